Context: an optimization exercise on an open-source flow, tuned for small area, a short achievable clock period and few clock cycles per item. The choices shown serve that exercise and are no tape-out recipe. At most, simulation tests tie the RTL to the original design; equivalence was not proved. The runs stand in the order in which they began. Some may have run side by side, so a run need not build on the results above it, and the first need not be the original design. The series may have gaps, and a smaller design here may also do less where the tests do not look. For runs 1 to 16 and 25, only the layout was checked, not whether the RTL still works. Power figures rest on the tool's default switching activity, not on a simulated workload.

`flow/design.v`:
```
module mac3_const (
  input  wire [7:0] x0, x1, x2,
  input  wire [7:0] g0, g1, g2,
  output wire [18:0] so, co
);
  wire t0 = ~(x0[0] & g0[0]);
  wire t1 = ~(x0[0] & g0[1]);
  wire t2 = ~(x0[0] & g0[2]);
  wire t3 = ~(x0[0] & g0[3]);
  wire t4 = ~(x0[0] & g0[4]);
  wire t5 = ~(x0[0] & g0[5]);
  wire t6 = ~(x0[0] & g0[6]);
  wire t7 = (x0[0] & g0[7]);
  wire t8 = ~(x0[1] & g0[0]);
  wire t9 = ~(x0[1] & g0[1]);
  wire t10 = ~(x0[1] & g0[2]);
  wire t11 = ~(x0[1] & g0[3]);
  wire t12 = ~(x0[1] & g0[4]);
  wire t13 = ~(x0[1] & g0[5]);
  wire t14 = ~(x0[1] & g0[6]);
  wire t15 = (x0[1] & g0[7]);
  wire t16 = ~(x0[2] & g0[0]);
  wire t17 = ~(x0[2] & g0[1]);
  wire t18 = ~(x0[2] & g0[2]);
  wire t19 = ~(x0[2] & g0[3]);
  wire t20 = ~(x0[2] & g0[4]);
  wire t21 = ~(x0[2] & g0[5]);
  wire t22 = ~(x0[2] & g0[6]);
  wire t23 = (x0[2] & g0[7]);
  wire t24 = ~(x0[3] & g0[0]);
  wire t25 = ~(x0[3] & g0[1]);
  wire t26 = ~(x0[3] & g0[2]);
  wire t27 = ~(x0[3] & g0[3]);
  wire t28 = ~(x0[3] & g0[4]);
  wire t29 = ~(x0[3] & g0[5]);
  wire t30 = ~(x0[3] & g0[6]);
  wire t31 = (x0[3] & g0[7]);
  wire t32 = ~(x0[4] & g0[0]);
  wire t33 = ~(x0[4] & g0[1]);
  wire t34 = ~(x0[4] & g0[2]);
  wire t35 = ~(x0[4] & g0[3]);
  wire t36 = ~(x0[4] & g0[4]);
  wire t37 = ~(x0[4] & g0[5]);
  wire t38 = ~(x0[4] & g0[6]);
  wire t39 = (x0[4] & g0[7]);
  wire t40 = ~(x0[5] & g0[0]);
  wire t41 = ~(x0[5] & g0[1]);
  wire t42 = ~(x0[5] & g0[2]);
  wire t43 = ~(x0[5] & g0[3]);
  wire t44 = ~(x0[5] & g0[4]);
  wire t45 = ~(x0[5] & g0[5]);
  wire t46 = ~(x0[5] & g0[6]);
  wire t47 = (x0[5] & g0[7]);
  wire t48 = ~(x0[6] & g0[0]);
  wire t49 = ~(x0[6] & g0[1]);
  wire t50 = ~(x0[6] & g0[2]);
  wire t51 = ~(x0[6] & g0[3]);
  wire t52 = ~(x0[6] & g0[4]);
  wire t53 = ~(x0[6] & g0[5]);
  wire t54 = ~(x0[6] & g0[6]);
  wire t55 = (x0[6] & g0[7]);
  wire t56 = (x0[7] & g0[0]);
  wire t57 = (x0[7] & g0[1]);
  wire t58 = (x0[7] & g0[2]);
  wire t59 = (x0[7] & g0[3]);
  wire t60 = (x0[7] & g0[4]);
  wire t61 = (x0[7] & g0[5]);
  wire t62 = (x0[7] & g0[6]);
  wire t63 = ~(x0[7] & g0[7]);
  wire t64 = ~(x1[0] & g1[0]);
  wire t65 = ~(x1[0] & g1[1]);
  wire t66 = ~(x1[0] & g1[2]);
  wire t67 = ~(x1[0] & g1[3]);
  wire t68 = ~(x1[0] & g1[4]);
  wire t69 = ~(x1[0] & g1[5]);
  wire t70 = ~(x1[0] & g1[6]);
  wire t71 = (x1[0] & g1[7]);
  wire t72 = ~(x1[1] & g1[0]);
  wire t73 = ~(x1[1] & g1[1]);
  wire t74 = ~(x1[1] & g1[2]);
  wire t75 = ~(x1[1] & g1[3]);
  wire t76 = ~(x1[1] & g1[4]);
  wire t77 = ~(x1[1] & g1[5]);
  wire t78 = ~(x1[1] & g1[6]);
  wire t79 = (x1[1] & g1[7]);
  wire t80 = ~(x1[2] & g1[0]);
  wire t81 = ~(x1[2] & g1[1]);
  wire t82 = ~(x1[2] & g1[2]);
  wire t83 = ~(x1[2] & g1[3]);
  wire t84 = ~(x1[2] & g1[4]);
  wire t85 = ~(x1[2] & g1[5]);
  wire t86 = ~(x1[2] & g1[6]);
  wire t87 = (x1[2] & g1[7]);
  wire t88 = ~(x1[3] & g1[0]);
  wire t89 = ~(x1[3] & g1[1]);
  wire t90 = ~(x1[3] & g1[2]);
  wire t91 = ~(x1[3] & g1[3]);
  wire t92 = ~(x1[3] & g1[4]);
  wire t93 = ~(x1[3] & g1[5]);
  wire t94 = ~(x1[3] & g1[6]);
  wire t95 = (x1[3] & g1[7]);
  wire t96 = ~(x1[4] & g1[0]);
  wire t97 = ~(x1[4] & g1[1]);
  wire t98 = ~(x1[4] & g1[2]);
  wire t99 = ~(x1[4] & g1[3]);
  wire t100 = ~(x1[4] & g1[4]);
  wire t101 = ~(x1[4] & g1[5]);
  wire t102 = ~(x1[4] & g1[6]);
  wire t103 = (x1[4] & g1[7]);
  wire t104 = ~(x1[5] & g1[0]);
  wire t105 = ~(x1[5] & g1[1]);
  wire t106 = ~(x1[5] & g1[2]);
  wire t107 = ~(x1[5] & g1[3]);
  wire t108 = ~(x1[5] & g1[4]);
  wire t109 = ~(x1[5] & g1[5]);
  wire t110 = ~(x1[5] & g1[6]);
  wire t111 = (x1[5] & g1[7]);
  wire t112 = ~(x1[6] & g1[0]);
  wire t113 = ~(x1[6] & g1[1]);
  wire t114 = ~(x1[6] & g1[2]);
  wire t115 = ~(x1[6] & g1[3]);
  wire t116 = ~(x1[6] & g1[4]);
  wire t117 = ~(x1[6] & g1[5]);
  wire t118 = ~(x1[6] & g1[6]);
  wire t119 = (x1[6] & g1[7]);
  wire t120 = (x1[7] & g1[0]);
  wire t121 = (x1[7] & g1[1]);
  wire t122 = (x1[7] & g1[2]);
  wire t123 = (x1[7] & g1[3]);
  wire t124 = (x1[7] & g1[4]);
  wire t125 = (x1[7] & g1[5]);
  wire t126 = (x1[7] & g1[6]);
  wire t127 = ~(x1[7] & g1[7]);
  wire t128 = ~(x2[0] & g2[0]);
  wire t129 = ~(x2[0] & g2[1]);
  wire t130 = ~(x2[0] & g2[2]);
  wire t131 = ~(x2[0] & g2[3]);
  wire t132 = ~(x2[0] & g2[4]);
  wire t133 = ~(x2[0] & g2[5]);
  wire t134 = ~(x2[0] & g2[6]);
  wire t135 = (x2[0] & g2[7]);
  wire t136 = ~(x2[1] & g2[0]);
  wire t137 = ~(x2[1] & g2[1]);
  wire t138 = ~(x2[1] & g2[2]);
  wire t139 = ~(x2[1] & g2[3]);
  wire t140 = ~(x2[1] & g2[4]);
  wire t141 = ~(x2[1] & g2[5]);
  wire t142 = ~(x2[1] & g2[6]);
  wire t143 = (x2[1] & g2[7]);
  wire t144 = ~(x2[2] & g2[0]);
  wire t145 = ~(x2[2] & g2[1]);
  wire t146 = ~(x2[2] & g2[2]);
  wire t147 = ~(x2[2] & g2[3]);
  wire t148 = ~(x2[2] & g2[4]);
  wire t149 = ~(x2[2] & g2[5]);
  wire t150 = ~(x2[2] & g2[6]);
  wire t151 = (x2[2] & g2[7]);
  wire t152 = ~(x2[3] & g2[0]);
  wire t153 = ~(x2[3] & g2[1]);
  wire t154 = ~(x2[3] & g2[2]);
  wire t155 = ~(x2[3] & g2[3]);
  wire t156 = ~(x2[3] & g2[4]);
  wire t157 = ~(x2[3] & g2[5]);
  wire t158 = ~(x2[3] & g2[6]);
  wire t159 = (x2[3] & g2[7]);
  wire t160 = ~(x2[4] & g2[0]);
  wire t161 = ~(x2[4] & g2[1]);
  wire t162 = ~(x2[4] & g2[2]);
  wire t163 = ~(x2[4] & g2[3]);
  wire t164 = ~(x2[4] & g2[4]);
  wire t165 = ~(x2[4] & g2[5]);
  wire t166 = ~(x2[4] & g2[6]);
  wire t167 = (x2[4] & g2[7]);
  wire t168 = ~(x2[5] & g2[0]);
  wire t169 = ~(x2[5] & g2[1]);
  wire t170 = ~(x2[5] & g2[2]);
  wire t171 = ~(x2[5] & g2[3]);
  wire t172 = ~(x2[5] & g2[4]);
  wire t173 = ~(x2[5] & g2[5]);
  wire t174 = ~(x2[5] & g2[6]);
  wire t175 = (x2[5] & g2[7]);
  wire t176 = ~(x2[6] & g2[0]);
  wire t177 = ~(x2[6] & g2[1]);
  wire t178 = ~(x2[6] & g2[2]);
  wire t179 = ~(x2[6] & g2[3]);
  wire t180 = ~(x2[6] & g2[4]);
  wire t181 = ~(x2[6] & g2[5]);
  wire t182 = ~(x2[6] & g2[6]);
  wire t183 = (x2[6] & g2[7]);
  wire t184 = (x2[7] & g2[0]);
  wire t185 = (x2[7] & g2[1]);
  wire t186 = (x2[7] & g2[2]);
  wire t187 = (x2[7] & g2[3]);
  wire t188 = (x2[7] & g2[4]);
  wire t189 = (x2[7] & g2[5]);
  wire t190 = (x2[7] & g2[6]);
  wire t191 = ~(x2[7] & g2[7]);
  wire t192 = ~(t0 ^ t64);
  wire t193 = t0 | t64;
  wire t194, t195;
  ha_bit u196 (.a(t128), .b(t192), .s(t194), .co(t195));
  wire t196, t197;
  fa_bit u198 (.a(t1), .b(t8), .c(t65), .s(t196), .co(t197));
  wire t198, t199;
  fa_bit u200 (.a(t72), .b(t129), .c(t136), .s(t198), .co(t199));
  wire t200, t201;
  fa_bit u202 (.a(t193), .b(t196), .c(t198), .s(t200), .co(t201));
  wire t202, t203;
  ha_bit u204 (.a(t195), .b(t200), .s(t202), .co(t203));
  wire t204 = ~(t2 ^ t9);
  wire t205 = t2 | t9;
  wire t206, t207;
  fa_bit u208 (.a(t16), .b(t66), .c(t73), .s(t206), .co(t207));
  wire t208, t209;
  fa_bit u210 (.a(t80), .b(t130), .c(t137), .s(t208), .co(t209));
  wire t210, t211;
  fa_bit u212 (.a(t144), .b(t197), .c(t199), .s(t210), .co(t211));
  wire t212, t213;
  fa_bit u214 (.a(t204), .b(t206), .c(t208), .s(t212), .co(t213));
  wire t214, t215;
  fa_bit u216 (.a(t201), .b(t210), .c(t212), .s(t214), .co(t215));
  wire t216, t217;
  ha_bit u218 (.a(t203), .b(t214), .s(t216), .co(t217));
  wire t218, t219;
  fa_bit u220 (.a(t3), .b(t10), .c(t17), .s(t218), .co(t219));
  wire t220, t221;
  fa_bit u222 (.a(t24), .b(t67), .c(t74), .s(t220), .co(t221));
  wire t222, t223;
  fa_bit u224 (.a(t81), .b(t88), .c(t131), .s(t222), .co(t223));
  wire t224, t225;
  fa_bit u226 (.a(t138), .b(t145), .c(t152), .s(t224), .co(t225));
  wire t226, t227;
  fa_bit u228 (.a(t205), .b(t207), .c(t209), .s(t226), .co(t227));
  wire t228, t229;
  fa_bit u230 (.a(t218), .b(t220), .c(t222), .s(t228), .co(t229));
  wire t230, t231;
  fa_bit u232 (.a(t224), .b(t211), .c(t213), .s(t230), .co(t231));
  wire t232, t233;
  fa_bit u234 (.a(t226), .b(t228), .c(t215), .s(t232), .co(t233));
  wire t234, t235;
  fa_bit u236 (.a(t230), .b(t217), .c(t232), .s(t234), .co(t235));
  wire t236 = ~(t4 ^ t11);
  wire t237 = t4 | t11;
  wire t238, t239;
  fa_bit u240 (.a(t18), .b(t25), .c(t32), .s(t238), .co(t239));
  wire t240, t241;
  fa_bit u242 (.a(t68), .b(t75), .c(t82), .s(t240), .co(t241));
  wire t242, t243;
  fa_bit u244 (.a(t89), .b(t96), .c(t132), .s(t242), .co(t243));
  wire t244, t245;
  fa_bit u246 (.a(t139), .b(t146), .c(t153), .s(t244), .co(t245));
  wire t246, t247;
  fa_bit u248 (.a(t160), .b(t219), .c(t221), .s(t246), .co(t247));
  wire t248, t249;
  fa_bit u250 (.a(t223), .b(t225), .c(t236), .s(t248), .co(t249));
  wire t250, t251;
  fa_bit u252 (.a(t238), .b(t240), .c(t242), .s(t250), .co(t251));
  wire t252, t253;
  fa_bit u254 (.a(t244), .b(t227), .c(t229), .s(t252), .co(t253));
  wire t254, t255;
  fa_bit u256 (.a(t246), .b(t248), .c(t250), .s(t254), .co(t255));
  wire t256, t257;
  fa_bit u258 (.a(t231), .b(t252), .c(t254), .s(t256), .co(t257));
  wire t258, t259;
  fa_bit u260 (.a(t233), .b(t256), .c(t235), .s(t258), .co(t259));
  wire t260 = ~(t5 ^ t12);
  wire t261 = t5 | t12;
  wire t262, t263;
  fa_bit u264 (.a(t19), .b(t26), .c(t33), .s(t262), .co(t263));
  wire t264, t265;
  fa_bit u266 (.a(t40), .b(t69), .c(t76), .s(t264), .co(t265));
  wire t266, t267;
  fa_bit u268 (.a(t83), .b(t90), .c(t97), .s(t266), .co(t267));
  wire t268, t269;
  fa_bit u270 (.a(t104), .b(t133), .c(t140), .s(t268), .co(t269));
  wire t270, t271;
  fa_bit u272 (.a(t147), .b(t154), .c(t161), .s(t270), .co(t271));
  wire t272, t273;
  fa_bit u274 (.a(t168), .b(t237), .c(t239), .s(t272), .co(t273));
  wire t274, t275;
  fa_bit u276 (.a(t241), .b(t243), .c(t245), .s(t274), .co(t275));
  wire t276, t277;
  fa_bit u278 (.a(t260), .b(t262), .c(t264), .s(t276), .co(t277));
  wire t278, t279;
  fa_bit u280 (.a(t266), .b(t268), .c(t270), .s(t278), .co(t279));
  wire t280, t281;
  fa_bit u282 (.a(t247), .b(t249), .c(t251), .s(t280), .co(t281));
  wire t282, t283;
  fa_bit u284 (.a(t272), .b(t274), .c(t276), .s(t282), .co(t283));
  wire t284, t285;
  fa_bit u286 (.a(t278), .b(t253), .c(t255), .s(t284), .co(t285));
  wire t286, t287;
  fa_bit u288 (.a(t280), .b(t282), .c(t257), .s(t286), .co(t287));
  wire t288, t289;
  fa_bit u290 (.a(t284), .b(t286), .c(t259), .s(t288), .co(t289));
  wire t290 = ~(t6 ^ t13);
  wire t291 = t6 | t13;
  wire t292, t293;
  fa_bit u294 (.a(t20), .b(t27), .c(t34), .s(t292), .co(t293));
  wire t294, t295;
  fa_bit u296 (.a(t41), .b(t48), .c(t70), .s(t294), .co(t295));
  wire t296, t297;
  fa_bit u298 (.a(t77), .b(t84), .c(t91), .s(t296), .co(t297));
  wire t298, t299;
  fa_bit u300 (.a(t98), .b(t105), .c(t112), .s(t298), .co(t299));
  wire t300, t301;
  fa_bit u302 (.a(t134), .b(t141), .c(t148), .s(t300), .co(t301));
  wire t302, t303;
  fa_bit u304 (.a(t155), .b(t162), .c(t169), .s(t302), .co(t303));
  wire t304, t305;
  fa_bit u306 (.a(t176), .b(t261), .c(t263), .s(t304), .co(t305));
  wire t306, t307;
  fa_bit u308 (.a(t265), .b(t267), .c(t269), .s(t306), .co(t307));
  wire t308, t309;
  fa_bit u310 (.a(t271), .b(t290), .c(t292), .s(t308), .co(t309));
  wire t310, t311;
  fa_bit u312 (.a(t294), .b(t296), .c(t298), .s(t310), .co(t311));
  wire t312, t313;
  fa_bit u314 (.a(t300), .b(t302), .c(t273), .s(t312), .co(t313));
  wire t314, t315;
  fa_bit u316 (.a(t275), .b(t277), .c(t279), .s(t314), .co(t315));
  wire t316, t317;
  fa_bit u318 (.a(t304), .b(t306), .c(t308), .s(t316), .co(t317));
  wire t318, t319;
  fa_bit u320 (.a(t310), .b(t312), .c(t281), .s(t318), .co(t319));
  wire t320, t321;
  fa_bit u322 (.a(t283), .b(t314), .c(t316), .s(t320), .co(t321));
  wire t322, t323;
  fa_bit u324 (.a(t318), .b(t285), .c(t320), .s(t322), .co(t323));
  wire t324, t325;
  ha_bit u326 (.a(t287), .b(t322), .s(t324), .co(t325));
  wire t326 = ~(t7 ^ t14);
  wire t327 = t7 | t14;
  wire t328, t329;
  fa_bit u330 (.a(t21), .b(t28), .c(t35), .s(t328), .co(t329));
  wire t330, t331;
  fa_bit u332 (.a(t42), .b(t49), .c(t56), .s(t330), .co(t331));
  wire t332, t333;
  fa_bit u334 (.a(t71), .b(t78), .c(t85), .s(t332), .co(t333));
  wire t334, t335;
  fa_bit u336 (.a(t92), .b(t99), .c(t106), .s(t334), .co(t335));
  wire t336, t337;
  fa_bit u338 (.a(t113), .b(t120), .c(t135), .s(t336), .co(t337));
  wire t338, t339;
  fa_bit u340 (.a(t142), .b(t149), .c(t156), .s(t338), .co(t339));
  wire t340, t341;
  fa_bit u342 (.a(t163), .b(t170), .c(t177), .s(t340), .co(t341));
  wire t342, t343;
  fa_bit u344 (.a(t184), .b(t291), .c(t293), .s(t342), .co(t343));
  wire t344, t345;
  fa_bit u346 (.a(t295), .b(t297), .c(t299), .s(t344), .co(t345));
  wire t346, t347;
  fa_bit u348 (.a(t301), .b(t303), .c(t326), .s(t346), .co(t347));
  wire t348, t349;
  fa_bit u350 (.a(t328), .b(t330), .c(t332), .s(t348), .co(t349));
  wire t350, t351;
  fa_bit u352 (.a(t334), .b(t336), .c(t338), .s(t350), .co(t351));
  wire t352, t353;
  fa_bit u354 (.a(t340), .b(t305), .c(t307), .s(t352), .co(t353));
  wire t354, t355;
  fa_bit u356 (.a(t309), .b(t311), .c(t342), .s(t354), .co(t355));
  wire t356, t357;
  fa_bit u358 (.a(t344), .b(t346), .c(t348), .s(t356), .co(t357));
  wire t358, t359;
  fa_bit u360 (.a(t350), .b(t313), .c(t315), .s(t358), .co(t359));
  wire t360, t361;
  fa_bit u362 (.a(t317), .b(t352), .c(t354), .s(t360), .co(t361));
  wire t362, t363;
  fa_bit u364 (.a(t356), .b(t319), .c(t358), .s(t362), .co(t363));
  wire t364, t365;
  fa_bit u366 (.a(t321), .b(t360), .c(t362), .s(t364), .co(t365));
  wire t366, t367;
  ha_bit u368 (.a(t323), .b(t325), .s(t366), .co(t367));
  wire t368, t369;
  fa_bit u370 (.a(t15), .b(t22), .c(t29), .s(t368), .co(t369));
  wire t370, t371;
  fa_bit u372 (.a(t36), .b(t43), .c(t50), .s(t370), .co(t371));
  wire t372, t373;
  fa_bit u374 (.a(t57), .b(t79), .c(t86), .s(t372), .co(t373));
  wire t374, t375;
  fa_bit u376 (.a(t93), .b(t100), .c(t107), .s(t374), .co(t375));
  wire t376, t377;
  fa_bit u378 (.a(t114), .b(t121), .c(t143), .s(t376), .co(t377));
  wire t378, t379;
  fa_bit u380 (.a(t150), .b(t157), .c(t164), .s(t378), .co(t379));
  wire t380, t381;
  fa_bit u382 (.a(t171), .b(t178), .c(t185), .s(t380), .co(t381));
  wire t382, t383;
  fa_bit u384 (.a(t327), .b(t329), .c(t331), .s(t382), .co(t383));
  wire t384, t385;
  fa_bit u386 (.a(t333), .b(t335), .c(t337), .s(t384), .co(t385));
  wire t386, t387;
  fa_bit u388 (.a(t339), .b(t341), .c(t368), .s(t386), .co(t387));
  wire t388, t389;
  fa_bit u390 (.a(t370), .b(t372), .c(t374), .s(t388), .co(t389));
  wire t390, t391;
  fa_bit u392 (.a(t376), .b(t378), .c(t380), .s(t390), .co(t391));
  wire t392, t393;
  fa_bit u394 (.a(t343), .b(t345), .c(t347), .s(t392), .co(t393));
  wire t394, t395;
  fa_bit u396 (.a(t349), .b(t351), .c(t382), .s(t394), .co(t395));
  wire t396, t397;
  fa_bit u398 (.a(t384), .b(t386), .c(t388), .s(t396), .co(t397));
  wire t398, t399;
  fa_bit u400 (.a(t390), .b(t353), .c(t355), .s(t398), .co(t399));
  wire t400, t401;
  fa_bit u402 (.a(t357), .b(t392), .c(t394), .s(t400), .co(t401));
  wire t402, t403;
  fa_bit u404 (.a(t396), .b(t359), .c(t361), .s(t402), .co(t403));
  wire t404, t405;
  fa_bit u406 (.a(t398), .b(t400), .c(t363), .s(t404), .co(t405));
  wire t406, t407;
  fa_bit u408 (.a(t402), .b(t404), .c(t365), .s(t406), .co(t407));
  wire t408, t409;
  fa_bit u410 (.a(t23), .b(t30), .c(t37), .s(t408), .co(t409));
  wire t410, t411;
  fa_bit u412 (.a(t44), .b(t51), .c(t58), .s(t410), .co(t411));
  wire t412, t413;
  fa_bit u414 (.a(t87), .b(t94), .c(t101), .s(t412), .co(t413));
  wire t414, t415;
  fa_bit u416 (.a(t108), .b(t115), .c(t122), .s(t414), .co(t415));
  wire t416, t417;
  fa_bit u418 (.a(t151), .b(t158), .c(t165), .s(t416), .co(t417));
  wire t418, t419;
  fa_bit u420 (.a(t172), .b(t179), .c(t186), .s(t418), .co(t419));
  wire t420, t421;
  fa_bit u422 (.a(t369), .b(t371), .c(t373), .s(t420), .co(t421));
  wire t422, t423;
  fa_bit u424 (.a(t375), .b(t377), .c(t379), .s(t422), .co(t423));
  wire t424, t425;
  fa_bit u426 (.a(t381), .b(t408), .c(t410), .s(t424), .co(t425));
  wire t426, t427;
  fa_bit u428 (.a(t412), .b(t414), .c(t416), .s(t426), .co(t427));
  wire t428, t429;
  fa_bit u430 (.a(t418), .b(t383), .c(t385), .s(t428), .co(t429));
  wire t430, t431;
  fa_bit u432 (.a(t387), .b(t389), .c(t391), .s(t430), .co(t431));
  wire t432, t433;
  fa_bit u434 (.a(t420), .b(t422), .c(t424), .s(t432), .co(t433));
  wire t434, t435;
  fa_bit u436 (.a(t426), .b(t393), .c(t395), .s(t434), .co(t435));
  wire t436, t437;
  fa_bit u438 (.a(t397), .b(t428), .c(t430), .s(t436), .co(t437));
  wire t438, t439;
  fa_bit u440 (.a(t432), .b(t399), .c(t401), .s(t438), .co(t439));
  wire t440, t441;
  fa_bit u442 (.a(t434), .b(t436), .c(t403), .s(t440), .co(t441));
  wire t442, t443;
  fa_bit u444 (.a(t438), .b(t405), .c(t440), .s(t442), .co(t443));
  wire t444, t445;
  fa_bit u446 (.a(t31), .b(t38), .c(t45), .s(t444), .co(t445));
  wire t446, t447;
  fa_bit u448 (.a(t52), .b(t59), .c(t95), .s(t446), .co(t447));
  wire t448, t449;
  fa_bit u450 (.a(t102), .b(t109), .c(t116), .s(t448), .co(t449));
  wire t450, t451;
  fa_bit u452 (.a(t123), .b(t159), .c(t166), .s(t450), .co(t451));
  wire t452, t453;
  fa_bit u454 (.a(t173), .b(t180), .c(t187), .s(t452), .co(t453));
  wire t454, t455;
  fa_bit u456 (.a(t409), .b(t411), .c(t413), .s(t454), .co(t455));
  wire t456, t457;
  fa_bit u458 (.a(t415), .b(t417), .c(t419), .s(t456), .co(t457));
  wire t458, t459;
  fa_bit u460 (.a(t444), .b(t446), .c(t448), .s(t458), .co(t459));
  wire t460, t461;
  fa_bit u462 (.a(t450), .b(t452), .c(t421), .s(t460), .co(t461));
  wire t462, t463;
  fa_bit u464 (.a(t423), .b(t425), .c(t427), .s(t462), .co(t463));
  wire t464, t465;
  fa_bit u466 (.a(t454), .b(t456), .c(t458), .s(t464), .co(t465));
  wire t466, t467;
  fa_bit u468 (.a(t460), .b(t429), .c(t431), .s(t466), .co(t467));
  wire t468, t469;
  fa_bit u470 (.a(t433), .b(t462), .c(t464), .s(t468), .co(t469));
  wire t470, t471;
  fa_bit u472 (.a(t435), .b(t437), .c(t466), .s(t470), .co(t471));
  wire t472, t473;
  fa_bit u474 (.a(t468), .b(t439), .c(t470), .s(t472), .co(t473));
  wire t474, t475;
  ha_bit u476 (.a(t441), .b(t472), .s(t474), .co(t475));
  wire t476 = ~(t39 ^ t46);
  wire t477 = t39 | t46;
  wire t478, t479;
  fa_bit u480 (.a(t53), .b(t60), .c(t103), .s(t478), .co(t479));
  wire t480, t481;
  fa_bit u482 (.a(t110), .b(t117), .c(t124), .s(t480), .co(t481));
  wire t482, t483;
  fa_bit u484 (.a(t167), .b(t174), .c(t181), .s(t482), .co(t483));
  wire t484, t485;
  fa_bit u486 (.a(t188), .b(t445), .c(t447), .s(t484), .co(t485));
  wire t486, t487;
  fa_bit u488 (.a(t449), .b(t451), .c(t453), .s(t486), .co(t487));
  wire t488, t489;
  fa_bit u490 (.a(t476), .b(t478), .c(t480), .s(t488), .co(t489));
  wire t490, t491;
  fa_bit u492 (.a(t482), .b(t455), .c(t457), .s(t490), .co(t491));
  wire t492, t493;
  fa_bit u494 (.a(t459), .b(t484), .c(t486), .s(t492), .co(t493));
  wire t494, t495;
  fa_bit u496 (.a(t488), .b(t461), .c(t463), .s(t494), .co(t495));
  wire t496, t497;
  fa_bit u498 (.a(t465), .b(t490), .c(t492), .s(t496), .co(t497));
  wire t498, t499;
  fa_bit u500 (.a(t494), .b(t467), .c(t469), .s(t498), .co(t499));
  wire t500, t501;
  fa_bit u502 (.a(t496), .b(t471), .c(t498), .s(t500), .co(t501));
  wire t502, t503;
  ha_bit u504 (.a(t473), .b(t500), .s(t502), .co(t503));
  wire t504, t505;
  fa_bit u506 (.a(t47), .b(t54), .c(t61), .s(t504), .co(t505));
  wire t506, t507;
  fa_bit u508 (.a(t111), .b(t118), .c(t125), .s(t506), .co(t507));
  wire t508, t509;
  fa_bit u510 (.a(t175), .b(t182), .c(t189), .s(t508), .co(t509));
  wire t510, t511;
  fa_bit u512 (.a(t477), .b(t479), .c(t481), .s(t510), .co(t511));
  wire t512, t513;
  fa_bit u514 (.a(t483), .b(t504), .c(t506), .s(t512), .co(t513));
  wire t514, t515;
  fa_bit u516 (.a(t508), .b(t485), .c(t487), .s(t514), .co(t515));
  wire t516, t517;
  fa_bit u518 (.a(t489), .b(t510), .c(t512), .s(t516), .co(t517));
  wire t518, t519;
  fa_bit u520 (.a(t491), .b(t493), .c(t514), .s(t518), .co(t519));
  wire t520, t521;
  fa_bit u522 (.a(t516), .b(t495), .c(t497), .s(t520), .co(t521));
  wire t522, t523;
  fa_bit u524 (.a(t518), .b(t520), .c(t499), .s(t522), .co(t523));
  wire t524, t525;
  ha_bit u526 (.a(t522), .b(t501), .s(t524), .co(t525));
  wire t526, t527;
  fa_bit u528 (.a(t55), .b(t62), .c(t119), .s(t526), .co(t527));
  wire t528, t529;
  fa_bit u530 (.a(t126), .b(t183), .c(t190), .s(t528), .co(t529));
  wire t530, t531;
  fa_bit u532 (.a(t505), .b(t507), .c(t509), .s(t530), .co(t531));
  wire t532, t533;
  fa_bit u534 (.a(t526), .b(t528), .c(t511), .s(t532), .co(t533));
  wire t534, t535;
  fa_bit u536 (.a(t513), .b(t530), .c(t532), .s(t534), .co(t535));
  wire t536, t537;
  fa_bit u538 (.a(t515), .b(t517), .c(t534), .s(t536), .co(t537));
  wire t538, t539;
  fa_bit u540 (.a(t519), .b(t536), .c(t521), .s(t538), .co(t539));
  wire t540, t541;
  ha_bit u542 (.a(t538), .b(t523), .s(t540), .co(t541));
  wire t542, t543;
  fa_bit u544 (.a(t63), .b(t127), .c(t191), .s(t542), .co(t543));
  wire t544, t545;
  fa_bit u546 (.a(t527), .b(t529), .c(t542), .s(t544), .co(t545));
  wire t546, t547;
  fa_bit u548 (.a(t531), .b(t544), .c(t533), .s(t546), .co(t547));
  wire t548, t549;
  fa_bit u550 (.a(t535), .b(t546), .c(t537), .s(t548), .co(t549));
  wire t550, t551;
  ha_bit u552 (.a(t548), .b(t539), .s(t550), .co(t551));
  wire t552 = ~(t543 ^ t545);
  wire t553 = t543 | t545;
  wire t554, t555;
  fa_bit u556 (.a(t552), .b(t547), .c(t549), .s(t554), .co(t555));
  wire t556 = ~t553;
  assign so = {1'b0, 1'b1, t556, t554, t550, t525, t503, t475, t443, t407, t367, t364, t324, t288, t258, t234, t216, t202, t194};
  assign co = {1'b0, t553, t555, t551, t541, t540, t524, t502, t474, t442, t406, t366, t289, 1'b0, 1'b0, 1'b0, 1'b0, 1'b0, 1'b0};
endmodule
module mac3_cs (
  input  wire [7:0] x0, x1, x2,
  input  wire [7:0] g0, g1, g2,
  input  wire [18:0] si, ci,
  output wire [18:0] so, co
);
  wire t0 = ~(x0[0] & g0[0]);
  wire t1 = ~(x0[0] & g0[1]);
  wire t2 = ~(x0[0] & g0[2]);
  wire t3 = ~(x0[0] & g0[3]);
  wire t4 = ~(x0[0] & g0[4]);
  wire t5 = ~(x0[0] & g0[5]);
  wire t6 = ~(x0[0] & g0[6]);
  wire t7 = (x0[0] & g0[7]);
  wire t8 = ~(x0[1] & g0[0]);
  wire t9 = ~(x0[1] & g0[1]);
  wire t10 = ~(x0[1] & g0[2]);
  wire t11 = ~(x0[1] & g0[3]);
  wire t12 = ~(x0[1] & g0[4]);
  wire t13 = ~(x0[1] & g0[5]);
  wire t14 = ~(x0[1] & g0[6]);
  wire t15 = (x0[1] & g0[7]);
  wire t16 = ~(x0[2] & g0[0]);
  wire t17 = ~(x0[2] & g0[1]);
  wire t18 = ~(x0[2] & g0[2]);
  wire t19 = ~(x0[2] & g0[3]);
  wire t20 = ~(x0[2] & g0[4]);
  wire t21 = ~(x0[2] & g0[5]);
  wire t22 = ~(x0[2] & g0[6]);
  wire t23 = (x0[2] & g0[7]);
  wire t24 = ~(x0[3] & g0[0]);
  wire t25 = ~(x0[3] & g0[1]);
  wire t26 = ~(x0[3] & g0[2]);
  wire t27 = ~(x0[3] & g0[3]);
  wire t28 = ~(x0[3] & g0[4]);
  wire t29 = ~(x0[3] & g0[5]);
  wire t30 = ~(x0[3] & g0[6]);
  wire t31 = (x0[3] & g0[7]);
  wire t32 = ~(x0[4] & g0[0]);
  wire t33 = ~(x0[4] & g0[1]);
  wire t34 = ~(x0[4] & g0[2]);
  wire t35 = ~(x0[4] & g0[3]);
  wire t36 = ~(x0[4] & g0[4]);
  wire t37 = ~(x0[4] & g0[5]);
  wire t38 = ~(x0[4] & g0[6]);
  wire t39 = (x0[4] & g0[7]);
  wire t40 = ~(x0[5] & g0[0]);
  wire t41 = ~(x0[5] & g0[1]);
  wire t42 = ~(x0[5] & g0[2]);
  wire t43 = ~(x0[5] & g0[3]);
  wire t44 = ~(x0[5] & g0[4]);
  wire t45 = ~(x0[5] & g0[5]);
  wire t46 = ~(x0[5] & g0[6]);
  wire t47 = (x0[5] & g0[7]);
  wire t48 = ~(x0[6] & g0[0]);
  wire t49 = ~(x0[6] & g0[1]);
  wire t50 = ~(x0[6] & g0[2]);
  wire t51 = ~(x0[6] & g0[3]);
  wire t52 = ~(x0[6] & g0[4]);
  wire t53 = ~(x0[6] & g0[5]);
  wire t54 = ~(x0[6] & g0[6]);
  wire t55 = (x0[6] & g0[7]);
  wire t56 = (x0[7] & g0[0]);
  wire t57 = (x0[7] & g0[1]);
  wire t58 = (x0[7] & g0[2]);
  wire t59 = (x0[7] & g0[3]);
  wire t60 = (x0[7] & g0[4]);
  wire t61 = (x0[7] & g0[5]);
  wire t62 = (x0[7] & g0[6]);
  wire t63 = ~(x0[7] & g0[7]);
  wire t64 = ~(x1[0] & g1[0]);
  wire t65 = ~(x1[0] & g1[1]);
  wire t66 = ~(x1[0] & g1[2]);
  wire t67 = ~(x1[0] & g1[3]);
  wire t68 = ~(x1[0] & g1[4]);
  wire t69 = ~(x1[0] & g1[5]);
  wire t70 = ~(x1[0] & g1[6]);
  wire t71 = (x1[0] & g1[7]);
  wire t72 = ~(x1[1] & g1[0]);
  wire t73 = ~(x1[1] & g1[1]);
  wire t74 = ~(x1[1] & g1[2]);
  wire t75 = ~(x1[1] & g1[3]);
  wire t76 = ~(x1[1] & g1[4]);
  wire t77 = ~(x1[1] & g1[5]);
  wire t78 = ~(x1[1] & g1[6]);
  wire t79 = (x1[1] & g1[7]);
  wire t80 = ~(x1[2] & g1[0]);
  wire t81 = ~(x1[2] & g1[1]);
  wire t82 = ~(x1[2] & g1[2]);
  wire t83 = ~(x1[2] & g1[3]);
  wire t84 = ~(x1[2] & g1[4]);
  wire t85 = ~(x1[2] & g1[5]);
  wire t86 = ~(x1[2] & g1[6]);
  wire t87 = (x1[2] & g1[7]);
  wire t88 = ~(x1[3] & g1[0]);
  wire t89 = ~(x1[3] & g1[1]);
  wire t90 = ~(x1[3] & g1[2]);
  wire t91 = ~(x1[3] & g1[3]);
  wire t92 = ~(x1[3] & g1[4]);
  wire t93 = ~(x1[3] & g1[5]);
  wire t94 = ~(x1[3] & g1[6]);
  wire t95 = (x1[3] & g1[7]);
  wire t96 = ~(x1[4] & g1[0]);
  wire t97 = ~(x1[4] & g1[1]);
  wire t98 = ~(x1[4] & g1[2]);
  wire t99 = ~(x1[4] & g1[3]);
  wire t100 = ~(x1[4] & g1[4]);
  wire t101 = ~(x1[4] & g1[5]);
  wire t102 = ~(x1[4] & g1[6]);
  wire t103 = (x1[4] & g1[7]);
  wire t104 = ~(x1[5] & g1[0]);
  wire t105 = ~(x1[5] & g1[1]);
  wire t106 = ~(x1[5] & g1[2]);
  wire t107 = ~(x1[5] & g1[3]);
  wire t108 = ~(x1[5] & g1[4]);
  wire t109 = ~(x1[5] & g1[5]);
  wire t110 = ~(x1[5] & g1[6]);
  wire t111 = (x1[5] & g1[7]);
  wire t112 = ~(x1[6] & g1[0]);
  wire t113 = ~(x1[6] & g1[1]);
  wire t114 = ~(x1[6] & g1[2]);
  wire t115 = ~(x1[6] & g1[3]);
  wire t116 = ~(x1[6] & g1[4]);
  wire t117 = ~(x1[6] & g1[5]);
  wire t118 = ~(x1[6] & g1[6]);
  wire t119 = (x1[6] & g1[7]);
  wire t120 = (x1[7] & g1[0]);
  wire t121 = (x1[7] & g1[1]);
  wire t122 = (x1[7] & g1[2]);
  wire t123 = (x1[7] & g1[3]);
  wire t124 = (x1[7] & g1[4]);
  wire t125 = (x1[7] & g1[5]);
  wire t126 = (x1[7] & g1[6]);
  wire t127 = ~(x1[7] & g1[7]);
  wire t128 = ~(x2[0] & g2[0]);
  wire t129 = ~(x2[0] & g2[1]);
  wire t130 = ~(x2[0] & g2[2]);
  wire t131 = ~(x2[0] & g2[3]);
  wire t132 = ~(x2[0] & g2[4]);
  wire t133 = ~(x2[0] & g2[5]);
  wire t134 = ~(x2[0] & g2[6]);
  wire t135 = (x2[0] & g2[7]);
  wire t136 = ~(x2[1] & g2[0]);
  wire t137 = ~(x2[1] & g2[1]);
  wire t138 = ~(x2[1] & g2[2]);
  wire t139 = ~(x2[1] & g2[3]);
  wire t140 = ~(x2[1] & g2[4]);
  wire t141 = ~(x2[1] & g2[5]);
  wire t142 = ~(x2[1] & g2[6]);
  wire t143 = (x2[1] & g2[7]);
  wire t144 = ~(x2[2] & g2[0]);
  wire t145 = ~(x2[2] & g2[1]);
  wire t146 = ~(x2[2] & g2[2]);
  wire t147 = ~(x2[2] & g2[3]);
  wire t148 = ~(x2[2] & g2[4]);
  wire t149 = ~(x2[2] & g2[5]);
  wire t150 = ~(x2[2] & g2[6]);
  wire t151 = (x2[2] & g2[7]);
  wire t152 = ~(x2[3] & g2[0]);
  wire t153 = ~(x2[3] & g2[1]);
  wire t154 = ~(x2[3] & g2[2]);
  wire t155 = ~(x2[3] & g2[3]);
  wire t156 = ~(x2[3] & g2[4]);
  wire t157 = ~(x2[3] & g2[5]);
  wire t158 = ~(x2[3] & g2[6]);
  wire t159 = (x2[3] & g2[7]);
  wire t160 = ~(x2[4] & g2[0]);
  wire t161 = ~(x2[4] & g2[1]);
  wire t162 = ~(x2[4] & g2[2]);
  wire t163 = ~(x2[4] & g2[3]);
  wire t164 = ~(x2[4] & g2[4]);
  wire t165 = ~(x2[4] & g2[5]);
  wire t166 = ~(x2[4] & g2[6]);
  wire t167 = (x2[4] & g2[7]);
  wire t168 = ~(x2[5] & g2[0]);
  wire t169 = ~(x2[5] & g2[1]);
  wire t170 = ~(x2[5] & g2[2]);
  wire t171 = ~(x2[5] & g2[3]);
  wire t172 = ~(x2[5] & g2[4]);
  wire t173 = ~(x2[5] & g2[5]);
  wire t174 = ~(x2[5] & g2[6]);
  wire t175 = (x2[5] & g2[7]);
  wire t176 = ~(x2[6] & g2[0]);
  wire t177 = ~(x2[6] & g2[1]);
  wire t178 = ~(x2[6] & g2[2]);
  wire t179 = ~(x2[6] & g2[3]);
  wire t180 = ~(x2[6] & g2[4]);
  wire t181 = ~(x2[6] & g2[5]);
  wire t182 = ~(x2[6] & g2[6]);
  wire t183 = (x2[6] & g2[7]);
  wire t184 = (x2[7] & g2[0]);
  wire t185 = (x2[7] & g2[1]);
  wire t186 = (x2[7] & g2[2]);
  wire t187 = (x2[7] & g2[3]);
  wire t188 = (x2[7] & g2[4]);
  wire t189 = (x2[7] & g2[5]);
  wire t190 = (x2[7] & g2[6]);
  wire t191 = ~(x2[7] & g2[7]);
  wire t192, t193;
  fa_bit u194 (.a(si[0]), .b(ci[0]), .c(t0), .s(t192), .co(t193));
  wire t194, t195;
  fa_bit u196 (.a(t64), .b(t128), .c(t192), .s(t194), .co(t195));
  wire t196, t197;
  fa_bit u198 (.a(si[1]), .b(ci[1]), .c(t1), .s(t196), .co(t197));
  wire t198, t199;
  fa_bit u200 (.a(t8), .b(t65), .c(t72), .s(t198), .co(t199));
  wire t200, t201;
  fa_bit u202 (.a(t129), .b(t136), .c(t193), .s(t200), .co(t201));
  wire t202, t203;
  fa_bit u204 (.a(t196), .b(t198), .c(t195), .s(t202), .co(t203));
  wire t204, t205;
  ha_bit u206 (.a(t200), .b(t202), .s(t204), .co(t205));
  wire t206, t207;
  fa_bit u208 (.a(si[2]), .b(ci[2]), .c(t2), .s(t206), .co(t207));
  wire t208, t209;
  fa_bit u210 (.a(t9), .b(t16), .c(t66), .s(t208), .co(t209));
  wire t210, t211;
  fa_bit u212 (.a(t73), .b(t80), .c(t130), .s(t210), .co(t211));
  wire t212, t213;
  fa_bit u214 (.a(t137), .b(t144), .c(t197), .s(t212), .co(t213));
  wire t214, t215;
  fa_bit u216 (.a(t206), .b(t199), .c(t208), .s(t214), .co(t215));
  wire t216, t217;
  fa_bit u218 (.a(t210), .b(t201), .c(t212), .s(t216), .co(t217));
  wire t218, t219;
  fa_bit u220 (.a(t214), .b(t203), .c(t216), .s(t218), .co(t219));
  wire t220, t221;
  ha_bit u222 (.a(t205), .b(t218), .s(t220), .co(t221));
  wire t222, t223;
  fa_bit u224 (.a(si[3]), .b(ci[3]), .c(t3), .s(t222), .co(t223));
  wire t224, t225;
  fa_bit u226 (.a(t10), .b(t17), .c(t24), .s(t224), .co(t225));
  wire t226, t227;
  fa_bit u228 (.a(t67), .b(t74), .c(t81), .s(t226), .co(t227));
  wire t228, t229;
  fa_bit u230 (.a(t88), .b(t131), .c(t138), .s(t228), .co(t229));
  wire t230, t231;
  fa_bit u232 (.a(t145), .b(t152), .c(t207), .s(t230), .co(t231));
  wire t232, t233;
  fa_bit u234 (.a(t222), .b(t209), .c(t211), .s(t232), .co(t233));
  wire t234, t235;
  fa_bit u236 (.a(t224), .b(t226), .c(t228), .s(t234), .co(t235));
  wire t236, t237;
  fa_bit u238 (.a(t213), .b(t230), .c(t215), .s(t236), .co(t237));
  wire t238, t239;
  fa_bit u240 (.a(t232), .b(t234), .c(t217), .s(t238), .co(t239));
  wire t240, t241;
  fa_bit u242 (.a(t236), .b(t238), .c(t219), .s(t240), .co(t241));
  wire t242, t243;
  ha_bit u244 (.a(t221), .b(t240), .s(t242), .co(t243));
  wire t244, t245;
  fa_bit u246 (.a(si[4]), .b(ci[4]), .c(t4), .s(t244), .co(t245));
  wire t246, t247;
  fa_bit u248 (.a(t11), .b(t18), .c(t25), .s(t246), .co(t247));
  wire t248, t249;
  fa_bit u250 (.a(t32), .b(t68), .c(t75), .s(t248), .co(t249));
  wire t250, t251;
  fa_bit u252 (.a(t82), .b(t89), .c(t96), .s(t250), .co(t251));
  wire t252, t253;
  fa_bit u254 (.a(t132), .b(t139), .c(t146), .s(t252), .co(t253));
  wire t254, t255;
  fa_bit u256 (.a(t153), .b(t160), .c(t223), .s(t254), .co(t255));
  wire t256, t257;
  fa_bit u258 (.a(t244), .b(t225), .c(t227), .s(t256), .co(t257));
  wire t258, t259;
  fa_bit u260 (.a(t229), .b(t246), .c(t248), .s(t258), .co(t259));
  wire t260, t261;
  fa_bit u262 (.a(t250), .b(t252), .c(t231), .s(t260), .co(t261));
  wire t262, t263;
  fa_bit u264 (.a(t254), .b(t233), .c(t235), .s(t262), .co(t263));
  wire t264, t265;
  fa_bit u266 (.a(t256), .b(t258), .c(t260), .s(t264), .co(t265));
  wire t266, t267;
  fa_bit u268 (.a(t237), .b(t262), .c(t239), .s(t266), .co(t267));
  wire t268, t269;
  fa_bit u270 (.a(t264), .b(t266), .c(t241), .s(t268), .co(t269));
  wire t270, t271;
  ha_bit u272 (.a(t243), .b(t268), .s(t270), .co(t271));
  wire t272, t273;
  fa_bit u274 (.a(si[5]), .b(ci[5]), .c(t5), .s(t272), .co(t273));
  wire t274, t275;
  fa_bit u276 (.a(t12), .b(t19), .c(t26), .s(t274), .co(t275));
  wire t276, t277;
  fa_bit u278 (.a(t33), .b(t40), .c(t69), .s(t276), .co(t277));
  wire t278, t279;
  fa_bit u280 (.a(t76), .b(t83), .c(t90), .s(t278), .co(t279));
  wire t280, t281;
  fa_bit u282 (.a(t97), .b(t104), .c(t133), .s(t280), .co(t281));
  wire t282, t283;
  fa_bit u284 (.a(t140), .b(t147), .c(t154), .s(t282), .co(t283));
  wire t284, t285;
  fa_bit u286 (.a(t161), .b(t168), .c(t245), .s(t284), .co(t285));
  wire t286, t287;
  fa_bit u288 (.a(t272), .b(t247), .c(t249), .s(t286), .co(t287));
  wire t288, t289;
  fa_bit u290 (.a(t251), .b(t253), .c(t274), .s(t288), .co(t289));
  wire t290, t291;
  fa_bit u292 (.a(t276), .b(t278), .c(t280), .s(t290), .co(t291));
  wire t292, t293;
  fa_bit u294 (.a(t282), .b(t255), .c(t284), .s(t292), .co(t293));
  wire t294, t295;
  fa_bit u296 (.a(t257), .b(t259), .c(t286), .s(t294), .co(t295));
  wire t296, t297;
  fa_bit u298 (.a(t288), .b(t261), .c(t290), .s(t296), .co(t297));
  wire t298, t299;
  fa_bit u300 (.a(t292), .b(t263), .c(t265), .s(t298), .co(t299));
  wire t300, t301;
  fa_bit u302 (.a(t294), .b(t296), .c(t267), .s(t300), .co(t301));
  wire t302, t303;
  fa_bit u304 (.a(t298), .b(t300), .c(t269), .s(t302), .co(t303));
  wire t304, t305;
  ha_bit u306 (.a(t271), .b(t302), .s(t304), .co(t305));
  wire t306, t307;
  fa_bit u308 (.a(si[6]), .b(ci[6]), .c(t6), .s(t306), .co(t307));
  wire t308, t309;
  fa_bit u310 (.a(t13), .b(t20), .c(t27), .s(t308), .co(t309));
  wire t310, t311;
  fa_bit u312 (.a(t34), .b(t41), .c(t48), .s(t310), .co(t311));
  wire t312, t313;
  fa_bit u314 (.a(t70), .b(t77), .c(t84), .s(t312), .co(t313));
  wire t314, t315;
  fa_bit u316 (.a(t91), .b(t98), .c(t105), .s(t314), .co(t315));
  wire t316, t317;
  fa_bit u318 (.a(t112), .b(t134), .c(t141), .s(t316), .co(t317));
  wire t318, t319;
  fa_bit u320 (.a(t148), .b(t155), .c(t162), .s(t318), .co(t319));
  wire t320, t321;
  fa_bit u322 (.a(t169), .b(t176), .c(t273), .s(t320), .co(t321));
  wire t322, t323;
  fa_bit u324 (.a(t306), .b(t275), .c(t277), .s(t322), .co(t323));
  wire t324, t325;
  fa_bit u326 (.a(t279), .b(t281), .c(t283), .s(t324), .co(t325));
  wire t326, t327;
  fa_bit u328 (.a(t308), .b(t310), .c(t312), .s(t326), .co(t327));
  wire t328, t329;
  fa_bit u330 (.a(t314), .b(t316), .c(t318), .s(t328), .co(t329));
  wire t330, t331;
  fa_bit u332 (.a(t285), .b(t320), .c(t287), .s(t330), .co(t331));
  wire t332, t333;
  fa_bit u334 (.a(t289), .b(t291), .c(t322), .s(t332), .co(t333));
  wire t334, t335;
  fa_bit u336 (.a(t324), .b(t326), .c(t328), .s(t334), .co(t335));
  wire t336, t337;
  fa_bit u338 (.a(t293), .b(t330), .c(t295), .s(t336), .co(t337));
  wire t338, t339;
  fa_bit u340 (.a(t297), .b(t332), .c(t334), .s(t338), .co(t339));
  wire t340, t341;
  fa_bit u342 (.a(t336), .b(t299), .c(t338), .s(t340), .co(t341));
  wire t342, t343;
  fa_bit u344 (.a(t301), .b(t340), .c(t303), .s(t342), .co(t343));
  wire t344, t345;
  fa_bit u346 (.a(si[7]), .b(ci[7]), .c(t7), .s(t344), .co(t345));
  wire t346, t347;
  fa_bit u348 (.a(t14), .b(t21), .c(t28), .s(t346), .co(t347));
  wire t348, t349;
  fa_bit u350 (.a(t35), .b(t42), .c(t49), .s(t348), .co(t349));
  wire t350, t351;
  fa_bit u352 (.a(t56), .b(t71), .c(t78), .s(t350), .co(t351));
  wire t352, t353;
  fa_bit u354 (.a(t85), .b(t92), .c(t99), .s(t352), .co(t353));
  wire t354, t355;
  fa_bit u356 (.a(t106), .b(t113), .c(t120), .s(t354), .co(t355));
  wire t356, t357;
  fa_bit u358 (.a(t135), .b(t142), .c(t149), .s(t356), .co(t357));
  wire t358, t359;
  fa_bit u360 (.a(t156), .b(t163), .c(t170), .s(t358), .co(t359));
  wire t360, t361;
  fa_bit u362 (.a(t177), .b(t184), .c(t307), .s(t360), .co(t361));
  wire t362, t363;
  fa_bit u364 (.a(t344), .b(t309), .c(t311), .s(t362), .co(t363));
  wire t364, t365;
  fa_bit u366 (.a(t313), .b(t315), .c(t317), .s(t364), .co(t365));
  wire t366, t367;
  fa_bit u368 (.a(t319), .b(t346), .c(t348), .s(t366), .co(t367));
  wire t368, t369;
  fa_bit u370 (.a(t350), .b(t352), .c(t354), .s(t368), .co(t369));
  wire t370, t371;
  fa_bit u372 (.a(t356), .b(t358), .c(t321), .s(t370), .co(t371));
  wire t372, t373;
  fa_bit u374 (.a(t360), .b(t323), .c(t325), .s(t372), .co(t373));
  wire t374, t375;
  fa_bit u376 (.a(t327), .b(t329), .c(t362), .s(t374), .co(t375));
  wire t376, t377;
  fa_bit u378 (.a(t364), .b(t366), .c(t368), .s(t376), .co(t377));
  wire t378, t379;
  fa_bit u380 (.a(t370), .b(t331), .c(t333), .s(t378), .co(t379));
  wire t380, t381;
  fa_bit u382 (.a(t372), .b(t335), .c(t374), .s(t380), .co(t381));
  wire t382, t383;
  fa_bit u384 (.a(t376), .b(t337), .c(t378), .s(t382), .co(t383));
  wire t384, t385;
  fa_bit u386 (.a(t339), .b(t380), .c(t382), .s(t384), .co(t385));
  wire t386, t387;
  ha_bit u388 (.a(t341), .b(t384), .s(t386), .co(t387));
  wire t388, t389;
  fa_bit u390 (.a(si[8]), .b(ci[8]), .c(t15), .s(t388), .co(t389));
  wire t390, t391;
  fa_bit u392 (.a(t22), .b(t29), .c(t36), .s(t390), .co(t391));
  wire t392, t393;
  fa_bit u394 (.a(t43), .b(t50), .c(t57), .s(t392), .co(t393));
  wire t394, t395;
  fa_bit u396 (.a(t79), .b(t86), .c(t93), .s(t394), .co(t395));
  wire t396, t397;
  fa_bit u398 (.a(t100), .b(t107), .c(t114), .s(t396), .co(t397));
  wire t398, t399;
  fa_bit u400 (.a(t121), .b(t143), .c(t150), .s(t398), .co(t399));
  wire t400, t401;
  fa_bit u402 (.a(t157), .b(t164), .c(t171), .s(t400), .co(t401));
  wire t402, t403;
  fa_bit u404 (.a(t178), .b(t185), .c(t345), .s(t402), .co(t403));
  wire t404, t405;
  fa_bit u406 (.a(t388), .b(t347), .c(t349), .s(t404), .co(t405));
  wire t406, t407;
  fa_bit u408 (.a(t351), .b(t353), .c(t355), .s(t406), .co(t407));
  wire t408, t409;
  fa_bit u410 (.a(t357), .b(t359), .c(t390), .s(t408), .co(t409));
  wire t410, t411;
  fa_bit u412 (.a(t392), .b(t394), .c(t396), .s(t410), .co(t411));
  wire t412, t413;
  fa_bit u414 (.a(t398), .b(t400), .c(t361), .s(t412), .co(t413));
  wire t414, t415;
  fa_bit u416 (.a(t402), .b(t363), .c(t365), .s(t414), .co(t415));
  wire t416, t417;
  fa_bit u418 (.a(t367), .b(t369), .c(t404), .s(t416), .co(t417));
  wire t418, t419;
  fa_bit u420 (.a(t406), .b(t408), .c(t371), .s(t418), .co(t419));
  wire t420, t421;
  fa_bit u422 (.a(t410), .b(t412), .c(t373), .s(t420), .co(t421));
  wire t422, t423;
  fa_bit u424 (.a(t375), .b(t414), .c(t377), .s(t422), .co(t423));
  wire t424, t425;
  fa_bit u426 (.a(t416), .b(t418), .c(t420), .s(t424), .co(t425));
  wire t426, t427;
  fa_bit u428 (.a(t379), .b(t381), .c(t422), .s(t426), .co(t427));
  wire t428, t429;
  fa_bit u430 (.a(t424), .b(t383), .c(t426), .s(t428), .co(t429));
  wire t430, t431;
  ha_bit u432 (.a(t385), .b(t428), .s(t430), .co(t431));
  wire t432, t433;
  fa_bit u434 (.a(si[9]), .b(ci[9]), .c(t23), .s(t432), .co(t433));
  wire t434, t435;
  fa_bit u436 (.a(t30), .b(t37), .c(t44), .s(t434), .co(t435));
  wire t436, t437;
  fa_bit u438 (.a(t51), .b(t58), .c(t87), .s(t436), .co(t437));
  wire t438, t439;
  fa_bit u440 (.a(t94), .b(t101), .c(t108), .s(t438), .co(t439));
  wire t440, t441;
  fa_bit u442 (.a(t115), .b(t122), .c(t151), .s(t440), .co(t441));
  wire t442, t443;
  fa_bit u444 (.a(t158), .b(t165), .c(t172), .s(t442), .co(t443));
  wire t444, t445;
  fa_bit u446 (.a(t179), .b(t186), .c(t389), .s(t444), .co(t445));
  wire t446, t447;
  fa_bit u448 (.a(t432), .b(t391), .c(t393), .s(t446), .co(t447));
  wire t448, t449;
  fa_bit u450 (.a(t395), .b(t397), .c(t399), .s(t448), .co(t449));
  wire t450, t451;
  fa_bit u452 (.a(t401), .b(t434), .c(t436), .s(t450), .co(t451));
  wire t452, t453;
  fa_bit u454 (.a(t438), .b(t440), .c(t442), .s(t452), .co(t453));
  wire t454, t455;
  fa_bit u456 (.a(t403), .b(t444), .c(t405), .s(t454), .co(t455));
  wire t456, t457;
  fa_bit u458 (.a(t407), .b(t409), .c(t411), .s(t456), .co(t457));
  wire t458, t459;
  fa_bit u460 (.a(t446), .b(t448), .c(t413), .s(t458), .co(t459));
  wire t460, t461;
  fa_bit u462 (.a(t450), .b(t452), .c(t454), .s(t460), .co(t461));
  wire t462, t463;
  fa_bit u464 (.a(t415), .b(t417), .c(t419), .s(t462), .co(t463));
  wire t464, t465;
  fa_bit u466 (.a(t456), .b(t458), .c(t460), .s(t464), .co(t465));
  wire t466, t467;
  fa_bit u468 (.a(t421), .b(t423), .c(t462), .s(t466), .co(t467));
  wire t468, t469;
  fa_bit u470 (.a(t464), .b(t425), .c(t427), .s(t468), .co(t469));
  wire t470, t471;
  fa_bit u472 (.a(t466), .b(t468), .c(t429), .s(t470), .co(t471));
  wire t472, t473;
  fa_bit u474 (.a(si[10]), .b(ci[10]), .c(t31), .s(t472), .co(t473));
  wire t474, t475;
  fa_bit u476 (.a(t38), .b(t45), .c(t52), .s(t474), .co(t475));
  wire t476, t477;
  fa_bit u478 (.a(t59), .b(t95), .c(t102), .s(t476), .co(t477));
  wire t478, t479;
  fa_bit u480 (.a(t109), .b(t116), .c(t123), .s(t478), .co(t479));
  wire t480, t481;
  fa_bit u482 (.a(t159), .b(t166), .c(t173), .s(t480), .co(t481));
  wire t482, t483;
  fa_bit u484 (.a(t180), .b(t187), .c(t433), .s(t482), .co(t483));
  wire t484, t485;
  fa_bit u486 (.a(t472), .b(t435), .c(t437), .s(t484), .co(t485));
  wire t486, t487;
  fa_bit u488 (.a(t439), .b(t441), .c(t443), .s(t486), .co(t487));
  wire t488, t489;
  fa_bit u490 (.a(t474), .b(t476), .c(t478), .s(t488), .co(t489));
  wire t490, t491;
  fa_bit u492 (.a(t480), .b(t445), .c(t482), .s(t490), .co(t491));
  wire t492, t493;
  fa_bit u494 (.a(t447), .b(t449), .c(t451), .s(t492), .co(t493));
  wire t494, t495;
  fa_bit u496 (.a(t453), .b(t484), .c(t486), .s(t494), .co(t495));
  wire t496, t497;
  fa_bit u498 (.a(t488), .b(t490), .c(t455), .s(t496), .co(t497));
  wire t498, t499;
  fa_bit u500 (.a(t457), .b(t459), .c(t492), .s(t498), .co(t499));
  wire t500, t501;
  fa_bit u502 (.a(t494), .b(t461), .c(t496), .s(t500), .co(t501));
  wire t502, t503;
  fa_bit u504 (.a(t463), .b(t498), .c(t465), .s(t502), .co(t503));
  wire t504, t505;
  fa_bit u506 (.a(t500), .b(t467), .c(t502), .s(t504), .co(t505));
  wire t506, t507;
  ha_bit u508 (.a(t469), .b(t504), .s(t506), .co(t507));
  wire t508, t509;
  fa_bit u510 (.a(si[11]), .b(ci[11]), .c(t39), .s(t508), .co(t509));
  wire t510, t511;
  fa_bit u512 (.a(t46), .b(t53), .c(t60), .s(t510), .co(t511));
  wire t512, t513;
  fa_bit u514 (.a(t103), .b(t110), .c(t117), .s(t512), .co(t513));
  wire t514, t515;
  fa_bit u516 (.a(t124), .b(t167), .c(t174), .s(t514), .co(t515));
  wire t516, t517;
  fa_bit u518 (.a(t181), .b(t188), .c(t473), .s(t516), .co(t517));
  wire t518, t519;
  fa_bit u520 (.a(t508), .b(t475), .c(t477), .s(t518), .co(t519));
  wire t520, t521;
  fa_bit u522 (.a(t479), .b(t481), .c(t510), .s(t520), .co(t521));
  wire t522, t523;
  fa_bit u524 (.a(t512), .b(t514), .c(t483), .s(t522), .co(t523));
  wire t524, t525;
  fa_bit u526 (.a(t516), .b(t485), .c(t487), .s(t524), .co(t525));
  wire t526, t527;
  fa_bit u528 (.a(t489), .b(t518), .c(t520), .s(t526), .co(t527));
  wire t528, t529;
  fa_bit u530 (.a(t522), .b(t491), .c(t493), .s(t528), .co(t529));
  wire t530, t531;
  fa_bit u532 (.a(t495), .b(t524), .c(t526), .s(t530), .co(t531));
  wire t532, t533;
  fa_bit u534 (.a(t497), .b(t528), .c(t499), .s(t532), .co(t533));
  wire t534, t535;
  fa_bit u536 (.a(t530), .b(t501), .c(t532), .s(t534), .co(t535));
  wire t536, t537;
  fa_bit u538 (.a(t503), .b(t534), .c(t505), .s(t536), .co(t537));
  wire t538, t539;
  fa_bit u540 (.a(si[12]), .b(ci[12]), .c(t47), .s(t538), .co(t539));
  wire t540, t541;
  fa_bit u542 (.a(t54), .b(t61), .c(t111), .s(t540), .co(t541));
  wire t542, t543;
  fa_bit u544 (.a(t118), .b(t125), .c(t175), .s(t542), .co(t543));
  wire t544, t545;
  fa_bit u546 (.a(t182), .b(t189), .c(t509), .s(t544), .co(t545));
  wire t546, t547;
  fa_bit u548 (.a(t538), .b(t511), .c(t513), .s(t546), .co(t547));
  wire t548, t549;
  fa_bit u550 (.a(t515), .b(t540), .c(t542), .s(t548), .co(t549));
  wire t550, t551;
  fa_bit u552 (.a(t517), .b(t544), .c(t519), .s(t550), .co(t551));
  wire t552, t553;
  fa_bit u554 (.a(t521), .b(t546), .c(t523), .s(t552), .co(t553));
  wire t554, t555;
  fa_bit u556 (.a(t548), .b(t550), .c(t525), .s(t554), .co(t555));
  wire t556, t557;
  fa_bit u558 (.a(t527), .b(t552), .c(t529), .s(t556), .co(t557));
  wire t558, t559;
  fa_bit u560 (.a(t554), .b(t531), .c(t556), .s(t558), .co(t559));
  wire t560, t561;
  fa_bit u562 (.a(t533), .b(t558), .c(t535), .s(t560), .co(t561));
  wire t562, t563;
  fa_bit u564 (.a(si[13]), .b(ci[13]), .c(t55), .s(t562), .co(t563));
  wire t564, t565;
  fa_bit u566 (.a(t62), .b(t119), .c(t126), .s(t564), .co(t565));
  wire t566, t567;
  fa_bit u568 (.a(t183), .b(t190), .c(t539), .s(t566), .co(t567));
  wire t568, t569;
  fa_bit u570 (.a(t562), .b(t541), .c(t543), .s(t568), .co(t569));
  wire t570, t571;
  fa_bit u572 (.a(t564), .b(t545), .c(t566), .s(t570), .co(t571));
  wire t572, t573;
  fa_bit u574 (.a(t547), .b(t549), .c(t568), .s(t572), .co(t573));
  wire t574, t575;
  fa_bit u576 (.a(t570), .b(t551), .c(t553), .s(t574), .co(t575));
  wire t576, t577;
  fa_bit u578 (.a(t572), .b(t555), .c(t574), .s(t576), .co(t577));
  wire t578, t579;
  fa_bit u580 (.a(t557), .b(t576), .c(t559), .s(t578), .co(t579));
  wire t580, t581;
  fa_bit u582 (.a(si[14]), .b(ci[14]), .c(t63), .s(t580), .co(t581));
  wire t582, t583;
  fa_bit u584 (.a(t127), .b(t191), .c(t563), .s(t582), .co(t583));
  wire t584, t585;
  fa_bit u586 (.a(t580), .b(t565), .c(t567), .s(t584), .co(t585));
  wire t586, t587;
  fa_bit u588 (.a(t582), .b(t569), .c(t584), .s(t586), .co(t587));
  wire t588, t589;
  fa_bit u590 (.a(t571), .b(t573), .c(t586), .s(t588), .co(t589));
  wire t590, t591;
  fa_bit u592 (.a(t575), .b(t588), .c(t577), .s(t590), .co(t591));
  wire t592, t593;
  fa_bit u594 (.a(si[15]), .b(ci[15]), .c(t581), .s(t592), .co(t593));
  wire t594, t595;
  fa_bit u596 (.a(t583), .b(t592), .c(t585), .s(t594), .co(t595));
  wire t596, t597;
  fa_bit u598 (.a(t587), .b(t594), .c(t589), .s(t596), .co(t597));
  wire t598, t599;
  fa_bit u600 (.a(si[16]), .b(ci[16]), .c(t593), .s(t598), .co(t599));
  wire t600, t601;
  ha_bit u602 (.a(t598), .b(t595), .s(t600), .co(t601));
  wire t602, t603;
  fa_bit u604 (.a(si[17]), .b(ci[17]), .c(t599), .s(t602), .co(t603));
  wire t604, t605;
  ha_bit u606 (.a(si[18]), .b(ci[18]), .s(t604), .co(t605));
  assign so = {t604, t602, t600, t596, t590, t578, t560, t507, t506, t431, t387, t386, t305, t304, t270, t242, t220, t204, t194};
  assign co = {t603, t601, t597, t591, t579, t561, t537, t536, t471, t470, t430, t343, t342, 1'b0, 1'b0, 1'b0, 1'b0, 1'b0, 1'b0};
endmodule
module fa_bit (input wire a, b, c, output wire s, co);
  assign s = a ^ b ^ c;
  assign co = (a & b) | (a & c) | (b & c);
endmodule
module ha_bit (input wire a, b, output wire s, co);
  assign s = a ^ b;
  assign co = a & b;
endmodule
module MyDesign (
  input   wire dut_run,
  output  wire dut_busy,
  input   wire reset_b,
  input   wire clk,
  output wire        input_sram_write_enable,
  output wire [11:0] input_sram_write_addresss,
  output wire [15:0] input_sram_write_data,
  output reg  [11:0] input_sram_read_address,
  input  wire [15:0] input_sram_read_data,
  output wire        output_sram_write_enable,
  output reg  [11:0] output_sram_write_addresss,
  output wire [15:0] output_sram_write_data,
  output wire [11:0] output_sram_read_address,
  input  wire [15:0] output_sram_read_data,
  output wire        scratchpad_sram_write_enable,
  output wire [11:0] scratchpad_sram_write_addresss,
  output wire [15:0] scratchpad_sram_write_data,
  output wire [11:0] scratchpad_sram_read_address,
  input  wire [15:0] scratchpad_sram_read_data,
  output wire        weights_sram_write_enable,
  output wire [11:0] weights_sram_write_addresss,
  output wire [15:0] weights_sram_write_data,
  output wire [11:0] weights_sram_read_address,
  input  wire [15:0] weights_sram_read_data
);
  assign input_sram_write_enable   = 1'b0;
  assign input_sram_write_addresss = 12'd0;
  assign input_sram_write_data     = 16'd0;
  reg        busy;
  reg        av;                  
  reg  [2:0] wcnt;                
  reg  [3:0] endsr;               
  wire       start = dut_run & ~busy;
  reg        pv, ph;
  reg  [5:0] pr;
  reg  [4:0] pj;
  reg  [6:0] nreg;
  wire [4:0] cmask = {nreg[6], |nreg[6:5], |nreg[6:4], |nreg[6:3], |nreg[6:2]};
  wire [5:0] rmask = {nreg[6], |nreg[6:5], |nreg[6:4], |nreg[6:3], |nreg[6:2], |nreg[6:1]};
  wire       lastcol = (pj == cmask);
  wire       lastrow = (pr == rmask);
  reg  [15:0] XR, XRp, XA, XAp, XB, XBp;
  reg         xv, xh, xlast, xn4;
  reg  [5:0]  xr;
  reg  [4:0]  xj;
  wire        endd = xh & (&XR);
  reg  [6:0]  wra;                
  reg  [4:0]  jA, jB, jC, jD;     
  always @(posedge clk) begin
    if (!reset_b) begin
      busy  <= 1'b0;
      av    <= 1'b0;
      pv    <= 1'b0;
      endsr <= 4'd0;
    end else begin
      endsr <= {endsr[2:0], endd};
      if (start) begin
        busy <= 1'b1;
        av   <= 1'b1;
        pv   <= 1'b0;
      end else begin
        if (endsr[3]) busy <= 1'b0;
        if (endd) begin
          av <= 1'b0;
          pv <= 1'b0;
        end else
          pv <= av;
      end
    end
  end
  always @(posedge clk) begin
    if (!reset_b) begin
      wcnt <= 3'd6;
    end else if (start) begin
      input_sram_read_address <= 12'd0;
      ph   <= 1'b1;
      wcnt <= 3'd0;
      wra  <= 7'd0;
    end else begin
      if (av) input_sram_read_address <= input_sram_read_address + 12'd1;
      if (wcnt != 3'd6) begin
        wcnt <= wcnt + 3'd1;
      end
      if (wcnt < 3'd4)
        wra <= {4'd0, wcnt + 3'd1};
      else
        wra <= {2'b10, pj};
      if (pv) begin
        if (ph) begin
          ph   <= 1'b0;
          pr   <= 6'd0;
          pj   <= 5'd0;
          nreg <= input_sram_read_data[6:0];
        end else if (lastcol) begin
          pj <= 5'd0;
          if (lastrow) ph <= 1'b1;
          else         pr <= pr + 6'd1;
        end else
          pj <= pj + 5'd1;
      end
    end
  end
  always @(posedge clk) begin
    XR  <= input_sram_read_data;
    XRp <= XR;
    XA  <= scratchpad_sram_read_data;
    XAp <= XA;
    XB  <= weights_sram_read_data;
    XBp <= XB;
    xh    <= pv & ph;
    xv    <= pv & ~ph;
    xr    <= pr;
    xj    <= pj;
    xlast <= lastcol & lastrow;
    xn4   <= ~|cmask[4:1];
    jA <= xj;
    jB <= jA;
    jC <= jB;
    jD <= jC;
  end
  assign scratchpad_sram_read_address   = {7'd0, pj};
  assign scratchpad_sram_write_enable   = busy;
  assign scratchpad_sram_write_addresss = {7'd0, xj};
  assign scratchpad_sram_write_data     = XR;
  assign weights_sram_read_address      = {5'd0, wra};
  assign weights_sram_write_enable      = busy;
  assign weights_sram_write_addresss    = {7'b0000010, jA};
  assign weights_sram_write_data        = XA;
  assign output_sram_read_address       = {7'b1000000, jB};
  reg [7:0] k00, k01, k02, k10, k11, k12, k20, k21, k22;
  always @(posedge clk) begin
    case (wcnt)
      3'd1: begin k00 <= weights_sram_read_data[15:8]; k01 <= weights_sram_read_data[7:0]; end
      3'd2: begin k02 <= weights_sram_read_data[15:8]; k10 <= weights_sram_read_data[7:0]; end
      3'd3: begin k11 <= weights_sram_read_data[15:8]; k12 <= weights_sram_read_data[7:0]; end
      3'd4: begin k20 <= weights_sram_read_data[15:8]; k21 <= weights_sram_read_data[7:0]; end
      3'd5: begin k22 <= weights_sram_read_data[15:8]; end
      default: ;
    endcase
  end
  wire [18:0] s1a, c1a, s1b, c1b, s2a, c2a, s2b, c2b, s3a, c3a, s3b, c3b;
  reg  [18:0] P1sa, P1ca, P1sb, P1cb, P2sa, P2ca, P2sb, P2cb, P3sa, P3ca, P3sb, P3cb;
  mac3_const m1a (.x0(XRp[15:8]), .x1(XRp[7:0]), .x2(XR[15:8]), .g0(k20), .g1(k21), .g2(k22), .so(s1a), .co(c1a));
  mac3_const m1b (.x0(XRp[7:0]), .x1(XR[15:8]), .x2(XR[7:0]),  .g0(k20), .g1(k21), .g2(k22), .so(s1b), .co(c1b));
  mac3_cs    m2a (.x0(XAp[15:8]), .x1(XAp[7:0]), .x2(XA[15:8]), .g0(k10), .g1(k11), .g2(k12),
                  .si(P1sa), .ci(P1ca), .so(s2a), .co(c2a));
  mac3_cs    m2b (.x0(XAp[7:0]), .x1(XA[15:8]), .x2(XA[7:0]),  .g0(k10), .g1(k11), .g2(k12),
                  .si(P1sb), .ci(P1cb), .so(s2b), .co(c2b));
  mac3_cs    m3a (.x0(XBp[15:8]), .x1(XBp[7:0]), .x2(XB[15:8]), .g0(k00), .g1(k01), .g2(k02),
                  .si(P2sa), .ci(P2ca), .so(s3a), .co(c3a));
  mac3_cs    m3b (.x0(XBp[7:0]), .x1(XB[15:8]), .x2(XB[7:0]),  .g0(k00), .g1(k01), .g2(k02),
                  .si(P2sb), .ci(P2cb), .so(s3b), .co(c3b));
  always @(posedge clk) begin
    P1sa <= s1a; P1ca <= c1a; P1sb <= s1b; P1cb <= c1b;
    P2sa <= s2a; P2ca <= c2a; P2sb <= s2b; P2cb <= c2b;
    P3sa <= s3a; P3ca <= c3a; P3sb <= s3b; P3cb <= c3b;
  end
  wire [18:0] sum0 = ~P3sa + ~P3ca;
  wire [18:0] sum1 = ~P3sb + ~P3cb;
  wire [6:0]  r0 = sum0[18] ? 7'd0 : (|sum0[17:7] ? 7'd127 : sum0[6:0]);
  wire [6:0]  r1 = sum1[18] ? 7'd0 : (|sum1[17:7] ? 7'd127 : sum1[6:0]);
  reg  [6:0]  H;
  always @(posedge clk) H <= (r1 > r0) ? r1 : r0;
  reg [4:0] T1, T2, T3, T4;
  wire [4:0] T0 = {xv & (|xr[5:1]) & (|xj), ~xr[0], xr[1] ^ xj[0], xlast, xn4};
  always @(posedge clk) begin
    if (!reset_b) begin
      T1 <= 5'd0; T2 <= 5'd0; T3 <= 5'd0; T4 <= 5'd0;
    end else begin
      T1 <= T0; T2 <= T1; T3 <= T2; T4 <= T3;
    end
  end
  wire t_ov = T4[4], t_even = T4[3], t_par = T4[2], t_last = T4[1], t_n4 = T4[0];
  reg  [6:0]  Creg, Hhold, pend;
  reg  [11:0] oaddr;
  reg         owe;
  reg  [6:0]  owh, owl;
  wire [6:0]  cv   = t_n4 ? Hhold : Creg;
  wire [6:0]  item = (H > cv) ? H : cv;
  always @(posedge clk) Creg <= output_sram_read_data[14:8];
  always @(posedge clk) begin
    if (!reset_b) begin
      owe <= 1'b0;
    end else begin
      owe <= t_ov & (t_even | t_par | t_last);
    end
  end
  always @(posedge clk) begin
    if (start) oaddr <= 12'd0;
    if (t_ov) begin
      if (t_even) begin
        Hhold <= H;
        owh   <= H;
        output_sram_write_addresss <= {7'b1000000, jD};
      end else begin
        output_sram_write_addresss <= oaddr;
        if (t_par) begin
          owh <= pend;
          owl <= item;
          oaddr <= oaddr + 12'd1;
        end else begin
          pend <= item;
          owh  <= item;
          owl  <= 7'd0;
          if (t_last) oaddr <= oaddr + 12'd1;
        end
      end
    end
  end
  assign output_sram_write_enable = owe;
  assign output_sram_write_data   = {1'b0, owh, 1'b0, owl};
  assign dut_busy = busy;
endmodule
```
`flow/run.sh`:
```
#!/bin/bash
# synth_recipe.tcl (not shown) runs the flow's synth.tcl, then flattens the netlist and writes it again
# the make line also repeats each setting of config.mk as NAME=value (left out here)
make -C /OpenROAD-flow-scripts/flow DESIGN_CONFIG=/design/flow/config.mk WORK_HOME=/design/flow/orfs CLKGATE_MAP_FILE= SYNTH_SCRIPT=/design/flow/synth_recipe.tcl finish
```
`flow/config.mk`:
```
export PLATFORM = sky130hd
export DESIGN_NAME = MyDesign
export DESIGN_NICKNAME = MyDesign
export VERILOG_FILES = /design/flow/design.v
export SDC_FILE = /design/flow/constraint.sdc
export NUM_CORES = 4
export LEC_CHECK = 0
export CAP_MARGIN = 70
export CORE_MARGIN = 2
export CORE_UTILIZATION = 40
export SLEW_MARGIN = 70
export SYNTH_HIERARCHICAL = 1
```
`flow/constraint.sdc`:
```
create_clock -name core_clock -period 12.0 [get_ports {clk}]
set_input_delay 2.4000 -clock core_clock [delete_from_list [all_inputs] [get_ports {clk}]]
set_output_delay 2.4000 -clock core_clock [all_outputs]
set_load 0.01 [all_outputs]
```
==> summary.md, run 1 <==
| Metric | Value |
|---|---|
| Status | finished clean |
| P_int | 8.93 mW |
| Slowest stage cell, crit path | fa_1 |
| Initial Util | 0.403 |
| Slowest stage delay, CP | 0.52 ns |
| Hold Crit Class | reg2reg |
| Worst Setup Start Kind | register |
| Hold Path End | jD[0] |
| Post-layout minimum cycle time | 4.66 ns |
| P&R area growth vs syn | 9.73% |
| Core ar. | 122000 um^2 |
| CP endpoint kind | register |
| Post-synthesis area per instance | 12.0 um^2 |
| Antenna Cells | 0 |
| Most common cell after layout, fill and taps aside | fa_1 |
| Antenna-violating nets left | 0 |
| Clk slew on worst S/H paths | 0.06 ns |
| Total grt overflow | 0 |
| Library cells used by synthesis | 69 |
| Setup TNS Final | 0 ns |
| DRT iter0 DRCs | 2464 |
| Drt pass-1 iters | 5 |
| Largest net degree at the start of global routing | 34 |
| Critical path class | reg2reg |
| Flop2flop setup slack | 7.34 ns |
| I/O Pins | 232 |
| Dpl cell area | 51100 um^2 |
| Seq pwr share | 0.192 |
| Largest family of logic cells by synthesized area | adder cells |
| RSZ-0062 raised after global routing | false |
| Post-Route WL | 128000 um |
| Hpwl dp | 102000 um |
| Post-synth top flop | dfxtp_1 |
| Final hold vios | 0 |
| Register bit total from synthesis | 564 |
| Worst Setup Slack, final | 7.34 ns |
| PortBufs | 157 |
| Synth Cell Area | 48900 um^2 |
| DIE HEIGHT | 354 um |
| CTS Hold Bufs | 0 |
| Yosys warnings | 7 |
| Initial antenna violation count | 5 |
| CTS Buf Count | 73 |
| Seq/Total Area, Yosys | 0.261 |
| # rows | 128 |
| FFs w/ async S/R, synth | 0 |
| GPL Wtd Cong | 0.857 |
| Synth Instances | 4088 |
| Worst reg2reg path startpoint | k10[0] |
| Die X | 354 um |
| Reg2reg end | P2ca[11] |
| Nets | 5511 |
| CP required | 12.53 ns |
| Simple-Gate Fraction of Synth Area | 0.131 |
| Clock share of power | 0.147 |
| TritonCTS clock tree | built |
| Pre-CTS worst setup slack | 7.22 ns |
| CTS Sinks | 564 |
| DR WL/cell | 21.8 um |
| # fillers | 11200 |
| Setup bufs post-CTS | 0 |
| Post-Synth Adder-Cell Area | 0.492 |
| Count of flip-flops with a built-in enable after synthesis | 148 |
| H-tree Lvls | 3 |
| Final setup fails | 0 |
| Hold path startpoint | jC[0] |
| Post_cts resized | 0 |
| Clock latency on the worst-skew pair | 0.70 ns |
| Number of global-route vias before repair | 33500 |
| F_max | 214 MHz |
| First-pass GRT wire length | 200000 um |
| Compound-Gate Fraction of Synth Area | 0.0267 |
| DIE AREA | 125000 um^2 |
| Sw power | 6.84 mW |
| Slew Viols, Final | 0 |
| Final Cell Area | 53700 um^2 |
| CP Max Fanout | 6 |
| XOR/XNOR share of the synthesized area | 0.00680 |
| Clock tree buffer depth | 3 |
| Period utilization | 0.389 |
| Final core utilization | 0.442 |
| Worst EP arrival | 5.20 ns |
| Drt via density | 5.11 |
| R2R depth | 11 |
| Worst Skew | 0.0540 ns |
| Share of power burned in combinational logic | 0.661 |
| Switching share of power | 0.434 |
| Leak | 20.7 nW |
| WHS Path Cells | 0 |
| Hold slack final | 0.328 ns |
| Layout cell share with drive strength beyond 1 | 0.111 |
| CP most frequent cell | fa_1 |
| Via count | 30000 |
| Post-route DRC | 0 |
| Root Buffer Master | clkbuf_16 |
| Most frequent cells in the layout | 1118 x fa_1, 936 x nand2_1, 343 x dfxtp_1, 298 x and2_1, 148 x edfxtp_1 |
| Total track usage | 0.210 |
| Crit-path cells | buf_2 -> buf_4 -> buf_2 -> and2_1 -> fa_1 -> fa_1 -> fa_1 -> fa_1 -> fa_1 -> fa_1 -> fa_1 |
| Post-synthesis mux area share | 0.00706 |
| Peak supply drop | 0.293 mV |
| Max-cap viol count | 0 |
| Power density over the cells | 294 nW/um^2 |
==> layout make-up <==
class / instances / area, um^2 / area share
Multi-Input combinational cell: 3057 / 33000 / 0.615
Inverter: 136 / 510 / 0.00951
Clock buffer: 87 / 2030 / 0.0377
Clock inverter: 47 / 515 / 0.00960
Timing Repair Buffer: 357 / 2660 / 0.0495
Sequential cell: 564 / 13000 / 0.241
Tap cell: 1625 / 2030 / 0.0379
==> metal layers <==
| layer | vias up | GRT usage | routed length [um] |
|---|---|---|---|
| met3 | 287 | 0.0542 | 12200 |
| met4 | 0 | 0.0804 | 4900 |
| met2 | 1534 | 0.328 | 58800 |
| met1 | 15600 | 0.281 | 52200 |
| li1 | 12600 | - | - |
| met5 | - | 0 | 0 |
==> worst max-delay path by stage <==
stage,from,to,slack [ns],cells after the start
floorplan,XAp[1],P2cb[11],7.62,11
global placement,P3sa[0],H[4],6.94,19
detailed placement,P3sa[0],H[3],7.22,20
CTS,P3sa[0],H[3],7.18,20
global route,P3sa[0],H[3],7.00,21
finish,k10[0],P2ca[11],7.34,11
==> per-module statistics from Yosys (local to each module, per instance) <==
module | cell area, um^2 | copies in the design | cells inside
MyDesign | 17900 | 1 | 1360
mac3_const | 1400 | 2 | 270
mac3_cs | 1280 | 4 | 253
fa_bit | 20.0 | 1116 | 1
ha_bit | 12.5 | 60 | 1
==> critical path, delay by kind of cell (launching register included) <==
| kind | cells | cell delay, ns |
|---|---|---|
| AND/OR/NAND/NOR | 1 | 0.19 |
| buffers and inverters | 3 | 0.54 |
| flip-flops | 1 | 0.48 |
| adder cells (fa/ha/maj) | 7 | 3.31 |
==> cell usage after synthesis, types with 17 or more instances <==
cell type	instances	area, um^2
mux2_2	20	225
a21oi_1	41	205
xnor2_1	21	184
o21ai_0	62	310
dfxtp_1	416	8330
ha_1	137	1710
xor2_1	17	149
nand3_1	28	140
fa_1	1118	22400
nand2_1	936	3510
and2_1	300	1880
nor2_1	75	282
edfxtp_1	148	4440
buf_4	403	3030
inv_1	136	510
==> through the flow <==
step / total power [mW] / instances
after global routing: 17.7 / 5873
after detailed placement: 13.7 / 5736
final: 15.8 / 5873
after CTS: 16.1 / 5870
after floorplan: 15.0 / 4185
after global placement: 13.2 / 5553
==> cells by family after synthesis <==
logic type,count (synthesis)
AOI/OAI and AO/OA,199
xor gates and xnor gates,38
adders and majority gates,1255
buffers and inverters,564
DFF,564
muxes,32
other,10
and+or+nand+nor,1426
==> power groups by stage <==
stage / clock network [mW] / logic, mW / registers (mW)
after detailed placement: 0 / 10.6 / 3.06
after global routing: 2.46 / 12.2 / 3.06
final: 2.32 / 10.4 / 3.02
after global placement: 0 / 10.1 / 3.12
after CTS: 2.38 / 10.7 / 3.02
after floorplan: 0 / 12.1 / 2.95
==> run 2, diff against run 1 <==
--- a/flow/config.mk
+++ b/flow/config.mk
@@ -5,8 +5,8 @@
 export SDC_FILE = /design/flow/constraint.sdc
 export NUM_CORES = 4
 export LEC_CHECK = 0
-export CAP_MARGIN = 70
+export CAP_MARGIN = 20
 export CORE_MARGIN = 2
 export CORE_UTILIZATION = 40
-export SLEW_MARGIN = 70
+export SLEW_MARGIN = 20
 export SYNTH_HIERARCHICAL = 1
==> summary.md, run 2 <==
| Metric | Value |
|---|---|
| Status | finished clean (unchanged) |
| Post_cts resized | 0 (unchanged) |
| Leak | 19.8 nW (was 20.7 nW) |
| I/O Pins | 232 (unchanged) |
| Clk slew on worst S/H paths | 0.07 ns (was 0.06 ns) |
| Post-synth top flop | dfxtp_1 (unchanged) |
| Final setup fails | 0 (unchanged) |
| Synth top area share | 0.457 (unchanged) |
| Period utilization | 0.431 (was 0.389) |
| # rows | 128 (unchanged) |
| Clock tree buffer depth | 3 (unchanged) |
| Layout cell share with drive strength beyond 1 | 0.0453 (was 0.111) |
| Worst EP arrival | 5.74 ns (was 5.20 ns) |
| Post-synthesis area per instance | 12.0 um^2 (unchanged) |
| Number of global-route vias before repair | 32900 (was 33500) |
| Register Area | 12800 um^2 (was 13000 um^2) |
| DR WL/cell | 22.4 um (was 21.8 um) |
| Synth top area cells | fa_1 46%, dfxtp_1 17%, edfxtp_1 9.1% (unchanged) |
| Switching share of power | 0.433 (was 0.434) |
| CTS Hold Bufs | 0 (unchanged) |
| Nets | 5322 (was 5511) |
| Drt via density | 5.20 (was 5.11) |
| Top cells by count, synth | 1118 x fa_1, 936 x nand2_1, 416 x dfxtp_1 (unchanged) |
| Most common cell after layout, fill and taps aside | fa_1 (unchanged) |
| Total track usage | 0.209 (was 0.210) |
| Synth Instances | 4088 (unchanged) |
| Post-layout minimum cycle time | 5.17 ns (was 4.66 ns) |
| Post-Route WL | 127000 um (was 128000 um) |
| P_int | 8.81 mW (was 8.93 mW) |
| Most common cell in the netlist | fa_1 (unchanged) |
| P&R area growth vs syn | 6.94% (was 9.73%) |
| DIE AREA | 125000 um^2 (unchanged) |
| TritonCTS clock tree | built (unchanged) |
| Initial Util | 0.403 (unchanged) |
| Total chip power | 15.5 mW (was 15.8 mW) |
| Worst Setup Slack, final | 6.83 ns (was 7.34 ns) |
| CTS Sinks | 564 (unchanged) |
| GPL Wtd Cong | 0.857 (unchanged) |
| Worst Setup Start Kind | register (unchanged) |
| PortBufs | 157 (unchanged) |
| Most frequent cells in the layout | 1118 x fa_1, 936 x nand2_1, 413 x dfxtp_1, 300 x and2_1, 157 x clkdlybuf4s50_1 (was 1118 x fa_1, 936 x nand2_1, 343 x dfxtp_1, 298 x and2_1, 148 x edfxtp_1) |
| Worst Skew | 0.0500 ns (was 0.0540 ns) |
| First-pass GRT wire length | 198000 um (was 200000 um) |
| Die X | 354 um (unchanged) |
| Via count | 29500 (was 30000) |
| Final hold vios | 0 (unchanged) |
| CP required | 12.57 ns (was 12.53 ns) |
| Root Buffer Master | clkbuf_16 (unchanged) |
| DRT iter0 DRCs | 2313 (was 2464) |
| Seq pwr share | 0.199 (was 0.192) |
| Setup bufs post-CTS | 0 (unchanged) |
| Synth Cell Area | 48900 um^2 (unchanged) |
| RSZ-0062 raised after global routing | false (unchanged) |
| CTS Buf Count | 70 (was 73) |
| Core ar. | 122000 um^2 (unchanged) |
| FFs w/ async S/R, synth | 0 (unchanged) |
| Seq/Total Area, Yosys | 0.261 (unchanged) |
| Peak supply drop | 0.251 mV (was 0.293 mV) |
| Antenna-violating nets left | 0 (unchanged) |
| Yosys warnings | 7 (unchanged) |
| Power density over the cells | 297 nW/um^2 (was 294 nW/um^2) |
| Register bit total from synthesis | 564 (unchanged) |
| Drt pass-1 iters | 5 (unchanged) |
| CP endpoint kind | register (unchanged) |
| Total grt overflow | 0 (unchanged) |
| Final core utilization | 0.431 (was 0.442) |
| Worst-Margin Slew | 1.20 ns |
| Post-route DRC | 0 (unchanged) |
| Clock share of power | 0.142 (was 0.147) |
| Clock latency on the worst-skew pair | 0.68 ns (was 0.70 ns) |
| Hold Crit Class | reg2reg (unchanged) |
| Flop2flop setup slack | 6.83 ns (was 7.34 ns) |
| Pre-CTS worst setup slack | 6.86 ns (was 7.22 ns) |
| Rel. slew slack | 0.197 |
| Max-cap viol count | 0 (unchanged) |
| Hpwl dp | 93800 um (was 102000 um) |
| F_max | 193 MHz (was 214 MHz) |
| Cell accounting for the most synthesized area | fa_1 (unchanged) |
| Largest net degree at the start of global routing | 34 (unchanged) |
| Library cells used by synthesis | 69 (unchanged) |
| Slew Viols, Final | 0 (unchanged) |
| CP Max Fanout | 7 (was 6) |
| # fillers | 11200 (about the same) |
| Share of power burned in combinational logic | 0.659 (was 0.661) |
| DIE HEIGHT | 354 um (unchanged) |
| Initial antenna violation count | 1 (was 5) |
| Setup TNS Final | 0 ns (unchanged) |
| Multi-input logic area | 32900 um^2 (was 33000 um^2) |
| Sw power | 6.73 mW (was 6.84 mW) |
| H-tree Lvls | 3 (unchanged) |
| Count of flip-flops with a built-in enable after synthesis | 148 (unchanged) |
| Critical path class | reg2reg (unchanged) |
## run 2: modules after synthesis, one instance, submodules excluded
module      cells inside  area, um^2  copies in the design
ha_bit                 1        12.5                    60
MyDesign            1360       17900                     1
mac3_cs              253        1280                     4
fa_bit                 1        20.0                  1116
mac3_const           270        1400                     2
## run 2: logic make-up (layout without fill, tap and decap cells)
family / after synthesis / count (layout) / synth area share
adders and majority gates: 1255 / 1255 / 0.492
muxes: 32 / 32 / 0.00706
AOI/OAI and AO/OA: 199 / 199 / 0.0267
and+or+nand+nor: 1426 / 1426 / 0.131
other: 10 / 108 / 0.000767
xor gates and xnor gates: 38 / 38 / 0.00680
DFF: 564 / 564 / 0.261
buffers and inverters: 564 / 437 / 0.0746
## run 2: cell type report
class,instances,area share
Inverter,136,0.00975
Multi-Input combinational cell,3057,0.628
Clock inverter,38,0.00832
Sequential cell,564,0.244
Tap cell,1625,0.0389
Clock buffer,92,0.0386
Timing Repair Buffer,171,0.0320
Antenna cell,1,0.0000478
## run 2: worst max-delay path, stage by stage (launching register included)
cell and delay, ns:
dfxtp_1 0.31, inv_1 0.04, ha_1 0.22, fa_1 0.41, a21o_1 0.23, a221oi_2 0.44, o21ai_0 0.21, xnor2_1 0.18
o2111ai_1 0.13, nor3_1 0.67, nand3b_1 0.47, and2_1 0.31, ha_1 0.18, inv_1 0.05, a21o_1 0.10, a21oi_1 0.06
o21ai_0 0.18, nor2_1 0.11, or3_1 0.46, o2bb2ai_1 0.30
## run 2: worst paths after layout
path	startpoint	endpoint	cells past startpoint
hold reg to reg	jC[2]	jD[2]	0
setup / recovery	P3sa[0]	H[3]	19
setup reg to reg	P3sa[0]	H[3]	19
hold / removal	jC[2]	jD[2]	0
## run 2: per-layer routing
layer	GRT usage	routed length, um	vias to the layer above
met1	0.280	51800	15600
met2	0.325	58200	1407
met3	0.0525	11900	304
li1	-	-	12200
met4	0.0864	5430	0
met5	0	0	-
## run 2: power groups by stage
stage | registers [mW] | clock network, mW | logic, mW
after global placement | 3.12 | 0 | 10.1
final | 3.09 | 2.21 | 10.2
after global routing | 3.13 | 2.35 | 12.0
after detailed placement | 3.12 | 0 | 10.4
after floorplan | 2.95 | 0 | 12.1
after CTS | 3.08 | 2.27 | 10.5
## run 2: stage by stage
step / instances / hold WS [ns] / cell area, um^2
6_report: 5684 / 0.317 / 52300
4_1_cts: 5683 / 0.293 / 52300
5_1_grt: 5683 / 0.305 / 52300
3_5_place_dp: 5553 / 0.314 / 49900
3_3_place_gp: 5553 / 0.314 / 49900
2_1_floorplan: 4185 / 0.310 / 49300
==> run 3, diff against run 2 <==
--- a/flow/config.mk
+++ b/flow/config.mk
@@ -5,8 +5,8 @@
 export SDC_FILE = /design/flow/constraint.sdc
 export NUM_CORES = 4
 export LEC_CHECK = 0
-export CAP_MARGIN = 20
+export CAP_MARGIN = 85
 export CORE_MARGIN = 2
 export CORE_UTILIZATION = 40
-export SLEW_MARGIN = 20
+export SLEW_MARGIN = 85
 export SYNTH_HIERARCHICAL = 1
==> summary.md, run 3 <==
| Metric | Value |
|---|---|
| Final core utilization | 0.464 (was 0.431) |
| Via count | 31500 (was 29500) |
| Most frequent cells in the layout | 1112 x fa_1, 925 x nand2_1, 312 x dfxtp_1, 296 x and2_1, 230 x buf_1 (was 1118 x fa_1, 936 x nand2_1, 413 x dfxtp_1, 300 x and2_1, 157 x clkdlybuf4s50_1) |
| CP required | 12.58 ns (was 12.57 ns) |
| Synth Instances | 4088 (unchanged) |
| I/O Pins | 232 (unchanged) |
| GPL Wtd Cong | 0.857 (unchanged) |
| Layout cell share with drive strength beyond 1 | 0.163 (was 0.0453) |
| Clk slew on worst S/H paths | 0.06 ns (was 0.07 ns) |
| Total track usage | 0.214 (was 0.209) |
| DIE HEIGHT | 354 um (unchanged) |
| Most common cell in the netlist | fa_1 (unchanged) |
| Final hold vios | 0 (unchanged) |
| Register Area | 13100 um^2 (was 12800 um^2) |
| Clock latency on the worst-skew pair | 0.69 ns (was 0.68 ns) |
| Top cells by count, synth | 1118 x fa_1, 936 x nand2_1, 416 x dfxtp_1 (unchanged) |
| Antenna-violating nets left | 0 (unchanged) |
| Total chip power | 16.2 mW (was 15.5 mW) |
| Hold slack final | 0.325 ns (was 0.317 ns) |
| Post-synth top flop | dfxtp_1 (unchanged) |
| CP most frequent cell | clkdlybuf4s50_1 |
| DR WL/cell | 20.8 um (was 22.4 um) |
| Multi-input logic area | 33600 um^2 (was 32900 um^2) |
| Seq/Total Area, Yosys | 0.261 (unchanged) |
| CTS Buf Count | 70 (unchanged) |
| Status | finished clean (unchanged) |
| Synth top area cells | fa_1 46%, dfxtp_1 17%, edfxtp_1 9.1% (unchanged) |
| Most common cell after layout, fill and taps aside | fa_1 (unchanged) |
| Nets | 5897 (was 5322) |
| Post-route DRC | 0 (unchanged) |
| First-pass GRT wire length | 205000 um (was 198000 um) |
| Setup TNS Final | 0 ns (unchanged) |
| Max-cap viol count | 0 (unchanged) |
| Synth top area share | 0.457 (unchanged) |
| Slowest stage cell, crit path | clkdlybuf4s50_1 (was nor3_1) |
| CTS Hold Bufs | 0 (unchanged) |
| Hold Crit Class | reg2reg (unchanged) |
| Number of global-route vias before repair | 35000 (was 32900) |
| CTS Sinks | 564 (unchanged) |
| Clock tree buffer depth | 3 (unchanged) |
| Slew Viols, Final | 0 (unchanged) |
| Cell accounting for the most synthesized area | fa_1 (unchanged) |
| P&R area growth vs syn | 15.3% (was 6.94%) |
| Final setup fails | 0 (unchanged) |
| F_max | 167 MHz (was 193 MHz) |
| Count of flip-flops with a built-in enable after synthesis | 148 (unchanged) |
| Antenna Cells | 0 (was 1) |
| # rows | 128 (unchanged) |
| Initial Util | 0.403 (unchanged) |
| Root Buffer Master | clkbuf_16 (unchanged) |
| Leak | 21.8 nW (was 19.8 nW) |
| DRT iter0 DRCs | 2643 (was 2313) |
| Post-layout minimum cycle time | 5.99 ns (was 5.17 ns) |
| RSZ-0062 raised after global routing | false (unchanged) |
| Die X | 354 um (unchanged) |
| # fillers | 10900 (was 11200) |
| CP Max Fanout | 6 (was 7) |
| Setup bufs post-CTS | 0 (unchanged) |
| CP endpoint kind | register (unchanged) |
| Worst EP arrival | 6.57 ns (was 5.74 ns) |
| Total grt overflow | 0 (unchanged) |
| Post-Route WL | 130000 um (was 127000 um) |
| Drt pass-1 iters | 7 (was 5) |
| Power density over the cells | 287 nW/um^2 (was 297 nW/um^2) |
| Worst Skew | 0.0528 ns (was 0.0500 ns) |
| FFs w/ async S/R, synth | 0 (unchanged) |
| Initial antenna violation count | 3 (was 1) |
| DIE AREA | 125000 um^2 (unchanged) |
| Worst Setup Start Kind | register (unchanged) |
| Post-synthesis area per instance | 12.0 um^2 (unchanged) |
| Post_cts resized | 0 (unchanged) |
| Library cells used by synthesis | 69 (unchanged) |
| Synth Cell Area | 48900 um^2 (unchanged) |
| Drt via density | 5.03 (was 5.20) |
| PortBufs | 157 (unchanged) |
| Register bit total from synthesis | 564 (unchanged) |
| TritonCTS clock tree | built (unchanged) |
| H-tree Lvls | 3 (unchanged) |
| Largest net degree at the start of global routing | 34 (unchanged) |
| Slowest stage delay, CP | 0.54 ns (was 0.67 ns) |
| Critical path class | reg2reg (unchanged) |
| Hpwl dp | 109000 um (was 93800 um) |
| Core ar. | 122000 um^2 (unchanged) |
| Peak supply drop | 0.259 mV (was 0.251 mV) |
| Yosys warnings | 7 (unchanged) |
| Period utilization | 0.499 (was 0.431) |
==> run 3: layer usage <==
| metal | track usage | wire [um] |
|---|---|---|
| met1 | 0.291 | 53000 |
| met2 | 0.335 | 60300 |
| met3 | 0.0469 | 11400 |
| met4 | 0.0856 | 5520 |
| met5 | 0 | 0 |
==> run 3: per-module statistics from Yosys (local to each module, per instance) <==
module | copies in the design | area (um^2) | flip-flops and latches | cells inside
mac3_const | 2 | 1400 | 0 | 270
ha_bit | 60 | 12.5 | 0 | 1
mac3_cs | 4 | 1280 | 0 | 253
MyDesign | 1 | 17900 | 564 | 1360
fa_bit | 1116 | 20.0 | 0 | 1
==> run 3: path summary, 6_finish.rpt <==
path	start	endpoint	slack [ns]	cells past startpoint
worst max-delay path	P3sb[1]	H[3]	6.01	25
worst min-delay path	jC[1]	jD[1]	0.33	0
worst max register to register	P3sb[1]	H[3]	6.01	25
worst min register to register	jC[1]	jD[1]	0.33	0
==> run 3: power breakdown <==
group	total [mW]	internal [mW]	switching, mW	leakage [nW]
clock	2.23	1.31	0.921	1.17
sequential	2.97	2.69	0.272	4.90
combinational	11.0	5.19	5.80	15.7
==> run 3: cells by family (layout without fill, tap and decap cells) <==
group | after synthesis | count (layout) | synth area share
simple gates | 1426 | 1426 | 0.131
fa+ha+maj | 1255 | 1255 | 0.492
flops | 564 | 564 | 0.261
buf+inv | 564 | 1012 | 0.0746
compound gates | 199 | 199 | 0.0267
xor+xnor | 38 | 38 | 0.00680
mux | 32 | 32 | 0.00706
other cells | 10 | 107 | 0.000767
==> run 3: final cells by class <==
type,instances,area share
multi-input cells,3057,0.596
flip-flops and latches,564,0.233
repair buffers,746,0.0835
well taps,1625,0.0360
clock buffers,94,0.0350
inverters,136,0.00905
clock inverters,36,0.00761
==> run 3: critical path: cells and delay by family (launching register included) <==
| kind | cells | cell delay [ns] |
|---|---|---|
| AOI/OAI and AO/OA | 8 | 1.43 |
| adders and majority gates | 2 | 0.53 |
| buffers and inverters | 9 | 2.46 |
| DFF | 1 | 0.31 |
| and+or+nand+nor | 6 | 1.14 |
==> run 3: through the flow <==
| stage | cells | setup WS [ns] | cell area, um^2 |
|---|---|---|---|
| finish | 6258 | 6.01 | 56400 |
| global route | 6258 | 5.64 | 56400 |
| CTS | 6238 | 5.95 | 55800 |
| detailed placement | 6108 | 5.98 | 53400 |
| global placement | 5553 | 6.94 | 49900 |
| floorplan | 4185 | 7.62 | 49300 |
==> run 4, diff against run 3 <==
==> flow/config.mk (replaced) <==
export PLATFORM = sky130hd
export DESIGN_NAME = MyDesign
export DESIGN_NICKNAME = MyDesign
export VERILOG_FILES = /design/flow/design.v
export SDC_FILE = /design/flow/constraint.sdc
export NUM_CORES = 4
export LEC_CHECK = 0
export CAP_MARGIN = 70
export CORE_MARGIN = 2
export CORE_UTILIZATION = 60
export SLEW_MARGIN = 70
export SYNTH_HIERARCHICAL = 1
==> summary.md, run 4 <==
| Metric | Value |
|---|---|
| Post-Route WL | 132000 um (was 130000 um) |
| Synth Cell Area | 48900 um^2 (unchanged) |
| CP required | 12.58 ns (about the same) |
| DIE HEIGHT | 290 um (was 354 um) |
| Hpwl dp | 105000 um (was 109000 um) |
| Library cells used by synthesis | 69 (unchanged) |
| Layout cell share with drive strength beyond 1 | 0.107 (was 0.163) |
| Initial antenna violation count | 6 (was 3) |
| Drt via density | 5.79 (was 5.03) |
| RSZ-0062 raised after global routing | false (unchanged) |
| Worst reg2reg path startpoint | P3sa[0] (was P3sb[1]) |
| Initial Util | 0.607 (was 0.403) |
| Count of flip-flops with a built-in enable after synthesis | 148 (unchanged) |
| Die X | 290 um (was 354 um) |
| Yosys warnings | 7 (unchanged) |
| Antenna-violating nets left | 0 (unchanged) |
| Post-synthesis area per instance | 12.0 um^2 (unchanged) |
| First-pass GRT wire length | 205000 um (about the same) |
| Crit path from | P3sa[0] (was P3sb[1]) |
| Nets | 5496 (was 5897) |
| Clock tree buffer depth | 3 (unchanged) |
| Synth Instances | 4088 (unchanged) |
| Slowest stage delay, CP | 0.46 ns (was 0.54 ns) |
| Top cells by count, synth | 1118 x fa_1, 936 x nand2_1, 416 x dfxtp_1 (unchanged) |
| H-tree Lvls | 2 (was 3) |
| Worst Skew | 0.0403 ns (was 0.0528 ns) |
| Post-layout minimum cycle time | 4.73 ns (was 5.99 ns) |
| R2R depth | 20 (was 25) |
| Post-synth top flop | dfxtp_1 (unchanged) |
| DRT iter0 DRCs | 2543 (was 2643) |
| Seq/Total Area, Yosys | 0.261 (unchanged) |
| Critical path class | reg2reg (unchanged) |
| # rows | 104 (was 128) |
| Post_cts resized | 0 (unchanged) |
| DIE AREA | 83900 um^2 (was 125000 um^2) |
| F_max | 212 MHz (was 167 MHz) |
| Placed Cells | 5168 (was 6108) |
| Status | finished clean (unchanged) |
| Synth top area share | 0.457 (unchanged) |
| Root Buffer Master | clkbuf_16 (unchanged) |
| DR WL/cell | 24.9 um (was 20.8 um) |
| Post-route DRC | 0 (unchanged) |
| FFs w/ async S/R, synth | 0 (unchanged) |
| Drt pass-1 iters | 6 (was 7) |
| Period utilization | 0.394 (was 0.499) |
| Setup bufs post-CTS | 0 (unchanged) |
| Most common cell after layout, fill and taps aside | fa_1 (unchanged) |
| Reg2reg end | H[4] (was H[3]) |
| Crit-path cells | inv_1 -> ha_1 -> fa_1 -> a21o_1 -> a22o_1 -> o211ai_1 -> a31oi_1 -> mux2_2 -> a211oi_4 -> buf_2 -> nand3b_1 -> and2_1 -> ha_1 -> inv_1 -> a21o_1 -> a21oi_1 -> o21ai_0 -> nor2_1 -> or3_1 -> o2bb2ai_1 |
| CP endpoint kind | register (unchanged) |
| Final hold vios | 0 (unchanged) |
| Largest net degree at the start of global routing | 34 (unchanged) |
| Setup TNS Final | 0 ns (unchanged) |
| I/O Pins | 232 (unchanged) |
| # fillers | 6276 (was 10900) |
| CP Max Fanout | 7 (was 6) |
| Hold slack final | 0.329 ns (was 0.325 ns) |
| End point of the critical path | H[4] (was H[3]) |
| Max-cap viol count | 0 (unchanged) |
| P&R area growth vs syn | 7.64% (was 15.3%) |
| Finished Layout Cells | 5288 (was 6258) |
| Clock latency on the worst-skew pair | 0.67 ns (was 0.69 ns) |
| GPL Wtd Cong | 0.900 (was 0.857) |
| CTS Buf Count | 61 (was 70) |
| Clk slew on worst S/H paths | 0.06 ns (about the same) |
| CTS Sinks | 564 (unchanged) |
| PortBufs | 157 (unchanged) |
| Hold Crit Class | reg2reg (unchanged) |
| Final setup fails | 0 (unchanged) |
| Number of global-route vias before repair | 34700 (was 35000) |
| Total grt overflow | 0 (unchanged) |
| Most frequent cells in the layout | 1118 x fa_1, 936 x nand2_1, 338 x dfxtp_1, 298 x and2_1, 148 x edfxtp_1 (was 1112 x fa_1, 925 x nand2_1, 312 x dfxtp_1, 296 x and2_1, 230 x buf_1) |
| Via count | 30600 (was 31500) |
| Slowest stage cell, crit path | or3_1 (was clkdlybuf4s50_1) |
| Synth top area cells | fa_1 46%, dfxtp_1 17%, edfxtp_1 9.1% (unchanged) |
| Worst Setup Start Kind | register (unchanged) |
| Worst EP arrival | 5.30 ns (was 6.57 ns) |
| Core ar. | 80700 um^2 (was 122000 um^2) |
| Flop2flop setup slack | 7.27 ns (was 6.01 ns) |
| Total track usage | 0.330 (was 0.214) |
| Register bit total from synthesis | 564 (unchanged) |
| Slew Viols, Final | 0 (unchanged) |
| TritonCTS clock tree | built (unchanged) |
| CTS Hold Bufs | 0 (unchanged) |
| Cell accounting for the most synthesized area | fa_1 (unchanged) |
| Most common cell in the netlist | fa_1 (unchanged) |
==> run 4: worst min-delay path by stage <==
stage / cells past startpoint / slack (ns) / end / startpoint
6_report: 0 / 0.33 / jD[4] / jC[4]
3_5_place_dp: 0 / 0.31 / jD[2] / jC[2]
3_3_place_gp: 0 / 0.31 / jD[2] / jC[2]
2_1_floorplan: 0 / 0.31 / jD[0] / jC[0]
5_1_grt: 0 / 0.33 / jD[0] / jC[0]
4_1_cts: 0 / 0.33 / jD[2] / jC[2]
==> run 4: worst max-delay path, delay by kind of cell, from the launching register on <==
kind,cells,cell delay (ns)
buf+inv,3,0.32
simple gates,4,1.17
mux,1,0.33
compound gates,9,1.67
fa+ha+maj,3,0.82
flops,1,0.31
==> run 4: per-module statistics from Yosys (local to each module, per instance) <==
module | area [um^2] | flip-flops and latches | times used | cells inside
MyDesign | 17900 | 564 | 1 | 1360
mac3_const | 1400 | 0 | 2 | 270
mac3_cs | 1280 | 0 | 4 | 253
fa_bit | 20.0 | 0 | 1116 | 1
ha_bit | 12.5 | 0 | 60 | 1
==> run 4: cell type report <==
type,instances,area [um^2],share of cell area
sequential,564,13000,0.246
multi-input combinational,3057,33000,0.627
antenna,1,2.50,0.0000475
tap,1060,1330,0.0252
inverter,136,510,0.00969
timing repair buffer,354,2690,0.0511
clock inverter,35,368,0.00698
clock buffer,81,1790,0.0339
==> run 4: cells by family after synthesis <==
kind of cell             synth area share
other                            0.000767
multiplexers                      0.00706
adder cells (fa/ha/maj)             0.492
flip-flops                          0.261
AND/OR/NAND/NOR                     0.131
buffers and inverters              0.0746
AO/OA/AOI/OAI                      0.0267
XOR/XNOR                          0.00680
==> run 4: routing by layer <==
metal / share of wire / global-route usage / wire [um]
met4: 0.060 / 0.165 / 7960
met1: 0.37 / 0.428 / 48800
met5: 0.00024 / 0 / 31
met3: 0.088 / 0.0672 / 11600
met2: 0.48 / 0.533 / 63400
==> run 4: per-stage QoR <==
| stage | worst slack [ns] | area (um^2) | util |
|---|---|---|---|
| 3_3_place_gp | 7.04 | 49100 | 0.609 |
| 4_1_cts | 7.29 | 52600 | 0.652 |
| 3_5_place_dp | 7.34 | 50400 | 0.625 |
| 6_report | 7.27 | 52700 | 0.653 |
| 2_1_floorplan | 7.62 | 49300 | - |
| 5_1_grt | 7.01 | 52700 | 0.653 |
Power of run 4 is not shown: the default activity estimate is doubtful for this run.
==> run 5, diff against run 4 <==
--- a/flow/design.v
+++ b/flow/design.v
@@ -1,7 +1,7 @@
-module mac3_const (
+module mac_s1 (
   input  wire [7:0] x0, x1, x2,
   input  wire [7:0] g0, g1, g2,
-  output wire [18:0] so, co
+  output wire [28:0] o
 );
   wire t0 = ~(x0[0] & g0[0]);
   wire t1 = ~(x0[0] & g0[1]);
@@ -214,11 +214,11 @@
   wire t208, t209;
   fa_bit u210 (.a(t80), .b(t130), .c(t137), .s(t208), .co(t209));
   wire t210, t211;
-  fa_bit u212 (.a(t144), .b(t197), .c(t199), .s(t210), .co(t211));
+  fa_bit u212 (.a(t144), .b(t204), .c(t197), .s(t210), .co(t211));
   wire t212, t213;
-  fa_bit u214 (.a(t204), .b(t206), .c(t208), .s(t212), .co(t213));
+  fa_bit u214 (.a(t199), .b(t206), .c(t208), .s(t212), .co(t213));
   wire t214, t215;
-  fa_bit u216 (.a(t201), .b(t210), .c(t212), .s(t214), .co(t215));
+  fa_bit u216 (.a(t210), .b(t201), .c(t212), .s(t214), .co(t215));
   wire t216, t217;
   ha_bit u218 (.a(t203), .b(t214), .s(t216), .co(t217));
   wire t218, t219;
@@ -236,9 +236,9 @@
   wire t230, t231;
   fa_bit u232 (.a(t224), .b(t211), .c(t213), .s(t230), .co(t231));
   wire t232, t233;
-  fa_bit u234 (.a(t226), .b(t228), .c(t215), .s(t232), .co(t233));
+  fa_bit u234 (.a(t226), .b(t228), .c(t230), .s(t232), .co(t233));
   wire t234, t235;
-  fa_bit u236 (.a(t230), .b(t217), .c(t232), .s(t234), .co(t235));
+  fa_bit u236 (.a(t215), .b(t232), .c(t217), .s(t234), .co(t235));
   wire t236 = ~(t4 ^ t11);
   wire t237 = t4 | t11;
   wire t238, t239;
@@ -250,15 +250,15 @@
   wire t244, t245;
   fa_bit u246 (.a(t139), .b(t146), .c(t153), .s(t244), .co(t245));
   wire t246, t247;
-  fa_bit u248 (.a(t160), .b(t219), .c(t221), .s(t246), .co(t247));
+  fa_bit u248 (.a(t160), .b(t236), .c(t219), .s(t246), .co(t247));
   wire t248, t249;
-  fa_bit u250 (.a(t223), .b(t225), .c(t236), .s(t248), .co(t249));
+  fa_bit u250 (.a(t221), .b(t223), .c(t225), .s(t248), .co(t249));
   wire t250, t251;
   fa_bit u252 (.a(t238), .b(t240), .c(t242), .s(t250), .co(t251));
   wire t252, t253;
-  fa_bit u254 (.a(t244), .b(t227), .c(t229), .s(t252), .co(t253));
+  fa_bit u254 (.a(t244), .b(t246), .c(t227), .s(t252), .co(t253));
   wire t254, t255;
-  fa_bit u256 (.a(t246), .b(t248), .c(t250), .s(t254), .co(t255));
+  fa_bit u256 (.a(t229), .b(t248), .c(t250), .s(t254), .co(t255));
   wire t256, t257;
   fa_bit u258 (.a(t231), .b(t252), .c(t254), .s(t256), .co(t257));
   wire t258, t259;
@@ -276,23 +276,23 @@
   wire t270, t271;
   fa_bit u272 (.a(t147), .b(t154), .c(t161), .s(t270), .co(t271));
   wire t272, t273;
-  fa_bit u274 (.a(t168), .b(t237), .c(t239), .s(t272), .co(t273));
+  fa_bit u274 (.a(t168), .b(t237), .c(t260), .s(t272), .co(t273));
   wire t274, t275;
-  fa_bit u276 (.a(t241), .b(t243), .c(t245), .s(t274), .co(t275));
+  fa_bit u276 (.a(t239), .b(t241), .c(t243), .s(t274), .co(t275));
   wire t276, t277;
-  fa_bit u278 (.a(t260), .b(t262), .c(t264), .s(t276), .co(t277));
+  fa_bit u278 (.a(t245), .b(t262), .c(t264), .s(t276), .co(t277));
   wire t278, t279;
   fa_bit u280 (.a(t266), .b(t268), .c(t270), .s(t278), .co(t279));
   wire t280, t281;
-  fa_bit u282 (.a(t247), .b(t249), .c(t251), .s(t280), .co(t281));
+  fa_bit u282 (.a(t272), .b(t247), .c(t249), .s(t280), .co(t281));
   wire t282, t283;
-  fa_bit u284 (.a(t272), .b(t274), .c(t276), .s(t282), .co(t283));
+  fa_bit u284 (.a(t251), .b(t274), .c(t276), .s(t282), .co(t283));
   wire t284, t285;
-  fa_bit u286 (.a(t278), .b(t253), .c(t255), .s(t284), .co(t285));
+  fa_bit u286 (.a(t278), .b(t253), .c(t280), .s(t284), .co(t285));
   wire t286, t287;
-  fa_bit u288 (.a(t280), .b(t282), .c(t257), .s(t286), .co(t287));
+  fa_bit u288 (.a(t255), .b(t282), .c(t284), .s(t286), .co(t287));
   wire t288, t289;
-  fa_bit u290 (.a(t284), .b(t286), .c(t259), .s(t288), .co(t289));
+  fa_bit u290 (.a(t257), .b(t286), .c(t259), .s(t288), .co(t289));
   wire t290 = ~(t6 ^ t13);
   wire t291 = t6 | t13;
   wire t292, t293;
@@ -308,19 +308,19 @@
   wire t302, t303;
   fa_bit u304 (.a(t155), .b(t162), .c(t169), .s(t302), .co(t303));
   wire t304, t305;
-  fa_bit u306 (.a(t176), .b(t261), .c(t263), .s(t304), .co(t305));
+  fa_bit u306 (.a(t176), .b(t261), .c(t290), .s(t304), .co(t305));
   wire t306, t307;
-  fa_bit u308 (.a(t265), .b(t267), .c(t269), .s(t306), .co(t307));
+  fa_bit u308 (.a(t263), .b(t265), .c(t267), .s(t306), .co(t307));
   wire t308, t309;
-  fa_bit u310 (.a(t271), .b(t290), .c(t292), .s(t308), .co(t309));
+  fa_bit u310 (.a(t269), .b(t271), .c(t292), .s(t308), .co(t309));
   wire t310, t311;
   fa_bit u312 (.a(t294), .b(t296), .c(t298), .s(t310), .co(t311));
   wire t312, t313;
   fa_bit u314 (.a(t300), .b(t302), .c(t273), .s(t312), .co(t313));
   wire t314, t315;
-  fa_bit u316 (.a(t275), .b(t277), .c(t279), .s(t314), .co(t315));
+  fa_bit u316 (.a(t304), .b(t275), .c(t277), .s(t314), .co(t315));
   wire t316, t317;
-  fa_bit u318 (.a(t304), .b(t306), .c(t308), .s(t316), .co(t317));
+  fa_bit u318 (.a(t279), .b(t306), .c(t308), .s(t316), .co(t317));
   wire t318, t319;
   fa_bit u320 (.a(t310), .b(t312), .c(t281), .s(t318), .co(t319));
   wire t320, t321;
@@ -346,31 +346,31 @@
   wire t340, t341;
   fa_bit u342 (.a(t163), .b(t170), .c(t177), .s(t340), .co(t341));
   wire t342, t343;
-  fa_bit u344 (.a(t184), .b(t291), .c(t293), .s(t342), .co(t343));
+  fa_bit u344 (.a(t184), .b(t291), .c(t326), .s(t342), .co(t343));
   wire t344, t345;
-  fa_bit u346 (.a(t295), .b(t297), .c(t299), .s(t344), .co(t345));
+  fa_bit u346 (.a(t293), .b(t295), .c(t297), .s(t344), .co(t345));
   wire t346, t347;
-  fa_bit u348 (.a(t301), .b(t303), .c(t326), .s(t346), .co(t347));
+  fa_bit u348 (.a(t299), .b(t301), .c(t303), .s(t346), .co(t347));
   wire t348, t349;
   fa_bit u350 (.a(t328), .b(t330), .c(t332), .s(t348), .co(t349));
   wire t350, t351;
   fa_bit u352 (.a(t334), .b(t336), .c(t338), .s(t350), .co(t351));
   wire t352, t353;
-  fa_bit u354 (.a(t340), .b(t305), .c(t307), .s(t352), .co(t353));
+  fa_bit u354 (.a(t340), .b(t305), .c(t342), .s(t352), .co(t353));
   wire t354, t355;
-  fa_bit u356 (.a(t309), .b(t311), .c(t342), .s(t354), .co(t355));
+  fa_bit u356 (.a(t307), .b(t309), .c(t311), .s(t354), .co(t355));
   wire t356, t357;
   fa_bit u358 (.a(t344), .b(t346), .c(t348), .s(t356), .co(t357));
   wire t358, t359;
-  fa_bit u360 (.a(t350), .b(t313), .c(t315), .s(t358), .co(t359));
+  fa_bit u360 (.a(t350), .b(t313), .c(t352), .s(t358), .co(t359));
   wire t360, t361;
-  fa_bit u362 (.a(t317), .b(t352), .c(t354), .s(t360), .co(t361));
+  fa_bit u362 (.a(t315), .b(t317), .c(t354), .s(t360), .co(t361));
   wire t362, t363;
-  fa_bit u364 (.a(t356), .b(t319), .c(t358), .s(t362), .co(t363));
+  fa_bit u364 (.a(t356), .b(t358), .c(t319), .s(t362), .co(t363));
   wire t364, t365;
   fa_bit u366 (.a(t321), .b(t360), .c(t362), .s(t364), .co(t365));
   wire t366, t367;
-  ha_bit u368 (.a(t323), .b(t325), .s(t366), .co(t367));
+  ha_bit u368 (.a(t323), .b(t364), .s(t366), .co(t367));
   wire t368, t369;
   fa_bit u370 (.a(t15), .b(t22), .c(t29), .s(t368), .co(t369));
   wire t370, t371;
@@ -406,11 +406,11 @@
   wire t400, t401;
   fa_bit u402 (.a(t357), .b(t392), .c(t394), .s(t400), .co(t401));
   wire t402, t403;
-  fa_bit u404 (.a(t396), .b(t359), .c(t361), .s(t402), .co(t403));
+  fa_bit u404 (.a(t396), .b(t359), .c(t398), .s(t402), .co(t403));
   wire t404, t405;
-  fa_bit u406 (.a(t398), .b(t400), .c(t363), .s(t404), .co(t405));
+  fa_bit u406 (.a(t361), .b(t400), .c(t363), .s(t404), .co(t405));
   wire t406, t407;
-  fa_bit u408 (.a(t402), .b(t404), .c(t365), .s(t406), .co(t407));
+  fa_bit u408 (.a(t402), .b(t365), .c(t404), .s(t406), .co(t407));
   wire t408, t409;
   fa_bit u410 (.a(t23), .b(t30), .c(t37), .s(t408), .co(t409));
   wire t410, t411;
@@ -488,19 +488,19 @@
   wire t482, t483;
   fa_bit u484 (.a(t167), .b(t174), .c(t181), .s(t482), .co(t483));
   wire t484, t485;
-  fa_bit u486 (.a(t188), .b(t445), .c(t447), .s(t484), .co(t485));
+  fa_bit u486 (.a(t188), .b(t476), .c(t445), .s(t484), .co(t485));
   wire t486, t487;
-  fa_bit u488 (.a(t449), .b(t451), .c(t453), .s(t486), .co(t487));
+  fa_bit u488 (.a(t447), .b(t449), .c(t451), .s(t486), .co(t487));
   wire t488, t489;
-  fa_bit u490 (.a(t476), .b(t478), .c(t480), .s(t488), .co(t489));
+  fa_bit u490 (.a(t453), .b(t478), .c(t480), .s(t488), .co(t489));
   wire t490, t491;
-  fa_bit u492 (.a(t482), .b(t455), .c(t457), .s(t490), .co(t491));
+  fa_bit u492 (.a(t482), .b(t484), .c(t455), .s(t490), .co(t491));
   wire t492, t493;
-  fa_bit u494 (.a(t459), .b(t484), .c(t486), .s(t492), .co(t493));
+  fa_bit u494 (.a(t457), .b(t459), .c(t486), .s(t492), .co(t493));
   wire t494, t495;
-  fa_bit u496 (.a(t488), .b(t461), .c(t463), .s(t494), .co(t495));
+  fa_bit u496 (.a(t488), .b(t461), .c(t490), .s(t494), .co(t495));
   wire t496, t497;
-  fa_bit u498 (.a(t465), .b(t490), .c(t492), .s(t496), .co(t497));
+  fa_bit u498 (.a(t463), .b(t465), .c(t492), .s(t496), .co(t497));
   wire t498, t499;
   fa_bit u500 (.a(t494), .b(t467), .c(t469), .s(t498), .co(t499));
   wire t500, t501;
@@ -522,11 +522,11 @@
   wire t516, t517;
   fa_bit u518 (.a(t489), .b(t510), .c(t512), .s(t516), .co(t517));
   wire t518, t519;
-  fa_bit u520 (.a(t491), .b(t493), .c(t514), .s(t518), .co(t519));
+  fa_bit u520 (.a(t491), .b(t514), .c(t493), .s(t518), .co(t519));
   wire t520, t521;
-  fa_bit u522 (.a(t516), .b(t495), .c(t497), .s(t520), .co(t521));
+  fa_bit u522 (.a(t516), .b(t495), .c(t518), .s(t520), .co(t521));
   wire t522, t523;
-  fa_bit u524 (.a(t518), .b(t520), .c(t499), .s(t522), .co(t523));
+  fa_bit u524 (.a(t497), .b(t520), .c(t499), .s(t522), .co(t523));
   wire t524, t525;
   ha_bit u526 (.a(t522), .b(t501), .s(t524), .co(t525));
   wire t526, t527;
@@ -538,9 +538,9 @@
   wire t532, t533;
   fa_bit u534 (.a(t526), .b(t528), .c(t511), .s(t532), .co(t533));
   wire t534, t535;
-  fa_bit u536 (.a(t513), .b(t530), .c(t532), .s(t534), .co(t535));
+  fa_bit u536 (.a(t513), .b(t530), .c(t515), .s(t534), .co(t535));
   wire t536, t537;
-  fa_bit u538 (.a(t515), .b(t517), .c(t534), .s(t536), .co(t537));
+  fa_bit u538 (.a(t532), .b(t517), .c(t534), .s(t536), .co(t537));
   wire t538, t539;
   fa_bit u540 (.a(t519), .b(t536), .c(t521), .s(t538), .co(t539));
   wire t540, t541;
@@ -560,14 +560,13 @@
   wire t554, t555;
   fa_bit u556 (.a(t552), .b(t547), .c(t549), .s(t554), .co(t555));
   wire t556 = ~t553;
-  assign so = {1'b0, 1'b1, t556, t554, t550, t525, t503, t475, t443, t407, t367, t364, t324, t288, t258, t234, t216, t202, t194};
-  assign co = {1'b0, t553, t555, t551, t541, t540, t524, t502, t474, t442, t406, t366, t289, 1'b0, 1'b0, 1'b0, 1'b0, 1'b0, 1'b0};
+  assign o = {t553, t555, t556, t551, t554, t541, t550, t525, t540, t524, t503, t502, t475, t474, t443, t442, t407, t406, t367, t366, t325, t289, t324, t288, t258, t234, t216, t202, t194};
 endmodule
-module mac3_cs (
+module mac_s2 (
   input  wire [7:0] x0, x1, x2,
   input  wire [7:0] g0, g1, g2,
-  input  wire [18:0] si, ci,
-  output wire [18:0] so, co
+  input  wire [28:0] i,
+  output wire [30:0] o
 );
   wire t0 = ~(x0[0] & g0[0]);
   wire t1 = ~(x0[0] & g0[1]);
@@ -762,428 +761,1026 @@
   wire t190 = (x2[7] & g2[6]);
   wire t191 = ~(x2[7] & g2[7]);
   wire t192, t193;
-  fa_bit u194 (.a(si[0]), .b(ci[0]), .c(t0), .s(t192), .co(t193));
+  fa_bit u194 (.a(i[0]), .b(t0), .c(t64), .s(t192), .co(t193));
   wire t194, t195;
-  fa_bit u196 (.a(t64), .b(t128), .c(t192), .s(t194), .co(t195));
+  ha_bit u196 (.a(t128), .b(t192), .s(t194), .co(t195));
   wire t196, t197;
-  fa_bit u198 (.a(si[1]), .b(ci[1]), .c(t1), .s(t196), .co(t197));
+  fa_bit u198 (.a(i[1]), .b(t1), .c(t8), .s(t196), .co(t197));
   wire t198, t199;
-  fa_bit u200 (.a(t8), .b(t65), .c(t72), .s(t198), .co(t199));
+  fa_bit u200 (.a(t65), .b(t72), .c(t129), .s(t198), .co(t199));
   wire t200, t201;
-  fa_bit u202 (.a(t129), .b(t136), .c(t193), .s(t200), .co(t201));
+  fa_bit u202 (.a(t136), .b(t193), .c(t196), .s(t200), .co(t201));
   wire t202, t203;
-  fa_bit u204 (.a(t196), .b(t198), .c(t195), .s(t202), .co(t203));
+  fa_bit u204 (.a(t198), .b(t195), .c(t200), .s(t202), .co(t203));
   wire t204, t205;
-  ha_bit u206 (.a(t200), .b(t202), .s(t204), .co(t205));
+  fa_bit u206 (.a(i[2]), .b(t2), .c(t9), .s(t204), .co(t205));
   wire t206, t207;
-  fa_bit u208 (.a(si[2]), .b(ci[2]), .c(t2), .s(t206), .co(t207));
+  fa_bit u208 (.a(t16), .b(t66), .c(t73), .s(t206), .co(t207));
   wire t208, t209;
-  fa_bit u210 (.a(t9), .b(t16), .c(t66), .s(t208), .co(t209));
+  fa_bit u210 (.a(t80), .b(t130), .c(t137), .s(t208), .co(t209));
   wire t210, t211;
-  fa_bit u212 (.a(t73), .b(t80), .c(t130), .s(t210), .co(t211));
+  fa_bit u212 (.a(t144), .b(t197), .c(t199), .s(t210), .co(t211));
   wire t212, t213;
-  fa_bit u214 (.a(t137), .b(t144), .c(t197), .s(t212), .co(t213));
+  fa_bit u214 (.a(t204), .b(t206), .c(t208), .s(t212), .co(t213));
   wire t214, t215;
-  fa_bit u216 (.a(t206), .b(t199), .c(t208), .s(t214), .co(t215));
+  fa_bit u216 (.a(t201), .b(t210), .c(t212), .s(t214), .co(t215));
   wire t216, t217;
-  fa_bit u218 (.a(t210), .b(t201), .c(t212), .s(t216), .co(t217));
+  ha_bit u218 (.a(t203), .b(t214), .s(t216), .co(t217));
   wire t218, t219;
-  fa_bit u220 (.a(t214), .b(t203), .c(t216), .s(t218), .co(t219));
+  fa_bit u220 (.a(i[3]), .b(t3), .c(t10), .s(t218), .co(t219));
   wire t220, t221;
-  ha_bit u222 (.a(t205), .b(t218), .s(t220), .co(t221));
+  fa_bit u222 (.a(t17), .b(t24), .c(t67), .s(t220), .co(t221));
   wire t222, t223;
-  fa_bit u224 (.a(si[3]), .b(ci[3]), .c(t3), .s(t222), .co(t223));
+  fa_bit u224 (.a(t74), .b(t81), .c(t88), .s(t222), .co(t223));
   wire t224, t225;
-  fa_bit u226 (.a(t10), .b(t17), .c(t24), .s(t224), .co(t225));
+  fa_bit u226 (.a(t131), .b(t138), .c(t145), .s(t224), .co(t225));
   wire t226, t227;
-  fa_bit u228 (.a(t67), .b(t74), .c(t81), .s(t226), .co(t227));
+  fa_bit u228 (.a(t152), .b(t205), .c(t207), .s(t226), .co(t227));
   wire t228, t229;
-  fa_bit u230 (.a(t88), .b(t131), .c(t138), .s(t228), .co(t229));
+  fa_bit u230 (.a(t209), .b(t218), .c(t220), .s(t228), .co(t229));
   wire t230, t231;
-  fa_bit u232 (.a(t145), .b(t152), .c(t207), .s(t230), .co(t231));
+  fa_bit u232 (.a(t222), .b(t224), .c(t211), .s(t230), .co(t231));
   wire t232, t233;
-  fa_bit u234 (.a(t222), .b(t209), .c(t211), .s(t232), .co(t233));
+  fa_bit u234 (.a(t213), .b(t226), .c(t228), .s(t232), .co(t233));
   wire t234, t235;
-  fa_bit u236 (.a(t224), .b(t226), .c(t228), .s(t234), .co(t235));
+  fa_bit u236 (.a(t230), .b(t215), .c(t232), .s(t234), .co(t235));
   wire t236, t237;
-  fa_bit u238 (.a(t213), .b(t230), .c(t215), .s(t236), .co(t237));
+  ha_bit u238 (.a(t217), .b(t234), .s(t236), .co(t237));
   wire t238, t239;
-  fa_bit u240 (.a(t232), .b(t234), .c(t217), .s(t238), .co(t239));
+  fa_bit u240 (.a(i[4]), .b(t4), .c(t11), .s(t238), .co(t239));
   wire t240, t241;
-  fa_bit u242 (.a(t236), .b(t238), .c(t219), .s(t240), .co(t241));
+  fa_bit u242 (.a(t18), .b(t25), .c(t32), .s(t240), .co(t241));
   wire t242, t243;
-  ha_bit u244 (.a(t221), .b(t240), .s(t242), .co(t243));
+  fa_bit u244 (.a(t68), .b(t75), .c(t82), .s(t242), .co(t243));
   wire t244, t245;
-  fa_bit u246 (.a(si[4]), .b(ci[4]), .c(t4), .s(t244), .co(t245));
+  fa_bit u246 (.a(t89), .b(t96), .c(t132), .s(t244), .co(t245));
   wire t246, t247;
-  fa_bit u248 (.a(t11), .b(t18), .c(t25), .s(t246), .co(t247));
+  fa_bit u248 (.a(t139), .b(t146), .c(t153), .s(t246), .co(t247));
   wire t248, t249;
-  fa_bit u250 (.a(t32), .b(t68), .c(t75), .s(t248), .co(t249));
+  fa_bit u250 (.a(t160), .b(t219), .c(t221), .s(t248), .co(t249));
   wire t250, t251;
-  fa_bit u252 (.a(t82), .b(t89), .c(t96), .s(t250), .co(t251));
+  fa_bit u252 (.a(t223), .b(t225), .c(t238), .s(t250), .co(t251));
   wire t252, t253;
-  fa_bit u254 (.a(t132), .b(t139), .c(t146), .s(t252), .co(t253));
+  fa_bit u254 (.a(t240), .b(t242), .c(t244), .s(t252), .co(t253));
   wire t254, t255;
-  fa_bit u256 (.a(t153), .b(t160), .c(t223), .s(t254), .co(t255));
+  fa_bit u256 (.a(t246), .b(t227), .c(t229), .s(t254), .co(t255));
   wire t256, t257;
-  fa_bit u258 (.a(t244), .b(t225), .c(t227), .s(t256), .co(t257));
+  fa_bit u258 (.a(t248), .b(t250), .c(t252), .s(t256), .co(t257));
   wire t258, t259;
-  fa_bit u260 (.a(t229), .b(t246), .c(t248), .s(t258), .co(t259));
+  fa_bit u260 (.a(t231), .b(t233), .c(t254), .s(t258), .co(t259));
   wire t260, t261;
-  fa_bit u262 (.a(t250), .b(t252), .c(t231), .s(t260), .co(t261));
+  fa_bit u262 (.a(t256), .b(t235), .c(t258), .s(t260), .co(t261));
   wire t262, t263;
-  fa_bit u264 (.a(t254), .b(t233), .c(t235), .s(t262), .co(t263));
+  ha_bit u264 (.a(t237), .b(t260), .s(t262), .co(t263));
   wire t264, t265;
-  fa_bit u266 (.a(t256), .b(t258), .c(t260), .s(t264), .co(t265));
+  fa_bit u266 (.a(i[5]), .b(t5), .c(t12), .s(t264), .co(t265));
   wire t266, t267;
-  fa_bit u268 (.a(t237), .b(t262), .c(t239), .s(t266), .co(t267));
+  fa_bit u268 (.a(t19), .b(t26), .c(t33), .s(t266), .co(t267));
   wire t268, t269;
-  fa_bit u270 (.a(t264), .b(t266), .c(t241), .s(t268), .co(t269));
+  fa_bit u270 (.a(t40), .b(t69), .c(t76), .s(t268), .co(t269));
   wire t270, t271;
-  ha_bit u272 (.a(t243), .b(t268), .s(t270), .co(t271));
+  fa_bit u272 (.a(t83), .b(t90), .c(t97), .s(t270), .co(t271));
   wire t272, t273;
-  fa_bit u274 (.a(si[5]), .b(ci[5]), .c(t5), .s(t272), .co(t273));
+  fa_bit u274 (.a(t104), .b(t133), .c(t140), .s(t272), .co(t273));
   wire t274, t275;
-  fa_bit u276 (.a(t12), .b(t19), .c(t26), .s(t274), .co(t275));
+  fa_bit u276 (.a(t147), .b(t154), .c(t161), .s(t274), .co(t275));
   wire t276, t277;
-  fa_bit u278 (.a(t33), .b(t40), .c(t69), .s(t276), .co(t277));
+  fa_bit u278 (.a(t168), .b(t239), .c(t241), .s(t276), .co(t277));
   wire t278, t279;
-  fa_bit u280 (.a(t76), .b(t83), .c(t90), .s(t278), .co(t279));
+  fa_bit u280 (.a(t243), .b(t245), .c(t247), .s(t278), .co(t279));
   wire t280, t281;
-  fa_bit u282 (.a(t97), .b(t104), .c(t133), .s(t280), .co(t281));
+  fa_bit u282 (.a(t264), .b(t266), .c(t268), .s(t280), .co(t281));
   wire t282, t283;
-  fa_bit u284 (.a(t140), .b(t147), .c(t154), .s(t282), .co(t283));
+  fa_bit u284 (.a(t270), .b(t272), .c(t274), .s(t282), .co(t283));
   wire t284, t285;
-  fa_bit u286 (.a(t161), .b(t168), .c(t245), .s(t284), .co(t285));
+  fa_bit u286 (.a(t249), .b(t251), .c(t253), .s(t284), .co(t285));
   wire t286, t287;
-  fa_bit u288 (.a(t272), .b(t247), .c(t249), .s(t286), .co(t287));
+  fa_bit u288 (.a(t276), .b(t278), .c(t280), .s(t286), .co(t287));
   wire t288, t289;
-  fa_bit u290 (.a(t251), .b(t253), .c(t274), .s(t288), .co(t289));
+  fa_bit u290 (.a(t282), .b(t255), .c(t257), .s(t288), .co(t289));
   wire t290, t291;
-  fa_bit u292 (.a(t276), .b(t278), .c(t280), .s(t290), .co(t291));
+  fa_bit u292 (.a(t284), .b(t286), .c(t259), .s(t290), .co(t291));
   wire t292, t293;
-  fa_bit u294 (.a(t282), .b(t255), .c(t284), .s(t292), .co(t293));
+  fa_bit u294 (.a(t288), .b(t290), .c(t261), .s(t292), .co(t293));
   wire t294, t295;
-  fa_bit u296 (.a(t257), .b(t259), .c(t286), .s(t294), .co(t295));
+  ha_bit u296 (.a(t263), .b(t292), .s(t294), .co(t295));
   wire t296, t297;
-  fa_bit u298 (.a(t288), .b(t261), .c(t290), .s(t296), .co(t297));
+  fa_bit u298 (.a(i[6]), .b(i[7]), .c(t6), .s(t296), .co(t297));
   wire t298, t299;
-  fa_bit u300 (.a(t292), .b(t263), .c(t265), .s(t298), .co(t299));
+  fa_bit u300 (.a(t13), .b(t20), .c(t27), .s(t298), .co(t299));
   wire t300, t301;
-  fa_bit u302 (.a(t294), .b(t296), .c(t267), .s(t300), .co(t301));
+  fa_bit u302 (.a(t34), .b(t41), .c(t48), .s(t300), .co(t301));
   wire t302, t303;
-  fa_bit u304 (.a(t298), .b(t300), .c(t269), .s(t302), .co(t303));
+  fa_bit u304 (.a(t70), .b(t77), .c(t84), .s(t302), .co(t303));
   wire t304, t305;
-  ha_bit u306 (.a(t271), .b(t302), .s(t304), .co(t305));
+  fa_bit u306 (.a(t91), .b(t98), .c(t105), .s(t304), .co(t305));
   wire t306, t307;
-  fa_bit u308 (.a(si[6]), .b(ci[6]), .c(t6), .s(t306), .co(t307));
+  fa_bit u308 (.a(t112), .b(t134), .c(t141), .s(t306), .co(t307));
   wire t308, t309;
-  fa_bit u310 (.a(t13), .b(t20), .c(t27), .s(t308), .co(t309));
+  fa_bit u310 (.a(t148), .b(t155), .c(t162), .s(t308), .co(t309));
   wire t310, t311;
-  fa_bit u312 (.a(t34), .b(t41), .c(t48), .s(t310), .co(t311));
+  fa_bit u312 (.a(t169), .b(t176), .c(t296), .s(t310), .co(t311));
   wire t312, t313;
-  fa_bit u314 (.a(t70), .b(t77), .c(t84), .s(t312), .co(t313));
+  fa_bit u314 (.a(t265), .b(t267), .c(t269), .s(t312), .co(t313));
   wire t314, t315;
-  fa_bit u316 (.a(t91), .b(t98), .c(t105), .s(t314), .co(t315));
+  fa_bit u316 (.a(t271), .b(t273), .c(t275), .s(t314), .co(t315));
   wire t316, t317;
-  fa_bit u318 (.a(t112), .b(t134), .c(t141), .s(t316), .co(t317));
+  fa_bit u318 (.a(t298), .b(t300), .c(t302), .s(t316), .co(t317));
   wire t318, t319;
-  fa_bit u320 (.a(t148), .b(t155), .c(t162), .s(t318), .co(t319));
+  fa_bit u320 (.a(t304), .b(t306), .c(t308), .s(t318), .co(t319));
   wire t320, t321;
-  fa_bit u322 (.a(t169), .b(t176), .c(t273), .s(t320), .co(t321));
+  fa_bit u322 (.a(t310), .b(t277), .c(t279), .s(t320), .co(t321));
   wire t322, t323;
-  fa_bit u324 (.a(t306), .b(t275), .c(t277), .s(t322), .co(t323));
+  fa_bit u324 (.a(t281), .b(t283), .c(t312), .s(t322), .co(t323));
   wire t324, t325;
-  fa_bit u326 (.a(t279), .b(t281), .c(t283), .s(t324), .co(t325));
+  fa_bit u326 (.a(t314), .b(t316), .c(t318), .s(t324), .co(t325));
   wire t326, t327;
-  fa_bit u328 (.a(t308), .b(t310), .c(t312), .s(t326), .co(t327));
+  fa_bit u328 (.a(t285), .b(t287), .c(t320), .s(t326), .co(t327));
   wire t328, t329;
-  fa_bit u330 (.a(t314), .b(t316), .c(t318), .s(t328), .co(t329));
+  fa_bit u330 (.a(t322), .b(t324), .c(t289), .s(t328), .co(t329));
   wire t330, t331;
-  fa_bit u332 (.a(t285), .b(t320), .c(t287), .s(t330), .co(t331));
+  fa_bit u332 (.a(t326), .b(t328), .c(t291), .s(t330), .co(t331));
   wire t332, t333;
-  fa_bit u334 (.a(t289), .b(t291), .c(t322), .s(t332), .co(t333));
+  ha_bit u334 (.a(t293), .b(t330), .s(t332), .co(t333));
   wire t334, t335;
-  fa_bit u336 (.a(t324), .b(t326), .c(t328), .s(t334), .co(t335));
+  fa_bit u336 (.a(i[8]), .b(i[9]), .c(t7), .s(t334), .co(t335));
   wire t336, t337;
-  fa_bit u338 (.a(t293), .b(t330), .c(t295), .s(t336), .co(t337));
+  fa_bit u338 (.a(t14), .b(t21), .c(t28), .s(t336), .co(t337));
   wire t338, t339;
-  fa_bit u340 (.a(t297), .b(t332), .c(t334), .s(t338), .co(t339));
+  fa_bit u340 (.a(t35), .b(t42), .c(t49), .s(t338), .co(t339));
   wire t340, t341;
-  fa_bit u342 (.a(t336), .b(t299), .c(t338), .s(t340), .co(t341));
+  fa_bit u342 (.a(t56), .b(t71), .c(t78), .s(t340), .co(t341));
   wire t342, t343;
-  fa_bit u344 (.a(t301), .b(t340), .c(t303), .s(t342), .co(t343));
+  fa_bit u344 (.a(t85), .b(t92), .c(t99), .s(t342), .co(t343));
   wire t344, t345;
-  fa_bit u346 (.a(si[7]), .b(ci[7]), .c(t7), .s(t344), .co(t345));
+  fa_bit u346 (.a(t106), .b(t113), .c(t120), .s(t344), .co(t345));
   wire t346, t347;
-  fa_bit u348 (.a(t14), .b(t21), .c(t28), .s(t346), .co(t347));
+  fa_bit u348 (.a(t135), .b(t142), .c(t149), .s(t346), .co(t347));
   wire t348, t349;
-  fa_bit u350 (.a(t35), .b(t42), .c(t49), .s(t348), .co(t349));
+  fa_bit u350 (.a(t156), .b(t163), .c(t170), .s(t348), .co(t349));
   wire t350, t351;
-  fa_bit u352 (.a(t56), .b(t71), .c(t78), .s(t350), .co(t351));
+  fa_bit u352 (.a(t177), .b(t184), .c(t297), .s(t350), .co(t351));
   wire t352, t353;
-  fa_bit u354 (.a(t85), .b(t92), .c(t99), .s(t352), .co(t353));
+  fa_bit u354 (.a(t334), .b(t299), .c(t301), .s(t352), .co(t353));
   wire t354, t355;
-  fa_bit u356 (.a(t106), .b(t113), .c(t120), .s(t354), .co(t355));
+  fa_bit u356 (.a(t303), .b(t305), .c(t307), .s(t354), .co(t355));
   wire t356, t357;
-  fa_bit u358 (.a(t135), .b(t142), .c(t149), .s(t356), .co(t357));
+  fa_bit u358 (.a(t309), .b(t336), .c(t338), .s(t356), .co(t357));
   wire t358, t359;
-  fa_bit u360 (.a(t156), .b(t163), .c(t170), .s(t358), .co(t359));
+  fa_bit u360 (.a(t340), .b(t342), .c(t344), .s(t358), .co(t359));
   wire t360, t361;
-  fa_bit u362 (.a(t177), .b(t184), .c(t307), .s(t360), .co(t361));
+  fa_bit u362 (.a(t346), .b(t348), .c(t311), .s(t360), .co(t361));
   wire t362, t363;
-  fa_bit u364 (.a(t344), .b(t309), .c(t311), .s(t362), .co(t363));
+  fa_bit u364 (.a(t350), .b(t313), .c(t315), .s(t362), .co(t363));
   wire t364, t365;
-  fa_bit u366 (.a(t313), .b(t315), .c(t317), .s(t364), .co(t365));
+  fa_bit u366 (.a(t317), .b(t319), .c(t352), .s(t364), .co(t365));
   wire t366, t367;
-  fa_bit u368 (.a(t319), .b(t346), .c(t348), .s(t366), .co(t367));
+  fa_bit u368 (.a(t354), .b(t356), .c(t358), .s(t366), .co(t367));
   wire t368, t369;
-  fa_bit u370 (.a(t350), .b(t352), .c(t354), .s(t368), .co(t369));
+  fa_bit u370 (.a(t360), .b(t321), .c(t323), .s(t368), .co(t369));
   wire t370, t371;
-  fa_bit u372 (.a(t356), .b(t358), .c(t321), .s(t370), .co(t371));
+  fa_bit u372 (.a(t362), .b(t325), .c(t364), .s(t370), .co(t371));
   wire t372, t373;
-  fa_bit u374 (.a(t360), .b(t323), .c(t325), .s(t372), .co(t373));
+  fa_bit u374 (.a(t366), .b(t327), .c(t368), .s(t372), .co(t373));
   wire t374, t375;
-  fa_bit u376 (.a(t327), .b(t329), .c(t362), .s(t374), .co(t375));
+  fa_bit u376 (.a(t370), .b(t329), .c(t372), .s(t374), .co(t375));
   wire t376, t377;
-  fa_bit u378 (.a(t364), .b(t366), .c(t368), .s(t376), .co(t377));
+  ha_bit u378 (.a(t331), .b(t374), .s(t376), .co(t377));
   wire t378, t379;
-  fa_bit u380 (.a(t370), .b(t331), .c(t333), .s(t378), .co(t379));
+  fa_bit u380 (.a(i[10]), .b(i[11]), .c(t15), .s(t378), .co(t379));
   wire t380, t381;
-  fa_bit u382 (.a(t372), .b(t335), .c(t374), .s(t380), .co(t381));
+  fa_bit u382 (.a(t22), .b(t29), .c(t36), .s(t380), .co(t381));
   wire t382, t383;
-  fa_bit u384 (.a(t376), .b(t337), .c(t378), .s(t382), .co(t383));
+  fa_bit u384 (.a(t43), .b(t50), .c(t57), .s(t382), .co(t383));
   wire t384, t385;
-  fa_bit u386 (.a(t339), .b(t380), .c(t382), .s(t384), .co(t385));
+  fa_bit u386 (.a(t79), .b(t86), .c(t93), .s(t384), .co(t385));
   wire t386, t387;
-  ha_bit u388 (.a(t341), .b(t384), .s(t386), .co(t387));
+  fa_bit u388 (.a(t100), .b(t107), .c(t114), .s(t386), .co(t387));
   wire t388, t389;
-  fa_bit u390 (.a(si[8]), .b(ci[8]), .c(t15), .s(t388), .co(t389));
+  fa_bit u390 (.a(t121), .b(t143), .c(t150), .s(t388), .co(t389));
   wire t390, t391;
-  fa_bit u392 (.a(t22), .b(t29), .c(t36), .s(t390), .co(t391));
+  fa_bit u392 (.a(t157), .b(t164), .c(t171), .s(t390), .co(t391));
   wire t392, t393;
-  fa_bit u394 (.a(t43), .b(t50), .c(t57), .s(t392), .co(t393));
+  fa_bit u394 (.a(t178), .b(t185), .c(t335), .s(t392), .co(t393));
   wire t394, t395;
-  fa_bit u396 (.a(t79), .b(t86), .c(t93), .s(t394), .co(t395));
+  fa_bit u396 (.a(t378), .b(t337), .c(t339), .s(t394), .co(t395));
   wire t396, t397;
-  fa_bit u398 (.a(t100), .b(t107), .c(t114), .s(t396), .co(t397));
+  fa_bit u398 (.a(t341), .b(t343), .c(t345), .s(t396), .co(t397));
   wire t398, t399;
-  fa_bit u400 (.a(t121), .b(t143), .c(t150), .s(t398), .co(t399));
+  fa_bit u400 (.a(t347), .b(t349), .c(t380), .s(t398), .co(t399));
   wire t400, t401;
-  fa_bit u402 (.a(t157), .b(t164), .c(t171), .s(t400), .co(t401));
+  fa_bit u402 (.a(t382), .b(t384), .c(t386), .s(t400), .co(t401));
   wire t402, t403;
-  fa_bit u404 (.a(t178), .b(t185), .c(t345), .s(t402), .co(t403));
+  fa_bit u404 (.a(t388), .b(t390), .c(t351), .s(t402), .co(t403));
   wire t404, t405;
-  fa_bit u406 (.a(t388), .b(t347), .c(t349), .s(t404), .co(t405));
+  fa_bit u406 (.a(t392), .b(t353), .c(t355), .s(t404), .co(t405));
   wire t406, t407;
-  fa_bit u408 (.a(t351), .b(t353), .c(t355), .s(t406), .co(t407));
+  fa_bit u408 (.a(t357), .b(t359), .c(t394), .s(t406), .co(t407));
   wire t408, t409;
-  fa_bit u410 (.a(t357), .b(t359), .c(t390), .s(t408), .co(t409));
+  fa_bit u410 (.a(t396), .b(t398), .c(t400), .s(t408), .co(t409));
   wire t410, t411;
-  fa_bit u412 (.a(t392), .b(t394), .c(t396), .s(t410), .co(t411));
+  fa_bit u412 (.a(t361), .b(t402), .c(t363), .s(t410), .co(t411));
   wire t412, t413;
-  fa_bit u414 (.a(t398), .b(t400), .c(t361), .s(t412), .co(t413));
+  fa_bit u414 (.a(t365), .b(t404), .c(t367), .s(t412), .co(t413));
   wire t414, t415;
-  fa_bit u416 (.a(t402), .b(t363), .c(t365), .s(t414), .co(t415));
+  fa_bit u416 (.a(t406), .b(t408), .c(t410), .s(t414), .co(t415));
   wire t416, t417;
-  fa_bit u418 (.a(t367), .b(t369), .c(t404), .s(t416), .co(t417));
+  fa_bit u418 (.a(t369), .b(t371), .c(t412), .s(t416), .co(t417));
   wire t418, t419;
-  fa_bit u420 (.a(t406), .b(t408), .c(t371), .s(t418), .co(t419));
+  fa_bit u420 (.a(t414), .b(t373), .c(t416), .s(t418), .co(t419));
   wire t420, t421;
-  fa_bit u422 (.a(t410), .b(t412), .c(t373), .s(t420), .co(t421));
+  ha_bit u422 (.a(t375), .b(t418), .s(t420), .co(t421));
   wire t422, t423;
-  fa_bit u424 (.a(t375), .b(t414), .c(t377), .s(t422), .co(t423));
+  fa_bit u424 (.a(i[12]), .b(i[13]), .c(t23), .s(t422), .co(t423));
   wire t424, t425;
-  fa_bit u426 (.a(t416), .b(t418), .c(t420), .s(t424), .co(t425));
+  fa_bit u426 (.a(t30), .b(t37), .c(t44), .s(t424), .co(t425));
   wire t426, t427;
-  fa_bit u428 (.a(t379), .b(t381), .c(t422), .s(t426), .co(t427));
+  fa_bit u428 (.a(t51), .b(t58), .c(t87), .s(t426), .co(t427));
   wire t428, t429;
-  fa_bit u430 (.a(t424), .b(t383), .c(t426), .s(t428), .co(t429));
+  fa_bit u430 (.a(t94), .b(t101), .c(t108), .s(t428), .co(t429));
   wire t430, t431;
-  ha_bit u432 (.a(t385), .b(t428), .s(t430), .co(t431));
+  fa_bit u432 (.a(t115), .b(t122), .c(t151), .s(t430), .co(t431));
   wire t432, t433;
-  fa_bit u434 (.a(si[9]), .b(ci[9]), .c(t23), .s(t432), .co(t433));
+  fa_bit u434 (.a(t158), .b(t165), .c(t172), .s(t432), .co(t433));
   wire t434, t435;
-  fa_bit u436 (.a(t30), .b(t37), .c(t44), .s(t434), .co(t435));
+  fa_bit u436 (.a(t179), .b(t186), .c(t379), .s(t434), .co(t435));
   wire t436, t437;
-  fa_bit u438 (.a(t51), .b(t58), .c(t87), .s(t436), .co(t437));
+  fa_bit u438 (.a(t422), .b(t381), .c(t383), .s(t436), .co(t437));
   wire t438, t439;
-  fa_bit u440 (.a(t94), .b(t101), .c(t108), .s(t438), .co(t439));
+  fa_bit u440 (.a(t385), .b(t387), .c(t389), .s(t438), .co(t439));
   wire t440, t441;
-  fa_bit u442 (.a(t115), .b(t122), .c(t151), .s(t440), .co(t441));
+  fa_bit u442 (.a(t391), .b(t424), .c(t426), .s(t440), .co(t441));
   wire t442, t443;
-  fa_bit u444 (.a(t158), .b(t165), .c(t172), .s(t442), .co(t443));
+  fa_bit u444 (.a(t428), .b(t430), .c(t432), .s(t442), .co(t443));
   wire t444, t445;
-  fa_bit u446 (.a(t179), .b(t186), .c(t389), .s(t444), .co(t445));
+  fa_bit u446 (.a(t393), .b(t434), .c(t395), .s(t444), .co(t445));
   wire t446, t447;
-  fa_bit u448 (.a(t432), .b(t391), .c(t393), .s(t446), .co(t447));
+  fa_bit u448 (.a(t397), .b(t399), .c(t401), .s(t446), .co(t447));
   wire t448, t449;
-  fa_bit u450 (.a(t395), .b(t397), .c(t399), .s(t448), .co(t449));
+  fa_bit u450 (.a(t436), .b(t438), .c(t403), .s(t448), .co(t449));
   wire t450, t451;
-  fa_bit u452 (.a(t401), .b(t434), .c(t436), .s(t450), .co(t451));
+  fa_bit u452 (.a(t440), .b(t442), .c(t444), .s(t450), .co(t451));
   wire t452, t453;
-  fa_bit u454 (.a(t438), .b(t440), .c(t442), .s(t452), .co(t453));
+  fa_bit u454 (.a(t405), .b(t407), .c(t409), .s(t452), .co(t453));
   wire t454, t455;
-  fa_bit u456 (.a(t403), .b(t444), .c(t405), .s(t454), .co(t455));
+  fa_bit u456 (.a(t446), .b(t448), .c(t450), .s(t454), .co(t455));
   wire t456, t457;
-  fa_bit u458 (.a(t407), .b(t409), .c(t411), .s(t456), .co(t457));
+  fa_bit u458 (.a(t411), .b(t413), .c(t452), .s(t456), .co(t457));
   wire t458, t459;
-  fa_bit u460 (.a(t446), .b(t448), .c(t413), .s(t458), .co(t459));
+  fa_bit u460 (.a(t454), .b(t415), .c(t417), .s(t458), .co(t459));
   wire t460, t461;
-  fa_bit u462 (.a(t450), .b(t452), .c(t454), .s(t460), .co(t461));
+  fa_bit u462 (.a(t456), .b(t458), .c(t419), .s(t460), .co(t461));
   wire t462, t463;
-  fa_bit u464 (.a(t415), .b(t417), .c(t419), .s(t462), .co(t463));
+  fa_bit u464 (.a(i[14]), .b(i[15]), .c(t31), .s(t462), .co(t463));
   wire t464, t465;
-  fa_bit u466 (.a(t456), .b(t458), .c(t460), .s(t464), .co(t465));
+  fa_bit u466 (.a(t38), .b(t45), .c(t52), .s(t464), .co(t465));
   wire t466, t467;
-  fa_bit u468 (.a(t421), .b(t423), .c(t462), .s(t466), .co(t467));
+  fa_bit u468 (.a(t59), .b(t95), .c(t102), .s(t466), .co(t467));
   wire t468, t469;
-  fa_bit u470 (.a(t464), .b(t425), .c(t427), .s(t468), .co(t469));
+  fa_bit u470 (.a(t109), .b(t116), .c(t123), .s(t468), .co(t469));
   wire t470, t471;
-  fa_bit u472 (.a(t466), .b(t468), .c(t429), .s(t470), .co(t471));
+  fa_bit u472 (.a(t159), .b(t166), .c(t173), .s(t470), .co(t471));
   wire t472, t473;
-  fa_bit u474 (.a(si[10]), .b(ci[10]), .c(t31), .s(t472), .co(t473));
+  fa_bit u474 (.a(t180), .b(t187), .c(t423), .s(t472), .co(t473));
   wire t474, t475;
-  fa_bit u476 (.a(t38), .b(t45), .c(t52), .s(t474), .co(t475));
+  fa_bit u476 (.a(t462), .b(t425), .c(t427), .s(t474), .co(t475));
   wire t476, t477;
-  fa_bit u478 (.a(t59), .b(t95), .c(t102), .s(t476), .co(t477));
+  fa_bit u478 (.a(t429), .b(t431), .c(t433), .s(t476), .co(t477));
   wire t478, t479;
-  fa_bit u480 (.a(t109), .b(t116), .c(t123), .s(t478), .co(t479));
+  fa_bit u480 (.a(t464), .b(t466), .c(t468), .s(t478), .co(t479));
   wire t480, t481;
-  fa_bit u482 (.a(t159), .b(t166), .c(t173), .s(t480), .co(t481));
+  fa_bit u482 (.a(t470), .b(t435), .c(t472), .s(t480), .co(t481));
   wire t482, t483;
-  fa_bit u484 (.a(t180), .b(t187), .c(t433), .s(t482), .co(t483));
+  fa_bit u484 (.a(t437), .b(t439), .c(t441), .s(t482), .co(t483));
   wire t484, t485;
-  fa_bit u486 (.a(t472), .b(t435), .c(t437), .s(t484), .co(t485));
+  fa_bit u486 (.a(t443), .b(t474), .c(t476), .s(t484), .co(t485));
   wire t486, t487;
-  fa_bit u488 (.a(t439), .b(t441), .c(t443), .s(t486), .co(t487));
+  fa_bit u488 (.a(t478), .b(t480), .c(t445), .s(t486), .co(t487));
   wire t488, t489;
-  fa_bit u490 (.a(t474), .b(t476), .c(t478), .s(t488), .co(t489));
+  fa_bit u490 (.a(t447), .b(t449), .c(t482), .s(t488), .co(t489));
   wire t490, t491;
-  fa_bit u492 (.a(t480), .b(t445), .c(t482), .s(t490), .co(t491));
+  fa_bit u492 (.a(t484), .b(t451), .c(t486), .s(t490), .co(t491));
   wire t492, t493;
-  fa_bit u494 (.a(t447), .b(t449), .c(t451), .s(t492), .co(t493));
+  fa_bit u494 (.a(t453), .b(t488), .c(t455), .s(t492), .co(t493));
   wire t494, t495;
-  fa_bit u496 (.a(t453), .b(t484), .c(t486), .s(t494), .co(t495));
+  fa_bit u496 (.a(t490), .b(t457), .c(t492), .s(t494), .co(t495));
   wire t496, t497;
-  fa_bit u498 (.a(t488), .b(t490), .c(t455), .s(t496), .co(t497));
+  ha_bit u498 (.a(t459), .b(t494), .s(t496), .co(t497));
   wire t498, t499;
-  fa_bit u500 (.a(t457), .b(t459), .c(t492), .s(t498), .co(t499));
+  fa_bit u500 (.a(i[16]), .b(i[17]), .c(t39), .s(t498), .co(t499));
   wire t500, t501;
-  fa_bit u502 (.a(t494), .b(t461), .c(t496), .s(t500), .co(t501));
+  fa_bit u502 (.a(t46), .b(t53), .c(t60), .s(t500), .co(t501));
   wire t502, t503;
-  fa_bit u504 (.a(t463), .b(t498), .c(t465), .s(t502), .co(t503));
+  fa_bit u504 (.a(t103), .b(t110), .c(t117), .s(t502), .co(t503));
   wire t504, t505;
-  fa_bit u506 (.a(t500), .b(t467), .c(t502), .s(t504), .co(t505));
+  fa_bit u506 (.a(t124), .b(t167), .c(t174), .s(t504), .co(t505));
   wire t506, t507;
-  ha_bit u508 (.a(t469), .b(t504), .s(t506), .co(t507));
+  fa_bit u508 (.a(t181), .b(t188), .c(t463), .s(t506), .co(t507));
   wire t508, t509;
-  fa_bit u510 (.a(si[11]), .b(ci[11]), .c(t39), .s(t508), .co(t509));
+  fa_bit u510 (.a(t498), .b(t465), .c(t467), .s(t508), .co(t509));
   wire t510, t511;
-  fa_bit u512 (.a(t46), .b(t53), .c(t60), .s(t510), .co(t511));
+  fa_bit u512 (.a(t469), .b(t471), .c(t500), .s(t510), .co(t511));
   wire t512, t513;
-  fa_bit u514 (.a(t103), .b(t110), .c(t117), .s(t512), .co(t513));
+  fa_bit u514 (.a(t502), .b(t504), .c(t473), .s(t512), .co(t513));
   wire t514, t515;
-  fa_bit u516 (.a(t124), .b(t167), .c(t174), .s(t514), .co(t515));
+  fa_bit u516 (.a(t506), .b(t475), .c(t477), .s(t514), .co(t515));
   wire t516, t517;
-  fa_bit u518 (.a(t181), .b(t188), .c(t473), .s(t516), .co(t517));
+  fa_bit u518 (.a(t479), .b(t508), .c(t510), .s(t516), .co(t517));
   wire t518, t519;
-  fa_bit u520 (.a(t508), .b(t475), .c(t477), .s(t518), .co(t519));
+  fa_bit u520 (.a(t512), .b(t481), .c(t483), .s(t518), .co(t519));
   wire t520, t521;
-  fa_bit u522 (.a(t479), .b(t481), .c(t510), .s(t520), .co(t521));
+  fa_bit u522 (.a(t485), .b(t514), .c(t516), .s(t520), .co(t521));
   wire t522, t523;
-  fa_bit u524 (.a(t512), .b(t514), .c(t483), .s(t522), .co(t523));
+  fa_bit u524 (.a(t487), .b(t518), .c(t489), .s(t522), .co(t523));
   wire t524, t525;
-  fa_bit u526 (.a(t516), .b(t485), .c(t487), .s(t524), .co(t525));
+  fa_bit u526 (.a(t520), .b(t491), .c(t522), .s(t524), .co(t525));
   wire t526, t527;
-  fa_bit u528 (.a(t489), .b(t518), .c(t520), .s(t526), .co(t527));
+  fa_bit u528 (.a(t493), .b(t524), .c(t495), .s(t526), .co(t527));
   wire t528, t529;
-  fa_bit u530 (.a(t522), .b(t491), .c(t493), .s(t528), .co(t529));
+  fa_bit u530 (.a(i[18]), .b(i[19]), .c(t47), .s(t528), .co(t529));
   wire t530, t531;
-  fa_bit u532 (.a(t495), .b(t524), .c(t526), .s(t530), .co(t531));
+  fa_bit u532 (.a(t54), .b(t61), .c(t111), .s(t530), .co(t531));
   wire t532, t533;
-  fa_bit u534 (.a(t497), .b(t528), .c(t499), .s(t532), .co(t533));
+  fa_bit u534 (.a(t118), .b(t125), .c(t175), .s(t532), .co(t533));
   wire t534, t535;
-  fa_bit u536 (.a(t530), .b(t501), .c(t532), .s(t534), .co(t535));
+  fa_bit u536 (.a(t182), .b(t189), .c(t499), .s(t534), .co(t535));
   wire t536, t537;
-  fa_bit u538 (.a(t503), .b(t534), .c(t505), .s(t536), .co(t537));
+  fa_bit u538 (.a(t528), .b(t501), .c(t503), .s(t536), .co(t537));
   wire t538, t539;
-  fa_bit u540 (.a(si[12]), .b(ci[12]), .c(t47), .s(t538), .co(t539));
+  fa_bit u540 (.a(t505), .b(t530), .c(t532), .s(t538), .co(t539));
   wire t540, t541;
-  fa_bit u542 (.a(t54), .b(t61), .c(t111), .s(t540), .co(t541));
+  fa_bit u542 (.a(t507), .b(t534), .c(t509), .s(t540), .co(t541));
   wire t542, t543;
-  fa_bit u544 (.a(t118), .b(t125), .c(t175), .s(t542), .co(t543));
+  fa_bit u544 (.a(t511), .b(t536), .c(t513), .s(t542), .co(t543));
   wire t544, t545;
-  fa_bit u546 (.a(t182), .b(t189), .c(t509), .s(t544), .co(t545));
+  fa_bit u546 (.a(t538), .b(t540), .c(t515), .s(t544), .co(t545));
   wire t546, t547;
-  fa_bit u548 (.a(t538), .b(t511), .c(t513), .s(t546), .co(t547));
+  fa_bit u548 (.a(t517), .b(t542), .c(t519), .s(t546), .co(t547));
   wire t548, t549;
-  fa_bit u550 (.a(t515), .b(t540), .c(t542), .s(t548), .co(t549));
+  fa_bit u550 (.a(t544), .b(t521), .c(t546), .s(t548), .co(t549));
   wire t550, t551;
-  fa_bit u552 (.a(t517), .b(t544), .c(t519), .s(t550), .co(t551));
+  fa_bit u552 (.a(t523), .b(t548), .c(t525), .s(t550), .co(t551));
   wire t552, t553;
-  fa_bit u554 (.a(t521), .b(t546), .c(t523), .s(t552), .co(t553));
+  fa_bit u554 (.a(i[20]), .b(i[21]), .c(t55), .s(t552), .co(t553));
   wire t554, t555;
-  fa_bit u556 (.a(t548), .b(t550), .c(t525), .s(t554), .co(t555));
+  fa_bit u556 (.a(t62), .b(t119), .c(t126), .s(t554), .co(t555));
   wire t556, t557;
-  fa_bit u558 (.a(t527), .b(t552), .c(t529), .s(t556), .co(t557));
+  fa_bit u558 (.a(t183), .b(t190), .c(t529), .s(t556), .co(t557));
   wire t558, t559;
-  fa_bit u560 (.a(t554), .b(t531), .c(t556), .s(t558), .co(t559));
+  fa_bit u560 (.a(t552), .b(t531), .c(t533), .s(t558), .co(t559));
   wire t560, t561;
-  fa_bit u562 (.a(t533), .b(t558), .c(t535), .s(t560), .co(t561));
+  fa_bit u562 (.a(t554), .b(t535), .c(t556), .s(t560), .co(t561));
   wire t562, t563;
-  fa_bit u564 (.a(si[13]), .b(ci[13]), .c(t55), .s(t562), .co(t563));
+  fa_bit u564 (.a(t537), .b(t539), .c(t558), .s(t562), .co(t563));
   wire t564, t565;
-  fa_bit u566 (.a(t62), .b(t119), .c(t126), .s(t564), .co(t565));
+  fa_bit u566 (.a(t560), .b(t541), .c(t543), .s(t564), .co(t565));
   wire t566, t567;
-  fa_bit u568 (.a(t183), .b(t190), .c(t539), .s(t566), .co(t567));
+  fa_bit u568 (.a(t562), .b(t545), .c(t564), .s(t566), .co(t567));
   wire t568, t569;
-  fa_bit u570 (.a(t562), .b(t541), .c(t543), .s(t568), .co(t569));
+  fa_bit u570 (.a(t547), .b(t566), .c(t549), .s(t568), .co(t569));
   wire t570, t571;
-  fa_bit u572 (.a(t564), .b(t545), .c(t566), .s(t570), .co(t571));
+  fa_bit u572 (.a(i[22]), .b(i[23]), .c(t63), .s(t570), .co(t571));
   wire t572, t573;
-  fa_bit u574 (.a(t547), .b(t549), .c(t568), .s(t572), .co(t573));
+  fa_bit u574 (.a(t127), .b(t191), .c(t553), .s(t572), .co(t573));
   wire t574, t575;
-  fa_bit u576 (.a(t570), .b(t551), .c(t553), .s(t574), .co(t575));
+  fa_bit u576 (.a(t570), .b(t555), .c(t557), .s(t574), .co(t575));
   wire t576, t577;
-  fa_bit u578 (.a(t572), .b(t555), .c(t574), .s(t576), .co(t577));
+  fa_bit u578 (.a(t572), .b(t559), .c(t574), .s(t576), .co(t577));
   wire t578, t579;
-  fa_bit u580 (.a(t557), .b(t576), .c(t559), .s(t578), .co(t579));
+  fa_bit u580 (.a(t561), .b(t563), .c(t576), .s(t578), .co(t579));
   wire t580, t581;
-  fa_bit u582 (.a(si[14]), .b(ci[14]), .c(t63), .s(t580), .co(t581));
+  fa_bit u582 (.a(t565), .b(t578), .c(t567), .s(t580), .co(t581));
   wire t582, t583;
-  fa_bit u584 (.a(t127), .b(t191), .c(t563), .s(t582), .co(t583));
+  fa_bit u584 (.a(i[24]), .b(i[25]), .c(t571), .s(t582), .co(t583));
   wire t584, t585;
-  fa_bit u586 (.a(t580), .b(t565), .c(t567), .s(t584), .co(t585));
+  fa_bit u586 (.a(t573), .b(t582), .c(t575), .s(t584), .co(t585));
   wire t586, t587;
-  fa_bit u588 (.a(t582), .b(t569), .c(t584), .s(t586), .co(t587));
+  fa_bit u588 (.a(t577), .b(t584), .c(t579), .s(t586), .co(t587));
   wire t588, t589;
-  fa_bit u590 (.a(t571), .b(t573), .c(t586), .s(t588), .co(t589));
+  fa_bit u590 (.a(i[26]), .b(i[27]), .c(t583), .s(t588), .co(t589));
   wire t590, t591;
-  fa_bit u592 (.a(t575), .b(t588), .c(t577), .s(t590), .co(t591));
+  ha_bit u592 (.a(t588), .b(t585), .s(t590), .co(t591));
+  wire t592 = ~(i[28] ^ t589);
+  wire t593 = i[28] | t589;
+  assign o = {t593, t591, t592, t587, t590, t581, t586, t569, t580, t551, t568, t527, t550, t526, t497, t461, t496, t460, t421, t420, t377, t376, t333, t332, t295, t294, t262, t236, t216, t202, t194};
+endmodule
+module mac_s3 (
+  input  wire [7:0] x0, x1, x2,
+  input  wire [7:0] g0, g1, g2,
+  input  wire [30:0] i,
+  output wire [31:0] o
+);
+  wire t0 = ~(x0[0] & g0[0]);
+  wire t1 = ~(x0[0] & g0[1]);
+  wire t2 = ~(x0[0] & g0[2]);
+  wire t3 = ~(x0[0] & g0[3]);
+  wire t4 = ~(x0[0] & g0[4]);
+  wire t5 = ~(x0[0] & g0[5]);
+  wire t6 = ~(x0[0] & g0[6]);
+  wire t7 = (x0[0] & g0[7]);
+  wire t8 = ~(x0[1] & g0[0]);
+  wire t9 = ~(x0[1] & g0[1]);
+  wire t10 = ~(x0[1] & g0[2]);
+  wire t11 = ~(x0[1] & g0[3]);
+  wire t12 = ~(x0[1] & g0[4]);
+  wire t13 = ~(x0[1] & g0[5]);
+  wire t14 = ~(x0[1] & g0[6]);
+  wire t15 = (x0[1] & g0[7]);
+  wire t16 = ~(x0[2] & g0[0]);
+  wire t17 = ~(x0[2] & g0[1]);
+  wire t18 = ~(x0[2] & g0[2]);
+  wire t19 = ~(x0[2] & g0[3]);
+  wire t20 = ~(x0[2] & g0[4]);
+  wire t21 = ~(x0[2] & g0[5]);
+  wire t22 = ~(x0[2] & g0[6]);
+  wire t23 = (x0[2] & g0[7]);
+  wire t24 = ~(x0[3] & g0[0]);
+  wire t25 = ~(x0[3] & g0[1]);
+  wire t26 = ~(x0[3] & g0[2]);
+  wire t27 = ~(x0[3] & g0[3]);
+  wire t28 = ~(x0[3] & g0[4]);
+  wire t29 = ~(x0[3] & g0[5]);
+  wire t30 = ~(x0[3] & g0[6]);
+  wire t31 = (x0[3] & g0[7]);
+  wire t32 = ~(x0[4] & g0[0]);
+  wire t33 = ~(x0[4] & g0[1]);
+  wire t34 = ~(x0[4] & g0[2]);
+  wire t35 = ~(x0[4] & g0[3]);
+  wire t36 = ~(x0[4] & g0[4]);
+  wire t37 = ~(x0[4] & g0[5]);
+  wire t38 = ~(x0[4] & g0[6]);
+  wire t39 = (x0[4] & g0[7]);
+  wire t40 = ~(x0[5] & g0[0]);
+  wire t41 = ~(x0[5] & g0[1]);
+  wire t42 = ~(x0[5] & g0[2]);
+  wire t43 = ~(x0[5] & g0[3]);
+  wire t44 = ~(x0[5] & g0[4]);
+  wire t45 = ~(x0[5] & g0[5]);
+  wire t46 = ~(x0[5] & g0[6]);
+  wire t47 = (x0[5] & g0[7]);
+  wire t48 = ~(x0[6] & g0[0]);
+  wire t49 = ~(x0[6] & g0[1]);
+  wire t50 = ~(x0[6] & g0[2]);
+  wire t51 = ~(x0[6] & g0[3]);
+  wire t52 = ~(x0[6] & g0[4]);
+  wire t53 = ~(x0[6] & g0[5]);
+  wire t54 = ~(x0[6] & g0[6]);
+  wire t55 = (x0[6] & g0[7]);
+  wire t56 = (x0[7] & g0[0]);
+  wire t57 = (x0[7] & g0[1]);
+  wire t58 = (x0[7] & g0[2]);
+  wire t59 = (x0[7] & g0[3]);
+  wire t60 = (x0[7] & g0[4]);
+  wire t61 = (x0[7] & g0[5]);
+  wire t62 = (x0[7] & g0[6]);
+  wire t63 = ~(x0[7] & g0[7]);
+  wire t64 = ~(x1[0] & g1[0]);
+  wire t65 = ~(x1[0] & g1[1]);
+  wire t66 = ~(x1[0] & g1[2]);
+  wire t67 = ~(x1[0] & g1[3]);
+  wire t68 = ~(x1[0] & g1[4]);
+  wire t69 = ~(x1[0] & g1[5]);
+  wire t70 = ~(x1[0] & g1[6]);
+  wire t71 = (x1[0] & g1[7]);
+  wire t72 = ~(x1[1] & g1[0]);
+  wire t73 = ~(x1[1] & g1[1]);
+  wire t74 = ~(x1[1] & g1[2]);
+  wire t75 = ~(x1[1] & g1[3]);
+  wire t76 = ~(x1[1] & g1[4]);
+  wire t77 = ~(x1[1] & g1[5]);
+  wire t78 = ~(x1[1] & g1[6]);
+  wire t79 = (x1[1] & g1[7]);
+  wire t80 = ~(x1[2] & g1[0]);
+  wire t81 = ~(x1[2] & g1[1]);
+  wire t82 = ~(x1[2] & g1[2]);
+  wire t83 = ~(x1[2] & g1[3]);
+  wire t84 = ~(x1[2] & g1[4]);
+  wire t85 = ~(x1[2] & g1[5]);
+  wire t86 = ~(x1[2] & g1[6]);
+  wire t87 = (x1[2] & g1[7]);
+  wire t88 = ~(x1[3] & g1[0]);
+  wire t89 = ~(x1[3] & g1[1]);
+  wire t90 = ~(x1[3] & g1[2]);
+  wire t91 = ~(x1[3] & g1[3]);
+  wire t92 = ~(x1[3] & g1[4]);
+  wire t93 = ~(x1[3] & g1[5]);
+  wire t94 = ~(x1[3] & g1[6]);
+  wire t95 = (x1[3] & g1[7]);
+  wire t96 = ~(x1[4] & g1[0]);
+  wire t97 = ~(x1[4] & g1[1]);
+  wire t98 = ~(x1[4] & g1[2]);
+  wire t99 = ~(x1[4] & g1[3]);
+  wire t100 = ~(x1[4] & g1[4]);
+  wire t101 = ~(x1[4] & g1[5]);
+  wire t102 = ~(x1[4] & g1[6]);
+  wire t103 = (x1[4] & g1[7]);
+  wire t104 = ~(x1[5] & g1[0]);
+  wire t105 = ~(x1[5] & g1[1]);
+  wire t106 = ~(x1[5] & g1[2]);
+  wire t107 = ~(x1[5] & g1[3]);
+  wire t108 = ~(x1[5] & g1[4]);
+  wire t109 = ~(x1[5] & g1[5]);
+  wire t110 = ~(x1[5] & g1[6]);
+  wire t111 = (x1[5] & g1[7]);
+  wire t112 = ~(x1[6] & g1[0]);
+  wire t113 = ~(x1[6] & g1[1]);
+  wire t114 = ~(x1[6] & g1[2]);
+  wire t115 = ~(x1[6] & g1[3]);
+  wire t116 = ~(x1[6] & g1[4]);
+  wire t117 = ~(x1[6] & g1[5]);
+  wire t118 = ~(x1[6] & g1[6]);
+  wire t119 = (x1[6] & g1[7]);
+  wire t120 = (x1[7] & g1[0]);
+  wire t121 = (x1[7] & g1[1]);
+  wire t122 = (x1[7] & g1[2]);
+  wire t123 = (x1[7] & g1[3]);
+  wire t124 = (x1[7] & g1[4]);
+  wire t125 = (x1[7] & g1[5]);
+  wire t126 = (x1[7] & g1[6]);
+  wire t127 = ~(x1[7] & g1[7]);
+  wire t128 = ~(x2[0] & g2[0]);
+  wire t129 = ~(x2[0] & g2[1]);
+  wire t130 = ~(x2[0] & g2[2]);
+  wire t131 = ~(x2[0] & g2[3]);
+  wire t132 = ~(x2[0] & g2[4]);
+  wire t133 = ~(x2[0] & g2[5]);
+  wire t134 = ~(x2[0] & g2[6]);
+  wire t135 = (x2[0] & g2[7]);
+  wire t136 = ~(x2[1] & g2[0]);
+  wire t137 = ~(x2[1] & g2[1]);
+  wire t138 = ~(x2[1] & g2[2]);
+  wire t139 = ~(x2[1] & g2[3]);
+  wire t140 = ~(x2[1] & g2[4]);
+  wire t141 = ~(x2[1] & g2[5]);
+  wire t142 = ~(x2[1] & g2[6]);
+  wire t143 = (x2[1] & g2[7]);
+  wire t144 = ~(x2[2] & g2[0]);
+  wire t145 = ~(x2[2] & g2[1]);
+  wire t146 = ~(x2[2] & g2[2]);
+  wire t147 = ~(x2[2] & g2[3]);
+  wire t148 = ~(x2[2] & g2[4]);
+  wire t149 = ~(x2[2] & g2[5]);
+  wire t150 = ~(x2[2] & g2[6]);
+  wire t151 = (x2[2] & g2[7]);
+  wire t152 = ~(x2[3] & g2[0]);
+  wire t153 = ~(x2[3] & g2[1]);
+  wire t154 = ~(x2[3] & g2[2]);
+  wire t155 = ~(x2[3] & g2[3]);
+  wire t156 = ~(x2[3] & g2[4]);
+  wire t157 = ~(x2[3] & g2[5]);
+  wire t158 = ~(x2[3] & g2[6]);
+  wire t159 = (x2[3] & g2[7]);
+  wire t160 = ~(x2[4] & g2[0]);
+  wire t161 = ~(x2[4] & g2[1]);
+  wire t162 = ~(x2[4] & g2[2]);
+  wire t163 = ~(x2[4] & g2[3]);
+  wire t164 = ~(x2[4] & g2[4]);
+  wire t165 = ~(x2[4] & g2[5]);
+  wire t166 = ~(x2[4] & g2[6]);
+  wire t167 = (x2[4] & g2[7]);
+  wire t168 = ~(x2[5] & g2[0]);
+  wire t169 = ~(x2[5] & g2[1]);
+  wire t170 = ~(x2[5] & g2[2]);
+  wire t171 = ~(x2[5] & g2[3]);
+  wire t172 = ~(x2[5] & g2[4]);
+  wire t173 = ~(x2[5] & g2[5]);
+  wire t174 = ~(x2[5] & g2[6]);
+  wire t175 = (x2[5] & g2[7]);
+  wire t176 = ~(x2[6] & g2[0]);
+  wire t177 = ~(x2[6] & g2[1]);
+  wire t178 = ~(x2[6] & g2[2]);
+  wire t179 = ~(x2[6] & g2[3]);
+  wire t180 = ~(x2[6] & g2[4]);
+  wire t181 = ~(x2[6] & g2[5]);
+  wire t182 = ~(x2[6] & g2[6]);
+  wire t183 = (x2[6] & g2[7]);
+  wire t184 = (x2[7] & g2[0]);
+  wire t185 = (x2[7] & g2[1]);
+  wire t186 = (x2[7] & g2[2]);
+  wire t187 = (x2[7] & g2[3]);
+  wire t188 = (x2[7] & g2[4]);
+  wire t189 = (x2[7] & g2[5]);
+  wire t190 = (x2[7] & g2[6]);
+  wire t191 = ~(x2[7] & g2[7]);
+  wire t192, t193;
+  fa_bit u194 (.a(i[0]), .b(t0), .c(t64), .s(t192), .co(t193));
+  wire t194, t195;
+  ha_bit u196 (.a(t128), .b(t192), .s(t194), .co(t195));
+  wire t196, t197;
+  fa_bit u198 (.a(i[1]), .b(t1), .c(t8), .s(t196), .co(t197));
+  wire t198, t199;
+  fa_bit u200 (.a(t65), .b(t72), .c(t129), .s(t198), .co(t199));
+  wire t200, t201;
+  fa_bit u202 (.a(t136), .b(t193), .c(t196), .s(t200), .co(t201));
+  wire t202, t203;
+  fa_bit u204 (.a(t198), .b(t195), .c(t200), .s(t202), .co(t203));
+  wire t204, t205;
+  fa_bit u206 (.a(i[2]), .b(t2), .c(t9), .s(t204), .co(t205));
+  wire t206, t207;
+  fa_bit u208 (.a(t16), .b(t66), .c(t73), .s(t206), .co(t207));
+  wire t208, t209;
+  fa_bit u210 (.a(t80), .b(t130), .c(t137), .s(t208), .co(t209));
+  wire t210, t211;
+  fa_bit u212 (.a(t144), .b(t197), .c(t199), .s(t210), .co(t211));
+  wire t212, t213;
+  fa_bit u214 (.a(t204), .b(t206), .c(t208), .s(t212), .co(t213));
+  wire t214, t215;
+  fa_bit u216 (.a(t201), .b(t210), .c(t212), .s(t214), .co(t215));
+  wire t216, t217;
+  ha_bit u218 (.a(t203), .b(t214), .s(t216), .co(t217));
+  wire t218, t219;
+  fa_bit u220 (.a(i[3]), .b(t3), .c(t10), .s(t218), .co(t219));
+  wire t220, t221;
+  fa_bit u222 (.a(t17), .b(t24), .c(t67), .s(t220), .co(t221));
+  wire t222, t223;
+  fa_bit u224 (.a(t74), .b(t81), .c(t88), .s(t222), .co(t223));
+  wire t224, t225;
+  fa_bit u226 (.a(t131), .b(t138), .c(t145), .s(t224), .co(t225));
+  wire t226, t227;
+  fa_bit u228 (.a(t152), .b(t205), .c(t207), .s(t226), .co(t227));
+  wire t228, t229;
+  fa_bit u230 (.a(t209), .b(t218), .c(t220), .s(t228), .co(t229));
+  wire t230, t231;
+  fa_bit u232 (.a(t222), .b(t224), .c(t211), .s(t230), .co(t231));
+  wire t232, t233;
+  fa_bit u234 (.a(t213), .b(t226), .c(t228), .s(t232), .co(t233));
+  wire t234, t235;
+  fa_bit u236 (.a(t230), .b(t215), .c(t232), .s(t234), .co(t235));
+  wire t236, t237;
+  ha_bit u238 (.a(t217), .b(t234), .s(t236), .co(t237));
+  wire t238, t239;
+  fa_bit u240 (.a(i[4]), .b(t4), .c(t11), .s(t238), .co(t239));
+  wire t240, t241;
+  fa_bit u242 (.a(t18), .b(t25), .c(t32), .s(t240), .co(t241));
+  wire t242, t243;
+  fa_bit u244 (.a(t68), .b(t75), .c(t82), .s(t242), .co(t243));
+  wire t244, t245;
+  fa_bit u246 (.a(t89), .b(t96), .c(t132), .s(t244), .co(t245));
+  wire t246, t247;
+  fa_bit u248 (.a(t139), .b(t146), .c(t153), .s(t246), .co(t247));
+  wire t248, t249;
+  fa_bit u250 (.a(t160), .b(t219), .c(t221), .s(t248), .co(t249));
+  wire t250, t251;
+  fa_bit u252 (.a(t223), .b(t225), .c(t238), .s(t250), .co(t251));
+  wire t252, t253;
+  fa_bit u254 (.a(t240), .b(t242), .c(t244), .s(t252), .co(t253));
+  wire t254, t255;
+  fa_bit u256 (.a(t246), .b(t227), .c(t229), .s(t254), .co(t255));
+  wire t256, t257;
+  fa_bit u258 (.a(t248), .b(t250), .c(t252), .s(t256), .co(t257));
+  wire t258, t259;
+  fa_bit u260 (.a(t231), .b(t233), .c(t254), .s(t258), .co(t259));
+  wire t260, t261;
+  fa_bit u262 (.a(t256), .b(t235), .c(t258), .s(t260), .co(t261));
+  wire t262, t263;
+  ha_bit u264 (.a(t237), .b(t260), .s(t262), .co(t263));
+  wire t264, t265;
+  fa_bit u266 (.a(i[5]), .b(t5), .c(t12), .s(t264), .co(t265));
+  wire t266, t267;
+  fa_bit u268 (.a(t19), .b(t26), .c(t33), .s(t266), .co(t267));
+  wire t268, t269;
+  fa_bit u270 (.a(t40), .b(t69), .c(t76), .s(t268), .co(t269));
+  wire t270, t271;
+  fa_bit u272 (.a(t83), .b(t90), .c(t97), .s(t270), .co(t271));
+  wire t272, t273;
+  fa_bit u274 (.a(t104), .b(t133), .c(t140), .s(t272), .co(t273));
+  wire t274, t275;
+  fa_bit u276 (.a(t147), .b(t154), .c(t161), .s(t274), .co(t275));
+  wire t276, t277;
+  fa_bit u278 (.a(t168), .b(t239), .c(t241), .s(t276), .co(t277));
+  wire t278, t279;
+  fa_bit u280 (.a(t243), .b(t245), .c(t247), .s(t278), .co(t279));
+  wire t280, t281;
+  fa_bit u282 (.a(t264), .b(t266), .c(t268), .s(t280), .co(t281));
+  wire t282, t283;
+  fa_bit u284 (.a(t270), .b(t272), .c(t274), .s(t282), .co(t283));
+  wire t284, t285;
+  fa_bit u286 (.a(t249), .b(t251), .c(t253), .s(t284), .co(t285));
+  wire t286, t287;
+  fa_bit u288 (.a(t276), .b(t278), .c(t280), .s(t286), .co(t287));
+  wire t288, t289;
+  fa_bit u290 (.a(t282), .b(t255), .c(t257), .s(t288), .co(t289));
+  wire t290, t291;
+  fa_bit u292 (.a(t284), .b(t286), .c(t259), .s(t290), .co(t291));
+  wire t292, t293;
+  fa_bit u294 (.a(t288), .b(t290), .c(t261), .s(t292), .co(t293));
+  wire t294, t295;
+  ha_bit u296 (.a(t263), .b(t292), .s(t294), .co(t295));
+  wire t296, t297;
+  fa_bit u298 (.a(i[6]), .b(i[7]), .c(t6), .s(t296), .co(t297));
+  wire t298, t299;
+  fa_bit u300 (.a(t13), .b(t20), .c(t27), .s(t298), .co(t299));
+  wire t300, t301;
+  fa_bit u302 (.a(t34), .b(t41), .c(t48), .s(t300), .co(t301));
+  wire t302, t303;
+  fa_bit u304 (.a(t70), .b(t77), .c(t84), .s(t302), .co(t303));
+  wire t304, t305;
+  fa_bit u306 (.a(t91), .b(t98), .c(t105), .s(t304), .co(t305));
+  wire t306, t307;
+  fa_bit u308 (.a(t112), .b(t134), .c(t141), .s(t306), .co(t307));
+  wire t308, t309;
+  fa_bit u310 (.a(t148), .b(t155), .c(t162), .s(t308), .co(t309));
+  wire t310, t311;
+  fa_bit u312 (.a(t169), .b(t176), .c(t296), .s(t310), .co(t311));
+  wire t312, t313;
+  fa_bit u314 (.a(t265), .b(t267), .c(t269), .s(t312), .co(t313));
+  wire t314, t315;
+  fa_bit u316 (.a(t271), .b(t273), .c(t275), .s(t314), .co(t315));
+  wire t316, t317;
+  fa_bit u318 (.a(t298), .b(t300), .c(t302), .s(t316), .co(t317));
+  wire t318, t319;
+  fa_bit u320 (.a(t304), .b(t306), .c(t308), .s(t318), .co(t319));
+  wire t320, t321;
+  fa_bit u322 (.a(t310), .b(t277), .c(t279), .s(t320), .co(t321));
+  wire t322, t323;
+  fa_bit u324 (.a(t281), .b(t283), .c(t312), .s(t322), .co(t323));
+  wire t324, t325;
+  fa_bit u326 (.a(t314), .b(t316), .c(t318), .s(t324), .co(t325));
+  wire t326, t327;
+  fa_bit u328 (.a(t285), .b(t287), .c(t320), .s(t326), .co(t327));
+  wire t328, t329;
+  fa_bit u330 (.a(t322), .b(t324), .c(t289), .s(t328), .co(t329));
+  wire t330, t331;
+  fa_bit u332 (.a(t326), .b(t328), .c(t291), .s(t330), .co(t331));
+  wire t332, t333;
+  ha_bit u334 (.a(t293), .b(t330), .s(t332), .co(t333));
+  wire t334, t335;
+  fa_bit u336 (.a(i[8]), .b(i[9]), .c(t7), .s(t334), .co(t335));
+  wire t336, t337;
+  fa_bit u338 (.a(t14), .b(t21), .c(t28), .s(t336), .co(t337));
+  wire t338, t339;
+  fa_bit u340 (.a(t35), .b(t42), .c(t49), .s(t338), .co(t339));
+  wire t340, t341;
+  fa_bit u342 (.a(t56), .b(t71), .c(t78), .s(t340), .co(t341));
+  wire t342, t343;
+  fa_bit u344 (.a(t85), .b(t92), .c(t99), .s(t342), .co(t343));
+  wire t344, t345;
+  fa_bit u346 (.a(t106), .b(t113), .c(t120), .s(t344), .co(t345));
+  wire t346, t347;
+  fa_bit u348 (.a(t135), .b(t142), .c(t149), .s(t346), .co(t347));
+  wire t348, t349;
+  fa_bit u350 (.a(t156), .b(t163), .c(t170), .s(t348), .co(t349));
+  wire t350, t351;
+  fa_bit u352 (.a(t177), .b(t184), .c(t297), .s(t350), .co(t351));
+  wire t352, t353;
+  fa_bit u354 (.a(t334), .b(t299), .c(t301), .s(t352), .co(t353));
+  wire t354, t355;
+  fa_bit u356 (.a(t303), .b(t305), .c(t307), .s(t354), .co(t355));
+  wire t356, t357;
+  fa_bit u358 (.a(t309), .b(t336), .c(t338), .s(t356), .co(t357));
+  wire t358, t359;
+  fa_bit u360 (.a(t340), .b(t342), .c(t344), .s(t358), .co(t359));
+  wire t360, t361;
+  fa_bit u362 (.a(t346), .b(t348), .c(t311), .s(t360), .co(t361));
+  wire t362, t363;
+  fa_bit u364 (.a(t350), .b(t313), .c(t315), .s(t362), .co(t363));
+  wire t364, t365;
+  fa_bit u366 (.a(t317), .b(t319), .c(t352), .s(t364), .co(t365));
+  wire t366, t367;
+  fa_bit u368 (.a(t354), .b(t356), .c(t358), .s(t366), .co(t367));
+  wire t368, t369;
+  fa_bit u370 (.a(t360), .b(t321), .c(t323), .s(t368), .co(t369));
+  wire t370, t371;
+  fa_bit u372 (.a(t362), .b(t325), .c(t364), .s(t370), .co(t371));
+  wire t372, t373;
+  fa_bit u374 (.a(t366), .b(t327), .c(t368), .s(t372), .co(t373));
+  wire t374, t375;
+  fa_bit u376 (.a(t370), .b(t329), .c(t372), .s(t374), .co(t375));
+  wire t376, t377;
+  ha_bit u378 (.a(t331), .b(t374), .s(t376), .co(t377));
+  wire t378, t379;
+  fa_bit u380 (.a(i[10]), .b(i[11]), .c(t15), .s(t378), .co(t379));
+  wire t380, t381;
+  fa_bit u382 (.a(t22), .b(t29), .c(t36), .s(t380), .co(t381));
+  wire t382, t383;
+  fa_bit u384 (.a(t43), .b(t50), .c(t57), .s(t382), .co(t383));
+  wire t384, t385;
+  fa_bit u386 (.a(t79), .b(t86), .c(t93), .s(t384), .co(t385));
+  wire t386, t387;
+  fa_bit u388 (.a(t100), .b(t107), .c(t114), .s(t386), .co(t387));
+  wire t388, t389;
+  fa_bit u390 (.a(t121), .b(t143), .c(t150), .s(t388), .co(t389));
+  wire t390, t391;
+  fa_bit u392 (.a(t157), .b(t164), .c(t171), .s(t390), .co(t391));
+  wire t392, t393;
+  fa_bit u394 (.a(t178), .b(t185), .c(t335), .s(t392), .co(t393));
+  wire t394, t395;
+  fa_bit u396 (.a(t378), .b(t337), .c(t339), .s(t394), .co(t395));
+  wire t396, t397;
+  fa_bit u398 (.a(t341), .b(t343), .c(t345), .s(t396), .co(t397));
+  wire t398, t399;
+  fa_bit u400 (.a(t347), .b(t349), .c(t380), .s(t398), .co(t399));
+  wire t400, t401;
+  fa_bit u402 (.a(t382), .b(t384), .c(t386), .s(t400), .co(t401));
+  wire t402, t403;
+  fa_bit u404 (.a(t388), .b(t390), .c(t351), .s(t402), .co(t403));
+  wire t404, t405;
+  fa_bit u406 (.a(t392), .b(t353), .c(t355), .s(t404), .co(t405));
+  wire t406, t407;
+  fa_bit u408 (.a(t357), .b(t359), .c(t394), .s(t406), .co(t407));
+  wire t408, t409;
+  fa_bit u410 (.a(t396), .b(t398), .c(t400), .s(t408), .co(t409));
+  wire t410, t411;
+  fa_bit u412 (.a(t361), .b(t402), .c(t363), .s(t410), .co(t411));
+  wire t412, t413;
+  fa_bit u414 (.a(t365), .b(t404), .c(t367), .s(t412), .co(t413));
+  wire t414, t415;
+  fa_bit u416 (.a(t406), .b(t408), .c(t410), .s(t414), .co(t415));
+  wire t416, t417;
+  fa_bit u418 (.a(t369), .b(t371), .c(t412), .s(t416), .co(t417));
+  wire t418, t419;
+  fa_bit u420 (.a(t414), .b(t373), .c(t416), .s(t418), .co(t419));
+  wire t420, t421;
+  ha_bit u422 (.a(t375), .b(t418), .s(t420), .co(t421));
+  wire t422, t423;
+  fa_bit u424 (.a(i[12]), .b(i[13]), .c(t23), .s(t422), .co(t423));
+  wire t424, t425;
+  fa_bit u426 (.a(t30), .b(t37), .c(t44), .s(t424), .co(t425));
+  wire t426, t427;
+  fa_bit u428 (.a(t51), .b(t58), .c(t87), .s(t426), .co(t427));
+  wire t428, t429;
+  fa_bit u430 (.a(t94), .b(t101), .c(t108), .s(t428), .co(t429));
+  wire t430, t431;
+  fa_bit u432 (.a(t115), .b(t122), .c(t151), .s(t430), .co(t431));
+  wire t432, t433;
+  fa_bit u434 (.a(t158), .b(t165), .c(t172), .s(t432), .co(t433));
+  wire t434, t435;
+  fa_bit u436 (.a(t179), .b(t186), .c(t379), .s(t434), .co(t435));
+  wire t436, t437;
+  fa_bit u438 (.a(t422), .b(t381), .c(t383), .s(t436), .co(t437));
+  wire t438, t439;
+  fa_bit u440 (.a(t385), .b(t387), .c(t389), .s(t438), .co(t439));
+  wire t440, t441;
+  fa_bit u442 (.a(t391), .b(t424), .c(t426), .s(t440), .co(t441));
+  wire t442, t443;
+  fa_bit u444 (.a(t428), .b(t430), .c(t432), .s(t442), .co(t443));
+  wire t444, t445;
+  fa_bit u446 (.a(t393), .b(t434), .c(t395), .s(t444), .co(t445));
+  wire t446, t447;
+  fa_bit u448 (.a(t397), .b(t399), .c(t401), .s(t446), .co(t447));
+  wire t448, t449;
+  fa_bit u450 (.a(t436), .b(t438), .c(t403), .s(t448), .co(t449));
+  wire t450, t451;
+  fa_bit u452 (.a(t440), .b(t442), .c(t444), .s(t450), .co(t451));
+  wire t452, t453;
+  fa_bit u454 (.a(t405), .b(t407), .c(t409), .s(t452), .co(t453));
+  wire t454, t455;
+  fa_bit u456 (.a(t446), .b(t448), .c(t450), .s(t454), .co(t455));
+  wire t456, t457;
+  fa_bit u458 (.a(t411), .b(t413), .c(t452), .s(t456), .co(t457));
+  wire t458, t459;
+  fa_bit u460 (.a(t454), .b(t415), .c(t417), .s(t458), .co(t459));
+  wire t460, t461;
+  fa_bit u462 (.a(t456), .b(t458), .c(t419), .s(t460), .co(t461));
+  wire t462, t463;
+  fa_bit u464 (.a(i[14]), .b(i[15]), .c(t31), .s(t462), .co(t463));
+  wire t464, t465;
+  fa_bit u466 (.a(t38), .b(t45), .c(t52), .s(t464), .co(t465));
+  wire t466, t467;
+  fa_bit u468 (.a(t59), .b(t95), .c(t102), .s(t466), .co(t467));
+  wire t468, t469;
+  fa_bit u470 (.a(t109), .b(t116), .c(t123), .s(t468), .co(t469));
+  wire t470, t471;
+  fa_bit u472 (.a(t159), .b(t166), .c(t173), .s(t470), .co(t471));
+  wire t472, t473;
+  fa_bit u474 (.a(t180), .b(t187), .c(t423), .s(t472), .co(t473));
+  wire t474, t475;
+  fa_bit u476 (.a(t462), .b(t425), .c(t427), .s(t474), .co(t475));
+  wire t476, t477;
+  fa_bit u478 (.a(t429), .b(t431), .c(t433), .s(t476), .co(t477));
+  wire t478, t479;
+  fa_bit u480 (.a(t464), .b(t466), .c(t468), .s(t478), .co(t479));
+  wire t480, t481;
+  fa_bit u482 (.a(t470), .b(t435), .c(t472), .s(t480), .co(t481));
+  wire t482, t483;
+  fa_bit u484 (.a(t437), .b(t439), .c(t441), .s(t482), .co(t483));
+  wire t484, t485;
+  fa_bit u486 (.a(t443), .b(t474), .c(t476), .s(t484), .co(t485));
+  wire t486, t487;
+  fa_bit u488 (.a(t478), .b(t480), .c(t445), .s(t486), .co(t487));
+  wire t488, t489;
+  fa_bit u490 (.a(t447), .b(t449), .c(t482), .s(t488), .co(t489));
+  wire t490, t491;
+  fa_bit u492 (.a(t484), .b(t451), .c(t486), .s(t490), .co(t491));
+  wire t492, t493;
+  fa_bit u494 (.a(t453), .b(t488), .c(t455), .s(t492), .co(t493));
+  wire t494, t495;
+  fa_bit u496 (.a(t490), .b(t457), .c(t492), .s(t494), .co(t495));
+  wire t496, t497;
+  ha_bit u498 (.a(t459), .b(t494), .s(t496), .co(t497));
+  wire t498, t499;
+  fa_bit u500 (.a(i[16]), .b(i[17]), .c(t39), .s(t498), .co(t499));
+  wire t500, t501;
+  fa_bit u502 (.a(t46), .b(t53), .c(t60), .s(t500), .co(t501));
+  wire t502, t503;
+  fa_bit u504 (.a(t103), .b(t110), .c(t117), .s(t502), .co(t503));
+  wire t504, t505;
+  fa_bit u506 (.a(t124), .b(t167), .c(t174), .s(t504), .co(t505));
+  wire t506, t507;
+  fa_bit u508 (.a(t181), .b(t188), .c(t463), .s(t506), .co(t507));
+  wire t508, t509;
+  fa_bit u510 (.a(t498), .b(t465), .c(t467), .s(t508), .co(t509));
+  wire t510, t511;
+  fa_bit u512 (.a(t469), .b(t471), .c(t500), .s(t510), .co(t511));
+  wire t512, t513;
+  fa_bit u514 (.a(t502), .b(t504), .c(t473), .s(t512), .co(t513));
+  wire t514, t515;
+  fa_bit u516 (.a(t506), .b(t475), .c(t477), .s(t514), .co(t515));
+  wire t516, t517;
+  fa_bit u518 (.a(t479), .b(t508), .c(t510), .s(t516), .co(t517));
+  wire t518, t519;
+  fa_bit u520 (.a(t512), .b(t481), .c(t483), .s(t518), .co(t519));
+  wire t520, t521;
+  fa_bit u522 (.a(t485), .b(t514), .c(t516), .s(t520), .co(t521));
+  wire t522, t523;
+  fa_bit u524 (.a(t487), .b(t518), .c(t489), .s(t522), .co(t523));
+  wire t524, t525;
+  fa_bit u526 (.a(t520), .b(t491), .c(t522), .s(t524), .co(t525));
+  wire t526, t527;
+  fa_bit u528 (.a(t493), .b(t524), .c(t495), .s(t526), .co(t527));
+  wire t528, t529;
+  fa_bit u530 (.a(i[18]), .b(i[19]), .c(t47), .s(t528), .co(t529));
+  wire t530, t531;
+  fa_bit u532 (.a(t54), .b(t61), .c(t111), .s(t530), .co(t531));
+  wire t532, t533;
+  fa_bit u534 (.a(t118), .b(t125), .c(t175), .s(t532), .co(t533));
+  wire t534, t535;
+  fa_bit u536 (.a(t182), .b(t189), .c(t499), .s(t534), .co(t535));
+  wire t536, t537;
+  fa_bit u538 (.a(t528), .b(t501), .c(t503), .s(t536), .co(t537));
+  wire t538, t539;
+  fa_bit u540 (.a(t505), .b(t530), .c(t532), .s(t538), .co(t539));
+  wire t540, t541;
+  fa_bit u542 (.a(t507), .b(t534), .c(t509), .s(t540), .co(t541));
+  wire t542, t543;
+  fa_bit u544 (.a(t511), .b(t536), .c(t513), .s(t542), .co(t543));
+  wire t544, t545;
+  fa_bit u546 (.a(t538), .b(t540), .c(t515), .s(t544), .co(t545));
+  wire t546, t547;
+  fa_bit u548 (.a(t517), .b(t542), .c(t519), .s(t546), .co(t547));
+  wire t548, t549;
+  fa_bit u550 (.a(t544), .b(t521), .c(t546), .s(t548), .co(t549));
+  wire t550, t551;
+  fa_bit u552 (.a(t523), .b(t548), .c(t525), .s(t550), .co(t551));
+  wire t552, t553;
+  fa_bit u554 (.a(i[20]), .b(i[21]), .c(t55), .s(t552), .co(t553));
+  wire t554, t555;
+  fa_bit u556 (.a(t62), .b(t119), .c(t126), .s(t554), .co(t555));
+  wire t556, t557;
+  fa_bit u558 (.a(t183), .b(t190), .c(t529), .s(t556), .co(t557));
+  wire t558, t559;
+  fa_bit u560 (.a(t552), .b(t531), .c(t533), .s(t558), .co(t559));
+  wire t560, t561;
+  fa_bit u562 (.a(t554), .b(t535), .c(t556), .s(t560), .co(t561));
+  wire t562, t563;
+  fa_bit u564 (.a(t537), .b(t539), .c(t558), .s(t562), .co(t563));
+  wire t564, t565;
+  fa_bit u566 (.a(t560), .b(t541), .c(t543), .s(t564), .co(t565));
+  wire t566, t567;
+  fa_bit u568 (.a(t562), .b(t545), .c(t564), .s(t566), .co(t567));
+  wire t568, t569;
+  fa_bit u570 (.a(t547), .b(t566), .c(t549), .s(t568), .co(t569));
+  wire t570, t571;
+  fa_bit u572 (.a(i[22]), .b(i[23]), .c(t63), .s(t570), .co(t571));
+  wire t572, t573;
+  fa_bit u574 (.a(t127), .b(t191), .c(t553), .s(t572), .co(t573));
+  wire t574, t575;
+  fa_bit u576 (.a(t570), .b(t555), .c(t557), .s(t574), .co(t575));
+  wire t576, t577;
+  fa_bit u578 (.a(t572), .b(t559), .c(t574), .s(t576), .co(t577));
+  wire t578, t579;
+  fa_bit u580 (.a(t561), .b(t563), .c(t576), .s(t578), .co(t579));
+  wire t580, t581;
+  fa_bit u582 (.a(t565), .b(t578), .c(t567), .s(t580), .co(t581));
+  wire t582, t583;
+  fa_bit u584 (.a(i[24]), .b(i[25]), .c(t571), .s(t582), .co(t583));
+  wire t584, t585;
+  fa_bit u586 (.a(t573), .b(t582), .c(t575), .s(t584), .co(t585));
+  wire t586, t587;
+  fa_bit u588 (.a(t577), .b(t584), .c(t579), .s(t586), .co(t587));
+  wire t588, t589;
+  fa_bit u590 (.a(i[26]), .b(i[27]), .c(t583), .s(t588), .co(t589));
+  wire t590, t591;
+  ha_bit u592 (.a(t588), .b(t585), .s(t590), .co(t591));
   wire t592, t593;
-  fa_bit u594 (.a(si[15]), .b(ci[15]), .c(t581), .s(t592), .co(t593));
-  wire t594, t595;
-  fa_bit u596 (.a(t583), .b(t592), .c(t585), .s(t594), .co(t595));
-  wire t596, t597;
-  fa_bit u598 (.a(t587), .b(t594), .c(t589), .s(t596), .co(t597));
-  wire t598, t599;
-  fa_bit u600 (.a(si[16]), .b(ci[16]), .c(t593), .s(t598), .co(t599));
-  wire t600, t601;
-  ha_bit u602 (.a(t598), .b(t595), .s(t600), .co(t601));
-  wire t602, t603;
-  fa_bit u604 (.a(si[17]), .b(ci[17]), .c(t599), .s(t602), .co(t603));
-  wire t604, t605;
-  ha_bit u606 (.a(si[18]), .b(ci[18]), .s(t604), .co(t605));
-  assign so = {t604, t602, t600, t596, t590, t578, t560, t507, t506, t431, t387, t386, t305, t304, t270, t242, t220, t204, t194};
-  assign co = {t603, t601, t597, t591, t579, t561, t537, t536, t471, t470, t430, t343, t342, 1'b0, 1'b0, 1'b0, 1'b0, 1'b0, 1'b0};
+  fa_bit u594 (.a(i[28]), .b(i[29]), .c(t589), .s(t592), .co(t593));
+  assign o = {t593, i[30], t591, t592, t587, t590, t581, t586, t569, t580, t551, t568, t527, t550, t526, t497, t461, t496, t460, t421, t420, t377, t376, t333, t332, t295, t294, t262, t236, t216, t202, t194};
+endmodule
+module fin (
+  input  wire [31:0] i,
+  output wire [6:0] r
+);
+  wire [18:0] qa = {i[30], i[28], i[26], i[24], i[22], i[20], i[18], i[16], i[14], i[12], i[10], i[8], i[6], i[5], i[4], i[3], i[2], i[1], i[0]};
+  wire [18:0] qb = {i[31], i[29], i[27], i[25], i[23], i[21], i[19], i[17], i[15], i[13], i[11], i[9], i[7], 1'b0, 1'b0, 1'b0, 1'b0, 1'b0, 1'b0};
+  wire [18:0] s = ~qa + ~qb;
+  assign r = s[18] ? 7'd0 : (|s[17:7] ? 7'd127 : s[6:0]);
 endmodule
 module fa_bit (input wire a, b, c, output wire s, co);
-  assign s = a ^ b ^ c;
+  assign s  = a ^ b ^ c;
   assign co = (a & b) | (a & c) | (b & c);
 endmodule
 module ha_bit (input wire a, b, output wire s, co);
-  assign s = a ^ b;
+  assign s  = a ^ b;
   assign co = a & b;
 endmodule
 module MyDesign (
@@ -1327,29 +1924,32 @@
       default: ;
     endcase
   end
-  wire [18:0] s1a, c1a, s1b, c1b, s2a, c2a, s2b, c2b, s3a, c3a, s3b, c3b;
-  reg  [18:0] P1sa, P1ca, P1sb, P1cb, P2sa, P2ca, P2sb, P2cb, P3sa, P3ca, P3sb, P3cb;
-  mac3_const m1a (.x0(XRp[15:8]), .x1(XRp[7:0]), .x2(XR[15:8]), .g0(k20), .g1(k21), .g2(k22), .so(s1a), .co(c1a));
-  mac3_const m1b (.x0(XRp[7:0]), .x1(XR[15:8]), .x2(XR[7:0]),  .g0(k20), .g1(k21), .g2(k22), .so(s1b), .co(c1b));
-  mac3_cs    m2a (.x0(XAp[15:8]), .x1(XAp[7:0]), .x2(XA[15:8]), .g0(k10), .g1(k11), .g2(k12),
-                  .si(P1sa), .ci(P1ca), .so(s2a), .co(c2a));
-  mac3_cs    m2b (.x0(XAp[7:0]), .x1(XA[15:8]), .x2(XA[7:0]),  .g0(k10), .g1(k11), .g2(k12),
-                  .si(P1sb), .ci(P1cb), .so(s2b), .co(c2b));
-  mac3_cs    m3a (.x0(XBp[15:8]), .x1(XBp[7:0]), .x2(XB[15:8]), .g0(k00), .g1(k01), .g2(k02),
-                  .si(P2sa), .ci(P2ca), .so(s3a), .co(c3a));
-  mac3_cs    m3b (.x0(XBp[7:0]), .x1(XB[15:8]), .x2(XB[7:0]),  .g0(k00), .g1(k01), .g2(k02),
-                  .si(P2sb), .ci(P2cb), .so(s3b), .co(c3b));
+  wire [28:0] s1a, s1b;
+  wire [30:0] s2a, s2b;
+  wire [31:0] s3a, s3b;
+  reg  [28:0] P1a, P1b;
+  reg  [30:0] P2a, P2b;
+  reg  [31:0] P3a, P3b;
+  mac_s1 m1a (.x0(XRp[15:8]), .x1(XRp[7:0]), .x2(XR[15:8]), .g0(k20), .g1(k21), .g2(k22), .o(s1a));
+  mac_s1 m1b (.x0(XRp[7:0]), .x1(XR[15:8]), .x2(XR[7:0]),  .g0(k20), .g1(k21), .g2(k22), .o(s1b));
+  mac_s2 m2a (.x0(XAp[15:8]), .x1(XAp[7:0]), .x2(XA[15:8]), .g0(k10), .g1(k11), .g2(k12), .i(P1a), .o(s2a));
+  mac_s2 m2b (.x0(XAp[7:0]), .x1(XA[15:8]), .x2(XA[7:0]),  .g0(k10), .g1(k11), .g2(k12), .i(P1b), .o(s2b));
+  mac_s3 m3a (.x0(XBp[15:8]), .x1(XBp[7:0]), .x2(XB[15:8]), .g0(k00), .g1(k01), .g2(k02), .i(P2a), .o(s3a));
+  mac_s3 m3b (.x0(XBp[7:0]), .x1(XB[15:8]), .x2(XB[7:0]),  .g0(k00), .g1(k01), .g2(k02), .i(P2b), .o(s3b));
+  always @(posedge clk) begin
+    P1a <= s1a; P1b <= s1b;
+    P2a <= s2a; P2b <= s2b;
+    P3a <= s3a; P3b <= s3b;
+  end
+  wire [6:0] r0, r1;
+  fin f0 (.i(P3a), .r(r0));
+  fin f1 (.i(P3b), .r(r1));
+  reg  [6:0]  R0, R1;
   always @(posedge clk) begin
-    P1sa <= s1a; P1ca <= c1a; P1sb <= s1b; P1cb <= c1b;
-    P2sa <= s2a; P2ca <= c2a; P2sb <= s2b; P2cb <= c2b;
-    P3sa <= s3a; P3ca <= c3a; P3sb <= s3b; P3cb <= c3b;
+    R0 <= r0;
+    R1 <= r1;
   end
-  wire [18:0] sum0 = ~P3sa + ~P3ca;
-  wire [18:0] sum1 = ~P3sb + ~P3cb;
-  wire [6:0]  r0 = sum0[18] ? 7'd0 : (|sum0[17:7] ? 7'd127 : sum0[6:0]);
-  wire [6:0]  r1 = sum1[18] ? 7'd0 : (|sum1[17:7] ? 7'd127 : sum1[6:0]);
-  reg  [6:0]  H;
-  always @(posedge clk) H <= (r1 > r0) ? r1 : r0;
+  wire [6:0]  H = (R1 > R0) ? R1 : R0;
   reg [4:0] T1, T2, T3, T4;
   wire [4:0] T0 = {xv & (|xr[5:1]) & (|xj), ~xr[0], xr[1] ^ xj[0], xlast, xn4};
   always @(posedge clk) begin
==> summary.md, run 5 <==
| Metric | Value |
|---|---|
| Library cells used by synthesis | 72 (was 69) |
| Antenna-violating nets left | 0 (unchanged) |
| DIE HEIGHT | 284 um (was 290 um) |
| Hold path startpoint | jC[4] (unchanged) |
| Hold Crit Class | reg2reg (unchanged) |
| Post_cts resized | 0 (unchanged) |
| Worst Setup Start Kind | register (unchanged) |
| Flop2flop setup slack | 7.26 ns (was 7.27 ns) |
| Die X | 284 um (was 290 um) |
| I/O Pins | 232 (unchanged) |
| Post-synth top flop | dfxtp_1 (unchanged) |
| DR WL/cell | 24.8 um (was 24.9 um) |
| PortBufs | 157 (unchanged) |
| Clock tree buffer depth | 3 (unchanged) |
| Post-layout minimum cycle time | 4.74 ns (was 4.73 ns) |
| Hold Path End | jD[4] (unchanged) |
| Biggest regs | P3a (32), P3b (32) |
| Worst reg2reg path startpoint | k00[2] (was P3sa[0]) |
| Synth Instances | 3915 (was 4088) |
| Root Buffer Master | clkbuf_16 (unchanged) |
| Max-cap viol count | 0 (unchanged) |
| RSZ-0062 raised after global routing | false (unchanged) |
| CTS Buf Count | 60 (was 61) |
| Post-Route WL | 126000 um (was 132000 um) |
| Synth top area share | 0.464 (was 0.457) |
| Most common cell after layout, fill and taps aside | fa_1 (unchanged) |
| TritonCTS clock tree | built (unchanged) |
| P&R area growth vs syn | 8.05% (was 7.64%) |
| CTS Hold Bufs | 0 (unchanged) |
| Slew Viols, Final | 0 (unchanged) |
| CP Max Fanout | 7 (unchanged) |
| Post-route DRC | 0 (unchanged) |
| Period utilization | 0.395 (was 0.394) |
| Drt pass-1 iters | 6 (unchanged) |
| DIE AREA | 80600 um^2 (was 83900 um^2) |
| First-pass GRT wire length | 198000 um (was 205000 um) |
| Reg2reg end | P3b[17] (was H[4]) |
| Drt via density | 5.76 (was 5.79) |
| Post-synthesis area per instance | 12.0 um^2 (about the same) |
| Status | finished clean (unchanged) |
| Total grt overflow | 0 (unchanged) |
| DRT iter0 DRCs | 2505 (was 2543) |
| Most frequent cells in the layout | 1090 x fa_1, 922 x nand2_1, 304 x dfxtp_1, 298 x and2_1, 148 x edfxtp_1 (was 1118 x fa_1, 936 x nand2_1, 338 x dfxtp_1, 298 x and2_1, 148 x edfxtp_1) |
| CP required | 12.55 ns (was 12.58 ns) |
| Final setup fails | 0 (unchanged) |
| Register bit total from synthesis | 527 (was 564) |
| Largest net degree at the start of global routing | 34 (unchanged) |
| H-tree Lvls | 2 (unchanged) |
| Number of global-route vias before repair | 33900 (was 34700) |
| Initial antenna violation count | 5 (was 6) |
| Initial Util | 0.607 (about the same) |
| FFs w/ async S/R, synth | 0 (unchanged) |
| Cell accounting for the most synthesized area | fa_1 (unchanged) |
| # rows | 102 (was 104) |
| Core ar. | 77500 um^2 (was 80700 um^2) |
| R2R depth | 12 (was 20) |
| Yosys warnings | 7 (unchanged) |
| Final core utilization | 0.655 (was 0.653) |
| Clock latency on the worst-skew pair | 0.68 ns (was 0.67 ns) |
| Seq/Total Area, Yosys | 0.256 (was 0.261) |
| Synth Cell Area | 47000 um^2 (was 48900 um^2) |
| CTS Sinks | 527 (was 564) |
| Hpwl dp | 100000 um (was 105000 um) |
| Setup TNS Final | 0 ns (unchanged) |
| Top cells by count, synth | 1090 x fa_1, 922 x nand2_1, 379 x dfxtp_1 (was 1118 x fa_1, 936 x nand2_1, 416 x dfxtp_1) |
| Worst EP arrival | 5.30 ns (about the same) |
| Pre-CTS worst setup slack | 7.30 ns (was 7.34 ns) |
| Synth top area cells | fa_1 46%, dfxtp_1 16%, edfxtp_1 9.5% (was fa_1 46%, dfxtp_1 17%, edfxtp_1 9.1%) |
| Critical path class | reg2reg (unchanged) |
| Total track usage | 0.326 (was 0.330) |
| Via count | 29300 (was 30600) |
| F_max | 211 MHz (was 212 MHz) |
| Final hold vios | 0 (unchanged) |
| CP endpoint kind | register (unchanged) |
| Worst Skew | 0.0618 ns (was 0.0403 ns) |
| Layout cell share with drive strength beyond 1 | 0.109 (was 0.107) |
| Nets | 5284 (was 5496) |
| Count of flip-flops with a built-in enable after synthesis | 148 (unchanged) |
| Clk slew on worst S/H paths | 0.06 ns (about the same) |
| WHS Path Cells | 0 (unchanged) |
| Most common cell in the netlist | fa_1 (unchanged) |
| GPL Wtd Cong | 0.901 (was 0.900) |
| Setup bufs post-CTS | 0 (unchanged) |
| Placed Cells | 4976 (was 5168) |
| Worst Setup Slack, final | 7.26 ns (was 7.27 ns) |
| # fillers | 6009 (was 6276) |
| Finished Layout Cells | 5092 (was 5288) |
-- run 5: cell types whose count changed after synthesis, moves of 8 or more --
| cell | before | now |
|---|---|---|
| dfxtp_1 | 416 | 379 |
| a21o_1 | 16 | 1 |
| buf_4 | 403 | 359 |
| o21ai_0 | 62 | 35 |
| ha_1 | 137 | 129 |
| nand2_1 | 936 | 922 |
| o211ai_1 | 16 | 7 |
| fa_1 | 1118 | 1090 |
| a21oi_1 | 41 | 54 |
| conb_1 | 10 | 2 |
-- run 5: through the flow --
step                      area, um^2  hold slack, ns
after detailed placement       48600           0.314
final                          50800           0.322
after global placement         47400           0.313
after CTS                      50700           0.325
after floorplan                47200           0.310
after global routing           50800           0.328
-- run 5: critical path, cell delays in order, from the launching register on --
cell      delay (ns)
edfxtp_1        0.43
buf_2           0.23
buf_2           0.25
buf_4           0.19
nand2_1         0.08
fa_1            0.42
fa_1            0.39
fa_1            0.53
fa_1            0.44
fa_1            0.39
fa_1            0.46
fa_1            0.39
fa_1            0.43
-- run 5: cells by family (layout without fill, tap and decap cells) --
group / Yosys count / in the layout / synth area share
adders and majority gates: 1219 / 1219 / 0.499
other: 2 / 67 / 0.000160
and+or+nand+nor: 1397 / 1397 / 0.134
DFF: 527 / 527 / 0.256
AOI/OAI and AO/OA: 177 / 177 / 0.0258
buffers and inverters: 523 / 595 / 0.0709
muxes: 30 / 30 / 0.00692
xor gates and xnor gates: 40 / 40 / 0.00746
-- run 5: worst max path at each step --
stage,start,endpoint,cells after the start
after floorplan,XAp[1],P2b[17],11
after global placement,XR[11],P1b[15],8
after detailed placement,k00[2],P3b[17],12
after CTS,k10[2],P2b[17],11
after global routing,k00[2],P3b[17],12
final,k00[2],P3b[17],12
-- run 5: per-layer routing --
metal	GRT usage	wire [um]	vias to the layer above
li1	-	-	12100
met1	0.425	47000	15300
met2	0.527	60900	1522
met3	0.0564	10200	402
met4	0.175	8140	0
met5	0	0	-
-- run 5: final cells by class --
type | instances | area (um^2) | area share
diodes | 2 | 5.00 | 0.0000986
clock inverters | 27 | 352 | 0.00692
repair buffers | 339 | 2540 | 0.0501
clock buffers | 87 | 1740 | 0.0342
inverters | 142 | 533 | 0.0105
multi-input cells | 2928 | 32100 | 0.632
well taps | 1040 | 1300 | 0.0256
flip-flops and latches | 527 | 12200 | 0.240
-- run 5: modules after synthesis, one instance, submodules excluded --
module    flops+latches  times used
mac_s1                0           2
mac_s2                0           2
fin                   0           2
MyDesign            527           1
ha_bit                0          60
mac_s3                0           2
fa_bit                0        1090
Power of run 5 is not shown: the default activity estimate is doubtful for this run.
==> run 6, diff against run 5 <==
--- a/flow/config.mk
+++ b/flow/config.mk
@@ -8,5 +8,6 @@
 export CAP_MARGIN = 70
 export CORE_MARGIN = 2
 export CORE_UTILIZATION = 60
+export CTS_BUF_LIST = sky130_fd_sc_hd__clkbuf_4 sky130_fd_sc_hd__clkbuf_8
 export SLEW_MARGIN = 70
 export SYNTH_HIERARCHICAL = 1
==> summary.md, run 6 <==
| Metric | Value |
|---|---|
| WHS Path Cells | 0 (unchanged) |
| Status | finished clean (unchanged) |
| # fillers | 6027 (was 6009) |
| Cell accounting for the most synthesized area | fa_1 (unchanged) |
| Library cells used by synthesis | 72 (unchanged) |
| DR WL/cell | 24.6 um (was 24.8 um) |
| Total grt overflow | 0 (unchanged) |
| Post-layout minimum cycle time | 4.75 ns (was 4.74 ns) |
| Nets | 5319 (was 5284) |
| Number of global-route vias before repair | 34300 (was 33900) |
| Initial Util | 0.607 (unchanged) |
| Drt via density | 5.73 (was 5.76) |
| First-pass GRT wire length | 199000 um (was 198000 um) |
| Final hold vios | 0 (unchanged) |
| Post_cts resized | 0 (unchanged) |
| CP required | 12.55 ns (about the same) |
| Worst Setup Start Kind | register (unchanged) |
| CTS Hold Bufs | 0 (unchanged) |
| Hpwl dp | 100000 um (unchanged) |
| R2R depth | 11 (was 12) |
| Seq/Total Area, Yosys | 0.256 (unchanged) |
| Total track usage | 0.328 (was 0.326) |
| Hold Path End | jD[4] (unchanged) |
| Hold path startpoint | jC[4] (unchanged) |
| Hold Crit Class | reg2reg (unchanged) |
| Drt pass-1 iters | 6 (unchanged) |
| Synth Cell Area | 47000 um^2 (unchanged) |
| Setup bufs post-CTS | 0 (unchanged) |
| Post-Route WL | 127000 um (was 126000 um) |
| Most common cell in the netlist | fa_1 (unchanged) |
| I/O Pins | 232 (unchanged) |
| Worst Skew | 0.0459 ns (was 0.0618 ns) |
| Core ar. | 77500 um^2 (unchanged) |
| Worst reg2reg path startpoint | k10[2] (was k00[2]) |
| Largest net degree at the start of global routing | 34 (unchanged) |
| Most frequent cells in the layout | 1090 x fa_1, 922 x nand2_1, 304 x dfxtp_1, 298 x and2_1, 148 x edfxtp_1 (unchanged) |
| # rows | 102 (unchanged) |
| Most common cell after layout, fill and taps aside | fa_1 (unchanged) |
| Slew Viols, Final | 0 (unchanged) |
| Synth Instances | 3915 (unchanged) |
| CTS Sinks | 527 (unchanged) |
| Layout cell share with drive strength beyond 1 | 0.126 (was 0.109) |
| Count of flip-flops with a built-in enable after synthesis | 148 (unchanged) |
| Via count | 29600 (was 29300) |
| F_max | 210 MHz (was 211 MHz) |
| DIE AREA | 80600 um^2 (unchanged) |
| TritonCTS clock tree | built (unchanged) |
| RSZ-0062 raised after global routing | false (unchanged) |
| CTS Buf Count | 94 (was 60) |
| CP Max Fanout | 7 (unchanged) |
| H-tree Lvls | 3 (was 2) |
| Initial antenna violation count | 8 (was 5) |
| Post-synthesis area per instance | 12.0 um^2 (unchanged) |
| Final setup fails | 0 (unchanged) |
| DRT iter0 DRCs | 2621 (was 2505) |
| Post-route DRC | 0 (unchanged) |
| PortBufs | 157 (unchanged) |
| Critical path class | reg2reg (unchanged) |
| Clk slew on worst S/H paths | 0.06 ns (about the same) |
| Clock tree buffer depth | 3 (unchanged) |
| Register bit total from synthesis | 527 (unchanged) |
| Top cells by count, synth | 1090 x fa_1, 922 x nand2_1, 379 x dfxtp_1 (unchanged) |
| Biggest regs | P3a (32), P3b (32) (unchanged) |
| FFs w/ async S/R, synth | 0 (unchanged) |
| Worst EP arrival | 5.30 ns (about the same) |
| Yosys warnings | 7 (unchanged) |
| Max-cap viol count | 0 (unchanged) |
| Die X | 284 um (unchanged) |
| GPL Wtd Cong | 0.901 (unchanged) |
| Synth top area share | 0.464 (unchanged) |
| Post-synth top flop | dfxtp_1 (unchanged) |
| DIE HEIGHT | 284 um (unchanged) |
| Period utilization | 0.396 (was 0.395) |
| Flop2flop setup slack | 7.25 ns (was 7.26 ns) |
| Antenna-violating nets left | 0 (unchanged) |
| Setup TNS Final | 0 ns (unchanged) |
| Synth top area cells | fa_1 46%, dfxtp_1 16%, edfxtp_1 9.5% (unchanged) |
| Reg2reg end | P2b[17] (was P3b[17]) |
| Clock latency on the worst-skew pair | 0.73 ns (was 0.68 ns) |
| Root Buffer Master | clkbuf_8 (was clkbuf_16) |
| P&R area growth vs syn | 8.43% (was 8.05%) |
| CP endpoint kind | register (unchanged) |
[run 6: final cells by class]
| class | instances | area [um^2] | share of cell area |
|---|---|---|---|
| Antenna cell | 4 | 10.0 | 0.000196 |
| Sequential cell | 527 | 12200 | 0.239 |
| Tap cell | 1040 | 1300 | 0.0255 |
| Clock buffer | 135 | 1730 | 0.0339 |
| Clock inverter | 43 | 522 | 0.0102 |
| Multi-Input combinational cell | 2928 | 32100 | 0.630 |
| Inverter | 142 | 533 | 0.0105 |
| Timing Repair Buffer | 340 | 2560 | 0.0502 |
[run 6: how the worst max path moves through the flow]
stage	cells past startpoint	endpoint	start	slack, ns
floorplan	11	P2b[17]	XAp[1]	7.62
global placement	8	P1b[15]	XR[11]	7.27
detailed placement	12	P3b[17]	k00[2]	7.30
CTS	12	P3b[17]	k00[2]	7.26
global route	12	P3b[17]	k00[2]	7.13
finish	11	P2b[17]	k10[2]	7.25
[run 6: per-module statistics from Yosys, one instance, submodules excluded]
module	flops+latches	cells inside	area [um^2]	copies in the design
ha_bit	0	1	12.5	60
fin	0	132	905	2
mac_s2	0	250	1250	2
MyDesign	527	991	15000	1
mac_s1	0	259	1330	2
mac_s3	0	246	1230	2
fa_bit	0	1	20.0	1090
[run 6: worst max-delay path: stages, from the launching register on]
cell and delay [ns]:
edfxtp_1 0.50, buf_4 0.22, buf_2 0.22, nand2_1 0.10
fa_1 0.42, fa_1 0.39, fa_1 0.54, fa_1 0.45
fa_1 0.39, fa_1 0.46, fa_1 0.39, fa_1 0.51
[run 6: through the flow]
stage,hold slack (ns),worst slack [ns],cell area [um^2],instances,util
global placement,0.313,7.27,47400,4805,0.612
global route,0.332,7.13,51000,5159,0.658
detailed placement,0.314,7.30,48600,4976,0.628
CTS,0.328,7.26,50900,5154,0.657
finish,0.327,7.25,51000,5159,0.658
floorplan,0.310,7.62,47200,3978,-
[run 6: metal layers]
layer / vias up / track usage / share of wire
met5: - / 0 / 0.000087
met4: 2 / 0.168 / 0.058
met3: 399 / 0.0686 / 0.088
met2: 1584 / 0.532 / 0.49
met1: 15400 / 0.421 / 0.37
li1: 12200 / - / -
[run 6: logic make-up after synthesis]
group	Yosys count	synth area share
compound gates	177	0.0258
xor+xnor	40	0.00746
fa+ha+maj	1219	0.499
buf+inv	523	0.0709
flops	527	0.256
mux	30	0.00692
other cells	2	0.000160
simple gates	1397	0.134
Power of run 6 is not shown: the default activity estimate is doubtful for this run.
==> run 7, diff against run 6 <==
--- a/flow/design.v
+++ b/flow/design.v
@@ -1826,26 +1826,30 @@
   wire       lastcol = (pj == cmask);
   wire       lastrow = (pr == rmask);
   reg  [15:0] XR, XRp, XA, XAp, XB, XBp;
+  reg         weo;                
   reg         xv, xh, xlast, xn4;
   reg  [5:0]  xr;
   reg  [4:0]  xj;
-  wire        endd = xh & (&XR);
+  wire        endd = busy & xh & (&XR);
   reg  [6:0]  wra;                
   reg  [4:0]  jA, jB, jC, jD;     
   always @(posedge clk) begin
     if (!reset_b) begin
       busy  <= 1'b0;
+      weo   <= 1'b0;
       av    <= 1'b0;
       pv    <= 1'b0;
       endsr <= 4'd0;
     end else begin
       endsr <= {endsr[2:0], endd};
       if (start) begin
-        busy <= 1'b1;
+        busy  <= 1'b1;
+        weo   <= 1'b1;
         av   <= 1'b1;
         pv   <= 1'b0;
       end else begin
         if (endsr[3]) busy <= 1'b0;
+        if (endsr[0]) weo <= 1'b0;
         if (endd) begin
           av <= 1'b0;
           pv <= 1'b0;
@@ -1905,11 +1909,11 @@
     jD <= jC;
   end
   assign scratchpad_sram_read_address   = {7'd0, pj};
-  assign scratchpad_sram_write_enable   = busy;
+  assign scratchpad_sram_write_enable   = weo;
   assign scratchpad_sram_write_addresss = {7'd0, xj};
   assign scratchpad_sram_write_data     = XR;
   assign weights_sram_read_address      = {5'd0, wra};
-  assign weights_sram_write_enable      = busy;
+  assign weights_sram_write_enable      = weo;
   assign weights_sram_write_addresss    = {7'b0000010, jA};
   assign weights_sram_write_data        = XA;
   assign output_sram_read_address       = {7'b1000000, jB};
--- a/flow/config.mk
+++ b/flow/config.mk
@@ -8,6 +8,6 @@
 export CAP_MARGIN = 70
 export CORE_MARGIN = 2
 export CORE_UTILIZATION = 60
-export CTS_BUF_LIST = sky130_fd_sc_hd__clkbuf_4 sky130_fd_sc_hd__clkbuf_8
+export CTS_CLUSTER_SIZE = 30
 export SLEW_MARGIN = 70
 export SYNTH_HIERARCHICAL = 1
==> summary.md, run 7 <==
| Metric | Value |
|---|---|
| Final setup fails | 0 (unchanged) |
| Hold Crit Class | reg2reg (unchanged) |
| I/O Pins | 232 (unchanged) |
| Yosys warnings | 7 (unchanged) |
| Crit path from | k00[4] (was k10[2]) |
| Number of global-route vias before repair | 34200 (was 34300) |
| Most frequent cells in the layout | 1090 x fa_1, 919 x nand2_1, 302 x dfxtp_1, 299 x and2_1, 148 x edfxtp_1 (was 1090 x fa_1, 922 x nand2_1, 304 x dfxtp_1, 298 x and2_1, 148 x edfxtp_1) |
| Worst Setup Slack, final | 7.30 ns (was 7.25 ns) |
| Post-synth top flop | dfxtp_1 (unchanged) |
| Initial antenna violation count | 2 (was 8) |
| Nets | 5279 (was 5319) |
| Cell accounting for the most synthesized area | fa_1 (unchanged) |
| Via count | 29500 (was 29600) |
| Critical path class | reg2reg (unchanged) |
| DIE AREA | 80500 um^2 (was 80600 um^2) |
| Final hold vios | 0 (unchanged) |
| GPL Wtd Cong | 0.897 (was 0.901) |
| Library cells used by synthesis | 66 (was 72) |
| PortBufs | 157 (unchanged) |
| Clk slew on worst S/H paths | 0.07 ns (was 0.06 ns) |
| Register bit total from synthesis | 528 (was 527) |
| Pre-CTS worst setup slack | 7.32 ns (was 7.30 ns) |
| Setup TNS Final | 0 ns (unchanged) |
| Synth top area cells | fa_1 46%, dfxtp_1 16%, edfxtp_1 9.5% (unchanged) |
| CTS Buf Count | 59 (was 94) |
| Drt via density | 5.81 (was 5.73) |
| Drt pass-1 iters | 6 (unchanged) |
| # rows | 102 (unchanged) |
| Core ar. | 77500 um^2 (unchanged) |
| P&R area growth vs syn | 8.43% (about the same) |
| Die X | 284 um (about the same) |
| # fillers | 5947 (was 6027) |
| Clock tree buffer depth | 3 (unchanged) |
| CP required | 12.53 ns (was 12.55 ns) |
| Post-Route WL | 127000 um (about the same) |
| Hpwl dp | 101000 um (was 100000 um) |
| Max-cap viol count | 0 (unchanged) |
| Clock latency on the worst-skew pair | 0.67 ns (was 0.73 ns) |
| Total grt overflow | 0 (unchanged) |
| H-tree Lvls | 2 (was 3) |
| CTS Hold Bufs | 0 (unchanged) |
| DIE HEIGHT | 284 um (about the same) |
| Seq/Total Area, Yosys | 0.257 (was 0.256) |
| Top cells by count, synth | 1090 x fa_1, 919 x nand2_1, 380 x dfxtp_1 (was 1090 x fa_1, 922 x nand2_1, 379 x dfxtp_1) |
| Post_cts resized | 0 (unchanged) |
| Post-route DRC | 0 (unchanged) |
| CP Max Fanout | 6 (was 7) |
| Synth Instances | 3906 (was 3915) |
| Status | finished clean (unchanged) |
| Count of flip-flops with a built-in enable after synthesis | 148 (unchanged) |
| Root Buffer Master | clkbuf_16 (was clkbuf_8) |
| Post-layout minimum cycle time | 4.70 ns (was 4.75 ns) |
| F_max | 213 MHz (was 210 MHz) |
| Worst reg2reg path startpoint | k00[4] (was k10[2]) |
| Initial Util | 0.606 (was 0.607) |
| Synth top area share | 0.465 (was 0.464) |
| First-pass GRT wire length | 199000 um (about the same) |
| RSZ-0062 raised after global routing | false (unchanged) |
| CTS Sinks | 528 (was 527) |
| Most common cell in the netlist | fa_1 (unchanged) |
| Biggest regs | P3a (32), P3b (32) (unchanged) |
| Total track usage | 0.327 (was 0.328) |
| Largest net degree at the start of global routing | 35 (was 34) |
| Period utilization | 0.392 (was 0.396) |
| Worst EP arrival | 5.23 ns (was 5.30 ns) |
| Post-synthesis area per instance | 12.0 um^2 (about the same) |
| Slew Viols, Final | 0 (unchanged) |
| Layout cell share with drive strength beyond 1 | 0.111 (was 0.126) |
| Worst Setup Start Kind | register (unchanged) |
| DR WL/cell | 25.1 um (was 24.6 um) |
| FFs w/ async S/R, synth | 0 (unchanged) |
| CP endpoint kind | register (unchanged) |
| Synth Cell Area | 47000 um^2 (about the same) |
| Most common cell after layout, fill and taps aside | fa_1 (unchanged) |
| Setup bufs post-CTS | 0 (unchanged) |
| Hold path startpoint | P2a[30] (was jC[4]) |
| Worst Skew | 0.0303 ns (was 0.0459 ns) |
| Antenna-violating nets left | 0 (unchanged) |
| DRT iter0 DRCs | 2271 (was 2621) |
| TritonCTS clock tree | built (unchanged) |
## run 7: changes by cell type after synthesis, moves of 3 or more
cell | previous run | this run
and4_1 | 2 | 6
inv_1 | 142 | 136
o21ai_0 | 35 | 32
nand2_1 | 922 | 919
a21oi_1 | 54 | 49
nand4_1 | 15 | 12
clkbuf_1 | 14 | 17
xor2_1 | 21 | 25
and3_1 | 8 | 14
## run 7: path summary, 6_finish.rpt
check / to / slack, ns / cells after the start
hold reg to reg: P3a[30] / 0.33 / 0
setup / recovery: P3b[17] / 7.30 / 12
hold / removal: P3a[30] / 0.33 / 0
setup reg to reg: P3b[17] / 7.30 / 12
## run 7: critical path, cell delays in order, from the launching register on
cell,delay [ns]
edfxtp_1,0.38
buf_2,0.23
buf_4,0.21
buf_4,0.18
nand2_1,0.08
fa_1,0.40
fa_1,0.43
fa_1,0.57
fa_1,0.45
fa_1,0.39
fa_1,0.45
fa_1,0.39
fa_1,0.42
## run 7: area by class of cell
cell class              count  area (um^2)  share of cell area
diodes                      1         2.50           0.0000491
clock buffers              72         1660              0.0327
clock inverters            40          508             0.00997
inverters                 136          510              0.0100
multi-input cells        2925        32100               0.631
flip-flops and latches    528        12200               0.240
well taps                1040         1300              0.0256
repair buffers            343         2590              0.0509
## run 7: per-module statistics from Yosys (local to each module, per instance)
module,area [um^2],cells
MyDesign,15000,982
mac_s1,1330,259
mac_s2,1250,250
mac_s3,1230,246
fin,905,132
fa_bit,20.0,1
ha_bit,12.5,1
## run 7: cells by family after synthesis
family	synth area share
simple gates	0.135
fa+ha+maj	0.499
flops	0.257
buf+inv	0.0700
compound gates	0.0234
xor+xnor	0.00839
mux	0.00738
other cells	0.000160
## run 7: routing by layer
metal	vias up	track usage	wire, um
met2	1649	0.529	61700
met3	446	0.0675	11400
li1	12100	-	-
met5	-	0	0
met1	15300	0.416	46300
met4	0	0.181	8000
## run 7: per-stage QoR
stage | instances | util | instance area, um^2 | hold WS, ns
2_1_floorplan | 3969 | - | 47200 | 0.310
3_3_place_gp | 4796 | 0.612 | 47400 | 0.311
3_5_place_dp | 4971 | 0.629 | 48700 | 0.313
4_1_cts | 5083 | 0.657 | 50900 | 0.328
5_1_grt | 5084 | 0.657 | 50900 | 0.330
6_report | 5085 | 0.657 | 50900 | 0.327
Power of run 7 is not shown: the default activity estimate is doubtful for this run.
--- run 8: outline of the changes from run 7 ---
flow/design.v: 2006 -> 2005 lines; modules unchanged: 2
  mac_s1: edited, 564 -> 517 lines, not shown
  mac_s2: edited, 602 -> 596 lines, not shown
  mac_s3: edited, 602 -> 600 lines, shown in part
  fin: edited, 9 -> 63 lines
  MyDesign: edited, 221 -> 221 lines
==> module mac_s3, changes in run 8, first 43 of 558 lines <==
@@ -1,8 +1,8 @@
 module mac_s3 (
   input  wire [7:0] x0, x1, x2,
   input  wire [7:0] g0, g1, g2,
-  input  wire [30:0] i,
-  output wire [31:0] o
+  input  wire [54:0] i,
+  output wire [57:0] o
 );
   wire t0 = ~(x0[0] & g0[0]);
   wire t1 = ~(x0[0] & g0[1]);
@@ -237,366 +237,364 @@
   wire t230, t231;
   fa_bit u232 (.a(t222), .b(t224), .c(t211), .s(t230), .co(t231));
   wire t232, t233;
-  fa_bit u234 (.a(t213), .b(t226), .c(t228), .s(t232), .co(t233));
+  fa_bit u234 (.a(t226), .b(t213), .c(t228), .s(t232), .co(t233));
   wire t234, t235;
   fa_bit u236 (.a(t230), .b(t215), .c(t232), .s(t234), .co(t235));
   wire t236, t237;
   ha_bit u238 (.a(t217), .b(t234), .s(t236), .co(t237));
   wire t238, t239;
-  fa_bit u240 (.a(i[4]), .b(t4), .c(t11), .s(t238), .co(t239));
+  fa_bit u240 (.a(i[4]), .b(i[5]), .c(i[6]), .s(t238), .co(t239));
   wire t240, t241;
-  fa_bit u242 (.a(t18), .b(t25), .c(t32), .s(t240), .co(t241));
+  fa_bit u242 (.a(i[7]), .b(t238), .c(t4), .s(t240), .co(t241));
   wire t242, t243;
-  fa_bit u244 (.a(t68), .b(t75), .c(t82), .s(t242), .co(t243));
+  fa_bit u244 (.a(t11), .b(t18), .c(t25), .s(t242), .co(t243));
   wire t244, t245;
-  fa_bit u246 (.a(t89), .b(t96), .c(t132), .s(t244), .co(t245));
+  fa_bit u246 (.a(t32), .b(t68), .c(t75), .s(t244), .co(t245));
   wire t246, t247;
-  fa_bit u248 (.a(t139), .b(t146), .c(t153), .s(t246), .co(t247));
+  fa_bit u248 (.a(t82), .b(t89), .c(t96), .s(t246), .co(t247));
   wire t248, t249;
-  fa_bit u250 (.a(t160), .b(t219), .c(t221), .s(t248), .co(t249));
+  fa_bit u250 (.a(t132), .b(t139), .c(t146), .s(t248), .co(t249));
   wire t250, t251;
-  fa_bit u252 (.a(t223), .b(t225), .c(t238), .s(t250), .co(t251));
+  fa_bit u252 (.a(t153), .b(t160), .c(t219), .s(t250), .co(t251));
   wire t252, t253;
==> module fin as of run 8 <==
module fin (
  input  wire [57:0] i,
  output wire [6:0] r
);
  wire t0, t1;
  fa_bit u2 (.a(i[4]), .b(i[5]), .c(i[6]), .s(t0), .co(t1));
  wire t2, t3;
  fa_bit u4 (.a(i[8]), .b(i[9]), .c(i[10]), .s(t2), .co(t3));
  wire t4, t5;
  ha_bit u6 (.a(i[11]), .b(t1), .s(t4), .co(t5));
  wire t6, t7;
  fa_bit u8 (.a(i[12]), .b(i[13]), .c(i[14]), .s(t6), .co(t7));
  wire t8, t9;
  fa_bit u10 (.a(i[15]), .b(t3), .c(t6), .s(t8), .co(t9));
  wire t10, t11;
  fa_bit u12 (.a(i[16]), .b(i[17]), .c(i[18]), .s(t10), .co(t11));
  wire t12, t13;
  fa_bit u14 (.a(i[19]), .b(t7), .c(t10), .s(t12), .co(t13));
  wire t14, t15;
  fa_bit u16 (.a(i[20]), .b(i[21]), .c(i[22]), .s(t14), .co(t15));
  wire t16, t17;
  fa_bit u18 (.a(i[23]), .b(t11), .c(t14), .s(t16), .co(t17));
  wire t18, t19;
  fa_bit u20 (.a(i[24]), .b(i[25]), .c(i[26]), .s(t18), .co(t19));
  wire t20, t21;
  fa_bit u22 (.a(i[27]), .b(t15), .c(t18), .s(t20), .co(t21));
  wire t22, t23;
  fa_bit u24 (.a(i[28]), .b(i[29]), .c(i[30]), .s(t22), .co(t23));
  wire t24, t25;
  fa_bit u26 (.a(i[31]), .b(t19), .c(t22), .s(t24), .co(t25));
  wire t26, t27;
  fa_bit u28 (.a(i[32]), .b(i[33]), .c(i[34]), .s(t26), .co(t27));
  wire t28, t29;
  fa_bit u30 (.a(i[35]), .b(t23), .c(t26), .s(t28), .co(t29));
  wire t30, t31;
  fa_bit u32 (.a(i[36]), .b(i[37]), .c(i[38]), .s(t30), .co(t31));
  wire t32, t33;
  fa_bit u34 (.a(i[39]), .b(t27), .c(t30), .s(t32), .co(t33));
  wire t34, t35;
  fa_bit u36 (.a(i[40]), .b(i[41]), .c(i[42]), .s(t34), .co(t35));
  wire t36, t37;
  fa_bit u38 (.a(i[43]), .b(t31), .c(t34), .s(t36), .co(t37));
  wire t38, t39;
  fa_bit u40 (.a(i[44]), .b(i[45]), .c(i[46]), .s(t38), .co(t39));
  wire t40, t41;
  fa_bit u42 (.a(i[47]), .b(t35), .c(t38), .s(t40), .co(t41));
  wire t42, t43;
  fa_bit u44 (.a(i[48]), .b(i[49]), .c(i[50]), .s(t42), .co(t43));
  wire t44, t45;
  fa_bit u46 (.a(i[51]), .b(t39), .c(t42), .s(t44), .co(t45));
  wire t46, t47;
  fa_bit u48 (.a(i[52]), .b(i[53]), .c(i[54]), .s(t46), .co(t47));
  wire t48, t49;
  fa_bit u50 (.a(i[55]), .b(t43), .c(t46), .s(t48), .co(t49));
  wire t50 = ~(i[56] ^ i[57]);
  wire t51 = i[56] | i[57];
  wire t52, t53;
  ha_bit u54 (.a(t50), .b(t47), .s(t52), .co(t53));
  wire [18:0] qa = {t51, t52, t45, t41, t37, t33, t29, t25, t21, t17, t13, t9, t5, t2, i[7], i[3], i[2], i[1], i[0]};
  wire [18:0] qb = {t53, t49, t48, t44, t40, t36, t32, t28, t24, t20, t16, t12, t8, t4, t0, 1'b0, 1'b0, 1'b0, 1'b0};
  wire [18:0] s = ~qa + ~qb;
  assign r = s[18] ? 7'd0 : (|s[17:7] ? 7'd127 : s[6:0]);
endmodule
==> module MyDesign, changes in run 8 <==
@@ -41,6 +41,7 @@
   wire       lastcol = (pj == cmask);
   wire       lastrow = (pr == rmask);
   reg  [15:0] XR, XRp, XA, XAp, XB, XBp;
+  reg  [15:0] XRo, XAo;           
   reg         weo;                
   reg         xv, xh, xlast, xn4;
   reg  [5:0]  xr;
@@ -74,36 +75,26 @@
     end
   end
   always @(posedge clk) begin
-    if (!reset_b) begin
-      wcnt <= 3'd6;
-    end else if (start) begin
-      input_sram_read_address <= 12'd0;
-      ph   <= 1'b1;
-      wcnt <= 3'd0;
-      wra  <= 7'd0;
-    end else begin
-      if (av) input_sram_read_address <= input_sram_read_address + 12'd1;
-      if (wcnt != 3'd6) begin
-        wcnt <= wcnt + 3'd1;
-      end
-      if (wcnt < 3'd4)
-        wra <= {4'd0, wcnt + 3'd1};
-      else
-        wra <= {2'b10, pj};
-      if (pv) begin
-        if (ph) begin
-          ph   <= 1'b0;
-          pr   <= 6'd0;
-          pj   <= 5'd0;
-          nreg <= input_sram_read_data[6:0];
-        end else if (lastcol) begin
-          pj <= 5'd0;
-          if (lastrow) ph <= 1'b1;
-          else         pr <= pr + 6'd1;
-        end else
-          pj <= pj + 5'd1;
-      end
-    end
+    if (av) input_sram_read_address <= input_sram_read_address + 12'd1;
+    else    input_sram_read_address <= 12'd0;
+    if (!busy)              wcnt <= 3'd0;
+    else if (wcnt != 3'd6)  wcnt <= wcnt + 3'd1;
+    if (!busy)              wra <= 7'd0;
+    else if (wcnt < 3'd4)   wra <= {4'd0, wcnt + 3'd1};
+    else                    wra <= {2'b10, pj};
+    if (!pv)
+      ph <= 1'b1;
+    else if (ph) begin
+      ph   <= 1'b0;
+      pr   <= 6'd0;
+      pj   <= 5'd0;
+      nreg <= input_sram_read_data[6:0];
+    end else if (lastcol) begin
+      pj <= 5'd0;
+      if (lastrow) ph <= 1'b1;
+      else         pr <= pr + 6'd1;
+    end else
+      pj <= pj + 5'd1;
   end
   always @(posedge clk) begin
     XR  <= input_sram_read_data;
@@ -123,14 +114,23 @@
     jC <= jB;
     jD <= jC;
   end
+  always @(posedge clk) begin
+    if (!reset_b) begin
+      XRo <= 16'd0;
+      XAo <= 16'd0;
+    end else begin
+      XRo <= input_sram_read_data;
+      XAo <= scratchpad_sram_read_data;
+    end
+  end
   assign scratchpad_sram_read_address   = {7'd0, pj};
   assign scratchpad_sram_write_enable   = weo;
   assign scratchpad_sram_write_addresss = {7'd0, xj};
-  assign scratchpad_sram_write_data     = XR;
+  assign scratchpad_sram_write_data     = XRo;
   assign weights_sram_read_address      = {5'd0, wra};
   assign weights_sram_write_enable      = weo;
   assign weights_sram_write_addresss    = {7'b0000010, jA};
-  assign weights_sram_write_data        = XA;
+  assign weights_sram_write_data        = XAo;
   assign output_sram_read_address       = {7'b1000000, jB};
   reg [7:0] k00, k01, k02, k10, k11, k12, k20, k21, k22;
   always @(posedge clk) begin
@@ -143,12 +143,12 @@
       default: ;
     endcase
   end
-  wire [28:0] s1a, s1b;
-  wire [30:0] s2a, s2b;
-  wire [31:0] s3a, s3b;
-  reg  [28:0] P1a, P1b;
-  reg  [30:0] P2a, P2b;
-  reg  [31:0] P3a, P3b;
+  wire [50:0] s1a, s1b;
+  wire [54:0] s2a, s2b;
+  wire [57:0] s3a, s3b;
+  reg  [50:0] P1a, P1b;
+  reg  [54:0] P2a, P2b;
+  reg  [57:0] P3a, P3b;
   mac_s1 m1a (.x0(XRp[15:8]), .x1(XRp[7:0]), .x2(XR[15:8]), .g0(k20), .g1(k21), .g2(k22), .o(s1a));
   mac_s1 m1b (.x0(XRp[7:0]), .x1(XR[15:8]), .x2(XR[7:0]),  .g0(k20), .g1(k21), .g2(k22), .o(s1b));
   mac_s2 m2a (.x0(XAp[15:8]), .x1(XAp[7:0]), .x2(XA[15:8]), .g0(k10), .g1(k11), .g2(k12), .i(P1a), .o(s2a));
@@ -194,7 +194,7 @@
     end
   end
   always @(posedge clk) begin
-    if (start) oaddr <= 12'd0;
+    if (!busy) oaddr <= 12'd0;
     if (t_ov) begin
       if (t_even) begin
         Hhold <= H;
==> summary.md, run 8 <==
| Metric | Value |
|---|---|
| Status | finished clean (unchanged) |
| Setup TNS Final | 0 ns (unchanged) |
| Post-layout minimum cycle time | 4.16 ns (was 4.70 ns) |
| Largest net degree at the start of global routing | 57 (was 35) |
| Setup bufs post-CTS | 0 (unchanged) |
| Total grt overflow | 0 (unchanged) |
| Cell accounting for the most synthesized area | fa_1 (unchanged) |
| Clock tree buffer depth | 3 (unchanged) |
| Register bit total from synthesis | 704 (was 528) |
| F_max | 241 MHz (was 213 MHz) |
| DIE AREA | 89100 um^2 (was 80500 um^2) |
| Synth Cell Area | 52000 um^2 (was 47000 um^2) |
| Hold Crit Class | reg2reg (unchanged) |
| Final setup fails | 0 (unchanged) |
| Final core utilization | 0.649 (was 0.657) |
| WHS Path Cells | 0 (unchanged) |
| DRT iter0 DRCs | 2496 (was 2271) |
| Synth top area cells | fa_1 42%, dfxtp_1 22%, edfxtp_1 7.4% (was fa_1 46%, dfxtp_1 16%, edfxtp_1 9.5%) |
| Slowest stage delay, CP | 0.60 ns (was 0.57 ns) |
| Worst Setup Start Kind | register (unchanged) |
| Critical path class | reg2out (was reg2reg) |
| CP endpoint kind | primary output (was register) |
| Clock latency on the worst-skew pair | 0.64 ns (was 0.67 ns) |
| Period utilization | 0.346 (was 0.392) |
| Synth Instances | 4332 (was 3906) |
| RSZ-0062 raised after global routing | false (unchanged) |
| Worst Setup Slack, final | 7.84 ns (was 7.30 ns) |
| CTS Buf Count | 79 (was 59) |
| Pre-CTS worst setup slack | 7.90 ns (was 7.32 ns) |
| Initial antenna violation count | 1 (was 2) |
| Register Area | 15500 um^2 (was 12200 um^2) |
| Multi-input logic area | 32600 um^2 (was 32100 um^2) |
| Core ar. | 85500 um^2 (was 77500 um^2) |
| Hpwl dp | 101000 um (about the same) |
| CP Max Fanout | 9 (was 6) |
| Post-Route WL | 125000 um (was 127000 um) |
| Post-synth top flop | dfxtp_1 (unchanged) |
| Yosys warnings | 7 (unchanged) |
| Seq/Total Area, Yosys | 0.296 (was 0.257) |
| Biggest regs | P3a (58), P3b (58) (was P3a (32), P3b (32)) |
| CTS Hold Bufs | 0 (unchanged) |
| H-tree Lvls | 3 (was 2) |
| Via count | 30300 (was 29500) |
| First-pass GRT wire length | 195000 um (was 199000 um) |
| Slowest stage cell, crit path | clkdlybuf4s50_1 (was fa_1) |
| Post_cts resized | 0 (unchanged) |
| Top cells by count, synth | 1084 x fa_1, 929 x nand2_1, 575 x dfxtp_1 (was 1090 x fa_1, 919 x nand2_1, 380 x dfxtp_1) |
| Max-cap viol count | 0 (unchanged) |
| PortBufs | 157 (unchanged) |
| # rows | 107 (was 102) |
| Final hold vios | 0 (unchanged) |
| Nets | 5570 (was 5279) |
| Synth top area share | 0.417 (was 0.465) |
| Most common cell in the netlist | fa_1 (unchanged) |
| Antenna Cells | 0 (was 1) |
| WP depth | 1 (was 12) |
| Die X | 298 um (was 284 um) |
| Post-route DRC | 0 (unchanged) |
| Total track usage | 0.290 (was 0.327) |
| I/O Pins | 232 (unchanged) |
| Slew Viols, Final | 0 (unchanged) |
| Most common cell after layout, fill and taps aside | fa_1 (unchanged) |
| TritonCTS clock tree | built (unchanged) |
| Root Buffer Master | clkbuf_16 (unchanged) |
| DR WL/cell | 22.7 um (was 25.1 um) |
| FFs w/ async S/R, synth | 0 (unchanged) |
| R2R depth | 15 (was 12) |
| Drt pass-1 iters | 5 (was 6) |
| Clk slew on worst S/H paths | 0.06 ns (was 0.07 ns) |
| Library cells used by synthesis | 80 (was 66) |
| Crit-path cells | clkdlybuf4s50_1 (was buf_2 -> buf_4 -> buf_4 -> nand2_1 -> fa_1 -> fa_1 -> fa_1 -> fa_1 -> fa_1 -> fa_1 -> fa_1 -> fa_1) |
| Initial Util | 0.608 (was 0.606) |
| CP required | 9.60 ns (was 12.53 ns) |
| Delay-heaviest family, CP | buffers and inverters (was adder cells) |
| # fillers | 6638 (was 5947) |
| Layout cell share with drive strength beyond 1 | 0.106 (was 0.111) |
| P&R area growth vs syn | 6.68% (was 8.43%) |
| Worst EP arrival | 1.76 ns (was 5.23 ns) |
| Worst Skew | 0.0266 ns (was 0.0303 ns) |
| Number of global-route vias before repair | 33400 (was 34200) |
| GPL Wtd Cong | 0.894 (was 0.897) |
| Drt via density | 5.52 (was 5.81) |
| CTS Sinks | 704 (was 528) |
| Antenna-violating nets left | 0 (unchanged) |
| Post-synthesis area per instance | 12.0 um^2 (about the same) |
| Most frequent cells in the layout | 1084 x fa_1, 928 x nand2_1, 513 x dfxtp_1, 342 x and2_1, 140 x clkdlybuf4s50_1 (was 1090 x fa_1, 919 x nand2_1, 302 x dfxtp_1, 299 x and2_1, 148 x edfxtp_1) |
| Crit path buffers/inverters | 1 (was 3) |
| Count of flip-flops with a built-in enable after synthesis | 129 (was 148) |
| DIE HEIGHT | 298 um (was 284 um) |
## run 8: changes by cell type in the layout (fill, tap and decap cells not counted), sizes merged, moves of 10 or more
cell,before,now
dfxtp,380,575
and2,301,344
clkbuf,72,105
edfxtp,148,129
a41oi,0,18
nand2,919,929
## run 8: stage by stage
step / cells / area, um^2 / hold slack [ns]
6_report: 5491 / 55500 / 0.326
5_1_grt: 5491 / 55500 / 0.328
4_1_cts: 5490 / 55500 / 0.329
3_5_place_dp: 5344 / 52700 / 0.315
3_3_place_gp: 5174 / 51400 / 0.313
2_1_floorplan: 4395 / 52200 / 0.310
## run 8: worst register-to-register path, stage by stage, from the launching register on
cell and delay, ns:
dfxtp_1 0.31, fa_1 0.49, fa_1 0.48, inv_1 0.04, ha_1 0.37, a21oi_1 0.20, o21ai_1 0.12, a22oi_1 0.29
a21oi_1 0.19, o21a_1 0.23, o211ai_1 0.27, buf_2 0.21, buf_1 0.19, buf_1 0.23, buf_1 0.19, a41oi_2 0.10
## run 8: path summary, 6_finish.rpt
check             startpoint                              end  slack, ns
setup / recovery       pj[2]  scratchpad_sram_read_address[2]       7.84
hold / removal         jC[1]                            jD[1]       0.33
hold reg to reg        jC[1]                            jD[1]       0.33
setup reg to reg     P3a[24]                            R0[0]       7.88
## run 8: logic make-up after synthesis
logic type / share of synthesized area
AOI/OAI and AO/OA: 0.0278
xor gates and xnor gates: 0.00635
adders and majority gates: 0.450
buffers and inverters: 0.0857
DFF: 0.296
muxes: 0.00361
other: 0.000144
and+or+nand+nor: 0.130
## run 8: cell type report
class | count | share of cell area
clock buffer | 104 | 0.0412
clock inverter | 42 | 0.00940
inverter | 141 | 0.00954
multi-input combinational | 3015 | 0.588
sequential | 704 | 0.280
tap | 1144 | 0.0258
timing repair buffer | 341 | 0.0467
## run 8: modules after synthesis, one instance, submodules excluded
module / flops+latches / cells
MyDesign: 704 / 1208
fa_bit: 0 / 1
fin: 0 / 162
ha_bit: 0 / 1
mac_s1: 0 / 275
mac_s2: 0 / 274
mac_s3: 0 / 277
## run 8: layer usage
layer	vias up	GRT usage	wire length (um)	part of all wire
met4	0	0.0979	4590	0.037
met1	15600	0.390	50600	0.41
met2	1327	0.471	59500	0.48
met3	305	0.0631	9810	0.079
met5	-	0	0	0
li1	13100	-	-	-
Power of run 8 is not shown: the default activity estimate is doubtful for this run.
==> run 9, diff against run 8 <==
--- a/flow/design.v
+++ b/flow/design.v
@@ -1713,7 +1713,7 @@
 endmodule
 module fin (
   input  wire [57:0] i,
-  output wire [6:0] r
+  output wire [8:0] r
 );
   wire t0, t1;
   fa_bit u2 (.a(i[4]), .b(i[5]), .c(i[6]), .s(t0), .co(t1));
@@ -1772,7 +1772,7 @@
   wire [18:0] qa = {t51, t52, t45, t41, t37, t33, t29, t25, t21, t17, t13, t9, t5, t2, i[7], i[3], i[2], i[1], i[0]};
   wire [18:0] qb = {t53, t49, t48, t44, t40, t36, t32, t28, t24, t20, t16, t12, t8, t4, t0, 1'b0, 1'b0, 1'b0, 1'b0};
   wire [18:0] s = ~qa + ~qb;
-  assign r = s[18] ? 7'd0 : (|s[17:7] ? 7'd127 : s[6:0]);
+  assign r = {s[18], |s[17:7], s[6:0]};
 endmodule
 module fa_bit (input wire a, b, c, output wire s, co);
   assign s  = a ^ b ^ c;
@@ -1831,6 +1831,8 @@
   reg  [5:0]  xr;
   reg  [4:0]  xj;
   wire        endd = busy & xh & (&XR);
+  reg  [11:0] ira;                
+  reg  [4:0]  spra;               
   reg  [6:0]  wra;                
   reg  [4:0]  jA, jB, jC, jD;     
   always @(posedge clk) begin
@@ -1859,8 +1861,8 @@
     end
   end
   always @(posedge clk) begin
-    if (av) input_sram_read_address <= input_sram_read_address + 12'd1;
-    else    input_sram_read_address <= 12'd0;
+    if (av) ira <= ira + 12'd1;
+    else    ira <= 12'd0;
     if (!busy)              wcnt <= 3'd0;
     else if (wcnt != 3'd6)  wcnt <= wcnt + 3'd1;
     if (!busy)              wra <= 7'd0;
@@ -1881,6 +1883,19 @@
       pj <= pj + 5'd1;
   end
   always @(posedge clk) begin
+    if (!reset_b) begin
+      input_sram_read_address <= 12'd0;
+      spra <= 5'd0;
+    end else begin
+      if (av) input_sram_read_address <= ira + 12'd1;
+      else    input_sram_read_address <= 12'd0;
+      if (pv) begin
+        if (ph | lastcol) spra <= 5'd0;
+        else              spra <= pj + 5'd1;
+      end
+    end
+  end
+  always @(posedge clk) begin
     XR  <= input_sram_read_data;
     XRp <= XR;
     XA  <= scratchpad_sram_read_data;
@@ -1907,7 +1922,7 @@
       XAo <= scratchpad_sram_read_data;
     end
   end
-  assign scratchpad_sram_read_address   = {7'd0, pj};
+  assign scratchpad_sram_read_address   = {7'd0, spra};
   assign scratchpad_sram_write_enable   = weo;
   assign scratchpad_sram_write_addresss = {7'd0, xj};
   assign scratchpad_sram_write_data     = XRo;
@@ -1944,15 +1959,14 @@
     P2a <= s2a; P2b <= s2b;
     P3a <= s3a; P3b <= s3b;
   end
-  wire [6:0] r0, r1;
+  wire [8:0] r0, r1;
   fin f0 (.i(P3a), .r(r0));
   fin f1 (.i(P3b), .r(r1));
-  reg  [6:0]  R0, R1;
+  reg  [8:0]  R0, R1;
   always @(posedge clk) begin
     R0 <= r0;
     R1 <= r1;
   end
-  wire [6:0]  H = (R1 > R0) ? R1 : R0;
   reg [4:0] T1, T2, T3, T4;
   wire [4:0] T0 = {xv & (|xr[5:1]) & (|xj), ~xr[0], xr[1] ^ xj[0], xlast, xn4};
   always @(posedge clk) begin
@@ -1962,14 +1976,19 @@
       T1 <= T0; T2 <= T1; T3 <= T2; T4 <= T3;
     end
   end
-  wire t_ov = T4[4], t_even = T4[3], t_par = T4[2], t_last = T4[1], t_n4 = T4[0];
+  wire t_ov = T4[4], t_even = T4[3], t_par = T4[2], t_last = T4[1];
   reg  [6:0]  Creg, Hhold, pend;
   reg  [11:0] oaddr;
   reg         owe;
   reg  [6:0]  owh, owl;
-  wire [6:0]  cv   = t_n4 ? Hhold : Creg;
-  wire [6:0]  item = (H > cv) ? H : cv;
-  always @(posedge clk) Creg <= output_sram_read_data[14:8];
+  wire [6:0]  c0 = R0[8] ? 7'd0 : (R0[7] ? 7'd127 : R0[6:0]);
+  wire [6:0]  c1 = R1[8] ? 7'd0 : (R1[7] ? 7'd127 : R1[6:0]);
+  wire        g01 = c0 > c1;
+  wire        g0c = c0 > Creg;
+  wire        g1c = c1 > Creg;
+  wire [6:0]  H    = g01 ? c0 : c1;
+  wire [6:0]  item = (g01 & g0c) ? c0 : ((~g01 & g1c) ? c1 : Creg);
+  always @(posedge clk) Creg <= T3[0] ? Hhold : output_sram_read_data[14:8];
   always @(posedge clk) begin
     if (!reset_b) begin
       owe <= 1'b0;
==> summary.md, run 9 <==
| Metric | Value |
|---|---|
| Status | finished clean (unchanged) |
| DRT iter0 DRCs | 2255 (was 2496) |
| Most common cell after layout, fill and taps aside | fa_1 (unchanged) |
| DIE HEIGHT | 300 um (was 298 um) |
| Worst EP arrival | 1.85 ns (was 1.76 ns) |
| H-tree Lvls | 3 (unchanged) |
| Setup bufs post-CTS | 0 (unchanged) |
| Crit-path cells | clkdlybuf4s50_1 (unchanged) |
| Slew Viols, Final | 0 (unchanged) |
| Initial Util | 0.607 (was 0.608) |
| Most frequent cells in the layout | 1084 x fa_1, 933 x nand2_1, 532 x dfxtp_1, 341 x and2_1, 144 x inv_1 (was 1084 x fa_1, 928 x nand2_1, 513 x dfxtp_1, 342 x and2_1, 140 x clkdlybuf4s50_1) |
| Slowest stage delay, CP | 0.62 ns (was 0.60 ns) |
| Setup TNS Final | 0 ns (unchanged) |
| FFs w/ async S/R, synth | 0 (unchanged) |
| P&R area growth vs syn | 6.33% (was 6.68%) |
| Clk slew on worst S/H paths | 0.06 ns (about the same) |
| Clock latency on the worst-skew pair | 0.67 ns (was 0.64 ns) |
| Slowest stage cell, crit path | clkdlybuf4s50_1 (unchanged) |
| Layout cell share with drive strength beyond 1 | 0.0996 (was 0.106) |
| Delay-heaviest family, CP | buffers and inverters (unchanged) |
| Top cells by count, synth | 1084 x fa_1, 933 x nand2_1, 595 x dfxtp_1 (was 1084 x fa_1, 929 x nand2_1, 575 x dfxtp_1) |
| Total grt overflow | 0 (unchanged) |
| Synth top area share | 0.412 (was 0.417) |
| Total track usage | 0.295 (was 0.290) |
| PortBufs | 157 (unchanged) |
| Post-Route WL | 127000 um (was 125000 um) |
| Crit path buffers/inverters | 1 (unchanged) |
| XOR/XNOR share of the synthesized area | 0.00731 (was 0.00635) |
| RSZ-0062 raised after global routing | false (unchanged) |
| Drt via density | 5.47 (was 5.52) |
| CTS Hold Bufs | 0 (unchanged) |
| Die X | 300 um (was 298 um) |
| Post-synthesis mux area share | 0.00418 (was 0.00361) |
| TritonCTS clock tree | built (unchanged) |
| Count of flip-flops with a built-in enable after synthesis | 129 (unchanged) |
| Hpwl dp | 102000 um (was 101000 um) |
| Final hold vios | 0 (unchanged) |
| Synth Cell Area | 52700 um^2 (was 52000 um^2) |
| DIE AREA | 90200 um^2 (was 89100 um^2) |
| Core ar. | 86900 um^2 (was 85500 um^2) |
| Clock tree buffer depth | 3 (unchanged) |
| Number of global-route vias before repair | 34000 (was 33400) |
| Cell accounting for the most synthesized area | fa_1 (unchanged) |
| CTS Sinks | 724 (was 704) |
| Period utilization | 0.354 (was 0.346) |
| F_max | 235 MHz (was 241 MHz) |
| Drt pass-1 iters | 5 (unchanged) |
| GPL Wtd Cong | 0.876 (was 0.894) |
| Biggest regs | P3a (58), P3b (58) (unchanged) |
| Largest family of logic cells by synthesized area | adder cells (unchanged) |
| Seq/Total Area, Yosys | 0.299 (was 0.296) |
| First-pass GRT wire length | 200000 um (was 195000 um) |
| Antenna-violating nets left | 0 (unchanged) |
| Post_cts resized | 0 (unchanged) |
| Critical path class | reg2out (unchanged) |
| Via count | 30600 (was 30300) |
| Largest net degree at the start of global routing | 70 (was 57) |
| Synth Instances | 4420 (was 4332) |
| Register bit total from synthesis | 724 (was 704) |
| I/O Pins | 232 (unchanged) |
| Root Buffer Master | clkbuf_16 (unchanged) |
| Compound-Gate Fraction of Synth Area | 0.0216 (was 0.0278) |
| Post-Synth Adder-Cell Area | 0.446 (was 0.450) |
| Final setup fails | 0 (unchanged) |
| # rows | 108 (was 107) |
| CP Max Fanout | 15 (was 9) |
| Post-layout minimum cycle time | 4.25 ns (was 4.16 ns) |
| Worst Skew | 0.0295 ns (was 0.0266 ns) |
| Library cells used by synthesis | 64 (was 80) |
| Synth top area cells | fa_1 41%, dfxtp_1 23%, edfxtp_1 7.3% (was fa_1 42%, dfxtp_1 22%, edfxtp_1 7.4%) |
| Initial antenna violation count | 1 (unchanged) |
| Most common cell in the netlist | fa_1 (unchanged) |
| Hold Crit Class | reg2reg (unchanged) |
| Post-synth top flop | dfxtp_1 (unchanged) |
| CTS Buf Count | 80 (was 79) |
| Worst Setup Start Kind | register (unchanged) |
| DR WL/cell | 22.8 um (was 22.7 um) |
| Post-synthesis area per instance | 11.9 um^2 (was 12.0 um^2) |
| Max-cap viol count | 0 (unchanged) |
| Post-route DRC | 0 (unchanged) |
| CP required | 9.60 ns (about the same) |
| Nets | 5658 (was 5570) |
| CP endpoint kind | primary output (unchanged) |
| Yosys warnings | 7 (unchanged) |
| Simple-Gate Fraction of Synth Area | 0.137 (was 0.130) |
-- run 9: per-stage QoR --
step                utilization  instances  worst slack (ns)  area [um^2]  hold slack [ns]
global placement          0.601       5274              8.07        52200            0.311
CTS                       0.645       5583              7.71        56000            0.328
floorplan                     -       4483              8.60        53000            0.310
finish                    0.645       5584              7.75        56100            0.326
global route              0.645       5583              7.71        56100            0.335
detailed placement        0.614       5436              8.38        53300            0.315
-- run 9: area by class of cell --
type / instances / area [um^2]
Antenna cell: 1 / 2.50
Clock buffer: 110 / 2280
Clock inverter: 37 / 452
Fill cell: 6836 / 30800
Inverter: 144 / 541
Multi-Input combinational cell: 3074 / 32800
Sequential cell: 724 / 15900
Tap cell: 1155 / 1450
Timing Repair Buffer: 339 / 2590
-- run 9: per-module statistics from Yosys, one instance, submodules excluded, excerpt --
| module | cells inside | copies in the design | cell area, um^2 |
|---|---|---|---|
| mac_s3 | 277 | 2 | 1450 |
| fin | 148 | 2 | 955 |
| mac_s1 | 275 | 2 | 1450 |
| mac_s2 | 274 | 2 | 1430 |
| ha_bit | 1 | 64 | 12.5 |
| fa_bit | 1 | 1084 | 20.0 |
-- run 9: final timing paths --
path           start        to  slack [ns]  cells after the start
max             busy  dut_busy        7.75                      1
min reg2reg    jC[2]     jD[2]        0.33                      0
min            jC[2]     jD[2]        0.33                      0
max reg2reg  P3a[52]     R0[7]        8.36                     11
-- run 9: cells by family (layout without fill, tap and decap cells) --
logic type | count (synthesis) | in the layout
AOI/OAI and AO/OA | 169 | 169
xor gates and xnor gates | 44 | 44
adders and majority gates | 1228 | 1228
buffers and inverters | 685 | 630
DFF | 724 | 724
muxes | 20 | 20
other | 2 | 66
and+or+nand+nor | 1548 | 1548
-- run 9: per-layer routing --
| metal | routed length (um) | track usage | up-vias |
|---|---|---|---|
| li1 | - | - | 13300 |
| met1 | 52600 | 0.402 | 15700 |
| met2 | 60700 | 0.479 | 1251 |
| met3 | 9210 | 0.0527 | 278 |
| met4 | 4630 | 0.108 | 0 |
| met5 | 0 | 0 | - |
Power of run 9 is not shown: the default activity estimate is doubtful for this run.
==> run 10, diff against run 9 <==
--- a/flow/design.v
+++ b/flow/design.v
@@ -1,7 +1,7 @@
 module mac_s1 (
   input  wire [7:0] x0, x1, x2,
   input  wire [7:0] g0, g1, g2,
-  output wire [50:0] o
+  output wire [40:0] o
 );
   wire t0 = ~(x0[0] & g0[0]);
   wire t1 = ~(x0[0] & g0[1]);
@@ -260,7 +260,7 @@
   wire t254, t255;
   fa_bit u256 (.a(t248), .b(t229), .c(t250), .s(t254), .co(t255));
   wire t256, t257;
-  ha_bit u258 (.a(t231), .b(t252), .s(t256), .co(t257));
+  fa_bit u258 (.a(t231), .b(t252), .c(t254), .s(t256), .co(t257));
   wire t258 = ~(t5 ^ t12);
   wire t259 = t5 | t12;
   wire t260, t261;
@@ -287,238 +287,260 @@
   fa_bit u282 (.a(t272), .b(t251), .c(t274), .s(t280), .co(t281));
   wire t282, t283;
   fa_bit u284 (.a(t276), .b(t253), .c(t278), .s(t282), .co(t283));
-  wire t284 = ~(t6 ^ t13);
-  wire t285 = t6 | t13;
-  wire t286, t287;
-  fa_bit u288 (.a(t20), .b(t27), .c(t34), .s(t286), .co(t287));
+  wire t284, t285;
+  ha_bit u286 (.a(t255), .b(t280), .s(t284), .co(t285));
+  wire t286 = ~(t6 ^ t13);
+  wire t287 = t6 | t13;
   wire t288, t289;
-  fa_bit u290 (.a(t41), .b(t48), .c(t70), .s(t288), .co(t289));
+  fa_bit u290 (.a(t20), .b(t27), .c(t34), .s(t288), .co(t289));
   wire t290, t291;
-  fa_bit u292 (.a(t77), .b(t84), .c(t91), .s(t290), .co(t291));
+  fa_bit u292 (.a(t41), .b(t48), .c(t70), .s(t290), .co(t291));
   wire t292, t293;
-  fa_bit u294 (.a(t98), .b(t105), .c(t112), .s(t292), .co(t293));
+  fa_bit u294 (.a(t77), .b(t84), .c(t91), .s(t292), .co(t293));
   wire t294, t295;
-  fa_bit u296 (.a(t134), .b(t141), .c(t148), .s(t294), .co(t295));
+  fa_bit u296 (.a(t98), .b(t105), .c(t112), .s(t294), .co(t295));
   wire t296, t297;
-  fa_bit u298 (.a(t155), .b(t162), .c(t169), .s(t296), .co(t297));
+  fa_bit u298 (.a(t134), .b(t141), .c(t148), .s(t296), .co(t297));
   wire t298, t299;
-  fa_bit u300 (.a(t176), .b(t259), .c(t284), .s(t298), .co(t299));
+  fa_bit u300 (.a(t155), .b(t162), .c(t169), .s(t298), .co(t299));
   wire t300, t301;
-  fa_bit u302 (.a(t261), .b(t263), .c(t265), .s(t300), .co(t301));
+  fa_bit u302 (.a(t176), .b(t259), .c(t286), .s(t300), .co(t301));
   wire t302, t303;
-  fa_bit u304 (.a(t267), .b(t269), .c(t286), .s(t302), .co(t303));
+  fa_bit u304 (.a(t261), .b(t263), .c(t265), .s(t302), .co(t303));
   wire t304, t305;
-  fa_bit u306 (.a(t288), .b(t290), .c(t292), .s(t304), .co(t305));
+  fa_bit u306 (.a(t267), .b(t269), .c(t288), .s(t304), .co(t305));
   wire t306, t307;
-  fa_bit u308 (.a(t294), .b(t296), .c(t271), .s(t306), .co(t307));
+  fa_bit u308 (.a(t290), .b(t292), .c(t294), .s(t306), .co(t307));
   wire t308, t309;
-  fa_bit u310 (.a(t298), .b(t273), .c(t300), .s(t308), .co(t309));
+  fa_bit u310 (.a(t296), .b(t298), .c(t271), .s(t308), .co(t309));
   wire t310, t311;
-  fa_bit u312 (.a(t275), .b(t277), .c(t302), .s(t310), .co(t311));
+  fa_bit u312 (.a(t300), .b(t273), .c(t302), .s(t310), .co(t311));
   wire t312, t313;
-  fa_bit u314 (.a(t304), .b(t306), .c(t279), .s(t312), .co(t313));
+  fa_bit u314 (.a(t275), .b(t277), .c(t304), .s(t312), .co(t313));
   wire t314, t315;
-  ha_bit u316 (.a(t281), .b(t308), .s(t314), .co(t315));
-  wire t316 = ~(t7 ^ t14);
-  wire t317 = t7 | t14;
+  fa_bit u316 (.a(t306), .b(t308), .c(t279), .s(t314), .co(t315));
+  wire t316, t317;
+  fa_bit u318 (.a(t281), .b(t310), .c(t312), .s(t316), .co(t317));
   wire t318, t319;
-  fa_bit u320 (.a(t21), .b(t28), .c(t35), .s(t318), .co(t319));
-  wire t320, t321;
-  fa_bit u322 (.a(t42), .b(t49), .c(t56), .s(t320), .co(t321));
+  ha_bit u320 (.a(t314), .b(t285), .s(t318), .co(t319));
+  wire t320 = ~(t7 ^ t14);
+  wire t321 = t7 | t14;
   wire t322, t323;
-  fa_bit u324 (.a(t71), .b(t78), .c(t85), .s(t322), .co(t323));
+  fa_bit u324 (.a(t21), .b(t28), .c(t35), .s(t322), .co(t323));
   wire t324, t325;
-  fa_bit u326 (.a(t92), .b(t99), .c(t106), .s(t324), .co(t325));
+  fa_bit u326 (.a(t42), .b(t49), .c(t56), .s(t324), .co(t325));
   wire t326, t327;
-  fa_bit u328 (.a(t113), .b(t120), .c(t135), .s(t326), .co(t327));
+  fa_bit u328 (.a(t71), .b(t78), .c(t85), .s(t326), .co(t327));
   wire t328, t329;
-  fa_bit u330 (.a(t142), .b(t149), .c(t156), .s(t328), .co(t329));
+  fa_bit u330 (.a(t92), .b(t99), .c(t106), .s(t328), .co(t329));
   wire t330, t331;
-  fa_bit u332 (.a(t163), .b(t170), .c(t177), .s(t330), .co(t331));
+  fa_bit u332 (.a(t113), .b(t120), .c(t135), .s(t330), .co(t331));
   wire t332, t333;
-  fa_bit u334 (.a(t184), .b(t285), .c(t316), .s(t332), .co(t333));
+  fa_bit u334 (.a(t142), .b(t149), .c(t156), .s(t332), .co(t333));
   wire t334, t335;
-  fa_bit u336 (.a(t287), .b(t289), .c(t291), .s(t334), .co(t335));
+  fa_bit u336 (.a(t163), .b(t170), .c(t177), .s(t334), .co(t335));
   wire t336, t337;
-  fa_bit u338 (.a(t293), .b(t295), .c(t297), .s(t336), .co(t337));
+  fa_bit u338 (.a(t184), .b(t287), .c(t320), .s(t336), .co(t337));
   wire t338, t339;
-  fa_bit u340 (.a(t318), .b(t320), .c(t322), .s(t338), .co(t339));
+  fa_bit u340 (.a(t289), .b(t291), .c(t293), .s(t338), .co(t339));
   wire t340, t341;
-  fa_bit u342 (.a(t324), .b(t326), .c(t328), .s(t340), .co(t341));
+  fa_bit u342 (.a(t295), .b(t297), .c(t299), .s(t340), .co(t341));
   wire t342, t343;
-  fa_bit u344 (.a(t330), .b(t299), .c(t332), .s(t342), .co(t343));
+  fa_bit u344 (.a(t322), .b(t324), .c(t326), .s(t342), .co(t343));
   wire t344, t345;
-  fa_bit u346 (.a(t301), .b(t303), .c(t334), .s(t344), .co(t345));
+  fa_bit u346 (.a(t328), .b(t330), .c(t332), .s(t344), .co(t345));
   wire t346, t347;
-  fa_bit u348 (.a(t336), .b(t305), .c(t307), .s(t346), .co(t347));
+  fa_bit u348 (.a(t334), .b(t301), .c(t336), .s(t346), .co(t347));
   wire t348, t349;
-  fa_bit u350 (.a(t338), .b(t340), .c(t342), .s(t348), .co(t349));
+  fa_bit u350 (.a(t303), .b(t305), .c(t338), .s(t348), .co(t349));
   wire t350, t351;
-  fa_bit u352 (.a(t309), .b(t311), .c(t344), .s(t350), .co(t351));
+  fa_bit u352 (.a(t340), .b(t307), .c(t309), .s(t350), .co(t351));
   wire t352, t353;
-  ha_bit u354 (.a(t346), .b(t313), .s(t352), .co(t353));
+  fa_bit u354 (.a(t342), .b(t344), .c(t346), .s(t352), .co(t353));
   wire t354, t355;
-  fa_bit u356 (.a(t15), .b(t22), .c(t29), .s(t354), .co(t355));
+  fa_bit u356 (.a(t311), .b(t313), .c(t348), .s(t354), .co(t355));
   wire t356, t357;
-  fa_bit u358 (.a(t36), .b(t43), .c(t50), .s(t356), .co(t357));
+  fa_bit u358 (.a(t350), .b(t315), .c(t352), .s(t356), .co(t357));
   wire t358, t359;
-  fa_bit u360 (.a(t57), .b(t79), .c(t86), .s(t358), .co(t359));
+  ha_bit u360 (.a(t317), .b(t354), .s(t358), .co(t359));
   wire t360, t361;
-  fa_bit u362 (.a(t93), .b(t100), .c(t107), .s(t360), .co(t361));
+  fa_bit u362 (.a(t15), .b(t22), .c(t29), .s(t360), .co(t361));
   wire t362, t363;
-  fa_bit u364 (.a(t114), .b(t121), .c(t143), .s(t362), .co(t363));
+  fa_bit u364 (.a(t36), .b(t43), .c(t50), .s(t362), .co(t363));
   wire t364, t365;
-  fa_bit u366 (.a(t150), .b(t157), .c(t164), .s(t364), .co(t365));
+  fa_bit u366 (.a(t57), .b(t79), .c(t86), .s(t364), .co(t365));
   wire t366, t367;
-  fa_bit u368 (.a(t171), .b(t178), .c(t185), .s(t366), .co(t367));
+  fa_bit u368 (.a(t93), .b(t100), .c(t107), .s(t366), .co(t367));
   wire t368, t369;
-  fa_bit u370 (.a(t317), .b(t319), .c(t321), .s(t368), .co(t369));
+  fa_bit u370 (.a(t114), .b(t121), .c(t143), .s(t368), .co(t369));
   wire t370, t371;
-  fa_bit u372 (.a(t323), .b(t325), .c(t327), .s(t370), .co(t371));
+  fa_bit u372 (.a(t150), .b(t157), .c(t164), .s(t370), .co(t371));
   wire t372, t373;
-  fa_bit u374 (.a(t329), .b(t331), .c(t354), .s(t372), .co(t373));
+  fa_bit u374 (.a(t171), .b(t178), .c(t185), .s(t372), .co(t373));
   wire t374, t375;
-  fa_bit u376 (.a(t356), .b(t358), .c(t360), .s(t374), .co(t375));
+  fa_bit u376 (.a(t321), .b(t323), .c(t325), .s(t374), .co(t375));
   wire t376, t377;
-  fa_bit u378 (.a(t362), .b(t364), .c(t366), .s(t376), .co(t377));
+  fa_bit u378 (.a(t327), .b(t329), .c(t331), .s(t376), .co(t377));
   wire t378, t379;
-  fa_bit u380 (.a(t333), .b(t335), .c(t337), .s(t378), .co(t379));
+  fa_bit u380 (.a(t333), .b(t335), .c(t360), .s(t378), .co(t379));
   wire t380, t381;
-  fa_bit u382 (.a(t368), .b(t370), .c(t339), .s(t380), .co(t381));
+  fa_bit u382 (.a(t362), .b(t364), .c(t366), .s(t380), .co(t381));
   wire t382, t383;
-  fa_bit u384 (.a(t341), .b(t372), .c(t374), .s(t382), .co(t383));
+  fa_bit u384 (.a(t368), .b(t370), .c(t372), .s(t382), .co(t383));
   wire t384, t385;
-  fa_bit u386 (.a(t376), .b(t343), .c(t345), .s(t384), .co(t385));
+  fa_bit u386 (.a(t337), .b(t339), .c(t341), .s(t384), .co(t385));
   wire t386, t387;
-  fa_bit u388 (.a(t347), .b(t378), .c(t380), .s(t386), .co(t387));
+  fa_bit u388 (.a(t374), .b(t376), .c(t343), .s(t386), .co(t387));
   wire t388, t389;
-  fa_bit u390 (.a(t382), .b(t349), .c(t384), .s(t388), .co(t389));
+  fa_bit u390 (.a(t345), .b(t378), .c(t380), .s(t388), .co(t389));
   wire t390, t391;
-  fa_bit u392 (.a(t23), .b(t30), .c(t37), .s(t390), .co(t391));
+  fa_bit u392 (.a(t382), .b(t347), .c(t349), .s(t390), .co(t391));
   wire t392, t393;
-  fa_bit u394 (.a(t44), .b(t51), .c(t58), .s(t392), .co(t393));
+  fa_bit u394 (.a(t351), .b(t384), .c(t386), .s(t392), .co(t393));
   wire t394, t395;
-  fa_bit u396 (.a(t87), .b(t94), .c(t101), .s(t394), .co(t395));
+  fa_bit u396 (.a(t388), .b(t353), .c(t390), .s(t394), .co(t395));
   wire t396, t397;
-  fa_bit u398 (.a(t108), .b(t115), .c(t122), .s(t396), .co(t397));
+  fa_bit u398 (.a(t355), .b(t392), .c(t357), .s(t396), .co(t397));
   wire t398, t399;
-  fa_bit u400 (.a(t151), .b(t158), .c(t165), .s(t398), .co(t399));
+  fa_bit u400 (.a(t23), .b(t30), .c(t37), .s(t398), .co(t399));
   wire t400, t401;
-  fa_bit u402 (.a(t172), .b(t179), .c(t186), .s(t400), .co(t401));
+  fa_bit u402 (.a(t44), .b(t51), .c(t58), .s(t400), .co(t401));
   wire t402, t403;
-  fa_bit u404 (.a(t355), .b(t357), .c(t359), .s(t402), .co(t403));
+  fa_bit u404 (.a(t87), .b(t94), .c(t101), .s(t402), .co(t403));
   wire t404, t405;
-  fa_bit u406 (.a(t361), .b(t363), .c(t365), .s(t404), .co(t405));
+  fa_bit u406 (.a(t108), .b(t115), .c(t122), .s(t404), .co(t405));
   wire t406, t407;
-  fa_bit u408 (.a(t367), .b(t390), .c(t392), .s(t406), .co(t407));
+  fa_bit u408 (.a(t151), .b(t158), .c(t165), .s(t406), .co(t407));
   wire t408, t409;
-  fa_bit u410 (.a(t394), .b(t396), .c(t398), .s(t408), .co(t409));
+  fa_bit u410 (.a(t172), .b(t179), .c(t186), .s(t408), .co(t409));
   wire t410, t411;
-  fa_bit u412 (.a(t400), .b(t369), .c(t371), .s(t410), .co(t411));
+  fa_bit u412 (.a(t361), .b(t363), .c(t365), .s(t410), .co(t411));
   wire t412, t413;
-  fa_bit u414 (.a(t373), .b(t402), .c(t404), .s(t412), .co(t413));
+  fa_bit u414 (.a(t367), .b(t369), .c(t371), .s(t412), .co(t413));
   wire t414, t415;
-  fa_bit u416 (.a(t375), .b(t377), .c(t406), .s(t414), .co(t415));
+  fa_bit u416 (.a(t373), .b(t398), .c(t400), .s(t414), .co(t415));
   wire t416, t417;
-  fa_bit u418 (.a(t408), .b(t379), .c(t381), .s(t416), .co(t417));
+  fa_bit u418 (.a(t402), .b(t404), .c(t406), .s(t416), .co(t417));
   wire t418, t419;
-  fa_bit u420 (.a(t383), .b(t410), .c(t412), .s(t418), .co(t419));
+  fa_bit u420 (.a(t408), .b(t375), .c(t377), .s(t418), .co(t419));
   wire t420, t421;
-  fa_bit u422 (.a(t414), .b(t385), .c(t416), .s(t420), .co(t421));
+  fa_bit u422 (.a(t379), .b(t410), .c(t412), .s(t420), .co(t421));
   wire t422, t423;
-  fa_bit u424 (.a(t31), .b(t38), .c(t45), .s(t422), .co(t423));
+  fa_bit u424 (.a(t381), .b(t383), .c(t414), .s(t422), .co(t423));
   wire t424, t425;
-  fa_bit u426 (.a(t52), .b(t59), .c(t95), .s(t424), .co(t425));
+  fa_bit u426 (.a(t416), .b(t385), .c(t387), .s(t424), .co(t425));
   wire t426, t427;
-  fa_bit u428 (.a(t102), .b(t109), .c(t116), .s(t426), .co(t427));
+  fa_bit u428 (.a(t389), .b(t418), .c(t420), .s(t426), .co(t427));
   wire t428, t429;
-  fa_bit u430 (.a(t123), .b(t159), .c(t166), .s(t428), .co(t429));
+  fa_bit u430 (.a(t422), .b(t391), .c(t424), .s(t428), .co(t429));
   wire t430, t431;
-  fa_bit u432 (.a(t173), .b(t180), .c(t187), .s(t430), .co(t431));
+  fa_bit u432 (.a(t393), .b(t426), .c(t395), .s(t430), .co(t431));
   wire t432, t433;
-  fa_bit u434 (.a(t391), .b(t393), .c(t395), .s(t432), .co(t433));
+  fa_bit u434 (.a(t31), .b(t38), .c(t45), .s(t432), .co(t433));
   wire t434, t435;
-  fa_bit u436 (.a(t397), .b(t399), .c(t401), .s(t434), .co(t435));
+  fa_bit u436 (.a(t52), .b(t59), .c(t95), .s(t434), .co(t435));
   wire t436, t437;
-  fa_bit u438 (.a(t422), .b(t424), .c(t426), .s(t436), .co(t437));
+  fa_bit u438 (.a(t102), .b(t109), .c(t116), .s(t436), .co(t437));
   wire t438, t439;
-  fa_bit u440 (.a(t428), .b(t430), .c(t403), .s(t438), .co(t439));
+  fa_bit u440 (.a(t123), .b(t159), .c(t166), .s(t438), .co(t439));
   wire t440, t441;
-  fa_bit u442 (.a(t405), .b(t432), .c(t434), .s(t440), .co(t441));
+  fa_bit u442 (.a(t173), .b(t180), .c(t187), .s(t440), .co(t441));
   wire t442, t443;
-  fa_bit u444 (.a(t407), .b(t409), .c(t436), .s(t442), .co(t443));
+  fa_bit u444 (.a(t399), .b(t401), .c(t403), .s(t442), .co(t443));
   wire t444, t445;
-  fa_bit u446 (.a(t411), .b(t438), .c(t413), .s(t444), .co(t445));
+  fa_bit u446 (.a(t405), .b(t407), .c(t409), .s(t444), .co(t445));
   wire t446, t447;
-  fa_bit u448 (.a(t415), .b(t440), .c(t442), .s(t446), .co(t447));
+  fa_bit u448 (.a(t432), .b(t434), .c(t436), .s(t446), .co(t447));
   wire t448, t449;
-  ha_bit u450 (.a(t417), .b(t444), .s(t448), .co(t449));
-  wire t450 = ~(t39 ^ t46);
-  wire t451 = t39 | t46;
+  fa_bit u450 (.a(t438), .b(t440), .c(t411), .s(t448), .co(t449));
+  wire t450, t451;
+  fa_bit u452 (.a(t413), .b(t442), .c(t444), .s(t450), .co(t451));
   wire t452, t453;
-  fa_bit u454 (.a(t53), .b(t60), .c(t103), .s(t452), .co(t453));
+  fa_bit u454 (.a(t415), .b(t417), .c(t446), .s(t452), .co(t453));
   wire t454, t455;
-  fa_bit u456 (.a(t110), .b(t117), .c(t124), .s(t454), .co(t455));
+  fa_bit u456 (.a(t419), .b(t448), .c(t421), .s(t454), .co(t455));
   wire t456, t457;
-  fa_bit u458 (.a(t167), .b(t174), .c(t181), .s(t456), .co(t457));
+  fa_bit u458 (.a(t423), .b(t450), .c(t452), .s(t456), .co(t457));
   wire t458, t459;
-  fa_bit u460 (.a(t188), .b(t450), .c(t423), .s(t458), .co(t459));
+  fa_bit u460 (.a(t425), .b(t454), .c(t427), .s(t458), .co(t459));
   wire t460, t461;
-  fa_bit u462 (.a(t425), .b(t427), .c(t429), .s(t460), .co(t461));
-  wire t462, t463;
-  fa_bit u464 (.a(t431), .b(t452), .c(t454), .s(t462), .co(t463));
+  ha_bit u462 (.a(t456), .b(t429), .s(t460), .co(t461));
+  wire t462 = ~(t39 ^ t46);
+  wire t463 = t39 | t46;
   wire t464, t465;
-  fa_bit u466 (.a(t456), .b(t433), .c(t435), .s(t464), .co(t465));
+  fa_bit u466 (.a(t53), .b(t60), .c(t103), .s(t464), .co(t465));
   wire t466, t467;
-  fa_bit u468 (.a(t458), .b(t460), .c(t437), .s(t466), .co(t467));
+  fa_bit u468 (.a(t110), .b(t117), .c(t124), .s(t466), .co(t467));
   wire t468, t469;
-  fa_bit u470 (.a(t462), .b(t439), .c(t441), .s(t468), .co(t469));
+  fa_bit u470 (.a(t167), .b(t174), .c(t181), .s(t468), .co(t469));
   wire t470, t471;
-  fa_bit u472 (.a(t443), .b(t464), .c(t466), .s(t470), .co(t471));
+  fa_bit u472 (.a(t188), .b(t462), .c(t433), .s(t470), .co(t471));
   wire t472, t473;
-  ha_bit u474 (.a(t445), .b(t468), .s(t472), .co(t473));
+  fa_bit u474 (.a(t435), .b(t437), .c(t439), .s(t472), .co(t473));
   wire t474, t475;
-  fa_bit u476 (.a(t47), .b(t54), .c(t61), .s(t474), .co(t475));
+  fa_bit u476 (.a(t441), .b(t464), .c(t466), .s(t474), .co(t475));
   wire t476, t477;
-  fa_bit u478 (.a(t111), .b(t118), .c(t125), .s(t476), .co(t477));
+  fa_bit u478 (.a(t468), .b(t443), .c(t445), .s(t476), .co(t477));
   wire t478, t479;
-  fa_bit u480 (.a(t175), .b(t182), .c(t189), .s(t478), .co(t479));
+  fa_bit u480 (.a(t470), .b(t472), .c(t447), .s(t478), .co(t479));
   wire t480, t481;
-  fa_bit u482 (.a(t451), .b(t453), .c(t455), .s(t480), .co(t481));
+  fa_bit u482 (.a(t474), .b(t449), .c(t451), .s(t480), .co(t481));
   wire t482, t483;
-  fa_bit u484 (.a(t457), .b(t474), .c(t476), .s(t482), .co(t483));
+  fa_bit u484 (.a(t453), .b(t476), .c(t478), .s(t482), .co(t483));
   wire t484, t485;
-  fa_bit u486 (.a(t478), .b(t459), .c(t461), .s(t484), .co(t485));
+  fa_bit u486 (.a(t455), .b(t480), .c(t457), .s(t484), .co(t485));
   wire t486, t487;
-  fa_bit u488 (.a(t480), .b(t463), .c(t482), .s(t486), .co(t487));
+  ha_bit u488 (.a(t482), .b(t459), .s(t486), .co(t487));
   wire t488, t489;
-  fa_bit u490 (.a(t465), .b(t484), .c(t467), .s(t488), .co(t489));
+  fa_bit u490 (.a(t47), .b(t54), .c(t61), .s(t488), .co(t489));
   wire t490, t491;
-  ha_bit u492 (.a(t486), .b(t469), .s(t490), .co(t491));
+  fa_bit u492 (.a(t111), .b(t118), .c(t125), .s(t490), .co(t491));
   wire t492, t493;
-  fa_bit u494 (.a(t55), .b(t62), .c(t119), .s(t492), .co(t493));
+  fa_bit u494 (.a(t175), .b(t182), .c(t189), .s(t492), .co(t493));
   wire t494, t495;
-  fa_bit u496 (.a(t126), .b(t183), .c(t190), .s(t494), .co(t495));
+  fa_bit u496 (.a(t463), .b(t465), .c(t467), .s(t494), .co(t495));
   wire t496, t497;
-  fa_bit u498 (.a(t475), .b(t477), .c(t479), .s(t496), .co(t497));
+  fa_bit u498 (.a(t469), .b(t488), .c(t490), .s(t496), .co(t497));
   wire t498, t499;
-  fa_bit u500 (.a(t492), .b(t494), .c(t481), .s(t498), .co(t499));
+  fa_bit u500 (.a(t492), .b(t471), .c(t473), .s(t498), .co(t499));
   wire t500, t501;
-  fa_bit u502 (.a(t496), .b(t483), .c(t485), .s(t500), .co(t501));
+  fa_bit u502 (.a(t494), .b(t475), .c(t496), .s(t500), .co(t501));
   wire t502, t503;
-  ha_bit u504 (.a(t498), .b(t487), .s(t502), .co(t503));
+  fa_bit u504 (.a(t477), .b(t498), .c(t479), .s(t502), .co(t503));
   wire t504, t505;
-  fa_bit u506 (.a(t63), .b(t127), .c(t191), .s(t504), .co(t505));
+  fa_bit u506 (.a(t500), .b(t481), .c(t502), .s(t504), .co(t505));
   wire t506, t507;
-  fa_bit u508 (.a(t493), .b(t495), .c(t504), .s(t506), .co(t507));
+  ha_bit u508 (.a(t483), .b(t485), .s(t506), .co(t507));
   wire t508, t509;
-  ha_bit u510 (.a(t497), .b(t506), .s(t508), .co(t509));
-  assign o = {t509, t507, t505, t503, t501, t508, t499, t491, t489, t502, t500, t473, t490, t471, t488, t472, t449, t470, t447, t421, t448, t446, t419, t420, t389, t418, t387, t388, t386, t353, t351, t352, t350, t315, t348, t283, t314, t312, t310, t282, t257, t280, t255, t235, t233, t256, t254, t234, t216, t202, t194};
+  fa_bit u510 (.a(t55), .b(t62), .c(t119), .s(t508), .co(t509));
+  wire t510, t511;
+  fa_bit u512 (.a(t126), .b(t183), .c(t190), .s(t510), .co(t511));
+  wire t512, t513;
+  fa_bit u514 (.a(t489), .b(t491), .c(t493), .s(t512), .co(t513));
+  wire t514, t515;
+  fa_bit u516 (.a(t508), .b(t510), .c(t495), .s(t514), .co(t515));
+  wire t516, t517;
+  fa_bit u518 (.a(t512), .b(t497), .c(t499), .s(t516), .co(t517));
+  wire t518, t519;
+  fa_bit u520 (.a(t514), .b(t501), .c(t516), .s(t518), .co(t519));
+  wire t520, t521;
+  ha_bit u522 (.a(t503), .b(t518), .s(t520), .co(t521));
+  wire t522, t523;
+  fa_bit u524 (.a(t63), .b(t127), .c(t191), .s(t522), .co(t523));
+  wire t524, t525;
+  fa_bit u526 (.a(t509), .b(t511), .c(t522), .s(t524), .co(t525));
+  wire t526, t527;
+  fa_bit u528 (.a(t513), .b(t524), .c(t515), .s(t526), .co(t527));
+  wire t528, t529;
+  ha_bit u530 (.a(t517), .b(t526), .s(t528), .co(t529));
+  wire t530 = ~(t523 ^ t525);
+  wire t531 = t523 | t525;
+  assign o = {t531, t529, t527, t530, t521, t519, t528, t507, t520, t505, t506, t487, t504, t486, t461, t484, t460, t431, t458, t430, t397, t428, t396, t394, t359, t358, t356, t319, t318, t316, t283, t257, t282, t284, t235, t256, t233, t234, t216, t202, t194};
 endmodule
 module mac_s2 (
   input  wire [7:0] x0, x1, x2,
   input  wire [7:0] g0, g1, g2,
-  input  wire [50:0] i,
+  input  wire [40:0] i,
   output wire [54:0] o
 );
   wire t0 = ~(x0[0] & g0[0]);
@@ -762,354 +784,330 @@
   wire t238, t239;
   fa_bit u240 (.a(i[4]), .b(i[5]), .c(i[6]), .s(t238), .co(t239));
   wire t240, t241;
-  fa_bit u242 (.a(i[7]), .b(t238), .c(t4), .s(t240), .co(t241));
+  fa_bit u242 (.a(t238), .b(t4), .c(t11), .s(t240), .co(t241));
   wire t242, t243;
-  fa_bit u244 (.a(t11), .b(t18), .c(t25), .s(t242), .co(t243));
+  fa_bit u244 (.a(t18), .b(t25), .c(t32), .s(t242), .co(t243));
   wire t244, t245;
-  fa_bit u246 (.a(t32), .b(t68), .c(t75), .s(t244), .co(t245));
+  fa_bit u246 (.a(t68), .b(t75), .c(t82), .s(t244), .co(t245));
   wire t246, t247;
-  fa_bit u248 (.a(t82), .b(t89), .c(t96), .s(t246), .co(t247));
+  fa_bit u248 (.a(t89), .b(t96), .c(t132), .s(t246), .co(t247));
   wire t248, t249;
-  fa_bit u250 (.a(t132), .b(t139), .c(t146), .s(t248), .co(t249));
+  fa_bit u250 (.a(t139), .b(t146), .c(t153), .s(t248), .co(t249));
   wire t250, t251;
-  fa_bit u252 (.a(t153), .b(t160), .c(t219), .s(t250), .co(t251));
+  fa_bit u252 (.a(t160), .b(t219), .c(t221), .s(t250), .co(t251));
   wire t252, t253;
-  fa_bit u254 (.a(t221), .b(t223), .c(t225), .s(t252), .co(t253));
+  fa_bit u254 (.a(t223), .b(t225), .c(t240), .s(t252), .co(t253));
   wire t254, t255;
-  fa_bit u256 (.a(t240), .b(t242), .c(t244), .s(t254), .co(t255));
+  fa_bit u256 (.a(t242), .b(t244), .c(t246), .s(t254), .co(t255));
   wire t256, t257;
-  fa_bit u258 (.a(t246), .b(t248), .c(t227), .s(t256), .co(t257));
+  fa_bit u258 (.a(t248), .b(t227), .c(t250), .s(t256), .co(t257));
   wire t258, t259;
-  fa_bit u260 (.a(t250), .b(t252), .c(t229), .s(t258), .co(t259));
+  fa_bit u260 (.a(t229), .b(t252), .c(t254), .s(t258), .co(t259));
   wire t260, t261;
-  fa_bit u262 (.a(t254), .b(t231), .c(t256), .s(t260), .co(t261));
+  fa_bit u262 (.a(t231), .b(t233), .c(t256), .s(t260), .co(t261));
   wire t262, t263;
-  ha_bit u264 (.a(t233), .b(t258), .s(t262), .co(t263));
+  fa_bit u264 (.a(i[7]), .b(i[8]), .c(i[9]), .s(t262), .co(t263));
   wire t264, t265;
-  fa_bit u266 (.a(i[8]), .b(i[9]), .c(i[10]), .s(t264), .co(t265));
+  fa_bit u266 (.a(t239), .b(t262), .c(t5), .s(t264), .co(t265));
   wire t266, t267;
-  fa_bit u268 (.a(i[11]), .b(t239), .c(t264), .s(t266), .co(t267));
+  fa_bit u268 (.a(t12), .b(t19), .c(t26), .s(t266), .co(t267));
   wire t268, t269;
-  fa_bit u270 (.a(t5), .b(t12), .c(t19), .s(t268), .co(t269));
+  fa_bit u270 (.a(t33), .b(t40), .c(t69), .s(t268), .co(t269));
   wire t270, t271;
-  fa_bit u272 (.a(t26), .b(t33), .c(t40), .s(t270), .co(t271));
+  fa_bit u272 (.a(t76), .b(t83), .c(t90), .s(t270), .co(t271));
   wire t272, t273;
-  fa_bit u274 (.a(t69), .b(t76), .c(t83), .s(t272), .co(t273));
+  fa_bit u274 (.a(t97), .b(t104), .c(t133), .s(t272), .co(t273));
   wire t274, t275;
-  fa_bit u276 (.a(t90), .b(t97), .c(t104), .s(t274), .co(t275));
+  fa_bit u276 (.a(t140), .b(t147), .c(t154), .s(t274), .co(t275));
   wire t276, t277;
-  fa_bit u278 (.a(t133), .b(t140), .c(t147), .s(t276), .co(t277));
+  fa_bit u278 (.a(t161), .b(t168), .c(t241), .s(t276), .co(t277));
   wire t278, t279;
-  fa_bit u280 (.a(t154), .b(t161), .c(t168), .s(t278), .co(t279));
+  fa_bit u280 (.a(t243), .b(t245), .c(t247), .s(t278), .co(t279));
   wire t280, t281;
-  fa_bit u282 (.a(t266), .b(t241), .c(t243), .s(t280), .co(t281));
+  fa_bit u282 (.a(t249), .b(t264), .c(t266), .s(t280), .co(t281));
   wire t282, t283;
-  fa_bit u284 (.a(t245), .b(t247), .c(t249), .s(t282), .co(t283));
+  fa_bit u284 (.a(t268), .b(t270), .c(t272), .s(t282), .co(t283));
   wire t284, t285;
-  fa_bit u286 (.a(t268), .b(t270), .c(t272), .s(t284), .co(t285));
+  fa_bit u286 (.a(t274), .b(t251), .c(t276), .s(t284), .co(t285));
   wire t286, t287;
-  fa_bit u288 (.a(t274), .b(t276), .c(t278), .s(t286), .co(t287));
+  fa_bit u288 (.a(t253), .b(t278), .c(t255), .s(t286), .co(t287));
   wire t288, t289;
-  fa_bit u290 (.a(t251), .b(t253), .c(t280), .s(t288), .co(t289));
+  fa_bit u290 (.a(t280), .b(t282), .c(t257), .s(t288), .co(t289));
   wire t290, t291;
-  fa_bit u292 (.a(t282), .b(t255), .c(t284), .s(t290), .co(t291));
+  ha_bit u292 (.a(t259), .b(t284), .s(t290), .co(t291));
   wire t292, t293;
-  fa_bit u294 (.a(t286), .b(t257), .c(t259), .s(t292), .co(t293));
+  fa_bit u294 (.a(i[10]), .b(i[11]), .c(i[12]), .s(t292), .co(t293));
   wire t294, t295;
-  ha_bit u296 (.a(t288), .b(t290), .s(t294), .co(t295));
+  fa_bit u296 (.a(t263), .b(t292), .c(t6), .s(t294), .co(t295));
   wire t296, t297;
-  fa_bit u298 (.a(i[12]), .b(i[13]), .c(i[14]), .s(t296), .co(t297));
+  fa_bit u298 (.a(t13), .b(t20), .c(t27), .s(t296), .co(t297));
   wire t298, t299;
-  fa_bit u300 (.a(i[15]), .b(t265), .c(t296), .s(t298), .co(t299));
+  fa_bit u300 (.a(t34), .b(t41), .c(t48), .s(t298), .co(t299));
   wire t300, t301;
-  fa_bit u302 (.a(t6), .b(t13), .c(t20), .s(t300), .co(t301));
+  fa_bit u302 (.a(t70), .b(t77), .c(t84), .s(t300), .co(t301));
   wire t302, t303;
-  fa_bit u304 (.a(t27), .b(t34), .c(t41), .s(t302), .co(t303));
+  fa_bit u304 (.a(t91), .b(t98), .c(t105), .s(t302), .co(t303));
   wire t304, t305;
-  fa_bit u306 (.a(t48), .b(t70), .c(t77), .s(t304), .co(t305));
+  fa_bit u306 (.a(t112), .b(t134), .c(t141), .s(t304), .co(t305));
   wire t306, t307;
-  fa_bit u308 (.a(t84), .b(t91), .c(t98), .s(t306), .co(t307));
+  fa_bit u308 (.a(t148), .b(t155), .c(t162), .s(t306), .co(t307));
   wire t308, t309;
-  fa_bit u310 (.a(t105), .b(t112), .c(t134), .s(t308), .co(t309));
+  fa_bit u310 (.a(t169), .b(t176), .c(t265), .s(t308), .co(t309));
   wire t310, t311;
-  fa_bit u312 (.a(t141), .b(t148), .c(t155), .s(t310), .co(t311));
+  fa_bit u312 (.a(t267), .b(t269), .c(t271), .s(t310), .co(t311));
   wire t312, t313;
-  fa_bit u314 (.a(t162), .b(t169), .c(t176), .s(t312), .co(t313));
+  fa_bit u314 (.a(t273), .b(t275), .c(t294), .s(t312), .co(t313));
   wire t314, t315;
-  fa_bit u316 (.a(t267), .b(t298), .c(t269), .s(t314), .co(t315));
+  fa_bit u316 (.a(t296), .b(t298), .c(t300), .s(t314), .co(t315));
   wire t316, t317;
-  fa_bit u318 (.a(t271), .b(t273), .c(t275), .s(t316), .co(t317));
+  fa_bit u318 (.a(t302), .b(t304), .c(t306), .s(t316), .co(t317));
   wire t318, t319;
-  fa_bit u320 (.a(t277), .b(t279), .c(t300), .s(t318), .co(t319));
+  fa_bit u320 (.a(t277), .b(t308), .c(t279), .s(t318), .co(t319));
   wire t320, t321;
-  fa_bit u322 (.a(t302), .b(t304), .c(t306), .s(t320), .co(t321));
+  fa_bit u322 (.a(t281), .b(t310), .c(t312), .s(t320), .co(t321));
   wire t322, t323;
-  fa_bit u324 (.a(t308), .b(t310), .c(t312), .s(t322), .co(t323));
+  fa_bit u324 (.a(t283), .b(t314), .c(t316), .s(t322), .co(t323));
   wire t324, t325;
-  fa_bit u326 (.a(t281), .b(t283), .c(t314), .s(t324), .co(t325));
+  fa_bit u326 (.a(t285), .b(t318), .c(t287), .s(t324), .co(t325));
   wire t326, t327;
-  fa_bit u328 (.a(t316), .b(t285), .c(t287), .s(t326), .co(t327));
+  ha_bit u328 (.a(t320), .b(t322), .s(t326), .co(t327));
   wire t328, t329;
-  fa_bit u330 (.a(t318), .b(t320), .c(t322), .s(t328), .co(t329));
+  fa_bit u330 (.a(i[13]), .b(i[14]), .c(i[15]), .s(t328), .co(t329));
   wire t330, t331;
-  fa_bit u332 (.a(t289), .b(t291), .c(t324), .s(t330), .co(t331));
+  fa_bit u332 (.a(t293), .b(t328), .c(t7), .s(t330), .co(t331));
   wire t332, t333;
-  ha_bit u334 (.a(t326), .b(t328), .s(t332), .co(t333));
+  fa_bit u334 (.a(t14), .b(t21), .c(t28), .s(t332), .co(t333));
   wire t334, t335;
-  fa_bit u336 (.a(i[16]), .b(i[17]), .c(i[18]), .s(t334), .co(t335));
+  fa_bit u336 (.a(t35), .b(t42), .c(t49), .s(t334), .co(t335));
   wire t336, t337;
-  fa_bit u338 (.a(i[19]), .b(t297), .c(t334), .s(t336), .co(t337));
+  fa_bit u338 (.a(t56), .b(t71), .c(t78), .s(t336), .co(t337));
   wire t338, t339;
-  fa_bit u340 (.a(t7), .b(t14), .c(t21), .s(t338), .co(t339));
+  fa_bit u340 (.a(t85), .b(t92), .c(t99), .s(t338), .co(t339));
   wire t340, t341;
-  fa_bit u342 (.a(t28), .b(t35), .c(t42), .s(t340), .co(t341));
+  fa_bit u342 (.a(t106), .b(t113), .c(t120), .s(t340), .co(t341));
   wire t342, t343;
-  fa_bit u344 (.a(t49), .b(t56), .c(t71), .s(t342), .co(t343));
+  fa_bit u344 (.a(t135), .b(t142), .c(t149), .s(t342), .co(t343));
   wire t344, t345;
-  fa_bit u346 (.a(t78), .b(t85), .c(t92), .s(t344), .co(t345));
+  fa_bit u346 (.a(t156), .b(t163), .c(t170), .s(t344), .co(t345));
   wire t346, t347;
-  fa_bit u348 (.a(t99), .b(t106), .c(t113), .s(t346), .co(t347));
+  fa_bit u348 (.a(t177), .b(t184), .c(t295), .s(t346), .co(t347));
   wire t348, t349;
-  fa_bit u350 (.a(t120), .b(t135), .c(t142), .s(t348), .co(t349));
+  fa_bit u350 (.a(t297), .b(t299), .c(t301), .s(t348), .co(t349));
   wire t350, t351;
-  fa_bit u352 (.a(t149), .b(t156), .c(t163), .s(t350), .co(t351));
+  fa_bit u352 (.a(t303), .b(t305), .c(t307), .s(t350), .co(t351));
   wire t352, t353;
-  fa_bit u354 (.a(t170), .b(t177), .c(t184), .s(t352), .co(t353));
+  fa_bit u354 (.a(t330), .b(t332), .c(t334), .s(t352), .co(t353));
   wire t354, t355;
-  fa_bit u356 (.a(t299), .b(t336), .c(t301), .s(t354), .co(t355));
+  fa_bit u356 (.a(t336), .b(t338), .c(t340), .s(t354), .co(t355));
   wire t356, t357;
-  fa_bit u358 (.a(t303), .b(t305), .c(t307), .s(t356), .co(t357));
+  fa_bit u358 (.a(t342), .b(t344), .c(t309), .s(t356), .co(t357));
   wire t358, t359;
-  fa_bit u360 (.a(t309), .b(t311), .c(t313), .s(t358), .co(t359));
+  fa_bit u360 (.a(t346), .b(t311), .c(t313), .s(t358), .co(t359));
   wire t360, t361;
-  fa_bit u362 (.a(t338), .b(t340), .c(t342), .s(t360), .co(t361));
+  fa_bit u362 (.a(t348), .b(t350), .c(t315), .s(t360), .co(t361));
   wire t362, t363;
-  fa_bit u364 (.a(t344), .b(t346), .c(t348), .s(t362), .co(t363));
+  fa_bit u364 (.a(t317), .b(t352), .c(t354), .s(t362), .co(t363));
   wire t364, t365;
-  fa_bit u366 (.a(t350), .b(t352), .c(t315), .s(t364), .co(t365));
+  fa_bit u366 (.a(t356), .b(t319), .c(t321), .s(t364), .co(t365));
   wire t366, t367;
-  fa_bit u368 (.a(t317), .b(t354), .c(t319), .s(t366), .co(t367));
+  fa_bit u368 (.a(t358), .b(t360), .c(t323), .s(t366), .co(t367));
   wire t368, t369;
-  fa_bit u370 (.a(t356), .b(t358), .c(t321), .s(t368), .co(t369));
+  ha_bit u370 (.a(t362), .b(t325), .s(t368), .co(t369));
   wire t370, t371;
-  fa_bit u372 (.a(t323), .b(t360), .c(t362), .s(t370), .co(t371));
+  fa_bit u372 (.a(i[16]), .b(i[17]), .c(i[18]), .s(t370), .co(t371));
   wire t372, t373;
-  fa_bit u374 (.a(t364), .b(t325), .c(t327), .s(t372), .co(t373));
+  fa_bit u374 (.a(t329), .b(t370), .c(t15), .s(t372), .co(t373));
   wire t374, t375;
-  fa_bit u376 (.a(t366), .b(t368), .c(t329), .s(t374), .co(t375));
+  fa_bit u376 (.a(t22), .b(t29), .c(t36), .s(t374), .co(t375));
   wire t376, t377;
-  ha_bit u378 (.a(t370), .b(t333), .s(t376), .co(t377));
+  fa_bit u378 (.a(t43), .b(t50), .c(t57), .s(t376), .co(t377));
   wire t378, t379;
-  fa_bit u380 (.a(i[20]), .b(i[21]), .c(i[22]), .s(t378), .co(t379));
+  fa_bit u380 (.a(t79), .b(t86), .c(t93), .s(t378), .co(t379));
   wire t380, t381;
-  fa_bit u382 (.a(i[23]), .b(t335), .c(t378), .s(t380), .co(t381));
+  fa_bit u382 (.a(t100), .b(t107), .c(t114), .s(t380), .co(t381));
   wire t382, t383;
-  fa_bit u384 (.a(t15), .b(t22), .c(t29), .s(t382), .co(t383));
+  fa_bit u384 (.a(t121), .b(t143), .c(t150), .s(t382), .co(t383));
   wire t384, t385;
-  fa_bit u386 (.a(t36), .b(t43), .c(t50), .s(t384), .co(t385));
+  fa_bit u386 (.a(t157), .b(t164), .c(t171), .s(t384), .co(t385));
   wire t386, t387;
-  fa_bit u388 (.a(t57), .b(t79), .c(t86), .s(t386), .co(t387));
+  fa_bit u388 (.a(t178), .b(t185), .c(t331), .s(t386), .co(t387));
   wire t388, t389;
-  fa_bit u390 (.a(t93), .b(t100), .c(t107), .s(t388), .co(t389));
+  fa_bit u390 (.a(t333), .b(t335), .c(t337), .s(t388), .co(t389));
   wire t390, t391;
-  fa_bit u392 (.a(t114), .b(t121), .c(t143), .s(t390), .co(t391));
+  fa_bit u392 (.a(t339), .b(t341), .c(t343), .s(t390), .co(t391));
   wire t392, t393;
-  fa_bit u394 (.a(t150), .b(t157), .c(t164), .s(t392), .co(t393));
+  fa_bit u394 (.a(t345), .b(t372), .c(t374), .s(t392), .co(t393));
   wire t394, t395;
-  fa_bit u396 (.a(t171), .b(t178), .c(t185), .s(t394), .co(t395));
+  fa_bit u396 (.a(t376), .b(t378), .c(t380), .s(t394), .co(t395));
   wire t396, t397;
-  fa_bit u398 (.a(t337), .b(t380), .c(t339), .s(t396), .co(t397));
+  fa_bit u398 (.a(t382), .b(t384), .c(t347), .s(t396), .co(t397));
   wire t398, t399;
-  fa_bit u400 (.a(t341), .b(t343), .c(t345), .s(t398), .co(t399));
+  fa_bit u400 (.a(t386), .b(t349), .c(t351), .s(t398), .co(t399));
   wire t400, t401;
-  fa_bit u402 (.a(t347), .b(t349), .c(t351), .s(t400), .co(t401));
+  fa_bit u402 (.a(t388), .b(t390), .c(t353), .s(t400), .co(t401));
   wire t402, t403;
-  fa_bit u404 (.a(t353), .b(t382), .c(t384), .s(t402), .co(t403));
+  fa_bit u404 (.a(t355), .b(t392), .c(t394), .s(t402), .co(t403));
   wire t404, t405;
-  fa_bit u406 (.a(t386), .b(t388), .c(t390), .s(t404), .co(t405));
+  fa_bit u406 (.a(t357), .b(t396), .c(t359), .s(t404), .co(t405));
   wire t406, t407;
-  fa_bit u408 (.a(t392), .b(t394), .c(t355), .s(t406), .co(t407));
+  fa_bit u408 (.a(t361), .b(t398), .c(t400), .s(t406), .co(t407));
   wire t408, t409;
-  fa_bit u410 (.a(t357), .b(t359), .c(t396), .s(t408), .co(t409));
+  fa_bit u410 (.a(t363), .b(t402), .c(t365), .s(t408), .co(t409));
   wire t410, t411;
-  fa_bit u412 (.a(t398), .b(t400), .c(t361), .s(t410), .co(t411));
+  ha_bit u412 (.a(t404), .b(t367), .s(t410), .co(t411));
   wire t412, t413;
-  fa_bit u414 (.a(t363), .b(t402), .c(t404), .s(t412), .co(t413));
+  fa_bit u414 (.a(i[19]), .b(i[20]), .c(i[21]), .s(t412), .co(t413));
   wire t414, t415;
-  fa_bit u416 (.a(t365), .b(t406), .c(t367), .s(t414), .co(t415));
+  fa_bit u416 (.a(t371), .b(t412), .c(t23), .s(t414), .co(t415));
   wire t416, t417;
-  fa_bit u418 (.a(t369), .b(t408), .c(t410), .s(t416), .co(t417));
+  fa_bit u418 (.a(t30), .b(t37), .c(t44), .s(t416), .co(t417));
   wire t418, t419;
-  fa_bit u420 (.a(t371), .b(t412), .c(t373), .s(t418), .co(t419));
+  fa_bit u420 (.a(t51), .b(t58), .c(t87), .s(t418), .co(t419));
   wire t420, t421;
-  ha_bit u422 (.a(t414), .b(t375), .s(t420), .co(t421));
+  fa_bit u422 (.a(t94), .b(t101), .c(t108), .s(t420), .co(t421));
   wire t422, t423;
-  fa_bit u424 (.a(i[24]), .b(i[25]), .c(i[26]), .s(t422), .co(t423));
+  fa_bit u424 (.a(t115), .b(t122), .c(t151), .s(t422), .co(t423));
   wire t424, t425;
-  fa_bit u426 (.a(i[27]), .b(t379), .c(t422), .s(t424), .co(t425));
+  fa_bit u426 (.a(t158), .b(t165), .c(t172), .s(t424), .co(t425));
   wire t426, t427;
-  fa_bit u428 (.a(t23), .b(t30), .c(t37), .s(t426), .co(t427));
+  fa_bit u428 (.a(t179), .b(t186), .c(t373), .s(t426), .co(t427));
   wire t428, t429;
-  fa_bit u430 (.a(t44), .b(t51), .c(t58), .s(t428), .co(t429));
+  fa_bit u430 (.a(t375), .b(t377), .c(t379), .s(t428), .co(t429));
   wire t430, t431;
-  fa_bit u432 (.a(t87), .b(t94), .c(t101), .s(t430), .co(t431));
+  fa_bit u432 (.a(t381), .b(t383), .c(t385), .s(t430), .co(t431));
   wire t432, t433;
-  fa_bit u434 (.a(t108), .b(t115), .c(t122), .s(t432), .co(t433));
+  fa_bit u434 (.a(t414), .b(t416), .c(t418), .s(t432), .co(t433));
   wire t434, t435;
-  fa_bit u436 (.a(t151), .b(t158), .c(t165), .s(t434), .co(t435));
+  fa_bit u436 (.a(t420), .b(t422), .c(t424), .s(t434), .co(t435));
   wire t436, t437;
-  fa_bit u438 (.a(t172), .b(t179), .c(t186), .s(t436), .co(t437));
+  fa_bit u438 (.a(t387), .b(t426), .c(t389), .s(t436), .co(t437));
   wire t438, t439;
-  fa_bit u440 (.a(t381), .b(t424), .c(t383), .s(t438), .co(t439));
+  fa_bit u440 (.a(t391), .b(t393), .c(t428), .s(t438), .co(t439));
   wire t440, t441;
-  fa_bit u442 (.a(t385), .b(t387), .c(t389), .s(t440), .co(t441));
+  fa_bit u442 (.a(t430), .b(t395), .c(t432), .s(t440), .co(t441));
   wire t442, t443;
-  fa_bit u444 (.a(t391), .b(t393), .c(t395), .s(t442), .co(t443));
+  fa_bit u444 (.a(t434), .b(t397), .c(t399), .s(t442), .co(t443));
   wire t444, t445;
-  fa_bit u446 (.a(t426), .b(t428), .c(t430), .s(t444), .co(t445));
+  fa_bit u446 (.a(t436), .b(t401), .c(t403), .s(t444), .co(t445));
   wire t446, t447;
-  fa_bit u448 (.a(t432), .b(t434), .c(t436), .s(t446), .co(t447));
+  fa_bit u448 (.a(t438), .b(t440), .c(t405), .s(t446), .co(t447));
   wire t448, t449;
-  fa_bit u450 (.a(t397), .b(t399), .c(t401), .s(t448), .co(t449));
+  fa_bit u450 (.a(t442), .b(t407), .c(t444), .s(t448), .co(t449));
   wire t450, t451;
-  fa_bit u452 (.a(t438), .b(t440), .c(t442), .s(t450), .co(t451));
+  fa_bit u452 (.a(i[22]), .b(i[23]), .c(i[24]), .s(t450), .co(t451));
   wire t452, t453;
-  fa_bit u454 (.a(t403), .b(t405), .c(t444), .s(t452), .co(t453));
+  fa_bit u454 (.a(t413), .b(t450), .c(t31), .s(t452), .co(t453));
   wire t454, t455;
-  fa_bit u456 (.a(t446), .b(t407), .c(t409), .s(t454), .co(t455));
+  fa_bit u456 (.a(t38), .b(t45), .c(t52), .s(t454), .co(t455));
   wire t456, t457;
-  fa_bit u458 (.a(t411), .b(t448), .c(t450), .s(t456), .co(t457));
+  fa_bit u458 (.a(t59), .b(t95), .c(t102), .s(t456), .co(t457));
   wire t458, t459;
-  fa_bit u460 (.a(t413), .b(t452), .c(t415), .s(t458), .co(t459));
+  fa_bit u460 (.a(t109), .b(t116), .c(t123), .s(t458), .co(t459));
   wire t460, t461;
-  fa_bit u462 (.a(t454), .b(t417), .c(t456), .s(t460), .co(t461));
+  fa_bit u462 (.a(t159), .b(t166), .c(t173), .s(t460), .co(t461));
   wire t462, t463;
-  fa_bit u464 (.a(i[28]), .b(i[29]), .c(i[30]), .s(t462), .co(t463));
+  fa_bit u464 (.a(t180), .b(t187), .c(t415), .s(t462), .co(t463));
   wire t464, t465;
-  fa_bit u466 (.a(i[31]), .b(t423), .c(t462), .s(t464), .co(t465));
+  fa_bit u466 (.a(t417), .b(t419), .c(t421), .s(t464), .co(t465));
   wire t466, t467;
-  fa_bit u468 (.a(t31), .b(t38), .c(t45), .s(t466), .co(t467));
+  fa_bit u468 (.a(t423), .b(t425), .c(t452), .s(t466), .co(t467));
   wire t468, t469;
-  fa_bit u470 (.a(t52), .b(t59), .c(t95), .s(t468), .co(t469));
+  fa_bit u470 (.a(t454), .b(t456), .c(t458), .s(t468), .co(t469));
   wire t470, t471;
-  fa_bit u472 (.a(t102), .b(t109), .c(t116), .s(t470), .co(t471));
+  fa_bit u472 (.a(t460), .b(t427), .c(t462), .s(t470), .co(t471));
   wire t472, t473;
-  fa_bit u474 (.a(t123), .b(t159), .c(t166), .s(t472), .co(t473));
+  fa_bit u474 (.a(t429), .b(t431), .c(t464), .s(t472), .co(t473));
   wire t474, t475;
-  fa_bit u476 (.a(t173), .b(t180), .c(t187), .s(t474), .co(t475));
+  fa_bit u476 (.a(t466), .b(t433), .c(t435), .s(t474), .co(t475));
   wire t476, t477;
-  fa_bit u478 (.a(t425), .b(t464), .c(t427), .s(t476), .co(t477));
+  fa_bit u478 (.a(t468), .b(t437), .c(t470), .s(t476), .co(t477));
   wire t478, t479;
-  fa_bit u480 (.a(t429), .b(t431), .c(t433), .s(t478), .co(t479));
+  fa_bit u480 (.a(t439), .b(t441), .c(t472), .s(t478), .co(t479));
   wire t480, t481;
-  fa_bit u482 (.a(t435), .b(t437), .c(t466), .s(t480), .co(t481));
+  fa_bit u482 (.a(t474), .b(t443), .c(t476), .s(t480), .co(t481));
   wire t482, t483;
-  fa_bit u484 (.a(t468), .b(t470), .c(t472), .s(t482), .co(t483));
+  ha_bit u484 (.a(t445), .b(t478), .s(t482), .co(t483));
   wire t484, t485;
-  fa_bit u486 (.a(t474), .b(t439), .c(t441), .s(t484), .co(t485));
+  fa_bit u486 (.a(i[25]), .b(i[26]), .c(i[27]), .s(t484), .co(t485));
   wire t486, t487;
-  fa_bit u488 (.a(t443), .b(t476), .c(t478), .s(t486), .co(t487));
+  fa_bit u488 (.a(t451), .b(t484), .c(t39), .s(t486), .co(t487));
   wire t488, t489;
-  fa_bit u490 (.a(t445), .b(t447), .c(t480), .s(t488), .co(t489));
+  fa_bit u490 (.a(t46), .b(t53), .c(t60), .s(t488), .co(t489));
   wire t490, t491;
-  fa_bit u492 (.a(t482), .b(t449), .c(t484), .s(t490), .co(t491));
+  fa_bit u492 (.a(t103), .b(t110), .c(t117), .s(t490), .co(t491));
   wire t492, t493;
-  fa_bit u494 (.a(t451), .b(t453), .c(t486), .s(t492), .co(t493));
+  fa_bit u494 (.a(t124), .b(t167), .c(t174), .s(t492), .co(t493));
   wire t494, t495;
-  fa_bit u496 (.a(t488), .b(t455), .c(t490), .s(t494), .co(t495));
+  fa_bit u496 (.a(t181), .b(t188), .c(t453), .s(t494), .co(t495));
   wire t496, t497;
-  ha_bit u498 (.a(t457), .b(t492), .s(t496), .co(t497));
+  fa_bit u498 (.a(t455), .b(t457), .c(t459), .s(t496), .co(t497));
   wire t498, t499;
-  fa_bit u500 (.a(i[32]), .b(i[33]), .c(i[34]), .s(t498), .co(t499));
+  fa_bit u500 (.a(t461), .b(t486), .c(t488), .s(t498), .co(t499));
   wire t500, t501;
-  fa_bit u502 (.a(i[35]), .b(t463), .c(t498), .s(t500), .co(t501));
+  fa_bit u502 (.a(t490), .b(t492), .c(t463), .s(t500), .co(t501));
   wire t502, t503;
-  fa_bit u504 (.a(t39), .b(t46), .c(t53), .s(t502), .co(t503));
+  fa_bit u504 (.a(t494), .b(t465), .c(t467), .s(t502), .co(t503));
   wire t504, t505;
-  fa_bit u506 (.a(t60), .b(t103), .c(t110), .s(t504), .co(t505));
+  fa_bit u506 (.a(t496), .b(t469), .c(t498), .s(t504), .co(t505));
   wire t506, t507;
-  fa_bit u508 (.a(t117), .b(t124), .c(t167), .s(t506), .co(t507));
+  fa_bit u508 (.a(t471), .b(t500), .c(t473), .s(t506), .co(t507));
   wire t508, t509;
-  fa_bit u510 (.a(t174), .b(t181), .c(t188), .s(t508), .co(t509));
+  fa_bit u510 (.a(t475), .b(t502), .c(t504), .s(t508), .co(t509));
   wire t510, t511;
-  fa_bit u512 (.a(t465), .b(t500), .c(t467), .s(t510), .co(t511));
+  fa_bit u512 (.a(t477), .b(t506), .c(t479), .s(t510), .co(t511));
   wire t512, t513;
-  fa_bit u514 (.a(t469), .b(t471), .c(t473), .s(t512), .co(t513));
+  fa_bit u514 (.a(i[28]), .b(i[29]), .c(i[30]), .s(t512), .co(t513));
   wire t514, t515;
-  fa_bit u516 (.a(t475), .b(t502), .c(t504), .s(t514), .co(t515));
+  fa_bit u516 (.a(t485), .b(t512), .c(t47), .s(t514), .co(t515));
   wire t516, t517;
-  fa_bit u518 (.a(t506), .b(t508), .c(t477), .s(t516), .co(t517));
+  fa_bit u518 (.a(t54), .b(t61), .c(t111), .s(t516), .co(t517));
   wire t518, t519;
-  fa_bit u520 (.a(t479), .b(t510), .c(t481), .s(t518), .co(t519));
+  fa_bit u520 (.a(t118), .b(t125), .c(t175), .s(t518), .co(t519));
   wire t520, t521;
-  fa_bit u522 (.a(t512), .b(t483), .c(t514), .s(t520), .co(t521));
+  fa_bit u522 (.a(t182), .b(t189), .c(t487), .s(t520), .co(t521));
   wire t522, t523;
-  fa_bit u524 (.a(t485), .b(t516), .c(t487), .s(t522), .co(t523));
+  fa_bit u524 (.a(t489), .b(t491), .c(t493), .s(t522), .co(t523));
   wire t524, t525;
-  fa_bit u526 (.a(t489), .b(t518), .c(t520), .s(t524), .co(t525));
+  fa_bit u526 (.a(t514), .b(t516), .c(t518), .s(t524), .co(t525));
   wire t526, t527;
-  fa_bit u528 (.a(t491), .b(t522), .c(t493), .s(t526), .co(t527));
+  fa_bit u528 (.a(t495), .b(t520), .c(t497), .s(t526), .co(t527));
   wire t528, t529;
-  fa_bit u530 (.a(i[36]), .b(i[37]), .c(i[38]), .s(t528), .co(t529));
+  fa_bit u530 (.a(t499), .b(t522), .c(t524), .s(t528), .co(t529));
   wire t530, t531;
-  fa_bit u532 (.a(i[39]), .b(t499), .c(t528), .s(t530), .co(t531));
+  fa_bit u532 (.a(t501), .b(t503), .c(t526), .s(t530), .co(t531));
   wire t532, t533;
-  fa_bit u534 (.a(t47), .b(t54), .c(t61), .s(t532), .co(t533));
+  fa_bit u534 (.a(t505), .b(t528), .c(t507), .s(t532), .co(t533));
   wire t534, t535;
-  fa_bit u536 (.a(t111), .b(t118), .c(t125), .s(t534), .co(t535));
+  fa_bit u536 (.a(i[31]), .b(i[32]), .c(i[33]), .s(t534), .co(t535));
   wire t536, t537;
-  fa_bit u538 (.a(t175), .b(t182), .c(t189), .s(t536), .co(t537));
+  fa_bit u538 (.a(t513), .b(t534), .c(t55), .s(t536), .co(t537));
   wire t538, t539;
-  fa_bit u540 (.a(t501), .b(t530), .c(t503), .s(t538), .co(t539));
+  fa_bit u540 (.a(t62), .b(t119), .c(t126), .s(t538), .co(t539));
   wire t540, t541;
-  fa_bit u542 (.a(t505), .b(t507), .c(t509), .s(t540), .co(t541));
+  fa_bit u542 (.a(t183), .b(t190), .c(t515), .s(t540), .co(t541));
   wire t542, t543;
-  fa_bit u544 (.a(t532), .b(t534), .c(t536), .s(t542), .co(t543));
+  fa_bit u544 (.a(t517), .b(t519), .c(t536), .s(t542), .co(t543));
   wire t544, t545;
-  fa_bit u546 (.a(t511), .b(t513), .c(t538), .s(t544), .co(t545));
+  fa_bit u546 (.a(t538), .b(t521), .c(t540), .s(t544), .co(t545));
   wire t546, t547;
-  fa_bit u548 (.a(t540), .b(t515), .c(t542), .s(t546), .co(t547));
+  fa_bit u548 (.a(t523), .b(t542), .c(t525), .s(t546), .co(t547));
   wire t548, t549;
-  fa_bit u550 (.a(t517), .b(t519), .c(t521), .s(t548), .co(t549));
+  fa_bit u550 (.a(t527), .b(t544), .c(t529), .s(t548), .co(t549));
   wire t550, t551;
-  fa_bit u552 (.a(t544), .b(t546), .c(t523), .s(t550), .co(t551));
+  fa_bit u552 (.a(i[34]), .b(i[35]), .c(i[36]), .s(t550), .co(t551));
   wire t552, t553;
-  fa_bit u554 (.a(i[40]), .b(i[41]), .c(i[42]), .s(t552), .co(t553));
+  fa_bit u554 (.a(t535), .b(t550), .c(t63), .s(t552), .co(t553));
   wire t554, t555;
-  fa_bit u556 (.a(i[43]), .b(t529), .c(t552), .s(t554), .co(t555));
+  fa_bit u556 (.a(t127), .b(t191), .c(t537), .s(t554), .co(t555));
   wire t556, t557;
-  fa_bit u558 (.a(t55), .b(t62), .c(t119), .s(t556), .co(t557));
+  fa_bit u558 (.a(t539), .b(t552), .c(t541), .s(t556), .co(t557));
   wire t558, t559;
-  fa_bit u560 (.a(t126), .b(t183), .c(t190), .s(t558), .co(t559));
+  fa_bit u560 (.a(t554), .b(t543), .c(t545), .s(t558), .co(t559));
   wire t560, t561;
-  fa_bit u562 (.a(t531), .b(t554), .c(t533), .s(t560), .co(t561));
+  fa_bit u562 (.a(i[37]), .b(i[38]), .c(i[39]), .s(t560), .co(t561));
   wire t562, t563;
-  fa_bit u564 (.a(t535), .b(t537), .c(t556), .s(t562), .co(t563));
-  wire t564, t565;
-  fa_bit u566 (.a(t558), .b(t539), .c(t541), .s(t564), .co(t565));
-  wire t566, t567;
-  fa_bit u568 (.a(t560), .b(t543), .c(t562), .s(t566), .co(t567));
-  wire t568, t569;
-  fa_bit u570 (.a(t545), .b(t564), .c(t547), .s(t568), .co(t569));
-  wire t570, t571;
-  fa_bit u572 (.a(i[44]), .b(i[45]), .c(i[46]), .s(t570), .co(t571));
-  wire t572, t573;
-  fa_bit u574 (.a(i[47]), .b(t553), .c(t570), .s(t572), .co(t573));
-  wire t574, t575;
-  fa_bit u576 (.a(t63), .b(t127), .c(t191), .s(t574), .co(t575));
-  wire t576, t577;
-  fa_bit u578 (.a(t555), .b(t572), .c(t557), .s(t576), .co(t577));
-  wire t578, t579;
-  fa_bit u580 (.a(t559), .b(t574), .c(t561), .s(t578), .co(t579));
-  wire t580, t581;
-  fa_bit u582 (.a(t576), .b(t563), .c(t565), .s(t580), .co(t581));
-  wire t582 = ~(i[48] ^ i[49]);
-  wire t583 = i[48] | i[49];
-  wire t584, t585;
-  fa_bit u586 (.a(i[50]), .b(t582), .c(t571), .s(t584), .co(t585));
-  wire t586, t587;
-  fa_bit u588 (.a(t573), .b(t584), .c(t575), .s(t586), .co(t587));
-  assign o = {t587, t585, t583, t581, t579, t586, t577, t569, t580, t567, t578, t551, t568, t549, t566, t527, t550, t525, t548, t526, t495, t497, t524, t461, t494, t496, t459, t460, t421, t419, t458, t420, t418, t377, t416, t376, t374, t372, t331, t330, t332, t293, t295, t292, t294, t263, t261, t237, t235, t262, t260, t236, t216, t202, t194};
+  fa_bit u564 (.a(t551), .b(t560), .c(t553), .s(t562), .co(t563));
+  assign o = {t563, t561, i[40], t559, t557, t562, t555, t549, t558, t547, t556, t533, t548, t531, t546, t511, t532, t509, t530, t510, t483, t481, t508, t449, t482, t480, t447, t448, t411, t446, t409, t410, t408, t369, t406, t368, t366, t364, t327, t326, t324, t289, t291, t261, t288, t290, t286, t237, t260, t235, t258, t236, t216, t202, t194};
 endmodule
 module mac_s3 (
   input  wire [7:0] x0, x1, x2,
@@ -1942,10 +1940,10 @@
       default: ;
     endcase
   end
-  wire [50:0] s1a, s1b;
+  wire [40:0] s1a, s1b;
   wire [54:0] s2a, s2b;
   wire [57:0] s3a, s3b;
-  reg  [50:0] P1a, P1b;
+  reg  [40:0] P1a, P1b;
   reg  [54:0] P2a, P2b;
   reg  [57:0] P3a, P3b;
   mac_s1 m1a (.x0(XRp[15:8]), .x1(XRp[7:0]), .x2(XR[15:8]), .g0(k20), .g1(k21), .g2(k22), .o(s1a));
==> summary.md, run 10 <==
| Metric | Value |
|---|---|
| Status | finished clean (unchanged) |
| P&R area growth vs syn | 6.86% (was 6.33%) |
| I/O Pins | 232 (unchanged) |
| Synth top area share | 0.416 (was 0.412) |
| Count of flip-flops with a built-in enable after synthesis | 129 (unchanged) |
| Final setup fails | 0 (unchanged) |
| Number of global-route vias before repair | 33800 (was 34000) |
| First-pass GRT wire length | 200000 um (about the same) |
| Crit-path cells | clkdlybuf4s50_1 (unchanged) |
| DIE AREA | 89300 um^2 (was 90200 um^2) |
| Largest net degree at the start of global routing | 70 (unchanged) |
| Yosys warnings | 7 (unchanged) |
| Synth Cell Area | 52100 um^2 (was 52700 um^2) |
| CTS Sinks | 704 (was 724) |
| Total grt overflow | 0 (unchanged) |
| Worst Setup Slack, final | 7.75 ns (about the same) |
| Initial Util | 0.603 (was 0.607) |
| Most frequent cells in the layout | 1084 x fa_1, 933 x nand2_1, 513 x dfxtp_1, 341 x and2_1, 144 x inv_1 (was 1084 x fa_1, 933 x nand2_1, 532 x dfxtp_1, 341 x and2_1, 144 x inv_1) |
| RSZ-0062 raised after global routing | false (unchanged) |
| Clk slew on worst S/H paths | 0.06 ns (about the same) |
| Layout cell share with drive strength beyond 1 | 0.103 (was 0.0996) |
| Die X | 299 um (was 300 um) |
| Setup TNS Final | 0 ns (unchanged) |
| Nets | 5646 (was 5658) |
| Worst EP arrival | 1.85 ns (about the same) |
| Clock tree buffer depth | 3 (unchanged) |
| H-tree Lvls | 3 (unchanged) |
| Hpwl dp | 102000 um (about the same) |
| Worst Skew | 0.0354 ns (was 0.0295 ns) |
| DR WL/cell | 23.0 um (was 22.8 um) |
| Drt via density | 5.53 (was 5.47) |
| CP required | 9.60 ns (about the same) |
| Max-cap viol count | 0 (unchanged) |
| Slowest stage delay, CP | 0.62 ns (about the same) |
| TritonCTS clock tree | built (unchanged) |
| Slowest stage cell, crit path | clkdlybuf4s50_1 (unchanged) |
| Final Cell Area | 55700 um^2 (was 56100 um^2) |
| Pre-CTS worst setup slack | 8.08 ns (was 8.38 ns) |
| PortBufs | 157 (unchanged) |
| Seq/Total Area, Yosys | 0.295 (was 0.299) |
| Clock latency on the worst-skew pair | 0.67 ns (about the same) |
| Period utilization | 0.354 (about the same) |
| Synth Instances | 4378 (was 4420) |
| Biggest regs | P3a (58), P3b (58) (unchanged) |
| Most common cell after layout, fill and taps aside | fa_1 (unchanged) |
| Antenna-violating nets left | 0 (unchanged) |
| Crit path buffers/inverters | 1 (unchanged) |
| CTS Hold Bufs | 0 (unchanged) |
| Post-route DRC | 0 (unchanged) |
| Most common cell in the netlist | fa_1 (unchanged) |
| Dpl cell area | 53000 um^2 (was 53300 um^2) |
| Post-synth top flop | dfxtp_1 (unchanged) |
| Root Buffer Master | clkbuf_16 (unchanged) |
| Core ar. | 86500 um^2 (was 86900 um^2) |
| CP endpoint kind | primary output (unchanged) |
| Setup bufs post-CTS | 0 (unchanged) |
| Final hold vios | 0 (unchanged) |
| # rows | 108 (unchanged) |
| CTS Buf Count | 77 (was 80) |
| DRT iter0 DRCs | 2439 (was 2255) |
| DIE HEIGHT | 299 um (was 300 um) |
| Placed Cells | 5428 (was 5436) |
| F_max | 235 MHz (about the same) |
| Flop2flop setup slack | 8.03 ns (was 8.36 ns) |
| Synth top area cells | fa_1 42%, dfxtp_1 22%, edfxtp_1 7.4% (was fa_1 41%, dfxtp_1 23%, edfxtp_1 7.3%) |
| GPL Wtd Cong | 0.890 (was 0.876) |
| Top cells by count, synth | 1084 x fa_1, 933 x nand2_1, 575 x dfxtp_1 (was 1084 x fa_1, 933 x nand2_1, 595 x dfxtp_1) |
| Post-layout minimum cycle time | 4.25 ns (about the same) |
| Post-Route WL | 128000 um (was 127000 um) |
| Delay-heaviest family, CP | buffers and inverters (unchanged) |
| Register bit total from synthesis | 704 (was 724) |
| Drt pass-1 iters | 5 (unchanged) |
| Via count | 30800 (was 30600) |
| Post-synthesis area per instance | 11.9 um^2 (about the same) |
| Post_cts resized | 0 (unchanged) |
| Total track usage | 0.298 (was 0.295) |
| FFs w/ async S/R, synth | 0 (unchanged) |
| Worst Setup Start Kind | register (unchanged) |
| Initial antenna violation count | 2 (was 1) |
| Hold Crit Class | reg2reg (unchanged) |
| Cell accounting for the most synthesized area | fa_1 (unchanged) |
| Finished Layout Cells | 5576 (was 5584) |
| Critical path class | reg2out (unchanged) |
| CP Max Fanout | 15 (unchanged) |
| Slew Viols, Final | 0 (unchanged) |
| Library cells used by synthesis | 64 (unchanged) |
run 10: changes by cell type after synthesis, sizes merged:
cell   change
buf       -20
dfxtp     -20
ha         -2
run 10: layer usage:
layer	GRT usage	wire length, um	part of all wire
met1	0.404	52600	0.41
met2	0.481	60700	0.47
met3	0.0566	9520	0.074
met4	0.117	5600	0.044
met5	0	0	0
run 10: layout make-up:
| class | instances | area, um^2 |
|---|---|---|
| Multi-Input combinational cell | 3072 | 32800 |
| Fill cell | 6812 | 30800 |
| Sequential cell | 704 | 15500 |
| Timing Repair Buffer | 354 | 2690 |
| Clock buffer | 102 | 2140 |
| Tap cell | 1155 | 1450 |
| Clock inverter | 42 | 582 |
| Inverter | 144 | 541 |
| Antenna cell | 3 | 7.51 |
run 10: final timing paths:
check               from  endpoint  depth (start not counted)
setup / recovery    busy  dut_busy                          1
hold / removal     jC[3]     jD[3]                          0
setup reg to reg  k20[4]   P1a[21]                         10
hold reg to reg    jC[3]     jD[3]                          0
run 10: through the flow:
step / hold slack, ns / utilization
after floorplan: 0.310 / -
after CTS: 0.325 / 0.644
after detailed placement: 0.312 / 0.613
final: 0.323 / 0.644
after global placement: 0.312 / 0.599
after global routing: 0.331 / 0.644
run 10: per-module statistics from Yosys, one instance, submodules excluded:
module	flip-flops and latches	area [um^2]	copies in the design	cells inside
fa_bit	0	20.0	1084	1
mac_s2	0	1400	2	269
fin	0	955	2	148
MyDesign	704	19200	1	1304
ha_bit	0	12.5	62	1
mac_s3	0	1450	2	277
mac_s1	0	1410	2	270
run 10: cells by family after synthesis:
kind of cell | synth area share
fa+ha+maj | 0.450
buf+inv | 0.0829
compound gates | 0.0219
mux | 0.00422
other cells | 0.000144
flops | 0.295
simple gates | 0.138
xor+xnor | 0.00739
Power of run 10 is not shown: the default activity estimate is doubtful for this run.
==> run 11, diff against run 10 <==
--- a/flow/design.v
+++ b/flow/design.v
@@ -1825,6 +1825,8 @@
   reg  [15:0] XR, XRp, XA, XAp, XB, XBp;
   reg  [15:0] XRo, XAo;           
   reg         weo;                
+  reg         busyo;              
+  reg  [4:0]  spwa;               
   reg         xv, xh, xlast, xn4;
   reg  [5:0]  xr;
   reg  [4:0]  xj;
@@ -1836,6 +1838,7 @@
   always @(posedge clk) begin
     if (!reset_b) begin
       busy  <= 1'b0;
+      busyo <= 1'b0;
       weo   <= 1'b0;
       av    <= 1'b0;
       pv    <= 1'b0;
@@ -1844,11 +1847,15 @@
       endsr <= {endsr[2:0], endd};
       if (start) begin
         busy  <= 1'b1;
+        busyo <= 1'b1;
         weo   <= 1'b1;
         av   <= 1'b1;
         pv   <= 1'b0;
       end else begin
-        if (endsr[3]) busy <= 1'b0;
+        if (endsr[3]) begin
+          busy  <= 1'b0;
+          busyo <= 1'b0;
+        end
         if (endsr[0]) weo <= 1'b0;
         if (endd) begin
           av <= 1'b0;
@@ -1884,7 +1891,9 @@
     if (!reset_b) begin
       input_sram_read_address <= 12'd0;
       spra <= 5'd0;
+      spwa <= 5'd0;
     end else begin
+      spwa <= pj;
       if (av) input_sram_read_address <= ira + 12'd1;
       else    input_sram_read_address <= 12'd0;
       if (pv) begin
@@ -1922,7 +1931,7 @@
   end
   assign scratchpad_sram_read_address   = {7'd0, spra};
   assign scratchpad_sram_write_enable   = weo;
-  assign scratchpad_sram_write_addresss = {7'd0, xj};
+  assign scratchpad_sram_write_addresss = {7'd0, spwa};
   assign scratchpad_sram_write_data     = XRo;
   assign weights_sram_read_address      = {5'd0, wra};
   assign weights_sram_write_enable      = weo;
@@ -2018,5 +2027,5 @@
   end
   assign output_sram_write_enable = owe;
   assign output_sram_write_data   = {1'b0, owh, 1'b0, owl};
-  assign dut_busy = busy;
+  assign dut_busy = busyo;
 endmodule
==> summary.md, run 11 <==
| Metric | Value |
|---|---|
| Status | finished clean (unchanged) |
| Critical path class | reg2out (unchanged) |
| FFs w/ async S/R, synth | 0 (unchanged) |
| Crit-path cells | clkdlybuf4s50_1 (unchanged) |
| Final hold vios | 0 (unchanged) |
| Worst Skew | 0.0368 ns (was 0.0354 ns) |
| Post-route DRC | 0 (unchanged) |
| Core ar. | 86600 um^2 (was 86500 um^2) |
| Biggest regs | P3a (58), P3b (58) (unchanged) |
| Final setup fails | 0 (unchanged) |
| Post-synthesis area per instance | 11.9 um^2 (about the same) |
| Synth top area cells | fa_1 42%, dfxtp_1 22%, edfxtp_1 7.4% (unchanged) |
| RSZ-0062 raised after global routing | false (unchanged) |
| Number of global-route vias before repair | 34200 (was 33800) |
| Hold slack final | 0.322 ns (was 0.323 ns) |
| Register bit total from synthesis | 709 (was 704) |
| Via count | 31000 (was 30800) |
| CTS Hold Bufs | 0 (unchanged) |
| Count of flip-flops with a built-in enable after synthesis | 129 (unchanged) |
| Post-synth top flop | dfxtp_1 (unchanged) |
| Initial Util | 0.604 (was 0.603) |
| Nets | 5661 (was 5646) |
| Root Buffer Master | clkbuf_16 (unchanged) |
| CP endpoint kind | primary output (unchanged) |
| Slew Viols, Final | 0 (unchanged) |
| DIE AREA | 89500 um^2 (was 89300 um^2) |
| Final core utilization | 0.644 (about the same) |
| Crit path buffers/inverters | 1 (unchanged) |
| CP Max Fanout | 12 (was 15) |
| H-tree Lvls | 3 (unchanged) |
| Initial antenna violation count | 2 (unchanged) |
| Synth top area share | 0.415 (was 0.416) |
| Yosys warnings | 7 (unchanged) |
| Drt pass-1 iters | 6 (was 5) |
| Synth Cell Area | 52300 um^2 (was 52100 um^2) |
| DR WL/cell | 23.0 um (about the same) |
| Die X | 299 um (about the same) |
| Worst EP arrival | 1.79 ns (was 1.85 ns) |
| DRT iter0 DRCs | 2276 (was 2439) |
| Cell accounting for the most synthesized area | fa_1 (unchanged) |
| DIE HEIGHT | 299 um (about the same) |
| Period utilization | 0.349 (was 0.354) |
| CTS Buf Count | 78 (was 77) |
| First-pass GRT wire length | 201000 um (was 200000 um) |
| Most common cell in the netlist | fa_1 (unchanged) |
| # rows | 108 (unchanged) |
| Delay-heaviest family, CP | buffers and inverters (unchanged) |
| Total grt overflow | 0 (unchanged) |
| Layout cell share with drive strength beyond 1 | 0.102 (was 0.103) |
| CTS Sinks | 709 (was 704) |
| Hpwl dp | 102000 um (about the same) |
| Most frequent cells in the layout | 1084 x fa_1, 933 x nand2_1, 521 x dfxtp_1, 345 x and2_1, 144 x inv_1 (was 1084 x fa_1, 933 x nand2_1, 513 x dfxtp_1, 341 x and2_1, 144 x inv_1) |
| Worst Setup Start Kind | register (unchanged) |
| Most common cell after layout, fill and taps aside | fa_1 (unchanged) |
| Setup TNS Final | 0 ns (unchanged) |
| Max-cap viol count | 0 (unchanged) |
| Post_cts resized | 0 (unchanged) |
| Total track usage | 0.298 (about the same) |
| Post-layout minimum cycle time | 4.19 ns (was 4.25 ns) |
| Antenna Cells | 0 (was 3) |
| P&R area growth vs syn | 6.68% (was 6.86%) |
| F_max | 239 MHz (was 235 MHz) |
| Clock latency on the worst-skew pair | 0.65 ns (was 0.67 ns) |
| Top cells by count, synth | 1084 x fa_1, 933 x nand2_1, 580 x dfxtp_1 (was 1084 x fa_1, 933 x nand2_1, 575 x dfxtp_1) |
| Library cells used by synthesis | 65 (was 64) |
| Hold Crit Class | reg2reg (unchanged) |
| Largest net degree at the start of global routing | 75 (was 70) |
| Post-Route WL | 128000 um (about the same) |
| TritonCTS clock tree | built (unchanged) |
| Seq/Total Area, Yosys | 0.296 (was 0.295) |
| Clk slew on worst S/H paths | 0.06 ns (about the same) |
| Setup bufs post-CTS | 0 (unchanged) |
| GPL Wtd Cong | 0.883 (was 0.890) |
| # fillers | 6765 (was 6812) |
| Antenna-violating nets left | 0 (unchanged) |
| I/O Pins | 232 (unchanged) |
| Clock tree buffer depth | 3 (unchanged) |
| CP required | 9.60 ns (about the same) |
| PortBufs | 157 (unchanged) |
| Slowest stage cell, crit path | clkdlybuf4s50_1 (unchanged) |
| Slowest stage delay, CP | 0.61 ns (was 0.62 ns) |
| Synth Instances | 4394 (was 4378) |
| Drt via density | 5.55 (was 5.53) |
-- run 11: cell types whose count changed in the layout (fill, tap and decap cells not counted), sizes merged, moves of 4 or more --
| cell | delta |
|---|---|
| clkbuf | +6 |
| and2 | +4 |
| dfxtp | +5 |
| inv | -4 |
| bufinv | -5 |
-- run 11: final timing paths --
| kind | startpoint | to | slack, ns | depth (start not counted) |
|---|---|---|---|---|
| max reg2reg | k21[4] | P1a[21] | 8.18 | 10 |
| min | jC[3] | jD[3] | 0.32 | 0 |
| max | busy | dut_busy | 7.81 | 1 |
| min reg2reg | jC[3] | jD[3] | 0.32 | 0 |
-- run 11: logic make-up (layout without fill, tap and decap cells) --
group	after synthesis	after routing	synth area share
flops	709	709	0.296
compound gates	169	169	0.0215
fa+ha+maj	1226	1226	0.449
xor+xnor	45	45	0.00754
buf+inv	669	643	0.0830
other cells	2	65	0.000144
simple gates	1556	1556	0.139
mux	18	18	0.00378
-- run 11: layer usage --
layer  share of wire  global-route usage  up-vias
met2            0.47               0.477     1416
met4           0.044               0.122        0
met5               0                   0        -
met3           0.080              0.0543      355
li1                -                   -    13300
met1            0.40               0.408    15900
-- run 11: area by class of cell --
cell class	instances	area (um^2)	area share
clock buffer	108	2200	0.0394
sequential	709	15600	0.280
multi-input combinational	3079	32800	0.589
tap	1155	1450	0.0259
clock inverter	35	413	0.00740
inverter	145	544	0.00976
timing repair buffer	355	2710	0.0485
-- run 11: modules after synthesis, one instance, submodules excluded, excerpt --
module | flops+latches | area (um^2) | copies in the design | cells
MyDesign | 709 | 19400 | 1 | 1320
mac_s3 | 0 | 1450 | 2 | 277
mac_s1 | 0 | 1410 | 2 | 270
mac_s2 | 0 | 1400 | 2 | 269
fa_bit | 0 | 20.0 | 1084 | 1
ha_bit | 0 | 12.5 | 62 | 1
-- run 11: through the flow --
stage | instances | setup slack, ns | area (um^2)
floorplan | 4457 | 8.52 | 52500
global placement | 5266 | 7.96 | 51900
detailed placement | 5443 | 8.21 | 53100
CTS | 5586 | 7.75 | 55700
global route | 5586 | 7.75 | 55800
finish | 5586 | 7.81 | 55800
Power of run 11 is not shown: the default activity estimate is doubtful for this run.
## Run 12: large edit since run 11, in outline
flow/design.v: 2031 -> 2031 lines; modules unchanged: 4
  mac_s1: edited, 539 -> 517 lines, not shown
  mac_s2: edited, 572 -> 596 lines, shown in part
  MyDesign: edited, 249 -> 247 lines
==> module mac_s2, changes in run 12, first 41 of 525 lines <==
@@ -1,7 +1,7 @@
 module mac_s2 (
   input  wire [7:0] x0, x1, x2,
   input  wire [7:0] g0, g1, g2,
-  input  wire [40:0] i,
+  input  wire [50:0] i,
   output wire [54:0] o
 );
   wire t0 = ~(x0[0] & g0[0]);
@@ -245,328 +245,352 @@
   wire t238, t239;
   fa_bit u240 (.a(i[4]), .b(i[5]), .c(i[6]), .s(t238), .co(t239));
   wire t240, t241;
-  fa_bit u242 (.a(t238), .b(t4), .c(t11), .s(t240), .co(t241));
+  fa_bit u242 (.a(i[7]), .b(t238), .c(t4), .s(t240), .co(t241));
   wire t242, t243;
-  fa_bit u244 (.a(t18), .b(t25), .c(t32), .s(t242), .co(t243));
+  fa_bit u244 (.a(t11), .b(t18), .c(t25), .s(t242), .co(t243));
   wire t244, t245;
-  fa_bit u246 (.a(t68), .b(t75), .c(t82), .s(t244), .co(t245));
+  fa_bit u246 (.a(t32), .b(t68), .c(t75), .s(t244), .co(t245));
   wire t246, t247;
-  fa_bit u248 (.a(t89), .b(t96), .c(t132), .s(t246), .co(t247));
+  fa_bit u248 (.a(t82), .b(t89), .c(t96), .s(t246), .co(t247));
   wire t248, t249;
-  fa_bit u250 (.a(t139), .b(t146), .c(t153), .s(t248), .co(t249));
+  fa_bit u250 (.a(t132), .b(t139), .c(t146), .s(t248), .co(t249));
   wire t250, t251;
-  fa_bit u252 (.a(t160), .b(t219), .c(t221), .s(t250), .co(t251));
+  fa_bit u252 (.a(t153), .b(t160), .c(t219), .s(t250), .co(t251));
   wire t252, t253;
-  fa_bit u254 (.a(t223), .b(t225), .c(t240), .s(t252), .co(t253));
+  fa_bit u254 (.a(t221), .b(t223), .c(t225), .s(t252), .co(t253));
   wire t254, t255;
-  fa_bit u256 (.a(t242), .b(t244), .c(t246), .s(t254), .co(t255));
+  fa_bit u256 (.a(t240), .b(t242), .c(t244), .s(t254), .co(t255));
   wire t256, t257;
-  fa_bit u258 (.a(t248), .b(t227), .c(t250), .s(t256), .co(t257));
+  fa_bit u258 (.a(t246), .b(t248), .c(t227), .s(t256), .co(t257));
   wire t258, t259;
-  fa_bit u260 (.a(t229), .b(t252), .c(t254), .s(t258), .co(t259));
==> module MyDesign, changes in run 12 <==
@@ -27,7 +27,8 @@
   assign input_sram_write_enable   = 1'b0;
   assign input_sram_write_addresss = 12'd0;
   assign input_sram_write_data     = 16'd0;
-  reg        busy;
+  reg        busy;                
+  reg        run;                 
   reg        av;                  
   reg  [2:0] wcnt;                
   reg  [3:0] endsr;               
@@ -43,12 +44,11 @@
   reg  [15:0] XR, XRp, XA, XAp, XB, XBp;
   reg  [15:0] XRo, XAo;           
   reg         weo;                
-  reg         busyo;              
   reg  [4:0]  spwa;               
   reg         xv, xh, xlast, xn4;
   reg  [5:0]  xr;
   reg  [4:0]  xj;
-  wire        endd = busy & xh & (&XR);
+  wire        endd = run & xh & (&XR);
   reg  [11:0] ira;                
   reg  [4:0]  spra;               
   reg  [6:0]  wra;                
@@ -56,7 +56,7 @@
   always @(posedge clk) begin
     if (!reset_b) begin
       busy  <= 1'b0;
-      busyo <= 1'b0;
+      run   <= 1'b0;
       weo   <= 1'b0;
       av    <= 1'b0;
       pv    <= 1'b0;
@@ -65,15 +65,13 @@
       endsr <= {endsr[2:0], endd};
       if (start) begin
         busy  <= 1'b1;
-        busyo <= 1'b1;
+        run   <= 1'b1;
         weo   <= 1'b1;
         av   <= 1'b1;
         pv   <= 1'b0;
       end else begin
-        if (endsr[3]) begin
-          busy  <= 1'b0;
-          busyo <= 1'b0;
-        end
+        if (endsr[2]) run  <= 1'b0;
+        if (endsr[3]) busy <= 1'b0;
         if (endsr[0]) weo <= 1'b0;
         if (endd) begin
           av <= 1'b0;
@@ -86,9 +84,9 @@
   always @(posedge clk) begin
     if (av) ira <= ira + 12'd1;
     else    ira <= 12'd0;
-    if (!busy)              wcnt <= 3'd0;
+    if (!run)               wcnt <= 3'd0;
     else if (wcnt != 3'd6)  wcnt <= wcnt + 3'd1;
-    if (!busy)              wra <= 7'd0;
+    if (!run)               wra <= 7'd0;
     else if (wcnt < 3'd4)   wra <= {4'd0, wcnt + 3'd1};
     else                    wra <= {2'b10, pj};
     if (!pv)
@@ -167,10 +165,10 @@
       default: ;
     endcase
   end
-  wire [40:0] s1a, s1b;
+  wire [50:0] s1a, s1b;
   wire [54:0] s2a, s2b;
   wire [57:0] s3a, s3b;
-  reg  [40:0] P1a, P1b;
+  reg  [50:0] P1a, P1b;
   reg  [54:0] P2a, P2b;
   reg  [57:0] P3a, P3b;
   mac_s1 m1a (.x0(XRp[15:8]), .x1(XRp[7:0]), .x2(XR[15:8]), .g0(k20), .g1(k21), .g2(k22), .o(s1a));
@@ -222,7 +220,7 @@
     end
   end
   always @(posedge clk) begin
-    if (!busy) oaddr <= 12'd0;
+    if (!run) oaddr <= 12'd0;
     if (t_ov) begin
       if (t_even) begin
         Hhold <= H;
@@ -245,5 +243,5 @@
   end
   assign output_sram_write_enable = owe;
   assign output_sram_write_data   = {1'b0, owh, 1'b0, owl};
-  assign dut_busy = busyo;
+  assign dut_busy = busy;
 endmodule
removed: flow/run.sh
==> flow/flow/run.sh (new file) <==
#!/bin/bash
# The standard layout (standard.sh, standard synthesis unchanged), with
# the port buffers inserted by buffer_ports made from buf_2 cells instead of
# the default choice. Each tool's output goes to ORFS's own logs under orfs/;
# this script's output goes to run_flow.log.
set -euo pipefail
export BUFFER_PORTS_ARGS="-buffer_cell sky130_fd_sc_hd__buf_2"
bash standard.sh > run_flow.log 2>&1
==> flow/standard.sh (new file) <==
#!/bin/bash
# synth_recipe.tcl (not shown) runs the flow's synth.tcl, then flattens the netlist and writes it again
# the make line also repeats each setting of config.mk as NAME=value (left out here)
make -C /OpenROAD-flow-scripts/flow DESIGN_CONFIG=/design/flow/config.mk WORK_HOME=/design/flow/orfs CLKGATE_MAP_FILE= SYNTH_SCRIPT=/design/flow/synth_recipe.tcl "${@:-finish}"
--- a/flow/config.mk
+++ b/flow/config.mk
@@ -8,6 +8,7 @@
 export CAP_MARGIN = 70
 export CORE_MARGIN = 2
 export CORE_UTILIZATION = 60
-export CTS_CLUSTER_SIZE = 30
+export CTS_CLUSTER_DIAMETER = 150
+export CTS_CLUSTER_SIZE = 25
 export SLEW_MARGIN = 70
 export SYNTH_HIERARCHICAL = 1
==> summary.md, run 12 <==
| Metric | Value |
|---|---|
| Final setup fails | 0 (unchanged) |
| Most common cell in the netlist | fa_1 (unchanged) |
| CP required | 12.47 ns (was 9.60 ns) |
| Initial Util | 0.608 (was 0.604) |
| Crit path buffers/inverters | 3 (was 1) |
| Worst reg2reg path startpoint | k12[5] (was k21[4]) |
| Post-synth top flop | dfxtp_1 (unchanged) |
| Hpwl dp | 101000 um (was 102000 um) |
| Clock tree buffer depth | 3 (unchanged) |
| R2R depth | 9 (was 10) |
| Most frequent cells in the layout | 1084 x fa_1, 935 x nand2_1, 536 x dfxtp_1, 348 x and2_1, 275 x buf_2 (was 1084 x fa_1, 933 x nand2_1, 521 x dfxtp_1, 345 x and2_1, 144 x inv_1) |
| CTS Hold Bufs | 0 (unchanged) |
| Post_cts resized | 0 (unchanged) |
| FFs w/ async S/R, synth | 0 (unchanged) |
| Nets | 5638 (was 5661) |
| Largest net degree at the start of global routing | 75 (unchanged) |
| CP most frequent cell | fa_1 |
| Root Buffer Master | clkbuf_16 (unchanged) |
| Hold Crit Class | reg2reg (unchanged) |
| Synth Instances | 4435 (was 4394) |
| Clk slew on worst S/H paths | 0.11 ns (was 0.06 ns) |
| TritonCTS clock tree | built (unchanged) |
| GRT met2 Usage | 0.464 (was 0.477) |
| Finished Layout Cells | 5520 (was 5586) |
| Worst Skew | 0.0295 ns (was 0.0368 ns) |
| Layout cell share with drive strength beyond 1 | 0.117 (was 0.102) |
| Final hold vios | 0 (unchanged) |
| Library cells used by synthesis | 65 (unchanged) |
| Dpl cell area | 52800 um^2 (was 53100 um^2) |
| GRT met1 Usage | 0.395 (was 0.408) |
| Top cells by count, synth | 1084 x fa_1, 935 x nand2_1, 601 x dfxtp_1 (was 1084 x fa_1, 933 x nand2_1, 580 x dfxtp_1) |
| PortBufs | 157 (unchanged) |
| First-pass GRT wire length | 195000 um (was 201000 um) |
| DIE HEIGHT | 301 um (was 299 um) |
| Slowest stage cell, crit path | fa_1 (was clkdlybuf4s50_1) |
| Max-cap viol count | 0 (unchanged) |
| Synth top area share | 0.410 (was 0.415) |
| GRT met3 Usage | 0.0483 (was 0.0543) |
| Yosys warnings | 7 (unchanged) |
| DRT iter0 DRCs | 2304 (was 2276) |
| Post-synthesis area per instance | 11.9 um^2 (about the same) |
| Post-Route WL | 125000 um (was 128000 um) |
| Clock latency on the worst-skew pair | 0.61 ns (was 0.65 ns) |
| Final Cell Area | 53900 um^2 (was 55800 um^2) |
| P&R area growth vs syn | 1.87% (was 6.68%) |
| Hold path startpoint | jC[2] (was jC[3]) |
| # rows | 108 (unchanged) |
| Flop2flop setup slack | 8.19 ns (was 8.18 ns) |
| Worst EP arrival | 4.29 ns (was 1.79 ns) |
| Biggest regs | P3a (58), P3b (58) (unchanged) |
| CTS Sinks | 730 (was 709) |
| Cell accounting for the most synthesized area | fa_1 (unchanged) |
| Via count | 30600 (was 31000) |
| CP Max Fanout | 6 (was 12) |
| Die X | 301 um (was 299 um) |
| Crit-path cells | buf_2 -> buf_4 -> buf_2 -> nand2_1 -> fa_1 -> fa_1 -> fa_1 -> fa_1 -> fa_1 (was clkdlybuf4s50_1) |
| Setup bufs post-CTS | 0 (unchanged) |
| Most Crowded Layer GR | met2 (unchanged) |
| Critical path class | reg2reg (was reg2out) |
| H-tree Lvls | 2 (was 3) |
| CTS Buf Count | 35 (was 78) |
| Slowest stage delay, CP | 0.58 ns (was 0.61 ns) |
| Setup TNS Final | 0 ns (unchanged) |
| Period utilization | 0.318 (was 0.349) |
| Drt via density | 5.54 (was 5.55) |
| CP endpoint kind | register (was primary output) |
| Seq/Total Area, Yosys | 0.301 (was 0.296) |
| Status | finished clean (unchanged) |
| F_max | 262 MHz (was 239 MHz) |
| Final core utilization | 0.619 (was 0.644) |
| Synth top area cells | fa_1 41%, dfxtp_1 23%, edfxtp_1 7.3% (was fa_1 42%, dfxtp_1 22%, edfxtp_1 7.4%) |
| Hold Path End | jD[2] (was jD[3]) |
| # fillers | 7133 (was 6765) |
| GPL Wtd Cong | 0.870 (was 0.883) |
| Delay-heaviest family, CP | adder cells (was buffers and inverters) |
| I/O Pins | 232 (unchanged) |
| Synth Cell Area | 52900 um^2 (was 52300 um^2) |
| Antenna-violating nets left | 0 (unchanged) |
| Post-layout minimum cycle time | 3.81 ns (was 4.19 ns) |
| Total grt overflow | 0 (unchanged) |
| WP depth | 9 (was 1) |
| Total track usage | 0.286 (was 0.298) |
| Most common cell after layout, fill and taps aside | fa_1 (unchanged) |
| Register bit total from synthesis | 730 (was 709) |
| Core ar. | 87000 um^2 (was 86600 um^2) |
| DIE AREA | 90600 um^2 (was 89500 um^2) |
| Count of flip-flops with a built-in enable after synthesis | 129 (unchanged) |
| WHS Path Cells | 0 (unchanged) |
| Worst Setup Start Kind | register (unchanged) |
| Number of global-route vias before repair | 33400 (was 34200) |
| DR WL/cell | 22.6 um (was 23.0 um) |
| Drt pass-1 iters | 5 (was 6) |
| Placed Cells | 5459 (was 5443) |
| Initial antenna violation count | 0 (was 2) |
| RSZ-0062 raised after global routing | false (unchanged) |
| Slew Viols, Final | 0 (unchanged) |
| Reg2reg end | P2a[27] (was P1a[21]) |
| Post-route DRC | 0 (unchanged) |
run 12: cell count changes in the layout (fill, tap and decap cells not counted), moves of 6 or more:
cell / change
clkinv_2: -12
clkbuf_16: -45
clkdlybuf4s50_1: -143
buf_4: -12
dfxtp_2: +6
clkbuf_8: -6
nor2_1: -12
buf_2: +146
dfxtp_1: +15
run 12: worst max path at each step:
stage            start       to  slack [ns]
6_report        k12[5]  P2a[27]        8.19
5_1_grt         k12[5]  P2a[27]        8.13
4_1_cts         k12[5]  P2a[27]        8.24
3_5_place_dp    k12[5]  P2a[27]        8.27
3_3_place_gp     R0[7]   owh[6]        8.07
2_1_floorplan  P1a[24]  P2a[27]        8.60
run 12: cell families (layout without fill, tap and decap cells):
group                    after synthesis  after routing  synth area share
AO/OA/AOI/OAI                        172            172            0.0219
adder cells (fa/ha/maj)             1228           1228             0.444
buffers and inverters                687            553            0.0847
other                                  2             66          0.000142
flip-flops                           730            730             0.301
AND/OR/NAND/NOR                     1552           1552             0.137
multiplexers                          19             19           0.00393
XOR/XNOR                              45             45           0.00745
run 12: worst register-to-register path, cell delays in order, from the launching register on:
cell	delay (ns)
edfxtp_1	0.49
buf_2	0.27
buf_4	0.20
buf_2	0.22
nand2_1	0.11
fa_1	0.47
fa_1	0.47
fa_1	0.46
fa_1	0.58
fa_1	0.41
run 12: metrics by stage:
stage,setup slack (ns),hold WS [ns]
2_1_floorplan,8.60,0.310
3_3_place_gp,8.07,0.312
3_5_place_dp,8.27,0.312
4_1_cts,8.24,0.333
5_1_grt,8.13,0.338
6_report,8.19,0.331
run 12: final cells by class:
type	instances	area (um^2)	area share
timing repair buffer	351	1970	0.0365
multi-input combinational	3081	32900	0.610
antenna	1	2.50	0.0000464
sequential	730	16000	0.298
inverter	144	541	0.0100
clock buffer	55	972	0.0180
tap	1155	1450	0.0268
clock inverter	3	45.0	0.000836
run 12: Yosys stat by module (local to each module, per instance):
| module | cell area (um^2) | cells inside | flip-flops and latches | times used |
|---|---|---|---|---|
| MyDesign | 19800 | 1339 | 730 | 1 |
| mac_s1 | 1450 | 275 | 0 | 2 |
| mac_s3 | 1450 | 277 | 0 | 2 |
| mac_s2 | 1430 | 274 | 0 | 2 |
| fin | 955 | 148 | 0 | 2 |
| fa_bit | 20.0 | 1 | 0 | 1084 |
| ha_bit | 12.5 | 1 | 0 | 64 |
run 12: layer usage:
| metal | share of wire | up-vias | wire length [um] |
|---|---|---|---|
| li1 | - | 13200 | - |
| met3 | 0.074 | 299 | 9270 |
| met2 | 0.48 | 1295 | 59300 |
| met1 | 0.41 | 15800 | 51200 |
| met5 | 0 | - | 0 |
| met4 | 0.040 | 0 | 5020 |
Power of run 12 is not shown: the default activity estimate is doubtful for this run.
==> run 13, diff against run 12 <==
--- a/flow/config.mk
+++ b/flow/config.mk
@@ -5,10 +5,10 @@
 export SDC_FILE = /design/flow/constraint.sdc
 export NUM_CORES = 4
 export LEC_CHECK = 0
-export CAP_MARGIN = 70
+export CAP_MARGIN = 50
 export CORE_MARGIN = 2
 export CORE_UTILIZATION = 60
 export CTS_CLUSTER_DIAMETER = 150
 export CTS_CLUSTER_SIZE = 25
-export SLEW_MARGIN = 70
+export SLEW_MARGIN = 50
 export SYNTH_HIERARCHICAL = 1
==> summary.md, run 13 <==
| Metric | Value |
|---|---|
| FFs w/ async S/R, synth | 0 (unchanged) |
| Antenna Cells | 0 (was 1) |
| Drt via density | 5.60 (was 5.54) |
| Period utilization | 0.318 (about the same) |
| Slowest stage cell, crit path | a2111oi_0 (was fa_1) |
| Initial Util | 0.608 (unchanged) |
| DIE HEIGHT | 301 um (unchanged) |
| Most frequent cells in the layout | 1084 x fa_1, 935 x nand2_1, 567 x dfxtp_1, 349 x and2_1, 157 x buf_2 (was 1084 x fa_1, 935 x nand2_1, 536 x dfxtp_1, 348 x and2_1, 275 x buf_2) |
| Die X | 301 um (unchanged) |
| Setup TNS Final | 0 ns (unchanged) |
| Drt pass-1 iters | 5 (unchanged) |
| Cell accounting for the most synthesized area | fa_1 (unchanged) |
| CP Max Fanout | 30 (was 6) |
| CP most frequent cell | nor2_1 (was fa_1) |
| Delay-heaviest family, CP | compound AO/OA/AOI/OAI gates (was adder cells) |
| Final hold vios | 0 (unchanged) |
| Clock latency on the worst-skew pair | 0.62 ns (was 0.61 ns) |
| Critical path class | reg2reg (unchanged) |
| Slowest stage delay, CP | 0.70 ns (was 0.58 ns) |
| F_max | 262 MHz (about the same) |
| Post-synthesis area per instance | 11.9 um^2 (unchanged) |
| Post-synth top flop | dfxtp_1 (unchanged) |
| Largest net degree at the start of global routing | 75 (unchanged) |
| H-tree Lvls | 2 (unchanged) |
| Post_cts resized | 0 (unchanged) |
| RSZ-0062 raised after global routing | false (unchanged) |
| Worst Setup Start Kind | register (unchanged) |
| Register bit total from synthesis | 730 (unchanged) |
| Layout cell share with drive strength beyond 1 | 0.0828 (was 0.117) |
| Synth Instances | 4435 (unchanged) |
| Worst EP arrival | 4.13 ns (was 4.29 ns) |
| Worst Skew | 0.0436 ns (was 0.0295 ns) |
| Status | finished clean (unchanged) |
| Number of global-route vias before repair | 33400 (about the same) |
| Seq/Total Area, Yosys | 0.301 (unchanged) |
| # rows | 108 (unchanged) |
| Synth top area cells | fa_1 41%, dfxtp_1 23%, edfxtp_1 7.3% (unchanged) |
| Root Buffer Master | clkbuf_16 (unchanged) |
| Rel. slew slack | 0.514 |
| Total track usage | 0.287 (was 0.286) |
| Post-layout minimum cycle time | 3.81 ns (about the same) |
| Initial antenna violation count | 1 (was 0) |
| Clk slew on worst S/H paths | 0.10 ns (was 0.11 ns) |
| Dpl cell area | 52100 um^2 (was 52800 um^2) |
| Biggest regs | P3a (58), P3b (58) (unchanged) |
| CP endpoint kind | register (unchanged) |
| Slew Viols, Final | 0 (unchanged) |
| Crit path buffers/inverters | 1 (was 3) |
| Setup bufs post-CTS | 0 (unchanged) |
| Nets | 5524 (was 5638) |
| Final core utilization | 0.612 (was 0.619) |
| CTS Hold Bufs | 0 (unchanged) |
| Crit-path cells | nor2_1 -> nor2_1 -> ha_1 -> a21oi_1 -> o21ai_0 -> o22ai_1 -> buf_4 -> mux2_2 -> a2111oi_0 -> nor2_1 (was buf_2 -> buf_4 -> buf_2 -> nand2_1 -> fa_1 -> fa_1 -> fa_1 -> fa_1 -> fa_1) |
| Synth top area share | 0.410 (unchanged) |
| I/O Pins | 232 (unchanged) |
| Max-cap viol count | 0 (unchanged) |
| Most common cell after layout, fill and taps aside | fa_1 (unchanged) |
| PortBufs | 157 (unchanged) |
| Pre-CTS worst setup slack | 8.21 ns (was 8.27 ns) |
| Via count | 30300 (was 30600) |
| Core ar. | 87000 um^2 (unchanged) |
| TritonCTS clock tree | built (unchanged) |
| P&R area growth vs syn | 0.681% (was 1.87%) |
| Clock tree buffer depth | 3 (unchanged) |
| Final setup fails | 0 (unchanged) |
| Worst Setup Slack, final | 8.19 ns (about the same) |
| Yosys warnings | 7 (unchanged) |
| Most common cell in the netlist | fa_1 (unchanged) |
| GPL Wtd Cong | 0.870 (unchanged) |
| Final Cell Area | 53300 um^2 (was 53900 um^2) |
| CTS Buf Count | 35 (unchanged) |
| Post-route DRC | 0 (unchanged) |
| Top cells by count, synth | 1084 x fa_1, 935 x nand2_1, 601 x dfxtp_1 (unchanged) |
| CP required | 12.31 ns (was 12.47 ns) |
| Hpwl dp | 98400 um (was 101000 um) |
| Hold Crit Class | reg2reg (unchanged) |
| Library cells used by synthesis | 65 (unchanged) |
| Worst-Margin Slew | 0.710 ns |
| DR WL/cell | 23.2 um (was 22.6 um) |
| Antenna-violating nets left | 0 (unchanged) |
| Synth Cell Area | 52900 um^2 (unchanged) |
| Post-Route WL | 126000 um (was 125000 um) |
| First-pass GRT wire length | 196000 um (was 195000 um) |
| Count of flip-flops with a built-in enable after synthesis | 129 (unchanged) |
| Total grt overflow | 0 (unchanged) |
| DRT iter0 DRCs | 2552 (was 2304) |
| DIE AREA | 90600 um^2 (unchanged) |
| CTS Sinks | 730 (unchanged) |
[run 13: cell count changes in the layout (fill, tap and decap cells not counted), sizes merged]
| cell | change |
|---|---|
| clkinv | -1 |
| inv | +2 |
| clkbuf | -3 |
| buf | -113 |
| diode | -1 |
[run 13: cells by family (layout without fill, tap and decap cells)]
group	count (synthesis)	in the layout	synth area share
compound gates	172	172	0.0219
xor+xnor	45	45	0.00745
fa+ha+maj	1228	1228	0.444
buf+inv	687	438	0.0847
flops	730	730	0.301
mux	19	19	0.00393
other cells	2	65	0.000142
simple gates	1552	1552	0.137
[run 13: modules after synthesis, one instance, submodules excluded, a selection]
module	cells	flip-flops and latches
MyDesign	1339	730
mac_s3	277	0
mac_s1	275	0
fin	148	0
fa_bit	1	0
ha_bit	1	0
[run 13: final cells by class]
type | instances | area, um^2
multi-input combinational | 3081 | 32800
clock inverter | 4 | 68.8
fill | 7182 | 33800
tap | 1155 | 1450
inverter | 144 | 541
sequential | 730 | 15900
clock buffer | 53 | 943
timing repair buffer | 237 | 1540
[run 13: per-layer routing]
layer | global-route usage | routed length [um] | vias to the layer above
li1 | - | - | 13000
met4 | 0.100 | 4990 | 0
met2 | 0.468 | 59600 | 1301
met3 | 0.0404 | 9050 | 284
met1 | 0.400 | 52000 | 15700
met5 | 0 | 0 | -
[run 13: worst paths after layout]
path,start,to,slack [ns],cells after the start
max reg2reg,R0[7],owh[0],8.19,10
max,R0[7],owh[0],8.19,10
min reg2reg,jC[1],jD[1],0.33,0
min,jC[1],jD[1],0.33,0
[run 13: stage by stage]
| step | std cells | hold slack [ns] |
|---|---|---|
| global route | 5404 | 0.338 |
| CTS | 5394 | 0.333 |
| floorplan | 4498 | 0.310 |
| detailed placement | 5337 | 0.312 |
| global placement | 5285 | 0.312 |
| finish | 5404 | 0.331 |
[run 13: worst reg2reg max path, delay by kind of cell (launching register included)]
family / cells / cell delay [ns]
mux: 1 / 0.44
buf+inv: 1 / 0.29
compound gates: 4 / 1.14
fa+ha+maj: 1 / 0.37
simple gates: 3 / 0.73
flops: 1 / 0.56
Power of run 13 is not shown: the default activity estimate is doubtful for this run.
==> run 14, diff against run 13 <==
==> flow/config.mk (replaced) <==
export PLATFORM = sky130hd
export DESIGN_NAME = MyDesign
export DESIGN_NICKNAME = MyDesign
export VERILOG_FILES = /design/flow/design.v
export SDC_FILE = /design/flow/constraint.sdc
export NUM_CORES = 4
export LEC_CHECK = 0
export CAP_MARGIN = 70
export CORE_MARGIN = 2
export CORE_UTILIZATION = 70
export CTS_CLUSTER_DIAMETER = 150
export CTS_CLUSTER_SIZE = 25
export SLEW_MARGIN = 70
export SYNTH_HIERARCHICAL = 1
==> summary.md, run 14 <==
| Metric | Value |
|---|---|
| Slowest stage cell, crit path | fa_1 (was a2111oi_0) |
| Register bit total from synthesis | 730 (unchanged) |
| Slew Viols, Final | 0 (unchanged) |
| I/O Pins | 232 (unchanged) |
| Post-synthesis area per instance | 11.9 um^2 (unchanged) |
| Setup bufs post-CTS | 0 (unchanged) |
| CTS Buf Count | 35 (unchanged) |
| Clock tree buffer depth | 3 (unchanged) |
| Die X | 279 um (was 301 um) |
| Initial antenna violation count | 0 (was 1) |
| Drt pass-1 iters | 6 (was 5) |
| Slowest stage delay, CP | 0.67 ns (was 0.70 ns) |
| XOR/XNOR share of the synthesized area | 0.00745 (unchanged) |
| CTS Sinks | 730 (unchanged) |
| Post_cts resized | 0 (unchanged) |
| DRT iter0 DRCs | 2850 (was 2552) |
| Initial Util | 0.709 (was 0.608) |
| Hpwl dp | 97700 um (was 98400 um) |
| Drt via density | 5.82 (was 5.60) |
| # rows | 100 (was 108) |
| Library cells used by synthesis | 65 (unchanged) |
| # fillers | 5381 (was 7182) |
| Total track usage | 0.326 (was 0.287) |
| Biggest regs | P3a (58), P3b (58) (unchanged) |
| H-tree Lvls | 2 (unchanged) |
| Root Buffer Master | clkbuf_16 (unchanged) |
| Clock latency on the worst-skew pair | 0.62 ns (about the same) |
| CTS Hold Bufs | 0 (unchanged) |
| Worst Setup Start Kind | register (unchanged) |
| Final hold vios | 0 (unchanged) |
| Yosys warnings | 7 (unchanged) |
| Post-route DRC | 0 (unchanged) |
| Max-cap viol count | 0 (unchanged) |
| Post-synth top flop | dfxtp_1 (unchanged) |
| TritonCTS clock tree | built (unchanged) |
| Number of global-route vias before repair | 34000 (was 33400) |
| CP Max Fanout | 4 (was 30) |
| Layout cell share with drive strength beyond 1 | 0.113 (was 0.0828) |
| Synth Instances | 4435 (unchanged) |
| Worst EP arrival | 4.17 ns (was 4.13 ns) |
| Simple-Gate Fraction of Synth Area | 0.137 (unchanged) |
| Setup TNS Final | 0 ns (unchanged) |
| Post-layout minimum cycle time | 3.68 ns (was 3.81 ns) |
| Via count | 30900 (was 30300) |
| Register Area | 16100 um^2 (was 15900 um^2) |
| Seq/Total Area, Yosys | 0.301 (unchanged) |
| Core ar. | 74600 um^2 (was 87000 um^2) |
| Synth Cell Area | 52900 um^2 (unchanged) |
| Largest family of logic cells by synthesized area | adder cells (unchanged) |
| Compound-Gate Fraction of Synth Area | 0.0219 (unchanged) |
| Most common cell in the netlist | fa_1 (unchanged) |
| DR WL/cell | 22.8 um (was 23.2 um) |
| Clk slew on worst S/H paths | 0.11 ns (was 0.10 ns) |
| DIE AREA | 77800 um^2 (was 90600 um^2) |
| Multi-input logic area | 32900 um^2 (was 32800 um^2) |
| FFs w/ async S/R, synth | 0 (unchanged) |
| Final setup fails | 0 (unchanged) |
| Top cells by count, synth | 1084 x fa_1, 935 x nand2_1, 601 x dfxtp_1 (unchanged) |
| Crit path buffers/inverters | 1 (unchanged) |
| Hold Crit Class | reg2reg (unchanged) |
| Delay-heaviest family, CP | adder cells (was compound AO/OA/AOI/OAI gates) |
| Most common cell after layout, fill and taps aside | fa_1 (unchanged) |
| Nets | 5621 (was 5524) |
| P&R area growth vs syn | 1.26% (was 0.681%) |
| First-pass GRT wire length | 192000 um (was 196000 um) |
| Post-synthesis mux area share | 0.00393 (unchanged) |
| Critical path class | reg2reg (unchanged) |
| CP required | 12.49 ns (was 12.31 ns) |
| Post-Route WL | 121000 um (was 126000 um) |
| Crit-path cells | fa_1 -> fa_1 -> inv_1 -> ha_1 -> nand2b_1 -> a21oi_1 -> a2111oi_0 -> o2111ai_1 -> or4_1 -> nor3_1 -> nand4_1 (was nor2_1 -> nor2_1 -> ha_1 -> a21oi_1 -> o21ai_0 -> o22ai_1 -> buf_4 -> mux2_2 -> a2111oi_0 -> nor2_1) |
| Post-Synth Adder-Cell Area | 0.444 (unchanged) |
| PortBufs | 157 (unchanged) |
| F_max | 271 MHz (was 262 MHz) |
| Count of flip-flops with a built-in enable after synthesis | 129 (unchanged) |
| Cell accounting for the most synthesized area | fa_1 (unchanged) |
| Total grt overflow | 0 (unchanged) |
| CP endpoint kind | register (unchanged) |
| Synth top area cells | fa_1 41%, dfxtp_1 23%, edfxtp_1 7.3% (unchanged) |
| Largest net degree at the start of global routing | 75 (unchanged) |
| Antenna-violating nets left | 0 (unchanged) |
| GPL Wtd Cong | 0.907 (was 0.870) |
| Synth top area share | 0.410 (unchanged) |
| Status | finished clean (unchanged) |
| Worst Skew | 0.0321 ns (was 0.0436 ns) |
| Period utilization | 0.307 (was 0.318) |
| CP most frequent cell | fa_1 (was nor2_1) |
| RSZ-0062 raised after global routing | false (unchanged) |
| DIE HEIGHT | 279 um (was 301 um) |
| Most frequent cells in the layout | 1084 x fa_1, 935 x nand2_1, 539 x dfxtp_1, 348 x and2_1, 266 x buf_2 (was 1084 x fa_1, 935 x nand2_1, 567 x dfxtp_1, 349 x and2_1, 157 x buf_2) |
[run 14: area by class of cell]
class / count / area share
clock inverters: 4 / 0.00135
flip-flops and latches: 730 / 0.300
repair buffers: 334 / 0.0347
clock buffers: 55 / 0.0177
diodes: 3 / 0.000140
inverters: 144 / 0.0101
multi-input cells: 3081 / 0.614
well taps: 969 / 0.0226
[run 14: worst paths after layout]
| kind | from | endpoint | slack, ns | cells past startpoint |
|---|---|---|---|---|
| max | P3b[52] | R1[7] | 8.32 | 11 |
| min | jC[2] | jD[2] | 0.33 | 0 |
| max reg2reg | P3b[52] | R1[7] | 8.32 | 11 |
| min reg2reg | jC[2] | jD[2] | 0.33 | 0 |
[run 14: worst register-to-register path: stages (launching register included)]
cell	delay, ns
dfxtp_1	0.33
fa_1	0.67
fa_1	0.46
inv_1	0.12
ha_1	0.30
nand2b_1	0.10
a21oi_1	0.09
a2111oi_0	0.45
o2111ai_1	0.18
or4_1	0.49
nor3_1	0.24
nand4_1	0.12
[run 14: metrics by stage]
step / instance area [um^2] / worst slack [ns] / hold WS, ns / cells / util
finish: 53600 / 8.32 / 0.333 / 5320 / 0.718
global route: 53600 / 8.17 / 0.338 / 5317 / 0.718
CTS: 53500 / 8.36 / 0.333 / 5316 / 0.717
detailed placement: 52500 / 8.38 / 0.312 / 5257 / 0.704
global placement: 51300 / 8.14 / 0.311 / 5095 / 0.688
floorplan: 53100 / 8.60 / 0.310 / 4498 / -
[run 14: per-layer routing]
layer  share of wire  up-vias  track usage
met5               0        -            0
met4           0.043        0        0.127
met3           0.085      323       0.0643
met2            0.48     1574        0.530
met1            0.39    15900        0.439
li1                -    13200            -
[run 14: modules after synthesis, one instance, submodules excluded]
module | flip-flops and latches | copies in the design | cells inside
MyDesign | 730 | 1 | 1339
fa_bit | 0 | 1084 | 1
fin | 0 | 2 | 148
ha_bit | 0 | 64 | 1
mac_s1 | 0 | 2 | 275
mac_s2 | 0 | 2 | 274
mac_s3 | 0 | 2 | 277
[run 14: kinds of logic (layout without fill, tap and decap cells)]
| family | after synthesis | count (layout) |
|---|---|---|
| AND/OR/NAND/NOR | 1552 | 1552 |
| adder cells (fa/ha/maj) | 1228 | 1228 |
| buffers and inverters | 687 | 537 |
| flip-flops | 730 | 730 |
| AO/OA/AOI/OAI | 172 | 172 |
| other | 2 | 68 |
| XOR/XNOR | 45 | 45 |
| multiplexers | 19 | 19 |
Power of run 14 is not shown: the default activity estimate is doubtful for this run.
--- run 15: outline of the changes from run 14 ---
flow/design.v: 2031 -> 2048 lines; modules unchanged: 2
  mac_s1: edited, 517 -> 536 lines, not shown
  mac_s2: edited, 596 -> 596 lines, not shown
  mac_s3: edited, 600 -> 606 lines, shown in part
  fin: edited, 63 -> 55 lines
  MyDesign: edited, 247 -> 247 lines
==> module mac_s3, changes in run 15, first 42 of 533 lines <==
@@ -1,8 +1,8 @@
 module mac_s3 (
   input  wire [7:0] x0, x1, x2,
   input  wire [7:0] g0, g1, g2,
-  input  wire [54:0] i,
-  output wire [57:0] o
+  input  wire [48:0] i,
+  output wire [47:0] o
 );
   wire t0 = ~(x0[0] & g0[0]);
   wire t1 = ~(x0[0] & g0[1]);
@@ -245,103 +245,103 @@
   wire t238, t239;
   fa_bit u240 (.a(i[4]), .b(i[5]), .c(i[6]), .s(t238), .co(t239));
   wire t240, t241;
-  fa_bit u242 (.a(i[7]), .b(t238), .c(t4), .s(t240), .co(t241));
+  fa_bit u242 (.a(t238), .b(t4), .c(t11), .s(t240), .co(t241));
   wire t242, t243;
-  fa_bit u244 (.a(t11), .b(t18), .c(t25), .s(t242), .co(t243));
+  fa_bit u244 (.a(t18), .b(t25), .c(t32), .s(t242), .co(t243));
   wire t244, t245;
-  fa_bit u246 (.a(t32), .b(t68), .c(t75), .s(t244), .co(t245));
+  fa_bit u246 (.a(t68), .b(t75), .c(t82), .s(t244), .co(t245));
   wire t246, t247;
-  fa_bit u248 (.a(t82), .b(t89), .c(t96), .s(t246), .co(t247));
+  fa_bit u248 (.a(t89), .b(t96), .c(t132), .s(t246), .co(t247));
   wire t248, t249;
-  fa_bit u250 (.a(t132), .b(t139), .c(t146), .s(t248), .co(t249));
+  fa_bit u250 (.a(t139), .b(t146), .c(t153), .s(t248), .co(t249));
   wire t250, t251;
-  fa_bit u252 (.a(t153), .b(t160), .c(t219), .s(t250), .co(t251));
+  fa_bit u252 (.a(t160), .b(t219), .c(t221), .s(t250), .co(t251));
   wire t252, t253;
-  fa_bit u254 (.a(t221), .b(t223), .c(t225), .s(t252), .co(t253));
+  fa_bit u254 (.a(t223), .b(t225), .c(t240), .s(t252), .co(t253));
   wire t254, t255;
-  fa_bit u256 (.a(t240), .b(t242), .c(t244), .s(t254), .co(t255));
+  fa_bit u256 (.a(t242), .b(t244), .c(t246), .s(t254), .co(t255));
   wire t256, t257;
-  fa_bit u258 (.a(t246), .b(t248), .c(t227), .s(t256), .co(t257));
+  fa_bit u258 (.a(t248), .b(t227), .c(t250), .s(t256), .co(t257));
   wire t258, t259;
==> module fin as of run 15 <==
module fin (
  input  wire [47:0] i,
  output wire [8:0] r
);
  wire t0, t1;
  ha_bit u2 (.a(i[8]), .b(i[9]), .s(t0), .co(t1));
  wire t2, t3;
  fa_bit u4 (.a(i[11]), .b(i[12]), .c(i[13]), .s(t2), .co(t3));
  wire t4, t5;
  ha_bit u6 (.a(i[14]), .b(t1), .s(t4), .co(t5));
  wire t6, t7;
  fa_bit u8 (.a(i[15]), .b(i[16]), .c(i[17]), .s(t6), .co(t7));
  wire t8, t9;
  ha_bit u10 (.a(t3), .b(t5), .s(t8), .co(t9));
  wire t10, t11;
  fa_bit u12 (.a(i[18]), .b(i[19]), .c(i[20]), .s(t10), .co(t11));
  wire t12, t13;
  fa_bit u14 (.a(i[21]), .b(t7), .c(t10), .s(t12), .co(t13));
  wire t14, t15;
  fa_bit u16 (.a(i[22]), .b(i[23]), .c(i[24]), .s(t14), .co(t15));
  wire t16, t17;
  fa_bit u18 (.a(i[25]), .b(i[26]), .c(t11), .s(t16), .co(t17));
  wire t18, t19;
  ha_bit u20 (.a(t14), .b(t13), .s(t18), .co(t19));
  wire t20, t21;
  fa_bit u22 (.a(i[27]), .b(i[28]), .c(i[29]), .s(t20), .co(t21));
  wire t22, t23;
  fa_bit u24 (.a(i[30]), .b(t15), .c(t20), .s(t22), .co(t23));
  wire t24, t25;
  ha_bit u26 (.a(t17), .b(t22), .s(t24), .co(t25));
  wire t26, t27;
  fa_bit u28 (.a(i[31]), .b(i[32]), .c(i[33]), .s(t26), .co(t27));
  wire t28, t29;
  fa_bit u30 (.a(t21), .b(t26), .c(t23), .s(t28), .co(t29));
  wire t30, t31;
  fa_bit u32 (.a(i[34]), .b(i[35]), .c(i[36]), .s(t30), .co(t31));
  wire t32, t33;
  ha_bit u34 (.a(t27), .b(t30), .s(t32), .co(t33));
  wire t34, t35;
  fa_bit u36 (.a(i[37]), .b(i[38]), .c(i[39]), .s(t34), .co(t35));
  wire t36, t37;
  ha_bit u38 (.a(t31), .b(t34), .s(t36), .co(t37));
  wire t38, t39;
  fa_bit u40 (.a(i[40]), .b(i[41]), .c(t35), .s(t38), .co(t39));
  wire t40, t41;
  ha_bit u42 (.a(i[42]), .b(i[43]), .s(t40), .co(t41));
  wire t42, t43;
  ha_bit u44 (.a(i[44]), .b(i[45]), .s(t42), .co(t43));
  wire t44, t45;
  ha_bit u46 (.a(i[46]), .b(i[47]), .s(t44), .co(t45));
  wire [18:0] qa = {t43, t41, t40, t37, t33, t32, t25, t19, t16, t9, t6, t2, i[10], i[6], i[4], i[3], i[2], i[1], i[0]};
  wire [18:0] qb = {t44, t42, t39, t38, t36, t29, t28, t24, t18, t12, t8, t4, t0, i[7], i[5], 1'b0, 1'b0, 1'b0, 1'b0};
  wire [18:0] s = ~qa + ~qb;
  assign r = {s[18], |s[17:7], s[6:0]};
endmodule
==> module MyDesign, changes in run 15 <==
@@ -165,12 +165,12 @@
       default: ;
     endcase
   end
-  wire [50:0] s1a, s1b;
-  wire [54:0] s2a, s2b;
-  wire [57:0] s3a, s3b;
-  reg  [50:0] P1a, P1b;
-  reg  [54:0] P2a, P2b;
-  reg  [57:0] P3a, P3b;
+  wire [41:0] s1a, s1b;
+  wire [48:0] s2a, s2b;
+  wire [47:0] s3a, s3b;
+  reg  [41:0] P1a, P1b;
+  reg  [48:0] P2a, P2b;
+  reg  [47:0] P3a, P3b;
   mac_s1 m1a (.x0(XRp[15:8]), .x1(XRp[7:0]), .x2(XR[15:8]), .g0(k20), .g1(k21), .g2(k22), .o(s1a));
   mac_s1 m1b (.x0(XRp[7:0]), .x1(XR[15:8]), .x2(XR[7:0]),  .g0(k20), .g1(k21), .g2(k22), .o(s1b));
   mac_s2 m2a (.x0(XAp[15:8]), .x1(XAp[7:0]), .x2(XA[15:8]), .g0(k10), .g1(k11), .g2(k12), .i(P1a), .o(s2a));
==> summary.md, run 15 <==
| Metric | Value |
|---|---|
| Status | finished clean (unchanged) |
| Total grt overflow | 0 (unchanged) |
| Worst EP arrival | 4.24 ns (was 4.17 ns) |
| Slew Viols, Final | 0 (unchanged) |
| CP endpoint kind | register (unchanged) |
| Top cells by count, synth | 1084 x fa_1, 937 x nand2_1, 551 x dfxtp_1 (was 1084 x fa_1, 935 x nand2_1, 601 x dfxtp_1) |
| Nets | 5606 (was 5621) |
| Flop2flop setup slack | 8.29 ns (was 8.32 ns) |
| Total track usage | 0.329 (was 0.326) |
| CTS Buf Count | 31 (was 35) |
| Most common cell after layout, fill and taps aside | fa_1 (unchanged) |
| Layout cell share with drive strength beyond 1 | 0.117 (was 0.113) |
| Post-synth top flop | dfxtp_1 (unchanged) |
| Count of flip-flops with a built-in enable after synthesis | 129 (unchanged) |
| Setup bufs post-CTS | 0 (unchanged) |
| CTS Sinks | 680 (was 730) |
| Synth Cell Area | 51900 um^2 (was 52900 um^2) |
| Worst Setup Start Kind | register (unchanged) |
| Critical path class | reg2reg (unchanged) |
| Hold Crit Class | reg2reg (unchanged) |
| Antenna-violating nets left | 0 (unchanged) |
| Reg2reg end | P1b[10] (was R1[7]) |
| Library cells used by synthesis | 74 (was 65) |
| Most frequent cells in the layout | 1084 x fa_1, 937 x nand2_1, 482 x dfxtp_1, 346 x and2_1, 254 x buf_2 (was 1084 x fa_1, 935 x nand2_1, 539 x dfxtp_1, 348 x and2_1, 266 x buf_2) |
| H-tree Lvls | 1 (was 2) |
| FFs w/ async S/R, synth | 0 (unchanged) |
| RSZ-0062 raised after global routing | false (unchanged) |
| Clock latency on the worst-skew pair | 0.65 ns (was 0.62 ns) |
| DIE HEIGHT | 276 um (was 279 um) |
| Yosys warnings | 7 (unchanged) |
| Post-route DRC | 0 (unchanged) |
| First-pass GRT wire length | 193000 um (was 192000 um) |
| WHS Path Cells | 0 (unchanged) |
| Period utilization | 0.310 (was 0.307) |
| DIE AREA | 76400 um^2 (was 77800 um^2) |
| DR WL/cell | 22.9 um (was 22.8 um) |
| Synth top area share | 0.418 (was 0.410) |
| Root Buffer Master | clkbuf_16 (unchanged) |
| F_max | 269 MHz (was 271 MHz) |
| I/O Pins | 232 (unchanged) |
| DRT iter0 DRCs | 2710 (was 2850) |
| P&R area growth vs syn | 1.65% (was 1.26%) |
| Final hold vios | 0 (unchanged) |
| Hold path startpoint | P2a[48] (was jC[2]) |
| Worst reg2reg path startpoint | k22[3] (was P3b[52]) |
| Clk slew on worst S/H paths | 0.09 ns (was 0.11 ns) |
| Synth Instances | 4361 (was 4435) |
| Setup TNS Final | 0 ns (unchanged) |
| R2R depth | 10 (was 11) |
| Final setup fails | 0 (unchanged) |
| CP required | 12.53 ns (was 12.49 ns) |
| Post-Route WL | 121000 um (about the same) |
| Post_cts resized | 0 (unchanged) |
| Register bit total from synthesis | 680 (was 730) |
| Hpwl dp | 97300 um (was 97700 um) |
| Via count | 30900 (about the same) |
| CP Max Fanout | 5 (was 4) |
| Cell accounting for the most synthesized area | fa_1 (unchanged) |
| Final Cell Area | 52800 um^2 (was 53600 um^2) |
| Max-cap viol count | 0 (unchanged) |
| Core ar. | 73200 um^2 (was 74600 um^2) |
| Drt pass-1 iters | 5 (was 6) |
| Biggest regs | P2a (49), P2b (49) (was P3a (58), P3b (58)) |
| Drt via density | 5.86 (was 5.82) |
| Worst Skew | 0.0202 ns (was 0.0321 ns) |
| Post-layout minimum cycle time | 3.71 ns (was 3.68 ns) |
| Dpl cell area | 51800 um^2 (was 52500 um^2) |
| Initial Util | 0.709 (about the same) |
| Most common cell in the netlist | fa_1 (unchanged) |
| CTS Hold Bufs | 0 (unchanged) |
| # rows | 99 (was 100) |
| Antenna Cells | 0 (was 3) |
| GPL Wtd Cong | 0.910 (was 0.907) |
| Synth top area cells | fa_1 42%, dfxtp_1 21%, edfxtp_1 7.5% (was fa_1 41%, dfxtp_1 23%, edfxtp_1 7.3%) |
| Largest net degree at the start of global routing | 75 (unchanged) |
| Number of global-route vias before repair | 34100 (was 34000) |
| Post-synthesis area per instance | 11.9 um^2 (about the same) |
| PortBufs | 157 (unchanged) |
| TritonCTS clock tree | built (unchanged) |
| Initial antenna violation count | 2 (was 0) |
| Seq/Total Area, Yosys | 0.287 (was 0.301) |
| Hold Path End | P3a[46] (was jD[2]) |
| Die X | 276 um (was 279 um) |
| Clock tree buffer depth | 3 (unchanged) |
## run 15: cell types whose count changed after synthesis, sizes merged, moves of 6 or more
cell / delta
buf: -48
ha: +18
o2111ai: -6
inv: -6
nor2: +8
nand3: +8
a21o: +12
dfxtp: -50
## run 15: worst max-delay path by stage
| stage | cells after the start | slack [ns] | startpoint | end |
|---|---|---|---|---|
| final | 10 | 8.29 | k22[3] | P1b[10] |
| after global placement | 6 | 8.18 | XR[11] | P1b[10] |
| after global routing | 12 | 8.10 | P3b[27] | R1[7] |
| after floorplan | 7 | 8.59 | P2a[13] | P3a[16] |
| after detailed placement | 10 | 8.28 | k22[3] | P1b[10] |
| after CTS | 10 | 8.29 | k22[3] | P1b[10] |
## run 15: cells by family (layout without fill, tap and decap cells)
| kind of cell | count (synthesis) | in the layout | share of synthesized area |
|---|---|---|---|
| buffers and inverters | 629 | 520 | 0.0791 |
| and+or+nand+nor | 1552 | 1552 | 0.139 |
| xor gates and xnor gates | 45 | 45 | 0.00759 |
| adders and majority gates | 1246 | 1246 | 0.457 |
| muxes | 21 | 21 | 0.00439 |
| DFF | 680 | 680 | 0.287 |
| other | 2 | 65 | 0.000145 |
| AOI/OAI and AO/OA | 186 | 186 | 0.0254 |
## run 15: layer usage
metal	wire length, um	vias up	track usage
li1	-	13100	-
met3	11500	431	0.0749
met2	58300	1648	0.544
met4	5980	0	0.136
met1	44900	15700	0.424
met5	0	-	0
## run 15: Yosys stat by module, one instance, submodules excluded
module | flops+latches | cells | times used
MyDesign | 680 | 1289 | 1
mac_s1 | 0 | 272 | 2
mac_s2 | 0 | 268 | 2
mac_s3 | 0 | 262 | 2
fin | 0 | 151 | 2
fa_bit | 0 | 1 | 1084
ha_bit | 0 | 1 | 82
## run 15: layout make-up
cell class | count | area, um^2
timing repair buffer | 327 | 1840
inverter | 138 | 518
tap | 959 | 1200
sequential | 680 | 15100
fill | 5245 | 20400
clock inverter | 3 | 33.8
multi-input combinational | 3115 | 33300
clock buffer | 52 | 855
## run 15: worst max-delay path, cell delays in order (launching register included)
cell and delay (ns):
edfxtp_1 0.40, buf_4 0.18, buf_4 0.16, buf_2 0.17
buf_2 0.20, nand2_1 0.10, fa_1 0.47, fa_1 0.55
fa_1 0.43, fa_1 0.52, fa_1 0.43
## run 15: stage by stage
| step | hold slack (ns) | utilization | cells | setup WS, ns |
|---|---|---|---|---|
| floorplan | 0.310 | - | 4424 | 8.59 |
| detailed placement | 0.312 | 0.708 | 5219 | 8.28 |
| CTS | 0.336 | 0.720 | 5274 | 8.29 |
| global route | 0.342 | 0.721 | 5274 | 8.10 |
| finish | 0.336 | 0.721 | 5274 | 8.29 |
| global placement | 0.310 | 0.692 | 5061 | 8.18 |
Power of run 15 is not shown: the default activity estimate is doubtful for this run.
==> run 16, diff against run 15 <==
==> flow/config.mk (replaced) <==
export PLATFORM = sky130hd
export DESIGN_NAME = MyDesign
export DESIGN_NICKNAME = MyDesign
export VERILOG_FILES = /design/flow/design.v
export SDC_FILE = /design/flow/constraint.sdc
export NUM_CORES = 4
export LEC_CHECK = 0
export CAP_MARGIN = 50
export CORE_MARGIN = 2
export CORE_UTILIZATION = 80
export CTS_CLUSTER_DIAMETER = 150
export CTS_CLUSTER_SIZE = 25
export SLEW_MARGIN = 50
export SYNTH_HIERARCHICAL = 1
==> summary.md, run 16 <==
| Metric | Value |
|---|---|
| Post-route DRC | 0 (unchanged) |
| PortBufs | 157 (unchanged) |
| Worst Setup Start Kind | register (unchanged) |
| Total track usage | 0.375 (was 0.329) |
| FFs w/ async S/R, synth | 0 (unchanged) |
| R2R depth | 12 (was 10) |
| P&R area growth vs syn | -0.0531% (was 1.65%) |
| Crit-path cells | fa_1 -> fa_1 -> fa_1 -> inv_1 -> ha_1 -> a21oi_2 -> nor3b_2 -> o21ai_1 -> a32oi_1 -> xnor2_1 -> a2111oi_1 -> nand4_1 (was buf_4 -> buf_4 -> buf_2 -> buf_2 -> nand2_1 -> fa_1 -> fa_1 -> fa_1 -> fa_1 -> fa_1) |
| Most frequent cells in the layout | 1084 x fa_1, 937 x nand2_1, 507 x dfxtp_1, 347 x and2_1, 161 x ha_1 (was 1084 x fa_1, 937 x nand2_1, 482 x dfxtp_1, 346 x and2_1, 254 x buf_2) |
| Library cells used by synthesis | 74 (unchanged) |
| Crit path buffers/inverters | 1 (was 4) |
| Worst Skew | 0.0449 ns (was 0.0202 ns) |
| Hold slack final | 0.327 ns (was 0.336 ns) |
| Rel. slew slack | 0.472 |
| CP most frequent cell | fa_1 (unchanged) |
| # fillers | 3823 (was 5245) |
| Final core utilization | 0.806 (was 0.721) |
| DRT iter0 DRCs | 3028 (was 2710) |
| Post_cts resized | 0 (unchanged) |
| Layout cell share with drive strength beyond 1 | 0.0825 (was 0.117) |
| Post-Synth Adder-Cell Area | 0.457 (unchanged) |
| Top cells by count, synth | 1084 x fa_1, 937 x nand2_1, 551 x dfxtp_1 (unchanged) |
| Largest net degree at the start of global routing | 75 (unchanged) |
| Drt pass-1 iters | 8 (was 5) |
| First-pass GRT wire length | 189000 um (was 193000 um) |
| CTS Hold Bufs | 0 (unchanged) |
| Max-cap viol count | 0 (unchanged) |
| XOR/XNOR share of the synthesized area | 0.00759 (unchanged) |
| Post-synthesis mux area share | 0.00439 (unchanged) |
| Clock tree buffer depth | 3 (unchanged) |
| I/O Pins | 232 (unchanged) |
| Seq/Total Area, Yosys | 0.287 (unchanged) |
| WP depth | 12 (was 10) |
| Post-Route WL | 121000 um (about the same) |
| Core ar. | 64300 um^2 (was 73200 um^2) |
| DIE HEIGHT | 259 um (was 276 um) |
| CTS Sinks | 680 (unchanged) |
| Root Buffer Master | clkbuf_16 (unchanged) |
| Initial antenna violation count | 1 (was 2) |
| Post-synthesis area per instance | 11.9 um^2 (unchanged) |
| Hold Crit Class | reg2reg (unchanged) |
| Critical path class | reg2reg (unchanged) |
| Slowest stage cell, crit path | fa_1 (unchanged) |
| Worst EP arrival | 4.22 ns (was 4.24 ns) |
| Most common cell in the netlist | fa_1 (unchanged) |
| Number of global-route vias before repair | 34700 (was 34100) |
| Post-layout minimum cycle time | 3.69 ns (was 3.71 ns) |
| F_max | 271 MHz (was 269 MHz) |
| # rows | 93 (was 99) |
| Slew Viols, Final | 0 (unchanged) |
| DIE AREA | 67000 um^2 (was 76400 um^2) |
| Count of flip-flops with a built-in enable after synthesis | 129 (unchanged) |
| GPL Wtd Cong | 0.928 (was 0.910) |
| Biggest regs | P2a (49), P2b (49) (unchanged) |
| Drt via density | 6.18 (was 5.86) |
| H-tree Lvls | 1 (unchanged) |
| TritonCTS clock tree | built (unchanged) |
| RSZ-0062 raised after global routing | false (unchanged) |
| Worst-Margin Slew | 0.792 ns |
| Antenna-violating nets left | 0 (unchanged) |
| Synth Instances | 4361 (unchanged) |
| Final setup fails | 0 (unchanged) |
| Cell accounting for the most synthesized area | fa_1 (unchanged) |
| Initial Util | 0.807 (was 0.709) |
| WHS Path Cells | 0 (unchanged) |
| Period utilization | 0.308 (was 0.310) |
| Largest family of logic cells by synthesized area | adder cells (unchanged) |
| Hpwl dp | 92400 um (was 97300 um) |
| Synth top area share | 0.418 (unchanged) |
| Via count | 31200 (was 30900) |
| Yosys warnings | 7 (unchanged) |
| CP endpoint kind | register (unchanged) |
| Clk slew on worst S/H paths | 0.11 ns (was 0.09 ns) |
| Setup bufs post-CTS | 0 (unchanged) |
| Compound-Gate Fraction of Synth Area | 0.0254 (unchanged) |
| Synth Cell Area | 51900 um^2 (unchanged) |
| Final hold vios | 0 (unchanged) |
| Synth top area cells | fa_1 42%, dfxtp_1 21%, edfxtp_1 7.5% (unchanged) |
| Total grt overflow | 0 (unchanged) |
| CP Max Fanout | 7 (was 5) |
| Register bit total from synthesis | 680 (unchanged) |
| Status | finished clean (unchanged) |
| Die X | 259 um (was 276 um) |
| Setup TNS Final | 0 ns (unchanged) |
| Slowest stage delay, CP | 0.49 ns (was 0.55 ns) |
| Clock latency on the worst-skew pair | 0.69 ns (was 0.65 ns) |
| Most common cell after layout, fill and taps aside | fa_1 (unchanged) |
| Post-synth top flop | dfxtp_1 (unchanged) |
| CTS Buf Count | 31 (unchanged) |
| Delay-heaviest family, CP | adder cells (unchanged) |
| Nets | 5489 (was 5606) |
| Simple-Gate Fraction of Synth Area | 0.139 (unchanged) |
| DR WL/cell | 23.9 um (was 22.9 um) |
| CP required | 12.53 ns (about the same) |
-- run 16: cell counts after synthesis --
Identical to the previous run, type by type.
-- run 16: final timing paths --
kind,startpoint,endpoint,slack (ns)
max,P3b[27],R1[7],8.31
min,jC[2],jD[2],0.33
max reg2reg,P3b[27],R1[7],8.31
min reg2reg,jC[2],jD[2],0.33
-- run 16: logic make-up after synthesis --
logic type / after synthesis
buffers and inverters: 629
adder cells (fa/ha/maj): 1246
flip-flops: 680
other: 2
AND/OR/NAND/NOR: 1552
AO/OA/AOI/OAI: 186
XOR/XNOR: 45
multiplexers: 21
-- run 16: per-layer routing --
layer / up-vias / wire [um] / part of all wire / GRT usage
li1: 12900 / - / - / -
met1: 15800 / 42900 / 0.36 / 0.481
met2: 2048 / 58000 / 0.48 / 0.610
met3: 494 / 13200 / 0.11 / 0.0913
met4: 0 / 6660 / 0.055 / 0.182
met5: - / 0 / 0 / 0
-- run 16: Yosys stat by module, one instance, submodules excluded --
| module | cell area [um^2] | times used |
|---|---|---|
| MyDesign | 18800 | 1 |
| fa_bit | 20.0 | 1084 |
| fin | 1030 | 2 |
| ha_bit | 12.5 | 82 |
| mac_s1 | 1430 | 2 |
| mac_s2 | 1390 | 2 |
| mac_s3 | 1350 | 2 |
-- run 16: final cells by class --
type	instances	area (um^2)	area share
clock inverter	2	40.0	0.000772
timing repair buffer	210	1310	0.0252
inverter	138	518	0.00998
multi-input combinational	3115	33200	0.639
antenna	2	5.00	0.0000964
clock buffer	49	843	0.0163
sequential	680	15000	0.288
tap	855	1070	0.0206
-- run 16: per-stage QoR --
stage / instance area [um^2] / setup WS (ns) / instances
floorplan: 52200 / 8.59 / 4424
global placement: 50500 / 8.20 / 4954
detailed placement: 50900 / 8.34 / 4984
CTS: 51700 / 8.30 / 5035
global route: 51900 / 8.11 / 5049
finish: 51900 / 8.31 / 5051
-- run 16: worst reg2reg max path, stage by stage (launching register included) --
cell and delay [ns]:
dfxtp_1 0.34, fa_1 0.48, fa_1 0.39, fa_1 0.49, inv_1 0.04, ha_1 0.37
a21oi_2 0.21, nor3b_2 0.23, o21ai_1 0.09, a32oi_1 0.18, xnor2_1 0.09, a2111oi_1 0.47
nand4_1 0.18
Power of run 16 is not shown: the default activity estimate is doubtful for this run.
==> run 17, diff against run 16 <==
--- a/flow/design.v
+++ b/flow/design.v
@@ -1992,7 +1992,7 @@
     R1 <= r1;
   end
   reg [4:0] T1, T2, T3, T4;
-  wire [4:0] T0 = {xv & (|xr[5:1]) & (|xj), ~xr[0], xr[1] ^ xj[0], xlast, xn4};
+  wire [4:0] T0 = {run & xv & (|xr[5:1]) & (|xj), ~xr[0], xr[1] ^ xj[0], xlast, xn4};
   always @(posedge clk) begin
     if (!reset_b) begin
       T1 <= 5'd0; T2 <= 5'd0; T3 <= 5'd0; T4 <= 5'd0;
==> summary.md, run 17 <==
| Metric | Value |
|---|---|
| Status | finished clean (unchanged) |
| Initial Util | 0.807 (about the same) |
| CP most frequent cell | fa_1 (unchanged) |
| Synth Cell Area | 51900 um^2 (about the same) |
| Biggest regs | P2a (49), P2b (49) (unchanged) |
| First-pass GRT wire length | 190000 um (was 189000 um) |
| Core ar. | 64300 um^2 (unchanged) |
| Worst EP arrival | 4.27 ns (was 4.22 ns) |
| Final setup fails | 0 (unchanged) |
| GPL Wtd Cong | 0.923 (was 0.928) |
| Clock tree buffer depth | 3 (unchanged) |
| Worst reg2reg path startpoint | k00[2] (was P3b[27]) |
| CTS Hold Bufs | 0 (unchanged) |
| Crit path from | k00[2] (was P3b[27]) |
| Library cells used by synthesis | 74 (unchanged) |
| Layout cell share with drive strength beyond 1 | 0.0838 (was 0.0825) |
| I/O Pins | 232 (unchanged) |
| Post-synth top flop | dfxtp_1 (unchanged) |
| Most common cell in the netlist | fa_1 (unchanged) |
| Count of flip-flops with a built-in enable after synthesis | 129 (unchanged) |
| Antenna Cells | 0 (was 2) |
| Most common cell after layout, fill and taps aside | fa_1 (unchanged) |
| Crit-path cells | nand2_1 -> fa_1 -> fa_1 -> fa_1 -> fa_1 -> fa_1 -> ha_1 (was fa_1 -> fa_1 -> fa_1 -> inv_1 -> ha_1 -> a21oi_2 -> nor3b_2 -> o21ai_1 -> a32oi_1 -> xnor2_1 -> a2111oi_1 -> nand4_1) |
| Nets | 5494 (was 5489) |
| Critical path class | reg2reg (unchanged) |
| CTS Sinks | 680 (unchanged) |
| Drt via density | 6.22 (was 6.18) |
| Post_cts resized | 0 (unchanged) |
| Setup TNS Final | 0 ns (unchanged) |
| Hold path startpoint | jC[4] (was jC[2]) |
| WHS Path Cells | 0 (unchanged) |
| Most frequent cells in the layout | 1084 x fa_1, 935 x nand2_1, 508 x dfxtp_1, 348 x and2_1, 161 x ha_1 (was 1084 x fa_1, 937 x nand2_1, 507 x dfxtp_1, 347 x and2_1, 161 x ha_1) |
| Final Cell Area | 51900 um^2 (about the same) |
| Total grt overflow | 0 (unchanged) |
| Flop2flop setup slack | 8.26 ns (was 8.31 ns) |
| RSZ-0062 raised after global routing | false (unchanged) |
| Yosys warnings | 7 (unchanged) |
| Synth Instances | 4365 (was 4361) |
| Reg2reg end | P3a[17] (was R1[7]) |
| Synth top area share | 0.418 (about the same) |
| Rel. slew slack | 0.488 (was 0.472) |
| Period utilization | 0.311 (was 0.308) |
| Via count | 31400 (was 31200) |
| Slowest stage delay, CP | 0.86 ns (was 0.49 ns) |
| Slowest stage cell, crit path | edfxtp_1 (was fa_1) |
| Number of global-route vias before repair | 34600 (was 34700) |
| Post-route DRC | 0 (unchanged) |
| Drt pass-1 iters | 8 (unchanged) |
| DIE AREA | 67000 um^2 (about the same) |
| Top cells by count, synth | 1084 x fa_1, 935 x nand2_1, 551 x dfxtp_1 (was 1084 x fa_1, 937 x nand2_1, 551 x dfxtp_1) |
| TritonCTS clock tree | built (unchanged) |
| Root Buffer Master | clkbuf_16 (unchanged) |
| Initial antenna violation count | 2 (was 1) |
| P&R area growth vs syn | 0.0168% (was -0.0531%) |
| Worst Setup Start Kind | register (unchanged) |
| Largest net degree at the start of global routing | 75 (unchanged) |
| Hold Crit Class | reg2reg (unchanged) |
| FFs w/ async S/R, synth | 0 (unchanged) |
| Total track usage | 0.377 (was 0.375) |
| H-tree Lvls | 1 (unchanged) |
| Post-synthesis area per instance | 11.9 um^2 (about the same) |
| DRT iter0 DRCs | 3028 (unchanged) |
| CP Max Fanout | 16 (was 7) |
| Register bit total from synthesis | 680 (unchanged) |
| Post-layout minimum cycle time | 3.74 ns (was 3.69 ns) |
| Die X | 259 um (about the same) |
| CP required | 12.54 ns (was 12.53 ns) |
| F_max | 268 MHz (was 271 MHz) |
| Clock latency on the worst-skew pair | 0.66 ns (was 0.69 ns) |
| CTS Buf Count | 31 (unchanged) |
| Post-Route WL | 122000 um (was 121000 um) |
| Synth top area cells | fa_1 42%, dfxtp_1 21%, edfxtp_1 7.5% (unchanged) |
| Antenna-violating nets left | 0 (unchanged) |
| Setup bufs post-CTS | 0 (unchanged) |
| Hold Path End | jD[4] (was jD[2]) |
| Clk slew on worst S/H paths | 0.10 ns (was 0.11 ns) |
| Final hold vios | 0 (unchanged) |
| Worst Skew | 0.0260 ns (was 0.0449 ns) |
| Cell accounting for the most synthesized area | fa_1 (unchanged) |
| Worst-Margin Slew | 0.768 ns (was 0.792 ns) |
| DIE HEIGHT | 259 um (about the same) |
| Hpwl dp | 92600 um (was 92400 um) |
| Max-cap viol count | 0 (unchanged) |
| # rows | 93 (unchanged) |
| DR WL/cell | 24.1 um (was 23.9 um) |
| Dpl cell area | 50900 um^2 (about the same) |
| PortBufs | 157 (unchanged) |
| CP endpoint kind | register (unchanged) |
| Slew Viols, Final | 0 (unchanged) |
| R2R depth | 7 (was 12) |
| Seq/Total Area, Yosys | 0.287 (about the same) |
==> run 17: logic make-up after synthesis <==
kind of cell	share of synthesized area
fa+ha+maj	0.457
other cells	0.000145
xor+xnor	0.00759
buf+inv	0.0793
flops	0.287
simple gates	0.140
compound gates	0.0249
mux	0.00419
==> run 17: cell type report <==
class                           instances  area, um^2
Clock buffer                           48         840
Clock inverter                          2        40.0
Fill cell                            3845       12400
Inverter                              138         518
Multi-Input combinational cell       3117       33200
Sequential cell                       680       15000
Tap cell                              855        1070
Timing Repair Buffer                  213        1350
==> run 17: Yosys stat by module (local to each module, per instance) <==
module	copies in the design	flops+latches	cell area, um^2
mac_s1	2	0	1430
ha_bit	82	0	12.5
fin	2	0	1030
mac_s2	2	0	1390
mac_s3	2	0	1350
fa_bit	1084	0	20.0
MyDesign	1	680	18800
==> run 17: per-stage QoR <==
| step | setup slack [ns] | cells | hold WS, ns | util |
|---|---|---|---|---|
| final | 8.26 | 5053 | 0.329 | 0.807 |
| after global routing | 8.13 | 5053 | 0.337 | 0.807 |
| after detailed placement | 8.32 | 4985 | 0.313 | 0.790 |
| after global placement | 8.25 | 4957 | 0.310 | 0.785 |
| after floorplan | 8.59 | 4428 | 0.310 | - |
| after CTS | 8.30 | 5035 | 0.334 | 0.804 |
==> run 17: how the worst max path moves through the flow <==
| stage | endpoint | slack, ns | cells after the start |
|---|---|---|---|
| 2_1_floorplan | P3a[16] | 8.59 | 7 |
| 3_3_place_gp | P1b[10] | 8.25 | 6 |
| 3_5_place_dp | P3a[17] | 8.32 | 7 |
| 4_1_cts | P3a[17] | 8.30 | 7 |
| 5_1_grt | R0[7] | 8.13 | 12 |
| 6_report | P3a[17] | 8.26 | 7 |
==> run 17: worst max-delay path: cells and delay by family, from the launching register on <==
| kind | cells | cell delay (ns) |
|---|---|---|
| DFF | 1 | 0.86 |
| adders and majority gates | 6 | 2.56 |
| and+or+nand+nor | 1 | 0.19 |
==> run 17: metal layers <==
| metal | wire [um] | global-route usage | vias to the layer above |
|---|---|---|---|
| li1 | - | - | 12900 |
| met1 | 42600 | 0.479 | 15900 |
| met2 | 58800 | 0.618 | 2069 |
| met3 | 13500 | 0.0911 | 556 |
| met4 | 6650 | 0.180 | 4 |
| met5 | 26 | 0 | - |
Testbench counts for the RTL of run 17, summed over its fixed seeds: cycles 36,652, items 15,932.
Power of run 17 is not shown: the default activity estimate is doubtful for this run.
==> run 18, diff against run 17 <==
==> flow/run.sh (new file) <==
#!/bin/bash
# synth_recipe.tcl (not shown) runs the flow's synth.tcl, then flattens the netlist and writes it again
# the make line also repeats each setting of config.mk as NAME=value (left out here)
make -C /OpenROAD-flow-scripts/flow DESIGN_CONFIG=/design/flow/config.mk WORK_HOME=/design/flow/orfs CLKGATE_MAP_FILE= SYNTH_SCRIPT=/design/flow/synth_recipe.tcl finish
removed: flow/flow/run.sh
removed: flow/standard.sh
==> summary.md, run 18 <==
| Metric | Value |
|---|---|
| Status | finished clean (unchanged) |
| Initial Util | 0.807 (unchanged) |
| Hold slack final | 0.330 ns (was 0.329 ns) |
| Nets | 5483 (was 5494) |
| Synth Instances | 4365 (unchanged) |
| Simple-Gate Fraction of Synth Area | 0.140 (unchanged) |
| Layout cell share with drive strength beyond 1 | 0.0437 (was 0.0838) |
| I/O Pins | 232 (unchanged) |
| Register Area | 15000 um^2 (about the same) |
| Final setup fails | 0 (unchanged) |
| P&R area growth vs syn | 1.27% (was 0.0168%) |
| # fillers | 3696 (was 3845) |
| First-pass GRT wire length | 193000 um (was 190000 um) |
| Drt pass-1 iters | 9 (was 8) |
| Drt via density | 6.31 (was 6.22) |
| Compound-Gate Fraction of Synth Area | 0.0249 (unchanged) |
| Finished Layout Cells | 5043 (was 5053) |
| Final hold vios | 0 (unchanged) |
| Post-Route WL | 123000 um (was 122000 um) |
| Post-synthesis mux area share | 0.00419 (unchanged) |
| RSZ-0062 raised after global routing | false (unchanged) |
| TritonCTS clock tree | built (unchanged) |
| Cell accounting for the most synthesized area | fa_1 (unchanged) |
| Top cells by count, synth | 1084 x fa_1, 935 x nand2_1, 551 x dfxtp_1 (unchanged) |
| CP required | 9.60 ns (was 12.54 ns) |
| Core ar. | 64300 um^2 (unchanged) |
| Count of flip-flops with a built-in enable after synthesis | 129 (unchanged) |
| Synth top area cells | fa_1 42%, dfxtp_1 21%, edfxtp_1 7.5% (unchanged) |
| Post-Synth Adder-Cell Area | 0.457 (unchanged) |
| R2R depth | 12 (was 7) |
| Setup TNS Final | 0 ns (unchanged) |
| Worst-Margin Slew | 0.799 ns (was 0.768 ns) |
| Placed Cells | 4981 (was 4985) |
| CP Max Fanout | 3 (was 16) |
| Worst Setup Start Kind | register (unchanged) |
| Setup bufs post-CTS | 0 (unchanged) |
| Post-synthesis area per instance | 11.9 um^2 (unchanged) |
| Biggest regs | P2a (49), P2b (49) (unchanged) |
| Hold Crit Class | reg2reg (unchanged) |
| Post-synth top flop | dfxtp_1 (unchanged) |
| WHS Path Cells | 0 (unchanged) |
| Most frequent cells in the layout | 1084 x fa_1, 935 x nand2_1, 509 x dfxtp_1, 348 x and2_1, 161 x ha_1 (was 1084 x fa_1, 935 x nand2_1, 508 x dfxtp_1, 348 x and2_1, 161 x ha_1) |
| Multi-input logic area | 33200 um^2 (about the same) |
| F_max | 249 MHz (was 268 MHz) |
| CTS Buf Count | 31 (unchanged) |
| Die X | 259 um (unchanged) |
| Largest net degree at the start of global routing | 75 (unchanged) |
| Initial antenna violation count | 3 (was 2) |
| Antenna Cells | 0 (unchanged) |
| Reg2reg end | R1[7] (was P3a[17]) |
| Most common cell in the netlist | fa_1 (unchanged) |
| Worst Skew | 0.0312 ns (was 0.0260 ns) |
| Period utilization | 0.334 (was 0.311) |
| Post-layout minimum cycle time | 4.01 ns (was 3.74 ns) |
| Library cells used by synthesis | 74 (unchanged) |
| XOR/XNOR share of the synthesized area | 0.00759 (unchanged) |
| PortBufs | 157 (unchanged) |
| Clock tree buffer depth | 3 (unchanged) |
| Slew Viols, Final | 0 (unchanged) |
| Register bit total from synthesis | 680 (unchanged) |
| Yosys warnings | 7 (unchanged) |
| CTS Hold Bufs | 0 (unchanged) |
| Flop2flop setup slack | 8.28 ns (was 8.26 ns) |
| Post_cts resized | 0 (unchanged) |
| # rows | 93 (unchanged) |
| DIE AREA | 67000 um^2 (unchanged) |
| Crit-path cells | clkdlybuf4s50_1 (was nand2_1 -> fa_1 -> fa_1 -> fa_1 -> fa_1 -> fa_1 -> ha_1) |
| Seq/Total Area, Yosys | 0.287 (unchanged) |
| DIE HEIGHT | 259 um (unchanged) |
| Total track usage | 0.383 (was 0.377) |
| Synth Cell Area | 51900 um^2 (unchanged) |
| Critical path class | reg2out (was reg2reg) |
| Root Buffer Master | clkbuf_16 (unchanged) |
| Largest family of logic cells by synthesized area | adder cells (unchanged) |
| Worst reg2reg path startpoint | P3b[27] (was k00[2]) |
| Clock latency on the worst-skew pair | 0.67 ns (was 0.66 ns) |
| Total grt overflow | 0 (unchanged) |
| Antenna-violating nets left | 0 (unchanged) |
| Rel. slew slack | 0.467 (was 0.488) |
| Hold path startpoint | jC[1] (was jC[4]) |
| Number of global-route vias before repair | 35300 (was 34600) |
| Max-cap viol count | 0 (unchanged) |
| Most common cell after layout, fill and taps aside | fa_1 (unchanged) |
| Hold Path End | jD[1] (was jD[4]) |
| FFs w/ async S/R, synth | 0 (unchanged) |
| DRT iter0 DRCs | 3293 (was 3028) |
| CP endpoint kind | primary output (was register) |
| Synth top area share | 0.418 (unchanged) |
| Via count | 31800 (was 31400) |
| Crit path buffers/inverters | 1 (was 0) |
| Hpwl dp | 94100 um (was 92600 um) |
| WP depth | 1 (was 7) |
| GPL Wtd Cong | 0.931 (was 0.923) |
| Slowest stage cell, crit path | clkdlybuf4s50_1 (was edfxtp_1) |
| Post-route DRC | 0 (unchanged) |
| Delay-heaviest family, CP | buffers and inverters (was adder cells) |
| CTS Sinks | 680 (unchanged) |
| Slowest stage delay, CP | 0.59 ns (was 0.86 ns) |
| H-tree Lvls | 1 (unchanged) |
| Clk slew on worst S/H paths | 0.10 ns (about the same) |
| DR WL/cell | 24.5 um (was 24.1 um) |
| Worst EP arrival | 1.61 ns (was 4.27 ns) |
## run 18: cell counts after synthesis
Identical to the previous run, type by type.
## run 18: through the flow
step / utilization / setup WS [ns] / cell area, um^2
floorplan: - / 8.59 / 52200
CTS: 0.815 / 7.94 / 52500
detailed placement: 0.802 / 8.32 / 51600
global placement: 0.797 / 8.21 / 51300
global route: 0.817 / 7.93 / 52600
finish: 0.817 / 7.99 / 52600
## run 18: cell type report
class	instances	area share
inverter	138	0.00985
timing repair buffer	202	0.0380
sequential	680	0.284
multi-input combinational	3117	0.631
clock buffer	49	0.0160
clock inverter	2	0.000761
tap	855	0.0203
## run 18: kinds of logic (layout without fill, tap and decap cells)
family	after synthesis	in the layout
compound gates	184	184
mux	20	20
buf+inv	631	391
flops	680	680
other cells	2	65
fa+ha+maj	1246	1246
simple gates	1557	1557
xor+xnor	45	45
## run 18: layer usage
layer,vias up,global-route usage,routed length (um)
li1,12900,-,-
met1,15900,0.484,42600
met2,2348,0.633,59600
met3,646,0.0847,13800
met4,0,0.193,7260
met5,-,0,0
## run 18: worst max path at each step
stage / startpoint / to / slack (ns)
after global placement: XR[10] / P1b[10] / 8.21
after floorplan: P2a[13] / P3a[16] / 8.59
after detailed placement: P3b[27] / R1[7] / 8.32
final: busy / dut_busy / 7.99
after CTS: busy / dut_busy / 7.94
after global routing: busy / dut_busy / 7.93
## run 18: Yosys stat by module, one instance, submodules excluded
module	cells	flip-flops and latches
MyDesign	1293	680
mac_s1	272	0
mac_s2	268	0
mac_s3	262	0
fin	151	0
fa_bit	1	0
ha_bit	1	0
Power of run 18 is not shown: the default activity estimate is doubtful for this run.
==> run 19, diff against run 18 <==
--- a/flow/design.v
+++ b/flow/design.v
@@ -1843,9 +1843,10 @@
   wire       lastcol = (pj == cmask);
   wire       lastrow = (pr == rmask);
   reg  [15:0] XR, XRp, XA, XAp, XB, XBp;
-  reg  [15:0] XRo, XAo;           
+  reg  [15:0] XRo;                
   reg         weo;                
   reg  [4:0]  spwa;               
+  reg         wbank;              
   reg         xv, xh, xlast, xn4;
   reg  [5:0]  xr;
   reg  [4:0]  xj;
@@ -1889,7 +1890,7 @@
     else if (wcnt != 3'd6)  wcnt <= wcnt + 3'd1;
     if (!run)               wra <= 7'd0;
     else if (wcnt < 3'd4)   wra <= {4'd0, wcnt + 3'd1};
-    else                    wra <= {2'b10, pj};
+    else                    wra <= {1'b1, pr[0], pj};
     if (!pv)
       ph <= 1'b1;
     else if (ph) begin
@@ -1909,8 +1910,10 @@
       input_sram_read_address <= 12'd0;
       spra <= 5'd0;
       spwa <= 5'd0;
+      wbank <= 1'b0;
     end else begin
       spwa <= pj;
+      wbank <= pr[0];
       if (av) input_sram_read_address <= ira + 12'd1;
       else    input_sram_read_address <= 12'd0;
       if (pv) begin
@@ -1940,10 +1943,8 @@
   always @(posedge clk) begin
     if (!reset_b) begin
       XRo <= 16'd0;
-      XAo <= 16'd0;
     end else begin
       XRo <= input_sram_read_data;
-      XAo <= scratchpad_sram_read_data;
     end
   end
   assign scratchpad_sram_read_address   = {7'd0, spra};
@@ -1952,8 +1953,8 @@
   assign scratchpad_sram_write_data     = XRo;
   assign weights_sram_read_address      = {5'd0, wra};
   assign weights_sram_write_enable      = weo;
-  assign weights_sram_write_addresss    = {7'b0000010, jA};
-  assign weights_sram_write_data        = XAo;
+  assign weights_sram_write_addresss    = {6'b000001, wbank, spwa};
+  assign weights_sram_write_data        = XRo;
   assign output_sram_read_address       = {7'b1000000, jB};
   reg [7:0] k00, k01, k02, k10, k11, k12, k20, k21, k22;
   always @(posedge clk) begin
==> flow/flow/run.sh (new file) <==
#!/bin/bash
# The standard layout (standard.sh, standard synthesis unchanged), with
# the port buffers inserted by buffer_ports made from buf_2 cells instead of
# the default choice. Each tool's output goes to ORFS's own logs under orfs/;
# this script's output goes to run_flow.log.
set -euo pipefail
export BUFFER_PORTS_ARGS="-buffer_cell sky130_fd_sc_hd__buf_2"
bash standard.sh > run_flow.log 2>&1
==> flow/standard.sh (new file) <==
#!/bin/bash
# synth_recipe.tcl (not shown) runs the flow's synth.tcl, then flattens the netlist and writes it again
# the make line also repeats each setting of config.mk as NAME=value (left out here)
make -C /OpenROAD-flow-scripts/flow DESIGN_CONFIG=/design/flow/config.mk WORK_HOME=/design/flow/orfs CLKGATE_MAP_FILE= SYNTH_SCRIPT=/design/flow/synth_recipe.tcl "${@:-finish}"
removed: flow/run.sh
==> summary.md, run 19 <==
| Metric | Value |
|---|---|
| Final setup fails | 0 (unchanged) |
| Delay-heaviest family, CP | compound AO/OA/AOI/OAI gates (was buffers and inverters) |
| Post-route DRC | 0 (unchanged) |
| Post-synth top flop | dfxtp_1 (unchanged) |
| PortBufs | 159 (was 157) |
| CTS Buf Count | 30 (was 31) |
| Worst Skew | 0.0348 ns (was 0.0312 ns) |
| Layout cell share with drive strength beyond 1 | 0.0854 (was 0.0437) |
| Library cells used by synthesis | 74 (unchanged) |
| CTS Sinks | 666 (was 680) |
| Via count | 30900 (was 31800) |
| DR WL/cell | 23.9 um (was 24.5 um) |
| Drt via density | 6.15 (was 6.31) |
| Post-Synth Adder-Cell Area | 0.459 (was 0.457) |
| Number of global-route vias before repair | 34500 (was 35300) |
| DIE AREA | 66700 um^2 (was 67000 um^2) |
| Post-layout minimum cycle time | 3.86 ns (was 4.01 ns) |
| Largest net degree at the start of global routing | 60 (was 75) |
| Worst EP arrival | 4.23 ns (was 1.61 ns) |
| Root Buffer Master | clkbuf_16 (unchanged) |
| Seq/Total Area, Yosys | 0.283 (was 0.287) |
| H-tree Lvls | 1 (unchanged) |
| Synth Cell Area | 51700 um^2 (was 51900 um^2) |
| Final hold vios | 0 (unchanged) |
| Compound-Gate Fraction of Synth Area | 0.0254 (was 0.0249) |
| Worst reg2reg path startpoint | R0[7] (was P3b[27]) |
| Synth top area cells | fa_1 42%, dfxtp_1 21%, edfxtp_1 7.5% (unchanged) |
| CP endpoint kind | register (was primary output) |
| Drt pass-1 iters | 9 (unchanged) |
| Count of flip-flops with a built-in enable after synthesis | 129 (unchanged) |
| Setup TNS Final | 0 ns (unchanged) |
| I/O Pins | 232 (unchanged) |
| Most common cell in the netlist | fa_1 (unchanged) |
| TritonCTS clock tree | built (unchanged) |
| Die X | 258 um (was 259 um) |
| First-pass GRT wire length | 188000 um (was 193000 um) |
| Cell accounting for the most synthesized area | fa_1 (unchanged) |
| Clock latency on the worst-skew pair | 0.67 ns (about the same) |
| Slowest stage cell, crit path | a2111oi_1 (was clkdlybuf4s50_1) |
| CP most frequent cell | nor2_1 |
| Critical path class | reg2reg (was reg2out) |
| Hold path startpoint | jA[0] (was jC[1]) |
| Register bit total from synthesis | 666 (was 680) |
| FFs w/ async S/R, synth | 0 (unchanged) |
| Hold Crit Class | reg2reg (unchanged) |
| Crit-path cells | nor2_1 -> nor2_1 -> ha_1 -> a21oi_1 -> o21ai_0 -> o22ai_1 -> buf_4 -> mux2_2 -> a2111oi_1 -> nor3_1 (was clkdlybuf4s50_1) |
| Synth top area share | 0.420 (was 0.418) |
| Period utilization | 0.321 (was 0.334) |
| Most frequent cells in the layout | 1084 x fa_1, 935 x nand2_1, 493 x dfxtp_1, 333 x and2_1, 161 x ha_1 (was 1084 x fa_1, 935 x nand2_1, 509 x dfxtp_1, 348 x and2_1, 161 x ha_1) |
| Initial antenna violation count | 3 (unchanged) |
| Antenna-violating nets left | 0 (unchanged) |
| Clk slew on worst S/H paths | 0.10 ns (about the same) |
| CP required | 12.37 ns (was 9.60 ns) |
| Post-Route WL | 120000 um (was 123000 um) |
| Crit path from | R0[7] (was busy) |
| Status | finished clean (unchanged) |
| Setup bufs post-CTS | 0 (unchanged) |
| Post-synthesis mux area share | 0.00443 (was 0.00419) |
| Rel. slew slack | 0.489 (was 0.467) |
| Crit path buffers/inverters | 1 (unchanged) |
| Initial Util | 0.806 (was 0.807) |
| F_max | 259 MHz (was 249 MHz) |
| Post-synthesis area per instance | 11.9 um^2 (about the same) |
| Worst-Margin Slew | 0.766 ns (was 0.799 ns) |
| Simple-Gate Fraction of Synth Area | 0.138 (was 0.140) |
| DRT iter0 DRCs | 3172 (was 3293) |
| CP Max Fanout | 30 (was 3) |
| Hpwl dp | 91500 um (was 94100 um) |
| Flop2flop setup slack | 8.14 ns (was 8.28 ns) |
| RSZ-0062 raised after global routing | false (unchanged) |
| Total track usage | 0.375 (was 0.383) |
| Core ar. | 64100 um^2 (was 64300 um^2) |
| Max-cap viol count | 0 (unchanged) |
| Top cells by count, synth | 1084 x fa_1, 935 x nand2_1, 537 x dfxtp_1 (was 1084 x fa_1, 935 x nand2_1, 551 x dfxtp_1) |
| XOR/XNOR share of the synthesized area | 0.00745 (was 0.00759) |
| DIE HEIGHT | 258 um (was 259 um) |
| P&R area growth vs syn | -0.317% (was 1.27%) |
| Post_cts resized | 0 (unchanged) |
| Total grt overflow | 0 (unchanged) |
| Clock tree buffer depth | 3 (unchanged) |
| Nets | 5465 (was 5483) |
| Slew Viols, Final | 0 (unchanged) |
| Synth Instances | 4352 (was 4365) |
| Largest family of logic cells by synthesized area | adder cells (unchanged) |
| # rows | 93 (unchanged) |
| Yosys warnings | 7 (unchanged) |
| GPL Wtd Cong | 0.920 (was 0.931) |
| Biggest regs | P2a (49), P2b (49) (unchanged) |
| Worst Setup Start Kind | register (unchanged) |
| Most common cell after layout, fill and taps aside | fa_1 (unchanged) |
| CTS Hold Bufs | 0 (unchanged) |
| Slowest stage delay, CP | 0.72 ns (was 0.59 ns) |
[run 19: modules after synthesis (local to each module, per instance)]
module,cells inside,flip-flops and latches,area [um^2]
MyDesign,1280,666,18600
mac_s1,272,0,1430
mac_s2,268,0,1390
mac_s3,262,0,1350
fin,151,0,1030
fa_bit,1,0,20.0
ha_bit,1,0,12.5
[run 19: final cells by class]
cell class              instances  area [um^2]
diodes                          2         5.00
clock buffers                  49          822
clock inverters                 2         27.5
fillers                      3820        12600
inverters                     137          514
multi-input cells            3099        33100
flip-flops and latches        666        14700
well taps                     855         1070
repair buffers                218         1360
[run 19: logic make-up after synthesis]
| kind of cell | Yosys count |
|---|---|
| adder cells (fa/ha/maj) | 1246 |
| AND/OR/NAND/NOR | 1540 |
| multiplexers | 21 |
| flip-flops | 666 |
| other | 2 |
| AO/OA/AOI/OAI | 185 |
| XOR/XNOR | 44 |
| buffers and inverters | 648 |
[run 19: worst paths after layout]
| kind | end | cells past startpoint |
|---|---|---|
| hold / removal | jB[0] | 0 |
| setup reg to reg | owh[6] | 10 |
| setup / recovery | owh[6] | 10 |
| hold reg to reg | jB[0] | 0 |
[run 19: worst register-to-register path, cell delays in order, from the launching register on]
cell and delay (ns):
dfxtp_1 0.52, nor2_1 0.09, nor2_1 0.55, ha_1 0.38, a21oi_1 0.12, o21ai_0 0.14, o22ai_1 0.21, buf_4 0.30
mux2_2 0.44, a2111oi_1 0.72, nor3_1 0.12
[run 19: routing by layer]
layer / vias up / wire [um] / GRT usage
met5: - / 23 / 0
met4: 4 / 6900 / 0.182
met3: 556 / 12400 / 0.0795
met2: 2017 / 58300 / 0.620
met1: 15500 / 42400 / 0.479
li1: 12800 / - / -
[run 19: per-stage QoR]
step | utilization | setup slack [ns] | hold WS, ns | cells | area (um^2)
floorplan | - | 8.59 | 0.310 | 4413 | 51900
global route | 0.804 | 7.94 | 0.342 | 5028 | 51500
global placement | 0.782 | 8.10 | 0.310 | 4925 | 50100
detailed placement | 0.787 | 8.17 | 0.312 | 4957 | 50500
finish | 0.804 | 8.14 | 0.334 | 5028 | 51500
CTS | 0.800 | 8.15 | 0.335 | 5008 | 51300
Testbench counts for the RTL of run 19, summed over its fixed seeds: cycles 36,652, items 15,932.
Power of run 19 is not shown: the default activity estimate is doubtful for this run.
==> run 20, diff against run 19 <==
==> flow/config.mk (replaced) <==
export PLATFORM = sky130hd
export DESIGN_NAME = MyDesign
export DESIGN_NICKNAME = MyDesign
export VERILOG_FILES = /design/flow/design.v
export SDC_FILE = /design/flow/constraint.sdc
export NUM_CORES = 4
export LEC_CHECK = 0
export CAP_MARGIN = 40
export CORE_MARGIN = 2
export CORE_UTILIZATION = 85
export CTS_CLUSTER_DIAMETER = 150
export CTS_CLUSTER_SIZE = 25
export SLEW_MARGIN = 40
export SYNTH_HIERARCHICAL = 1
==> summary.md, run 20 <==
| Metric | Value |
|---|---|
| Post-layout minimum cycle time | 3.91 ns (was 3.86 ns) |
| GPL Wtd Cong | 0.943 (was 0.920) |
| TritonCTS clock tree | built (unchanged) |
| Root Buffer Master | clkbuf_16 (unchanged) |
| Worst-Margin Slew | 0.966 ns (was 0.766 ns) |
| Synth top area share | 0.420 (unchanged) |
| Clock latency on the worst-skew pair | 0.65 ns (was 0.67 ns) |
| # fillers | 3110 (was 3820) |
| Synth Cell Area | 51700 um^2 (unchanged) |
| CP endpoint kind | register (unchanged) |
| Synth Instances | 4352 (unchanged) |
| Synth top area cells | fa_1 42%, dfxtp_1 21%, edfxtp_1 7.5% (unchanged) |
| Clock tree buffer depth | 3 (unchanged) |
| Worst reg2reg path startpoint | R0[7] (unchanged) |
| Clk slew on worst S/H paths | 0.10 ns (about the same) |
| Crit path from | R0[7] (unchanged) |
| Core ar. | 60200 um^2 (was 64100 um^2) |
| Post-route DRC | 0 (unchanged) |
| Post-Route WL | 124000 um (was 120000 um) |
| Status | finished clean (unchanged) |
| H-tree Lvls | 1 (unchanged) |
| Worst EP arrival | 4.28 ns (was 4.23 ns) |
| Most common cell after layout, fill and taps aside | fa_1 (unchanged) |
| Worst Setup Start Kind | register (unchanged) |
| Post-synth top flop | dfxtp_1 (unchanged) |
| First-pass GRT wire length | 192000 um (was 188000 um) |
| Hpwl dp | 92300 um (was 91500 um) |
| Rel. slew slack | 0.355 (was 0.489) |
| FFs w/ async S/R, synth | 0 (unchanged) |
| Final setup fails | 0 (unchanged) |
| I/O Pins | 232 (unchanged) |
| Pre-CTS worst setup slack | 8.10 ns (was 8.17 ns) |
| Via count | 31900 (was 30900) |
| Count of flip-flops with a built-in enable after synthesis | 129 (unchanged) |
| Total grt overflow | 0 (unchanged) |
| RSZ-0062 raised after global routing | false (unchanged) |
| Setup TNS Final | 0 ns (unchanged) |
| Register bit total from synthesis | 666 (unchanged) |
| Nets | 5424 (was 5465) |
| DIE HEIGHT | 251 um (was 258 um) |
| Hold path startpoint | P2b[48] (was jA[0]) |
| Yosys warnings | 7 (unchanged) |
| Top cells by count, synth | 1084 x fa_1, 935 x nand2_1, 537 x dfxtp_1 (unchanged) |
| Cell accounting for the most synthesized area | fa_1 (unchanged) |
| Layout cell share with drive strength beyond 1 | 0.0705 (was 0.0854) |
| CP Max Fanout | 30 (unchanged) |
| Antenna-violating nets left | 0 (unchanged) |
| Worst Setup Slack, final | 8.09 ns (was 8.14 ns) |
| Setup bufs post-CTS | 0 (unchanged) |
| Die X | 251 um (was 258 um) |
| CTS Sinks | 666 (unchanged) |
| PortBufs | 159 (unchanged) |
| CP required | 12.37 ns (about the same) |
| Drt via density | 6.49 (was 6.15) |
| Library cells used by synthesis | 74 (unchanged) |
| Initial antenna violation count | 1 (was 3) |
| Final hold vios | 0 (unchanged) |
| Critical path class | reg2reg (unchanged) |
| # rows | 90 (was 93) |
| Largest net degree at the start of global routing | 60 (unchanged) |
| DRT iter0 DRCs | 3706 (was 3172) |
| DR WL/cell | 25.2 um (was 23.9 um) |
| Most common cell in the netlist | fa_1 (unchanged) |
| Slew Viols, Final | 0 (unchanged) |
| Total track usage | 0.408 (was 0.375) |
| DIE AREA | 62800 um^2 (was 66700 um^2) |
| Number of global-route vias before repair | 35800 (was 34500) |
| Biggest regs | P2a (49), P2b (49) (unchanged) |
| Most frequent cells in the layout | 1084 x fa_1, 935 x nand2_1, 515 x dfxtp_1, 333 x and2_1, 161 x ha_1 (was 1084 x fa_1, 935 x nand2_1, 493 x dfxtp_1, 333 x and2_1, 161 x ha_1) |
| Drt pass-1 iters | 8 (was 9) |
| F_max | 256 MHz (was 259 MHz) |
| Seq/Total Area, Yosys | 0.283 (unchanged) |
| Hold Crit Class | reg2reg (unchanged) |
| Worst Skew | 0.0271 ns (was 0.0348 ns) |
| Post-synthesis area per instance | 11.9 um^2 (unchanged) |
| CTS Buf Count | 30 (unchanged) |
| P&R area growth vs syn | -1.27% (was -0.317%) |
| Period utilization | 0.326 (was 0.321) |
| Post_cts resized | 0 (unchanged) |
| CTS Hold Bufs | 0 (unchanged) |
| Initial Util | 0.858 (was 0.806) |
| Max-cap viol count | 0 (unchanged) |
[run 20: cell counts after synthesis]
Identical to the previous run, type by type.
[run 20: kinds of logic after synthesis]
family / share of synthesized area
AND/OR/NAND/NOR: 0.138
adder cells (fa/ha/maj): 0.459
flip-flops: 0.283
buffers and inverters: 0.0823
AO/OA/AOI/OAI: 0.0254
XOR/XNOR: 0.00745
multiplexers: 0.00443
other: 0.000145
[run 20: per-stage QoR]
stage,hold slack [ns],utilization,cell area (um^2),std cells
3_3_place_gp,0.311,0.830,50000,4849
4_1_cts,0.319,0.845,50900,4900
2_1_floorplan,0.310,-,51900,4413
5_1_grt,0.332,0.847,51000,4912
3_5_place_dp,0.312,0.831,50000,4850
6_report,0.322,0.847,51000,4912
[run 20: critical path, stage by stage (launching register included)]
cell,delay [ns]
dfxtp_1,0.49
nor2_1,0.08
nor2_1,0.63
ha_1,0.39
a21oi_1,0.13
o21ai_0,0.14
o22ai_1,0.18
buf_4,0.29
mux2_2,0.43
a2111oi_0,0.77
nor3_1,0.11
[run 20: Yosys stat by module (local to each module, per instance), a selection]
module | flops+latches | cells | area, um^2 | copies in the design
ha_bit | 0 | 1 | 12.5 | 82
MyDesign | 666 | 1280 | 18600 | 1
mac_s1 | 0 | 272 | 1430 | 2
fa_bit | 0 | 1 | 20.0 | 1084
mac_s2 | 0 | 268 | 1390 | 2
fin | 0 | 151 | 1030 | 2
[run 20: metal layers]
layer	wire length, um	part of all wire	GRT usage	up-vias
met1	41600	0.34	0.510	16000
met4	8340	0.067	0.237	2
met2	59200	0.48	0.653	2470
li1	-	-	-	12700
met3	14700	0.12	0.107	672
met5	81	0.00065	0.00849	-
[run 20: worst paths after layout]
check	slack, ns	cells after the start	endpoint
min	0.32	0	P3b[46]
max	8.09	10	owh[6]
min reg2reg	0.32	0	P3b[46]
max reg2reg	8.09	10	owh[6]
[run 20: cell type report]
class | instances | area, um^2 | share of cell area
multi-input cells | 3099 | 33100 | 0.648
flip-flops and latches | 666 | 14700 | 0.287
repair buffers | 177 | 997 | 0.0195
well taps | 782 | 978 | 0.0192
clock buffers | 48 | 818 | 0.0160
inverters | 137 | 514 | 0.0101
clock inverters | 2 | 27.5 | 0.000539
diodes | 1 | 2.50 | 0.0000490
Power of run 20 is not shown: the default activity estimate is doubtful for this run.
==> run 21, diff against run 20 <==
--- a/flow/config.mk
+++ b/flow/config.mk
@@ -5,6 +5,7 @@
 export SDC_FILE = /design/flow/constraint.sdc
 export NUM_CORES = 4
 export LEC_CHECK = 0
+export ABC_CLOCK_PERIOD_IN_PS = 3000
 export CAP_MARGIN = 40
 export CORE_MARGIN = 2
 export CORE_UTILIZATION = 85
==> summary.md, run 21 <==
| Metric | Value |
|---|---|
| Clock latency on the worst-skew pair | 0.65 ns (about the same) |
| Rel. slew slack | 0.355 (unchanged) |
| Synth Instances | 4352 (unchanged) |
| Period utilization | 0.326 (unchanged) |
| Synth Cell Area | 51700 um^2 (unchanged) |
| Post-Route WL | 124000 um (unchanged) |
| Antenna-violating nets left | 0 (unchanged) |
| Biggest regs | P2a (49), P2b (49) (unchanged) |
| Drt pass-1 iters | 8 (unchanged) |
| CTS Sinks | 666 (unchanged) |
| CP required | 12.37 ns (about the same) |
| Number of global-route vias before repair | 35800 (unchanged) |
| Worst EP arrival | 4.28 ns (about the same) |
| Setup bufs post-CTS | 0 (unchanged) |
| Met1 Wirelength | 41600 um (unchanged) |
| Cell accounting for the most synthesized area | fa_1 (unchanged) |
| First-pass GRT wire length | 192000 um (unchanged) |
| Hold Path End | P3b[46] (unchanged) |
| Via count | 31900 (unchanged) |
| Hold path startpoint | P2b[48] (unchanged) |
| CP endpoint kind | register (unchanged) |
| DRT iter0 DRCs | 3706 (unchanged) |
| Post-synthesis area per instance | 11.9 um^2 (unchanged) |
| Routed met3 length | 14700 um (unchanged) |
| Seq/Total Area, Yosys | 0.283 (unchanged) |
| Die X | 251 um (unchanged) |
| Post-layout minimum cycle time | 3.91 ns (unchanged) |
| R2R depth | 10 (unchanged) |
| Final hold vios | 0 (unchanged) |
| Worst-Margin Slew | 0.966 ns (unchanged) |
| Worst Skew | 0.0271 ns (unchanged) |
| FFs w/ async S/R, synth | 0 (unchanged) |
| Count of flip-flops with a built-in enable after synthesis | 129 (unchanged) |
| I/O Pins | 232 (unchanged) |
| F_max | 256 MHz (unchanged) |
| DIE AREA | 62800 um^2 (unchanged) |
| Post-synth top flop | dfxtp_1 (unchanged) |
| RSZ-0062 raised after global routing | false (unchanged) |
| Slew Viols, Final | 0 (unchanged) |
| Most common cell after layout, fill and taps aside | fa_1 (unchanged) |
| Pre-CTS worst setup slack | 8.10 ns (unchanged) |
| P&R area growth vs syn | -1.27% (unchanged) |
| Synth top area share | 0.420 (unchanged) |
| DR top layer | met5 (unchanged) |
| Total track usage | 0.408 (unchanged) |
| Clock tree buffer depth | 3 (unchanged) |
| Most common cell in the netlist | fa_1 (unchanged) |
| DIE HEIGHT | 251 um (unchanged) |
| CP Max Fanout | 30 (unchanged) |
| Worst Setup Slack, final | 8.09 ns (unchanged) |
| Worst Setup Start Kind | register (unchanged) |
| # rows | 90 (unchanged) |
| GPL Wtd Cong | 0.943 (unchanged) |
| PortBufs | 159 (unchanged) |
| Yosys warnings | 7 (unchanged) |
| CTS Hold Bufs | 0 (unchanged) |
| Drt via density | 6.49 (unchanged) |
| Hold Crit Class | reg2reg (unchanged) |
| Synth top area cells | fa_1 42%, dfxtp_1 21%, edfxtp_1 7.5% (unchanged) |
| Post-route DRC | 0 (unchanged) |
| TritonCTS clock tree | built (unchanged) |
| WHS Path Cells | 0 (unchanged) |
| Initial Util | 0.858 (unchanged) |
| Register bit total from synthesis | 666 (unchanged) |
| Nets | 5424 (unchanged) |
| Worst reg2reg path startpoint | R0[7] (unchanged) |
| Critical path class | reg2reg (unchanged) |
| Core ar. | 60200 um^2 (unchanged) |
| Post_cts resized | 0 (unchanged) |
| Top cells by count, synth | 1084 x fa_1, 935 x nand2_1, 537 x dfxtp_1 (unchanged) |
| Flop2flop setup slack | 8.09 ns (about the same) |
| Largest net degree at the start of global routing | 60 (unchanged) |
| Layout cell share with drive strength beyond 1 | 0.0705 (unchanged) |
| Reg2reg end | owh[6] (unchanged) |
| Status | finished clean (unchanged) |
| Hpwl dp | 92300 um (unchanged) |
| Clk slew on worst S/H paths | 0.10 ns (about the same) |
| Root Buffer Master | clkbuf_16 (unchanged) |
| Routed length on met2 | 59200 um (unchanged) |
| Max-cap viol count | 0 (unchanged) |
| Most frequent cells in the layout | 1084 x fa_1, 935 x nand2_1, 515 x dfxtp_1, 333 x and2_1, 161 x ha_1 (unchanged) |
| # fillers | 3110 (unchanged) |
| Final setup fails | 0 (unchanged) |
| CTS Buf Count | 30 (unchanged) |
| Total grt overflow | 0 (unchanged) |
| H-tree Lvls | 1 (unchanged) |
| Setup TNS Final | 0 ns (unchanged) |
| Initial antenna violation count | 1 (unchanged) |
| DR WL/cell | 25.2 um (unchanged) |
| Library cells used by synthesis | 74 (unchanged) |
run 21: cell counts after synthesis:
No cell type changed its count.
run 21: critical path, cell delays in order (launching register included):
cell       delay [ns]
dfxtp_1          0.49
nor2_1           0.08
nor2_1           0.63
ha_1             0.39
a21oi_1          0.13
o21ai_0          0.14
o22ai_1          0.18
buf_4            0.29
mux2_2           0.43
a2111oi_0        0.77
nor3_1           0.11
run 21: cells by family after synthesis:
kind of cell             count (synthesis)  share of synthesized area
XOR/XNOR                                44                    0.00745
adder cells (fa/ha/maj)               1246                      0.459
AO/OA/AOI/OAI                          185                     0.0254
AND/OR/NAND/NOR                       1540                      0.138
other                                    2                   0.000145
buffers and inverters                  648                     0.0823
flip-flops                             666                      0.283
multiplexers                            21                    0.00443
run 21: cell type report:
cell class / instances / area [um^2] / area share
clock inverters: 2 / 27.5 / 0.000539
well taps: 782 / 978 / 0.0192
inverters: 137 / 514 / 0.0101
clock buffers: 48 / 818 / 0.0160
repair buffers: 177 / 997 / 0.0195
flip-flops and latches: 666 / 14700 / 0.287
diodes: 1 / 2.50 / 0.0000490
multi-input cells: 3099 / 33100 / 0.648
run 21: worst max-delay path by stage:
stage,start,end,slack [ns],cells after the start
2_1_floorplan,P2a[13],P3a[16],8.59,7
3_3_place_gp,R0[7],owh[6],8.09,10
3_5_place_dp,R0[7],owh[6],8.10,10
4_1_cts,R0[7],owh[6],8.08,10
5_1_grt,R0[7],owh[6],7.83,10
6_report,R0[7],owh[6],8.09,10
run 21: per-layer routing:
layer,vias up,track usage
met3,672,0.107
met2,2470,0.653
met1,16000,0.510
met4,2,0.237
met5,-,0.00849
li1,12700,-
run 21: through the flow:
stage | hold WS (ns) | area (um^2) | util | std cells
2_1_floorplan | 0.310 | 51900 | - | 4413
3_3_place_gp | 0.311 | 50000 | 0.830 | 4849
3_5_place_dp | 0.312 | 50000 | 0.831 | 4850
4_1_cts | 0.319 | 50900 | 0.845 | 4900
5_1_grt | 0.332 | 51000 | 0.847 | 4912
6_report | 0.322 | 51000 | 0.847 | 4912
run 21: modules after synthesis, one instance, submodules excluded:
module | copies in the design | flops+latches
MyDesign | 1 | 666
mac_s1 | 2 | 0
mac_s2 | 2 | 0
mac_s3 | 2 | 0
fin | 2 | 0
fa_bit | 1084 | 0
ha_bit | 82 | 0
Power of run 21 is not shown: the default activity estimate is doubtful for this run.
==> run 22, diff against run 21 <==
--- a/flow/config.mk
+++ b/flow/config.mk
@@ -6,10 +6,10 @@
 export NUM_CORES = 4
 export LEC_CHECK = 0
 export ABC_CLOCK_PERIOD_IN_PS = 3000
-export CAP_MARGIN = 40
+export CAP_MARGIN = 50
 export CORE_MARGIN = 2
-export CORE_UTILIZATION = 85
+export CORE_UTILIZATION = 80
 export CTS_CLUSTER_DIAMETER = 150
 export CTS_CLUSTER_SIZE = 25
-export SLEW_MARGIN = 40
+export SLEW_MARGIN = 50
 export SYNTH_HIERARCHICAL = 1
==> summary.md, run 22 <==
| Metric | Value |
|---|---|
| Number of global-route vias before repair | 34500 (was 35800) |
| First-pass GRT wire length | 188000 um (was 192000 um) |
| Synth Cell Area | 51700 um^2 (unchanged) |
| Register bit total from synthesis | 666 (unchanged) |
| Delay-heaviest family, CP | compound AO/OA/AOI/OAI gates (unchanged) |
| Post-synthesis area per instance | 11.9 um^2 (unchanged) |
| FFs w/ async S/R, synth | 0 (unchanged) |
| WP depth | 10 (unchanged) |
| Seq/Total Area, Yosys | 0.283 (unchanged) |
| Yosys warnings | 7 (unchanged) |
| Layout cell share with drive strength beyond 1 | 0.0854 (was 0.0705) |
| Register Area | 14700 um^2 (about the same) |
| Most common cell in the netlist | fa_1 (unchanged) |
| Final hold vios | 0 (unchanged) |
| Root Buffer Master | clkbuf_16 (unchanged) |
| # rows | 93 (was 90) |
| Worst-Margin Slew | 0.766 ns (was 0.966 ns) |
| CP Max Fanout | 30 (unchanged) |
| Status | finished clean (unchanged) |
| Max-cap viol count | 0 (unchanged) |
| Worst Setup Start Kind | register (unchanged) |
| TritonCTS clock tree | built (unchanged) |
| Top cells by count, synth | 1084 x fa_1, 935 x nand2_1, 537 x dfxtp_1 (unchanged) |
| Synth top area cells | fa_1 42%, dfxtp_1 21%, edfxtp_1 7.5% (unchanged) |
| Drt pass-1 iters | 9 (was 8) |
| # fillers | 3820 (was 3110) |
| Count of flip-flops with a built-in enable after synthesis | 129 (unchanged) |
| Core ar. | 64100 um^2 (was 60200 um^2) |
| Biggest regs | P2a (49), P2b (49) (unchanged) |
| Slowest stage delay, CP | 0.72 ns (was 0.77 ns) |
| CTS Sinks | 666 (unchanged) |
| Total track usage | 0.375 (was 0.408) |
| Crit path buffers/inverters | 1 (unchanged) |
| H-tree Lvls | 1 (unchanged) |
| DRT iter0 DRCs | 3172 (was 3706) |
| Post-route DRC | 0 (unchanged) |
| Rel. slew slack | 0.489 (was 0.355) |
| Setup bufs post-CTS | 0 (unchanged) |
| Slowest stage cell, crit path | a2111oi_1 (was a2111oi_0) |
| Synth top area share | 0.420 (unchanged) |
| Drt via density | 6.15 (was 6.49) |
| CTS Buf Count | 30 (unchanged) |
| Hold Crit Class | reg2reg (unchanged) |
| Worst Skew | 0.0348 ns (was 0.0271 ns) |
| Most common cell after layout, fill and taps aside | fa_1 (unchanged) |
| Nets | 5465 (was 5424) |
| Post_cts resized | 0 (unchanged) |
| Post-Route WL | 120000 um (was 124000 um) |
| Final setup fails | 0 (unchanged) |
| Worst reg2reg path startpoint | R0[7] (unchanged) |
| Initial Util | 0.806 (was 0.858) |
| DR WL/cell | 23.9 um (was 25.2 um) |
| WHS Path Cells | 0 (unchanged) |
| Hpwl dp | 91500 um (was 92300 um) |
| Crit-path cells | nor2_1 -> nor2_1 -> ha_1 -> a21oi_1 -> o21ai_0 -> o22ai_1 -> buf_4 -> mux2_2 -> a2111oi_1 -> nor3_1 (was nor2_1 -> nor2_1 -> ha_1 -> a21oi_1 -> o21ai_0 -> o22ai_1 -> buf_4 -> mux2_2 -> a2111oi_0 -> nor3_1) |
| Initial antenna violation count | 3 (was 1) |
| DIE HEIGHT | 258 um (was 251 um) |
| CTS Hold Bufs | 0 (unchanged) |
| Post-layout minimum cycle time | 3.86 ns (was 3.91 ns) |
| CP required | 12.37 ns (about the same) |
| I/O Pins | 232 (unchanged) |
| GPL Wtd Cong | 0.920 (was 0.943) |
| CP endpoint kind | register (unchanged) |
| Post-synth top flop | dfxtp_1 (unchanged) |
| Critical path class | reg2reg (unchanged) |
| Hold path startpoint | jA[0] (was P2b[48]) |
| Multi-input logic area | 33100 um^2 (about the same) |
| Flop2flop setup slack | 8.14 ns (was 8.09 ns) |
| Period utilization | 0.321 (was 0.326) |
| Clk slew on worst S/H paths | 0.10 ns (about the same) |
| Largest net degree at the start of global routing | 60 (unchanged) |
| Antenna-violating nets left | 0 (unchanged) |
| P&R area growth vs syn | -0.317% (was -1.27%) |
| RSZ-0062 raised after global routing | false (unchanged) |
| CP most frequent cell | nor2_1 (unchanged) |
| Slew Viols, Final | 0 (unchanged) |
| Synth Instances | 4352 (unchanged) |
| Reg2reg end | owh[6] (unchanged) |
| Clock latency on the worst-skew pair | 0.67 ns (was 0.65 ns) |
| Setup TNS Final | 0 ns (unchanged) |
| Total grt overflow | 0 (unchanged) |
| Hold Path End | jB[0] (was P3b[46]) |
| F_max | 259 MHz (was 256 MHz) |
| Die X | 258 um (was 251 um) |
| Library cells used by synthesis | 74 (unchanged) |
| Via count | 30900 (was 31900) |
| Most frequent cells in the layout | 1084 x fa_1, 935 x nand2_1, 493 x dfxtp_1, 333 x and2_1, 161 x ha_1 (was 1084 x fa_1, 935 x nand2_1, 515 x dfxtp_1, 333 x and2_1, 161 x ha_1) |
| Worst EP arrival | 4.23 ns (was 4.28 ns) |
| PortBufs | 159 (unchanged) |
| DIE AREA | 66700 um^2 (was 62800 um^2) |
| R2R depth | 10 (unchanged) |
| Clock tree buffer depth | 3 (unchanged) |
| Cell accounting for the most synthesized area | fa_1 (unchanged) |
-- run 22: area by class of cell --
class / count / share of cell area
Multi-Input combinational cell: 3099 / 0.642
Sequential cell: 666 / 0.285
Timing Repair Buffer: 218 / 0.0263
Tap cell: 855 / 0.0208
Clock buffer: 49 / 0.0160
Inverter: 137 / 0.00998
Clock inverter: 2 / 0.000534
Antenna cell: 2 / 0.0000971
-- run 22: logic make-up after synthesis --
group,Yosys count,share of synthesized area
simple gates,1540,0.138
fa+ha+maj,1246,0.459
flops,666,0.283
buf+inv,648,0.0823
compound gates,185,0.0254
xor+xnor,44,0.00745
mux,21,0.00443
other cells,2,0.000145
-- run 22: metrics by stage --
step	cell area [um^2]	hold slack, ns	std cells	worst slack [ns]	utilization
after global routing	51500	0.342	5028	7.94	0.804
after global placement	50100	0.310	4925	8.10	0.782
final	51500	0.334	5028	8.14	0.804
after floorplan	51900	0.310	4413	8.59	-
after CTS	51300	0.335	5008	8.15	0.800
after detailed placement	50500	0.312	4957	8.17	0.787
-- run 22: Yosys stat by module, one instance, submodules excluded --
module,cell area [um^2],flip-flops and latches,times used
mac_s2,1390,0,2
ha_bit,12.5,0,82
fin,1030,0,2
fa_bit,20.0,0,1084
mac_s3,1350,0,2
mac_s1,1430,0,2
MyDesign,18600,666,1
-- run 22: worst max-delay path by stage --
stage                       start      end  slack [ns]
after floorplan           P2a[13]  P3a[16]        8.59
final                       R0[7]   owh[6]        8.14
after global placement      R0[7]   owh[6]        8.10
after global routing        R0[7]   owh[0]        7.94
after CTS                   R0[7]   owh[6]        8.15
after detailed placement    R0[7]   owh[6]        8.17
-- run 22: metal layers --
metal / routed length (um) / GRT usage
met3: 12400 / 0.0795
met1: 42400 / 0.479
met4: 6900 / 0.182
met5: 23 / 0
met2: 58300 / 0.620
Power of run 22 is not shown: the default activity estimate is doubtful for this run.
==> run 23, diff against run 22 <==
--- a/flow/design.v
+++ b/flow/design.v
@@ -1832,7 +1832,7 @@
   reg        run;                 
   reg        av;                  
   reg  [2:0] wcnt;                
-  reg  [3:0] endsr;               
+  reg  [4:0] endsr;               
   wire       start = dut_run & ~busy;
   reg        pv, ph;
   reg  [5:0] pr;
@@ -1854,7 +1854,7 @@
   reg  [11:0] ira;                
   reg  [4:0]  spra;               
   reg  [6:0]  wra;                
-  reg  [4:0]  jA, jB, jC, jD;     
+  reg  [4:0]  jA, jB, jC, jD, jE;  
   always @(posedge clk) begin
     if (!reset_b) begin
       busy  <= 1'b0;
@@ -1862,9 +1862,9 @@
       weo   <= 1'b0;
       av    <= 1'b0;
       pv    <= 1'b0;
-      endsr <= 4'd0;
+      endsr <= 5'd0;
     end else begin
-      endsr <= {endsr[2:0], endd};
+      endsr <= {endsr[3:0], endd};
       if (start) begin
         busy  <= 1'b1;
         run   <= 1'b1;
@@ -1872,8 +1872,8 @@
         av   <= 1'b1;
         pv   <= 1'b0;
       end else begin
-        if (endsr[2]) run  <= 1'b0;
-        if (endsr[3]) busy <= 1'b0;
+        if (endsr[3]) run  <= 1'b0;
+        if (endsr[4]) busy <= 1'b0;
         if (endsr[0]) weo <= 1'b0;
         if (endd) begin
           av <= 1'b0;
@@ -1939,6 +1939,7 @@
     jB <= jA;
     jC <= jB;
     jD <= jC;
+    jE <= jD;
   end
   always @(posedge clk) begin
     if (!reset_b) begin
@@ -1955,7 +1956,7 @@
   assign weights_sram_write_enable      = weo;
   assign weights_sram_write_addresss    = {6'b000001, wbank, spwa};
   assign weights_sram_write_data        = XRo;
-  assign output_sram_read_address       = {7'b1000000, jB};
+  assign output_sram_read_address       = {7'b1000000, jC};
   reg [7:0] k00, k01, k02, k10, k11, k12, k20, k21, k22;
   always @(posedge clk) begin
     case (wcnt)
@@ -1992,28 +1993,26 @@
     R0 <= r0;
     R1 <= r1;
   end
-  reg [4:0] T1, T2, T3, T4;
+  reg [4:0] T1, T2, T3, T4, T5;
   wire [4:0] T0 = {run & xv & (|xr[5:1]) & (|xj), ~xr[0], xr[1] ^ xj[0], xlast, xn4};
   always @(posedge clk) begin
     if (!reset_b) begin
-      T1 <= 5'd0; T2 <= 5'd0; T3 <= 5'd0; T4 <= 5'd0;
+      T1 <= 5'd0; T2 <= 5'd0; T3 <= 5'd0; T4 <= 5'd0; T5 <= 5'd0;
     end else begin
-      T1 <= T0; T2 <= T1; T3 <= T2; T4 <= T3;
+      T1 <= T0; T2 <= T1; T3 <= T2; T4 <= T3; T5 <= T4;
     end
   end
-  wire t_ov = T4[4], t_even = T4[3], t_par = T4[2], t_last = T4[1];
+  wire t_ov = T5[4], t_even = T5[3], t_par = T5[2], t_last = T5[1];
+  wire [6:0]  c0 = R0[8] ? 7'd0 : (R0[7] ? 7'd127 : R0[6:0]);
+  wire [6:0]  c1 = R1[8] ? 7'd0 : (R1[7] ? 7'd127 : R1[6:0]);
+  reg  [6:0]  HR;
+  always @(posedge clk) HR <= (c0 > c1) ? c0 : c1;
   reg  [6:0]  Creg, Hhold, pend;
   reg  [11:0] oaddr;
   reg         owe;
   reg  [6:0]  owh, owl;
-  wire [6:0]  c0 = R0[8] ? 7'd0 : (R0[7] ? 7'd127 : R0[6:0]);
-  wire [6:0]  c1 = R1[8] ? 7'd0 : (R1[7] ? 7'd127 : R1[6:0]);
-  wire        g01 = c0 > c1;
-  wire        g0c = c0 > Creg;
-  wire        g1c = c1 > Creg;
-  wire [6:0]  H    = g01 ? c0 : c1;
-  wire [6:0]  item = (g01 & g0c) ? c0 : ((~g01 & g1c) ? c1 : Creg);
-  always @(posedge clk) Creg <= T3[0] ? Hhold : output_sram_read_data[14:8];
+  wire [6:0]  item = (HR > Creg) ? HR : Creg;
+  always @(posedge clk) Creg <= T4[0] ? Hhold : output_sram_read_data[14:8];
   always @(posedge clk) begin
     if (!reset_b) begin
       owe <= 1'b0;
@@ -2025,9 +2024,9 @@
     if (!run) oaddr <= 12'd0;
     if (t_ov) begin
       if (t_even) begin
-        Hhold <= H;
-        owh   <= H;
-        output_sram_write_addresss <= {7'b1000000, jD};
+        Hhold <= HR;
+        owh   <= HR;
+        output_sram_write_addresss <= {7'b1000000, jE};
       end else begin
         output_sram_write_addresss <= oaddr;
         if (t_par) begin
--- a/flow/config.mk
+++ b/flow/config.mk
@@ -5,7 +5,6 @@
 export SDC_FILE = /design/flow/constraint.sdc
 export NUM_CORES = 4
 export LEC_CHECK = 0
-export ABC_CLOCK_PERIOD_IN_PS = 3000
 export CAP_MARGIN = 50
 export CORE_MARGIN = 2
 export CORE_UTILIZATION = 80
==> summary.md, run 23 <==
| Metric | Value |
|---|---|
| Status | finished clean (unchanged) |
| Initial Util | 0.807 (was 0.806) |
| Most common cell after layout, fill and taps aside | fa_1 (unchanged) |
| Drt pass-1 iters | 6 (was 9) |
| Dpl cell area | 50700 um^2 (was 50500 um^2) |
| Root Buffer Master | clkbuf_16 (unchanged) |
| Synth top area share | 0.418 (was 0.420) |
| Hpwl dp | 91200 um (was 91500 um) |
| DRT iter0 DRCs | 2947 (was 3172) |
| Post-Route WL | 119000 um (was 120000 um) |
| H-tree Lvls | 1 (unchanged) |
| Biggest regs | P2a (49), P2b (49) (unchanged) |
| Register Area | 15000 um^2 (was 14700 um^2) |
| First-pass GRT wire length | 187000 um (was 188000 um) |
| PortBufs | 159 (unchanged) |
| # rows | 93 (unchanged) |
| Final setup fails | 0 (unchanged) |
| CTS Buf Count | 31 (was 30) |
| TritonCTS clock tree | built (unchanged) |
| Clock tree buffer depth | 3 (unchanged) |
| Core ar. | 64300 um^2 (was 64100 um^2) |
| CP most frequent cell | fa_1 (was nor2_1) |
| Library cells used by synthesis | 75 (was 74) |
| Critical path class | reg2reg (unchanged) |
| Clk slew on worst S/H paths | 0.10 ns (about the same) |
| DIE AREA | 67000 um^2 (was 66700 um^2) |
| Period utilization | 0.315 (was 0.321) |
| CP required | 12.56 ns (was 12.37 ns) |
| Worst-Margin Slew | 0.783 ns (was 0.766 ns) |
| Post-layout minimum cycle time | 3.78 ns (was 3.86 ns) |
| Flop2flop setup slack | 8.22 ns (was 8.14 ns) |
| CTS Hold Bufs | 0 (unchanged) |
| Post_cts resized | 0 (unchanged) |
| Slowest stage cell, crit path | edfxtp_1 (was a2111oi_1) |
| Worst EP arrival | 4.34 ns (was 4.23 ns) |
| Worst Setup Start Kind | register (unchanged) |
| DIE HEIGHT | 259 um (was 258 um) |
| Clock latency on the worst-skew pair | 0.68 ns (was 0.67 ns) |
| Initial antenna violation count | 1 (was 3) |
| Max-cap viol count | 0 (unchanged) |
| Post-route DRC | 0 (unchanged) |
| Seq/Total Area, Yosys | 0.289 (was 0.283) |
| Final Cell Area | 51700 um^2 (was 51500 um^2) |
| Crit-path cells | nand2_1 -> fa_1 -> fa_1 -> fa_1 -> fa_1 -> fa_1 -> ha_1 (was nor2_1 -> nor2_1 -> ha_1 -> a21oi_1 -> o21ai_0 -> o22ai_1 -> buf_4 -> mux2_2 -> a2111oi_1 -> nor3_1) |
| Largest net degree at the start of global routing | 61 (was 60) |
| Hold slack final | 0.332 ns (was 0.334 ns) |
| Setup bufs post-CTS | 0 (unchanged) |
| Slowest stage delay, CP | 0.86 ns (was 0.72 ns) |
| Antenna-violating nets left | 0 (unchanged) |
| # fillers | 3857 (was 3820) |
| Count of flip-flops with a built-in enable after synthesis | 129 (unchanged) |
| Most frequent cells in the layout | 1084 x fa_1, 932 x nand2_1, 513 x dfxtp_1, 340 x and2_1, 158 x buf_2 (was 1084 x fa_1, 935 x nand2_1, 493 x dfxtp_1, 333 x and2_1, 161 x ha_1) |
| Drt via density | 6.20 (was 6.15) |
| Slew Viols, Final | 0 (unchanged) |
| Synth Cell Area | 51900 um^2 (was 51700 um^2) |
| Total track usage | 0.369 (was 0.375) |
| Die X | 259 um (was 258 um) |
| Post-synthesis area per instance | 12.0 um^2 (was 11.9 um^2) |
| Cell accounting for the most synthesized area | fa_1 (unchanged) |
| Final hold vios | 0 (unchanged) |
| Setup TNS Final | 0 ns (unchanged) |
| P&R area growth vs syn | -0.373% (was -0.317%) |
| F_max | 264 MHz (was 259 MHz) |
| I/O Pins | 232 (unchanged) |
| Antenna Cells | 0 (was 2) |
| Yosys warnings | 7 (unchanged) |
| CP endpoint kind | register (unchanged) |
| DR WL/cell | 23.8 um (was 23.9 um) |
| GPL Wtd Cong | 0.922 (was 0.920) |
| Top cells by count, synth | 1084 x fa_1, 932 x nand2_1, 555 x dfxtp_1 (was 1084 x fa_1, 935 x nand2_1, 537 x dfxtp_1) |
| Rel. slew slack | 0.478 (was 0.489) |
| Worst Skew | 0.0296 ns (was 0.0348 ns) |
| Nets | 5443 (was 5465) |
| CP Max Fanout | 16 (was 30) |
| Via count | 31100 (was 30900) |
| Synth Instances | 4343 (was 4352) |
| Synth top area cells | fa_1 42%, dfxtp_1 21%, edfxtp_1 7.5% (unchanged) |
| Total grt overflow | 0 (unchanged) |
| Layout cell share with drive strength beyond 1 | 0.0823 (was 0.0854) |
| Most common cell in the netlist | fa_1 (unchanged) |
| Post-synth top flop | dfxtp_1 (unchanged) |
| CTS Sinks | 684 (was 666) |
| Multi-input logic area | 32900 um^2 (was 33100 um^2) |
| Number of global-route vias before repair | 34600 (was 34500) |
| RSZ-0062 raised after global routing | false (unchanged) |
| Hold Crit Class | reg2reg (unchanged) |
| Register bit total from synthesis | 684 (was 666) |
| FFs w/ async S/R, synth | 0 (unchanged) |
==> run 23: cell types whose count changed after synthesis, sizes merged, moves of 7 or more <==
cell    before  now
o21ai       34   44
mux2i        6   21
and2       334  341
ha         162  155
nand3b      12    5
o22ai        8    0
dfxtp      537  555
nor3b       23   11
nor2        79   63
==> run 23: cell families after synthesis <==
group                      count (synthesis)  synth area share
AOI/OAI and AO/OA                        195            0.0267
xor gates and xnor gates                  41           0.00692
adders and majority gates               1239             0.455
buffers and inverters                    645            0.0818
DFF                                      684             0.289
muxes                                     33           0.00665
other                                      2          0.000145
and+or+nand+nor                         1504             0.134
==> run 23: routing by layer <==
layer	wire length, um	GRT usage	vias to the layer above
li1	-	-	12800
met3	12400	0.0855	550
met1	42100	0.465	15800
met2	57500	0.609	1996
met4	7120	0.187	0
met5	0	0	-
==> run 23: Yosys stat by module (local to each module, per instance) <==
module    copies in the design  area [um^2]
fin                          2         1030
ha_bit                      82         12.5
mac_s3                       2         1350
mac_s2                       2         1390
mac_s1                       2         1430
fa_bit                    1084         20.0
MyDesign                     1        18800
==> run 23: final timing paths <==
| check | startpoint | end | cells after the start |
|---|---|---|---|
| min | jD[3] | jE[3] | 0 |
| max | k00[2] | P3a[17] | 7 |
| min reg2reg | jD[3] | jE[3] | 0 |
| max reg2reg | k00[2] | P3a[17] | 7 |
==> run 23: stage by stage <==
step	utilization	std cells	setup slack, ns
after detailed placement	0.788	4945	8.32
after CTS	0.801	4996	8.30
after global routing	0.804	5010	8.14
after floorplan	-	4404	8.59
final	0.804	5010	8.22
after global placement	0.782	4914	8.21
==> run 23: critical path: cells and delay by family, from the launching register on <==
family / cells / cell delay, ns
adders and majority gates: 6 / 2.64
DFF: 1 / 0.86
and+or+nand+nor: 1 / 0.18
==> run 23: area by class of cell <==
type                       instances  share of cell area
clock inverter                     2            0.000701
timing repair buffer             211              0.0251
multi-input combinational       3075               0.637
tap                              855              0.0207
clock buffer                      49              0.0163
inverter                         134             0.00972
sequential                       684               0.291
Testbench counts for the RTL of run 23, summed over its fixed seeds: cycles 36,684, items 15,932.
Power of run 23 is not shown: the default activity estimate is doubtful for this run.
==> run 24, diff against run 23 <==
==> flow/config.mk (replaced) <==
export PLATFORM = sky130hd
export DESIGN_NAME = MyDesign
export DESIGN_NICKNAME = MyDesign
export VERILOG_FILES = /design/flow/design.v
export SDC_FILE = /design/flow/constraint.sdc
export NUM_CORES = 4
export LEC_CHECK = 0
export CAP_MARGIN = 40
export CORE_MARGIN = 2
export CORE_UTILIZATION = 85
export CTS_CLUSTER_DIAMETER = 150
export CTS_CLUSTER_SIZE = 25
export SLEW_MARGIN = 40
export SYNTH_HIERARCHICAL = 1
==> summary.md, run 24 <==
| Metric | Value |
|---|---|
| Status | finished clean (unchanged) |
| Worst EP arrival | 4.35 ns (was 4.34 ns) |
| Top cells by count, synth | 1084 x fa_1, 932 x nand2_1, 555 x dfxtp_1 (unchanged) |
| Post-Route WL | 122000 um (was 119000 um) |
| Most frequent cells in the layout | 1084 x fa_1, 932 x nand2_1, 538 x dfxtp_1, 340 x and2_1, 158 x buf_2 (was 1084 x fa_1, 932 x nand2_1, 513 x dfxtp_1, 340 x and2_1, 158 x buf_2) |
| Layout cell share with drive strength beyond 1 | 0.0677 (was 0.0823) |
| Nets | 5407 (was 5443) |
| Critical path class | reg2reg (unchanged) |
| DR WL/cell | 24.8 um (was 23.8 um) |
| Synth Instances | 4343 (unchanged) |
| DIE HEIGHT | 251 um (was 259 um) |
| TritonCTS clock tree | built (unchanged) |
| CTS Hold Bufs | 0 (unchanged) |
| Compound-Gate Fraction of Synth Area | 0.0267 (unchanged) |
| CTS Sinks | 684 (unchanged) |
| Antenna-violating nets left | 0 (unchanged) |
| F_max | 263 MHz (was 264 MHz) |
| Via count | 31900 (was 31100) |
| Library cells used by synthesis | 75 (unchanged) |
| Count of flip-flops with a built-in enable after synthesis | 129 (unchanged) |
| PortBufs | 159 (unchanged) |
| Most common cell after layout, fill and taps aside | fa_1 (unchanged) |
| Rel. slew slack | 0.370 (was 0.478) |
| GPL Wtd Cong | 0.947 (was 0.922) |
| Worst Setup Slack, final | 8.20 ns (was 8.22 ns) |
| Drt via density | 6.50 (was 6.20) |
| FFs w/ async S/R, synth | 0 (unchanged) |
| Post-synth top flop | dfxtp_1 (unchanged) |
| H-tree Lvls | 1 (unchanged) |
| Post-route DRC | 0 (unchanged) |
| Post-synthesis area per instance | 12.0 um^2 (unchanged) |
| Core ar. | 60400 um^2 (was 64300 um^2) |
| Setup TNS Final | 0 ns (unchanged) |
| Biggest regs | P2a (49), P2b (49) (unchanged) |
| Most common cell in the netlist | fa_1 (unchanged) |
| Worst-Margin Slew | 0.944 ns (was 0.783 ns) |
| I/O Pins | 232 (unchanged) |
| First-pass GRT wire length | 190000 um (was 187000 um) |
| Post-synthesis mux area share | 0.00665 (unchanged) |
| Clock tree buffer depth | 3 (unchanged) |
| Worst Skew | 0.0287 ns (was 0.0296 ns) |
| Hpwl dp | 89800 um (was 91200 um) |
| Setup bufs post-CTS | 0 (unchanged) |
| DIE AREA | 63100 um^2 (was 67000 um^2) |
| Final setup fails | 0 (unchanged) |
| Root Buffer Master | clkbuf_16 (unchanged) |
| Pre-CTS worst setup slack | 8.17 ns (was 8.32 ns) |
| Post-layout minimum cycle time | 3.80 ns (was 3.78 ns) |
| Register bit total from synthesis | 684 (unchanged) |
| CTS Buf Count | 31 (unchanged) |
| Post-Synth Adder-Cell Area | 0.455 (unchanged) |
| Post_cts resized | 0 (unchanged) |
| Final hold vios | 0 (unchanged) |
| Cell accounting for the most synthesized area | fa_1 (unchanged) |
| Max-cap viol count | 0 (unchanged) |
| Largest family of logic cells by synthesized area | adder cells (unchanged) |
| Total grt overflow | 0 (unchanged) |
| Period utilization | 0.317 (was 0.315) |
| Yosys warnings | 7 (unchanged) |
| Hold Crit Class | reg2reg (unchanged) |
| CP required | 12.55 ns (was 12.56 ns) |
| Number of global-route vias before repair | 35100 (was 34600) |
| Clock latency on the worst-skew pair | 0.68 ns (about the same) |
| Die X | 251 um (was 259 um) |
| Synth top area share | 0.418 (unchanged) |
| # fillers | 3124 (was 3857) |
| Synth top area cells | fa_1 42%, dfxtp_1 21%, edfxtp_1 7.5% (unchanged) |
| Total track usage | 0.401 (was 0.369) |
| P&R area growth vs syn | -1.30% (was -0.373%) |
| Seq/Total Area, Yosys | 0.289 (unchanged) |
| Clk slew on worst S/H paths | 0.10 ns (about the same) |
| Initial Util | 0.860 (was 0.807) |
| XOR/XNOR share of the synthesized area | 0.00692 (unchanged) |
| Initial antenna violation count | 2 (was 1) |
| Largest net degree at the start of global routing | 61 (unchanged) |
| CP Max Fanout | 16 (unchanged) |
| # rows | 90 (was 93) |
| RSZ-0062 raised after global routing | false (unchanged) |
| Slew Viols, Final | 0 (unchanged) |
| Drt pass-1 iters | 9 (was 6) |
| Worst Setup Start Kind | register (unchanged) |
| Synth Cell Area | 51900 um^2 (unchanged) |
| DRT iter0 DRCs | 3532 (was 2947) |
| Simple-Gate Fraction of Synth Area | 0.134 (unchanged) |
| CP endpoint kind | register (unchanged) |
run 24: layout make-up:
type | instances | area, um^2 | area share
multi-input combinational | 3075 | 32900 | 0.642
sequential | 684 | 15000 | 0.293
tap | 782 | 978 | 0.0191
timing repair buffer | 175 | 948 | 0.0185
clock buffer | 49 | 843 | 0.0165
inverter | 134 | 503 | 0.00982
clock inverter | 2 | 36.3 | 0.000708
antenna | 2 | 5.00 | 0.0000977
run 24: routing by layer:
metal,track usage,wire [um],vias to the layer above
met5,0,36,-
li1,-,-,12700
met2,0.648,58500,2425
met1,0.504,41000,16100
met3,0.100,14200,687
met4,0.226,7950,6
run 24: worst paths after layout:
| kind | start | slack (ns) | endpoint | depth (start not counted) |
|---|---|---|---|---|
| min reg2reg | jD[2] | 0.33 | jE[2] | 0 |
| min | jD[2] | 0.33 | jE[2] | 0 |
| max | k21[3] | 8.20 | P1b[10] | 6 |
| max reg2reg | k21[3] | 8.20 | P1b[10] | 6 |
run 24: Yosys stat by module, one instance, submodules excluded:
module / cells / times used / flops+latches
MyDesign: 1271 / 1 / 684
fa_bit: 1 / 1084 / 0
fin: 151 / 2 / 0
ha_bit: 1 / 82 / 0
mac_s1: 272 / 2 / 0
mac_s2: 268 / 2 / 0
mac_s3: 262 / 2 / 0
run 24: critical path: stages, from the launching register on:
cell and delay [ns]:
edfxtp_1 0.97, nand2_1 0.19, fa_1 0.57, fa_1 0.46, fa_1 0.48, fa_1 0.54, fa_1 0.45
run 24: per-stage QoR:
step,cells,utilization,cell area [um^2],hold slack (ns)
final,4903,0.849,51200,0.329
after global routing,4902,0.849,51200,0.338
after CTS,4896,0.848,51200,0.333
after detailed placement,4845,0.833,50300,0.312
after global placement,4843,0.832,50200,0.310
after floorplan,4404,-,52100,0.310
run 24: kinds of logic after synthesis:
kind of cell	Yosys count
AOI/OAI and AO/OA	195
buffers and inverters	645
and+or+nand+nor	1504
DFF	684
adders and majority gates	1239
other	2
muxes	33
xor gates and xnor gates	41
Power of run 24 is not shown: the default activity estimate is doubtful for this run.
## Run 25: large edit since run 24, in outline
flow/design.v: 2048 -> 2060 lines; modules unchanged: 2
  mac_s1: edited, 536 -> 534 lines, not shown
  mac_s2: edited, 596 -> 598 lines, not shown
  mac_s3: edited, 606 -> 608 lines, shown in part
  fin: edited, 55 -> 65 lines
  MyDesign: edited, 247 -> 247 lines
==> module mac_s3, changes in run 25, first 42 of 511 lines <==
@@ -1,8 +1,8 @@
 module mac_s3 (
   input  wire [7:0] x0, x1, x2,
   input  wire [7:0] g0, g1, g2,
-  input  wire [48:0] i,
-  output wire [47:0] o
+  input  wire [53:0] i,
+  output wire [55:0] o
 );
   wire t0 = ~(x0[0] & g0[0]);
   wire t1 = ~(x0[0] & g0[1]);
@@ -223,27 +223,27 @@
   wire t216, t217;
   ha_bit u218 (.a(t203), .b(t214), .s(t216), .co(t217));
   wire t218, t219;
-  fa_bit u220 (.a(i[3]), .b(t3), .c(t10), .s(t218), .co(t219));
+  fa_bit u220 (.a(i[3]), .b(i[4]), .c(t3), .s(t218), .co(t219));
   wire t220, t221;
-  fa_bit u222 (.a(t17), .b(t24), .c(t67), .s(t220), .co(t221));
+  fa_bit u222 (.a(t10), .b(t17), .c(t24), .s(t220), .co(t221));
   wire t222, t223;
-  fa_bit u224 (.a(t74), .b(t81), .c(t88), .s(t222), .co(t223));
+  fa_bit u224 (.a(t67), .b(t74), .c(t81), .s(t222), .co(t223));
   wire t224, t225;
-  fa_bit u226 (.a(t131), .b(t138), .c(t145), .s(t224), .co(t225));
+  fa_bit u226 (.a(t88), .b(t131), .c(t138), .s(t224), .co(t225));
   wire t226, t227;
-  fa_bit u228 (.a(t152), .b(t205), .c(t207), .s(t226), .co(t227));
+  fa_bit u228 (.a(t145), .b(t152), .c(t205), .s(t226), .co(t227));
   wire t228, t229;
-  fa_bit u230 (.a(t209), .b(t218), .c(t220), .s(t228), .co(t229));
+  fa_bit u230 (.a(t207), .b(t209), .c(t218), .s(t228), .co(t229));
   wire t230, t231;
-  fa_bit u232 (.a(t222), .b(t224), .c(t211), .s(t230), .co(t231));
+  fa_bit u232 (.a(t220), .b(t222), .c(t224), .s(t230), .co(t231));
   wire t232, t233;
-  fa_bit u234 (.a(t226), .b(t213), .c(t228), .s(t232), .co(t233));
+  fa_bit u234 (.a(t211), .b(t226), .c(t228), .s(t232), .co(t233));
   wire t234, t235;
-  fa_bit u236 (.a(t230), .b(t215), .c(t232), .s(t234), .co(t235));
+  fa_bit u236 (.a(t213), .b(t230), .c(t215), .s(t234), .co(t235));
   wire t236, t237;
==> module fin as of run 25 <==
module fin (
  input  wire [55:0] i,
  output wire [8:0] r
);
  wire t0, t1;
  ha_bit u2 (.a(i[5]), .b(i[6]), .s(t0), .co(t1));
  wire t2, t3;
  fa_bit u4 (.a(i[8]), .b(i[9]), .c(i[10]), .s(t2), .co(t3));
  wire t4, t5;
  fa_bit u6 (.a(i[11]), .b(i[12]), .c(i[13]), .s(t4), .co(t5));
  wire t6, t7;
  ha_bit u8 (.a(i[14]), .b(t3), .s(t6), .co(t7));
  wire t8, t9;
  fa_bit u10 (.a(i[15]), .b(i[16]), .c(i[17]), .s(t8), .co(t9));
  wire t10, t11;
  fa_bit u12 (.a(i[18]), .b(t5), .c(t8), .s(t10), .co(t11));
  wire t12, t13;
  fa_bit u14 (.a(i[19]), .b(i[20]), .c(i[21]), .s(t12), .co(t13));
  wire t14, t15;
  fa_bit u16 (.a(i[22]), .b(i[23]), .c(t9), .s(t14), .co(t15));
  wire t16, t17;
  ha_bit u18 (.a(t12), .b(t11), .s(t16), .co(t17));
  wire t18, t19;
  fa_bit u20 (.a(i[24]), .b(i[25]), .c(i[26]), .s(t18), .co(t19));
  wire t20, t21;
  fa_bit u22 (.a(i[27]), .b(i[28]), .c(t13), .s(t20), .co(t21));
  wire t22, t23;
  fa_bit u24 (.a(t18), .b(t15), .c(t20), .s(t22), .co(t23));
  wire t24, t25;
  fa_bit u26 (.a(i[29]), .b(i[30]), .c(i[31]), .s(t24), .co(t25));
  wire t26, t27;
  fa_bit u28 (.a(i[32]), .b(i[33]), .c(t19), .s(t26), .co(t27));
  wire t28, t29;
  fa_bit u30 (.a(t24), .b(t21), .c(t26), .s(t28), .co(t29));
  wire t30, t31;
  fa_bit u32 (.a(i[34]), .b(i[35]), .c(i[36]), .s(t30), .co(t31));
  wire t32, t33;
  fa_bit u34 (.a(i[37]), .b(t25), .c(t30), .s(t32), .co(t33));
  wire t34, t35;
  ha_bit u36 (.a(t27), .b(t32), .s(t34), .co(t35));
  wire t36, t37;
  fa_bit u38 (.a(i[38]), .b(i[39]), .c(i[40]), .s(t36), .co(t37));
  wire t38, t39;
  fa_bit u40 (.a(t31), .b(t36), .c(t33), .s(t38), .co(t39));
  wire t40, t41;
  fa_bit u42 (.a(i[41]), .b(i[42]), .c(i[43]), .s(t40), .co(t41));
  wire t42, t43;
  fa_bit u44 (.a(i[44]), .b(t37), .c(t40), .s(t42), .co(t43));
  wire t44, t45;
  fa_bit u46 (.a(i[45]), .b(i[46]), .c(i[47]), .s(t44), .co(t45));
  wire t46, t47;
  ha_bit u48 (.a(t41), .b(t44), .s(t46), .co(t47));
  wire t48, t49;
  fa_bit u50 (.a(i[48]), .b(i[49]), .c(t45), .s(t48), .co(t49));
  wire t50, t51;
  ha_bit u52 (.a(i[50]), .b(i[51]), .s(t50), .co(t51));
  wire t52, t53;
  ha_bit u54 (.a(i[52]), .b(i[53]), .s(t52), .co(t53));
  wire t54, t55;
  ha_bit u56 (.a(i[54]), .b(i[55]), .s(t54), .co(t55));
  wire [18:0] qa = {t53, t51, t50, t47, t46, t42, t35, t29, t23, t17, t14, t7, t4, t1, i[7], i[3], i[2], i[1], i[0]};
  wire [18:0] qb = {t54, t52, t49, t48, t43, t39, t38, t34, t28, t22, t16, t10, t6, t2, t0, i[4], 1'b0, 1'b0, 1'b0};
  wire [18:0] s = ~qa + ~qb;
  assign r = {s[18], |s[17:7], s[6:0]};
endmodule
==> module MyDesign, changes in run 25 <==
@@ -167,12 +167,12 @@
       default: ;
     endcase
   end
-  wire [41:0] s1a, s1b;
-  wire [48:0] s2a, s2b;
-  wire [47:0] s3a, s3b;
-  reg  [41:0] P1a, P1b;
-  reg  [48:0] P2a, P2b;
-  reg  [47:0] P3a, P3b;
+  wire [47:0] s1a, s1b;
+  wire [53:0] s2a, s2b;
+  wire [55:0] s3a, s3b;
+  reg  [47:0] P1a, P1b;
+  reg  [53:0] P2a, P2b;
+  reg  [55:0] P3a, P3b;
   mac_s1 m1a (.x0(XRp[15:8]), .x1(XRp[7:0]), .x2(XR[15:8]), .g0(k20), .g1(k21), .g2(k22), .o(s1a));
   mac_s1 m1b (.x0(XRp[7:0]), .x1(XR[15:8]), .x2(XR[7:0]),  .g0(k20), .g1(k21), .g2(k22), .o(s1b));
   mac_s2 m2a (.x0(XAp[15:8]), .x1(XAp[7:0]), .x2(XA[15:8]), .g0(k10), .g1(k11), .g2(k12), .i(P1a), .o(s2a));
==> flow/config.mk (replaced) <==
export PLATFORM = sky130hd
export DESIGN_NAME = MyDesign
export DESIGN_NICKNAME = MyDesign
export VERILOG_FILES = /design/flow/design.v
export SDC_FILE = /design/flow/constraint.sdc
export NUM_CORES = 4
export LEC_CHECK = 0
export CAP_MARGIN = 50
export CORE_MARGIN = 2
export CORE_UTILIZATION = 80
export CTS_CLUSTER_DIAMETER = 150
export CTS_CLUSTER_SIZE = 25
export SLEW_MARGIN = 50
export SYNTH_HIERARCHICAL = 1
==> summary.md, run 25 <==
| Metric | Value |
|---|---|
| Status | finished clean (unchanged) |
| Hpwl dp | 92500 um (was 89800 um) |
| CP Max Fanout | 11 (was 16) |
| Total grt overflow | 0 (unchanged) |
| Antenna Cells | 0 (was 2) |
| Most common cell after layout, fill and taps aside | fa_1 (unchanged) |
| Most frequent cells in the layout | 1082 x fa_1, 934 x nand2_1, 556 x dfxtp_1, 342 x and2_1, 170 x ha_1 (was 1084 x fa_1, 932 x nand2_1, 538 x dfxtp_1, 340 x and2_1, 158 x buf_2) |
| P&R area growth vs syn | -0.791% (was -1.30%) |
| Antenna-violating nets left | 0 (unchanged) |
| Most common cell in the netlist | fa_1 (unchanged) |
| Top cells by count, synth | 1082 x fa_1, 934 x nand2_1, 593 x dfxtp_1 (was 1084 x fa_1, 932 x nand2_1, 555 x dfxtp_1) |
| Hold path startpoint | jD[2] (unchanged) |
| Hold Path End | jE[2] (unchanged) |
| Worst Skew | 0.0250 ns (was 0.0287 ns) |
| Core ar. | 66900 um^2 (was 60400 um^2) |
| CP endpoint kind | register (unchanged) |
| Total track usage | 0.366 (was 0.401) |
| Clock latency on the worst-skew pair | 0.61 ns (was 0.68 ns) |
| Drt via density | 6.20 (was 6.50) |
| Post_cts resized | 0 (unchanged) |
| Slowest stage cell, crit path | fa_1 (was edfxtp_1) |
| Post-route DRC | 0 (unchanged) |
| Crit-path cells | fa_1 -> fa_1 -> fa_1 -> inv_1 -> ha_1 -> and4b_4 -> a2111oi_4 -> o2111ai_1 -> nor4_2 -> o2111ai_1 -> nor3_1 -> nand4_1 (was nand2_1 -> fa_1 -> fa_1 -> fa_1 -> fa_1 -> fa_1) |
| CTS Buf Count | 34 (was 31) |
| R2R depth | 12 (was 6) |
| Delay-heaviest family, CP | adder cells (unchanged) |
| Initial Util | 0.804 (was 0.860) |
| Crit path buffers/inverters | 1 (was 0) |
| Die X | 263 um (was 251 um) |
| H-tree Lvls | 2 (was 1) |
| Via count | 32000 (was 31900) |
| Synth top area share | 0.403 (was 0.418) |
| FFs w/ async S/R, synth | 0 (unchanged) |
| Final hold vios | 0 (unchanged) |
| # rows | 95 (was 90) |
| Post-Route WL | 122000 um (about the same) |
| DR WL/cell | 23.7 um (was 24.8 um) |
| Max-cap viol count | 0 (unchanged) |
| Synth top area cells | fa_1 40%, dfxtp_1 22%, edfxtp_1 7.2% (was fa_1 42%, dfxtp_1 21%, edfxtp_1 7.5%) |
| CP most frequent cell | fa_1 (unchanged) |
| Layout cell share with drive strength beyond 1 | 0.0818 (was 0.0677) |
| Register bit total from synthesis | 722 (was 684) |
| Drt pass-1 iters | 8 (was 9) |
| Largest net degree at the start of global routing | 61 (unchanged) |
| Synth Instances | 4519 (was 4343) |
| Setup TNS Final | 0 ns (unchanged) |
| Post-layout minimum cycle time | 3.85 ns (was 3.80 ns) |
| Period utilization | 0.321 (was 0.317) |
| Final setup fails | 0 (unchanged) |
| Slowest stage delay, CP | 0.50 ns (was 0.97 ns) |
| PortBufs | 159 (unchanged) |
| DIE HEIGHT | 263 um (was 251 um) |
| First-pass GRT wire length | 192000 um (was 190000 um) |
| Library cells used by synthesis | 83 (was 75) |
| Post-synth top flop | dfxtp_1 (unchanged) |
| DIE AREA | 69300 um^2 (was 63100 um^2) |
| Clock tree buffer depth | 3 (unchanged) |
| Clk slew on worst S/H paths | 0.10 ns (about the same) |
| Worst reg2reg path startpoint | P3b[24] (was k21[3]) |
| RSZ-0062 raised after global routing | false (unchanged) |
| Critical path class | reg2reg (unchanged) |
| Root Buffer Master | clkbuf_16 (unchanged) |
| Count of flip-flops with a built-in enable after synthesis | 129 (unchanged) |
| Yosys warnings | 7 (unchanged) |
| F_max | 260 MHz (was 263 MHz) |
| Number of global-route vias before repair | 35100 (about the same) |
| Cell accounting for the most synthesized area | fa_1 (unchanged) |
| Rel. slew slack | 0.484 (was 0.370) |
| GPL Wtd Cong | 0.929 (was 0.947) |
| Initial antenna violation count | 0 (was 2) |
| I/O Pins | 232 (unchanged) |
| Slew Viols, Final | 0 (unchanged) |
| Synth Cell Area | 53800 um^2 (was 51900 um^2) |
| CTS Sinks | 722 (was 684) |
| CP required | 12.47 ns (was 12.55 ns) |
| Worst Setup Start Kind | register (unchanged) |
| Worst-Margin Slew | 0.774 ns (was 0.944 ns) |
| DRT iter0 DRCs | 3060 (was 3532) |
| Worst EP arrival | 4.32 ns (was 4.35 ns) |
| WHS Path Cells | 0 (unchanged) |
| Hold slack final | 0.322 ns (was 0.329 ns) |
| Biggest regs | P3a (56), P3b (56) (was P2a (49), P2b (49)) |
| CTS Hold Bufs | 0 (unchanged) |
| TritonCTS clock tree | built (unchanged) |
| Post-synthesis area per instance | 11.9 um^2 (was 12.0 um^2) |
| Reg2reg end | R1[7] (was P1b[10]) |
| Nets | 5589 (was 5407) |
| Seq/Total Area, Yosys | 0.293 (was 0.289) |
| Setup bufs post-CTS | 0 (unchanged) |
| Hold Crit Class | reg2reg (unchanged) |
| Flop2flop setup slack | 8.15 ns (was 8.20 ns) |
[run 25: cell types whose count changed in the layout (fill, tap and decap cells not counted), moves of 6 or more]
cell and change:
a21oi_1 +6, buf_6 +23, xor2_1 -6, buf_4 +15, nor2b_1 +10, ha_1 +16
o21ai_0 +10, inv_1 +18, dfxtp_1 +18, dfxtp_2 +20, nor3_1 +6
[run 25: worst max path at each step]
stage,startpoint,depth (start not counted),slack (ns),endpoint
floorplan,P2a[24],8,8.58,P3a[40]
global placement,reset_b,3,8.18,spra[0]
detailed placement,P3b[24],12,8.19,R1[7]
CTS,P3b[24],12,8.14,R1[7]
global route,P3a[34],12,7.92,R0[7]
finish,P3b[24],12,8.15,R1[7]
[run 25: layer usage]
metal	vias up	routed length [um]	track usage	part of all wire
li1	13200	-	-	-
met2	1991	59100	0.599	0.48
met3	585	12600	0.0805	0.10
met4	0	7050	0.177	0.058
met5	-	0	0	0
met1	16200	43400	0.470	0.36
[run 25: per-stage QoR]
stage | cell area (um^2) | setup slack (ns) | utilization | std cells
floorplan | 54000 | 8.58 | - | 4580
global route | 53400 | 7.92 | 0.797 | 5162
detailed placement | 52200 | 8.19 | 0.781 | 5092
CTS | 53200 | 8.14 | 0.795 | 5148
global placement | 51900 | 8.18 | 0.775 | 5062
finish | 53400 | 8.15 | 0.797 | 5162
[run 25: kinds of logic (layout without fill, tap and decap cells)]
family          Yosys count  in the layout  synth area share
xor+xnor                 37             37           0.00603
simple gates           1526           1526             0.132
other cells               2             63          0.000140
buf+inv                 713            422            0.0871
flops                   722            722             0.293
compound gates          229            229            0.0321
fa+ha+maj              1253           1253             0.443
mux                      37             37           0.00717
[run 25: area by class of cell]
| class | count | area (um^2) |
|---|---|---|
| clock inverters | 4 | 38.8 |
| fillers | 4103 | 13600 |
| clock buffers | 52 | 918 |
| flip-flops and latches | 722 | 15800 |
| repair buffers | 214 | 1330 |
| multi-input cells | 3145 | 33600 |
| inverters | 152 | 571 |
| well taps | 873 | 1090 |
[run 25: per-module statistics from Yosys (local to each module, per instance)]
module	copies in the design	flip-flops and latches
MyDesign	1	722
mac_s1	2	0
mac_s2	2	0
mac_s3	2	0
fin	2	0
fa_bit	1082	0
ha_bit	96	0
Power of run 25 is not shown: the default activity estimate is doubtful for this run.

-- static timing again, ports no longer ideal --
The flow's constraints put no driver on any port. The routed layouts listed below were extracted and timed again, unchanged, in two steps. Step 1 assumes that a clkbuf_16 drives the clock port and a buf_2 every other input. Step 2, shift: input delay + t, output delay - t, t = (earliest + latest rising clock arrival at the registers) / 2. This alone moves slack from input paths to output paths. a / b / c = ideal ports / drivers / drivers and shift; a / b = the first two.
| run | t (ns) | setup WS [ns] | worst setup path at the end |
|---|---|---|---|
| run 1 | 0.748 | 7.336 / 7.336 / 7.336 | register to register |
| run 2 | 0.728 | 6.828 / 6.828 / 6.828 | register to register |
| run 3 | 0.740 | 6.012 / 6.012 / 6.012 | register to register |
| run 4 | 0.724 | 7.275 / 7.275 / 7.275 | register to register |
| run 5 | 0.721 | 7.257 / 7.257 / 7.257 | register to register |
| run 6 | 0.768 | 7.249 / 7.249 / 7.249 | register to register |
| run 7 | 0.717 | 7.302 / 7.302 / 7.302 | register to register |
| run 8 | 0.695 | 7.842 / 7.775 / 7.876 | register to register |
| run 9 | 0.723 | 7.753 / 7.684 / 8.362 | register to register |
| run 10 | 0.719 | 7.750 / 7.681 / 8.028 | register to register |
| run 11 | 0.700 | 7.813 / 7.744 / 8.176 | register to register |
| run 12 | 0.665 | 8.186 / 8.186 / 8.186 | register to register |
| run 13 | 0.674 | 8.186 / 8.186 / 8.186 | register to register |
| run 14 | 0.665 | 8.316 / 8.316 / 8.316 | register to register |
| run 15 | 0.712 | 8.285 / 8.285 / 8.285 | register to register |
| run 16 | 0.734 | 8.305 / 8.305 / 8.305 | register to register |
| run 17 | 0.712 | 8.265 / 8.265 / 8.265 | register to register |
| run 18 | 0.718 | 7.987 / 7.921 / 8.279 | register to register |
| run 19 | 0.718 | 8.143 / 8.143 / 8.143 | register to register |
| run 20 | 0.706 | 8.089 / 8.089 / 8.089 | register to register |
| run 21 | 0.706 | 8.089 / 8.089 / 8.089 | register to register |
| run 22 | 0.718 | 8.143 / 8.143 / 8.143 | register to register |
| run 23 | 0.728 | 8.219 / 8.219 / 8.219 | register to register |
| run 24 | 0.733 | 8.199 / 8.199 / 8.199 | register to register |
| run 25 | 0.662 | 8.151 / 8.151 / 8.151 | register to register |
After both steps setup and hold are still met in every run listed.
